This design comes from an exercise in tuning for small area, a short achievable clock period and few clock cycles per item on the open sky130 flow, not from production work. Where RTL was checked, it was by simulation tests only, not by an equivalence proof against the original. Order is by start time. A run may have started before the one above it ended, and the first run may already hold edits. Some runs may be left out. An edit can pass the tests and still lose a function that they never use. No functional check of the RTL was part of runs 2 to 7, 10, 12, 13 and 16. Power is estimated from default activity; no workload was simulated.

**flow/run.sh**
```bash
#!/bin/bash
# synth_recipe.tcl (not shown) runs the flow's synth.tcl, then flattens the netlist and writes it again
# the make line also repeats each setting of config.mk as NAME=value (left out here)
make -C /OpenROAD-flow-scripts/flow DESIGN_CONFIG=/design/flow/config.mk WORK_HOME=/design/flow/orfs CLKGATE_MAP_FILE= SYNTH_SCRIPT=/design/flow/synth_recipe.tcl finish
```
**flow/config.mk**
```make
export PLATFORM = sky130hd
export DESIGN_NAME = ysyx_22040228multiplier
export DESIGN_NICKNAME = ysyx_22040228multiplier
export VERILOG_FILES = /design/flow/design.v
export SDC_FILE = /design/flow/constraint.sdc
export NUM_CORES = 4
export LEC_CHECK = 0
export CAP_MARGIN = 20
export CORE_MARGIN = 2
export CORE_UTILIZATION = 40
export PLACE_DENSITY = 0.6
export SLEW_MARGIN = 20
```
**flow/constraint.sdc**
```tcl
create_clock -name core_clock -period 6.5 [get_ports {clk}]
set_input_delay 1.3000 -clock core_clock [delete_from_list [all_inputs] [get_ports {clk}]]
set_output_delay 1.3000 -clock core_clock [all_outputs]
set_load 0.01 [all_outputs]
```
**flow/design.v**
```verilog
module ysyx_22040228multiplier (
    input          wire                                            clk              ,
    input          wire                                            rst              ,
    input          wire                                            mult_ready       ,
    input          wire            [7 :0]                          inst_opcode      ,
    input          wire            [63:0]                          mult_op1         ,
    input          wire            [63:0]                          mult_op2         ,
    output         wire            [63:0]                          product_val      ,
    output         wire                                            mult_finish              
);
    reg     mult_valid ;
    reg  [63:0] multipler ;
    assign  mult_finish = mult_valid & ~( | multipler) ;
    always @(posedge clk) begin
        if(rst == 1'b1)
            mult_valid <= 1'b0  ;
        else if(~mult_ready | mult_finish)
            mult_valid <= 1'b0  ;
        else 
            mult_valid <= 1'b1  ;
    end
    wire         op1_signbit ;
    wire         op2_signbit ;
    wire  [63:0] op1_absolute;
    wire  [63:0] op2_absolute;
    wire   op1_signed   = (inst_opcode != 8'b01110000) ;
    wire   op2_signed   = (inst_opcode != 8'b01110000) && (inst_opcode != 8'b00111000) ;
    assign op1_signbit  = mult_op1[63] & op1_signed ;
    assign op2_signbit  = mult_op2[63] & op2_signed ;
    assign op1_absolute = op1_signbit ? (~mult_op1 + 1) : mult_op1 ;
    assign op2_absolute = op2_signbit ? (~mult_op2 + 1) : mult_op2 ; 
    reg  [127:0] multiplcand ;
    always @(posedge clk) begin
        if(rst == 1'b1)
            multiplcand <= 128'h000000000000000000000000000000 ;
        else if(mult_valid)
            multiplcand <= {multiplcand[126:0],1'b0} ;
        else if(mult_ready)
            multiplcand <= {64'b0,op1_absolute}; 
    end
    always @(posedge clk) begin
        if(rst == 1'b1)
            multipler <= 64'h0000000000000000 ;
        else if(mult_valid)
            multipler <= {1'b0, multipler[63:1]} ;
        else if(mult_ready)
            multipler <= op2_absolute ;
    end
    wire [127:0] product_lins ;
    assign product_lins = multipler[0] ? multiplcand : 128'b0 ;
    reg  [127:0] product_temp ;
    always @(posedge clk) begin
        if(rst == 1'b1)
            product_temp <= 128'h0;
        else if(mult_valid)
            product_temp <= product_temp + product_lins ;
        else if(mult_ready)
            product_temp <= 128'b0  ;
    end
    reg   product_signbit ;
    always @(posedge clk) begin
        if(rst == 1'b1)
            product_signbit <= 1'b0 ;
        else if(mult_valid)
            product_signbit <= op1_signbit ^ op2_signbit ;
        else 
            product_signbit <= op1_signbit ^ op2_signbit ;
    end
    wire [127:0] product_full ;
    assign product_full = product_signbit ? (~product_temp + 128'd1) : product_temp ;
    assign product_val = (inst_opcode == 8'b00001110)      ? product_full[63:0]   :
                         (inst_opcode == 8'b00011100)     ? product_full[127:64] :
                         (inst_opcode == 8'b00111000)   ? product_full[127:64] :
                         (inst_opcode == 8'b01110000)    ? product_full[127:64] :
                         (inst_opcode == 8'b11100000)     ? {{32{product_full[31]}}, product_full[31:0]} :
                                                                                                                            64'h0000000000000000;
endmodule
```
==> results_dict.tcl, run 1 <==
set metrics [dict create \
    final_cells 4918 \
    cts_sinks 322 \
    initial_utilization_pct 40.5 \
    critPathCaptureType "primary output" \
    hold_viol_final 0 \
    worstPathCellList "or4_4 > or3_1 > or4_4 > or2_4 > or3_1 > or3_4 > o41a_1 > a21oi_1 > xor2_2 > o22ai_1 > clkdlybuf4s50_1" \
    via_count 29400 \
    fin_util_pct 46.8 \
    drcViolationCount 0 \
    finalClockSkew_ns 0.0157 \
    fillers 7089 \
    numCtsBuffers 42 \
    yosysWarnings 1 \
    core_um2 68700 \
    crit_fanout 9 \
    diodes 0 \
    intPower_w 0.00391 \
    antenna_left 0 \
    timing.hold.ws_ns 0.483 \
    synth_top_family_by_area "compound AO/OA/AOI/OAI gates" \
    grt_overflow 0 \
    cts_tree "done" \
    hold_buffers 0 \
    final_common_cell "nor2_1" \
    p_per_area_nw_per_um2 171 \
    synth-edff-count 0 \
    first_global_vias 26900 \
    synthCells 3907 \
    area_delta_synth_final_pct 15.5 \
    post-dp-hpwl_mm 84.1 \
    synth_ff_type "dfxtp_1" \
    p_switching_w 0.00158 \
    layout_common_cells "504 x nor2_1, 468 x a21oi_1, 336 x nand2_1, 319 x dfxtp_1, 264 x o21ai_0" \
    synth_compound_gate_area_share_pct 27.8 \
    io_buffers 203 \
    layout_setup_ws_ns 0.0641 \
    cpPeakStageDelay_ns 0.57 \
    fmax_ghz 0.155 \
    nets 4226 \
    drt-total-wl_mm 109 \
    avgSynthCellArea_um2 7.12 \
    syn_area_um2 27800 \
    ys_types 80 \
    initialDrtViolationCount 3019 \
    antenna_found_initial 2 \
    row_count 96 \
    r2r-start "multipler[0]" \
    p_clk_share_pct 45.9 \
    muxShareOfSynthArea_pct 0.508 \
    slew_violations 0 \
    dp_slack_ns 0.589 \
    critPathCapture "product_val[25]" \
    period_share_pct 99.0 \
    run_status "no timing/DRC/antenna violations" \
    cts_buffer_depth 3 \
    r2r_cells 19 \
    ir_drop_mv 0.160 \
    cpMaxStageDelayCell "or4_4" \
    post_drt_via_cell_ratio 5.97 \
    root_buffer "clkbuf_16" \
    grt_use_total_pct 29.7 \
    worstMarginPinSlew_ns 1.05 \
    maxSlewHeadroom_pct 29.6 \
    crit_type "flip-flop to primary output" \
    rrSetupSlack_ns 1.16 \
    yosysSeqAreaShare_pct 23.2 \
    die_y_um 268 \
    insertion_delay_ns 0.59 \
    synth_xor_area_share_pct 11.3 \
    hp-class "flip-flop to flip-flop" \
    switching_share_pct 28.7 \
    max-cap-violations 0 \
    ios 204 \
    async_flop_share_pct 0 \
    synth_nets 4177 \
    synth_simple_gate_area_share_pct 27.1 \
    p_comb_share_pct 15.5 \
    synth_fa_ha_area_share_pct 5.92 \
    routedWlPerCell_um 22.1 \
    min_from "multiplcand[59]" \
    power_frac_seq_pct 38.6 \
    die_w_um 268 \
    htreeDepth 2 \
    p_leak_nw 12.8 \
    layout_min_cycle_time_ns 6.44 \
    layout-drive-gt1-share_pct 5.04 \
    start_kind "flip-flop" \
    synth-seq-cells 322 \
    finalSetupViolations 0 \
    place_inst 4842 \
    arrival_ns 5.14 \
    grt_pass1_wl_mm 165 \
    cp.required_ns 5.20 \
    r2r-end "product_temp[122]" \
    grt_max_degree 211 \
    path_clk_slew_ns 0.06 \
    firstDrtPassIters 5 \
    place.gp.congestion 1.01 \
    dieArea_um2 71600 \
    startpoint "product_temp[18]" \
]
## how the worst min path moves through the flow
stage / endpoint / slack [ns] / cells past startpoint
after global routing: multipler[47] / 0.51 / 2
after floorplan: multiplcand[58] / 0.43 / 2
after global placement: multiplcand[60] / 0.46 / 2
after detailed placement: multipler[54] / 0.47 / 1
final: multiplcand[60] / 0.48 / 2
after CTS: multipler[47] / 0.49 / 2
## stage by stage
| step | power (W) | area (µm²) | setup TNS (ns) |
|---|---|---|---|
| 6_report | 0.00549 | 32100 | 0 |
| 4_1_cts | 0.00553 | 32000 | 0 |
| 5_1_grt | 0.00571 | 32100 | -0.0402 |
| 3_3_place_gp | 0.00298 | 30600 | 0 |
| 2_1_floorplan | 0.00266 | 27800 | 0 |
| 3_5_place_dp | 0.00298 | 30600 | 0 |
## power by group through the flow
stage / sequential [W] / combinational [W] / clock, W
floorplan: 0.00212 / 0.000540 / 0
finish: 0.00212 / 0.000850 / 0.00252
global placement: 0.00216 / 0.000819 / 0
detailed placement: 0.00216 / 0.000823 / 0
CTS: 0.00212 / 0.000828 / 0.00258
global route: 0.00213 / 0.000925 / 0.00265
## state kept, by name (all words and copies together) (netlist names)
register         cells
multiplcand        128
multipler           64
product_signbit      1
mult_valid           1
product_temp       128
## kinds of logic (layout without fill, tap and decap cells)
kind of cell | after synthesis | in the layout
AOI/OAI and AO/OA | 1255 | 1255
xor gates and xnor gates | 358 | 358
adders and majority gates | 131 | 131
DFF | 322 | 322
muxes | 14 | 14
and+or+nand+nor | 1518 | 1518
buffers and inverters | 309 | 389
## layer usage
metal | share of wire (%) | wire length, µm | global-route usage (%) | up-vias
met1 | 46 | 50300 | 43.2 | 13800
met5 | 0.018 | 20 | 0 | -
met3 | 8.1 | 8850 | 4.44 | 166
met2 | 42 | 46100 | 44.8 | 1136
li1 | - | - | - | 14200
met4 | 3.3 | 3550 | 9.23 | 2
## worst max-delay path, delay by kind of cell (launching register included)
| family | cells | cell delay, ns |
|---|---|---|
| compound gates | 3 | 0.96 |
| flops | 1 | 0.38 |
| simple gates | 6 | 2.47 |
| xor+xnor | 1 | 0.16 |
| buf+inv | 1 | 0.57 |
## area by class of cell
class	instances	area, µm²	area share (%)
multi-input combinational	3276	20300	63.1
sequential	322	6460	20.1
timing repair buffer	269	2570	8.01
clock buffer	63	1270	3.96
tap	931	1160	3.63
clock inverter	12	206	0.643
inverter	45	169	0.526
## synthesized netlist by cell type, types with 58 or more instances
| cell type | number | share of area [%] |
|---|---|---|
| and2_1 | 142 | 3.2 |
| o21ai_0 | 266 | 4.8 |
| dfxtp_1 | 322 | 23 |
| nand2_1 | 338 | 4.6 |
| a211oi_1 | 97 | 2.6 |
| nor3_1 | 61 | 1.1 |
| xnor2_1 | 121 | 3.8 |
| clkbuf_1 | 248 | 3.3 |
| xor2_1 | 237 | 7.5 |
| o31ai_1 | 71 | 1.9 |
| nor3b_1 | 116 | 3.1 |
| a21o_1 | 78 | 2.1 |
| nand4_1 | 58 | 1.3 |
| ha_1 | 130 | 5.8 |
| a21oi_1 | 469 | 8.4 |
| nor2_1 | 505 | 6.8 |
## timing repair
item / in CTS / in global routing
pin swaps: 0 / 1
buffers inserted: 0 / 1
setup endpoints to repair: 2 / 20
resized for setup: 1 / 23
hold endpoints to repair: 0 / 0
Testbench counts, summed over its fixed seeds: cycles 155,089, items 3,200.
==> inputs of run 2 (changes only) <==
==> flow/design.v (replaced) <==
module ysyx_22040228multiplier (
    input  wire        clk,
    input  wire        rst,
    input  wire        mult_ready,
    input  wire [7:0]  inst_opcode,
    input  wire [63:0] mult_op1,
    input  wire [63:0] mult_op2,
    output wire [63:0] product_val,
    output wire        mult_finish
);
    localparam K  = 8;               
    localparam G  = 64 / K + 1;      
    localparam GW = 4;               
    localparam W  = 65 + K;          
    wire op_mul    = (inst_opcode == 8'b00001110);
    wire op_mulh   = (inst_opcode == 8'b00011100);
    wire op_mulhsu = (inst_opcode == 8'b00111000);
    wire op_mulhu  = (inst_opcode == 8'b01110000);
    wire op_mulw   = (inst_opcode == 8'b11100000);
    wire lowmode   = op_mul | op_mulw;           
    wire sa        = ~op_mulhu;
    wire sb        = ~(op_mulhu | op_mulhsu);
    wire [64:0] a65 = op_mulw ? {{33{mult_op1[31]}}, mult_op1[31:0]} : {sa & mult_op1[63], mult_op1};
    wire [64:0] b65 = op_mulw ? {{33{mult_op2[31]}}, mult_op2[31:0]} : {sb & mult_op2[63], mult_op2};
    wire [G-1:0] fits_a, fits_b;
    genvar gi;
    generate
        for (gi = 1; gi <= G; gi = gi + 1) begin : g_fit
            if (gi * K >= 65) begin : g_all
                assign fits_a[gi-1] = 1'b1;
                assign fits_b[gi-1] = 1'b1;
            end else begin : g_chk
                assign fits_a[gi-1] = (&a65[64:gi*K-1]) | ~(|a65[64:gi*K-1]);
                assign fits_b[gi-1] = (&b65[64:gi*K-1]) | ~(|b65[64:gi*K-1]);
            end
        end
    endgenerate
    wire swap = |(fits_a & ~fits_b);
    wire [64:0] mp = swap ? a65 : b65;
    wire [64:0] mc = swap ? b65 : a65;
    wire [G-1:0] fits = swap ? fits_a : fits_b;
    reg [GW-1:0] nm1;
    integer i;
    always @(*) begin
        nm1 = G - 1;
        for (i = G - 1; i >= 1; i = i - 1)
            if (fits[i-1]) nm1 = i - 1;
    end
    wire [G*K+1:0] mpx = {{(G*K+1-65){mp[64]}}, mp, 1'b0};
    function [K:0] grp;
        input [GW-1:0] g;
        integer j;
        begin
            grp = {(K+1){1'b0}};
            for (j = 0; j < G; j = j + 1)
                if (g == j) grp = mpx[j*K +: K+1];
        end
    endfunction
    reg          busy;      
    reg          stepping;  
    reg          fin;
    reg          first;     
    reg          lsb;       
    reg [GW-1:0] cur;       
    reg [GW-1:0] last_r;    
    reg [K:0]    grp_r;
    reg [64:0]   mc_r;
    reg [W-1:0]  acc;
    wire start = mult_ready & ~busy;
    wire is_last = lsb ? (cur == last_r) : (cur == {GW{1'b0}});
    wire [GW-1:0] nxt = lsb ? cur + 1'b1 : cur - 1'b1;
    wire [GW-1:0] first_idx = lowmode ? nm1 : {GW{1'b0}};
    always @(posedge clk) begin
        if (rst) begin
            busy     <= 1'b0;
            stepping <= 1'b0;
            fin      <= 1'b0;
        end else if (start) begin
            busy     <= 1'b1;
            stepping <= 1'b1;
            fin      <= 1'b0;
        end else if (busy) begin
            if (fin | ~mult_ready) begin
                busy     <= 1'b0;
                stepping <= 1'b0;
                fin      <= 1'b0;
            end else if (stepping & is_last) begin
                stepping <= 1'b0;
                fin      <= 1'b1;
            end
        end
    end
    always @(posedge clk) begin
        mc_r  <= mc;
        first <= start;
        if (start) begin
            lsb    <= ~lowmode;
            cur    <= first_idx;
            last_r <= nm1;
            grp_r  <= grp(first_idx);
        end else begin
            cur    <= nxt;
            grp_r  <= grp(nxt);
        end
    end
    wire [W-1:0] mcx = {{(W-65){mc_r[64]}}, mc_r};
    reg  [W-1:0] ppsum;
    reg  [W-1:0] negv;
    integer d;
    reg [2:0] bd;
    reg [W-1:0] sel;
    reg b_one, b_two, b_neg;
    always @(*) begin
        ppsum = {W{1'b0}};
        negv  = {W{1'b0}};
        for (d = 0; d < K / 2; d = d + 1) begin
            bd    = grp_r[2*d +: 3];
            b_neg = bd[2];
            b_one = bd[1] ^ bd[0];
            b_two = (bd == 3'b011) | (bd == 3'b100);
            sel   = ({W{b_one}} & mcx) | ({W{b_two}} & (mcx << 1));
            ppsum = ppsum + (({W{b_neg}} ^ sel) << (2 * d));
            negv[2*d] = b_neg;
        end
    end
    wire [W-1:0] x = first ? {W{1'b0}} :
                     lsb   ? {{K{acc[W-1]}}, acc[W-1:K]} :
                             {acc[W-1-K:0], {K{1'b0}}};
    wire [W-1:0] s = x + ppsum + negv;
    always @(posedge clk) acc <= s;
    wire [GW-1:0] u = (64 / K) - last_r;               
    wire signed [W-1:0] accs = acc;
    wire signed [W-1:0] hi = accs >>> (u * K);
    assign product_val = op_mul  ? acc[63:0] :
                         op_mulw ? {{32{acc[31]}}, acc[31:0]} :
                         (op_mulh | op_mulhsu | op_mulhu) ? hi[63:0] : 64'd0;
    assign mult_finish = fin;
endmodule
==> results_dict.tcl, run 2 <==
set metrics [dict create \
    area_delta_synth_final_pct 16.6 \
    layout-drive-gt1-share_pct 10.7 \
    routedWlPerCell_um 23.2 \
    ys_types 88 \
    initial_utilization_pct 40.6 \
    synth_common_cells "390 x nand2_1, 260 x a22oi_1, 251 x xnor2_1" \
    layout_min_cycle_time_ns 6.23 \
    dpl_cell_area_um2 30500 \
    slew_violations 0 \
    worstMarginPinSlew_ns 1.12 \
    layout_common_cells "390 x nand2_1, 260 x a22oi_1, 249 x xnor2_1, 248 x inv_1" \
    finalSetupViolations 0 \
    die_y_um 263 \
    die_w_um 263 \
    row_count 94 \
    regMostFlops "acc" \
    grt_overflow 0 \
    grt_pass1_wl_mm 156 \
    max-cap-violations 0 \
    start_kind "input port" \
    io_buffers 203 \
    synth-edff-count 5 \
    cp.required_ns 6.86 \
    crit_type "input port to flip-flop" \
    tns_ns 0 \
    dieArea_um2 69100 \
    hp-class "flip-flop to flip-flop" \
    hold_viol_final 0 \
    path_clk_slew_ns 0.06 \
    maxSlewHeadroom_pct 25.1 \
    grt_max_degree 84 \
    via_count 26400 \
    synth_top_area_share_pct 15.4 \
    nets 4010 \
    core_um2 66000 \
    insertion_delay_ns 0.45 \
    run_status "no timing/DRC/antenna violations" \
    diodes 0 \
    rsz0062_at_grt "no" \
    post_drt_via_cell_ratio 6.02 \
    async_flop_share_pct 0 \
    synth_ff_type "dfxtp_1" \
    yosysSeqAreaShare_pct 12.1 \
    yosysWarnings 1 \
    drt-total-wl_mm 101 \
    antenna_left 0 \
    first_global_vias 25200 \
    crit_fanout 38 \
    final_common_cell "nand2_1" \
    synthCells 3367 \
    drcViolationCount 0 \
    firstDrtPassIters 9 \
    antenna_found_initial 2 \
    post-dp-hpwl_mm 80.6 \
    largest_reg_flops 73 \
    synth-seq-cells 160 \
    grt_use_total_pct 28.8 \
    fmax_ghz 0.161 \
    cts_buffer_depth 2 \
    fillers 6417 \
    synth.largest_area_cell "fa_1" \
    cts_tree "done" \
    root_buffer "clkbuf_16" \
    arrival_ns 6.58 \
    avgSynthCellArea_um2 7.96 \
    initialDrtViolationCount 3191 \
    top_regs "acc: 73 flops, mc_r: 65 flops, grp_r: 9 flops" \
    synth_most_common_cell "nand2_1" \
    cts_sinks 160 \
    finalClockSkew_ns 0.0135 \
    fin_util_pct 47.3 \
    syn_area_um2 26800 \
    numCtsBuffers 17 \
    final_cell_area_um2 31200 \
    timing.hold.ws_ns 0.496 \
    critPathCaptureType "flip-flop" \
    htreeDepth 4 \
    period_share_pct 95.8 \
    synth_nets 3871 \
    place.gp.congestion 1.04 \
    ios 204 \
    synthTopCellsByArea "fa_1 15%, dfxtp_1 12%, xnor2_1 8.2%" \
]
## run 2: final timing paths
kind / start / endpoint / slack (ns) / cells after the start
worst max-delay path: inst_opcode[7] / grp_r[4] / 0.27 / 20
worst min-delay path: stepping / stepping / 0.50 / 2
worst max register to register: grp_r[6] / acc[66] / 0.32 / 26
worst min register to register: stepping / stepping / 0.50 / 2
## run 2: repair_timing
| item | in CTS | in global routing |
|---|---|---|
| resized for setup | 0 | 26 |
| setup endpoints to repair | 0 | 25 |
| buffers inserted | 0 | 2 |
| hold buffers | 0 | 0 |
## run 2: metrics by stage
stage / std cells / worst slack (ns)
after floorplan: 3367 / 0.0274
final: 4382 / 0.274
after CTS: 4380 / 0.0213
after global placement: 4349 / -0.349
after detailed placement: 4349 / -0.338
after global routing: 4382 / 0.00382
## run 2: cells by family after synthesis
kind of cell / after synthesis / share of synthesized area [%]
compound gates: 904 / 22.9
simple gates: 868 / 14.7
buf+inv: 545 / 8.07
fa+ha+maj: 365 / 22.8
xor+xnor: 342 / 11.2
mux: 183 / 8.18
flops: 160 / 12.1
## run 2: worst max-delay path, cell delays in order
cell and delay, ns:
clkdlybuf4s50_1 0.50, buf_4 0.16, or4bb_1 0.47, or2_2 0.32
a21oi_1 0.20, ha_1 0.22, nand4b_1 0.12, or3_4 0.39
a2111oi_4 0.33, a211oi_1 0.12, a2111o_1 0.48, nor3_4 0.26
buf_4 0.20, buf_4 0.17, o21ai_2 0.08, buf_12 0.19
a31oi_1 0.52, mux2_2 0.28, a21oi_1 0.07, a22oi_1 0.20
## run 2: metal layers
metal  wire length [µm]  share of wire, %  vias to the layer above  GRT usage (%)
met1              45100                44                    12600           41.1
met3               8780               8.7                      219           4.57
met4               4250               4.2                        2           11.9
li1                   -                 -                    12100              -
met2              43400                43                     1425           43.1
met5                  8            0.0079                        -              0
## run 2: final cells by class
| class | count | area (µm²) | share of cell area (%) |
|---|---|---|---|
| multi-input cells | 2662 | 21600 | 69.0 |
| repair buffers | 413 | 3790 | 12.1 |
| flip-flops and latches | 160 | 3260 | 10.5 |
| well taps | 864 | 1080 | 3.46 |
| inverters | 252 | 946 | 3.03 |
| clock buffers | 22 | 454 | 1.45 |
| clock inverters | 9 | 136 | 0.437 |
Power of run 2 is not shown: default switching activity piles up to over one toggle a cycle in this logic, so the estimate is an artifact.
==> inputs of run 3 (changes only) <==
--- a/flow/config.mk
+++ b/flow/config.mk
@@ -9,4 +9,6 @@
 export CORE_MARGIN = 2
 export CORE_UTILIZATION = 40
 export PLACE_DENSITY = 0.6
+export SETUP_SLACK_MARGIN = 2.5
 export SLEW_MARGIN = 20
+export TNS_END_PERCENT = 100
==> results_dict.tcl, run 3 <==
set metrics [dict create \
    run_status "no timing/DRC/antenna violations" \
    place.gp.congestion 1.02 \
    r2r-start "grp_r[5]" \
    yosysWarnings 1 \
    tns_ns 0 \
    synth_most_common_cell "nand2_1" \
    layout_common_cells "310 x nand2_1, 239 x inv_1, 227 x xnor2_1, 216 x buf_4, 214 x a22oi_1" \
    finalSetupViolations 0 \
    syn_area_um2 26800 \
    ios 204 \
    cts_sinks 160 \
    firstDrtPassIters 6 \
    route.met3.wl_mm 10.1 \
    yosysSeqAreaShare_pct 12.1 \
    regMostFlops "acc" \
    hold_viol_final 0 \
    startpoint "grp_r[5]" \
    synth.largest_area_cell "fa_1" \
    drt-met1-wl_mm 49.2 \
    nets 4209 \
    antenna_found_initial 0 \
    via_count 28300 \
    initial_utilization_pct 40.6 \
    cp.required_ns 6.91 \
    maxSlewHeadroom_pct 33.3 \
    post_drt_via_cell_ratio 6.18 \
    synth-edff-count 5 \
    start_kind "flip-flop" \
    drcViolationCount 0 \
    grt_pass1_wl_mm 172 \
    cts_buffer_depth 2 \
    antenna_left 0 \
    crit_fanout 8 \
    routedWlPerCell_um 25.3 \
    numCtsBuffers 17 \
    route.met2.wl_mm 50.5 \
    first_global_vias 27300 \
    final_common_cell "nand2_1" \
    crit_type "flip-flop to flip-flop" \
    critPathTopFamily "adder cells" \
    cpMaxStageDelayCell "or4_4" \
    fillers 5822 \
    max-cap-violations 0 \
    core_um2 66000 \
    io_buffers 203 \
    die_w_um 263 \
    path_clk_slew_ns 0.08 \
    dieArea_um2 69100 \
    arrival_ns 6.47 \
    layout-drive-gt1-share_pct 30.6 \
    root_buffer "clkbuf_16" \
    fmax_ghz 0.165 \
    rsz0062_at_grt "yes" \
    synth_ff_type "dfxtp_1" \
    htreeDepth 4 \
    initialDrtViolationCount 3247 \
    synthTopCellsByArea "fa_1 15%, dfxtp_1 12%, xnor2_1 8.2%" \
    synthCells 3367 \
    min_from "stepping" \
    cts_tree "done" \
    layout_min_cycle_time_ns 6.06 \
    critPathCaptureType "flip-flop" \
    drt-total-wl_mm 116 \
    avgSynthCellArea_um2 7.96 \
    worst-path-buf-inv 8 \
    slew_violations 0 \
    area_delta_synth_final_pct 38.4 \
    finalClockSkew_ns 0.0171 \
    insertion_delay_ns 0.50 \
    synth_nets 3871 \
    period_share_pct 93.2 \
    cpPeakStageDelay_ns 0.58 \
    synth-seq-cells 160 \
    dr.max_layer_used "met4" \
    synth_top_area_share_pct 15.4 \
    async_flop_share_pct 0 \
    grt_overflow 0 \
    grt_use_total_pct 32.1 \
    diodes 0 \
    ys_types 88 \
    hp-class "flip-flop to flip-flop" \
    die_y_um 263 \
    worstMarginPinSlew_ns 1.00 \
    row_count 94 \
    top_regs "acc: 73 flops, mc_r: 65 flops, grp_r: 9 flops" \
    synth_common_cells "390 x nand2_1, 260 x a22oi_1, 251 x xnor2_1" \
    post-dp-hpwl_mm 83.6 \
    largest_reg_flops 73 \
    grt_max_degree 62 \
]
-- run 3: cells by family (layout without fill, tap and decap cells) --
| group | after synthesis | count (layout) | share of synthesized area (%) |
|---|---|---|---|
| AOI/OAI and AO/OA | 904 | 905 | 22.9 |
| xor gates and xnor gates | 342 | 343 | 11.2 |
| adders and majority gates | 365 | 365 | 22.8 |
| buffers and inverters | 545 | 889 | 8.07 |
| DFF | 160 | 160 | 12.1 |
| muxes | 183 | 188 | 8.18 |
| and+or+nand+nor | 868 | 868 | 14.7 |
-- run 3: metrics by stage --
stage	instance area (µm²)	utilization (%)	setup WS (ns)	hold slack [ns]	instances
4_1_cts	34700	52.6	0.510	0.493	4499
5_1_grt	37100	56.2	0.317	0.540	4582
3_5_place_dp	31100	47.1	0.0956	0.477	4309
3_3_place_gp	31100	47.1	0.0797	0.473	4309
2_1_floorplan	28200	-	0.472	0.450	3367
6_report	37100	56.2	0.439	0.486	4582
-- run 3: final cells by class --
class | instances | area [µm²] | share of cell area [%]
inverter | 252 | 968 | 2.61
clock buffer | 20 | 478 | 1.29
clock inverter | 12 | 121 | 0.327
tap | 864 | 1080 | 2.92
timing repair buffer | 605 | 6120 | 16.5
multi-input combinational | 2669 | 25000 | 67.5
sequential | 160 | 3280 | 8.85
-- run 3: final timing paths --
kind / to / slack [ns] / depth (start not counted)
min: stepping / 0.49 / 2
max reg2reg: acc[65] / 0.44 / 25
min reg2reg: stepping / 0.49 / 2
max: acc[65] / 0.44 / 25
-- run 3: what timing repair did --
action,CTS,global route
resized for setup,651,384
setup endpoints to repair,211,212
hold buffers,0,0
pin swaps,166,214
cloned,21,2
setup buffers,137,81
-- run 3: worst min-delay path, cell delays in order (launching register included) --
cell and delay, ns:
dfxtp_1 0.32, a21oi_1 0.06, nor2_1 0.07
-- run 3: metal layers --
| layer | up-vias | GRT usage (%) |
|---|---|---|
| li1 | 12500 | - |
| met1 | 13800 | 44.1 |
| met2 | 1604 | 48.3 |
| met3 | 350 | 5.40 |
| met4 | 0 | 16.5 |
| met5 | - | 0 |
Power of run 3 is left out for the same reason.
==> inputs of run 4 (changes only) <==
--- a/flow/design.v
+++ b/flow/design.v
@@ -9,6 +9,7 @@
     output wire        mult_finish
 );
     localparam K  = 8;               
+    localparam ND = K / 2;           
     localparam G  = 64 / K + 1;      
     localparam GW = 4;               
     localparam W  = 65 + K;          
@@ -17,11 +18,12 @@
     wire op_mulhsu = (inst_opcode == 8'b00111000);
     wire op_mulhu  = (inst_opcode == 8'b01110000);
     wire op_mulw   = (inst_opcode == 8'b11100000);
-    wire lowmode   = op_mul | op_mulw;           
-    wire sa        = ~op_mulhu;
-    wire sb        = ~(op_mulhu | op_mulhsu);
-    wire [64:0] a65 = op_mulw ? {{33{mult_op1[31]}}, mult_op1[31:0]} : {sa & mult_op1[63], mult_op1};
-    wire [64:0] b65 = op_mulw ? {{33{mult_op2[31]}}, mult_op2[31:0]} : {sb & mult_op2[63], mult_op2};
+    wire pw        = inst_opcode[7];                       
+    wire lowmode   = inst_opcode[7] | ~inst_opcode[4];     
+    wire sa        = ~inst_opcode[6] | inst_opcode[7];     
+    wire sb        = ~inst_opcode[5] | inst_opcode[7];     
+    wire [64:0] a65 = pw ? {{33{mult_op1[31]}}, mult_op1[31:0]} : {sa & mult_op1[63], mult_op1};
+    wire [64:0] b65 = pw ? {{33{mult_op2[31]}}, mult_op2[31:0]} : {sb & mult_op2[63], mult_op2};
     wire [G-1:0] fits_a, fits_b;
     genvar gi;
     generate
@@ -35,18 +37,32 @@
             end
         end
     endgenerate
+    wire [G-1:0] top_a = fits_a & ~{fits_a[G-2:0], 1'b0};
+    wire [G-1:0] top_b = fits_b & ~{fits_b[G-2:0], 1'b0};
     wire swap = |(fits_a & ~fits_b);
-    wire [64:0] mp = swap ? a65 : b65;
     wire [64:0] mc = swap ? b65 : a65;
-    wire [G-1:0] fits = swap ? fits_a : fits_b;
-    reg [GW-1:0] nm1;
+    wire [G*K+1:0] ax = {{(G*K+1-65){a65[64]}}, a65, 1'b0};
+    wire [G*K+1:0] bx = {{(G*K+1-65){b65[64]}}, b65, 1'b0};
+    reg  [K:0]    ga_top, gb_top;
+    reg  [GW-1:0] na_m1, nb_m1;
     integer i;
     always @(*) begin
-        nm1 = G - 1;
-        for (i = G - 1; i >= 1; i = i - 1)
-            if (fits[i-1]) nm1 = i - 1;
+        ga_top = {(K+1){1'b0}};
+        gb_top = {(K+1){1'b0}};
+        na_m1  = {GW{1'b0}};
+        nb_m1  = {GW{1'b0}};
+        for (i = 0; i < G; i = i + 1) begin
+            ga_top = ga_top | ({(K+1){top_a[i]}} & ax[i*K +: K+1]);
+            gb_top = gb_top | ({(K+1){top_b[i]}} & bx[i*K +: K+1]);
+            na_m1  = na_m1 | ({GW{top_a[i]}} & i[GW-1:0]);
+            nb_m1  = nb_m1 | ({GW{top_b[i]}} & i[GW-1:0]);
+        end
     end
-    wire [G*K+1:0] mpx = {{(G*K+1-65){mp[64]}}, mp, 1'b0};
+    wire [GW-1:0] nm1 = swap ? na_m1 : nb_m1;
+    wire [K:0] g_first = lowmode ? (swap ? ga_top : gb_top)
+                                 : (swap ? ax[K:0] : bx[K:0]);
+    reg swap_r;
+    wire [G*K+1:0] mpx = swap_r ? ax : bx;
     function [K:0] grp;
         input [GW-1:0] g;
         integer j;
@@ -56,14 +72,27 @@
                 if (g == j) grp = mpx[j*K +: K+1];
         end
     endfunction
+    function [3*ND-1:0] benc;
+        input [K:0] b;
+        integer j;
+        reg [2:0] t;
+        begin
+            for (j = 0; j < ND; j = j + 1) begin
+                t = b[2*j +: 3];
+                benc[3*j+2] = t[2];
+                benc[3*j+1] = (t == 3'b011) | (t == 3'b100);
+                benc[3*j]   = t[1] ^ t[0];
+            end
+        end
+    endfunction
     reg          busy;      
     reg          stepping;  
     reg          fin;
-    reg          first;     
+    reg          xl, xm;    
     reg          lsb;       
     reg [GW-1:0] cur;       
     reg [GW-1:0] last_r;    
-    reg [K:0]    grp_r;
+    reg [3*ND-1:0] enc_r;
     reg [64:0]   mc_r;
     reg [W-1:0]  acc;
     wire start = mult_ready & ~busy;
@@ -91,42 +120,43 @@
         end
     end
     always @(posedge clk) begin
-        mc_r  <= mc;
-        first <= start;
+        mc_r   <= mc;
+        swap_r <= swap;
+        xl   <= ~start & lsb;
+        xm   <= ~start & ~lsb;
         if (start) begin
             lsb    <= ~lowmode;
             cur    <= first_idx;
             last_r <= nm1;
-            grp_r  <= grp(first_idx);
+            enc_r  <= benc(g_first);
         end else begin
             cur    <= nxt;
-            grp_r  <= grp(nxt);
+            enc_r  <= benc(grp(nxt));
         end
     end
-    wire [W-1:0] mcx = {{(W-65){mc_r[64]}}, mc_r};
-    reg  [W-1:0] ppsum;
+    reg  [W-1:0] rows [0:ND-1];
     reg  [W-1:0] negv;
+    reg  [65:0]  sel;
+    reg  [W-1:0] cst;
     integer d;
-    reg [2:0] bd;
-    reg [W-1:0] sel;
-    reg b_one, b_two, b_neg;
     always @(*) begin
-        ppsum = {W{1'b0}};
-        negv  = {W{1'b0}};
-        for (d = 0; d < K / 2; d = d + 1) begin
-            bd    = grp_r[2*d +: 3];
-            b_neg = bd[2];
-            b_one = bd[1] ^ bd[0];
-            b_two = (bd == 3'b011) | (bd == 3'b100);
-            sel   = ({W{b_one}} & mcx) | ({W{b_two}} & (mcx << 1));
-            ppsum = ppsum + (({W{b_neg}} ^ sel) << (2 * d));
-            negv[2*d] = b_neg;
+        negv = {W{1'b0}};
+        cst  = {W{1'b0}};
+        for (d = 0; d < ND; d = d + 1) begin
+            sel = ({66{enc_r[3*d]}} & {mc_r[64], mc_r}) | ({66{enc_r[3*d+1]}} & {mc_r, 1'b0});
+            sel = sel ^ {66{enc_r[3*d+2]}};
+            rows[d] = {{(W-66){1'b0}}, ~sel[65], sel[64:0]} << (2 * d);
+            negv[2*d] = enc_r[3*d+2];
+            cst = cst - ({{(W-1){1'b0}}, 1'b1} << (65 + 2 * d));
         end
     end
-    wire [W-1:0] x = first ? {W{1'b0}} :
-                     lsb   ? {{K{acc[W-1]}}, acc[W-1:K]} :
-                             {acc[W-1-K:0], {K{1'b0}}};
-    wire [W-1:0] s = x + ppsum + negv;
+    wire [W-1:0] x = ({W{xl}} & {{K{acc[W-1]}}, acc[W-1:K]}) |
+                     ({W{xm}} & {acc[W-1-K:0], {K{1'b0}}});
+    reg [W-1:0] s;
+    always @(*) begin
+        s = x + negv + cst;
+        for (d = 0; d < ND; d = d + 1) s = s + rows[d];
+    end
     always @(posedge clk) acc <= s;
     wire [GW-1:0] u = (64 / K) - last_r;               
     wire signed [W-1:0] accs = acc;
--- a/flow/config.mk
+++ b/flow/config.mk
@@ -9,6 +9,4 @@
 export CORE_MARGIN = 2
 export CORE_UTILIZATION = 40
 export PLACE_DENSITY = 0.6
-export SETUP_SLACK_MARGIN = 2.5
 export SLEW_MARGIN = 20
-export TNS_END_PERCENT = 100
==> results_dict.tcl, run 4 <==
set metrics [dict create \
    first_global_vias 25400 \
    hold_viol_final 0 \
    r2r-end "acc[70]" \
    start_kind "flip-flop" \
    period_share_pct 93.3 \
    final_common_cell "inv_1" \
    antenna_left 0 \
    maxSlewHeadroom_pct 39.6 \
    diodes 0 \
    cts_buffer_depth 2 \
    tns_ns 0 \
    grt_pass1_wl_mm 164 \
    muxShareOfSynthArea_pct 7.30 \
    row_count 97 \
    layout_common_cells "388 x inv_1, 339 x nand2_1, 293 x xnor2_1, 268 x a22oi_1, 203 x clkdlybuf4s50_1" \
    layout_min_cycle_time_ns 6.06 \
    synth_most_common_cell "inv_1" \
    crit_type "flip-flop to flip-flop" \
    nets 4030 \
    cpMostUsedCell "fa_1" \
    synth-seq-cells 165 \
    async_flop_share_pct 0 \
    min_from "stepping" \
    htreeDepth 4 \
    yosysSeqAreaShare_pct 12.0 \
    synth_top_area_share_pct 14.0 \
    dieArea_um2 72300 \
    area_delta_synth_final_pct 12.1 \
    yosysWarnings 2 \
    synth_ff_type "dfxtp_1" \
    io_buffers 203 \
    post_drt_via_cell_ratio 6.05 \
    rrSetupSlack_ns 0.44 \
    fillers 7060 \
    die_w_um 269 \
    synth_compound_gate_area_share_pct 25.6 \
    cpPeakStageDelay_ns 0.68 \
    avgSynthCellArea_um2 8.00 \
    cts_tree "done" \
    finalSetupViolations 0 \
    synthCells 3508 \
    routedWlPerCell_um 24.7 \
    initialDrtViolationCount 3344 \
    place_inst 4444 \
    postCtsSetupBuffers 0 \
    firstDrtPassIters 6 \
    r2r_cells 18 \
    critPathCaptureType "flip-flop" \
    post-dp-hpwl_mm 87.5 \
    r2r-start "xl" \
    min_delay_path_depth 2 \
    place.gp.congestion 1.02 \
    arrival_ns 6.46 \
    cts_resized 0 \
    regMostFlops "acc" \
    synth_top_family_by_area "compound AO/OA/AOI/OAI gates" \
    die_y_um 269 \
    path_clk_slew_ns 0.07 \
    hold_buffers 0 \
    synth_xor_area_share_pct 10.6 \
    drt-total-wl_mm 111 \
    core_um2 69800 \
    synthTopCellsByArea "fa_1 14%, dfxtp_1 11%, xnor2_1 9.2%" \
    synth_fa_ha_area_share_pct 21.6 \
    syn_area_um2 28100 \
    max-cap-violations 0 \
    synth_nets 4014 \
    rsz0062_at_grt "no" \
    crit_fanout 29 \
    fmax_ghz 0.165 \
    synth_common_cells "388 x inv_1, 339 x nand2_1, 295 x xnor2_1" \
    numCtsBuffers 17 \
    hp-class "flip-flop to flip-flop" \
    top_regs "acc: 73 flops, mc_r: 65 flops, enc_r: 12 flops" \
    insertion_delay_ns 0.47 \
    initial_utilization_pct 40.2 \
    antenna_found_initial 0 \
    via_count 27100 \
    largest_reg_flops 73 \
    synth.largest_area_cell "fa_1" \
    layout-drive-gt1-share_pct 7.83 \
    startpoint "xl" \
    root_buffer "clkbuf_16" \
    final_cells 4477 \
    worstMarginPinSlew_ns 0.884 \
    hold_end "stepping" \
    ios 204 \
    synth_simple_gate_area_share_pct 13.2 \
    grt_max_degree 70 \
    slew_violations 0 \
    worstPathCellList "buf_4 > buf_4 > a22o_1 > fa_1 > inv_1 > fa_1 > fa_1 > inv_1 > ha_1 > and3_1 > or3b_2 > a311oi_1 > o211ai_1 > a31o_2 > a21oi_1 > a211oi_1 > o31ai_1 > xor2_1" \
    run_status "no timing/DRC/antenna violations" \
    cts_sinks 165 \
    ys_types 95 \
    grt_use_total_pct 30.1 \
    cp.required_ns 6.90 \
    cpMaxStageDelayCell "dfxtp_2" \
    finalClockSkew_ns 0.0185 \
    drcViolationCount 0 \
    grt_overflow 0 \
    synth-edff-count 5 \
]
[run 4: layer usage]
layer	part of all wire, %	global-route usage (%)	up-vias
met5	0	0	-
met4	4.3	12.9	0
met3	8.4	3.28	218
met2	42	44.6	1480
met1	45	44.1	13000
li1	-	-	12400
[run 4: critical path: cells and delay by family, from the launching register on]
kind | cells | cell delay (ns)
xor gates and xnor gates | 1 | 0.16
DFF | 1 | 0.68
buffers and inverters | 4 | 0.74
AOI/OAI and AO/OA | 7 | 1.82
and+or+nand+nor | 2 | 0.78
adders and majority gates | 4 | 1.79
[run 4: layout make-up]
cell class              count  area (µm²)  area share (%)
multi-input cells        2651       22000            70.1
inverters                 393        1480            4.69
repair buffers            296        2760            8.79
well taps                 940        1180            3.74
clock inverters            15         178           0.565
flip-flops and latches    165        3380            10.8
clock buffers              17         425            1.35
[run 4: metrics by stage]
step | instance area [µm²] | hold slack [ns] | setup slack (ns) | util [%]
floorplan | 28100 | 0.450 | 0.982 | -
global placement | 30800 | 0.479 | 0.484 | 44.2
detailed placement | 30800 | 0.481 | 0.510 | 44.2
CTS | 31400 | 0.501 | 0.492 | 45.0
global route | 31400 | 0.525 | 0.116 | 45.0
finish | 31400 | 0.494 | 0.436 | 45.0
[run 4: cell families after synthesis]
kind of cell / count (synthesis)
multiplexers: 131
flip-flops: 165
adder cells (fa/ha/maj): 367
buffers and inverters: 692
AO/OA/AOI/OAI: 1020
AND/OR/NAND/NOR: 792
XOR/XNOR: 341
[run 4: how the worst max path moves through the flow]
stage          cells after the start       to
3_3_place_gp                      18  acc[70]
3_5_place_dp                      18  acc[70]
4_1_cts                           18  acc[70]
6_report                          18  acc[70]
2_1_floorplan                     21  acc[69]
5_1_grt                           20  acc[72]
Power of run 4 is left out for the same reason.
==> inputs of run 5 (changes only) <==
==> flow/design.v (replaced) <==
module ysyx_22040228multiplier (
    input  wire        clk,
    input  wire        rst,
    input  wire        mult_ready,
    input  wire [7:0]  inst_opcode,
    input  wire [63:0] mult_op1,
    input  wire [63:0] mult_op2,
    output wire [63:0] product_val,
    output wire        mult_finish
);
    localparam K  = 8;                   
    localparam ND = K / 2;               
    localparam G  = (65 + K - 1) / K;    
    localparam GW = 4;                   
    localparam W  = 65 + K;              
    wire op_mul    = (inst_opcode == 8'b00001110);
    wire op_mulh   = (inst_opcode == 8'b00011100);
    wire op_mulhsu = (inst_opcode == 8'b00111000);
    wire op_mulhu  = (inst_opcode == 8'b01110000);
    wire op_mulw   = (inst_opcode == 8'b11100000);
    wire pw        = inst_opcode[7];                       
    wire lowmode   = inst_opcode[7] | ~inst_opcode[4];     
    wire sa        = ~inst_opcode[6] | inst_opcode[7];     
    wire sb        = ~inst_opcode[5] | inst_opcode[7];     
    wire [64:0] a65 = pw ? {{33{mult_op1[31]}}, mult_op1[31:0]} : {sa & mult_op1[63], mult_op1};
    wire [64:0] b65 = pw ? {{33{mult_op2[31]}}, mult_op2[31:0]} : {sb & mult_op2[63], mult_op2};
    wire [G-1:0] fits_a, fits_b;
    genvar gi;
    generate
        for (gi = 1; gi <= G; gi = gi + 1) begin : g_fit
            if (gi * K >= 65) begin : g_all
                assign fits_a[gi-1] = 1'b1;
                assign fits_b[gi-1] = 1'b1;
            end else begin : g_chk
                assign fits_a[gi-1] = (&a65[64:gi*K-1]) | ~(|a65[64:gi*K-1]);
                assign fits_b[gi-1] = (&b65[64:gi*K-1]) | ~(|b65[64:gi*K-1]);
            end
        end
    endgenerate
    wire [G-1:0] top_a = fits_a & ~{fits_a[G-2:0], 1'b0};
    wire [G-1:0] top_b = fits_b & ~{fits_b[G-2:0], 1'b0};
    wire swap = |(fits_a & ~fits_b);
    wire [64:0] mc = swap ? b65 : a65;
    localparam XW = G * K + 2;
    wire [XW-1:0] ax = {{(XW-66){a65[64]}}, a65, 1'b0};
    wire [XW-1:0] bx = {{(XW-66){b65[64]}}, b65, 1'b0};
    reg  [K:0]    ga_top, gb_top;
    reg  [GW-1:0] na_m1, nb_m1;
    integer i;
    always @(*) begin
        ga_top = {(K+1){1'b0}};
        gb_top = {(K+1){1'b0}};
        na_m1  = {GW{1'b0}};
        nb_m1  = {GW{1'b0}};
        for (i = 0; i < G; i = i + 1) begin
            ga_top = ga_top | ({(K+1){top_a[i]}} & ax[i*K +: K+1]);
            gb_top = gb_top | ({(K+1){top_b[i]}} & bx[i*K +: K+1]);
            na_m1  = na_m1 | ({GW{top_a[i]}} & i[GW-1:0]);
            nb_m1  = nb_m1 | ({GW{top_b[i]}} & i[GW-1:0]);
        end
    end
    wire [GW-1:0] nm1 = swap ? na_m1 : nb_m1;
    wire [K:0] g_first = lowmode ? (swap ? ga_top : gb_top)
                                 : (swap ? ax[K:0] : bx[K:0]);
    wire [GW-1:0] first_idx = lowmode ? nm1 : {GW{1'b0}};
    reg swap_r;
    wire [XW-1:0] mpx = swap_r ? ax : bx;
    function [K:0] grp;
        input [GW-1:0] g;
        integer j;
        begin
            grp = {(K+1){1'b0}};
            for (j = 0; j < G; j = j + 1)
                if (g == j) grp = mpx[j*K +: K+1];
        end
    endfunction
    function [3*ND-1:0] benc;
        input [K:0] b;
        integer j;
        reg [2:0] t;
        begin
            for (j = 0; j < ND; j = j + 1) begin
                t = b[2*j +: 3];
                benc[3*j+2] = t[2];
                benc[3*j+1] = (t == 3'b011) | (t == 3'b100);
                benc[3*j]   = t[1] ^ t[0];
            end
        end
    endfunction
    reg          busy;      
    reg          stepping;  
    reg          resolve;   
    reg          fin;
    reg          first;     
    reg          lsb;       
    reg [GW-1:0] cur;       
    reg [GW-1:0] last_r;    
    reg [3*ND-1:0] enc_r;
    reg [64:0]   mc_r;
    reg [W-1:0]  as, ac;    
    wire start = mult_ready & ~busy;
    wire is_last = lsb ? (cur == last_r) : (cur == {GW{1'b0}});
    wire [GW-1:0] nxt = lsb ? cur + 1'b1 : cur - 1'b1;
    always @(posedge clk) begin
        if (rst) begin
            busy     <= 1'b0;
            stepping <= 1'b0;
            resolve  <= 1'b0;
            fin      <= 1'b0;
        end else if (start) begin
            busy     <= 1'b1;
            stepping <= 1'b1;
            resolve  <= 1'b0;
            fin      <= 1'b0;
        end else if (fin | ~mult_ready) begin
            busy     <= 1'b0;
            stepping <= 1'b0;
            resolve  <= 1'b0;
            fin      <= 1'b0;
        end else begin
            stepping <= stepping & ~is_last;
            resolve  <= stepping & is_last;
            fin      <= resolve;
        end
    end
    always @(posedge clk) begin
        mc_r   <= mc;
        swap_r <= swap;
        first  <= start;
        if (start) begin
            lsb    <= ~lowmode;
            cur    <= first_idx;
            last_r <= nm1;
            enc_r  <= benc(g_first);
        end else begin
            cur    <= nxt;
            enc_r  <= benc(grp(nxt));
        end
    end
    localparam [W-1:0] BETA = {{(W-65){1'b0}}, 1'b1, 64'd0};
    reg  [66*ND-1:0] rows;
    reg  [ND-1:0]    ng;
    reg  [65:0]      sel;
    integer d;
    always @(*) begin
        for (d = 0; d < ND; d = d + 1) begin
            sel = ({66{enc_r[3*d]}} & {mc_r[64], mc_r}) | ({66{enc_r[3*d+1]}} & {mc_r, 1'b0});
            sel = sel ^ {66{enc_r[3*d+2]}};
            rows[66*d +: 66] = {~sel[65], sel[64:0]};
            ng[d] = enc_r[3*d+2];
        end
    end
    wire xl = lsb & ~first;
    wire xm = ~lsb & ~first;
    wire [W-1:0] xs = ({W{xl}} & {{K{1'b0}}, as[W-1:K]}) |
                      ({W{xm}} & {as[W-1-K:0], {K{1'b0}}}) |
                      ({W{first}} & BETA);
    wire [W-1:0] xc = ({W{xl}} & {{K{1'b0}}, ac[W-1:K]}) |
                      ({W{xm}} & {ac[W-1-K:0], {K{1'b0}}});
    wire [K:0] lowsum = {1'b0, as[K-1:0]} + {1'b0, ac[K-1:0]};
    wire clow = xl & lowsum[K];
    wire [W-1:0] cs_s, cs_c;
    ysyx_22040228multiplier_csa u_csa (
        .r0(rows[0 +: 66]), .r1(rows[66 +: 66]), .r2(rows[132 +: 66]), .r3(rows[198 +: 66]),
        .ng(ng), .xs(xs), .xc(xc), .cin(clow), .s(cs_s), .c(cs_c));
    wire [W-1:0] r = as + ac;
    wire [W-1:0] t = {r[W-1] ^ lsb, r[W-2:0]};    
    wire [GW-1:0] sh = last_r;
    reg  [63:0] hi;
    integer q;
    always @(*) begin
        hi = t[63:0];
        for (q = 0; q < G; q = q + 1)
            if (sh == q) hi = ($signed(t) >>> (64 - q * K));
    end
    wire [63:0] res = lsb ? hi : r[63:0];
    always @(posedge clk) begin
        as <= resolve ? {{(W-64){1'b0}}, res} : cs_s;
        ac <= resolve ? {W{1'b0}} : cs_c;
    end
    assign product_val = (op_mul | op_mulh | op_mulhsu | op_mulhu) ? as[63:0] :
                         op_mulw ? {{32{as[31]}}, as[31:0]} : 64'd0;
    assign mult_finish = fin;
endmodule
module ysyx_22040228multiplier_csa (
    input  wire [65:0] r0, r1, r2, r3,
    input  wire [3:0] ng,
    input  wire [72:0] xs,
    input  wire [72:0] xc,
    input  wire        cin,
    output wire [72:0] s,
    output wire [72:0] c
);
    wire t0s = xc[0] ^ xs[0] ^ cin;
    wire t0c = (xc[0] & xs[0]) | (xc[0] & cin) | (xs[0] & cin);
    wire t1s = ng[0] ^ r0[0];
    wire t1c = ng[0] & r0[0];
    wire t2s = xc[1] ^ xs[1] ^ r0[1];
    wire t2c = (xc[1] & xs[1]) | (xc[1] & r0[1]) | (xs[1] & r0[1]);
    wire t3s = t1c ^ t0c;
    wire t3c = t1c & t0c;
    wire t4s = xc[2] ^ xs[2] ^ ng[1];
    wire t4c = (xc[2] & xs[2]) | (xc[2] & ng[1]) | (xs[2] & ng[1]);
    wire t5s = r0[2] ^ r1[0] ^ t2c;
    wire t5c = (r0[2] & r1[0]) | (r0[2] & t2c) | (r1[0] & t2c);
    wire t6s = t4s ^ t3c;
    wire t6c = t4s & t3c;
    wire t7s = xc[3] ^ xs[3] ^ r0[3];
    wire t7c = (xc[3] & xs[3]) | (xc[3] & r0[3]) | (xs[3] & r0[3]);
    wire t8s = r1[1] ^ t4c ^ t7s;
    wire t8c = (r1[1] & t4c) | (r1[1] & t7s) | (t4c & t7s);
    wire t9s = t5c ^ t6c;
    wire t9c = t5c & t6c;
    wire t10s = xc[4] ^ xs[4] ^ ng[2];
    wire t10c = (xc[4] & xs[4]) | (xc[4] & ng[2]) | (xs[4] & ng[2]);
    wire t11s = r0[4] ^ r1[2] ^ r2[0];
    wire t11c = (r0[4] & r1[2]) | (r0[4] & r2[0]) | (r1[2] & r2[0]);
    wire t12s = t7c ^ t10s ^ t11s;
    wire t12c = (t7c & t10s) | (t7c & t11s) | (t10s & t11s);
    wire t13s = t8c ^ t12s;
    wire t13c = t8c & t12s;
    wire t14s = xc[5] ^ xs[5] ^ r0[5];
    wire t14c = (xc[5] & xs[5]) | (xc[5] & r0[5]) | (xs[5] & r0[5]);
    wire t15s = r1[3] ^ r2[1] ^ t10c;
    wire t15c = (r1[3] & r2[1]) | (r1[3] & t10c) | (r2[1] & t10c);
    wire t16s = t11c ^ t14s ^ t15s;
    wire t16c = (t11c & t14s) | (t11c & t15s) | (t14s & t15s);
    wire t17s = t12c ^ t13c;
    wire t17c = t12c & t13c;
    wire t18s = xc[6] ^ xs[6] ^ ng[3];
    wire t18c = (xc[6] & xs[6]) | (xc[6] & ng[3]) | (xs[6] & ng[3]);
    wire t19s = r0[6] ^ r1[4] ^ r2[2];
    wire t19c = (r0[6] & r1[4]) | (r0[6] & r2[2]) | (r1[4] & r2[2]);
    wire t20s = r3[0] ^ t14c ^ t18s;
    wire t20c = (r3[0] & t14c) | (r3[0] & t18s) | (t14c & t18s);
    wire t21s = t19s ^ t15c ^ t20s;
    wire t21c = (t19s & t15c) | (t19s & t20s) | (t15c & t20s);
    wire t22s = t16c ^ t21s;
    wire t22c = t16c & t21s;
    wire t23s = xc[7] ^ xs[7] ^ r0[7];
    wire t23c = (xc[7] & xs[7]) | (xc[7] & r0[7]) | (xs[7] & r0[7]);
    wire t24s = r1[5] ^ r2[3] ^ r3[1];
    wire t24c = (r1[5] & r2[3]) | (r1[5] & r3[1]) | (r2[3] & r3[1]);
    wire t25s = t18c ^ t19c ^ t23s;
    wire t25c = (t18c & t19c) | (t18c & t23s) | (t19c & t23s);
    wire t26s = t24s ^ t20c ^ t25s;
    wire t26c = (t24s & t20c) | (t24s & t25s) | (t20c & t25s);
    wire t27s = t21c ^ t26s;
    wire t27c = t21c & t26s;
    wire t28s = xc[8] ^ xs[8] ^ r0[8];
    wire t28c = (xc[8] & xs[8]) | (xc[8] & r0[8]) | (xs[8] & r0[8]);
    wire t29s = r1[6] ^ r2[4] ^ r3[2];
    wire t29c = (r1[6] & r2[4]) | (r1[6] & r3[2]) | (r2[4] & r3[2]);
    wire t30s = t23c ^ t24c ^ t28s;
    wire t30c = (t23c & t24c) | (t23c & t28s) | (t24c & t28s);
    wire t31s = t29s ^ t25c ^ t30s;
    wire t31c = (t29s & t25c) | (t29s & t30s) | (t25c & t30s);
    wire t32s = t26c ^ t31s;
    wire t32c = t26c & t31s;
    wire t33s = xc[9] ^ xs[9] ^ r0[9];
    wire t33c = (xc[9] & xs[9]) | (xc[9] & r0[9]) | (xs[9] & r0[9]);
    wire t34s = r1[7] ^ r2[5] ^ r3[3];
    wire t34c = (r1[7] & r2[5]) | (r1[7] & r3[3]) | (r2[5] & r3[3]);
    wire t35s = t28c ^ t29c ^ t33s;
    wire t35c = (t28c & t29c) | (t28c & t33s) | (t29c & t33s);
    wire t36s = t34s ^ t30c ^ t35s;
    wire t36c = (t34s & t30c) | (t34s & t35s) | (t30c & t35s);
    wire t37s = t31c ^ t36s;
    wire t37c = t31c & t36s;
    wire t38s = xc[10] ^ xs[10] ^ r0[10];
    wire t38c = (xc[10] & xs[10]) | (xc[10] & r0[10]) | (xs[10] & r0[10]);
    wire t39s = r1[8] ^ r2[6] ^ r3[4];
    wire t39c = (r1[8] & r2[6]) | (r1[8] & r3[4]) | (r2[6] & r3[4]);
    wire t40s = t33c ^ t34c ^ t38s;
    wire t40c = (t33c & t34c) | (t33c & t38s) | (t34c & t38s);
    wire t41s = t39s ^ t35c ^ t40s;
    wire t41c = (t39s & t35c) | (t39s & t40s) | (t35c & t40s);
    wire t42s = t36c ^ t41s;
    wire t42c = t36c & t41s;
    wire t43s = xc[11] ^ xs[11] ^ r0[11];
    wire t43c = (xc[11] & xs[11]) | (xc[11] & r0[11]) | (xs[11] & r0[11]);
    wire t44s = r1[9] ^ r2[7] ^ r3[5];
    wire t44c = (r1[9] & r2[7]) | (r1[9] & r3[5]) | (r2[7] & r3[5]);
    wire t45s = t38c ^ t39c ^ t43s;
    wire t45c = (t38c & t39c) | (t38c & t43s) | (t39c & t43s);
    wire t46s = t44s ^ t40c ^ t45s;
    wire t46c = (t44s & t40c) | (t44s & t45s) | (t40c & t45s);
    wire t47s = t41c ^ t46s;
    wire t47c = t41c & t46s;
    wire t48s = xc[12] ^ xs[12] ^ r0[12];
    wire t48c = (xc[12] & xs[12]) | (xc[12] & r0[12]) | (xs[12] & r0[12]);
    wire t49s = r1[10] ^ r2[8] ^ r3[6];
    wire t49c = (r1[10] & r2[8]) | (r1[10] & r3[6]) | (r2[8] & r3[6]);
    wire t50s = t43c ^ t44c ^ t48s;
    wire t50c = (t43c & t44c) | (t43c & t48s) | (t44c & t48s);
    wire t51s = t49s ^ t45c ^ t50s;
    wire t51c = (t49s & t45c) | (t49s & t50s) | (t45c & t50s);
    wire t52s = t46c ^ t51s;
    wire t52c = t46c & t51s;
    wire t53s = xc[13] ^ xs[13] ^ r0[13];
    wire t53c = (xc[13] & xs[13]) | (xc[13] & r0[13]) | (xs[13] & r0[13]);
    wire t54s = r1[11] ^ r2[9] ^ r3[7];
    wire t54c = (r1[11] & r2[9]) | (r1[11] & r3[7]) | (r2[9] & r3[7]);
    wire t55s = t48c ^ t49c ^ t53s;
    wire t55c = (t48c & t49c) | (t48c & t53s) | (t49c & t53s);
    wire t56s = t54s ^ t50c ^ t55s;
    wire t56c = (t54s & t50c) | (t54s & t55s) | (t50c & t55s);
    wire t57s = t51c ^ t56s;
    wire t57c = t51c & t56s;
    wire t58s = xc[14] ^ xs[14] ^ r0[14];
    wire t58c = (xc[14] & xs[14]) | (xc[14] & r0[14]) | (xs[14] & r0[14]);
    wire t59s = r1[12] ^ r2[10] ^ r3[8];
    wire t59c = (r1[12] & r2[10]) | (r1[12] & r3[8]) | (r2[10] & r3[8]);
    wire t60s = t53c ^ t54c ^ t58s;
    wire t60c = (t53c & t54c) | (t53c & t58s) | (t54c & t58s);
    wire t61s = t59s ^ t55c ^ t60s;
    wire t61c = (t59s & t55c) | (t59s & t60s) | (t55c & t60s);
    wire t62s = t56c ^ t61s;
    wire t62c = t56c & t61s;
    wire t63s = xc[15] ^ xs[15] ^ r0[15];
    wire t63c = (xc[15] & xs[15]) | (xc[15] & r0[15]) | (xs[15] & r0[15]);
    wire t64s = r1[13] ^ r2[11] ^ r3[9];
    wire t64c = (r1[13] & r2[11]) | (r1[13] & r3[9]) | (r2[11] & r3[9]);
    wire t65s = t58c ^ t59c ^ t63s;
    wire t65c = (t58c & t59c) | (t58c & t63s) | (t59c & t63s);
    wire t66s = t64s ^ t60c ^ t65s;
    wire t66c = (t64s & t60c) | (t64s & t65s) | (t60c & t65s);
    wire t67s = t61c ^ t66s;
    wire t67c = t61c & t66s;
    wire t68s = xc[16] ^ xs[16] ^ r0[16];
    wire t68c = (xc[16] & xs[16]) | (xc[16] & r0[16]) | (xs[16] & r0[16]);
    wire t69s = r1[14] ^ r2[12] ^ r3[10];
    wire t69c = (r1[14] & r2[12]) | (r1[14] & r3[10]) | (r2[12] & r3[10]);
    wire t70s = t63c ^ t64c ^ t68s;
    wire t70c = (t63c & t64c) | (t63c & t68s) | (t64c & t68s);
    wire t71s = t69s ^ t65c ^ t70s;
    wire t71c = (t69s & t65c) | (t69s & t70s) | (t65c & t70s);
    wire t72s = t66c ^ t71s;
    wire t72c = t66c & t71s;
    wire t73s = xc[17] ^ xs[17] ^ r0[17];
    wire t73c = (xc[17] & xs[17]) | (xc[17] & r0[17]) | (xs[17] & r0[17]);
    wire t74s = r1[15] ^ r2[13] ^ r3[11];
    wire t74c = (r1[15] & r2[13]) | (r1[15] & r3[11]) | (r2[13] & r3[11]);
    wire t75s = t68c ^ t69c ^ t73s;
    wire t75c = (t68c & t69c) | (t68c & t73s) | (t69c & t73s);
    wire t76s = t74s ^ t70c ^ t75s;
    wire t76c = (t74s & t70c) | (t74s & t75s) | (t70c & t75s);
    wire t77s = t71c ^ t76s;
    wire t77c = t71c & t76s;
    wire t78s = xc[18] ^ xs[18] ^ r0[18];
    wire t78c = (xc[18] & xs[18]) | (xc[18] & r0[18]) | (xs[18] & r0[18]);
    wire t79s = r1[16] ^ r2[14] ^ r3[12];
    wire t79c = (r1[16] & r2[14]) | (r1[16] & r3[12]) | (r2[14] & r3[12]);
    wire t80s = t73c ^ t74c ^ t78s;
    wire t80c = (t73c & t74c) | (t73c & t78s) | (t74c & t78s);
    wire t81s = t79s ^ t75c ^ t80s;
    wire t81c = (t79s & t75c) | (t79s & t80s) | (t75c & t80s);
    wire t82s = t76c ^ t81s;
    wire t82c = t76c & t81s;
    wire t83s = xc[19] ^ xs[19] ^ r0[19];
    wire t83c = (xc[19] & xs[19]) | (xc[19] & r0[19]) | (xs[19] & r0[19]);
    wire t84s = r1[17] ^ r2[15] ^ r3[13];
    wire t84c = (r1[17] & r2[15]) | (r1[17] & r3[13]) | (r2[15] & r3[13]);
    wire t85s = t78c ^ t79c ^ t83s;
    wire t85c = (t78c & t79c) | (t78c & t83s) | (t79c & t83s);
    wire t86s = t84s ^ t80c ^ t85s;
    wire t86c = (t84s & t80c) | (t84s & t85s) | (t80c & t85s);
    wire t87s = t81c ^ t86s;
    wire t87c = t81c & t86s;
    wire t88s = xc[20] ^ xs[20] ^ r0[20];
    wire t88c = (xc[20] & xs[20]) | (xc[20] & r0[20]) | (xs[20] & r0[20]);
    wire t89s = r1[18] ^ r2[16] ^ r3[14];
    wire t89c = (r1[18] & r2[16]) | (r1[18] & r3[14]) | (r2[16] & r3[14]);
    wire t90s = t83c ^ t84c ^ t88s;
    wire t90c = (t83c & t84c) | (t83c & t88s) | (t84c & t88s);
    wire t91s = t89s ^ t85c ^ t90s;
    wire t91c = (t89s & t85c) | (t89s & t90s) | (t85c & t90s);
    wire t92s = t86c ^ t91s;
    wire t92c = t86c & t91s;
    wire t93s = xc[21] ^ xs[21] ^ r0[21];
    wire t93c = (xc[21] & xs[21]) | (xc[21] & r0[21]) | (xs[21] & r0[21]);
    wire t94s = r1[19] ^ r2[17] ^ r3[15];
    wire t94c = (r1[19] & r2[17]) | (r1[19] & r3[15]) | (r2[17] & r3[15]);
    wire t95s = t88c ^ t89c ^ t93s;
    wire t95c = (t88c & t89c) | (t88c & t93s) | (t89c & t93s);
    wire t96s = t94s ^ t90c ^ t95s;
    wire t96c = (t94s & t90c) | (t94s & t95s) | (t90c & t95s);
    wire t97s = t91c ^ t96s;
    wire t97c = t91c & t96s;
    wire t98s = xc[22] ^ xs[22] ^ r0[22];
    wire t98c = (xc[22] & xs[22]) | (xc[22] & r0[22]) | (xs[22] & r0[22]);
    wire t99s = r1[20] ^ r2[18] ^ r3[16];
    wire t99c = (r1[20] & r2[18]) | (r1[20] & r3[16]) | (r2[18] & r3[16]);
    wire t100s = t93c ^ t94c ^ t98s;
    wire t100c = (t93c & t94c) | (t93c & t98s) | (t94c & t98s);
    wire t101s = t99s ^ t95c ^ t100s;
    wire t101c = (t99s & t95c) | (t99s & t100s) | (t95c & t100s);
    wire t102s = t96c ^ t101s;
    wire t102c = t96c & t101s;
    wire t103s = xc[23] ^ xs[23] ^ r0[23];
    wire t103c = (xc[23] & xs[23]) | (xc[23] & r0[23]) | (xs[23] & r0[23]);
    wire t104s = r1[21] ^ r2[19] ^ r3[17];
    wire t104c = (r1[21] & r2[19]) | (r1[21] & r3[17]) | (r2[19] & r3[17]);
    wire t105s = t98c ^ t99c ^ t103s;
    wire t105c = (t98c & t99c) | (t98c & t103s) | (t99c & t103s);
    wire t106s = t104s ^ t100c ^ t105s;
    wire t106c = (t104s & t100c) | (t104s & t105s) | (t100c & t105s);
    wire t107s = t101c ^ t106s;
    wire t107c = t101c & t106s;
    wire t108s = xc[24] ^ xs[24] ^ r0[24];
    wire t108c = (xc[24] & xs[24]) | (xc[24] & r0[24]) | (xs[24] & r0[24]);
    wire t109s = r1[22] ^ r2[20] ^ r3[18];
    wire t109c = (r1[22] & r2[20]) | (r1[22] & r3[18]) | (r2[20] & r3[18]);
    wire t110s = t103c ^ t104c ^ t108s;
    wire t110c = (t103c & t104c) | (t103c & t108s) | (t104c & t108s);
    wire t111s = t109s ^ t105c ^ t110s;
    wire t111c = (t109s & t105c) | (t109s & t110s) | (t105c & t110s);
    wire t112s = t106c ^ t111s;
    wire t112c = t106c & t111s;
    wire t113s = xc[25] ^ xs[25] ^ r0[25];
    wire t113c = (xc[25] & xs[25]) | (xc[25] & r0[25]) | (xs[25] & r0[25]);
    wire t114s = r1[23] ^ r2[21] ^ r3[19];
    wire t114c = (r1[23] & r2[21]) | (r1[23] & r3[19]) | (r2[21] & r3[19]);
    wire t115s = t108c ^ t109c ^ t113s;
    wire t115c = (t108c & t109c) | (t108c & t113s) | (t109c & t113s);
    wire t116s = t114s ^ t110c ^ t115s;
    wire t116c = (t114s & t110c) | (t114s & t115s) | (t110c & t115s);
    wire t117s = t111c ^ t116s;
    wire t117c = t111c & t116s;
    wire t118s = xc[26] ^ xs[26] ^ r0[26];
    wire t118c = (xc[26] & xs[26]) | (xc[26] & r0[26]) | (xs[26] & r0[26]);
    wire t119s = r1[24] ^ r2[22] ^ r3[20];
    wire t119c = (r1[24] & r2[22]) | (r1[24] & r3[20]) | (r2[22] & r3[20]);
    wire t120s = t113c ^ t114c ^ t118s;
    wire t120c = (t113c & t114c) | (t113c & t118s) | (t114c & t118s);
    wire t121s = t119s ^ t115c ^ t120s;
    wire t121c = (t119s & t115c) | (t119s & t120s) | (t115c & t120s);
    wire t122s = t116c ^ t121s;
    wire t122c = t116c & t121s;
    wire t123s = xc[27] ^ xs[27] ^ r0[27];
    wire t123c = (xc[27] & xs[27]) | (xc[27] & r0[27]) | (xs[27] & r0[27]);
    wire t124s = r1[25] ^ r2[23] ^ r3[21];
    wire t124c = (r1[25] & r2[23]) | (r1[25] & r3[21]) | (r2[23] & r3[21]);
    wire t125s = t118c ^ t119c ^ t123s;
    wire t125c = (t118c & t119c) | (t118c & t123s) | (t119c & t123s);
    wire t126s = t124s ^ t120c ^ t125s;
    wire t126c = (t124s & t120c) | (t124s & t125s) | (t120c & t125s);
    wire t127s = t121c ^ t126s;
    wire t127c = t121c & t126s;
    wire t128s = xc[28] ^ xs[28] ^ r0[28];
    wire t128c = (xc[28] & xs[28]) | (xc[28] & r0[28]) | (xs[28] & r0[28]);
    wire t129s = r1[26] ^ r2[24] ^ r3[22];
    wire t129c = (r1[26] & r2[24]) | (r1[26] & r3[22]) | (r2[24] & r3[22]);
    wire t130s = t123c ^ t124c ^ t128s;
    wire t130c = (t123c & t124c) | (t123c & t128s) | (t124c & t128s);
    wire t131s = t129s ^ t125c ^ t130s;
    wire t131c = (t129s & t125c) | (t129s & t130s) | (t125c & t130s);
    wire t132s = t126c ^ t131s;
    wire t132c = t126c & t131s;
    wire t133s = xc[29] ^ xs[29] ^ r0[29];
    wire t133c = (xc[29] & xs[29]) | (xc[29] & r0[29]) | (xs[29] & r0[29]);
    wire t134s = r1[27] ^ r2[25] ^ r3[23];
    wire t134c = (r1[27] & r2[25]) | (r1[27] & r3[23]) | (r2[25] & r3[23]);
    wire t135s = t128c ^ t129c ^ t133s;
    wire t135c = (t128c & t129c) | (t128c & t133s) | (t129c & t133s);
    wire t136s = t134s ^ t130c ^ t135s;
    wire t136c = (t134s & t130c) | (t134s & t135s) | (t130c & t135s);
    wire t137s = t131c ^ t136s;
    wire t137c = t131c & t136s;
    wire t138s = xc[30] ^ xs[30] ^ r0[30];
    wire t138c = (xc[30] & xs[30]) | (xc[30] & r0[30]) | (xs[30] & r0[30]);
    wire t139s = r1[28] ^ r2[26] ^ r3[24];
    wire t139c = (r1[28] & r2[26]) | (r1[28] & r3[24]) | (r2[26] & r3[24]);
    wire t140s = t133c ^ t134c ^ t138s;
    wire t140c = (t133c & t134c) | (t133c & t138s) | (t134c & t138s);
    wire t141s = t139s ^ t135c ^ t140s;
    wire t141c = (t139s & t135c) | (t139s & t140s) | (t135c & t140s);
    wire t142s = t136c ^ t141s;
    wire t142c = t136c & t141s;
    wire t143s = xc[31] ^ xs[31] ^ r0[31];
    wire t143c = (xc[31] & xs[31]) | (xc[31] & r0[31]) | (xs[31] & r0[31]);
    wire t144s = r1[29] ^ r2[27] ^ r3[25];
    wire t144c = (r1[29] & r2[27]) | (r1[29] & r3[25]) | (r2[27] & r3[25]);
    wire t145s = t138c ^ t139c ^ t143s;
    wire t145c = (t138c & t139c) | (t138c & t143s) | (t139c & t143s);
    wire t146s = t144s ^ t140c ^ t145s;
    wire t146c = (t144s & t140c) | (t144s & t145s) | (t140c & t145s);
    wire t147s = t141c ^ t146s;
    wire t147c = t141c & t146s;
    wire t148s = xc[32] ^ xs[32] ^ r0[32];
    wire t148c = (xc[32] & xs[32]) | (xc[32] & r0[32]) | (xs[32] & r0[32]);
    wire t149s = r1[30] ^ r2[28] ^ r3[26];
    wire t149c = (r1[30] & r2[28]) | (r1[30] & r3[26]) | (r2[28] & r3[26]);
    wire t150s = t143c ^ t144c ^ t148s;
    wire t150c = (t143c & t144c) | (t143c & t148s) | (t144c & t148s);
    wire t151s = t149s ^ t145c ^ t150s;
    wire t151c = (t149s & t145c) | (t149s & t150s) | (t145c & t150s);
    wire t152s = t146c ^ t151s;
    wire t152c = t146c & t151s;
    wire t153s = xc[33] ^ xs[33] ^ r0[33];
    wire t153c = (xc[33] & xs[33]) | (xc[33] & r0[33]) | (xs[33] & r0[33]);
    wire t154s = r1[31] ^ r2[29] ^ r3[27];
    wire t154c = (r1[31] & r2[29]) | (r1[31] & r3[27]) | (r2[29] & r3[27]);
    wire t155s = t148c ^ t149c ^ t153s;
    wire t155c = (t148c & t149c) | (t148c & t153s) | (t149c & t153s);
    wire t156s = t154s ^ t150c ^ t155s;
    wire t156c = (t154s & t150c) | (t154s & t155s) | (t150c & t155s);
    wire t157s = t151c ^ t156s;
    wire t157c = t151c & t156s;
    wire t158s = xc[34] ^ xs[34] ^ r0[34];
    wire t158c = (xc[34] & xs[34]) | (xc[34] & r0[34]) | (xs[34] & r0[34]);
    wire t159s = r1[32] ^ r2[30] ^ r3[28];
    wire t159c = (r1[32] & r2[30]) | (r1[32] & r3[28]) | (r2[30] & r3[28]);
    wire t160s = t153c ^ t154c ^ t158s;
    wire t160c = (t153c & t154c) | (t153c & t158s) | (t154c & t158s);
    wire t161s = t159s ^ t155c ^ t160s;
    wire t161c = (t159s & t155c) | (t159s & t160s) | (t155c & t160s);
    wire t162s = t156c ^ t161s;
    wire t162c = t156c & t161s;
    wire t163s = xc[35] ^ xs[35] ^ r0[35];
    wire t163c = (xc[35] & xs[35]) | (xc[35] & r0[35]) | (xs[35] & r0[35]);
    wire t164s = r1[33] ^ r2[31] ^ r3[29];
    wire t164c = (r1[33] & r2[31]) | (r1[33] & r3[29]) | (r2[31] & r3[29]);
    wire t165s = t158c ^ t159c ^ t163s;
    wire t165c = (t158c & t159c) | (t158c & t163s) | (t159c & t163s);
    wire t166s = t164s ^ t160c ^ t165s;
    wire t166c = (t164s & t160c) | (t164s & t165s) | (t160c & t165s);
    wire t167s = t161c ^ t166s;
    wire t167c = t161c & t166s;
    wire t168s = xc[36] ^ xs[36] ^ r0[36];
    wire t168c = (xc[36] & xs[36]) | (xc[36] & r0[36]) | (xs[36] & r0[36]);
    wire t169s = r1[34] ^ r2[32] ^ r3[30];
    wire t169c = (r1[34] & r2[32]) | (r1[34] & r3[30]) | (r2[32] & r3[30]);
    wire t170s = t163c ^ t164c ^ t168s;
    wire t170c = (t163c & t164c) | (t163c & t168s) | (t164c & t168s);
    wire t171s = t169s ^ t165c ^ t170s;
    wire t171c = (t169s & t165c) | (t169s & t170s) | (t165c & t170s);
    wire t172s = t166c ^ t171s;
    wire t172c = t166c & t171s;
    wire t173s = xc[37] ^ xs[37] ^ r0[37];
    wire t173c = (xc[37] & xs[37]) | (xc[37] & r0[37]) | (xs[37] & r0[37]);
    wire t174s = r1[35] ^ r2[33] ^ r3[31];
    wire t174c = (r1[35] & r2[33]) | (r1[35] & r3[31]) | (r2[33] & r3[31]);
    wire t175s = t168c ^ t169c ^ t173s;
    wire t175c = (t168c & t169c) | (t168c & t173s) | (t169c & t173s);
    wire t176s = t174s ^ t170c ^ t175s;
    wire t176c = (t174s & t170c) | (t174s & t175s) | (t170c & t175s);
    wire t177s = t171c ^ t176s;
    wire t177c = t171c & t176s;
    wire t178s = xc[38] ^ xs[38] ^ r0[38];
    wire t178c = (xc[38] & xs[38]) | (xc[38] & r0[38]) | (xs[38] & r0[38]);
    wire t179s = r1[36] ^ r2[34] ^ r3[32];
    wire t179c = (r1[36] & r2[34]) | (r1[36] & r3[32]) | (r2[34] & r3[32]);
    wire t180s = t173c ^ t174c ^ t178s;
    wire t180c = (t173c & t174c) | (t173c & t178s) | (t174c & t178s);
    wire t181s = t179s ^ t175c ^ t180s;
    wire t181c = (t179s & t175c) | (t179s & t180s) | (t175c & t180s);
    wire t182s = t176c ^ t181s;
    wire t182c = t176c & t181s;
    wire t183s = xc[39] ^ xs[39] ^ r0[39];
    wire t183c = (xc[39] & xs[39]) | (xc[39] & r0[39]) | (xs[39] & r0[39]);
    wire t184s = r1[37] ^ r2[35] ^ r3[33];
    wire t184c = (r1[37] & r2[35]) | (r1[37] & r3[33]) | (r2[35] & r3[33]);
    wire t185s = t178c ^ t179c ^ t183s;
    wire t185c = (t178c & t179c) | (t178c & t183s) | (t179c & t183s);
    wire t186s = t184s ^ t180c ^ t185s;
    wire t186c = (t184s & t180c) | (t184s & t185s) | (t180c & t185s);
    wire t187s = t181c ^ t186s;
    wire t187c = t181c & t186s;
    wire t188s = xc[40] ^ xs[40] ^ r0[40];
    wire t188c = (xc[40] & xs[40]) | (xc[40] & r0[40]) | (xs[40] & r0[40]);
    wire t189s = r1[38] ^ r2[36] ^ r3[34];
    wire t189c = (r1[38] & r2[36]) | (r1[38] & r3[34]) | (r2[36] & r3[34]);
    wire t190s = t183c ^ t184c ^ t188s;
    wire t190c = (t183c & t184c) | (t183c & t188s) | (t184c & t188s);
    wire t191s = t189s ^ t185c ^ t190s;
    wire t191c = (t189s & t185c) | (t189s & t190s) | (t185c & t190s);
    wire t192s = t186c ^ t191s;
    wire t192c = t186c & t191s;
    wire t193s = xc[41] ^ xs[41] ^ r0[41];
    wire t193c = (xc[41] & xs[41]) | (xc[41] & r0[41]) | (xs[41] & r0[41]);
    wire t194s = r1[39] ^ r2[37] ^ r3[35];
    wire t194c = (r1[39] & r2[37]) | (r1[39] & r3[35]) | (r2[37] & r3[35]);
    wire t195s = t188c ^ t189c ^ t193s;
    wire t195c = (t188c & t189c) | (t188c & t193s) | (t189c & t193s);
    wire t196s = t194s ^ t190c ^ t195s;
    wire t196c = (t194s & t190c) | (t194s & t195s) | (t190c & t195s);
    wire t197s = t191c ^ t196s;
    wire t197c = t191c & t196s;
    wire t198s = xc[42] ^ xs[42] ^ r0[42];
    wire t198c = (xc[42] & xs[42]) | (xc[42] & r0[42]) | (xs[42] & r0[42]);
    wire t199s = r1[40] ^ r2[38] ^ r3[36];
    wire t199c = (r1[40] & r2[38]) | (r1[40] & r3[36]) | (r2[38] & r3[36]);
    wire t200s = t193c ^ t194c ^ t198s;
    wire t200c = (t193c & t194c) | (t193c & t198s) | (t194c & t198s);
    wire t201s = t199s ^ t195c ^ t200s;
    wire t201c = (t199s & t195c) | (t199s & t200s) | (t195c & t200s);
    wire t202s = t196c ^ t201s;
    wire t202c = t196c & t201s;
    wire t203s = xc[43] ^ xs[43] ^ r0[43];
    wire t203c = (xc[43] & xs[43]) | (xc[43] & r0[43]) | (xs[43] & r0[43]);
    wire t204s = r1[41] ^ r2[39] ^ r3[37];
    wire t204c = (r1[41] & r2[39]) | (r1[41] & r3[37]) | (r2[39] & r3[37]);
    wire t205s = t198c ^ t199c ^ t203s;
    wire t205c = (t198c & t199c) | (t198c & t203s) | (t199c & t203s);
    wire t206s = t204s ^ t200c ^ t205s;
    wire t206c = (t204s & t200c) | (t204s & t205s) | (t200c & t205s);
    wire t207s = t201c ^ t206s;
    wire t207c = t201c & t206s;
    wire t208s = xc[44] ^ xs[44] ^ r0[44];
    wire t208c = (xc[44] & xs[44]) | (xc[44] & r0[44]) | (xs[44] & r0[44]);
    wire t209s = r1[42] ^ r2[40] ^ r3[38];
    wire t209c = (r1[42] & r2[40]) | (r1[42] & r3[38]) | (r2[40] & r3[38]);
    wire t210s = t203c ^ t204c ^ t208s;
    wire t210c = (t203c & t204c) | (t203c & t208s) | (t204c & t208s);
    wire t211s = t209s ^ t205c ^ t210s;
    wire t211c = (t209s & t205c) | (t209s & t210s) | (t205c & t210s);
    wire t212s = t206c ^ t211s;
    wire t212c = t206c & t211s;
    wire t213s = xc[45] ^ xs[45] ^ r0[45];
    wire t213c = (xc[45] & xs[45]) | (xc[45] & r0[45]) | (xs[45] & r0[45]);
    wire t214s = r1[43] ^ r2[41] ^ r3[39];
    wire t214c = (r1[43] & r2[41]) | (r1[43] & r3[39]) | (r2[41] & r3[39]);
    wire t215s = t208c ^ t209c ^ t213s;
    wire t215c = (t208c & t209c) | (t208c & t213s) | (t209c & t213s);
    wire t216s = t214s ^ t210c ^ t215s;
    wire t216c = (t214s & t210c) | (t214s & t215s) | (t210c & t215s);
    wire t217s = t211c ^ t216s;
    wire t217c = t211c & t216s;
    wire t218s = xc[46] ^ xs[46] ^ r0[46];
    wire t218c = (xc[46] & xs[46]) | (xc[46] & r0[46]) | (xs[46] & r0[46]);
    wire t219s = r1[44] ^ r2[42] ^ r3[40];
    wire t219c = (r1[44] & r2[42]) | (r1[44] & r3[40]) | (r2[42] & r3[40]);
    wire t220s = t213c ^ t214c ^ t218s;
    wire t220c = (t213c & t214c) | (t213c & t218s) | (t214c & t218s);
    wire t221s = t219s ^ t215c ^ t220s;
    wire t221c = (t219s & t215c) | (t219s & t220s) | (t215c & t220s);
    wire t222s = t216c ^ t221s;
    wire t222c = t216c & t221s;
    wire t223s = xc[47] ^ xs[47] ^ r0[47];
    wire t223c = (xc[47] & xs[47]) | (xc[47] & r0[47]) | (xs[47] & r0[47]);
    wire t224s = r1[45] ^ r2[43] ^ r3[41];
    wire t224c = (r1[45] & r2[43]) | (r1[45] & r3[41]) | (r2[43] & r3[41]);
    wire t225s = t218c ^ t219c ^ t223s;
    wire t225c = (t218c & t219c) | (t218c & t223s) | (t219c & t223s);
    wire t226s = t224s ^ t220c ^ t225s;
    wire t226c = (t224s & t220c) | (t224s & t225s) | (t220c & t225s);
    wire t227s = t221c ^ t226s;
    wire t227c = t221c & t226s;
    wire t228s = xc[48] ^ xs[48] ^ r0[48];
    wire t228c = (xc[48] & xs[48]) | (xc[48] & r0[48]) | (xs[48] & r0[48]);
    wire t229s = r1[46] ^ r2[44] ^ r3[42];
    wire t229c = (r1[46] & r2[44]) | (r1[46] & r3[42]) | (r2[44] & r3[42]);
    wire t230s = t223c ^ t224c ^ t228s;
    wire t230c = (t223c & t224c) | (t223c & t228s) | (t224c & t228s);
    wire t231s = t229s ^ t225c ^ t230s;
    wire t231c = (t229s & t225c) | (t229s & t230s) | (t225c & t230s);
    wire t232s = t226c ^ t231s;
    wire t232c = t226c & t231s;
    wire t233s = xc[49] ^ xs[49] ^ r0[49];
    wire t233c = (xc[49] & xs[49]) | (xc[49] & r0[49]) | (xs[49] & r0[49]);
    wire t234s = r1[47] ^ r2[45] ^ r3[43];
    wire t234c = (r1[47] & r2[45]) | (r1[47] & r3[43]) | (r2[45] & r3[43]);
    wire t235s = t228c ^ t229c ^ t233s;
    wire t235c = (t228c & t229c) | (t228c & t233s) | (t229c & t233s);
    wire t236s = t234s ^ t230c ^ t235s;
    wire t236c = (t234s & t230c) | (t234s & t235s) | (t230c & t235s);
    wire t237s = t231c ^ t236s;
    wire t237c = t231c & t236s;
    wire t238s = xc[50] ^ xs[50] ^ r0[50];
    wire t238c = (xc[50] & xs[50]) | (xc[50] & r0[50]) | (xs[50] & r0[50]);
    wire t239s = r1[48] ^ r2[46] ^ r3[44];
    wire t239c = (r1[48] & r2[46]) | (r1[48] & r3[44]) | (r2[46] & r3[44]);
    wire t240s = t233c ^ t234c ^ t238s;
    wire t240c = (t233c & t234c) | (t233c & t238s) | (t234c & t238s);
    wire t241s = t239s ^ t235c ^ t240s;
    wire t241c = (t239s & t235c) | (t239s & t240s) | (t235c & t240s);
    wire t242s = t236c ^ t241s;
    wire t242c = t236c & t241s;
    wire t243s = xc[51] ^ xs[51] ^ r0[51];
    wire t243c = (xc[51] & xs[51]) | (xc[51] & r0[51]) | (xs[51] & r0[51]);
    wire t244s = r1[49] ^ r2[47] ^ r3[45];
    wire t244c = (r1[49] & r2[47]) | (r1[49] & r3[45]) | (r2[47] & r3[45]);
    wire t245s = t238c ^ t239c ^ t243s;
    wire t245c = (t238c & t239c) | (t238c & t243s) | (t239c & t243s);
    wire t246s = t244s ^ t240c ^ t245s;
    wire t246c = (t244s & t240c) | (t244s & t245s) | (t240c & t245s);
    wire t247s = t241c ^ t246s;
    wire t247c = t241c & t246s;
    wire t248s = xc[52] ^ xs[52] ^ r0[52];
    wire t248c = (xc[52] & xs[52]) | (xc[52] & r0[52]) | (xs[52] & r0[52]);
    wire t249s = r1[50] ^ r2[48] ^ r3[46];
    wire t249c = (r1[50] & r2[48]) | (r1[50] & r3[46]) | (r2[48] & r3[46]);
    wire t250s = t243c ^ t244c ^ t248s;
    wire t250c = (t243c & t244c) | (t243c & t248s) | (t244c & t248s);
    wire t251s = t249s ^ t245c ^ t250s;
    wire t251c = (t249s & t245c) | (t249s & t250s) | (t245c & t250s);
    wire t252s = t246c ^ t251s;
    wire t252c = t246c & t251s;
    wire t253s = xc[53] ^ xs[53] ^ r0[53];
    wire t253c = (xc[53] & xs[53]) | (xc[53] & r0[53]) | (xs[53] & r0[53]);
    wire t254s = r1[51] ^ r2[49] ^ r3[47];
    wire t254c = (r1[51] & r2[49]) | (r1[51] & r3[47]) | (r2[49] & r3[47]);
    wire t255s = t248c ^ t249c ^ t253s;
    wire t255c = (t248c & t249c) | (t248c & t253s) | (t249c & t253s);
    wire t256s = t254s ^ t250c ^ t255s;
    wire t256c = (t254s & t250c) | (t254s & t255s) | (t250c & t255s);
    wire t257s = t251c ^ t256s;
    wire t257c = t251c & t256s;
    wire t258s = xc[54] ^ xs[54] ^ r0[54];
    wire t258c = (xc[54] & xs[54]) | (xc[54] & r0[54]) | (xs[54] & r0[54]);
    wire t259s = r1[52] ^ r2[50] ^ r3[48];
    wire t259c = (r1[52] & r2[50]) | (r1[52] & r3[48]) | (r2[50] & r3[48]);
    wire t260s = t253c ^ t254c ^ t258s;
    wire t260c = (t253c & t254c) | (t253c & t258s) | (t254c & t258s);
    wire t261s = t259s ^ t255c ^ t260s;
    wire t261c = (t259s & t255c) | (t259s & t260s) | (t255c & t260s);
    wire t262s = t256c ^ t261s;
    wire t262c = t256c & t261s;
    wire t263s = xc[55] ^ xs[55] ^ r0[55];
    wire t263c = (xc[55] & xs[55]) | (xc[55] & r0[55]) | (xs[55] & r0[55]);
    wire t264s = r1[53] ^ r2[51] ^ r3[49];
    wire t264c = (r1[53] & r2[51]) | (r1[53] & r3[49]) | (r2[51] & r3[49]);
    wire t265s = t258c ^ t259c ^ t263s;
    wire t265c = (t258c & t259c) | (t258c & t263s) | (t259c & t263s);
    wire t266s = t264s ^ t260c ^ t265s;
    wire t266c = (t264s & t260c) | (t264s & t265s) | (t260c & t265s);
    wire t267s = t261c ^ t266s;
    wire t267c = t261c & t266s;
    wire t268s = xc[56] ^ xs[56] ^ r0[56];
    wire t268c = (xc[56] & xs[56]) | (xc[56] & r0[56]) | (xs[56] & r0[56]);
    wire t269s = r1[54] ^ r2[52] ^ r3[50];
    wire t269c = (r1[54] & r2[52]) | (r1[54] & r3[50]) | (r2[52] & r3[50]);
    wire t270s = t263c ^ t264c ^ t268s;
    wire t270c = (t263c & t264c) | (t263c & t268s) | (t264c & t268s);
    wire t271s = t269s ^ t265c ^ t270s;
    wire t271c = (t269s & t265c) | (t269s & t270s) | (t265c & t270s);
    wire t272s = t266c ^ t271s;
    wire t272c = t266c & t271s;
    wire t273s = xc[57] ^ xs[57] ^ r0[57];
    wire t273c = (xc[57] & xs[57]) | (xc[57] & r0[57]) | (xs[57] & r0[57]);
    wire t274s = r1[55] ^ r2[53] ^ r3[51];
    wire t274c = (r1[55] & r2[53]) | (r1[55] & r3[51]) | (r2[53] & r3[51]);
    wire t275s = t268c ^ t269c ^ t273s;
    wire t275c = (t268c & t269c) | (t268c & t273s) | (t269c & t273s);
    wire t276s = t274s ^ t270c ^ t275s;
    wire t276c = (t274s & t270c) | (t274s & t275s) | (t270c & t275s);
    wire t277s = t271c ^ t276s;
    wire t277c = t271c & t276s;
    wire t278s = xc[58] ^ xs[58] ^ r0[58];
    wire t278c = (xc[58] & xs[58]) | (xc[58] & r0[58]) | (xs[58] & r0[58]);
    wire t279s = r1[56] ^ r2[54] ^ r3[52];
    wire t279c = (r1[56] & r2[54]) | (r1[56] & r3[52]) | (r2[54] & r3[52]);
    wire t280s = t273c ^ t274c ^ t278s;
    wire t280c = (t273c & t274c) | (t273c & t278s) | (t274c & t278s);
    wire t281s = t279s ^ t275c ^ t280s;
    wire t281c = (t279s & t275c) | (t279s & t280s) | (t275c & t280s);
    wire t282s = t276c ^ t281s;
    wire t282c = t276c & t281s;
    wire t283s = xc[59] ^ xs[59] ^ r0[59];
    wire t283c = (xc[59] & xs[59]) | (xc[59] & r0[59]) | (xs[59] & r0[59]);
    wire t284s = r1[57] ^ r2[55] ^ r3[53];
    wire t284c = (r1[57] & r2[55]) | (r1[57] & r3[53]) | (r2[55] & r3[53]);
    wire t285s = t278c ^ t279c ^ t283s;
    wire t285c = (t278c & t279c) | (t278c & t283s) | (t279c & t283s);
    wire t286s = t284s ^ t280c ^ t285s;
    wire t286c = (t284s & t280c) | (t284s & t285s) | (t280c & t285s);
    wire t287s = t281c ^ t286s;
    wire t287c = t281c & t286s;
    wire t288s = xc[60] ^ xs[60] ^ r0[60];
    wire t288c = (xc[60] & xs[60]) | (xc[60] & r0[60]) | (xs[60] & r0[60]);
    wire t289s = r1[58] ^ r2[56] ^ r3[54];
    wire t289c = (r1[58] & r2[56]) | (r1[58] & r3[54]) | (r2[56] & r3[54]);
    wire t290s = t283c ^ t284c ^ t288s;
    wire t290c = (t283c & t284c) | (t283c & t288s) | (t284c & t288s);
    wire t291s = t289s ^ t285c ^ t290s;
    wire t291c = (t289s & t285c) | (t289s & t290s) | (t285c & t290s);
    wire t292s = t286c ^ t291s;
    wire t292c = t286c & t291s;
    wire t293s = xc[61] ^ xs[61] ^ r0[61];
    wire t293c = (xc[61] & xs[61]) | (xc[61] & r0[61]) | (xs[61] & r0[61]);
    wire t294s = r1[59] ^ r2[57] ^ r3[55];
    wire t294c = (r1[59] & r2[57]) | (r1[59] & r3[55]) | (r2[57] & r3[55]);
    wire t295s = t288c ^ t289c ^ t293s;
    wire t295c = (t288c & t289c) | (t288c & t293s) | (t289c & t293s);
    wire t296s = t294s ^ t290c ^ t295s;
    wire t296c = (t294s & t290c) | (t294s & t295s) | (t290c & t295s);
    wire t297s = t291c ^ t296s;
    wire t297c = t291c & t296s;
    wire t298s = xc[62] ^ xs[62] ^ r0[62];
    wire t298c = (xc[62] & xs[62]) | (xc[62] & r0[62]) | (xs[62] & r0[62]);
    wire t299s = r1[60] ^ r2[58] ^ r3[56];
    wire t299c = (r1[60] & r2[58]) | (r1[60] & r3[56]) | (r2[58] & r3[56]);
    wire t300s = t293c ^ t294c ^ t298s;
    wire t300c = (t293c & t294c) | (t293c & t298s) | (t294c & t298s);
    wire t301s = t299s ^ t295c ^ t300s;
    wire t301c = (t299s & t295c) | (t299s & t300s) | (t295c & t300s);
    wire t302s = t296c ^ t301s;
    wire t302c = t296c & t301s;
    wire t303s = xc[63] ^ xs[63] ^ r0[63];
    wire t303c = (xc[63] & xs[63]) | (xc[63] & r0[63]) | (xs[63] & r0[63]);
    wire t304s = r1[61] ^ r2[59] ^ r3[57];
    wire t304c = (r1[61] & r2[59]) | (r1[61] & r3[57]) | (r2[59] & r3[57]);
    wire t305s = t298c ^ t299c ^ t303s;
    wire t305c = (t298c & t299c) | (t298c & t303s) | (t299c & t303s);
    wire t306s = t304s ^ t300c ^ t305s;
    wire t306c = (t304s & t300c) | (t304s & t305s) | (t300c & t305s);
    wire t307s = t301c ^ t306s;
    wire t307c = t301c & t306s;
    wire t308s = 1'b1 ^ xc[64] ^ xs[64];
    wire t308c = (1'b1 & xc[64]) | (1'b1 & xs[64]) | (xc[64] & xs[64]);
    wire t309s = t308s ^ r0[64] ^ r1[62];
    wire t309c = (t308s & r0[64]) | (t308s & r1[62]) | (r0[64] & r1[62]);
    wire t310s = r2[60] ^ r3[58] ^ t303c;
    wire t310c = (r2[60] & r3[58]) | (r2[60] & t303c) | (r3[58] & t303c);
    wire t311s = t304c ^ t309s ^ t310s;
    wire t311c = (t304c & t309s) | (t304c & t310s) | (t309s & t310s);
    wire t312s = t305c ^ t306c ^ t311s;
    wire t312c = (t305c & t306c) | (t305c & t311s) | (t306c & t311s);
    wire t313s = xc[65] ^ xs[65] ^ t308c;
    wire t313c = (xc[65] & xs[65]) | (xc[65] & t308c) | (xs[65] & t308c);
    wire t314s = r0[65] ^ r1[63] ^ r2[61];
    wire t314c = (r0[65] & r1[63]) | (r0[65] & r2[61]) | (r1[63] & r2[61]);
    wire t315s = r3[59] ^ t313s ^ t309c;
    wire t315c = (r3[59] & t313s) | (r3[59] & t309c) | (t313s & t309c);
    wire t316s = t314s ^ t310c ^ t315s;
    wire t316c = (t314s & t310c) | (t314s & t315s) | (t310c & t315s);
    wire t317s = t311c ^ t316s;
    wire t317c = t311c & t316s;
    wire t318s = 1'b1 ^ xc[66] ^ xs[66];
    wire t318c = (1'b1 & xc[66]) | (1'b1 & xs[66]) | (xc[66] & xs[66]);
    wire t319s = t318s ^ r1[64] ^ r2[62];
    wire t319c = (t318s & r1[64]) | (t318s & r2[62]) | (r1[64] & r2[62]);
    wire t320s = r3[60] ^ t313c ^ t314c;
    wire t320c = (r3[60] & t313c) | (r3[60] & t314c) | (t313c & t314c);
    wire t321s = t319s ^ t315c ^ t320s;
    wire t321c = (t319s & t315c) | (t319s & t320s) | (t315c & t320s);
    wire t322s = t316c ^ t321s;
    wire t322c = t316c & t321s;
    wire t323s = xc[67] ^ xs[67] ^ t318c;
    wire t323c = (xc[67] & xs[67]) | (xc[67] & t318c) | (xs[67] & t318c);
    wire t324s = r1[65] ^ r2[63] ^ r3[61];
    wire t324c = (r1[65] & r2[63]) | (r1[65] & r3[61]) | (r2[63] & r3[61]);
    wire t325s = t323s ^ t319c ^ t324s;
    wire t325c = (t323s & t319c) | (t323s & t324s) | (t319c & t324s);
    wire t326s = t320c ^ t325s ^ t321c;
    wire t326c = (t320c & t325s) | (t320c & t321c) | (t325s & t321c);
    wire t327s = 1'b1 ^ xc[68] ^ xs[68];
    wire t327c = (1'b1 & xc[68]) | (1'b1 & xs[68]) | (xc[68] & xs[68]);
    wire t328s = t327s ^ r2[64] ^ r3[62];
    wire t328c = (t327s & r2[64]) | (t327s & r3[62]) | (r2[64] & r3[62]);
    wire t329s = t323c ^ t324c ^ t328s;
    wire t329c = (t323c & t324c) | (t323c & t328s) | (t324c & t328s);
    wire t330s = t325c ^ t329s;
    wire t330c = t325c & t329s;
    wire t331s = xc[69] ^ xs[69] ^ t327c;
    wire t331c = (xc[69] & xs[69]) | (xc[69] & t327c) | (xs[69] & t327c);
    wire t332s = r2[65] ^ r3[63] ^ t331s;
    wire t332c = (r2[65] & r3[63]) | (r2[65] & t331s) | (r3[63] & t331s);
    wire t333s = t328c ^ t332s ^ t329c;
    wire t333c = (t328c & t332s) | (t328c & t329c) | (t332s & t329c);
    wire t334s = 1'b1 ^ xc[70] ^ xs[70];
    wire t334c = (1'b1 & xc[70]) | (1'b1 & xs[70]) | (xc[70] & xs[70]);
    wire t335s = t334s ^ r3[64] ^ t331c;
    wire t335c = (t334s & r3[64]) | (t334s & t331c) | (r3[64] & t331c);
    wire t336s = t332c ^ t335s;
    wire t336c = t332c & t335s;
    wire t337s = xc[71] ^ xs[71] ^ t334c;
    wire t337c = (xc[71] & xs[71]) | (xc[71] & t334c) | (xs[71] & t334c);
    wire t338s = r3[65] ^ t337s ^ t335c;
    wire t338c = (r3[65] & t337s) | (r3[65] & t335c) | (t337s & t335c);
    wire t339s = xc[72] ^ xs[72] ^ t337c;
    wire t339c = (xc[72] & xs[72]) | (xc[72] & t337c) | (xs[72] & t337c);
    assign s = {t339s, t336c, t336s, t330c, t330s, t322c, t317c, t317s, t307c, t302c, t297c, t292c, t287c, t282c, t277c, t272c, t267c, t262c, t257c, t252c, t247c, t242c, t237c, t232c, t227c, t222c, t217c, t212c, t207c, t202c, t197c, t192c, t187c, t182c, t177c, t172c, t167c, t162c, t157c, t152c, t147c, t142c, t137c, t132c, t127c, t122c, t117c, t112c, t107c, t102c, t97c, t92c, t87c, t82c, t77c, t72c, t67c, t62c, t57c, t52c, t47c, t42c, t37c, t32c, t27c, t22c, t17c, t16s, t9c, t8s, t5s, t2s, t1s};
    assign c = {t338c, t338s, t333c, t333s, t326c, t326s, t322s, t312c, t312s, t307s, t302s, t297s, t292s, t287s, t282s, t277s, t272s, t267s, t262s, t257s, t252s, t247s, t242s, t237s, t232s, t227s, t222s, t217s, t212s, t207s, t202s, t197s, t192s, t187s, t182s, t177s, t172s, t167s, t162s, t157s, t152s, t147s, t142s, t137s, t132s, t127s, t122s, t117s, t112s, t107s, t102s, t97s, t92s, t87s, t82s, t77s, t72s, t67s, t62s, t57s, t52s, t47s, t42s, t37s, t32s, t27s, t22s, t17s, t13s, t9s, t6s, t3s, t0s};
endmodule
==> results_dict.tcl, run 5 <==
set metrics [dict create \
    routedWlPerCell_um 30.3 \
    synth_most_common_cell "nand2_1" \
    final_cells 5390 \
    nets 4795 \
    top_regs "ac: 73 flops, as: 73 flops, mc_r: 65 flops" \
    layout_common_cells "340 x nand2_1, 287 x a21oi_1, 276 x a22oi_1, 269 x fa_1, 235 x xnor2_1" \
    grt_pass1_wl_mm 235 \
    io_buffers 203 \
    cts_buffer_depth 3 \
    ys_types 101 \
    cpMaxStageDelayCell "a222oi_1" \
    crit_fanout 22 \
    max-cap-violations 0 \
    post_drt_via_cell_ratio 6.49 \
    rsz0062_at_grt "no" \
    cts_tree "done" \
    yosysWarnings 1 \
    period_share_pct 86.5 \
    synthCells 4216 \
    synthTopCellsByArea "fa_1 16%, dfxtp_1 14%, ha_1 6.1%" \
    slew_violations 0 \
    synth.largest_area_cell "fa_1" \
    hold_buffers 0 \
    cts_resized 0 \
    hold_viol_final 0 \
    die_y_um 296 \
    grt_max_degree 103 \
    ios 204 \
    initial_utilization_pct 40.3 \
    min_from "stepping" \
    worstPathCellList "buf_2 > buf_4 > nor2b_1 > a41oi_1 > nor4b_4 > buf_4 > nor2_1 > nor2b_1 > a222oi_1 > o21ai_0 > a221oi_1 > o21ai_0 > mux4_2 > ha_1 > mux2_2 > nor3_1 > a211oi_1" \
    layout_min_cycle_time_ns 5.62 \
    antenna_found_initial 6 \
    crit_type "input port to flip-flop" \
    worstMarginPinSlew_ns 1.23 \
    path_clk_slew_ns 0.07 \
    root_buffer "clkbuf_16" \
    r2r_cells 12 \
    min_delay_path_depth 1 \
    rrSetupSlack_ns 1.08 \
    fmax_ghz 0.178 \
    synth_nets 4790 \
    tns_ns 0 \
    grt_overflow 0 \
    synth-edff-count 5 \
    cp.required_ns 6.92 \
    drcViolationCount 0 \
    avgSynthCellArea_um2 8.11 \
    synth_top_area_share_pct 15.8 \
    finalSetupViolations 0 \
    synth_common_cells "340 x nand2_1, 287 x a21oi_1, 276 x a22oi_1" \
    final_common_cell "nand2_1" \
    run_status "no timing/DRC/antenna violations" \
    arrival_ns 6.04 \
    postCtsSetupBuffers 0 \
    yosysSeqAreaShare_pct 14.1 \
    cts_sinks 238 \
    r2r-end "as[9]" \
    worst-path-buf-inv 3 \
    numCtsBuffers 34 \
    critPathTopFamily "compound AO/OA/AOI/OAI gates" \
    syn_area_um2 34200 \
    place.gp.congestion 1.06 \
    post-dp-hpwl_mm 126 \
    multi_input_area_um2 27100 \
    async_flop_share_pct 0 \
    row_count 107 \
    r2r-start "ac[17]" \
    cpPeakStageDelay_ns 0.59 \
    fillers 8585 \
    critPathCaptureType "flip-flop" \
    area_delta_synth_final_pct 12.1 \
    seqCellArea_um2 4850 \
    antenna_left 0 \
    dieArea_um2 87800 \
    hold_end "resolve" \
    initialDrtViolationCount 5237 \
    core_um2 84900 \
    firstDrtPassIters 9 \
    start_kind "input port" \
    grt_use_total_pct 36.4 \
    hp-class "flip-flop to flip-flop" \
    first_global_vias 33300 \
    via_count 35000 \
    finalClockSkew_ns 0.0518 \
    place_inst 5329 \
    htreeDepth 2 \
    drt-total-wl_mm 163 \
    die_w_um 296 \
    maxSlewHeadroom_pct 17.6 \
    synth_ff_type "dfxtp_1" \
    insertion_delay_ns 0.58 \
    layout-drive-gt1-share_pct 9.48 \
    synth-seq-cells 238 \
]
run 5: cells by family after synthesis:
logic type                 count (synthesis)  share of synthesized area (%)
DFF                                      238                           14.1
AOI/OAI and AO/OA                       1239                           24.5
xor gates and xnor gates                 349                           8.94
and+or+nand+nor                         1140                           16.6
adders and majority gates                435                           21.8
buffers and inverters                    580                           6.78
muxes                                    235                           7.24
run 5: metal layers:
layer,track usage [%],wire length [µm]
met5,0,39
met4,16.7,8980
met3,9.48,17700
met2,55.2,69900
met1,48.3,66600
run 5: cell type report:
class                      instances  share of cell area [%]
antenna                            4                  0.0261
clock buffer                      45                    2.49
clock inverter                    12                   0.343
inverter                         218                    2.14
multi-input combinational       3398                    70.7
sequential                       238                    12.7
tap                             1144                    3.74
timing repair buffer             331                    7.87
run 5: worst register-to-register path, cell delays in order, from the launching register on:
cell	delay (ns)
dfxtp_1	0.63
ha_1	0.40
a21oi_1	0.37
o21ai_0	0.25
a22oi_1	0.43
a21oi_1	0.18
o31ai_1	0.79
mux2i_1	0.25
and3_1	0.58
o21ai_0	0.59
a2111oi_0	0.66
nand2_1	0.10
o211ai_1	0.14
run 5: how the worst max path moves through the flow:
stage	depth (start not counted)	slack [ns]	endpoint	startpoint
finish	17	0.88	enc_r[7]	inst_opcode[7]
global route	15	0.79	enc_r[7]	mult_op1[63]
CTS	15	0.99	enc_r[7]	mult_op1[62]
detailed placement	15	0.40	enc_r[7]	mult_op1[63]
global placement	17	0.40	enc_r[7]	inst_opcode[7]
floorplan	14	1.70	enc_r[4]	inst_opcode[7]
run 5: per-stage QoR:
| stage | setup WS, ns | area (µm²) | hold WS [ns] | util [%] |
|---|---|---|---|---|
| after floorplan | 1.70 | 34200 | 0.435 | - |
| after global placement | 0.399 | 37200 | 0.473 | 43.8 |
| after detailed placement | 0.404 | 37200 | 0.466 | 43.8 |
| after CTS | 0.992 | 38300 | 0.473 | 45.1 |
| after global routing | 0.787 | 38300 | 0.487 | 45.1 |
| final | 0.880 | 38300 | 0.467 | 45.1 |
Power of run 5 is left out for the same reason.
==> inputs of run 6 (changes only) <==
==> flow/design.v (replaced) <==
module ysyx_22040228multiplier (
    input  wire        clk,
    input  wire        rst,
    input  wire        mult_ready,
    input  wire [7:0]  inst_opcode,
    input  wire [63:0] mult_op1,
    input  wire [63:0] mult_op2,
    output wire [63:0] product_val,
    output wire        mult_finish
);
    localparam K  = 8;                 
    localparam ND = 4;                 
    localparam G  = 9;                 
    localparam GW = 4;                 
    localparam W  = 73;                
    localparam XW = 74;                
    wire op_mul    = (inst_opcode == 8'b00001110);
    wire op_mulh   = (inst_opcode == 8'b00011100);
    wire op_mulhsu = (inst_opcode == 8'b00111000);
    wire op_mulhu  = (inst_opcode == 8'b01110000);
    wire op_mulw   = (inst_opcode == 8'b11100000);
    wire pw        = inst_opcode[7];                       
    wire lowmode   = inst_opcode[7] | ~inst_opcode[4];     
    wire sa        = ~inst_opcode[6] | inst_opcode[7];     
    wire sb        = ~inst_opcode[5] | inst_opcode[7];     
    wire [64:0] a65 = pw ? {{33{mult_op1[31]}}, mult_op1[31:0]} : {sa & mult_op1[63], mult_op1};
    wire [64:0] b65 = pw ? {{33{mult_op2[31]}}, mult_op2[31:0]} : {sb & mult_op2[63], mult_op2};
    function [G-1:0] fitv;
        input [63:0] o;
        input        w;      
        input        sg;     
        integer g, i;
        reg [G-1:0] f64, fu, f32;
        reg o64, z64, o32, z32;
        begin
            o64 = 1'b1; z64 = 1'b1; o32 = 1'b1; z32 = 1'b1;
            for (g = G; g >= 1; g = g - 1) begin
                for (i = 0; i < 64; i = i + 1)
                    if (i >= g * K - 1 && i <= g * K + K - 2) begin
                        o64 = o64 & o[i];
                        z64 = z64 & ~o[i];
                        if (i < 32) begin
                            o32 = o32 & o[i];
                            z32 = z32 & ~o[i];
                        end
                    end
                f64[g-1] = o64 | z64;
                fu[g-1]  = z64;
                f32[g-1] = o32 | z32;
            end
            fitv = w ? f32 : (sg ? f64 : fu);
        end
    endfunction
    wire [G-1:0] fits_a = fitv(mult_op1, pw, sa);
    wire [G-1:0] fits_b = fitv(mult_op2, pw, sb);
    wire [G-1:0] top_a = fits_a & ~{fits_a[G-2:0], 1'b0};
    wire [G-1:0] top_b = fits_b & ~{fits_b[G-2:0], 1'b0};
    wire swap = |(fits_a & ~fits_b);
    wire [64:0] mc = swap ? b65 : a65;
    wire [XW-1:0] ax = {{(XW-66){a65[64]}}, a65, 1'b0};
    wire [XW-1:0] bx = {{(XW-66){b65[64]}}, b65, 1'b0};
    reg  [K:0]    ga_top, gb_top;
    reg  [GW-1:0] na_m1, nb_m1;
    integer i;
    always @(*) begin
        ga_top = {(K+1){1'b0}};
        gb_top = {(K+1){1'b0}};
        na_m1  = {GW{1'b0}};
        nb_m1  = {GW{1'b0}};
        for (i = 0; i < G; i = i + 1) begin
            ga_top = ga_top | ({(K+1){top_a[i]}} & ax[i*K +: K+1]);
            gb_top = gb_top | ({(K+1){top_b[i]}} & bx[i*K +: K+1]);
            na_m1  = na_m1 | ({GW{top_a[i]}} & i[GW-1:0]);
            nb_m1  = nb_m1 | ({GW{top_b[i]}} & i[GW-1:0]);
        end
    end
    wire [GW-1:0] nm1 = swap ? na_m1 : nb_m1;
    wire [GW-1:0] first_idx = lowmode ? nm1 : {GW{1'b0}};
    reg swap_r;
    wire [XW-1:0] mpx = swap_r ? ax : bx;
    function [K:0] grp;
        input [GW-1:0] g;
        integer j;
        begin
            grp = {(K+1){1'b0}};
            for (j = 0; j < G; j = j + 1)
                if (g == j) grp = mpx[j*K +: K+1];
        end
    endfunction
    function [3*ND-1:0] benc;
        input [K:0] b;
        integer j;
        reg [2:0] t;
        begin
            for (j = 0; j < ND; j = j + 1) begin
                t = b[2*j +: 3];
                benc[3*j+2] = t[2];
                benc[3*j+1] = (t[2] ^ t[1]) & ~(t[1] ^ t[0]);
                benc[3*j]   = t[1] ^ t[0];
            end
        end
    endfunction
    reg          busy;      
    reg          stepping;  
    reg          fin;
    reg          lsb;       
    reg [GW-1:0] cur;       
    reg [GW-1:0] last_r;    
    reg [3*ND-1:0] enc_r;
    reg [64:0]   mc_r;
    reg [W-1:0]  acc;
    wire start = mult_ready & ~busy;
    wire is_last = lsb ? (cur == last_r) : (cur == {GW{1'b0}});
    wire [GW-1:0] nxt = lsb ? cur + 1'b1 : cur - 1'b1;
    always @(posedge clk) begin
        if (rst) begin
            busy     <= 1'b0;
            stepping <= 1'b0;
            fin      <= 1'b0;
        end else if (start) begin
            busy     <= 1'b1;
            stepping <= 1'b1;
            fin      <= 1'b0;
        end else if (fin | ~mult_ready) begin
            busy     <= 1'b0;
            stepping <= 1'b0;
            fin      <= 1'b0;
        end else begin
            stepping <= stepping & ~is_last;
            fin      <= stepping & is_last;
        end
    end
    always @(posedge clk) begin
        mc_r   <= mc;
        swap_r <= swap;
        if (start) begin
            lsb    <= ~lowmode;
            cur    <= first_idx;
            last_r <= nm1;
            enc_r  <= swap ? (lowmode ? benc(ga_top) : benc(ax[K:0]))
                           : (lowmode ? benc(gb_top) : benc(bx[K:0]));
        end else begin
            cur    <= nxt;
            enc_r  <= benc(grp(nxt));
        end
    end
    reg  [66*ND-1:0] rows;
    reg  [ND-1:0]    ng;
    reg  [65:0]      sel;
    integer d;
    always @(*) begin
        for (d = 0; d < ND; d = d + 1) begin
            sel = ({66{enc_r[3*d]}} & {mc_r[64], mc_r}) | ({66{enc_r[3*d+1]}} & {mc_r, 1'b0});
            sel = sel ^ {66{enc_r[3*d+2]}};
            rows[66*d +: 66] = {~sel[65], sel[64:0]};
            ng[d] = enc_r[3*d+2];
        end
    end
    wire [W-1:0] cs_s, cs_c, s;
    ysyx_22040228multiplier_csa u_csa (
        .r0(rows[0 +: 66]), .r1(rows[66 +: 66]), .r2(rows[132 +: 66]), .r3(rows[198 +: 66]),
        .ng(ng), .x(acc), .s(cs_s), .c(cs_c));
    ysyx_22040228multiplier_add u_add (.a(cs_s), .b(cs_c), .s(s));
    wire keep = stepping & is_last;
    wire shr  = ~start & ~keep & lsb;
    wire shl  = ~start & ~keep & ~lsb;
    wire hold = ~start & keep;
    always @(posedge clk)
        acc <= ({W{hold}} & s) |
               ({W{shr}}  & {{K{s[W-1]}}, s[W-1:K]}) |
               ({W{shl}}  & {s[W-1-K:0], {K{1'b0}}});
    wire [63:0] ash0 = $signed(acc) >>> 64;
    wire [63:0] ash1 = $signed(acc) >>> 56;
    wire [63:0] ash2 = $signed(acc) >>> 48;
    wire [63:0] ash3 = $signed(acc) >>> 40;
    wire [63:0] ash4 = $signed(acc) >>> 32;
    wire [63:0] ash5 = $signed(acc) >>> 24;
    wire [63:0] ash6 = $signed(acc) >>> 16;
    wire [63:0] ash7 = $signed(acc) >>> 8;
    wire [63:0] ash8 = $signed(acc) >>> 0;
    reg  [63:0] hi;
    always @(*) begin
        case (last_r)
            4'd0: hi = ash0;
            4'd1: hi = ash1;
            4'd2: hi = ash2;
            4'd3: hi = ash3;
            4'd4: hi = ash4;
            4'd5: hi = ash5;
            4'd6: hi = ash6;
            4'd7: hi = ash7;
            4'd8: hi = ash8;
            default: hi = ash0;
        endcase
    end
    assign product_val = op_mul  ? acc[63:0] :
                         op_mulw ? {{32{acc[31]}}, acc[31:0]} :
                         (op_mulh | op_mulhsu | op_mulhu) ? hi : 64'd0;
    assign mult_finish = fin;
endmodule
module ysyx_22040228multiplier_csa (
    input  wire [65:0] r0, r1, r2, r3,
    input  wire [3:0] ng,
    input  wire [72:0] x,
    output wire [72:0] s,
    output wire [72:0] c
);
    wire t0s = x[0] ^ ng[0];
    wire t0c = x[0] & ng[0];
    wire t1s = x[1] ^ r0[1];
    wire t1c = x[1] & r0[1];
    wire t2s = x[2] ^ ng[1] ^ r0[2];
    wire t2c = (x[2] & ng[1]) | (x[2] & r0[2]) | (ng[1] & r0[2]);
    wire t3s = r1[0] ^ t1c;
    wire t3c = r1[0] & t1c;
    wire t4s = x[3] ^ r0[3] ^ r1[1];
    wire t4c = (x[3] & r0[3]) | (x[3] & r1[1]) | (r0[3] & r1[1]);
    wire t5s = t2c ^ t4s;
    wire t5c = t2c & t4s;
    wire t6s = x[4] ^ ng[2] ^ r0[4];
    wire t6c = (x[4] & ng[2]) | (x[4] & r0[4]) | (ng[2] & r0[4]);
    wire t7s = r1[2] ^ r2[0] ^ t4c;
    wire t7c = (r1[2] & r2[0]) | (r1[2] & t4c) | (r2[0] & t4c);
    wire t8s = t6s ^ t5c;
    wire t8c = t6s & t5c;
    wire t9s = x[5] ^ r0[5] ^ r1[3];
    wire t9c = (x[5] & r0[5]) | (x[5] & r1[3]) | (r0[5] & r1[3]);
    wire t10s = r2[1] ^ t6c ^ t9s;
    wire t10c = (r2[1] & t6c) | (r2[1] & t9s) | (t6c & t9s);
    wire t11s = t7c ^ t10s;
    wire t11c = t7c & t10s;
    wire t12s = x[6] ^ ng[3] ^ r0[6];
    wire t12c = (x[6] & ng[3]) | (x[6] & r0[6]) | (ng[3] & r0[6]);
    wire t13s = r1[4] ^ r2[2] ^ r3[0];
    wire t13c = (r1[4] & r2[2]) | (r1[4] & r3[0]) | (r2[2] & r3[0]);
    wire t14s = t9c ^ t12s ^ t13s;
    wire t14c = (t9c & t12s) | (t9c & t13s) | (t12s & t13s);
    wire t15s = t10c ^ t14s;
    wire t15c = t10c & t14s;
    wire t16s = x[7] ^ r0[7] ^ r1[5];
    wire t16c = (x[7] & r0[7]) | (x[7] & r1[5]) | (r0[7] & r1[5]);
    wire t17s = r2[3] ^ r3[1] ^ t12c;
    wire t17c = (r2[3] & r3[1]) | (r2[3] & t12c) | (r3[1] & t12c);
    wire t18s = t13c ^ t16s ^ t17s;
    wire t18c = (t13c & t16s) | (t13c & t17s) | (t16s & t17s);
    wire t19s = t14c ^ t15c;
    wire t19c = t14c & t15c;
    wire t20s = x[8] ^ r0[8] ^ r1[6];
    wire t20c = (x[8] & r0[8]) | (x[8] & r1[6]) | (r0[8] & r1[6]);
    wire t21s = r2[4] ^ r3[2] ^ t16c;
    wire t21c = (r2[4] & r3[2]) | (r2[4] & t16c) | (r3[2] & t16c);
    wire t22s = t20s ^ t17c ^ t21s;
    wire t22c = (t20s & t17c) | (t20s & t21s) | (t17c & t21s);
    wire t23s = t18c ^ t22s;
    wire t23c = t18c & t22s;
    wire t24s = x[9] ^ r0[9] ^ r1[7];
    wire t24c = (x[9] & r0[9]) | (x[9] & r1[7]) | (r0[9] & r1[7]);
    wire t25s = r2[5] ^ r3[3] ^ t20c;
    wire t25c = (r2[5] & r3[3]) | (r2[5] & t20c) | (r3[3] & t20c);
    wire t26s = t24s ^ t21c ^ t25s;
    wire t26c = (t24s & t21c) | (t24s & t25s) | (t21c & t25s);
    wire t27s = t22c ^ t26s;
    wire t27c = t22c & t26s;
    wire t28s = x[10] ^ r0[10] ^ r1[8];
    wire t28c = (x[10] & r0[10]) | (x[10] & r1[8]) | (r0[10] & r1[8]);
    wire t29s = r2[6] ^ r3[4] ^ t24c;
    wire t29c = (r2[6] & r3[4]) | (r2[6] & t24c) | (r3[4] & t24c);
    wire t30s = t28s ^ t25c ^ t29s;
    wire t30c = (t28s & t25c) | (t28s & t29s) | (t25c & t29s);
    wire t31s = t26c ^ t30s;
    wire t31c = t26c & t30s;
    wire t32s = x[11] ^ r0[11] ^ r1[9];
    wire t32c = (x[11] & r0[11]) | (x[11] & r1[9]) | (r0[11] & r1[9]);
    wire t33s = r2[7] ^ r3[5] ^ t28c;
    wire t33c = (r2[7] & r3[5]) | (r2[7] & t28c) | (r3[5] & t28c);
    wire t34s = t32s ^ t29c ^ t33s;
    wire t34c = (t32s & t29c) | (t32s & t33s) | (t29c & t33s);
    wire t35s = t30c ^ t34s;
    wire t35c = t30c & t34s;
    wire t36s = x[12] ^ r0[12] ^ r1[10];
    wire t36c = (x[12] & r0[12]) | (x[12] & r1[10]) | (r0[12] & r1[10]);
    wire t37s = r2[8] ^ r3[6] ^ t32c;
    wire t37c = (r2[8] & r3[6]) | (r2[8] & t32c) | (r3[6] & t32c);
    wire t38s = t36s ^ t33c ^ t37s;
    wire t38c = (t36s & t33c) | (t36s & t37s) | (t33c & t37s);
    wire t39s = t34c ^ t38s;
    wire t39c = t34c & t38s;
    wire t40s = x[13] ^ r0[13] ^ r1[11];
    wire t40c = (x[13] & r0[13]) | (x[13] & r1[11]) | (r0[13] & r1[11]);
    wire t41s = r2[9] ^ r3[7] ^ t36c;
    wire t41c = (r2[9] & r3[7]) | (r2[9] & t36c) | (r3[7] & t36c);
    wire t42s = t40s ^ t37c ^ t41s;
    wire t42c = (t40s & t37c) | (t40s & t41s) | (t37c & t41s);
    wire t43s = t38c ^ t42s;
    wire t43c = t38c & t42s;
    wire t44s = x[14] ^ r0[14] ^ r1[12];
    wire t44c = (x[14] & r0[14]) | (x[14] & r1[12]) | (r0[14] & r1[12]);
    wire t45s = r2[10] ^ r3[8] ^ t40c;
    wire t45c = (r2[10] & r3[8]) | (r2[10] & t40c) | (r3[8] & t40c);
    wire t46s = t44s ^ t41c ^ t45s;
    wire t46c = (t44s & t41c) | (t44s & t45s) | (t41c & t45s);
    wire t47s = t42c ^ t46s;
    wire t47c = t42c & t46s;
    wire t48s = x[15] ^ r0[15] ^ r1[13];
    wire t48c = (x[15] & r0[15]) | (x[15] & r1[13]) | (r0[15] & r1[13]);
    wire t49s = r2[11] ^ r3[9] ^ t44c;
    wire t49c = (r2[11] & r3[9]) | (r2[11] & t44c) | (r3[9] & t44c);
    wire t50s = t48s ^ t45c ^ t49s;
    wire t50c = (t48s & t45c) | (t48s & t49s) | (t45c & t49s);
    wire t51s = t46c ^ t50s;
    wire t51c = t46c & t50s;
    wire t52s = x[16] ^ r0[16] ^ r1[14];
    wire t52c = (x[16] & r0[16]) | (x[16] & r1[14]) | (r0[16] & r1[14]);
    wire t53s = r2[12] ^ r3[10] ^ t48c;
    wire t53c = (r2[12] & r3[10]) | (r2[12] & t48c) | (r3[10] & t48c);
    wire t54s = t52s ^ t49c ^ t53s;
    wire t54c = (t52s & t49c) | (t52s & t53s) | (t49c & t53s);
    wire t55s = t50c ^ t54s;
    wire t55c = t50c & t54s;
    wire t56s = x[17] ^ r0[17] ^ r1[15];
    wire t56c = (x[17] & r0[17]) | (x[17] & r1[15]) | (r0[17] & r1[15]);
    wire t57s = r2[13] ^ r3[11] ^ t52c;
    wire t57c = (r2[13] & r3[11]) | (r2[13] & t52c) | (r3[11] & t52c);
    wire t58s = t56s ^ t53c ^ t57s;
    wire t58c = (t56s & t53c) | (t56s & t57s) | (t53c & t57s);
    wire t59s = t54c ^ t58s;
    wire t59c = t54c & t58s;
    wire t60s = x[18] ^ r0[18] ^ r1[16];
    wire t60c = (x[18] & r0[18]) | (x[18] & r1[16]) | (r0[18] & r1[16]);
    wire t61s = r2[14] ^ r3[12] ^ t56c;
    wire t61c = (r2[14] & r3[12]) | (r2[14] & t56c) | (r3[12] & t56c);
    wire t62s = t60s ^ t57c ^ t61s;
    wire t62c = (t60s & t57c) | (t60s & t61s) | (t57c & t61s);
    wire t63s = t58c ^ t62s;
    wire t63c = t58c & t62s;
    wire t64s = x[19] ^ r0[19] ^ r1[17];
    wire t64c = (x[19] & r0[19]) | (x[19] & r1[17]) | (r0[19] & r1[17]);
    wire t65s = r2[15] ^ r3[13] ^ t60c;
    wire t65c = (r2[15] & r3[13]) | (r2[15] & t60c) | (r3[13] & t60c);
    wire t66s = t64s ^ t61c ^ t65s;
    wire t66c = (t64s & t61c) | (t64s & t65s) | (t61c & t65s);
    wire t67s = t62c ^ t66s;
    wire t67c = t62c & t66s;
    wire t68s = x[20] ^ r0[20] ^ r1[18];
    wire t68c = (x[20] & r0[20]) | (x[20] & r1[18]) | (r0[20] & r1[18]);
    wire t69s = r2[16] ^ r3[14] ^ t64c;
    wire t69c = (r2[16] & r3[14]) | (r2[16] & t64c) | (r3[14] & t64c);
    wire t70s = t68s ^ t65c ^ t69s;
    wire t70c = (t68s & t65c) | (t68s & t69s) | (t65c & t69s);
    wire t71s = t66c ^ t70s;
    wire t71c = t66c & t70s;
    wire t72s = x[21] ^ r0[21] ^ r1[19];
    wire t72c = (x[21] & r0[21]) | (x[21] & r1[19]) | (r0[21] & r1[19]);
    wire t73s = r2[17] ^ r3[15] ^ t68c;
    wire t73c = (r2[17] & r3[15]) | (r2[17] & t68c) | (r3[15] & t68c);
    wire t74s = t72s ^ t69c ^ t73s;
    wire t74c = (t72s & t69c) | (t72s & t73s) | (t69c & t73s);
    wire t75s = t70c ^ t74s;
    wire t75c = t70c & t74s;
    wire t76s = x[22] ^ r0[22] ^ r1[20];
    wire t76c = (x[22] & r0[22]) | (x[22] & r1[20]) | (r0[22] & r1[20]);
    wire t77s = r2[18] ^ r3[16] ^ t72c;
    wire t77c = (r2[18] & r3[16]) | (r2[18] & t72c) | (r3[16] & t72c);
    wire t78s = t76s ^ t73c ^ t77s;
    wire t78c = (t76s & t73c) | (t76s & t77s) | (t73c & t77s);
    wire t79s = t74c ^ t78s;
    wire t79c = t74c & t78s;
    wire t80s = x[23] ^ r0[23] ^ r1[21];
    wire t80c = (x[23] & r0[23]) | (x[23] & r1[21]) | (r0[23] & r1[21]);
    wire t81s = r2[19] ^ r3[17] ^ t76c;
    wire t81c = (r2[19] & r3[17]) | (r2[19] & t76c) | (r3[17] & t76c);
    wire t82s = t80s ^ t77c ^ t81s;
    wire t82c = (t80s & t77c) | (t80s & t81s) | (t77c & t81s);
    wire t83s = t78c ^ t82s;
    wire t83c = t78c & t82s;
    wire t84s = x[24] ^ r0[24] ^ r1[22];
    wire t84c = (x[24] & r0[24]) | (x[24] & r1[22]) | (r0[24] & r1[22]);
    wire t85s = r2[20] ^ r3[18] ^ t80c;
    wire t85c = (r2[20] & r3[18]) | (r2[20] & t80c) | (r3[18] & t80c);
    wire t86s = t84s ^ t81c ^ t85s;
    wire t86c = (t84s & t81c) | (t84s & t85s) | (t81c & t85s);
    wire t87s = t82c ^ t86s;
    wire t87c = t82c & t86s;
    wire t88s = x[25] ^ r0[25] ^ r1[23];
    wire t88c = (x[25] & r0[25]) | (x[25] & r1[23]) | (r0[25] & r1[23]);
    wire t89s = r2[21] ^ r3[19] ^ t84c;
    wire t89c = (r2[21] & r3[19]) | (r2[21] & t84c) | (r3[19] & t84c);
    wire t90s = t88s ^ t85c ^ t89s;
    wire t90c = (t88s & t85c) | (t88s & t89s) | (t85c & t89s);
    wire t91s = t86c ^ t90s;
    wire t91c = t86c & t90s;
    wire t92s = x[26] ^ r0[26] ^ r1[24];
    wire t92c = (x[26] & r0[26]) | (x[26] & r1[24]) | (r0[26] & r1[24]);
    wire t93s = r2[22] ^ r3[20] ^ t88c;
    wire t93c = (r2[22] & r3[20]) | (r2[22] & t88c) | (r3[20] & t88c);
    wire t94s = t92s ^ t89c ^ t93s;
    wire t94c = (t92s & t89c) | (t92s & t93s) | (t89c & t93s);
    wire t95s = t90c ^ t94s;
    wire t95c = t90c & t94s;
    wire t96s = x[27] ^ r0[27] ^ r1[25];
    wire t96c = (x[27] & r0[27]) | (x[27] & r1[25]) | (r0[27] & r1[25]);
    wire t97s = r2[23] ^ r3[21] ^ t92c;
    wire t97c = (r2[23] & r3[21]) | (r2[23] & t92c) | (r3[21] & t92c);
    wire t98s = t96s ^ t93c ^ t97s;
    wire t98c = (t96s & t93c) | (t96s & t97s) | (t93c & t97s);
    wire t99s = t94c ^ t98s;
    wire t99c = t94c & t98s;
    wire t100s = x[28] ^ r0[28] ^ r1[26];
    wire t100c = (x[28] & r0[28]) | (x[28] & r1[26]) | (r0[28] & r1[26]);
    wire t101s = r2[24] ^ r3[22] ^ t96c;
    wire t101c = (r2[24] & r3[22]) | (r2[24] & t96c) | (r3[22] & t96c);
    wire t102s = t100s ^ t97c ^ t101s;
    wire t102c = (t100s & t97c) | (t100s & t101s) | (t97c & t101s);
    wire t103s = t98c ^ t102s;
    wire t103c = t98c & t102s;
    wire t104s = x[29] ^ r0[29] ^ r1[27];
    wire t104c = (x[29] & r0[29]) | (x[29] & r1[27]) | (r0[29] & r1[27]);
    wire t105s = r2[25] ^ r3[23] ^ t100c;
    wire t105c = (r2[25] & r3[23]) | (r2[25] & t100c) | (r3[23] & t100c);
    wire t106s = t104s ^ t101c ^ t105s;
    wire t106c = (t104s & t101c) | (t104s & t105s) | (t101c & t105s);
    wire t107s = t102c ^ t106s;
    wire t107c = t102c & t106s;
    wire t108s = x[30] ^ r0[30] ^ r1[28];
    wire t108c = (x[30] & r0[30]) | (x[30] & r1[28]) | (r0[30] & r1[28]);
    wire t109s = r2[26] ^ r3[24] ^ t104c;
    wire t109c = (r2[26] & r3[24]) | (r2[26] & t104c) | (r3[24] & t104c);
    wire t110s = t108s ^ t105c ^ t109s;
    wire t110c = (t108s & t105c) | (t108s & t109s) | (t105c & t109s);
    wire t111s = t106c ^ t110s;
    wire t111c = t106c & t110s;
    wire t112s = x[31] ^ r0[31] ^ r1[29];
    wire t112c = (x[31] & r0[31]) | (x[31] & r1[29]) | (r0[31] & r1[29]);
    wire t113s = r2[27] ^ r3[25] ^ t108c;
    wire t113c = (r2[27] & r3[25]) | (r2[27] & t108c) | (r3[25] & t108c);
    wire t114s = t112s ^ t109c ^ t113s;
    wire t114c = (t112s & t109c) | (t112s & t113s) | (t109c & t113s);
    wire t115s = t110c ^ t114s;
    wire t115c = t110c & t114s;
    wire t116s = x[32] ^ r0[32] ^ r1[30];
    wire t116c = (x[32] & r0[32]) | (x[32] & r1[30]) | (r0[32] & r1[30]);
    wire t117s = r2[28] ^ r3[26] ^ t112c;
    wire t117c = (r2[28] & r3[26]) | (r2[28] & t112c) | (r3[26] & t112c);
    wire t118s = t116s ^ t113c ^ t117s;
    wire t118c = (t116s & t113c) | (t116s & t117s) | (t113c & t117s);
    wire t119s = t114c ^ t118s;
    wire t119c = t114c & t118s;
    wire t120s = x[33] ^ r0[33] ^ r1[31];
    wire t120c = (x[33] & r0[33]) | (x[33] & r1[31]) | (r0[33] & r1[31]);
    wire t121s = r2[29] ^ r3[27] ^ t116c;
    wire t121c = (r2[29] & r3[27]) | (r2[29] & t116c) | (r3[27] & t116c);
    wire t122s = t120s ^ t117c ^ t121s;
    wire t122c = (t120s & t117c) | (t120s & t121s) | (t117c & t121s);
    wire t123s = t118c ^ t122s;
    wire t123c = t118c & t122s;
    wire t124s = x[34] ^ r0[34] ^ r1[32];
    wire t124c = (x[34] & r0[34]) | (x[34] & r1[32]) | (r0[34] & r1[32]);
    wire t125s = r2[30] ^ r3[28] ^ t120c;
    wire t125c = (r2[30] & r3[28]) | (r2[30] & t120c) | (r3[28] & t120c);
    wire t126s = t124s ^ t121c ^ t125s;
    wire t126c = (t124s & t121c) | (t124s & t125s) | (t121c & t125s);
    wire t127s = t122c ^ t126s;
    wire t127c = t122c & t126s;
    wire t128s = x[35] ^ r0[35] ^ r1[33];
    wire t128c = (x[35] & r0[35]) | (x[35] & r1[33]) | (r0[35] & r1[33]);
    wire t129s = r2[31] ^ r3[29] ^ t124c;
    wire t129c = (r2[31] & r3[29]) | (r2[31] & t124c) | (r3[29] & t124c);
    wire t130s = t128s ^ t125c ^ t129s;
    wire t130c = (t128s & t125c) | (t128s & t129s) | (t125c & t129s);
    wire t131s = t126c ^ t130s;
    wire t131c = t126c & t130s;
    wire t132s = x[36] ^ r0[36] ^ r1[34];
    wire t132c = (x[36] & r0[36]) | (x[36] & r1[34]) | (r0[36] & r1[34]);
    wire t133s = r2[32] ^ r3[30] ^ t128c;
    wire t133c = (r2[32] & r3[30]) | (r2[32] & t128c) | (r3[30] & t128c);
    wire t134s = t132s ^ t129c ^ t133s;
    wire t134c = (t132s & t129c) | (t132s & t133s) | (t129c & t133s);
    wire t135s = t130c ^ t134s;
    wire t135c = t130c & t134s;
    wire t136s = x[37] ^ r0[37] ^ r1[35];
    wire t136c = (x[37] & r0[37]) | (x[37] & r1[35]) | (r0[37] & r1[35]);
    wire t137s = r2[33] ^ r3[31] ^ t132c;
    wire t137c = (r2[33] & r3[31]) | (r2[33] & t132c) | (r3[31] & t132c);
    wire t138s = t136s ^ t133c ^ t137s;
    wire t138c = (t136s & t133c) | (t136s & t137s) | (t133c & t137s);
    wire t139s = t134c ^ t138s;
    wire t139c = t134c & t138s;
    wire t140s = x[38] ^ r0[38] ^ r1[36];
    wire t140c = (x[38] & r0[38]) | (x[38] & r1[36]) | (r0[38] & r1[36]);
    wire t141s = r2[34] ^ r3[32] ^ t136c;
    wire t141c = (r2[34] & r3[32]) | (r2[34] & t136c) | (r3[32] & t136c);
    wire t142s = t140s ^ t137c ^ t141s;
    wire t142c = (t140s & t137c) | (t140s & t141s) | (t137c & t141s);
    wire t143s = t138c ^ t142s;
    wire t143c = t138c & t142s;
    wire t144s = x[39] ^ r0[39] ^ r1[37];
    wire t144c = (x[39] & r0[39]) | (x[39] & r1[37]) | (r0[39] & r1[37]);
    wire t145s = r2[35] ^ r3[33] ^ t140c;
    wire t145c = (r2[35] & r3[33]) | (r2[35] & t140c) | (r3[33] & t140c);
    wire t146s = t144s ^ t141c ^ t145s;
    wire t146c = (t144s & t141c) | (t144s & t145s) | (t141c & t145s);
    wire t147s = t142c ^ t146s;
    wire t147c = t142c & t146s;
    wire t148s = x[40] ^ r0[40] ^ r1[38];
    wire t148c = (x[40] & r0[40]) | (x[40] & r1[38]) | (r0[40] & r1[38]);
    wire t149s = r2[36] ^ r3[34] ^ t144c;
    wire t149c = (r2[36] & r3[34]) | (r2[36] & t144c) | (r3[34] & t144c);
    wire t150s = t148s ^ t145c ^ t149s;
    wire t150c = (t148s & t145c) | (t148s & t149s) | (t145c & t149s);
    wire t151s = t146c ^ t150s;
    wire t151c = t146c & t150s;
    wire t152s = x[41] ^ r0[41] ^ r1[39];
    wire t152c = (x[41] & r0[41]) | (x[41] & r1[39]) | (r0[41] & r1[39]);
    wire t153s = r2[37] ^ r3[35] ^ t148c;
    wire t153c = (r2[37] & r3[35]) | (r2[37] & t148c) | (r3[35] & t148c);
    wire t154s = t152s ^ t149c ^ t153s;
    wire t154c = (t152s & t149c) | (t152s & t153s) | (t149c & t153s);
    wire t155s = t150c ^ t154s;
    wire t155c = t150c & t154s;
    wire t156s = x[42] ^ r0[42] ^ r1[40];
    wire t156c = (x[42] & r0[42]) | (x[42] & r1[40]) | (r0[42] & r1[40]);
    wire t157s = r2[38] ^ r3[36] ^ t152c;
    wire t157c = (r2[38] & r3[36]) | (r2[38] & t152c) | (r3[36] & t152c);
    wire t158s = t156s ^ t153c ^ t157s;
    wire t158c = (t156s & t153c) | (t156s & t157s) | (t153c & t157s);
    wire t159s = t154c ^ t158s;
    wire t159c = t154c & t158s;
    wire t160s = x[43] ^ r0[43] ^ r1[41];
    wire t160c = (x[43] & r0[43]) | (x[43] & r1[41]) | (r0[43] & r1[41]);
    wire t161s = r2[39] ^ r3[37] ^ t156c;
    wire t161c = (r2[39] & r3[37]) | (r2[39] & t156c) | (r3[37] & t156c);
    wire t162s = t160s ^ t157c ^ t161s;
    wire t162c = (t160s & t157c) | (t160s & t161s) | (t157c & t161s);
    wire t163s = t158c ^ t162s;
    wire t163c = t158c & t162s;
    wire t164s = x[44] ^ r0[44] ^ r1[42];
    wire t164c = (x[44] & r0[44]) | (x[44] & r1[42]) | (r0[44] & r1[42]);
    wire t165s = r2[40] ^ r3[38] ^ t160c;
    wire t165c = (r2[40] & r3[38]) | (r2[40] & t160c) | (r3[38] & t160c);
    wire t166s = t164s ^ t161c ^ t165s;
    wire t166c = (t164s & t161c) | (t164s & t165s) | (t161c & t165s);
    wire t167s = t162c ^ t166s;
    wire t167c = t162c & t166s;
    wire t168s = x[45] ^ r0[45] ^ r1[43];
    wire t168c = (x[45] & r0[45]) | (x[45] & r1[43]) | (r0[45] & r1[43]);
    wire t169s = r2[41] ^ r3[39] ^ t164c;
    wire t169c = (r2[41] & r3[39]) | (r2[41] & t164c) | (r3[39] & t164c);
    wire t170s = t168s ^ t165c ^ t169s;
    wire t170c = (t168s & t165c) | (t168s & t169s) | (t165c & t169s);
    wire t171s = t166c ^ t170s;
    wire t171c = t166c & t170s;
    wire t172s = x[46] ^ r0[46] ^ r1[44];
    wire t172c = (x[46] & r0[46]) | (x[46] & r1[44]) | (r0[46] & r1[44]);
    wire t173s = r2[42] ^ r3[40] ^ t168c;
    wire t173c = (r2[42] & r3[40]) | (r2[42] & t168c) | (r3[40] & t168c);
    wire t174s = t172s ^ t169c ^ t173s;
    wire t174c = (t172s & t169c) | (t172s & t173s) | (t169c & t173s);
    wire t175s = t170c ^ t174s;
    wire t175c = t170c & t174s;
    wire t176s = x[47] ^ r0[47] ^ r1[45];
    wire t176c = (x[47] & r0[47]) | (x[47] & r1[45]) | (r0[47] & r1[45]);
    wire t177s = r2[43] ^ r3[41] ^ t172c;
    wire t177c = (r2[43] & r3[41]) | (r2[43] & t172c) | (r3[41] & t172c);
    wire t178s = t176s ^ t173c ^ t177s;
    wire t178c = (t176s & t173c) | (t176s & t177s) | (t173c & t177s);
    wire t179s = t174c ^ t178s;
    wire t179c = t174c & t178s;
    wire t180s = x[48] ^ r0[48] ^ r1[46];
    wire t180c = (x[48] & r0[48]) | (x[48] & r1[46]) | (r0[48] & r1[46]);
    wire t181s = r2[44] ^ r3[42] ^ t176c;
    wire t181c = (r2[44] & r3[42]) | (r2[44] & t176c) | (r3[42] & t176c);
    wire t182s = t180s ^ t177c ^ t181s;
    wire t182c = (t180s & t177c) | (t180s & t181s) | (t177c & t181s);
    wire t183s = t178c ^ t182s;
    wire t183c = t178c & t182s;
    wire t184s = x[49] ^ r0[49] ^ r1[47];
    wire t184c = (x[49] & r0[49]) | (x[49] & r1[47]) | (r0[49] & r1[47]);
    wire t185s = r2[45] ^ r3[43] ^ t180c;
    wire t185c = (r2[45] & r3[43]) | (r2[45] & t180c) | (r3[43] & t180c);
    wire t186s = t184s ^ t181c ^ t185s;
    wire t186c = (t184s & t181c) | (t184s & t185s) | (t181c & t185s);
    wire t187s = t182c ^ t186s;
    wire t187c = t182c & t186s;
    wire t188s = x[50] ^ r0[50] ^ r1[48];
    wire t188c = (x[50] & r0[50]) | (x[50] & r1[48]) | (r0[50] & r1[48]);
    wire t189s = r2[46] ^ r3[44] ^ t184c;
    wire t189c = (r2[46] & r3[44]) | (r2[46] & t184c) | (r3[44] & t184c);
    wire t190s = t188s ^ t185c ^ t189s;
    wire t190c = (t188s & t185c) | (t188s & t189s) | (t185c & t189s);
    wire t191s = t186c ^ t190s;
    wire t191c = t186c & t190s;
    wire t192s = x[51] ^ r0[51] ^ r1[49];
    wire t192c = (x[51] & r0[51]) | (x[51] & r1[49]) | (r0[51] & r1[49]);
    wire t193s = r2[47] ^ r3[45] ^ t188c;
    wire t193c = (r2[47] & r3[45]) | (r2[47] & t188c) | (r3[45] & t188c);
    wire t194s = t192s ^ t189c ^ t193s;
    wire t194c = (t192s & t189c) | (t192s & t193s) | (t189c & t193s);
    wire t195s = t190c ^ t194s;
    wire t195c = t190c & t194s;
    wire t196s = x[52] ^ r0[52] ^ r1[50];
    wire t196c = (x[52] & r0[52]) | (x[52] & r1[50]) | (r0[52] & r1[50]);
    wire t197s = r2[48] ^ r3[46] ^ t192c;
    wire t197c = (r2[48] & r3[46]) | (r2[48] & t192c) | (r3[46] & t192c);
    wire t198s = t196s ^ t193c ^ t197s;
    wire t198c = (t196s & t193c) | (t196s & t197s) | (t193c & t197s);
    wire t199s = t194c ^ t198s;
    wire t199c = t194c & t198s;
    wire t200s = x[53] ^ r0[53] ^ r1[51];
    wire t200c = (x[53] & r0[53]) | (x[53] & r1[51]) | (r0[53] & r1[51]);
    wire t201s = r2[49] ^ r3[47] ^ t196c;
    wire t201c = (r2[49] & r3[47]) | (r2[49] & t196c) | (r3[47] & t196c);
    wire t202s = t200s ^ t197c ^ t201s;
    wire t202c = (t200s & t197c) | (t200s & t201s) | (t197c & t201s);
    wire t203s = t198c ^ t202s;
    wire t203c = t198c & t202s;
    wire t204s = x[54] ^ r0[54] ^ r1[52];
    wire t204c = (x[54] & r0[54]) | (x[54] & r1[52]) | (r0[54] & r1[52]);
    wire t205s = r2[50] ^ r3[48] ^ t200c;
    wire t205c = (r2[50] & r3[48]) | (r2[50] & t200c) | (r3[48] & t200c);
    wire t206s = t204s ^ t201c ^ t205s;
    wire t206c = (t204s & t201c) | (t204s & t205s) | (t201c & t205s);
    wire t207s = t202c ^ t206s;
    wire t207c = t202c & t206s;
    wire t208s = x[55] ^ r0[55] ^ r1[53];
    wire t208c = (x[55] & r0[55]) | (x[55] & r1[53]) | (r0[55] & r1[53]);
    wire t209s = r2[51] ^ r3[49] ^ t204c;
    wire t209c = (r2[51] & r3[49]) | (r2[51] & t204c) | (r3[49] & t204c);
    wire t210s = t208s ^ t205c ^ t209s;
    wire t210c = (t208s & t205c) | (t208s & t209s) | (t205c & t209s);
    wire t211s = t206c ^ t210s;
    wire t211c = t206c & t210s;
    wire t212s = x[56] ^ r0[56] ^ r1[54];
    wire t212c = (x[56] & r0[56]) | (x[56] & r1[54]) | (r0[56] & r1[54]);
    wire t213s = r2[52] ^ r3[50] ^ t208c;
    wire t213c = (r2[52] & r3[50]) | (r2[52] & t208c) | (r3[50] & t208c);
    wire t214s = t212s ^ t209c ^ t213s;
    wire t214c = (t212s & t209c) | (t212s & t213s) | (t209c & t213s);
    wire t215s = t210c ^ t214s;
    wire t215c = t210c & t214s;
    wire t216s = x[57] ^ r0[57] ^ r1[55];
    wire t216c = (x[57] & r0[57]) | (x[57] & r1[55]) | (r0[57] & r1[55]);
    wire t217s = r2[53] ^ r3[51] ^ t212c;
    wire t217c = (r2[53] & r3[51]) | (r2[53] & t212c) | (r3[51] & t212c);
    wire t218s = t216s ^ t213c ^ t217s;
    wire t218c = (t216s & t213c) | (t216s & t217s) | (t213c & t217s);
    wire t219s = t214c ^ t218s;
    wire t219c = t214c & t218s;
    wire t220s = x[58] ^ r0[58] ^ r1[56];
    wire t220c = (x[58] & r0[58]) | (x[58] & r1[56]) | (r0[58] & r1[56]);
    wire t221s = r2[54] ^ r3[52] ^ t216c;
    wire t221c = (r2[54] & r3[52]) | (r2[54] & t216c) | (r3[52] & t216c);
    wire t222s = t220s ^ t217c ^ t221s;
    wire t222c = (t220s & t217c) | (t220s & t221s) | (t217c & t221s);
    wire t223s = t218c ^ t222s;
    wire t223c = t218c & t222s;
    wire t224s = x[59] ^ r0[59] ^ r1[57];
    wire t224c = (x[59] & r0[59]) | (x[59] & r1[57]) | (r0[59] & r1[57]);
    wire t225s = r2[55] ^ r3[53] ^ t220c;
    wire t225c = (r2[55] & r3[53]) | (r2[55] & t220c) | (r3[53] & t220c);
    wire t226s = t224s ^ t221c ^ t225s;
    wire t226c = (t224s & t221c) | (t224s & t225s) | (t221c & t225s);
    wire t227s = t222c ^ t226s;
    wire t227c = t222c & t226s;
    wire t228s = x[60] ^ r0[60] ^ r1[58];
    wire t228c = (x[60] & r0[60]) | (x[60] & r1[58]) | (r0[60] & r1[58]);
    wire t229s = r2[56] ^ r3[54] ^ t224c;
    wire t229c = (r2[56] & r3[54]) | (r2[56] & t224c) | (r3[54] & t224c);
    wire t230s = t228s ^ t225c ^ t229s;
    wire t230c = (t228s & t225c) | (t228s & t229s) | (t225c & t229s);
    wire t231s = t226c ^ t230s;
    wire t231c = t226c & t230s;
    wire t232s = x[61] ^ r0[61] ^ r1[59];
    wire t232c = (x[61] & r0[61]) | (x[61] & r1[59]) | (r0[61] & r1[59]);
    wire t233s = r2[57] ^ r3[55] ^ t228c;
    wire t233c = (r2[57] & r3[55]) | (r2[57] & t228c) | (r3[55] & t228c);
    wire t234s = t232s ^ t229c ^ t233s;
    wire t234c = (t232s & t229c) | (t232s & t233s) | (t229c & t233s);
    wire t235s = t230c ^ t234s;
    wire t235c = t230c & t234s;
    wire t236s = x[62] ^ r0[62] ^ r1[60];
    wire t236c = (x[62] & r0[62]) | (x[62] & r1[60]) | (r0[62] & r1[60]);
    wire t237s = r2[58] ^ r3[56] ^ t232c;
    wire t237c = (r2[58] & r3[56]) | (r2[58] & t232c) | (r3[56] & t232c);
    wire t238s = t236s ^ t233c ^ t237s;
    wire t238c = (t236s & t233c) | (t236s & t237s) | (t233c & t237s);
    wire t239s = t234c ^ t238s;
    wire t239c = t234c & t238s;
    wire t240s = x[63] ^ r0[63] ^ r1[61];
    wire t240c = (x[63] & r0[63]) | (x[63] & r1[61]) | (r0[63] & r1[61]);
    wire t241s = r2[59] ^ r3[57] ^ t236c;
    wire t241c = (r2[59] & r3[57]) | (r2[59] & t236c) | (r3[57] & t236c);
    wire t242s = t240s ^ t237c ^ t241s;
    wire t242c = (t240s & t237c) | (t240s & t241s) | (t237c & t241s);
    wire t243s = t238c ^ t242s;
    wire t243c = t238c & t242s;
    wire t244s = x[64] ^ r0[64] ^ r1[62];
    wire t244c = (x[64] & r0[64]) | (x[64] & r1[62]) | (r0[64] & r1[62]);
    wire t245s = r2[60] ^ r3[58] ^ t240c;
    wire t245c = (r2[60] & r3[58]) | (r2[60] & t240c) | (r3[58] & t240c);
    wire t246s = t244s ^ t241c ^ t245s;
    wire t246c = (t244s & t241c) | (t244s & t245s) | (t241c & t245s);
    wire t247s = t242c ^ t246s;
    wire t247c = t242c & t246s;
    wire t248s = 1'b1 ^ x[65] ^ r0[65];
    wire t248c = (1'b1 & x[65]) | (1'b1 & r0[65]) | (x[65] & r0[65]);
    wire t249s = r1[63] ^ r2[61] ^ r3[59];
    wire t249c = (r1[63] & r2[61]) | (r1[63] & r3[59]) | (r2[61] & r3[59]);
    wire t250s = t244c ^ t248s ^ t249s;
    wire t250c = (t244c & t248s) | (t244c & t249s) | (t248s & t249s);
    wire t251s = t245c ^ t250s ^ t246c;
    wire t251c = (t245c & t250s) | (t245c & t246c) | (t250s & t246c);
    wire t252s = 1'b1 ^ x[66] ^ r1[64];
    wire t252c = (1'b1 & x[66]) | (1'b1 & r1[64]) | (x[66] & r1[64]);
    wire t253s = r2[62] ^ r3[60] ^ t248c;
    wire t253c = (r2[62] & r3[60]) | (r2[62] & t248c) | (r3[60] & t248c);
    wire t254s = t249c ^ t252s ^ t253s;
    wire t254c = (t249c & t252s) | (t249c & t253s) | (t252s & t253s);
    wire t255s = t250c ^ t254s;
    wire t255c = t250c & t254s;
    wire t256s = x[67] ^ r1[65] ^ r2[63];
    wire t256c = (x[67] & r1[65]) | (x[67] & r2[63]) | (r1[65] & r2[63]);
    wire t257s = r3[61] ^ t252c ^ t256s;
    wire t257c = (r3[61] & t252c) | (r3[61] & t256s) | (t252c & t256s);
    wire t258s = t253c ^ t257s ^ t254c;
    wire t258c = (t253c & t257s) | (t253c & t254c) | (t257s & t254c);
    wire t259s = 1'b1 ^ x[68] ^ r2[64];
    wire t259c = (1'b1 & x[68]) | (1'b1 & r2[64]) | (x[68] & r2[64]);
    wire t260s = r3[62] ^ t256c ^ t259s;
    wire t260c = (r3[62] & t256c) | (r3[62] & t259s) | (t256c & t259s);
    wire t261s = t257c ^ t260s;
    wire t261c = t257c & t260s;
    wire t262s = x[69] ^ r2[65] ^ r3[63];
    wire t262c = (x[69] & r2[65]) | (x[69] & r3[63]) | (r2[65] & r3[63]);
    wire t263s = t259c ^ t262s ^ t260c;
    wire t263c = (t259c & t262s) | (t259c & t260c) | (t262s & t260c);
    wire t264s = 1'b1 ^ x[70] ^ r3[64];
    wire t264c = (1'b1 & x[70]) | (1'b1 & r3[64]) | (x[70] & r3[64]);
    wire t265s = t262c ^ t264s;
    wire t265c = t262c & t264s;
    wire t266s = x[71] ^ r3[65] ^ t264c;
    wire t266c = (x[71] & r3[65]) | (x[71] & t264c) | (r3[65] & t264c);
    wire t267s = 1'b1 ^ x[72];
    wire t267c = 1'b1 & x[72];
    assign s = {t267s, t265c, t265s, t261c, t261s, t255c, t255s, t247c, t243c, t239c, t235c, t231c, t227c, t223c, t219c, t215c, t211c, t207c, t203c, t199c, t195c, t191c, t187c, t183c, t179c, t175c, t171c, t167c, t163c, t159c, t155c, t151c, t147c, t143c, t139c, t135c, t131c, t127c, t123c, t119c, t115c, t111c, t107c, t103c, t99c, t95c, t91c, t87c, t83c, t79c, t75c, t71c, t67c, t63c, t59c, t55c, t51c, t47c, t43c, t39c, t35c, t31c, t27c, t23c, t19c, t18s, t11c, t8c, t7s, t3c, t2s, t0c, r0[0]};
    assign c = {t266c, t266s, t263c, t263s, t258c, t258s, t251c, t251s, t247s, t243s, t239s, t235s, t231s, t227s, t223s, t219s, t215s, t211s, t207s, t203s, t199s, t195s, t191s, t187s, t183s, t179s, t175s, t171s, t167s, t163s, t159s, t155s, t151s, t147s, t143s, t139s, t135s, t131s, t127s, t123s, t119s, t115s, t111s, t107s, t103s, t99s, t95s, t91s, t87s, t83s, t79s, t75s, t71s, t67s, t63s, t59s, t55s, t51s, t47s, t43s, t39s, t35s, t31s, t27s, t23s, t19s, t15s, t11s, t8s, t5s, t3s, t1s, t0s};
endmodule
module ysyx_22040228multiplier_add (
    input  wire [72:0] a,
    input  wire [72:0] b,
    output wire [72:0] s
);
    wire [72:0] p0 = a ^ b;
    wire [72:0] g0 = a & b;
    wire gg0 = g0[1] | (p0[1] & g0[0]);
    wire pp0 = p0[1] & p0[0];
    wire gg1 = g0[3] | (p0[3] & g0[2]);
    wire pp1 = p0[3] & p0[2];
    wire gg2 = g0[5] | (p0[5] & g0[4]);
    wire pp2 = p0[5] & p0[4];
    wire gg3 = g0[7] | (p0[7] & g0[6]);
    wire pp3 = p0[7] & p0[6];
    wire gg4 = g0[9] | (p0[9] & g0[8]);
    wire pp4 = p0[9] & p0[8];
    wire gg5 = g0[11] | (p0[11] & g0[10]);
    wire pp5 = p0[11] & p0[10];
    wire gg6 = g0[13] | (p0[13] & g0[12]);
    wire pp6 = p0[13] & p0[12];
    wire gg7 = g0[15] | (p0[15] & g0[14]);
    wire pp7 = p0[15] & p0[14];
    wire gg8 = g0[17] | (p0[17] & g0[16]);
    wire pp8 = p0[17] & p0[16];
    wire gg9 = g0[19] | (p0[19] & g0[18]);
    wire pp9 = p0[19] & p0[18];
    wire gg10 = g0[21] | (p0[21] & g0[20]);
    wire pp10 = p0[21] & p0[20];
    wire gg11 = g0[23] | (p0[23] & g0[22]);
    wire pp11 = p0[23] & p0[22];
    wire gg12 = g0[25] | (p0[25] & g0[24]);
    wire pp12 = p0[25] & p0[24];
    wire gg13 = g0[27] | (p0[27] & g0[26]);
    wire pp13 = p0[27] & p0[26];
    wire gg14 = g0[29] | (p0[29] & g0[28]);
    wire pp14 = p0[29] & p0[28];
    wire gg15 = g0[31] | (p0[31] & g0[30]);
    wire pp15 = p0[31] & p0[30];
    wire gg16 = g0[33] | (p0[33] & g0[32]);
    wire pp16 = p0[33] & p0[32];
    wire gg17 = g0[35] | (p0[35] & g0[34]);
    wire pp17 = p0[35] & p0[34];
    wire gg18 = g0[37] | (p0[37] & g0[36]);
    wire pp18 = p0[37] & p0[36];
    wire gg19 = g0[39] | (p0[39] & g0[38]);
    wire pp19 = p0[39] & p0[38];
    wire gg20 = g0[41] | (p0[41] & g0[40]);
    wire pp20 = p0[41] & p0[40];
    wire gg21 = g0[43] | (p0[43] & g0[42]);
    wire pp21 = p0[43] & p0[42];
    wire gg22 = g0[45] | (p0[45] & g0[44]);
    wire pp22 = p0[45] & p0[44];
    wire gg23 = g0[47] | (p0[47] & g0[46]);
    wire pp23 = p0[47] & p0[46];
    wire gg24 = g0[49] | (p0[49] & g0[48]);
    wire pp24 = p0[49] & p0[48];
    wire gg25 = g0[51] | (p0[51] & g0[50]);
    wire pp25 = p0[51] & p0[50];
    wire gg26 = g0[53] | (p0[53] & g0[52]);
    wire pp26 = p0[53] & p0[52];
    wire gg27 = g0[55] | (p0[55] & g0[54]);
    wire pp27 = p0[55] & p0[54];
    wire gg28 = g0[57] | (p0[57] & g0[56]);
    wire pp28 = p0[57] & p0[56];
    wire gg29 = g0[59] | (p0[59] & g0[58]);
    wire pp29 = p0[59] & p0[58];
    wire gg30 = g0[61] | (p0[61] & g0[60]);
    wire pp30 = p0[61] & p0[60];
    wire gg31 = g0[63] | (p0[63] & g0[62]);
    wire pp31 = p0[63] & p0[62];
    wire gg32 = g0[65] | (p0[65] & g0[64]);
    wire pp32 = p0[65] & p0[64];
    wire gg33 = g0[67] | (p0[67] & g0[66]);
    wire pp33 = p0[67] & p0[66];
    wire gg34 = g0[69] | (p0[69] & g0[68]);
    wire pp34 = p0[69] & p0[68];
    wire gg35 = g0[71] | (p0[71] & g0[70]);
    wire pp35 = p0[71] & p0[70];
    wire gg36 = g0[2] | (p0[2] & gg0);
    wire pp36 = p0[2] & pp0;
    wire gg37 = gg1 | (pp1 & gg0);
    wire pp37 = pp1 & pp0;
    wire gg38 = g0[6] | (p0[6] & gg2);
    wire pp38 = p0[6] & pp2;
    wire gg39 = gg3 | (pp3 & gg2);
    wire pp39 = pp3 & pp2;
    wire gg40 = g0[10] | (p0[10] & gg4);
    wire pp40 = p0[10] & pp4;
    wire gg41 = gg5 | (pp5 & gg4);
    wire pp41 = pp5 & pp4;
    wire gg42 = g0[14] | (p0[14] & gg6);
    wire pp42 = p0[14] & pp6;
    wire gg43 = gg7 | (pp7 & gg6);
    wire pp43 = pp7 & pp6;
    wire gg44 = g0[18] | (p0[18] & gg8);
    wire pp44 = p0[18] & pp8;
    wire gg45 = gg9 | (pp9 & gg8);
    wire pp45 = pp9 & pp8;
    wire gg46 = g0[22] | (p0[22] & gg10);
    wire pp46 = p0[22] & pp10;
    wire gg47 = gg11 | (pp11 & gg10);
    wire pp47 = pp11 & pp10;
    wire gg48 = g0[26] | (p0[26] & gg12);
    wire pp48 = p0[26] & pp12;
    wire gg49 = gg13 | (pp13 & gg12);
    wire pp49 = pp13 & pp12;
    wire gg50 = g0[30] | (p0[30] & gg14);
    wire pp50 = p0[30] & pp14;
    wire gg51 = gg15 | (pp15 & gg14);
    wire pp51 = pp15 & pp14;
    wire gg52 = g0[34] | (p0[34] & gg16);
    wire pp52 = p0[34] & pp16;
    wire gg53 = gg17 | (pp17 & gg16);
    wire pp53 = pp17 & pp16;
    wire gg54 = g0[38] | (p0[38] & gg18);
    wire pp54 = p0[38] & pp18;
    wire gg55 = gg19 | (pp19 & gg18);
    wire pp55 = pp19 & pp18;
    wire gg56 = g0[42] | (p0[42] & gg20);
    wire pp56 = p0[42] & pp20;
    wire gg57 = gg21 | (pp21 & gg20);
    wire pp57 = pp21 & pp20;
    wire gg58 = g0[46] | (p0[46] & gg22);
    wire pp58 = p0[46] & pp22;
    wire gg59 = gg23 | (pp23 & gg22);
    wire pp59 = pp23 & pp22;
    wire gg60 = g0[50] | (p0[50] & gg24);
    wire pp60 = p0[50] & pp24;
    wire gg61 = gg25 | (pp25 & gg24);
    wire pp61 = pp25 & pp24;
    wire gg62 = g0[54] | (p0[54] & gg26);
    wire pp62 = p0[54] & pp26;
    wire gg63 = gg27 | (pp27 & gg26);
    wire pp63 = pp27 & pp26;
    wire gg64 = g0[58] | (p0[58] & gg28);
    wire pp64 = p0[58] & pp28;
    wire gg65 = gg29 | (pp29 & gg28);
    wire pp65 = pp29 & pp28;
    wire gg66 = g0[62] | (p0[62] & gg30);
    wire pp66 = p0[62] & pp30;
    wire gg67 = gg31 | (pp31 & gg30);
    wire pp67 = pp31 & pp30;
    wire gg68 = g0[66] | (p0[66] & gg32);
    wire pp68 = p0[66] & pp32;
    wire gg69 = gg33 | (pp33 & gg32);
    wire pp69 = pp33 & pp32;
    wire gg70 = g0[70] | (p0[70] & gg34);
    wire pp70 = p0[70] & pp34;
    wire gg71 = gg35 | (pp35 & gg34);
    wire pp71 = pp35 & pp34;
    wire gg72 = g0[4] | (p0[4] & gg37);
    wire pp72 = p0[4] & pp37;
    wire gg73 = gg2 | (pp2 & gg37);
    wire pp73 = pp2 & pp37;
    wire gg74 = gg38 | (pp38 & gg37);
    wire pp74 = pp38 & pp37;
    wire gg75 = gg39 | (pp39 & gg37);
    wire pp75 = pp39 & pp37;
    wire gg76 = g0[12] | (p0[12] & gg41);
    wire pp76 = p0[12] & pp41;
    wire gg77 = gg6 | (pp6 & gg41);
    wire pp77 = pp6 & pp41;
    wire gg78 = gg42 | (pp42 & gg41);
    wire pp78 = pp42 & pp41;
    wire gg79 = gg43 | (pp43 & gg41);
    wire pp79 = pp43 & pp41;
    wire gg80 = g0[20] | (p0[20] & gg45);
    wire pp80 = p0[20] & pp45;
    wire gg81 = gg10 | (pp10 & gg45);
    wire pp81 = pp10 & pp45;
    wire gg82 = gg46 | (pp46 & gg45);
    wire pp82 = pp46 & pp45;
    wire gg83 = gg47 | (pp47 & gg45);
    wire pp83 = pp47 & pp45;
    wire gg84 = g0[28] | (p0[28] & gg49);
    wire pp84 = p0[28] & pp49;
    wire gg85 = gg14 | (pp14 & gg49);
    wire pp85 = pp14 & pp49;
    wire gg86 = gg50 | (pp50 & gg49);
    wire pp86 = pp50 & pp49;
    wire gg87 = gg51 | (pp51 & gg49);
    wire pp87 = pp51 & pp49;
    wire gg88 = g0[36] | (p0[36] & gg53);
    wire pp88 = p0[36] & pp53;
    wire gg89 = gg18 | (pp18 & gg53);
    wire pp89 = pp18 & pp53;
    wire gg90 = gg54 | (pp54 & gg53);
    wire pp90 = pp54 & pp53;
    wire gg91 = gg55 | (pp55 & gg53);
    wire pp91 = pp55 & pp53;
    wire gg92 = g0[44] | (p0[44] & gg57);
    wire pp92 = p0[44] & pp57;
    wire gg93 = gg22 | (pp22 & gg57);
    wire pp93 = pp22 & pp57;
    wire gg94 = gg58 | (pp58 & gg57);
    wire pp94 = pp58 & pp57;
    wire gg95 = gg59 | (pp59 & gg57);
    wire pp95 = pp59 & pp57;
    wire gg96 = g0[52] | (p0[52] & gg61);
    wire pp96 = p0[52] & pp61;
    wire gg97 = gg26 | (pp26 & gg61);
    wire pp97 = pp26 & pp61;
    wire gg98 = gg62 | (pp62 & gg61);
    wire pp98 = pp62 & pp61;
    wire gg99 = gg63 | (pp63 & gg61);
    wire pp99 = pp63 & pp61;
    wire gg100 = g0[60] | (p0[60] & gg65);
    wire pp100 = p0[60] & pp65;
    wire gg101 = gg30 | (pp30 & gg65);
    wire pp101 = pp30 & pp65;
    wire gg102 = gg66 | (pp66 & gg65);
    wire pp102 = pp66 & pp65;
    wire gg103 = gg67 | (pp67 & gg65);
    wire pp103 = pp67 & pp65;
    wire gg104 = g0[68] | (p0[68] & gg69);
    wire pp104 = p0[68] & pp69;
    wire gg105 = gg34 | (pp34 & gg69);
    wire pp105 = pp34 & pp69;
    wire gg106 = gg70 | (pp70 & gg69);
    wire pp106 = pp70 & pp69;
    wire gg107 = gg71 | (pp71 & gg69);
    wire pp107 = pp71 & pp69;
    wire gg108 = g0[8] | (p0[8] & gg75);
    wire pp108 = p0[8] & pp75;
    wire gg109 = gg4 | (pp4 & gg75);
    wire pp109 = pp4 & pp75;
    wire gg110 = gg40 | (pp40 & gg75);
    wire pp110 = pp40 & pp75;
    wire gg111 = gg41 | (pp41 & gg75);
    wire pp111 = pp41 & pp75;
    wire gg112 = gg76 | (pp76 & gg75);
    wire pp112 = pp76 & pp75;
    wire gg113 = gg77 | (pp77 & gg75);
    wire pp113 = pp77 & pp75;
    wire gg114 = gg78 | (pp78 & gg75);
    wire pp114 = pp78 & pp75;
    wire gg115 = gg79 | (pp79 & gg75);
    wire pp115 = pp79 & pp75;
    wire gg116 = g0[24] | (p0[24] & gg83);
    wire pp116 = p0[24] & pp83;
    wire gg117 = gg12 | (pp12 & gg83);
    wire pp117 = pp12 & pp83;
    wire gg118 = gg48 | (pp48 & gg83);
    wire pp118 = pp48 & pp83;
    wire gg119 = gg49 | (pp49 & gg83);
    wire pp119 = pp49 & pp83;
    wire gg120 = gg84 | (pp84 & gg83);
    wire pp120 = pp84 & pp83;
    wire gg121 = gg85 | (pp85 & gg83);
    wire pp121 = pp85 & pp83;
    wire gg122 = gg86 | (pp86 & gg83);
    wire pp122 = pp86 & pp83;
    wire gg123 = gg87 | (pp87 & gg83);
    wire pp123 = pp87 & pp83;
    wire gg124 = g0[40] | (p0[40] & gg91);
    wire pp124 = p0[40] & pp91;
    wire gg125 = gg20 | (pp20 & gg91);
    wire pp125 = pp20 & pp91;
    wire gg126 = gg56 | (pp56 & gg91);
    wire pp126 = pp56 & pp91;
    wire gg127 = gg57 | (pp57 & gg91);
    wire pp127 = pp57 & pp91;
    wire gg128 = gg92 | (pp92 & gg91);
    wire pp128 = pp92 & pp91;
    wire gg129 = gg93 | (pp93 & gg91);
    wire pp129 = pp93 & pp91;
    wire gg130 = gg94 | (pp94 & gg91);
    wire pp130 = pp94 & pp91;
    wire gg131 = gg95 | (pp95 & gg91);
    wire pp131 = pp95 & pp91;
    wire gg132 = g0[56] | (p0[56] & gg99);
    wire pp132 = p0[56] & pp99;
    wire gg133 = gg28 | (pp28 & gg99);
    wire pp133 = pp28 & pp99;
    wire gg134 = gg64 | (pp64 & gg99);
    wire pp134 = pp64 & pp99;
    wire gg135 = gg65 | (pp65 & gg99);
    wire pp135 = pp65 & pp99;
    wire gg136 = gg100 | (pp100 & gg99);
    wire pp136 = pp100 & pp99;
    wire gg137 = gg101 | (pp101 & gg99);
    wire pp137 = pp101 & pp99;
    wire gg138 = gg102 | (pp102 & gg99);
    wire pp138 = pp102 & pp99;
    wire gg139 = gg103 | (pp103 & gg99);
    wire pp139 = pp103 & pp99;
    wire gg140 = g0[72] | (p0[72] & gg107);
    wire pp140 = p0[72] & pp107;
    wire gg141 = g0[16] | (p0[16] & gg115);
    wire pp141 = p0[16] & pp115;
    wire gg142 = gg8 | (pp8 & gg115);
    wire pp142 = pp8 & pp115;
    wire gg143 = gg44 | (pp44 & gg115);
    wire pp143 = pp44 & pp115;
    wire gg144 = gg45 | (pp45 & gg115);
    wire pp144 = pp45 & pp115;
    wire gg145 = gg80 | (pp80 & gg115);
    wire pp145 = pp80 & pp115;
    wire gg146 = gg81 | (pp81 & gg115);
    wire pp146 = pp81 & pp115;
    wire gg147 = gg82 | (pp82 & gg115);
    wire pp147 = pp82 & pp115;
    wire gg148 = gg83 | (pp83 & gg115);
    wire pp148 = pp83 & pp115;
    wire gg149 = gg116 | (pp116 & gg115);
    wire pp149 = pp116 & pp115;
    wire gg150 = gg117 | (pp117 & gg115);
    wire pp150 = pp117 & pp115;
    wire gg151 = gg118 | (pp118 & gg115);
    wire pp151 = pp118 & pp115;
    wire gg152 = gg119 | (pp119 & gg115);
    wire pp152 = pp119 & pp115;
    wire gg153 = gg120 | (pp120 & gg115);
    wire pp153 = pp120 & pp115;
    wire gg154 = gg121 | (pp121 & gg115);
    wire pp154 = pp121 & pp115;
    wire gg155 = gg122 | (pp122 & gg115);
    wire pp155 = pp122 & pp115;
    wire gg156 = gg123 | (pp123 & gg115);
    wire pp156 = pp123 & pp115;
    wire gg157 = g0[48] | (p0[48] & gg131);
    wire pp157 = p0[48] & pp131;
    wire gg158 = gg24 | (pp24 & gg131);
    wire pp158 = pp24 & pp131;
    wire gg159 = gg60 | (pp60 & gg131);
    wire pp159 = pp60 & pp131;
    wire gg160 = gg61 | (pp61 & gg131);
    wire pp160 = pp61 & pp131;
    wire gg161 = gg96 | (pp96 & gg131);
    wire pp161 = pp96 & pp131;
    wire gg162 = gg97 | (pp97 & gg131);
    wire pp162 = pp97 & pp131;
    wire gg163 = gg98 | (pp98 & gg131);
    wire pp163 = pp98 & pp131;
    wire gg164 = gg99 | (pp99 & gg131);
    wire pp164 = pp99 & pp131;
    wire gg165 = gg132 | (pp132 & gg131);
    wire pp165 = pp132 & pp131;
    wire gg166 = gg133 | (pp133 & gg131);
    wire pp166 = pp133 & pp131;
    wire gg167 = gg134 | (pp134 & gg131);
    wire pp167 = pp134 & pp131;
    wire gg168 = gg135 | (pp135 & gg131);
    wire pp168 = pp135 & pp131;
    wire gg169 = gg136 | (pp136 & gg131);
    wire pp169 = pp136 & pp131;
    wire gg170 = gg137 | (pp137 & gg131);
    wire pp170 = pp137 & pp131;
    wire gg171 = gg138 | (pp138 & gg131);
    wire pp171 = pp138 & pp131;
    wire gg172 = gg139 | (pp139 & gg131);
    wire pp172 = pp139 & pp131;
    wire gg173 = g0[32] | (p0[32] & gg156);
    wire pp173 = p0[32] & pp156;
    wire gg174 = gg16 | (pp16 & gg156);
    wire pp174 = pp16 & pp156;
    wire gg175 = gg52 | (pp52 & gg156);
    wire pp175 = pp52 & pp156;
    wire gg176 = gg53 | (pp53 & gg156);
    wire pp176 = pp53 & pp156;
    wire gg177 = gg88 | (pp88 & gg156);
    wire pp177 = pp88 & pp156;
    wire gg178 = gg89 | (pp89 & gg156);
    wire pp178 = pp89 & pp156;
    wire gg179 = gg90 | (pp90 & gg156);
    wire pp179 = pp90 & pp156;
    wire gg180 = gg91 | (pp91 & gg156);
    wire pp180 = pp91 & pp156;
    wire gg181 = gg124 | (pp124 & gg156);
    wire pp181 = pp124 & pp156;
    wire gg182 = gg125 | (pp125 & gg156);
    wire pp182 = pp125 & pp156;
    wire gg183 = gg126 | (pp126 & gg156);
    wire pp183 = pp126 & pp156;
    wire gg184 = gg127 | (pp127 & gg156);
    wire pp184 = pp127 & pp156;
    wire gg185 = gg128 | (pp128 & gg156);
    wire pp185 = pp128 & pp156;
    wire gg186 = gg129 | (pp129 & gg156);
    wire pp186 = pp129 & pp156;
    wire gg187 = gg130 | (pp130 & gg156);
    wire pp187 = pp130 & pp156;
    wire gg188 = gg131 | (pp131 & gg156);
    wire pp188 = pp131 & pp156;
    wire gg189 = gg157 | (pp157 & gg156);
    wire pp189 = pp157 & pp156;
    wire gg190 = gg158 | (pp158 & gg156);
    wire pp190 = pp158 & pp156;
    wire gg191 = gg159 | (pp159 & gg156);
    wire pp191 = pp159 & pp156;
    wire gg192 = gg160 | (pp160 & gg156);
    wire pp192 = pp160 & pp156;
    wire gg193 = gg161 | (pp161 & gg156);
    wire pp193 = pp161 & pp156;
    wire gg194 = gg162 | (pp162 & gg156);
    wire pp194 = pp162 & pp156;
    wire gg195 = gg163 | (pp163 & gg156);
    wire pp195 = pp163 & pp156;
    wire gg196 = gg164 | (pp164 & gg156);
    wire pp196 = pp164 & pp156;
    wire gg197 = gg165 | (pp165 & gg156);
    wire pp197 = pp165 & pp156;
    wire gg198 = gg166 | (pp166 & gg156);
    wire pp198 = pp166 & pp156;
    wire gg199 = gg167 | (pp167 & gg156);
    wire pp199 = pp167 & pp156;
    wire gg200 = gg168 | (pp168 & gg156);
    wire pp200 = pp168 & pp156;
    wire gg201 = gg169 | (pp169 & gg156);
    wire pp201 = pp169 & pp156;
    wire gg202 = gg170 | (pp170 & gg156);
    wire pp202 = pp170 & pp156;
    wire gg203 = gg171 | (pp171 & gg156);
    wire pp203 = pp171 & pp156;
    wire gg204 = gg172 | (pp172 & gg156);
    wire pp204 = pp172 & pp156;
    wire gg205 = g0[64] | (p0[64] & gg204);
    wire pp205 = p0[64] & pp204;
    wire gg206 = gg32 | (pp32 & gg204);
    wire pp206 = pp32 & pp204;
    wire gg207 = gg68 | (pp68 & gg204);
    wire pp207 = pp68 & pp204;
    wire gg208 = gg69 | (pp69 & gg204);
    wire pp208 = pp69 & pp204;
    wire gg209 = gg104 | (pp104 & gg204);
    wire pp209 = pp104 & pp204;
    wire gg210 = gg105 | (pp105 & gg204);
    wire pp210 = pp105 & pp204;
    wire gg211 = gg106 | (pp106 & gg204);
    wire pp211 = pp106 & pp204;
    wire gg212 = gg107 | (pp107 & gg204);
    wire pp212 = pp107 & pp204;
    wire gg213 = gg140 | (pp140 & gg204);
    wire pp213 = pp140 & pp204;
    assign s = {p0[72] ^ gg212, p0[71] ^ gg211, p0[70] ^ gg210, p0[69] ^ gg209, p0[68] ^ gg208, p0[67] ^ gg207, p0[66] ^ gg206, p0[65] ^ gg205, p0[64] ^ gg204, p0[63] ^ gg203, p0[62] ^ gg202, p0[61] ^ gg201, p0[60] ^ gg200, p0[59] ^ gg199, p0[58] ^ gg198, p0[57] ^ gg197, p0[56] ^ gg196, p0[55] ^ gg195, p0[54] ^ gg194, p0[53] ^ gg193, p0[52] ^ gg192, p0[51] ^ gg191, p0[50] ^ gg190, p0[49] ^ gg189, p0[48] ^ gg188, p0[47] ^ gg187, p0[46] ^ gg186, p0[45] ^ gg185, p0[44] ^ gg184, p0[43] ^ gg183, p0[42] ^ gg182, p0[41] ^ gg181, p0[40] ^ gg180, p0[39] ^ gg179, p0[38] ^ gg178, p0[37] ^ gg177, p0[36] ^ gg176, p0[35] ^ gg175, p0[34] ^ gg174, p0[33] ^ gg173, p0[32] ^ gg156, p0[31] ^ gg155, p0[30] ^ gg154, p0[29] ^ gg153, p0[28] ^ gg152, p0[27] ^ gg151, p0[26] ^ gg150, p0[25] ^ gg149, p0[24] ^ gg148, p0[23] ^ gg147, p0[22] ^ gg146, p0[21] ^ gg145, p0[20] ^ gg144, p0[19] ^ gg143, p0[18] ^ gg142, p0[17] ^ gg141, p0[16] ^ gg115, p0[15] ^ gg114, p0[14] ^ gg113, p0[13] ^ gg112, p0[12] ^ gg111, p0[11] ^ gg110, p0[10] ^ gg109, p0[9] ^ gg108, p0[8] ^ gg75, p0[7] ^ gg74, p0[6] ^ gg73, p0[5] ^ gg72, p0[4] ^ gg37, p0[3] ^ gg36, p0[2] ^ gg0, p0[1] ^ g0[0], p0[0]};
endmodule
==> results_dict.tcl, run 6 <==
set metrics [dict create \
    synth_common_cells "341 x a22oi_1, 271 x inv_1, 204 x clkbuf_1" \
    die_y_um 264 \
    numCtsBuffers 17 \
    postCtsSetupBuffers 0 \
    layout-drive-gt1-share_pct 6.23 \
    htreeDepth 4 \
    avgSynthCellArea_um2 8.17 \
    worst-path-buf-inv 2 \
    cpMaxStageDelayCell "fa_1" \
    initialDrtViolationCount 4227 \
    worstPathCellList "buf_12 > a22oi_1 > xor2_1 > fa_1 > fa_1 > fa_1 > inv_1 > ha_1 > ha_1 > o21ai_0 > nor2_1 > a221oi_1 > a21boi_1 > nand2_1 > o21ai_1 > o21ai_0 > a21oi_1 > fa_1 > nand2_1 > o211ai_1 > a21oi_1" \
    grt_max_degree 62 \
    area_delta_synth_final_pct 12.2 \
    ys_types 98 \
    cpPeakStageDelay_ns 0.52 \
    yosysWarnings 1 \
    antenna_left 0 \
    insertion_delay_ns 0.45 \
    critPathTopFamily "adder cells" \
    regMostFlops "acc" \
    cts_sinks 163 \
    period_share_pct 94.8 \
    post-dp-hpwl_mm 82.0 \
    hold_buffers 0 \
    finalClockSkew_ns 0.0121 \
    synth_most_common_cell "a22oi_1" \
    arrival_ns 6.54 \
    firstDrtPassIters 11 \
    rsz0062_at_grt "no" \
    grt_overflow 0 \
    run_status "no timing/DRC/antenna violations" \
    final_common_cell "a22oi_1" \
    synth-seq-cells 163 \
    start_kind "flip-flop" \
    hold_viol_final 0 \
    cts_tree "done" \
    largest_reg_flops 73 \
    routedWlPerCell_um 25.0 \
    cpMostUsedCell "fa_1" \
    ios 204 \
    crit_fanout 54 \
    slew_violations 0 \
    dieArea_um2 69400 \
    initial_utilization_pct 40.3 \
    finalSetupViolations 0 \
    max-cap-violations 0 \
    tns_ns 0 \
    place.gp.congestion 1.04 \
    critPathCaptureType "flip-flop" \
    cp.required_ns 6.88 \
    first_global_vias 25300 \
    drcViolationCount 0 \
    fmax_ghz 0.162 \
    worstMarginPinSlew_ns 1.08 \
    root_buffer "clkbuf_16" \
    grt_use_total_pct 29.2 \
    via_count 26500 \
    layout_common_cells "341 x a22oi_1, 270 x inv_1, 203 x fa_1, 202 x clkdlybuf4s50_1, 198 x xnor2_1" \
    top_regs "acc: 73 flops, mc_r: 65 flops, enc_r: 12 flops" \
    synth_nets 3790 \
    row_count 95 \
    post_drt_via_cell_ratio 6.37 \
    hp-class "flip-flop to flip-flop" \
    drt-total-wl_mm 104 \
    layout_setup_ws_ns 0.335 \
    cts_buffer_depth 2 \
    layout_min_cycle_time_ns 6.16 \
    final_cells 4163 \
    core_um2 66900 \
    dp_slack_ns 0.392 \
    nets 3768 \
    synth-edff-count 5 \
    synth.largest_area_cell "fa_1" \
    syn_area_um2 26900 \
    die_w_um 264 \
    diodes 0 \
    yosysSeqAreaShare_pct 12.3 \
    crit_type "flip-flop to flip-flop" \
    synthTopCellsByArea "fa_1 15%, dfxtp_1 12%, a22oi_1 9.5%" \
    maxSlewHeadroom_pct 27.8 \
    io_buffers 203 \
    antenna_found_initial 1 \
    synthCells 3299 \
    async_flop_share_pct 0 \
    synth_ff_type "dfxtp_1" \
    grt_pass1_wl_mm 158 \
    path_clk_slew_ns 0.07 \
    place_inst 4131 \
    timing.hold.ws_ns 0.470 \
    synth_top_area_share_pct 15.1 \
]
run 6: cell types whose count changed after synthesis, moves of 65 or more:
cell     before  now
nand2_1     340  176
or2_2       118    4
mux2i_1     184   75
nor2_1      226  123
a21oi_1     287  195
nor2b_1     106   17
dfxtp_1     233  158
fa_1        269  203
a22oi_1     276  341
run 6: worst reg2reg max path: stages (launching register included):
cell and delay, ns:
dfxtp_2 0.50, buf_12 0.27, a22oi_1 0.20, xor2_1 0.18, fa_1 0.46, fa_1 0.52
fa_1 0.52, inv_1 0.05, ha_1 0.27, ha_1 0.38, o21ai_0 0.28, nor2_1 0.09
a221oi_1 0.43, a21boi_1 0.29, nand2_1 0.16, o21ai_1 0.26, o21ai_0 0.17, a21oi_1 0.23
fa_1 0.49, nand2_1 0.10, o211ai_1 0.10, a21oi_1 0.17
run 6: per-layer routing:
metal	global-route usage (%)	up-vias	part of all wire, %
met3	4.57	253	9.5
met2	42.8	1692	42
met1	41.9	12500	44
met4	13.5	0	4.7
li1	-	12000	-
met5	0	-	0
run 6: worst paths after layout:
check                               from       end  slack, ns  cells after the start
worst max-delay path            enc_r[3]   acc[56]       0.34                     21
worst min-delay path                busy  stepping       0.47                      1
worst max register to register  enc_r[3]   acc[56]       0.34                     21
worst min register to register      busy  stepping       0.47                      1
run 6: timing repair:
action	4_1_cts	5_1_grt
setup endpoints to repair	0	14
hold endpoints to repair	0	0
gates resized for setup	0	5
run 6: area by class of cell:
class                      instances  area (µm²)
tap                              873        1090
multi-input combinational       2530       21300
timing repair buffer             288        2820
clock inverter                    10         141
inverter                         277        1040
clock buffer                      22         507
sequential                       163        3340
fill                            6638       36700
run 6: cell families after synthesis:
logic type	Yosys count	synth area share [%]
flops	163	12.3
fa+ha+maj	352	22.0
simple gates	602	11.4
compound gates	1118	29.6
xor+xnor	346	11.2
buf+inv	606	8.93
mux	112	4.50
run 6: metrics by stage:
| stage | area (µm²) | utilization, % |
|---|---|---|
| floorplan | 26900 | - |
| global placement | 29600 | 44.2 |
| detailed placement | 29600 | 44.2 |
| CTS | 30200 | 45.1 |
| global route | 30200 | 45.2 |
| finish | 30200 | 45.2 |
Power of run 6 is left out for the same reason.
==> inputs of run 7 (changes only) <==
--- a/flow/config.mk
+++ b/flow/config.mk
@@ -9,4 +9,5 @@
 export CORE_MARGIN = 2
 export CORE_UTILIZATION = 40
 export PLACE_DENSITY = 0.6
+export SETUP_SLACK_MARGIN = 1.5
 export SLEW_MARGIN = 20
==> results_dict.tcl, run 7 <==
set metrics [dict create \
    root_buffer "clkbuf_16" \
    post_drt_via_cell_ratio 6.50 \
    worstPathCellList "buf_8 > buf_16 > a22oi_1 > xor2_1 > fa_1 > fa_1 > fa_1 > inv_1 > ha_1 > ha_4 > nand2_1 > nor2_1 > nand4_1 > buf_4 > a32oi_4 > o21ai_4 > o21ai_4 > a21oi_4 > fa_2 > xnor2_2 > a21oi_1 > a211oi_2" \
    ios 204 \
    cp.required_ns 6.87 \
    grt_use_total_pct 32.2 \
    seqCellArea_um2 3370 \
    htreeDepth 4 \
    synth_nets 3790 \
    hp-class "flip-flop to flip-flop" \
    dieArea_um2 69400 \
    drcViolationCount 0 \
    area_delta_synth_final_pct 28.3 \
    drt-total-wl_mm 116 \
    max-cap-violations 0 \
    synth_most_common_cell "a22oi_1" \
    cts_buffer_depth 2 \
    critPathCaptureType "flip-flop" \
    first_global_vias 26800 \
    initialDrtViolationCount 4064 \
    rsz0062_at_grt "yes" \
    syn_area_um2 26900 \
    hold_buffers 0 \
    nets 3910 \
    start_kind "flip-flop" \
    period_share_pct 85.3 \
    synth_ff_type "dfxtp_1" \
    core_um2 66900 \
    firstDrtPassIters 12 \
    layout_common_cells "296 x a22oi_1, 263 x inv_1, 172 x xnor2_1, 171 x nand2_1, 162 x fa_1" \
    hold_viol_final 0 \
    synthCells 3299 \
    min_delay_path_depth 1 \
    multi_input_area_um2 24000 \
    insertion_delay_ns 0.46 \
    synth-edff-count 5 \
    grt_pass1_wl_mm 172 \
    avgSynthCellArea_um2 8.17 \
    antenna_found_initial 1 \
    row_count 95 \
    cpMaxStageDelayCell "fa_1" \
    place_inst 4122 \
    yosysSeqAreaShare_pct 12.3 \
    synth-seq-cells 163 \
    grt_overflow 0 \
    numCtsBuffers 17 \
    synth_common_cells "341 x a22oi_1, 271 x inv_1, 204 x clkbuf_1" \
    synth_top_area_share_pct 15.1 \
    finalClockSkew_ns 0.0108 \
    arrival_ns 5.92 \
    worstMarginPinSlew_ns 1.25 \
    synth.largest_area_cell "fa_1" \
    r2r_cells 22 \
    critPathTopFamily "adder cells" \
    run_status "no timing/DRC/antenna violations" \
    worst-path-buf-inv 4 \
    via_count 28000 \
    final_common_cell "a22oi_1" \
    crit_fanout 12 \
    routedWlPerCell_um 26.9 \
    path_depth 22 \
    maxSlewHeadroom_pct 16.5 \
    finalSetupViolations 0 \
    synthTopCellsByArea "fa_1 15%, dfxtp_1 12%, a22oi_1 9.5%" \
    largest_reg_flops 73 \
    die_y_um 264 \
    ys_types 98 \
    slew_violations 0 \
    layout-drive-gt1-share_pct 20.7 \
    final_cells 4305 \
    fmax_ghz 0.180 \
    top_regs "acc: 73 flops, mc_r: 65 flops, enc_r: 12 flops" \
    grt_max_degree 61 \
    die_w_um 264 \
    tns_ns 0 \
    path_clk_slew_ns 0.06 \
    place.gp.congestion 0.970 \
    cts_tree "done" \
    cpMostUsedCell "fa_1" \
    cts_sinks 163 \
    antenna_left 0 \
    cpPeakStageDelay_ns 0.49 \
    layout_min_cycle_time_ns 5.55 \
    io_buffers 203 \
    fillers 6221 \
    yosysWarnings 1 \
    post-dp-hpwl_mm 83.8 \
    crit_type "flip-flop to flip-flop" \
    initial_utilization_pct 40.3 \
    async_flop_share_pct 0 \
    regMostFlops "acc" \
]
[run 7: area by class of cell]
class | instances | share of cell area (%)
flip-flops and latches | 163 | 9.76
repair buffers | 425 | 12.9
clock buffers | 22 | 1.47
multi-input cells | 2535 | 69.4
diodes | 1 | 0.00724
well taps | 873 | 3.16
inverters | 277 | 3.05
clock inverters | 9 | 0.261
[run 7: path summary, 6_finish.rpt]
kind / startpoint / to / slack (ns)
max: enc_r[4] / acc[57] / 0.95
min: busy / busy / 0.48
max reg2reg: enc_r[4] / acc[57] / 0.95
min reg2reg: busy / busy / 0.48
[run 7: metal layers]
metal | share of wire, % | routed length (µm) | global-route usage [%] | vias up
met4 | 5.5 | 6400 | 14.6 | 2
met3 | 9.3 | 10800 | 5.01 | 353
li1 | - | - | - | 12300
met5 | 0.011 | 13 | 0 | -
met2 | 44 | 50800 | 49.7 | 1843
met1 | 41 | 47900 | 44.2 | 13500
[run 7: stage by stage]
step / hold slack [ns] / setup WS, ns / area (µm²) / utilization, %
finish: 0.476 / 0.953 / 34600 / 51.6
global route: 0.498 / 0.797 / 34600 / 51.6
CTS: 0.478 / 1.11 / 33600 / 50.2
detailed placement: 0.463 / 0.433 / 30000 / 44.8
global placement: 0.457 / 0.623 / 30000 / 44.8
floorplan: 0.435 / 1.47 / 27700 / -
[run 7: kinds of logic (layout without fill, tap and decap cells)]
| kind of cell | after synthesis | after routing | share of synthesized area [%] |
|---|---|---|---|
| compound gates | 1118 | 1121 | 29.6 |
| mux | 112 | 112 | 4.50 |
| flops | 163 | 163 | 12.3 |
| other cells | 0 | 1 | 0 |
| simple gates | 602 | 604 | 11.4 |
| xor+xnor | 346 | 346 | 11.2 |
| fa+ha+maj | 352 | 352 | 22.0 |
| buf+inv | 606 | 733 | 8.93 |
[run 7: repair_timing]
item	CTS	global route
endpoints found under the setup margin	132	171
pin swaps	151	84
endpoints found under the hold margin	0	0
resized for setup	390	158
gates cloned	14	1
buffers inserted	110	26
Power of run 7 is left out for the same reason.
==> inputs of run 8 (changes only) <==
==> flow/design.v (replaced) <==
module ysyx_22040228multiplier (
    input  wire        clk,
    input  wire        rst,
    input  wire        mult_ready,
    input  wire [7:0]  inst_opcode,
    input  wire [63:0] mult_op1,
    input  wire [63:0] mult_op2,
    output wire [63:0] product_val,
    output wire        mult_finish
);
    localparam K  = 8;                 
    localparam ND = 4;                 
    localparam G  = 9;                 
    localparam GW = 4;                 
    localparam W  = 73;                
    localparam XW = 74;                
    localparam NB = 9;                 
    wire op_mul    = (inst_opcode == 8'b00001110);
    wire op_mulh   = (inst_opcode == 8'b00011100);
    wire op_mulhsu = (inst_opcode == 8'b00111000);
    wire op_mulhu  = (inst_opcode == 8'b01110000);
    wire op_mulw   = (inst_opcode == 8'b11100000);
    wire pw        = inst_opcode[7];                       
    wire lowmode   = inst_opcode[7] | ~inst_opcode[4];     
    wire sa        = ~inst_opcode[6] | inst_opcode[7];     
    wire sb        = ~inst_opcode[5] | inst_opcode[7];     
    wire [64:0] a65 = pw ? {{33{mult_op1[31]}}, mult_op1[31:0]} : {sa & mult_op1[63], mult_op1};
    wire [64:0] b65 = pw ? {{33{mult_op2[31]}}, mult_op2[31:0]} : {sb & mult_op2[63], mult_op2};
    function [G-1:0] fitv;
        input [63:0] o;
        input        w;      
        input        sg;     
        integer g, i;
        reg [G-1:0] f64, fu, f32;
        reg o64, z64, o32, z32;
        begin
            o64 = 1'b1; z64 = 1'b1; o32 = 1'b1; z32 = 1'b1;
            for (g = G; g >= 1; g = g - 1) begin
                for (i = 0; i < 64; i = i + 1)
                    if (i >= g * K - 1 && i <= g * K + K - 2) begin
                        o64 = o64 & o[i];
                        z64 = z64 & ~o[i];
                        if (i < 32) begin
                            o32 = o32 & o[i];
                            z32 = z32 & ~o[i];
                        end
                    end
                f64[g-1] = o64 | z64;
                fu[g-1]  = z64;
                f32[g-1] = o32 | z32;
            end
            fitv = w ? f32 : (sg ? f64 : fu);
        end
    endfunction
    wire [G-1:0] fits_a = fitv(mult_op1, pw, sa);
    wire [G-1:0] fits_b = fitv(mult_op2, pw, sb);
    wire [G-1:0] top_a = fits_a & ~{fits_a[G-2:0], 1'b0};
    wire [G-1:0] top_b = fits_b & ~{fits_b[G-2:0], 1'b0};
    wire swap = |(fits_a & ~fits_b);
    wire [64:0] mc = swap ? b65 : a65;
    wire [XW-1:0] ax = {{(XW-66){a65[64]}}, a65, 1'b0};
    wire [XW-1:0] bx = {{(XW-66){b65[64]}}, b65, 1'b0};
    reg  [K:0]    ga_top, gb_top;
    reg  [GW-1:0] na_m1, nb_m1;
    integer i;
    always @(*) begin
        ga_top = {(K+1){1'b0}};
        gb_top = {(K+1){1'b0}};
        na_m1  = {GW{1'b0}};
        nb_m1  = {GW{1'b0}};
        for (i = 0; i < G; i = i + 1) begin
            ga_top = ga_top | ({(K+1){top_a[i]}} & ax[i*K +: K+1]);
            gb_top = gb_top | ({(K+1){top_b[i]}} & bx[i*K +: K+1]);
            na_m1  = na_m1 | ({GW{top_a[i]}} & i[GW-1:0]);
            nb_m1  = nb_m1 | ({GW{top_b[i]}} & i[GW-1:0]);
        end
    end
    wire [GW-1:0] nm1 = swap ? na_m1 : nb_m1;
    wire [GW-1:0] first_idx = lowmode ? nm1 : {GW{1'b0}};
    reg swap_r;
    wire [XW-1:0] mpx = swap_r ? ax : bx;
    function [K:0] grp;
        input [GW-1:0] g;
        integer j;
        begin
            grp = {(K+1){1'b0}};
            for (j = 0; j < G; j = j + 1)
                if (g == j) grp = mpx[j*K +: K+1];
        end
    endfunction
    function [3*ND-1:0] benc;
        input [K:0] b;
        integer j;
        reg [2:0] t;
        begin
            for (j = 0; j < ND; j = j + 1) begin
                t = b[2*j +: 3];
                benc[3*j+2] = t[2];
                benc[3*j+1] = (t[2] ^ t[1]) & ~(t[1] ^ t[0]);
                benc[3*j]   = t[1] ^ t[0];
            end
        end
    endfunction
    reg          busy;      
    reg          stepping;  
    reg          resolve;   
    reg          fin;
    reg          lsb;       
    reg [GW-1:0] cur;       
    reg [GW-1:0] last_r;    
    reg [3*ND-1:0] enc_r;
    reg [64:0]   mc_r;
    reg [W-1:0]  v;
    reg [NB-1:0] pc;
    wire start = mult_ready & ~busy;
    wire is_last = lsb ? (cur == last_r) : (cur == {GW{1'b0}});
    wire [GW-1:0] nxt = lsb ? cur + 1'b1 : cur - 1'b1;
    always @(posedge clk) begin
        if (rst) begin
            busy     <= 1'b0;
            stepping <= 1'b0;
            resolve  <= 1'b0;
            fin      <= 1'b0;
        end else if (start) begin
            busy     <= 1'b1;
            stepping <= 1'b1;
            resolve  <= 1'b0;
            fin      <= 1'b0;
        end else if (fin | ~mult_ready) begin
            busy     <= 1'b0;
            stepping <= 1'b0;
            resolve  <= 1'b0;
            fin      <= 1'b0;
        end else begin
            stepping <= stepping & ~is_last;
            resolve  <= 1'b0;
            fin      <= stepping & is_last;
        end
    end
    always @(posedge clk) begin
        mc_r   <= mc;
        swap_r <= swap;
        if (start) begin
            lsb    <= ~lowmode;
            cur    <= first_idx;
            last_r <= nm1;
            enc_r  <= swap ? (lowmode ? benc(ga_top) : benc(ax[K:0]))
                           : (lowmode ? benc(gb_top) : benc(bx[K:0]));
        end else begin
            cur    <= nxt;
            enc_r  <= benc(grp(nxt));
        end
    end
    reg  [66*ND-1:0] rows;
    reg  [ND-1:0]    ng;
    reg  [65:0]      sel;
    integer d;
    always @(*) begin
        for (d = 0; d < ND; d = d + 1) begin
            sel = ({66{enc_r[3*d]}} & {mc_r[64], mc_r}) | ({66{enc_r[3*d+1]}} & {mc_r, 1'b0});
            sel = sel ^ {66{enc_r[3*d+2]}};
            rows[66*d +: 66] = {~sel[65], sel[64:0]};
            ng[d] = enc_r[3*d+2];
        end
    end
    reg xl, xm, xf;
    always @(posedge clk) begin
        xl <= ~start & lsb;
        xm <= ~start & ~lsb;
        xf <= start;
    end
    localparam [W-1:0] BETA = {{(W-65){1'b0}}, 1'b1, 64'd0};
    wire [W-1:0] x = ({W{xl}} & {{K{1'b0}}, v[W-1:K]}) |
                     ({W{xm}} & {v[W-1-K:0], {K{1'b0}}}) |
                     ({W{xf}} & BETA);
    wire [NB-1:0] cin = ({NB{xl}} & {1'b0, pc[NB-1:1]}) |
                        ({NB{xm}} & {pc[NB-2:0], 1'b0});
    wire e = xl & pc[0] & (&v[K-1:0]);
    wire [W-1:0] cs_s, cs_c;
    ysyx_22040228multiplier_csa u_csa (
        .r0(rows[0 +: 66]), .r1(rows[66 +: 66]), .r2(rows[132 +: 66]), .r3(rows[198 +: 66]),
        .ng(ng), .x(x), .e(e), .cin(cin), .s(cs_s), .c(cs_c));
    wire [W-1:0]  bs;
    wire [NB-1:0] bco;
    assign {bco[0], bs[7:0]} = {1'b0, cs_s[7:0]} + {1'b0, cs_c[7:0]};
    assign {bco[1], bs[15:8]} = {1'b0, cs_s[15:8]} + {1'b0, cs_c[15:8]};
    assign {bco[2], bs[23:16]} = {1'b0, cs_s[23:16]} + {1'b0, cs_c[23:16]};
    assign {bco[3], bs[31:24]} = {1'b0, cs_s[31:24]} + {1'b0, cs_c[31:24]};
    assign {bco[4], bs[39:32]} = {1'b0, cs_s[39:32]} + {1'b0, cs_c[39:32]};
    assign {bco[5], bs[47:40]} = {1'b0, cs_s[47:40]} + {1'b0, cs_c[47:40]};
    assign {bco[6], bs[55:48]} = {1'b0, cs_s[55:48]} + {1'b0, cs_c[55:48]};
    assign {bco[7], bs[63:56]} = {1'b0, cs_s[63:56]} + {1'b0, cs_c[63:56]};
    assign {bco[8], bs[72:64]} = {1'b0, cs_s[72:64]} + {1'b0, cs_c[72:64]};
    wire [W-1:0] pcx;
    assign pcx = {1'b0, 1'b0, 1'b0, 1'b0, 1'b0, 1'b0, 1'b0, 1'b0, pc[8], 1'b0, 1'b0, 1'b0, 1'b0, 1'b0, 1'b0, 1'b0, pc[7], 1'b0, 1'b0, 1'b0, 1'b0, 1'b0, 1'b0, 1'b0, pc[6], 1'b0, 1'b0, 1'b0, 1'b0, 1'b0, 1'b0, 1'b0, pc[5], 1'b0, 1'b0, 1'b0, 1'b0, 1'b0, 1'b0, 1'b0, pc[4], 1'b0, 1'b0, 1'b0, 1'b0, 1'b0, 1'b0, 1'b0, pc[3], 1'b0, 1'b0, 1'b0, 1'b0, 1'b0, 1'b0, 1'b0, pc[2], 1'b0, 1'b0, 1'b0, 1'b0, 1'b0, 1'b0, 1'b0, pc[1], 1'b0, 1'b0, 1'b0, 1'b0, 1'b0, 1'b0, 1'b0, pc[0]};
    wire [W-1:0] r;
    ysyx_22040228multiplier_add u_add (.a(v), .b(pcx), .ci(1'b0), .s(r));
    wire [W-1:0] t = {~r[W-1], r[W-2:0]};
    wire [63:0] ash0 = {{55{t[W-1]}}, t[W-1:64]};
    wire [63:0] ash1 = {{47{t[W-1]}}, t[W-1:56]};
    wire [63:0] ash2 = {{39{t[W-1]}}, t[W-1:48]};
    wire [63:0] ash3 = {{31{t[W-1]}}, t[W-1:40]};
    wire [63:0] ash4 = {{23{t[W-1]}}, t[W-1:32]};
    wire [63:0] ash5 = {{15{t[W-1]}}, t[W-1:24]};
    wire [63:0] ash6 = {{7{t[W-1]}}, t[W-1:16]};
    wire [63:0] ash7 = t[71:8];
    wire [63:0] ash8 = t[63:0];
    reg  [63:0] hi;
    always @(*) begin
        case (last_r)
            4'd0: hi = ash0;
            4'd1: hi = ash1;
            4'd2: hi = ash2;
            4'd3: hi = ash3;
            4'd4: hi = ash4;
            4'd5: hi = ash5;
            4'd6: hi = ash6;
            4'd7: hi = ash7;
            4'd8: hi = ash8;
            default: hi = ash0;
        endcase
    end
    always @(posedge clk) begin
        v  <= bs;
        pc <= {bco[NB-2:0], 1'b0};
    end
    assign product_val = op_mul  ? r[63:0] :
                         op_mulw ? {{32{r[31]}}, r[31:0]} :
                         (op_mulh | op_mulhsu | op_mulhu) ? hi : 64'd0;
    assign mult_finish = fin;
endmodule
module ysyx_22040228multiplier_csa (
    input  wire [65:0] r0, r1, r2, r3,
    input  wire [3:0] ng,
    input  wire [72:0] x,
    input  wire        e,
    input  wire [8:0] cin,
    output wire [72:0] s,
    output wire [72:0] c
);
    wire t0s = 1'b1 ^ cin[8];
    wire t0c = 1'b1 & cin[8];
    wire t1s = cin[0] ^ x[0];
    wire t1c = cin[0] & x[0];
    wire t2s = x[4] ^ ng[2];
    wire t2c = x[4] & ng[2];
    wire t3s = x[5] ^ r0[5];
    wire t3c = x[5] & r0[5];
    wire t4s = x[6] ^ ng[3] ^ r0[6];
    wire t4c = (x[6] & ng[3]) | (x[6] & r0[6]) | (ng[3] & r0[6]);
    wire t5s = r1[4] ^ r2[2];
    wire t5c = r1[4] & r2[2];
    wire t6s = x[7] ^ r0[7] ^ r1[5];
    wire t6c = (x[7] & r0[7]) | (x[7] & r1[5]) | (r0[7] & r1[5]);
    wire t7s = r2[3] ^ r3[1];
    wire t7c = r2[3] & r3[1];
    wire t8s = cin[1] ^ x[8] ^ r0[8];
    wire t8c = (cin[1] & x[8]) | (cin[1] & r0[8]) | (x[8] & r0[8]);
    wire t9s = r1[6] ^ r2[4] ^ r3[2];
    wire t9c = (r1[6] & r2[4]) | (r1[6] & r3[2]) | (r2[4] & r3[2]);
    wire t10s = x[9] ^ r0[9] ^ r1[7];
    wire t10c = (x[9] & r0[9]) | (x[9] & r1[7]) | (r0[9] & r1[7]);
    wire t11s = r2[5] ^ r3[3];
    wire t11c = r2[5] & r3[3];
    wire t12s = x[10] ^ r0[10] ^ r1[8];
    wire t12c = (x[10] & r0[10]) | (x[10] & r1[8]) | (r0[10] & r1[8]);
    wire t13s = r2[6] ^ r3[4];
    wire t13c = r2[6] & r3[4];
    wire t14s = x[11] ^ r0[11] ^ r1[9];
    wire t14c = (x[11] & r0[11]) | (x[11] & r1[9]) | (r0[11] & r1[9]);
    wire t15s = r2[7] ^ r3[5];
    wire t15c = r2[7] & r3[5];
    wire t16s = x[12] ^ r0[12] ^ r1[10];
    wire t16c = (x[12] & r0[12]) | (x[12] & r1[10]) | (r0[12] & r1[10]);
    wire t17s = r2[8] ^ r3[6];
    wire t17c = r2[8] & r3[6];
    wire t18s = x[13] ^ r0[13] ^ r1[11];
    wire t18c = (x[13] & r0[13]) | (x[13] & r1[11]) | (r0[13] & r1[11]);
    wire t19s = r2[9] ^ r3[7];
    wire t19c = r2[9] & r3[7];
    wire t20s = x[14] ^ r0[14] ^ r1[12];
    wire t20c = (x[14] & r0[14]) | (x[14] & r1[12]) | (r0[14] & r1[12]);
    wire t21s = r2[10] ^ r3[8];
    wire t21c = r2[10] & r3[8];
    wire t22s = x[15] ^ r0[15] ^ r1[13];
    wire t22c = (x[15] & r0[15]) | (x[15] & r1[13]) | (r0[15] & r1[13]);
    wire t23s = r2[11] ^ r3[9];
    wire t23c = r2[11] & r3[9];
    wire t24s = cin[2] ^ x[16] ^ r0[16];
    wire t24c = (cin[2] & x[16]) | (cin[2] & r0[16]) | (x[16] & r0[16]);
    wire t25s = r1[14] ^ r2[12] ^ r3[10];
    wire t25c = (r1[14] & r2[12]) | (r1[14] & r3[10]) | (r2[12] & r3[10]);
    wire t26s = x[17] ^ r0[17] ^ r1[15];
    wire t26c = (x[17] & r0[17]) | (x[17] & r1[15]) | (r0[17] & r1[15]);
    wire t27s = r2[13] ^ r3[11];
    wire t27c = r2[13] & r3[11];
    wire t28s = x[18] ^ r0[18] ^ r1[16];
    wire t28c = (x[18] & r0[18]) | (x[18] & r1[16]) | (r0[18] & r1[16]);
    wire t29s = r2[14] ^ r3[12];
    wire t29c = r2[14] & r3[12];
    wire t30s = x[19] ^ r0[19] ^ r1[17];
    wire t30c = (x[19] & r0[19]) | (x[19] & r1[17]) | (r0[19] & r1[17]);
    wire t31s = r2[15] ^ r3[13];
    wire t31c = r2[15] & r3[13];
    wire t32s = x[20] ^ r0[20] ^ r1[18];
    wire t32c = (x[20] & r0[20]) | (x[20] & r1[18]) | (r0[20] & r1[18]);
    wire t33s = r2[16] ^ r3[14];
    wire t33c = r2[16] & r3[14];
    wire t34s = x[21] ^ r0[21] ^ r1[19];
    wire t34c = (x[21] & r0[21]) | (x[21] & r1[19]) | (r0[21] & r1[19]);
    wire t35s = r2[17] ^ r3[15];
    wire t35c = r2[17] & r3[15];
    wire t36s = x[22] ^ r0[22] ^ r1[20];
    wire t36c = (x[22] & r0[22]) | (x[22] & r1[20]) | (r0[22] & r1[20]);
    wire t37s = r2[18] ^ r3[16];
    wire t37c = r2[18] & r3[16];
    wire t38s = x[23] ^ r0[23] ^ r1[21];
    wire t38c = (x[23] & r0[23]) | (x[23] & r1[21]) | (r0[23] & r1[21]);
    wire t39s = r2[19] ^ r3[17];
    wire t39c = r2[19] & r3[17];
    wire t40s = cin[3] ^ x[24] ^ r0[24];
    wire t40c = (cin[3] & x[24]) | (cin[3] & r0[24]) | (x[24] & r0[24]);
    wire t41s = r1[22] ^ r2[20] ^ r3[18];
    wire t41c = (r1[22] & r2[20]) | (r1[22] & r3[18]) | (r2[20] & r3[18]);
    wire t42s = x[25] ^ r0[25] ^ r1[23];
    wire t42c = (x[25] & r0[25]) | (x[25] & r1[23]) | (r0[25] & r1[23]);
    wire t43s = r2[21] ^ r3[19];
    wire t43c = r2[21] & r3[19];
    wire t44s = x[26] ^ r0[26] ^ r1[24];
    wire t44c = (x[26] & r0[26]) | (x[26] & r1[24]) | (r0[26] & r1[24]);
    wire t45s = r2[22] ^ r3[20];
    wire t45c = r2[22] & r3[20];
    wire t46s = x[27] ^ r0[27] ^ r1[25];
    wire t46c = (x[27] & r0[27]) | (x[27] & r1[25]) | (r0[27] & r1[25]);
    wire t47s = r2[23] ^ r3[21];
    wire t47c = r2[23] & r3[21];
    wire t48s = x[28] ^ r0[28] ^ r1[26];
    wire t48c = (x[28] & r0[28]) | (x[28] & r1[26]) | (r0[28] & r1[26]);
    wire t49s = r2[24] ^ r3[22];
    wire t49c = r2[24] & r3[22];
    wire t50s = x[29] ^ r0[29] ^ r1[27];
    wire t50c = (x[29] & r0[29]) | (x[29] & r1[27]) | (r0[29] & r1[27]);
    wire t51s = r2[25] ^ r3[23];
    wire t51c = r2[25] & r3[23];
    wire t52s = x[30] ^ r0[30] ^ r1[28];
    wire t52c = (x[30] & r0[30]) | (x[30] & r1[28]) | (r0[30] & r1[28]);
    wire t53s = r2[26] ^ r3[24];
    wire t53c = r2[26] & r3[24];
    wire t54s = x[31] ^ r0[31] ^ r1[29];
    wire t54c = (x[31] & r0[31]) | (x[31] & r1[29]) | (r0[31] & r1[29]);
    wire t55s = r2[27] ^ r3[25];
    wire t55c = r2[27] & r3[25];
    wire t56s = cin[4] ^ x[32] ^ r0[32];
    wire t56c = (cin[4] & x[32]) | (cin[4] & r0[32]) | (x[32] & r0[32]);
    wire t57s = r1[30] ^ r2[28] ^ r3[26];
    wire t57c = (r1[30] & r2[28]) | (r1[30] & r3[26]) | (r2[28] & r3[26]);
    wire t58s = x[33] ^ r0[33] ^ r1[31];
    wire t58c = (x[33] & r0[33]) | (x[33] & r1[31]) | (r0[33] & r1[31]);
    wire t59s = r2[29] ^ r3[27];
    wire t59c = r2[29] & r3[27];
    wire t60s = x[34] ^ r0[34] ^ r1[32];
    wire t60c = (x[34] & r0[34]) | (x[34] & r1[32]) | (r0[34] & r1[32]);
    wire t61s = r2[30] ^ r3[28];
    wire t61c = r2[30] & r3[28];
    wire t62s = x[35] ^ r0[35] ^ r1[33];
    wire t62c = (x[35] & r0[35]) | (x[35] & r1[33]) | (r0[35] & r1[33]);
    wire t63s = r2[31] ^ r3[29];
    wire t63c = r2[31] & r3[29];
    wire t64s = x[36] ^ r0[36] ^ r1[34];
    wire t64c = (x[36] & r0[36]) | (x[36] & r1[34]) | (r0[36] & r1[34]);
    wire t65s = r2[32] ^ r3[30];
    wire t65c = r2[32] & r3[30];
    wire t66s = x[37] ^ r0[37] ^ r1[35];
    wire t66c = (x[37] & r0[37]) | (x[37] & r1[35]) | (r0[37] & r1[35]);
    wire t67s = r2[33] ^ r3[31];
    wire t67c = r2[33] & r3[31];
    wire t68s = x[38] ^ r0[38] ^ r1[36];
    wire t68c = (x[38] & r0[38]) | (x[38] & r1[36]) | (r0[38] & r1[36]);
    wire t69s = r2[34] ^ r3[32];
    wire t69c = r2[34] & r3[32];
    wire t70s = x[39] ^ r0[39] ^ r1[37];
    wire t70c = (x[39] & r0[39]) | (x[39] & r1[37]) | (r0[39] & r1[37]);
    wire t71s = r2[35] ^ r3[33];
    wire t71c = r2[35] & r3[33];
    wire t72s = cin[5] ^ x[40] ^ r0[40];
    wire t72c = (cin[5] & x[40]) | (cin[5] & r0[40]) | (x[40] & r0[40]);
    wire t73s = r1[38] ^ r2[36] ^ r3[34];
    wire t73c = (r1[38] & r2[36]) | (r1[38] & r3[34]) | (r2[36] & r3[34]);
    wire t74s = x[41] ^ r0[41] ^ r1[39];
    wire t74c = (x[41] & r0[41]) | (x[41] & r1[39]) | (r0[41] & r1[39]);
    wire t75s = r2[37] ^ r3[35];
    wire t75c = r2[37] & r3[35];
    wire t76s = x[42] ^ r0[42] ^ r1[40];
    wire t76c = (x[42] & r0[42]) | (x[42] & r1[40]) | (r0[42] & r1[40]);
    wire t77s = r2[38] ^ r3[36];
    wire t77c = r2[38] & r3[36];
    wire t78s = x[43] ^ r0[43] ^ r1[41];
    wire t78c = (x[43] & r0[43]) | (x[43] & r1[41]) | (r0[43] & r1[41]);
    wire t79s = r2[39] ^ r3[37];
    wire t79c = r2[39] & r3[37];
    wire t80s = x[44] ^ r0[44] ^ r1[42];
    wire t80c = (x[44] & r0[44]) | (x[44] & r1[42]) | (r0[44] & r1[42]);
    wire t81s = r2[40] ^ r3[38];
    wire t81c = r2[40] & r3[38];
    wire t82s = x[45] ^ r0[45] ^ r1[43];
    wire t82c = (x[45] & r0[45]) | (x[45] & r1[43]) | (r0[45] & r1[43]);
    wire t83s = r2[41] ^ r3[39];
    wire t83c = r2[41] & r3[39];
    wire t84s = x[46] ^ r0[46] ^ r1[44];
    wire t84c = (x[46] & r0[46]) | (x[46] & r1[44]) | (r0[46] & r1[44]);
    wire t85s = r2[42] ^ r3[40];
    wire t85c = r2[42] & r3[40];
    wire t86s = x[47] ^ r0[47] ^ r1[45];
    wire t86c = (x[47] & r0[47]) | (x[47] & r1[45]) | (r0[47] & r1[45]);
    wire t87s = r2[43] ^ r3[41];
    wire t87c = r2[43] & r3[41];
    wire t88s = cin[6] ^ x[48] ^ r0[48];
    wire t88c = (cin[6] & x[48]) | (cin[6] & r0[48]) | (x[48] & r0[48]);
    wire t89s = r1[46] ^ r2[44] ^ r3[42];
    wire t89c = (r1[46] & r2[44]) | (r1[46] & r3[42]) | (r2[44] & r3[42]);
    wire t90s = x[49] ^ r0[49] ^ r1[47];
    wire t90c = (x[49] & r0[49]) | (x[49] & r1[47]) | (r0[49] & r1[47]);
    wire t91s = r2[45] ^ r3[43];
    wire t91c = r2[45] & r3[43];
    wire t92s = x[50] ^ r0[50] ^ r1[48];
    wire t92c = (x[50] & r0[50]) | (x[50] & r1[48]) | (r0[50] & r1[48]);
    wire t93s = r2[46] ^ r3[44];
    wire t93c = r2[46] & r3[44];
    wire t94s = x[51] ^ r0[51] ^ r1[49];
    wire t94c = (x[51] & r0[51]) | (x[51] & r1[49]) | (r0[51] & r1[49]);
    wire t95s = r2[47] ^ r3[45];
    wire t95c = r2[47] & r3[45];
    wire t96s = x[52] ^ r0[52] ^ r1[50];
    wire t96c = (x[52] & r0[52]) | (x[52] & r1[50]) | (r0[52] & r1[50]);
    wire t97s = r2[48] ^ r3[46];
    wire t97c = r2[48] & r3[46];
    wire t98s = x[53] ^ r0[53] ^ r1[51];
    wire t98c = (x[53] & r0[53]) | (x[53] & r1[51]) | (r0[53] & r1[51]);
    wire t99s = r2[49] ^ r3[47];
    wire t99c = r2[49] & r3[47];
    wire t100s = x[54] ^ r0[54] ^ r1[52];
    wire t100c = (x[54] & r0[54]) | (x[54] & r1[52]) | (r0[54] & r1[52]);
    wire t101s = r2[50] ^ r3[48];
    wire t101c = r2[50] & r3[48];
    wire t102s = x[55] ^ r0[55] ^ r1[53];
    wire t102c = (x[55] & r0[55]) | (x[55] & r1[53]) | (r0[55] & r1[53]);
    wire t103s = r2[51] ^ r3[49];
    wire t103c = r2[51] & r3[49];
    wire t104s = cin[7] ^ x[56] ^ r0[56];
    wire t104c = (cin[7] & x[56]) | (cin[7] & r0[56]) | (x[56] & r0[56]);
    wire t105s = r1[54] ^ r2[52] ^ r3[50];
    wire t105c = (r1[54] & r2[52]) | (r1[54] & r3[50]) | (r2[52] & r3[50]);
    wire t106s = x[57] ^ r0[57] ^ r1[55];
    wire t106c = (x[57] & r0[57]) | (x[57] & r1[55]) | (r0[57] & r1[55]);
    wire t107s = r2[53] ^ r3[51];
    wire t107c = r2[53] & r3[51];
    wire t108s = x[58] ^ r0[58] ^ r1[56];
    wire t108c = (x[58] & r0[58]) | (x[58] & r1[56]) | (r0[58] & r1[56]);
    wire t109s = r2[54] ^ r3[52];
    wire t109c = r2[54] & r3[52];
    wire t110s = x[59] ^ r0[59] ^ r1[57];
    wire t110c = (x[59] & r0[59]) | (x[59] & r1[57]) | (r0[59] & r1[57]);
    wire t111s = r2[55] ^ r3[53];
    wire t111c = r2[55] & r3[53];
    wire t112s = x[60] ^ r0[60] ^ r1[58];
    wire t112c = (x[60] & r0[60]) | (x[60] & r1[58]) | (r0[60] & r1[58]);
    wire t113s = r2[56] ^ r3[54];
    wire t113c = r2[56] & r3[54];
    wire t114s = x[61] ^ r0[61] ^ r1[59];
    wire t114c = (x[61] & r0[61]) | (x[61] & r1[59]) | (r0[61] & r1[59]);
    wire t115s = r2[57] ^ r3[55];
    wire t115c = r2[57] & r3[55];
    wire t116s = x[62] ^ r0[62] ^ r1[60];
    wire t116c = (x[62] & r0[62]) | (x[62] & r1[60]) | (r0[62] & r1[60]);
    wire t117s = r2[58] ^ r3[56];
    wire t117c = r2[58] & r3[56];
    wire t118s = x[63] ^ r0[63] ^ r1[61];
    wire t118c = (x[63] & r0[63]) | (x[63] & r1[61]) | (r0[63] & r1[61]);
    wire t119s = r2[59] ^ r3[57];
    wire t119c = r2[59] & r3[57];
    wire t120s = x[64] ^ r0[64] ^ r1[62];
    wire t120c = (x[64] & r0[64]) | (x[64] & r1[62]) | (r0[64] & r1[62]);
    wire t121s = r2[60] ^ r3[58] ^ t0s;
    wire t121c = (r2[60] & r3[58]) | (r2[60] & t0s) | (r3[58] & t0s);
    wire t122s = x[65] ^ r0[65] ^ r1[63];
    wire t122c = (x[65] & r0[65]) | (x[65] & r1[63]) | (r0[65] & r1[63]);
    wire t123s = r2[61] ^ r3[59] ^ t0c;
    wire t123c = (r2[61] & r3[59]) | (r2[61] & t0c) | (r3[59] & t0c);
    wire t124s = 1'b1 ^ x[66] ^ r1[64];
    wire t124c = (1'b1 & x[66]) | (1'b1 & r1[64]) | (x[66] & r1[64]);
    wire t125s = r2[62] ^ r3[60];
    wire t125c = r2[62] & r3[60];
    wire t126s = x[67] ^ r1[65] ^ r2[63];
    wire t126c = (x[67] & r1[65]) | (x[67] & r2[63]) | (r1[65] & r2[63]);
    wire t127s = 1'b1 ^ x[68];
    wire t127c = 1'b1 & x[68];
    wire t128s = e ^ ng[0];
    wire t128c = e & ng[0];
    wire t129s = x[1] ^ r0[1];
    wire t129c = x[1] & r0[1];
    wire t130s = x[2] ^ ng[1] ^ r0[2];
    wire t130c = (x[2] & ng[1]) | (x[2] & r0[2]) | (ng[1] & r0[2]);
    wire t131s = x[3] ^ r0[3];
    wire t131c = x[3] & r0[3];
    wire t132s = r0[4] ^ r1[2] ^ r2[0];
    wire t132c = (r0[4] & r1[2]) | (r0[4] & r2[0]) | (r1[2] & r2[0]);
    wire t133s = r1[3] ^ r2[1] ^ t2c;
    wire t133c = (r1[3] & r2[1]) | (r1[3] & t2c) | (r2[1] & t2c);
    wire t134s = r3[0] ^ t3c ^ t4s;
    wire t134c = (r3[0] & t3c) | (r3[0] & t4s) | (t3c & t4s);
    wire t135s = t4c ^ t5c ^ t6s;
    wire t135c = (t4c & t5c) | (t4c & t6s) | (t5c & t6s);
    wire t136s = t6c ^ t7c ^ t8s;
    wire t136c = (t6c & t7c) | (t6c & t8s) | (t7c & t8s);
    wire t137s = t8c ^ t9c ^ t10s;
    wire t137c = (t8c & t9c) | (t8c & t10s) | (t9c & t10s);
    wire t138s = t10c ^ t11c ^ t12s;
    wire t138c = (t10c & t11c) | (t10c & t12s) | (t11c & t12s);
    wire t139s = t12c ^ t13c ^ t14s;
    wire t139c = (t12c & t13c) | (t12c & t14s) | (t13c & t14s);
    wire t140s = t14c ^ t15c ^ t16s;
    wire t140c = (t14c & t15c) | (t14c & t16s) | (t15c & t16s);
    wire t141s = t16c ^ t17c ^ t18s;
    wire t141c = (t16c & t17c) | (t16c & t18s) | (t17c & t18s);
    wire t142s = t18c ^ t19c ^ t20s;
    wire t142c = (t18c & t19c) | (t18c & t20s) | (t19c & t20s);
    wire t143s = t20c ^ t21c ^ t22s;
    wire t143c = (t20c & t21c) | (t20c & t22s) | (t21c & t22s);
    wire t144s = t22c ^ t23c ^ t24s;
    wire t144c = (t22c & t23c) | (t22c & t24s) | (t23c & t24s);
    wire t145s = t24c ^ t25c ^ t26s;
    wire t145c = (t24c & t25c) | (t24c & t26s) | (t25c & t26s);
    wire t146s = t26c ^ t27c ^ t28s;
    wire t146c = (t26c & t27c) | (t26c & t28s) | (t27c & t28s);
    wire t147s = t28c ^ t29c ^ t30s;
    wire t147c = (t28c & t29c) | (t28c & t30s) | (t29c & t30s);
    wire t148s = t30c ^ t31c ^ t32s;
    wire t148c = (t30c & t31c) | (t30c & t32s) | (t31c & t32s);
    wire t149s = t32c ^ t33c ^ t34s;
    wire t149c = (t32c & t33c) | (t32c & t34s) | (t33c & t34s);
    wire t150s = t34c ^ t35c ^ t36s;
    wire t150c = (t34c & t35c) | (t34c & t36s) | (t35c & t36s);
    wire t151s = t36c ^ t37c ^ t38s;
    wire t151c = (t36c & t37c) | (t36c & t38s) | (t37c & t38s);
    wire t152s = t38c ^ t39c ^ t40s;
    wire t152c = (t38c & t39c) | (t38c & t40s) | (t39c & t40s);
    wire t153s = t40c ^ t41c ^ t42s;
    wire t153c = (t40c & t41c) | (t40c & t42s) | (t41c & t42s);
    wire t154s = t42c ^ t43c ^ t44s;
    wire t154c = (t42c & t43c) | (t42c & t44s) | (t43c & t44s);
    wire t155s = t44c ^ t45c ^ t46s;
    wire t155c = (t44c & t45c) | (t44c & t46s) | (t45c & t46s);
    wire t156s = t46c ^ t47c ^ t48s;
    wire t156c = (t46c & t47c) | (t46c & t48s) | (t47c & t48s);
    wire t157s = t48c ^ t49c ^ t50s;
    wire t157c = (t48c & t49c) | (t48c & t50s) | (t49c & t50s);
    wire t158s = t50c ^ t51c ^ t52s;
    wire t158c = (t50c & t51c) | (t50c & t52s) | (t51c & t52s);
    wire t159s = t52c ^ t53c ^ t54s;
    wire t159c = (t52c & t53c) | (t52c & t54s) | (t53c & t54s);
    wire t160s = t54c ^ t55c ^ t56s;
    wire t160c = (t54c & t55c) | (t54c & t56s) | (t55c & t56s);
    wire t161s = t56c ^ t57c ^ t58s;
    wire t161c = (t56c & t57c) | (t56c & t58s) | (t57c & t58s);
    wire t162s = t58c ^ t59c ^ t60s;
    wire t162c = (t58c & t59c) | (t58c & t60s) | (t59c & t60s);
    wire t163s = t60c ^ t61c ^ t62s;
    wire t163c = (t60c & t61c) | (t60c & t62s) | (t61c & t62s);
    wire t164s = t62c ^ t63c ^ t64s;
    wire t164c = (t62c & t63c) | (t62c & t64s) | (t63c & t64s);
    wire t165s = t64c ^ t65c ^ t66s;
    wire t165c = (t64c & t65c) | (t64c & t66s) | (t65c & t66s);
    wire t166s = t66c ^ t67c ^ t68s;
    wire t166c = (t66c & t67c) | (t66c & t68s) | (t67c & t68s);
    wire t167s = t68c ^ t69c ^ t70s;
    wire t167c = (t68c & t69c) | (t68c & t70s) | (t69c & t70s);
    wire t168s = t70c ^ t71c ^ t72s;
    wire t168c = (t70c & t71c) | (t70c & t72s) | (t71c & t72s);
    wire t169s = t72c ^ t73c ^ t74s;
    wire t169c = (t72c & t73c) | (t72c & t74s) | (t73c & t74s);
    wire t170s = t74c ^ t75c ^ t76s;
    wire t170c = (t74c & t75c) | (t74c & t76s) | (t75c & t76s);
    wire t171s = t76c ^ t77c ^ t78s;
    wire t171c = (t76c & t77c) | (t76c & t78s) | (t77c & t78s);
    wire t172s = t78c ^ t79c ^ t80s;
    wire t172c = (t78c & t79c) | (t78c & t80s) | (t79c & t80s);
    wire t173s = t80c ^ t81c ^ t82s;
    wire t173c = (t80c & t81c) | (t80c & t82s) | (t81c & t82s);
    wire t174s = t82c ^ t83c ^ t84s;
    wire t174c = (t82c & t83c) | (t82c & t84s) | (t83c & t84s);
    wire t175s = t84c ^ t85c ^ t86s;
    wire t175c = (t84c & t85c) | (t84c & t86s) | (t85c & t86s);
    wire t176s = t86c ^ t87c ^ t88s;
    wire t176c = (t86c & t87c) | (t86c & t88s) | (t87c & t88s);
    wire t177s = t88c ^ t89c ^ t90s;
    wire t177c = (t88c & t89c) | (t88c & t90s) | (t89c & t90s);
    wire t178s = t90c ^ t91c ^ t92s;
    wire t178c = (t90c & t91c) | (t90c & t92s) | (t91c & t92s);
    wire t179s = t92c ^ t93c ^ t94s;
    wire t179c = (t92c & t93c) | (t92c & t94s) | (t93c & t94s);
    wire t180s = t94c ^ t95c ^ t96s;
    wire t180c = (t94c & t95c) | (t94c & t96s) | (t95c & t96s);
    wire t181s = t96c ^ t97c ^ t98s;
    wire t181c = (t96c & t97c) | (t96c & t98s) | (t97c & t98s);
    wire t182s = t98c ^ t99c ^ t100s;
    wire t182c = (t98c & t99c) | (t98c & t100s) | (t99c & t100s);
    wire t183s = t100c ^ t101c ^ t102s;
    wire t183c = (t100c & t101c) | (t100c & t102s) | (t101c & t102s);
    wire t184s = t102c ^ t103c ^ t104s;
    wire t184c = (t102c & t103c) | (t102c & t104s) | (t103c & t104s);
    wire t185s = t104c ^ t105c ^ t106s;
    wire t185c = (t104c & t105c) | (t104c & t106s) | (t105c & t106s);
    wire t186s = t106c ^ t107c ^ t108s;
    wire t186c = (t106c & t107c) | (t106c & t108s) | (t107c & t108s);
    wire t187s = t108c ^ t109c ^ t110s;
    wire t187c = (t108c & t109c) | (t108c & t110s) | (t109c & t110s);
    wire t188s = t110c ^ t111c ^ t112s;
    wire t188c = (t110c & t111c) | (t110c & t112s) | (t111c & t112s);
    wire t189s = t112c ^ t113c ^ t114s;
    wire t189c = (t112c & t113c) | (t112c & t114s) | (t113c & t114s);
    wire t190s = t114c ^ t115c ^ t116s;
    wire t190c = (t114c & t115c) | (t114c & t116s) | (t115c & t116s);
    wire t191s = t116c ^ t117c ^ t118s;
    wire t191c = (t116c & t117c) | (t116c & t118s) | (t117c & t118s);
    wire t192s = t118c ^ t119c ^ t120s;
    wire t192c = (t118c & t119c) | (t118c & t120s) | (t119c & t120s);
    wire t193s = t120c ^ t121c ^ t122s;
    wire t193c = (t120c & t121c) | (t120c & t122s) | (t121c & t122s);
    wire t194s = t122c ^ t123c ^ t124s;
    wire t194c = (t122c & t123c) | (t122c & t124s) | (t123c & t124s);
    wire t195s = r3[61] ^ t124c ^ t125c;
    wire t195c = (r3[61] & t124c) | (r3[61] & t125c) | (t124c & t125c);
    wire t196s = r2[64] ^ r3[62] ^ t126c;
    wire t196c = (r2[64] & r3[62]) | (r2[64] & t126c) | (r3[62] & t126c);
    wire t197s = x[69] ^ r2[65] ^ r3[63];
    wire t197c = (x[69] & r2[65]) | (x[69] & r3[63]) | (r2[65] & r3[63]);
    wire t198s = 1'b1 ^ x[70];
    wire t198c = 1'b1 & x[70];
    wire t199s = r0[0] ^ t1s;
    wire t199c = r0[0] & t1s;
    wire t200s = t1c ^ t128c ^ t129s;
    wire t200c = (t1c & t128c) | (t1c & t129s) | (t128c & t129s);
    wire t201s = r1[0] ^ t129c ^ t130s;
    wire t201c = (r1[0] & t129c) | (r1[0] & t130s) | (t129c & t130s);
    wire t202s = r1[1] ^ t130c ^ t131s;
    wire t202c = (r1[1] & t130c) | (r1[1] & t131s) | (t130c & t131s);
    wire t203s = t2s ^ t131c ^ t132s;
    wire t203c = (t2s & t131c) | (t2s & t132s) | (t131c & t132s);
    wire t204s = t3s ^ t132c ^ t133s;
    wire t204c = (t3s & t132c) | (t3s & t133s) | (t132c & t133s);
    wire t205s = t5s ^ t133c ^ t134s;
    wire t205c = (t5s & t133c) | (t5s & t134s) | (t133c & t134s);
    wire t206s = t7s ^ t134c ^ t135s;
    wire t206c = (t7s & t134c) | (t7s & t135s) | (t134c & t135s);
    wire t207s = t9s ^ t135c ^ t136s;
    wire t207c = (t9s & t135c) | (t9s & t136s) | (t135c & t136s);
    wire t208s = t11s ^ t136c ^ t137s;
    wire t208c = (t11s & t136c) | (t11s & t137s) | (t136c & t137s);
    wire t209s = t13s ^ t137c ^ t138s;
    wire t209c = (t13s & t137c) | (t13s & t138s) | (t137c & t138s);
    wire t210s = t15s ^ t138c ^ t139s;
    wire t210c = (t15s & t138c) | (t15s & t139s) | (t138c & t139s);
    wire t211s = t17s ^ t139c ^ t140s;
    wire t211c = (t17s & t139c) | (t17s & t140s) | (t139c & t140s);
    wire t212s = t19s ^ t140c ^ t141s;
    wire t212c = (t19s & t140c) | (t19s & t141s) | (t140c & t141s);
    wire t213s = t21s ^ t141c ^ t142s;
    wire t213c = (t21s & t141c) | (t21s & t142s) | (t141c & t142s);
    wire t214s = t23s ^ t142c ^ t143s;
    wire t214c = (t23s & t142c) | (t23s & t143s) | (t142c & t143s);
    wire t215s = t25s ^ t143c ^ t144s;
    wire t215c = (t25s & t143c) | (t25s & t144s) | (t143c & t144s);
    wire t216s = t27s ^ t144c ^ t145s;
    wire t216c = (t27s & t144c) | (t27s & t145s) | (t144c & t145s);
    wire t217s = t29s ^ t145c ^ t146s;
    wire t217c = (t29s & t145c) | (t29s & t146s) | (t145c & t146s);
    wire t218s = t31s ^ t146c ^ t147s;
    wire t218c = (t31s & t146c) | (t31s & t147s) | (t146c & t147s);
    wire t219s = t33s ^ t147c ^ t148s;
    wire t219c = (t33s & t147c) | (t33s & t148s) | (t147c & t148s);
    wire t220s = t35s ^ t148c ^ t149s;
    wire t220c = (t35s & t148c) | (t35s & t149s) | (t148c & t149s);
    wire t221s = t37s ^ t149c ^ t150s;
    wire t221c = (t37s & t149c) | (t37s & t150s) | (t149c & t150s);
    wire t222s = t39s ^ t150c ^ t151s;
    wire t222c = (t39s & t150c) | (t39s & t151s) | (t150c & t151s);
    wire t223s = t41s ^ t151c ^ t152s;
    wire t223c = (t41s & t151c) | (t41s & t152s) | (t151c & t152s);
    wire t224s = t43s ^ t152c ^ t153s;
    wire t224c = (t43s & t152c) | (t43s & t153s) | (t152c & t153s);
    wire t225s = t45s ^ t153c ^ t154s;
    wire t225c = (t45s & t153c) | (t45s & t154s) | (t153c & t154s);
    wire t226s = t47s ^ t154c ^ t155s;
    wire t226c = (t47s & t154c) | (t47s & t155s) | (t154c & t155s);
    wire t227s = t49s ^ t155c ^ t156s;
    wire t227c = (t49s & t155c) | (t49s & t156s) | (t155c & t156s);
    wire t228s = t51s ^ t156c ^ t157s;
    wire t228c = (t51s & t156c) | (t51s & t157s) | (t156c & t157s);
    wire t229s = t53s ^ t157c ^ t158s;
    wire t229c = (t53s & t157c) | (t53s & t158s) | (t157c & t158s);
    wire t230s = t55s ^ t158c ^ t159s;
    wire t230c = (t55s & t158c) | (t55s & t159s) | (t158c & t159s);
    wire t231s = t57s ^ t159c ^ t160s;
    wire t231c = (t57s & t159c) | (t57s & t160s) | (t159c & t160s);
    wire t232s = t59s ^ t160c ^ t161s;
    wire t232c = (t59s & t160c) | (t59s & t161s) | (t160c & t161s);
    wire t233s = t61s ^ t161c ^ t162s;
    wire t233c = (t61s & t161c) | (t61s & t162s) | (t161c & t162s);
    wire t234s = t63s ^ t162c ^ t163s;
    wire t234c = (t63s & t162c) | (t63s & t163s) | (t162c & t163s);
    wire t235s = t65s ^ t163c ^ t164s;
    wire t235c = (t65s & t163c) | (t65s & t164s) | (t163c & t164s);
    wire t236s = t67s ^ t164c ^ t165s;
    wire t236c = (t67s & t164c) | (t67s & t165s) | (t164c & t165s);
    wire t237s = t69s ^ t165c ^ t166s;
    wire t237c = (t69s & t165c) | (t69s & t166s) | (t165c & t166s);
    wire t238s = t71s ^ t166c ^ t167s;
    wire t238c = (t71s & t166c) | (t71s & t167s) | (t166c & t167s);
    wire t239s = t73s ^ t167c ^ t168s;
    wire t239c = (t73s & t167c) | (t73s & t168s) | (t167c & t168s);
    wire t240s = t75s ^ t168c ^ t169s;
    wire t240c = (t75s & t168c) | (t75s & t169s) | (t168c & t169s);
    wire t241s = t77s ^ t169c ^ t170s;
    wire t241c = (t77s & t169c) | (t77s & t170s) | (t169c & t170s);
    wire t242s = t79s ^ t170c ^ t171s;
    wire t242c = (t79s & t170c) | (t79s & t171s) | (t170c & t171s);
    wire t243s = t81s ^ t171c ^ t172s;
    wire t243c = (t81s & t171c) | (t81s & t172s) | (t171c & t172s);
    wire t244s = t83s ^ t172c ^ t173s;
    wire t244c = (t83s & t172c) | (t83s & t173s) | (t172c & t173s);
    wire t245s = t85s ^ t173c ^ t174s;
    wire t245c = (t85s & t173c) | (t85s & t174s) | (t173c & t174s);
    wire t246s = t87s ^ t174c ^ t175s;
    wire t246c = (t87s & t174c) | (t87s & t175s) | (t174c & t175s);
    wire t247s = t89s ^ t175c ^ t176s;
    wire t247c = (t89s & t175c) | (t89s & t176s) | (t175c & t176s);
    wire t248s = t91s ^ t176c ^ t177s;
    wire t248c = (t91s & t176c) | (t91s & t177s) | (t176c & t177s);
    wire t249s = t93s ^ t177c ^ t178s;
    wire t249c = (t93s & t177c) | (t93s & t178s) | (t177c & t178s);
    wire t250s = t95s ^ t178c ^ t179s;
    wire t250c = (t95s & t178c) | (t95s & t179s) | (t178c & t179s);
    wire t251s = t97s ^ t179c ^ t180s;
    wire t251c = (t97s & t179c) | (t97s & t180s) | (t179c & t180s);
    wire t252s = t99s ^ t180c ^ t181s;
    wire t252c = (t99s & t180c) | (t99s & t181s) | (t180c & t181s);
    wire t253s = t101s ^ t181c ^ t182s;
    wire t253c = (t101s & t181c) | (t101s & t182s) | (t181c & t182s);
    wire t254s = t103s ^ t182c ^ t183s;
    wire t254c = (t103s & t182c) | (t103s & t183s) | (t182c & t183s);
    wire t255s = t105s ^ t183c ^ t184s;
    wire t255c = (t105s & t183c) | (t105s & t184s) | (t183c & t184s);
    wire t256s = t107s ^ t184c ^ t185s;
    wire t256c = (t107s & t184c) | (t107s & t185s) | (t184c & t185s);
    wire t257s = t109s ^ t185c ^ t186s;
    wire t257c = (t109s & t185c) | (t109s & t186s) | (t185c & t186s);
    wire t258s = t111s ^ t186c ^ t187s;
    wire t258c = (t111s & t186c) | (t111s & t187s) | (t186c & t187s);
    wire t259s = t113s ^ t187c ^ t188s;
    wire t259c = (t113s & t187c) | (t113s & t188s) | (t187c & t188s);
    wire t260s = t115s ^ t188c ^ t189s;
    wire t260c = (t115s & t188c) | (t115s & t189s) | (t188c & t189s);
    wire t261s = t117s ^ t189c ^ t190s;
    wire t261c = (t117s & t189c) | (t117s & t190s) | (t189c & t190s);
    wire t262s = t119s ^ t190c ^ t191s;
    wire t262c = (t119s & t190c) | (t119s & t191s) | (t190c & t191s);
    wire t263s = t121s ^ t191c ^ t192s;
    wire t263c = (t121s & t191c) | (t121s & t192s) | (t191c & t192s);
    wire t264s = t123s ^ t192c ^ t193s;
    wire t264c = (t123s & t192c) | (t123s & t193s) | (t192c & t193s);
    wire t265s = t125s ^ t193c ^ t194s;
    wire t265c = (t125s & t193c) | (t125s & t194s) | (t193c & t194s);
    wire t266s = t126s ^ t194c ^ t195s;
    wire t266c = (t126s & t194c) | (t126s & t195s) | (t194c & t195s);
    wire t267s = t127s ^ t195c ^ t196s;
    wire t267c = (t127s & t195c) | (t127s & t196s) | (t195c & t196s);
    wire t268s = t127c ^ t196c ^ t197s;
    wire t268c = (t127c & t196c) | (t127c & t197s) | (t196c & t197s);
    wire t269s = r3[64] ^ t197c ^ t198s;
    wire t269c = (r3[64] & t197c) | (r3[64] & t198s) | (t197c & t198s);
    wire t270s = x[71] ^ r3[65] ^ t198c;
    wire t270c = (x[71] & r3[65]) | (x[71] & t198c) | (r3[65] & t198c);
    assign s = {x[72], t269c, t268c, t267c, t266c, t265c, t264c, t263c, t262c, t261c, t260c, t259c, t258c, t257c, t256c, t255c, t254c, t253c, t252c, t251c, t250c, t249c, t248c, t247c, t246c, t245c, t244c, t243c, t242c, t241c, t240c, t239c, t238c, t237c, t236c, t235c, t234c, t233c, t232c, t231c, t230c, t229c, t228c, t227c, t226c, t225c, t224c, t223c, t222c, t221c, t220c, t219c, t218c, t217c, t216c, t215c, t214c, t213c, t212c, t211c, t210c, t209c, t208c, t207c, t206c, t205c, t204c, t203c, t202c, t201c, t200c, t199c, t128s};
    assign c = {t270c, t270s, t269s, t268s, t267s, t266s, t265s, t264s, t263s, t262s, t261s, t260s, t259s, t258s, t257s, t256s, t255s, t254s, t253s, t252s, t251s, t250s, t249s, t248s, t247s, t246s, t245s, t244s, t243s, t242s, t241s, t240s, t239s, t238s, t237s, t236s, t235s, t234s, t233s, t232s, t231s, t230s, t229s, t228s, t227s, t226s, t225s, t224s, t223s, t222s, t221s, t220s, t219s, t218s, t217s, t216s, t215s, t214s, t213s, t212s, t211s, t210s, t209s, t208s, t207s, t206s, t205s, t204s, t203s, t202s, t201s, t200s, t199s};
endmodule
module ysyx_22040228multiplier_add (
    input  wire [72:0] a,
    input  wire [72:0] b,
    input  wire        ci,
    output wire [72:0] s
);
    wire [72:0] p0 = a ^ b;
    wire [72:0] g0 = a & b;
    wire gc = g0[0] | (p0[0] & ci);
    wire gg0 = g0[1] | (p0[1] & gc);
    wire pp0 = p0[1] & p0[0];
    wire gg1 = g0[3] | (p0[3] & g0[2]);
    wire pp1 = p0[3] & p0[2];
    wire gg2 = g0[5] | (p0[5] & g0[4]);
    wire pp2 = p0[5] & p0[4];
    wire gg3 = g0[7] | (p0[7] & g0[6]);
    wire pp3 = p0[7] & p0[6];
    wire gg4 = g0[9] | (p0[9] & g0[8]);
    wire pp4 = p0[9] & p0[8];
    wire gg5 = g0[11] | (p0[11] & g0[10]);
    wire pp5 = p0[11] & p0[10];
    wire gg6 = g0[13] | (p0[13] & g0[12]);
    wire pp6 = p0[13] & p0[12];
    wire gg7 = g0[15] | (p0[15] & g0[14]);
    wire pp7 = p0[15] & p0[14];
    wire gg8 = g0[17] | (p0[17] & g0[16]);
    wire pp8 = p0[17] & p0[16];
    wire gg9 = g0[19] | (p0[19] & g0[18]);
    wire pp9 = p0[19] & p0[18];
    wire gg10 = g0[21] | (p0[21] & g0[20]);
    wire pp10 = p0[21] & p0[20];
    wire gg11 = g0[23] | (p0[23] & g0[22]);
    wire pp11 = p0[23] & p0[22];
    wire gg12 = g0[25] | (p0[25] & g0[24]);
    wire pp12 = p0[25] & p0[24];
    wire gg13 = g0[27] | (p0[27] & g0[26]);
    wire pp13 = p0[27] & p0[26];
    wire gg14 = g0[29] | (p0[29] & g0[28]);
    wire pp14 = p0[29] & p0[28];
    wire gg15 = g0[31] | (p0[31] & g0[30]);
    wire pp15 = p0[31] & p0[30];
    wire gg16 = g0[33] | (p0[33] & g0[32]);
    wire pp16 = p0[33] & p0[32];
    wire gg17 = g0[35] | (p0[35] & g0[34]);
    wire pp17 = p0[35] & p0[34];
    wire gg18 = g0[37] | (p0[37] & g0[36]);
    wire pp18 = p0[37] & p0[36];
    wire gg19 = g0[39] | (p0[39] & g0[38]);
    wire pp19 = p0[39] & p0[38];
    wire gg20 = g0[41] | (p0[41] & g0[40]);
    wire pp20 = p0[41] & p0[40];
    wire gg21 = g0[43] | (p0[43] & g0[42]);
    wire pp21 = p0[43] & p0[42];
    wire gg22 = g0[45] | (p0[45] & g0[44]);
    wire pp22 = p0[45] & p0[44];
    wire gg23 = g0[47] | (p0[47] & g0[46]);
    wire pp23 = p0[47] & p0[46];
    wire gg24 = g0[49] | (p0[49] & g0[48]);
    wire pp24 = p0[49] & p0[48];
    wire gg25 = g0[51] | (p0[51] & g0[50]);
    wire pp25 = p0[51] & p0[50];
    wire gg26 = g0[53] | (p0[53] & g0[52]);
    wire pp26 = p0[53] & p0[52];
    wire gg27 = g0[55] | (p0[55] & g0[54]);
    wire pp27 = p0[55] & p0[54];
    wire gg28 = g0[57] | (p0[57] & g0[56]);
    wire pp28 = p0[57] & p0[56];
    wire gg29 = g0[59] | (p0[59] & g0[58]);
    wire pp29 = p0[59] & p0[58];
    wire gg30 = g0[61] | (p0[61] & g0[60]);
    wire pp30 = p0[61] & p0[60];
    wire gg31 = g0[63] | (p0[63] & g0[62]);
    wire pp31 = p0[63] & p0[62];
    wire gg32 = g0[65] | (p0[65] & g0[64]);
    wire pp32 = p0[65] & p0[64];
    wire gg33 = g0[67] | (p0[67] & g0[66]);
    wire pp33 = p0[67] & p0[66];
    wire gg34 = g0[69] | (p0[69] & g0[68]);
    wire pp34 = p0[69] & p0[68];
    wire gg35 = g0[71] | (p0[71] & g0[70]);
    wire pp35 = p0[71] & p0[70];
    wire gg36 = g0[2] | (p0[2] & gg0);
    wire pp36 = p0[2] & pp0;
    wire gg37 = gg1 | (pp1 & gg0);
    wire pp37 = pp1 & pp0;
    wire gg38 = g0[6] | (p0[6] & gg2);
    wire pp38 = p0[6] & pp2;
    wire gg39 = gg3 | (pp3 & gg2);
    wire pp39 = pp3 & pp2;
    wire gg40 = g0[10] | (p0[10] & gg4);
    wire pp40 = p0[10] & pp4;
    wire gg41 = gg5 | (pp5 & gg4);
    wire pp41 = pp5 & pp4;
    wire gg42 = g0[14] | (p0[14] & gg6);
    wire pp42 = p0[14] & pp6;
    wire gg43 = gg7 | (pp7 & gg6);
    wire pp43 = pp7 & pp6;
    wire gg44 = g0[18] | (p0[18] & gg8);
    wire pp44 = p0[18] & pp8;
    wire gg45 = gg9 | (pp9 & gg8);
    wire pp45 = pp9 & pp8;
    wire gg46 = g0[22] | (p0[22] & gg10);
    wire pp46 = p0[22] & pp10;
    wire gg47 = gg11 | (pp11 & gg10);
    wire pp47 = pp11 & pp10;
    wire gg48 = g0[26] | (p0[26] & gg12);
    wire pp48 = p0[26] & pp12;
    wire gg49 = gg13 | (pp13 & gg12);
    wire pp49 = pp13 & pp12;
    wire gg50 = g0[30] | (p0[30] & gg14);
    wire pp50 = p0[30] & pp14;
    wire gg51 = gg15 | (pp15 & gg14);
    wire pp51 = pp15 & pp14;
    wire gg52 = g0[34] | (p0[34] & gg16);
    wire pp52 = p0[34] & pp16;
    wire gg53 = gg17 | (pp17 & gg16);
    wire pp53 = pp17 & pp16;
    wire gg54 = g0[38] | (p0[38] & gg18);
    wire pp54 = p0[38] & pp18;
    wire gg55 = gg19 | (pp19 & gg18);
    wire pp55 = pp19 & pp18;
    wire gg56 = g0[42] | (p0[42] & gg20);
    wire pp56 = p0[42] & pp20;
    wire gg57 = gg21 | (pp21 & gg20);
    wire pp57 = pp21 & pp20;
    wire gg58 = g0[46] | (p0[46] & gg22);
    wire pp58 = p0[46] & pp22;
    wire gg59 = gg23 | (pp23 & gg22);
    wire pp59 = pp23 & pp22;
    wire gg60 = g0[50] | (p0[50] & gg24);
    wire pp60 = p0[50] & pp24;
    wire gg61 = gg25 | (pp25 & gg24);
    wire pp61 = pp25 & pp24;
    wire gg62 = g0[54] | (p0[54] & gg26);
    wire pp62 = p0[54] & pp26;
    wire gg63 = gg27 | (pp27 & gg26);
    wire pp63 = pp27 & pp26;
    wire gg64 = g0[58] | (p0[58] & gg28);
    wire pp64 = p0[58] & pp28;
    wire gg65 = gg29 | (pp29 & gg28);
    wire pp65 = pp29 & pp28;
    wire gg66 = g0[62] | (p0[62] & gg30);
    wire pp66 = p0[62] & pp30;
    wire gg67 = gg31 | (pp31 & gg30);
    wire pp67 = pp31 & pp30;
    wire gg68 = g0[66] | (p0[66] & gg32);
    wire pp68 = p0[66] & pp32;
    wire gg69 = gg33 | (pp33 & gg32);
    wire pp69 = pp33 & pp32;
    wire gg70 = g0[70] | (p0[70] & gg34);
    wire pp70 = p0[70] & pp34;
    wire gg71 = gg35 | (pp35 & gg34);
    wire pp71 = pp35 & pp34;
    wire gg72 = g0[4] | (p0[4] & gg37);
    wire pp72 = p0[4] & pp37;
    wire gg73 = gg2 | (pp2 & gg37);
    wire pp73 = pp2 & pp37;
    wire gg74 = gg38 | (pp38 & gg37);
    wire pp74 = pp38 & pp37;
    wire gg75 = gg39 | (pp39 & gg37);
    wire pp75 = pp39 & pp37;
    wire gg76 = g0[12] | (p0[12] & gg41);
    wire pp76 = p0[12] & pp41;
    wire gg77 = gg6 | (pp6 & gg41);
    wire pp77 = pp6 & pp41;
    wire gg78 = gg42 | (pp42 & gg41);
    wire pp78 = pp42 & pp41;
    wire gg79 = gg43 | (pp43 & gg41);
    wire pp79 = pp43 & pp41;
    wire gg80 = g0[20] | (p0[20] & gg45);
    wire pp80 = p0[20] & pp45;
    wire gg81 = gg10 | (pp10 & gg45);
    wire pp81 = pp10 & pp45;
    wire gg82 = gg46 | (pp46 & gg45);
    wire pp82 = pp46 & pp45;
    wire gg83 = gg47 | (pp47 & gg45);
    wire pp83 = pp47 & pp45;
    wire gg84 = g0[28] | (p0[28] & gg49);
    wire pp84 = p0[28] & pp49;
    wire gg85 = gg14 | (pp14 & gg49);
    wire pp85 = pp14 & pp49;
    wire gg86 = gg50 | (pp50 & gg49);
    wire pp86 = pp50 & pp49;
    wire gg87 = gg51 | (pp51 & gg49);
    wire pp87 = pp51 & pp49;
    wire gg88 = g0[36] | (p0[36] & gg53);
    wire pp88 = p0[36] & pp53;
    wire gg89 = gg18 | (pp18 & gg53);
    wire pp89 = pp18 & pp53;
    wire gg90 = gg54 | (pp54 & gg53);
    wire pp90 = pp54 & pp53;
    wire gg91 = gg55 | (pp55 & gg53);
    wire pp91 = pp55 & pp53;
    wire gg92 = g0[44] | (p0[44] & gg57);
    wire pp92 = p0[44] & pp57;
    wire gg93 = gg22 | (pp22 & gg57);
    wire pp93 = pp22 & pp57;
    wire gg94 = gg58 | (pp58 & gg57);
    wire pp94 = pp58 & pp57;
    wire gg95 = gg59 | (pp59 & gg57);
    wire pp95 = pp59 & pp57;
    wire gg96 = g0[52] | (p0[52] & gg61);
    wire pp96 = p0[52] & pp61;
    wire gg97 = gg26 | (pp26 & gg61);
    wire pp97 = pp26 & pp61;
    wire gg98 = gg62 | (pp62 & gg61);
    wire pp98 = pp62 & pp61;
    wire gg99 = gg63 | (pp63 & gg61);
    wire pp99 = pp63 & pp61;
    wire gg100 = g0[60] | (p0[60] & gg65);
    wire pp100 = p0[60] & pp65;
    wire gg101 = gg30 | (pp30 & gg65);
    wire pp101 = pp30 & pp65;
    wire gg102 = gg66 | (pp66 & gg65);
    wire pp102 = pp66 & pp65;
    wire gg103 = gg67 | (pp67 & gg65);
    wire pp103 = pp67 & pp65;
    wire gg104 = g0[68] | (p0[68] & gg69);
    wire pp104 = p0[68] & pp69;
    wire gg105 = gg34 | (pp34 & gg69);
    wire pp105 = pp34 & pp69;
    wire gg106 = gg70 | (pp70 & gg69);
    wire pp106 = pp70 & pp69;
    wire gg107 = gg71 | (pp71 & gg69);
    wire pp107 = pp71 & pp69;
    wire gg108 = g0[8] | (p0[8] & gg75);
    wire pp108 = p0[8] & pp75;
    wire gg109 = gg4 | (pp4 & gg75);
    wire pp109 = pp4 & pp75;
    wire gg110 = gg40 | (pp40 & gg75);
    wire pp110 = pp40 & pp75;
    wire gg111 = gg41 | (pp41 & gg75);
    wire pp111 = pp41 & pp75;
    wire gg112 = gg76 | (pp76 & gg75);
    wire pp112 = pp76 & pp75;
    wire gg113 = gg77 | (pp77 & gg75);
    wire pp113 = pp77 & pp75;
    wire gg114 = gg78 | (pp78 & gg75);
    wire pp114 = pp78 & pp75;
    wire gg115 = gg79 | (pp79 & gg75);
    wire pp115 = pp79 & pp75;
    wire gg116 = g0[24] | (p0[24] & gg83);
    wire pp116 = p0[24] & pp83;
    wire gg117 = gg12 | (pp12 & gg83);
    wire pp117 = pp12 & pp83;
    wire gg118 = gg48 | (pp48 & gg83);
    wire pp118 = pp48 & pp83;
    wire gg119 = gg49 | (pp49 & gg83);
    wire pp119 = pp49 & pp83;
    wire gg120 = gg84 | (pp84 & gg83);
    wire pp120 = pp84 & pp83;
    wire gg121 = gg85 | (pp85 & gg83);
    wire pp121 = pp85 & pp83;
    wire gg122 = gg86 | (pp86 & gg83);
    wire pp122 = pp86 & pp83;
    wire gg123 = gg87 | (pp87 & gg83);
    wire pp123 = pp87 & pp83;
    wire gg124 = g0[40] | (p0[40] & gg91);
    wire pp124 = p0[40] & pp91;
    wire gg125 = gg20 | (pp20 & gg91);
    wire pp125 = pp20 & pp91;
    wire gg126 = gg56 | (pp56 & gg91);
    wire pp126 = pp56 & pp91;
    wire gg127 = gg57 | (pp57 & gg91);
    wire pp127 = pp57 & pp91;
    wire gg128 = gg92 | (pp92 & gg91);
    wire pp128 = pp92 & pp91;
    wire gg129 = gg93 | (pp93 & gg91);
    wire pp129 = pp93 & pp91;
    wire gg130 = gg94 | (pp94 & gg91);
    wire pp130 = pp94 & pp91;
    wire gg131 = gg95 | (pp95 & gg91);
    wire pp131 = pp95 & pp91;
    wire gg132 = g0[56] | (p0[56] & gg99);
    wire pp132 = p0[56] & pp99;
    wire gg133 = gg28 | (pp28 & gg99);
    wire pp133 = pp28 & pp99;
    wire gg134 = gg64 | (pp64 & gg99);
    wire pp134 = pp64 & pp99;
    wire gg135 = gg65 | (pp65 & gg99);
    wire pp135 = pp65 & pp99;
    wire gg136 = gg100 | (pp100 & gg99);
    wire pp136 = pp100 & pp99;
    wire gg137 = gg101 | (pp101 & gg99);
    wire pp137 = pp101 & pp99;
    wire gg138 = gg102 | (pp102 & gg99);
    wire pp138 = pp102 & pp99;
    wire gg139 = gg103 | (pp103 & gg99);
    wire pp139 = pp103 & pp99;
    wire gg140 = g0[72] | (p0[72] & gg107);
    wire pp140 = p0[72] & pp107;
    wire gg141 = g0[16] | (p0[16] & gg115);
    wire pp141 = p0[16] & pp115;
    wire gg142 = gg8 | (pp8 & gg115);
    wire pp142 = pp8 & pp115;
    wire gg143 = gg44 | (pp44 & gg115);
    wire pp143 = pp44 & pp115;
    wire gg144 = gg45 | (pp45 & gg115);
    wire pp144 = pp45 & pp115;
    wire gg145 = gg80 | (pp80 & gg115);
    wire pp145 = pp80 & pp115;
    wire gg146 = gg81 | (pp81 & gg115);
    wire pp146 = pp81 & pp115;
    wire gg147 = gg82 | (pp82 & gg115);
    wire pp147 = pp82 & pp115;
    wire gg148 = gg83 | (pp83 & gg115);
    wire pp148 = pp83 & pp115;
    wire gg149 = gg116 | (pp116 & gg115);
    wire pp149 = pp116 & pp115;
    wire gg150 = gg117 | (pp117 & gg115);
    wire pp150 = pp117 & pp115;
    wire gg151 = gg118 | (pp118 & gg115);
    wire pp151 = pp118 & pp115;
    wire gg152 = gg119 | (pp119 & gg115);
    wire pp152 = pp119 & pp115;
    wire gg153 = gg120 | (pp120 & gg115);
    wire pp153 = pp120 & pp115;
    wire gg154 = gg121 | (pp121 & gg115);
    wire pp154 = pp121 & pp115;
    wire gg155 = gg122 | (pp122 & gg115);
    wire pp155 = pp122 & pp115;
    wire gg156 = gg123 | (pp123 & gg115);
    wire pp156 = pp123 & pp115;
    wire gg157 = g0[48] | (p0[48] & gg131);
    wire pp157 = p0[48] & pp131;
    wire gg158 = gg24 | (pp24 & gg131);
    wire pp158 = pp24 & pp131;
    wire gg159 = gg60 | (pp60 & gg131);
    wire pp159 = pp60 & pp131;
    wire gg160 = gg61 | (pp61 & gg131);
    wire pp160 = pp61 & pp131;
    wire gg161 = gg96 | (pp96 & gg131);
    wire pp161 = pp96 & pp131;
    wire gg162 = gg97 | (pp97 & gg131);
    wire pp162 = pp97 & pp131;
    wire gg163 = gg98 | (pp98 & gg131);
    wire pp163 = pp98 & pp131;
    wire gg164 = gg99 | (pp99 & gg131);
    wire pp164 = pp99 & pp131;
    wire gg165 = gg132 | (pp132 & gg131);
    wire pp165 = pp132 & pp131;
    wire gg166 = gg133 | (pp133 & gg131);
    wire pp166 = pp133 & pp131;
    wire gg167 = gg134 | (pp134 & gg131);
    wire pp167 = pp134 & pp131;
    wire gg168 = gg135 | (pp135 & gg131);
    wire pp168 = pp135 & pp131;
    wire gg169 = gg136 | (pp136 & gg131);
    wire pp169 = pp136 & pp131;
    wire gg170 = gg137 | (pp137 & gg131);
    wire pp170 = pp137 & pp131;
    wire gg171 = gg138 | (pp138 & gg131);
    wire pp171 = pp138 & pp131;
    wire gg172 = gg139 | (pp139 & gg131);
    wire pp172 = pp139 & pp131;
    wire gg173 = g0[32] | (p0[32] & gg156);
    wire pp173 = p0[32] & pp156;
    wire gg174 = gg16 | (pp16 & gg156);
    wire pp174 = pp16 & pp156;
    wire gg175 = gg52 | (pp52 & gg156);
    wire pp175 = pp52 & pp156;
    wire gg176 = gg53 | (pp53 & gg156);
    wire pp176 = pp53 & pp156;
    wire gg177 = gg88 | (pp88 & gg156);
    wire pp177 = pp88 & pp156;
    wire gg178 = gg89 | (pp89 & gg156);
    wire pp178 = pp89 & pp156;
    wire gg179 = gg90 | (pp90 & gg156);
    wire pp179 = pp90 & pp156;
    wire gg180 = gg91 | (pp91 & gg156);
    wire pp180 = pp91 & pp156;
    wire gg181 = gg124 | (pp124 & gg156);
    wire pp181 = pp124 & pp156;
    wire gg182 = gg125 | (pp125 & gg156);
    wire pp182 = pp125 & pp156;
    wire gg183 = gg126 | (pp126 & gg156);
    wire pp183 = pp126 & pp156;
    wire gg184 = gg127 | (pp127 & gg156);
    wire pp184 = pp127 & pp156;
    wire gg185 = gg128 | (pp128 & gg156);
    wire pp185 = pp128 & pp156;
    wire gg186 = gg129 | (pp129 & gg156);
    wire pp186 = pp129 & pp156;
    wire gg187 = gg130 | (pp130 & gg156);
    wire pp187 = pp130 & pp156;
    wire gg188 = gg131 | (pp131 & gg156);
    wire pp188 = pp131 & pp156;
    wire gg189 = gg157 | (pp157 & gg156);
    wire pp189 = pp157 & pp156;
    wire gg190 = gg158 | (pp158 & gg156);
    wire pp190 = pp158 & pp156;
    wire gg191 = gg159 | (pp159 & gg156);
    wire pp191 = pp159 & pp156;
    wire gg192 = gg160 | (pp160 & gg156);
    wire pp192 = pp160 & pp156;
    wire gg193 = gg161 | (pp161 & gg156);
    wire pp193 = pp161 & pp156;
    wire gg194 = gg162 | (pp162 & gg156);
    wire pp194 = pp162 & pp156;
    wire gg195 = gg163 | (pp163 & gg156);
    wire pp195 = pp163 & pp156;
    wire gg196 = gg164 | (pp164 & gg156);
    wire pp196 = pp164 & pp156;
    wire gg197 = gg165 | (pp165 & gg156);
    wire pp197 = pp165 & pp156;
    wire gg198 = gg166 | (pp166 & gg156);
    wire pp198 = pp166 & pp156;
    wire gg199 = gg167 | (pp167 & gg156);
    wire pp199 = pp167 & pp156;
    wire gg200 = gg168 | (pp168 & gg156);
    wire pp200 = pp168 & pp156;
    wire gg201 = gg169 | (pp169 & gg156);
    wire pp201 = pp169 & pp156;
    wire gg202 = gg170 | (pp170 & gg156);
    wire pp202 = pp170 & pp156;
    wire gg203 = gg171 | (pp171 & gg156);
    wire pp203 = pp171 & pp156;
    wire gg204 = gg172 | (pp172 & gg156);
    wire pp204 = pp172 & pp156;
    wire gg205 = g0[64] | (p0[64] & gg204);
    wire pp205 = p0[64] & pp204;
    wire gg206 = gg32 | (pp32 & gg204);
    wire pp206 = pp32 & pp204;
    wire gg207 = gg68 | (pp68 & gg204);
    wire pp207 = pp68 & pp204;
    wire gg208 = gg69 | (pp69 & gg204);
    wire pp208 = pp69 & pp204;
    wire gg209 = gg104 | (pp104 & gg204);
    wire pp209 = pp104 & pp204;
    wire gg210 = gg105 | (pp105 & gg204);
    wire pp210 = pp105 & pp204;
    wire gg211 = gg106 | (pp106 & gg204);
    wire pp211 = pp106 & pp204;
    wire gg212 = gg107 | (pp107 & gg204);
    wire pp212 = pp107 & pp204;
    wire gg213 = gg140 | (pp140 & gg204);
    wire pp213 = pp140 & pp204;
    assign s = {p0[72] ^ gg212, p0[71] ^ gg211, p0[70] ^ gg210, p0[69] ^ gg209, p0[68] ^ gg208, p0[67] ^ gg207, p0[66] ^ gg206, p0[65] ^ gg205, p0[64] ^ gg204, p0[63] ^ gg203, p0[62] ^ gg202, p0[61] ^ gg201, p0[60] ^ gg200, p0[59] ^ gg199, p0[58] ^ gg198, p0[57] ^ gg197, p0[56] ^ gg196, p0[55] ^ gg195, p0[54] ^ gg194, p0[53] ^ gg193, p0[52] ^ gg192, p0[51] ^ gg191, p0[50] ^ gg190, p0[49] ^ gg189, p0[48] ^ gg188, p0[47] ^ gg187, p0[46] ^ gg186, p0[45] ^ gg185, p0[44] ^ gg184, p0[43] ^ gg183, p0[42] ^ gg182, p0[41] ^ gg181, p0[40] ^ gg180, p0[39] ^ gg179, p0[38] ^ gg178, p0[37] ^ gg177, p0[36] ^ gg176, p0[35] ^ gg175, p0[34] ^ gg174, p0[33] ^ gg173, p0[32] ^ gg156, p0[31] ^ gg155, p0[30] ^ gg154, p0[29] ^ gg153, p0[28] ^ gg152, p0[27] ^ gg151, p0[26] ^ gg150, p0[25] ^ gg149, p0[24] ^ gg148, p0[23] ^ gg147, p0[22] ^ gg146, p0[21] ^ gg145, p0[20] ^ gg144, p0[19] ^ gg143, p0[18] ^ gg142, p0[17] ^ gg141, p0[16] ^ gg115, p0[15] ^ gg114, p0[14] ^ gg113, p0[13] ^ gg112, p0[12] ^ gg111, p0[11] ^ gg110, p0[10] ^ gg109, p0[9] ^ gg108, p0[8] ^ gg75, p0[7] ^ gg74, p0[6] ^ gg73, p0[5] ^ gg72, p0[4] ^ gg37, p0[3] ^ gg36, p0[2] ^ gg0, p0[1] ^ gc, p0[0] ^ ci};
endmodule
--- a/flow/config.mk
+++ b/flow/config.mk
@@ -9,5 +9,4 @@
 export CORE_MARGIN = 2
 export CORE_UTILIZATION = 40
 export PLACE_DENSITY = 0.6
-export SETUP_SLACK_MARGIN = 1.5
 export SLEW_MARGIN = 20
==> results_dict.tcl, run 8 <==
set metrics [dict create \
    antenna_found_initial 0 \
    hp-class "flip-flop to flip-flop" \
    maxSlewHeadroom_pct 24.1 \
    cp.required_ns 5.20 \
    ys_types 94 \
    start_kind "flip-flop" \
    critPathTopFamily "compound AO/OA/AOI/OAI gates" \
    grt_pass1_wl_mm 166 \
    syn_area_um2 28400 \
    critPathCaptureType "primary output" \
    path_clk_slew_ns 0.08 \
    root_buffer "clkbuf_16" \
    grt_max_degree 67 \
    final_common_cell "inv_1" \
    max-cap-violations 0 \
    rsz0062_at_grt "no" \
    post-dp-hpwl_mm 85.5 \
    fmax_ghz 0.164 \
    cpPeakStageDelay_ns 0.55 \
    crit_fanout 9 \
    hold_buffers 0 \
    via_count 27600 \
    hold_viol_final 0 \
    yosysSeqAreaShare_pct 12.5 \
    slew_violations 0 \
    grt_use_total_pct 29.2 \
    core_um2 70100 \
    worst-path-buf-inv 1 \
    ios 204 \
    synth.largest_area_cell "fa_1" \
    cpMostUsedCell "nand2_1" \
    place.gp.congestion 1.02 \
    routedWlPerCell_um 23.8 \
    regMostFlops "v" \
    die_y_um 270 \
    row_count 97 \
    layout-drive-gt1-share_pct 6.69 \
    tns_ns 0 \
    finalClockSkew_ns 0.0150 \
    io_buffers 203 \
    period_share_pct 93.6 \
    yosysWarnings 1 \
    layout_min_cycle_time_ns 6.09 \
    post_drt_via_cell_ratio 6.07 \
    cts_sinks 174 \
    synth-seq-cells 174 \
    nets 4099 \
    synthCells 3556 \
    cts_tree "done" \
    synth_nets 4064 \
    worstPathCellList "ha_1 > nand2_1 > or4_1 > o21a_1 > nor2_1 > nand4_1 > fa_1 > xor2_1 > o22ai_1 > a221o_1 > a221oi_1 > o21ai_0 > nand2_1 > nand3_1 > clkdlybuf4s50_1" \
    grt_overflow 0 \
    synth_top_area_share_pct 15.5 \
    firstDrtPassIters 8 \
    insertion_delay_ns 0.49 \
    arrival_ns 4.79 \
    area_delta_synth_final_pct 12.4 \
    final_cell_area_um2 31900 \
    worstMarginPinSlew_ns 1.13 \
    dieArea_um2 73100 \
    top_regs "v: 73 flops, mc_r: 65 flops, enc_r: 12 flops" \
    async_flop_share_pct 0 \
    antenna_left 0 \
    crit_type "flip-flop to primary output" \
    synthTopCellsByArea "fa_1 16%, dfxtp_1 12%, a22oi_1 9.0%" \
    initial_utilization_pct 40.4 \
    avgSynthCellArea_um2 7.98 \
    first_global_vias 26600 \
    cts_resized 0 \
    synth_ff_type "dfxtp_1" \
    htreeDepth 4 \
    die_w_um 270 \
    postCtsSetupBuffers 0 \
    synth_most_common_cell "inv_1" \
    drt-total-wl_mm 108 \
    synth-edff-count 5 \
    layout_common_cells "504 x inv_1, 340 x a22oi_1, 279 x xnor2_1, 220 x fa_1, 203 x clkdlybuf4s50_1" \
    initialDrtViolationCount 3353 \
    synth_common_cells "505 x inv_1, 340 x a22oi_1, 279 x xnor2_1" \
    run_status "no timing/DRC/antenna violations" \
    cts_buffer_depth 2 \
    numCtsBuffers 17 \
    largest_reg_flops 73 \
    finalSetupViolations 0 \
    dpl_cell_area_um2 31300 \
    drcViolationCount 0 \
    cpMaxStageDelayCell "clkdlybuf4s50_1" \
]
-- run 8: cell type report --
cell class | instances | area [µm²]
sequential | 174 | 3560
fill | 7112 | 38300
clock inverter | 14 | 150
multi-input combinational | 2576 | 21700
clock buffer | 18 | 439
inverter | 508 | 1910
tap | 940 | 1180
timing repair buffer | 314 | 2940
antenna | 1 | 2.50
-- run 8: path summary, 6_finish.rpt --
check               endpoint  slack, ns  startpoint  cells past startpoint
max          product_val[17]       0.41       v[24]                     15
min                 stepping       0.45        busy                      1
max reg2reg            v[63]       1.45   enc_r[11]                     16
min reg2reg         stepping       0.45        busy                      1
-- run 8: metal layers --
metal / global-route usage [%] / up-vias / part of all wire, %
met5: 0 / - / 0
li1: - / 12600 / -
met4: 12.9 / 0 / 4.8
met3: 4.99 / 292 / 9.2
met1: 40.3 / 13100 / 43
met2: 44.7 / 1670 / 43
-- run 8: cells by family (layout without fill, tap and decap cells) --
kind of cell | after synthesis | count (layout) | synth area share, %
AO/OA/AOI/OAI | 1015 | 1015 | 25.4
buffers and inverters | 806 | 854 | 11.1
multiplexers | 115 | 115 | 4.28
XOR/XNOR | 402 | 402 | 12.4
AND/OR/NAND/NOR | 675 | 675 | 12.2
flip-flops | 174 | 174 | 12.5
adder cells (fa/ha/maj) | 369 | 369 | 22.1
other | 0 | 1 | 0
-- run 8: stage by stage --
stage	util (%)	hold WS, ns	worst slack [ns]	std cells
2_1_floorplan	-	0.421	1.60	3556
3_3_place_gp	44.6	0.430	0.687	4512
3_5_place_dp	44.6	0.443	0.653	4512
4_1_cts	45.5	0.459	0.304	4544
5_1_grt	45.5	0.475	0.0932	4544
6_report	45.5	0.453	0.413	4545
Testbench counts for the RTL of run 8, summed over its fixed seeds: cycles 16,163, items 3,200.
Power of run 8 is left out for the same reason.
==> inputs of run 9 (changes only) <==
--- a/flow/design.v
+++ b/flow/design.v
@@ -15,17 +15,117 @@
     localparam W  = 73;                
     localparam XW = 74;                
     localparam NB = 9;                 
-    wire op_mul    = (inst_opcode == 8'b00001110);
-    wire op_mulh   = (inst_opcode == 8'b00011100);
-    wire op_mulhsu = (inst_opcode == 8'b00111000);
-    wire op_mulhu  = (inst_opcode == 8'b01110000);
-    wire op_mulw   = (inst_opcode == 8'b11100000);
-    wire pw        = inst_opcode[7];                       
-    wire lowmode   = inst_opcode[7] | ~inst_opcode[4];     
-    wire sa        = ~inst_opcode[6] | inst_opcode[7];     
-    wire sb        = ~inst_opcode[5] | inst_opcode[7];     
+    reg          busy;      
+    reg          stepping;  
+    reg          fin;
+    reg          lsb;       
+    reg          o_lo, o_w, o_hi;   
+    reg          swap_r;
+    reg [GW-1:0] cur;       
+    reg [GW-1:0] last_r;    
+    reg [3*ND-1:0] enc_r;
+    reg [64:0]   mc_r;
+    reg          xl, xm, xf;
+    reg [W-1:0]  v;
+    reg [NB-1:0] pc;
+    wire [64:0]     mc;
+    wire            swap, lowmode, c_lo, c_w, c_hi;
+    wire [GW-1:0]   nm1;
+    wire [3*ND-1:0] enc_first;
+    ysyx_22040228multiplier_prep u_prep (
+        .inst_opcode(inst_opcode), .mult_op1(mult_op1), .mult_op2(mult_op2),
+        .mc(mc), .swap(swap), .lowmode(lowmode), .nm1(nm1), .enc_first(enc_first),
+        .c_lo(c_lo), .c_w(c_w), .c_hi(c_hi));
+    wire start = mult_ready & ~busy;
+    wire is_last = lsb ? (cur == last_r) : (cur == {GW{1'b0}});
+    wire [GW-1:0] nxt = lsb ? cur + 1'b1 : cur - 1'b1;
+    wire [3*ND-1:0] enc_next;
+    ysyx_22040228multiplier_nenc u_nenc (
+        .inst_opcode(inst_opcode), .mult_op1(mult_op1), .mult_op2(mult_op2),
+        .swap(swap_r), .idx(nxt), .enc(enc_next));
+    always @(posedge clk) begin
+        if (rst) begin
+            busy     <= 1'b0;
+            stepping <= 1'b0;
+            fin      <= 1'b0;
+        end else if (start) begin
+            busy     <= 1'b1;
+            stepping <= 1'b1;
+            fin      <= 1'b0;
+        end else if (fin | ~mult_ready) begin
+            busy     <= 1'b0;
+            stepping <= 1'b0;
+            fin      <= 1'b0;
+        end else begin
+            stepping <= stepping & ~is_last;
+            fin      <= stepping & is_last;
+        end
+    end
+    always @(posedge clk) begin
+        mc_r   <= mc;
+        swap_r <= swap;
+        xl     <= ~start & lsb;
+        xm     <= ~start & ~lsb;
+        xf     <= start;
+        if (start) begin
+            o_lo   <= c_lo;
+            o_w    <= c_w;
+            o_hi   <= c_hi;
+            lsb    <= ~lowmode;
+            cur    <= lowmode ? nm1 : {GW{1'b0}};
+            last_r <= nm1;
+            enc_r  <= enc_first;
+        end else begin
+            cur    <= nxt;
+            enc_r  <= enc_next;
+        end
+    end
+    wire [W-1:0]  bs;
+    wire [NB-1:0] bco;
+    ysyx_22040228multiplier_step u_step (
+        .enc(enc_r), .mc(mc_r), .v(v), .pc(pc), .xl(xl), .xm(xm), .xf(xf),
+        .bs(bs), .bco(bco));
+    always @(posedge clk) begin
+        v  <= bs;
+        pc <= {bco[NB-2:0], 1'b0};
+    end
+    ysyx_22040228multiplier_out u_out (
+        .v(v), .pc(pc), .last(last_r), .o_lo(o_lo), .o_w(o_w), .o_hi(o_hi),
+        .product_val(product_val));
+    assign mult_finish = fin;
+endmodule
+module ysyx_22040228multiplier_prep (
+    input  wire [7:0]  inst_opcode,
+    input  wire [63:0] mult_op1,
+    input  wire [63:0] mult_op2,
+    output wire [64:0] mc,
+    output wire        swap,
+    output wire        lowmode,
+    output wire [3:0] nm1,
+    output wire [11:0] enc_first,
+    output wire        c_lo,
+    output wire        c_w,
+    output wire        c_hi
+);
+    localparam K  = 8;                 
+    localparam ND = 4;                 
+    localparam G  = 9;                 
+    localparam GW = 4;                 
+    localparam W  = 73;                
+    localparam XW = 74;                
+    localparam NB = 9;                 
+    assign c_lo = (inst_opcode == 8'b00001110);
+    assign c_w  = (inst_opcode == 8'b11100000);
+    assign c_hi = (inst_opcode == 8'b00011100) | (inst_opcode == 8'b00111000) |
+                  (inst_opcode == 8'b01110000);
+    assign lowmode = inst_opcode[7] | ~inst_opcode[4];     
+    wire pw = inst_opcode[7];                       
+    wire sa = ~inst_opcode[6] | inst_opcode[7];     
+    wire sb = ~inst_opcode[5] | inst_opcode[7];     
     wire [64:0] a65 = pw ? {{33{mult_op1[31]}}, mult_op1[31:0]} : {sa & mult_op1[63], mult_op1};
     wire [64:0] b65 = pw ? {{33{mult_op2[31]}}, mult_op2[31:0]} : {sb & mult_op2[63], mult_op2};
+    wire [XW-1:0] ax = {{(XW-66){a65[64]}}, a65, 1'b0};
+    wire [XW-1:0] bx = {{(XW-66){b65[64]}}, b65, 1'b0};
     function [G-1:0] fitv;
         input [63:0] o;
         input        w;      
@@ -56,10 +156,21 @@
     wire [G-1:0] fits_b = fitv(mult_op2, pw, sb);
     wire [G-1:0] top_a = fits_a & ~{fits_a[G-2:0], 1'b0};
     wire [G-1:0] top_b = fits_b & ~{fits_b[G-2:0], 1'b0};
-    wire swap = |(fits_a & ~fits_b);
-    wire [64:0] mc = swap ? b65 : a65;
-    wire [XW-1:0] ax = {{(XW-66){a65[64]}}, a65, 1'b0};
-    wire [XW-1:0] bx = {{(XW-66){b65[64]}}, b65, 1'b0};
+    assign swap = |(fits_a & ~fits_b);
+    assign mc = swap ? b65 : a65;
+    function [3*ND-1:0] benc;
+        input [K:0] b;
+        integer j;
+        reg [2:0] t;
+        begin
+            for (j = 0; j < ND; j = j + 1) begin
+                t = b[2*j +: 3];
+                benc[3*j+2] = t[2];
+                benc[3*j+1] = (t[2] ^ t[1]) & ~(t[1] ^ t[0]);
+                benc[3*j]   = t[1] ^ t[0];
+            end
+        end
+    endfunction
     reg  [K:0]    ga_top, gb_top;
     reg  [GW-1:0] na_m1, nb_m1;
     integer i;
@@ -75,19 +186,32 @@
             nb_m1  = nb_m1 | ({GW{top_b[i]}} & i[GW-1:0]);
         end
     end
-    wire [GW-1:0] nm1 = swap ? na_m1 : nb_m1;
-    wire [GW-1:0] first_idx = lowmode ? nm1 : {GW{1'b0}};
-    reg swap_r;
-    wire [XW-1:0] mpx = swap_r ? ax : bx;
-    function [K:0] grp;
-        input [GW-1:0] g;
-        integer j;
-        begin
-            grp = {(K+1){1'b0}};
-            for (j = 0; j < G; j = j + 1)
-                if (g == j) grp = mpx[j*K +: K+1];
-        end
-    endfunction
+    assign nm1 = swap ? na_m1 : nb_m1;
+    assign enc_first = swap ? (lowmode ? benc(ga_top) : benc(ax[K:0]))
+                            : (lowmode ? benc(gb_top) : benc(bx[K:0]));
+endmodule
+module ysyx_22040228multiplier_nenc (
+    input  wire [7:0]  inst_opcode,
+    input  wire [63:0] mult_op1,
+    input  wire [63:0] mult_op2,
+    input  wire        swap,
+    input  wire [3:0] idx,
+    output wire [11:0] enc
+);
+    localparam K  = 8;                 
+    localparam ND = 4;                 
+    localparam G  = 9;                 
+    localparam GW = 4;                 
+    localparam W  = 73;                
+    localparam XW = 74;                
+    localparam NB = 9;                 
+    wire pw = inst_opcode[7];                       
+    wire sa = ~inst_opcode[6] | inst_opcode[7];     
+    wire sb = ~inst_opcode[5] | inst_opcode[7];     
+    wire [64:0] a65 = pw ? {{33{mult_op1[31]}}, mult_op1[31:0]} : {sa & mult_op1[63], mult_op1};
+    wire [64:0] b65 = pw ? {{33{mult_op2[31]}}, mult_op2[31:0]} : {sb & mult_op2[63], mult_op2};
+    wire [XW-1:0] ax = {{(XW-66){a65[64]}}, a65, 1'b0};
+    wire [XW-1:0] bx = {{(XW-66){b65[64]}}, b65, 1'b0};
     function [3*ND-1:0] benc;
         input [K:0] b;
         integer j;
@@ -101,74 +225,46 @@
             end
         end
     endfunction
-    reg          busy;      
-    reg          stepping;  
-    reg          resolve;   
-    reg          fin;
-    reg          lsb;       
-    reg [GW-1:0] cur;       
-    reg [GW-1:0] last_r;    
-    reg [3*ND-1:0] enc_r;
-    reg [64:0]   mc_r;
-    reg [W-1:0]  v;
-    reg [NB-1:0] pc;
-    wire start = mult_ready & ~busy;
-    wire is_last = lsb ? (cur == last_r) : (cur == {GW{1'b0}});
-    wire [GW-1:0] nxt = lsb ? cur + 1'b1 : cur - 1'b1;
-    always @(posedge clk) begin
-        if (rst) begin
-            busy     <= 1'b0;
-            stepping <= 1'b0;
-            resolve  <= 1'b0;
-            fin      <= 1'b0;
-        end else if (start) begin
-            busy     <= 1'b1;
-            stepping <= 1'b1;
-            resolve  <= 1'b0;
-            fin      <= 1'b0;
-        end else if (fin | ~mult_ready) begin
-            busy     <= 1'b0;
-            stepping <= 1'b0;
-            resolve  <= 1'b0;
-            fin      <= 1'b0;
-        end else begin
-            stepping <= stepping & ~is_last;
-            resolve  <= 1'b0;
-            fin      <= stepping & is_last;
-        end
-    end
-    always @(posedge clk) begin
-        mc_r   <= mc;
-        swap_r <= swap;
-        if (start) begin
-            lsb    <= ~lowmode;
-            cur    <= first_idx;
-            last_r <= nm1;
-            enc_r  <= swap ? (lowmode ? benc(ga_top) : benc(ax[K:0]))
-                           : (lowmode ? benc(gb_top) : benc(bx[K:0]));
-        end else begin
-            cur    <= nxt;
-            enc_r  <= benc(grp(nxt));
-        end
+    wire [XW-1:0] mpx = swap ? ax : bx;
+    reg  [K:0] g;
+    integer j;
+    always @(*) begin
+        g = {(K+1){1'b0}};
+        for (j = 0; j < G; j = j + 1)
+            if (idx == j) g = mpx[j*K +: K+1];
     end
+    assign enc = benc(g);
+endmodule
+module ysyx_22040228multiplier_step (
+    input  wire [11:0] enc,
+    input  wire [64:0] mc,
+    input  wire [72:0] v,
+    input  wire [8:0] pc,
+    input  wire        xl,     
+    input  wire        xm,     
+    input  wire        xf,     
+    output wire [72:0] bs,
+    output wire [8:0] bco
+);
+    localparam K  = 8;                 
+    localparam ND = 4;                 
+    localparam G  = 9;                 
+    localparam GW = 4;                 
+    localparam W  = 73;                
+    localparam XW = 74;                
+    localparam NB = 9;                 
     reg  [66*ND-1:0] rows;
     reg  [ND-1:0]    ng;
     reg  [65:0]      sel;
     integer d;
     always @(*) begin
         for (d = 0; d < ND; d = d + 1) begin
-            sel = ({66{enc_r[3*d]}} & {mc_r[64], mc_r}) | ({66{enc_r[3*d+1]}} & {mc_r, 1'b0});
-            sel = sel ^ {66{enc_r[3*d+2]}};
+            sel = ({66{enc[3*d]}} & {mc[64], mc}) | ({66{enc[3*d+1]}} & {mc, 1'b0});
+            sel = sel ^ {66{enc[3*d+2]}};
             rows[66*d +: 66] = {~sel[65], sel[64:0]};
-            ng[d] = enc_r[3*d+2];
+            ng[d] = enc[3*d+2];
         end
     end
-    reg xl, xm, xf;
-    always @(posedge clk) begin
-        xl <= ~start & lsb;
-        xm <= ~start & ~lsb;
-        xf <= start;
-    end
     localparam [W-1:0] BETA = {{(W-65){1'b0}}, 1'b1, 64'd0};
     wire [W-1:0] x = ({W{xl}} & {{K{1'b0}}, v[W-1:K]}) |
                      ({W{xm}} & {v[W-1-K:0], {K{1'b0}}}) |
@@ -180,8 +276,6 @@
     ysyx_22040228multiplier_csa u_csa (
         .r0(rows[0 +: 66]), .r1(rows[66 +: 66]), .r2(rows[132 +: 66]), .r3(rows[198 +: 66]),
         .ng(ng), .x(x), .e(e), .cin(cin), .s(cs_s), .c(cs_c));
-    wire [W-1:0]  bs;
-    wire [NB-1:0] bco;
     assign {bco[0], bs[7:0]} = {1'b0, cs_s[7:0]} + {1'b0, cs_c[7:0]};
     assign {bco[1], bs[15:8]} = {1'b0, cs_s[15:8]} + {1'b0, cs_c[15:8]};
     assign {bco[2], bs[23:16]} = {1'b0, cs_s[23:16]} + {1'b0, cs_c[23:16]};
@@ -191,6 +285,23 @@
     assign {bco[6], bs[55:48]} = {1'b0, cs_s[55:48]} + {1'b0, cs_c[55:48]};
     assign {bco[7], bs[63:56]} = {1'b0, cs_s[63:56]} + {1'b0, cs_c[63:56]};
     assign {bco[8], bs[72:64]} = {1'b0, cs_s[72:64]} + {1'b0, cs_c[72:64]};
+endmodule
+module ysyx_22040228multiplier_out (
+    input  wire [72:0] v,
+    input  wire [8:0] pc,
+    input  wire [3:0] last,
+    input  wire        o_lo,
+    input  wire        o_w,
+    input  wire        o_hi,
+    output wire [63:0] product_val
+);
+    localparam K  = 8;                 
+    localparam ND = 4;                 
+    localparam G  = 9;                 
+    localparam GW = 4;                 
+    localparam W  = 73;                
+    localparam XW = 74;                
+    localparam NB = 9;                 
     wire [W-1:0] pcx;
     assign pcx = {1'b0, 1'b0, 1'b0, 1'b0, 1'b0, 1'b0, 1'b0, 1'b0, pc[8], 1'b0, 1'b0, 1'b0, 1'b0, 1'b0, 1'b0, 1'b0, pc[7], 1'b0, 1'b0, 1'b0, 1'b0, 1'b0, 1'b0, 1'b0, pc[6], 1'b0, 1'b0, 1'b0, 1'b0, 1'b0, 1'b0, 1'b0, pc[5], 1'b0, 1'b0, 1'b0, 1'b0, 1'b0, 1'b0, 1'b0, pc[4], 1'b0, 1'b0, 1'b0, 1'b0, 1'b0, 1'b0, 1'b0, pc[3], 1'b0, 1'b0, 1'b0, 1'b0, 1'b0, 1'b0, 1'b0, pc[2], 1'b0, 1'b0, 1'b0, 1'b0, 1'b0, 1'b0, 1'b0, pc[1], 1'b0, 1'b0, 1'b0, 1'b0, 1'b0, 1'b0, 1'b0, pc[0]};
     wire [W-1:0] r;
@@ -207,7 +318,7 @@
     wire [63:0] ash8 = t[63:0];
     reg  [63:0] hi;
     always @(*) begin
-        case (last_r)
+        case (last)
             4'd0: hi = ash0;
             4'd1: hi = ash1;
             4'd2: hi = ash2;
@@ -220,14 +331,9 @@
             default: hi = ash0;
         endcase
     end
-    always @(posedge clk) begin
-        v  <= bs;
-        pc <= {bco[NB-2:0], 1'b0};
-    end
-    assign product_val = op_mul  ? r[63:0] :
-                         op_mulw ? {{32{r[31]}}, r[31:0]} :
-                         (op_mulh | op_mulhsu | op_mulhu) ? hi : 64'd0;
-    assign mult_finish = fin;
+    assign product_val = ({64{o_lo}} & r[63:0]) |
+                         ({64{o_w}}  & {{32{r[31]}}, r[31:0]}) |
+                         ({64{o_hi}} & hi);
 endmodule
 module ysyx_22040228multiplier_csa (
     input  wire [65:0] r0, r1, r2, r3,
==> results_dict.tcl, run 9 <==
set metrics [dict create \
    run_status "no timing/DRC/antenna violations" \
    first_global_vias 26900 \
    nets 3992 \
    antenna_left 0 \
    post-dp-hpwl_mm 97.0 \
    slew_violations 0 \
    synthCells 3416 \
    final_common_cell "nand2_1" \
    diodes 0 \
    start_kind "flip-flop" \
    synth.largest_area_cell "fa_1" \
    grt_use_total_pct 34.4 \
    grt_overflow 0 \
    drt-total-wl_mm 124 \
    r2r-start "enc_r[2]" \
    layout-drive-gt1-share_pct 7.18 \
    cpMaxStageDelayCell "clkdlybuf4s50_1" \
    yosysWarnings 5 \
    period_share_pct 96.9 \
    cts_tree "done" \
    routedWlPerCell_um 28.4 \
    fmax_ghz 0.159 \
    worstPathCellList "ha_1 > ha_1 > and3_1 > a41o_1 > a21o_2 > o31a_1 > a22o_1 > nand3_1 > fa_2 > xnor2_1 > buf_4 > a22o_1 > a221oi_1 > o21ai_0 > a221oi_1 > a21oi_1 > a21o_1 > clkdlybuf4s50_1" \
    rrSetupSlack_ns 1.55 \
    multi_input_area_um2 21500 \
    grt_max_degree 76 \
    cpPeakStageDelay_ns 0.48 \
    layout_min_cycle_time_ns 6.30 \
    worstMarginPinSlew_ns 1.22 \
    firstDrtPassIters 9 \
    critPathCaptureType "primary output" \
    path_clk_slew_ns 0.09 \
    synth_ff_type "dfxtp_1" \
    max-cap-violations 0 \
    postCtsSetupBuffers 0 \
    ys_types 88 \
    htreeDepth 4 \
    synth_most_common_cell "nand2_1" \
    cts_sinks 177 \
    ios 204 \
    avgSynthCellArea_um2 8.03 \
    core_um2 68200 \
    largest_reg_flops 73 \
    synth-seq-cells 177 \
    antenna_found_initial 7 \
    hold_end "fin" \
    die_y_um 266 \
    syn_area_um2 27400 \
    final_cell_area_um2 31100 \
    hold_buffers 0 \
    fillers 6872 \
    top_regs "v: 73 flops, mc_r: 65 flops, enc_r: 12 flops" \
    cts_buffer_depth 2 \
    numCtsBuffers 17 \
    synth_common_cells "337 x nand2_1, 334 x a22oi_1, 296 x xnor2_1" \
    cp.required_ns 5.20 \
    synth_nets 3924 \
    via_count 28500 \
    finalSetupViolations 0 \
    layout_common_cells "337 x nand2_1, 334 x a22oi_1, 296 x xnor2_1, 287 x inv_1, 219 x fa_1" \
    seqCellArea_um2 3650 \
    insertion_delay_ns 0.52 \
    regMostFlops "v" \
    die_w_um 266 \
    crit_fanout 10 \
    rsz0062_at_grt "no" \
    drcViolationCount 0 \
    fin_util_pct 45.6 \
    root_buffer "clkbuf_16" \
    post_drt_via_cell_ratio 6.51 \
    initial_utilization_pct 40.2 \
    r2r-end "pc[4]" \
    synth-edff-count 8 \
    crit_type "flip-flop to primary output" \
    area_delta_synth_final_pct 13.5 \
    dieArea_um2 70700 \
    finalClockSkew_ns 0.0367 \
    row_count 96 \
    hold_viol_final 0 \
    synthTopCellsByArea "fa_1 16%, dfxtp_1 12%, xnor2_1 9.4%" \
    yosysSeqAreaShare_pct 13.2 \
    tns_ns 0 \
    min_delay_path_depth 2 \
    grt_pass1_wl_mm 181 \
    dpl_cell_area_um2 30500 \
    initialDrtViolationCount 4331 \
    synth_top_area_share_pct 16.1 \
    async_flop_share_pct 0 \
    r2r_cells 17 \
    min_from "stepping" \
    place.gp.congestion 1.09 \
    hp-class "flip-flop to flip-flop" \
    io_buffers 203 \
    maxSlewHeadroom_pct 17.7 \
    arrival_ns 5.00 \
]
==> run 9: changes by cell type in the layout (fill, tap and decap cells not counted), moves of 24 or more <==
cell      previous run  this run
o21ai_0            121       147
buf_4              105       141
inv_1              504       287
mux2i_1             73        41
o221ai_1            40        16
a31oi_1              4        50
nand2_1            165       337
nor3_1              55        24
==> run 9: kinds of logic after synthesis <==
logic type	Yosys count	share of synthesized area (%)
muxes	65	2.53
AOI/OAI and AO/OA	1049	26.7
buffers and inverters	590	8.43
xor gates and xnor gates	410	13.1
DFF	177	13.2
adders and majority gates	369	22.8
and+or+nand+nor	756	13.2
==> run 9: what timing repair did <==
action	4_1_cts	5_1_grt
resized for setup	0	2
endpoints found under the setup margin	0	5
hold endpoints to repair	0	0
==> run 9: metrics by stage <==
stage / std cells / hold WS [ns] / setup WS (ns)
finish: 4379 / 0.454 / 0.202
global route: 4379 / 0.472 / 0.0182
CTS: 4379 / 0.455 / 0.112
detailed placement: 4347 / 0.441 / 0.667
global placement: 4347 / 0.434 / 0.669
floorplan: 3416 / 0.421 / 1.66
==> run 9: how the worst max path moves through the flow <==
stage	startpoint	endpoint	depth (start not counted)
global placement	mult_op2[57]	mc_r[56]	16
floorplan	pc[1]	product_val[8]	19
global route	v[8]	product_val[17]	18
finish	v[8]	product_val[17]	18
detailed placement	mult_op2[57]	mc_r[55]	16
CTS	v[8]	product_val[17]	18
==> run 9: worst max-delay path: cells and delay by family, from the launching register on <==
| family | cells | cell delay (ns) |
|---|---|---|
| flip-flops | 1 | 0.37 |
| AO/OA/AOI/OAI | 10 | 2.23 |
| adder cells (fa/ha/maj) | 3 | 0.75 |
| AND/OR/NAND/NOR | 2 | 0.39 |
| buffers and inverters | 2 | 0.65 |
| XOR/XNOR | 1 | 0.13 |
==> run 9: final cells by class <==
cell class | instances | share of cell area, %
Multi-Input combinational cell | 2649 | 69.2
Sequential cell | 177 | 11.7
Timing Repair Buffer | 346 | 10.1
Tap cell | 882 | 3.54
Inverter | 293 | 3.53
Clock buffer | 17 | 1.37
Clock inverter | 15 | 0.619
==> run 9: layer usage <==
layer | GRT usage [%] | routed length [µm] | vias up
met5 | 0 | 76 | -
met3 | 6.74 | 12500 | 433
li1 | - | - | 12300
met2 | 52.8 | 53800 | 1933
met4 | 18.7 | 7840 | 12
met1 | 45.6 | 49900 | 13800
Testbench counts for the RTL of run 9, summed over its fixed seeds: cycles 16,163, items 3,200.
Power of run 9 is left out for the same reason.
## Run 10: large edit since run 9, in outline
flow/design.v: 1330 -> 1344 lines; modules unchanged: 1
  ysyx_22040228multiplier: edited, 96 -> 105 lines
  ysyx_22040228multiplier_prep: edited, 96 -> 97 lines
  ysyx_22040228multiplier_nenc: edited, 45 -> 46 lines
  ysyx_22040228multiplier_step: edited, 51 -> 54 lines
  ysyx_22040228multiplier_out: edited, 49 -> 52 lines
  ysyx_22040228multiplier_csa: edited, 554 -> 551 lines, shown in part
==> module ysyx_22040228multiplier, changes in run 10 <==
@@ -14,10 +14,12 @@
     localparam GW = 4;                 
     localparam W  = 73;                
     localparam XW = 74;                
-    localparam NB = 9;                 
+    localparam NB = 10;                 
+    localparam BL = 8;                
     reg          busy;      
     reg          stepping;  
     reg          fin;
+    reg          resolve;   
     reg          lsb;       
     reg          o_lo, o_w, o_hi;   
     reg          swap_r;
@@ -47,18 +49,22 @@
         if (rst) begin
             busy     <= 1'b0;
             stepping <= 1'b0;
+            resolve  <= 1'b0;
             fin      <= 1'b0;
         end else if (start) begin
             busy     <= 1'b1;
             stepping <= 1'b1;
+            resolve  <= 1'b0;
             fin      <= 1'b0;
         end else if (fin | ~mult_ready) begin
             busy     <= 1'b0;
             stepping <= 1'b0;
+            resolve  <= 1'b0;
             fin      <= 1'b0;
         end else begin
             stepping <= stepping & ~is_last;
-            fin      <= stepping & is_last;
+            resolve  <= stepping & is_last;
+            fin      <= resolve;
         end
     end
     always @(posedge clk) begin
@@ -86,11 +92,14 @@
         .enc(enc_r), .mc(mc_r), .v(v), .pc(pc), .xl(xl), .xm(xm), .xf(xf),
         .bs(bs), .bco(bco));
     always @(posedge clk) begin
-        v  <= bs;
-        pc <= {bco[NB-2:0], 1'b0};
+        v  <= resolve ? {{(W-64){1'b0}}, (lsb ? hi_al : r_al)} : bs;
+        pc <= resolve ? {NB{1'b0}} : {bco[NB-2:0], 1'b0};
     end
+    assign product_val = ({64{o_lo | o_hi}} & v[63:0]) |
+                         ({64{o_w}}  & {{32{v[31]}}, v[31:0]});
+    wire [63:0] hi_al, r_al, pv_unused;
     ysyx_22040228multiplier_out u_out (
         .v(v), .pc(pc), .last(last_r), .o_lo(o_lo), .o_w(o_w), .o_hi(o_hi),
-        .product_val(product_val));
+        .hi_al(hi_al), .r_al(r_al), .product_val(pv_unused));
     assign mult_finish = fin;
 endmodule
==> module ysyx_22040228multiplier_prep, changes in run 10 <==
@@ -17,7 +17,8 @@
     localparam GW = 4;                 
     localparam W  = 73;                
     localparam XW = 74;                
-    localparam NB = 9;                 
+    localparam NB = 10;                 
+    localparam BL = 8;                
     assign c_lo = (inst_opcode == 8'b00001110);
     assign c_w  = (inst_opcode == 8'b11100000);
     assign c_hi = (inst_opcode == 8'b00011100) | (inst_opcode == 8'b00111000) |
==> module ysyx_22040228multiplier_nenc, changes in run 10 <==
@@ -12,7 +12,8 @@
     localparam GW = 4;                 
     localparam W  = 73;                
     localparam XW = 74;                
-    localparam NB = 9;                 
+    localparam NB = 10;                 
+    localparam BL = 8;                
     wire pw = inst_opcode[7];                       
     wire sa = ~inst_opcode[6] | inst_opcode[7];     
     wire sb = ~inst_opcode[5] | inst_opcode[7];     
==> module ysyx_22040228multiplier_step as of run 10 <==
module ysyx_22040228multiplier_step (
    input  wire [11:0] enc,
    input  wire [64:0] mc,
    input  wire [72:0] v,
    input  wire [9:0] pc,
    input  wire        xl,     
    input  wire        xm,     
    input  wire        xf,     
    output wire [72:0] bs,
    output wire [9:0] bco
);
    localparam K  = 8;                 
    localparam ND = 4;                 
    localparam G  = 9;                 
    localparam GW = 4;                 
    localparam W  = 73;                
    localparam XW = 74;                
    localparam NB = 10;                 
    localparam BL = 8;                
    reg  [66*ND-1:0] rows;
    reg  [ND-1:0]    ng;
    reg  [65:0]      sel;
    integer d;
    always @(*) begin
        for (d = 0; d < ND; d = d + 1) begin
            sel = ({66{enc[3*d]}} & {mc[64], mc}) | ({66{enc[3*d+1]}} & {mc, 1'b0});
            sel = sel ^ {66{enc[3*d+2]}};
            rows[66*d +: 66] = {~sel[65], sel[64:0]};
            ng[d] = enc[3*d+2];
        end
    end
    localparam [W-1:0] BETA = {{(W-65){1'b0}}, 1'b1, 64'd0};
    wire [W-1:0] x = ({W{xl}} & {{K{1'b0}}, v[W-1:K]}) |
                     ({W{xm}} & {v[W-1-K:0], {K{1'b0}}}) |
                     ({W{xf}} & BETA);
    wire [W-1:0] pcx;
    assign pcx = {pc[9], 1'b0, 1'b0, 1'b0, 1'b0, 1'b0, 1'b0, 1'b0, pc[8], 1'b0, 1'b0, 1'b0, 1'b0, 1'b0, 1'b0, 1'b0, pc[7], 1'b0, 1'b0, 1'b0, 1'b0, 1'b0, 1'b0, 1'b0, pc[6], 1'b0, 1'b0, 1'b0, 1'b0, 1'b0, 1'b0, 1'b0, pc[5], 1'b0, 1'b0, 1'b0, 1'b0, 1'b0, 1'b0, 1'b0, pc[4], 1'b0, 1'b0, 1'b0, 1'b0, 1'b0, 1'b0, 1'b0, pc[3], 1'b0, 1'b0, 1'b0, 1'b0, 1'b0, 1'b0, 1'b0, pc[2], 1'b0, 1'b0, 1'b0, 1'b0, 1'b0, 1'b0, 1'b0, pc[1], 1'b0, 1'b0, 1'b0, 1'b0, 1'b0, 1'b0, 1'b0, pc[0]};
    wire [W-1:0] inj = ({W{xl}} & {{K{1'b0}}, pcx[W-1:K]}) |
                       ({W{xm}} & {pcx[W-1-K:0], {K{1'b0}}});
    wire [W-1:0] cs_s, cs_c;
    ysyx_22040228multiplier_csa u_csa (
        .r0(rows[0 +: 66]), .r1(rows[66 +: 66]), .r2(rows[132 +: 66]), .r3(rows[198 +: 66]),
        .ng(ng), .x(x), .inj(inj), .s(cs_s), .c(cs_c));
    assign {bco[0], bs[7:0]} = {1'b0, cs_s[7:0]} + {1'b0, cs_c[7:0]};
    assign {bco[1], bs[15:8]} = {1'b0, cs_s[15:8]} + {1'b0, cs_c[15:8]};
    assign {bco[2], bs[23:16]} = {1'b0, cs_s[23:16]} + {1'b0, cs_c[23:16]};
    assign {bco[3], bs[31:24]} = {1'b0, cs_s[31:24]} + {1'b0, cs_c[31:24]};
    assign {bco[4], bs[39:32]} = {1'b0, cs_s[39:32]} + {1'b0, cs_c[39:32]};
    assign {bco[5], bs[47:40]} = {1'b0, cs_s[47:40]} + {1'b0, cs_c[47:40]};
    assign {bco[6], bs[55:48]} = {1'b0, cs_s[55:48]} + {1'b0, cs_c[55:48]};
    assign {bco[7], bs[63:56]} = {1'b0, cs_s[63:56]} + {1'b0, cs_c[63:56]};
    assign {bco[8], bs[71:64]} = {1'b0, cs_s[71:64]} + {1'b0, cs_c[71:64]};
    assign {bco[9], bs[72:72]} = {1'b0, cs_s[72:72]} + {1'b0, cs_c[72:72]};
endmodule
==> module ysyx_22040228multiplier_out as of run 10 <==
module ysyx_22040228multiplier_out (
    input  wire [72:0] v,
    input  wire [9:0] pc,
    input  wire [3:0] last,
    input  wire        o_lo,
    input  wire        o_w,
    input  wire        o_hi,
    output wire [63:0] hi_al,
    output wire [63:0] r_al,
    output wire [63:0] product_val
);
    localparam K  = 8;                 
    localparam ND = 4;                 
    localparam G  = 9;                 
    localparam GW = 4;                 
    localparam W  = 73;                
    localparam XW = 74;                
    localparam NB = 10;                 
    localparam BL = 8;                
    wire [W-1:0] pcx;
    assign pcx = {pc[9], 1'b0, 1'b0, 1'b0, 1'b0, 1'b0, 1'b0, 1'b0, pc[8], 1'b0, 1'b0, 1'b0, 1'b0, 1'b0, 1'b0, 1'b0, pc[7], 1'b0, 1'b0, 1'b0, 1'b0, 1'b0, 1'b0, 1'b0, pc[6], 1'b0, 1'b0, 1'b0, 1'b0, 1'b0, 1'b0, 1'b0, pc[5], 1'b0, 1'b0, 1'b0, 1'b0, 1'b0, 1'b0, 1'b0, pc[4], 1'b0, 1'b0, 1'b0, 1'b0, 1'b0, 1'b0, 1'b0, pc[3], 1'b0, 1'b0, 1'b0, 1'b0, 1'b0, 1'b0, 1'b0, pc[2], 1'b0, 1'b0, 1'b0, 1'b0, 1'b0, 1'b0, 1'b0, pc[1], 1'b0, 1'b0, 1'b0, 1'b0, 1'b0, 1'b0, 1'b0, pc[0]};
    wire [W-1:0] r;
    ysyx_22040228multiplier_add u_add (.a(v), .b(pcx), .ci(1'b0), .s(r));
    wire [W-1:0] t = {~r[W-1], r[W-2:0]};
    wire [63:0] ash0 = {{55{t[W-1]}}, t[W-1:64]};
    wire [63:0] ash1 = {{47{t[W-1]}}, t[W-1:56]};
    wire [63:0] ash2 = {{39{t[W-1]}}, t[W-1:48]};
    wire [63:0] ash3 = {{31{t[W-1]}}, t[W-1:40]};
    wire [63:0] ash4 = {{23{t[W-1]}}, t[W-1:32]};
    wire [63:0] ash5 = {{15{t[W-1]}}, t[W-1:24]};
    wire [63:0] ash6 = {{7{t[W-1]}}, t[W-1:16]};
    wire [63:0] ash7 = t[71:8];
    wire [63:0] ash8 = t[63:0];
    reg  [63:0] hi;
    always @(*) begin
        case (last)
            4'd0: hi = ash0;
            4'd1: hi = ash1;
            4'd2: hi = ash2;
            4'd3: hi = ash3;
            4'd4: hi = ash4;
            4'd5: hi = ash5;
            4'd6: hi = ash6;
            4'd7: hi = ash7;
            4'd8: hi = ash8;
            default: hi = ash0;
        endcase
    end
    assign hi_al = hi;
    assign r_al  = r[63:0];
    assign product_val = 64'd0;    
endmodule
==> module ysyx_22040228multiplier_csa as of run 10, first 46 of 551 lines <==
module ysyx_22040228multiplier_csa (
    input  wire [65:0] r0, r1, r2, r3,
    input  wire [3:0] ng,
    input  wire [72:0] x,
    input  wire [72:0] inj,
    output wire [72:0] s,
    output wire [72:0] c
);
    wire t0s = 1'b1 ^ inj[64];
    wire t0c = 1'b1 & inj[64];
    wire t1s = x[4] ^ ng[2];
    wire t1c = x[4] & ng[2];
    wire t2s = x[5] ^ r0[5];
    wire t2c = x[5] & r0[5];
    wire t3s = x[6] ^ ng[3] ^ r0[6];
    wire t3c = (x[6] & ng[3]) | (x[6] & r0[6]) | (ng[3] & r0[6]);
    wire t4s = r1[4] ^ r2[2];
    wire t4c = r1[4] & r2[2];
    wire t5s = x[7] ^ r0[7] ^ r1[5];
    wire t5c = (x[7] & r0[7]) | (x[7] & r1[5]) | (r0[7] & r1[5]);
    wire t6s = r2[3] ^ r3[1];
    wire t6c = r2[3] & r3[1];
    wire t7s = inj[8] ^ x[8] ^ r0[8];
    wire t7c = (inj[8] & x[8]) | (inj[8] & r0[8]) | (x[8] & r0[8]);
    wire t8s = r1[6] ^ r2[4] ^ r3[2];
    wire t8c = (r1[6] & r2[4]) | (r1[6] & r3[2]) | (r2[4] & r3[2]);
    wire t9s = x[9] ^ r0[9] ^ r1[7];
    wire t9c = (x[9] & r0[9]) | (x[9] & r1[7]) | (r0[9] & r1[7]);
    wire t10s = r2[5] ^ r3[3];
    wire t10c = r2[5] & r3[3];
    wire t11s = x[10] ^ r0[10] ^ r1[8];
    wire t11c = (x[10] & r0[10]) | (x[10] & r1[8]) | (r0[10] & r1[8]);
    wire t12s = r2[6] ^ r3[4];
    wire t12c = r2[6] & r3[4];
    wire t13s = x[11] ^ r0[11] ^ r1[9];
    wire t13c = (x[11] & r0[11]) | (x[11] & r1[9]) | (r0[11] & r1[9]);
    wire t14s = r2[7] ^ r3[5];
    wire t14c = r2[7] & r3[5];
    wire t15s = x[12] ^ r0[12] ^ r1[10];
    wire t15c = (x[12] & r0[12]) | (x[12] & r1[10]) | (r0[12] & r1[10]);
    wire t16s = r2[8] ^ r3[6];
    wire t16c = r2[8] & r3[6];
    wire t17s = x[13] ^ r0[13] ^ r1[11];
    wire t17c = (x[13] & r0[13]) | (x[13] & r1[11]) | (r0[13] & r1[11]);
    wire t18s = r2[9] ^ r3[7];
    wire t18c = r2[9] & r3[7];
--- a/flow/config.mk
+++ b/flow/config.mk
@@ -9,4 +9,5 @@
 export CORE_MARGIN = 2
 export CORE_UTILIZATION = 40
 export PLACE_DENSITY = 0.6
+export SETUP_SLACK_MARGIN = 1.0
 export SLEW_MARGIN = 20
==> results_dict.tcl, run 10 <==
set metrics [dict create \
    synth-seq-cells 179 \
    synth_ff_type "dfxtp_1" \
    top_regs "v: 73 flops, mc_r: 65 flops, enc_r: 12 flops" \
    syn_area_um2 28800 \
    hold_viol_final 0 \
    core_um2 71400 \
    antenna_found_initial 0 \
    grt_max_degree 67 \
    initialDrtViolationCount 4749 \
    worstPathCellList "a22oi_1 > fa_1 > inv_1 > fa_1 > fa_1 > ha_1 > a21o_1 > a21o_1 > a21oi_1 > o21bai_1 > xnor2_1 > buf_4 > o221ai_1 > a221oi_1 > o221ai_1 > a221oi_1 > a21oi_1" \
    slew_violations 0 \
    layout_common_cells "354 x nand2_1, 333 x a22oi_1, 271 x inv_1, 238 x xnor2_1, 220 x fa_1" \
    die_y_um 272 \
    synth.largest_area_cell "fa_1" \
    synth_compound_gate_area_share_pct 27.2 \
    period_share_pct 80.9 \
    path_clk_slew_ns 0.09 \
    cpMaxStageDelayCell "dfxtp_1" \
    synth_simple_gate_area_share_pct 14.9 \
    crit_type "flip-flop to flip-flop" \
    dieArea_um2 74100 \
    cts_sinks 179 \
    layout_min_cycle_time_ns 5.26 \
    start_kind "flip-flop" \
    cts_resized 0 \
    synth_top_area_share_pct 15.3 \
    cts_buffer_depth 2 \
    yosysSeqAreaShare_pct 13.0 \
    postCtsSetupBuffers 0 \
    maxSlewHeadroom_pct 17.5 \
    grt_overflow 0 \
    synth_xor_area_share_pct 12.1 \
    tns_ns 0 \
    fmax_ghz 0.190 \
    numCtsBuffers 17 \
    synth_nets 4122 \
    hp-class "flip-flop to flip-flop" \
    avgSynthCellArea_um2 7.96 \
    root_buffer "clkbuf_16" \
    cpMostUsedCell "fa_1" \
    antenna_left 0 \
    dpl_cell_area_um2 31300 \
    finalSetupViolations 0 \
    post_drt_via_cell_ratio 6.40 \
    layout_setup_ws_ns 1.24 \
    grt_use_total_pct 32.9 \
    drcViolationCount 0 \
    routedWlPerCell_um 27.2 \
    row_count 98 \
    hold_buffers 0 \
    critPathCaptureType "flip-flop" \
    post-dp-hpwl_mm 95.4 \
    synthCells 3615 \
    crit_fanout 9 \
    via_count 29200 \
    cts_tree "done" \
    grt_pass1_wl_mm 184 \
    die_w_um 272 \
    synth_fa_ha_area_share_pct 21.7 \
    cp.required_ns 6.85 \
    nets 4098 \
    synth_most_common_cell "nand2_1" \
    regMostFlops "v" \
    cpPeakStageDelay_ns 0.74 \
    io_buffers 203 \
    yosysWarnings 5 \
    firstDrtPassIters 8 \
    htreeDepth 4 \
    layout-drive-gt1-share_pct 5.74 \
    initial_utilization_pct 40.3 \
    insertion_delay_ns 0.50 \
    first_global_vias 27600 \
    synth_common_cells "354 x nand2_1, 333 x a22oi_1, 272 x inv_1" \
    largest_reg_flops 73 \
    dp_slack_ns 1.05 \
    rsz0062_at_grt "yes" \
    diodes 0 \
    synthTopCellsByArea "fa_1 15%, dfxtp_1 11%, a22oi_1 8.7%" \
    ys_types 100 \
    arrival_ns 5.61 \
    synth-edff-count 16 \
    async_flop_share_pct 0 \
    muxShareOfSynthArea_pct 2.60 \
    drt-total-wl_mm 124 \
    area_delta_synth_final_pct 11.2 \
    worstMarginPinSlew_ns 1.23 \
    final_common_cell "nand2_1" \
    final_cell_area_um2 32000 \
    place.gp.congestion 1.05 \
    run_status "no timing/DRC/antenna violations" \
    finalClockSkew_ns 0.0161 \
    synth_top_family_by_area "compound AO/OA/AOI/OAI gates" \
    ios 204 \
    max-cap-violations 0 \
]
run 10: cell types whose count changed after synthesis, moves of 17 or more:
cell	change
nor2_1	+21
a21oi_1	-23
xor2_1	+47
xnor2_1	-57
clkbuf_1	+33
nor2b_1	+37
a21o_1	+31
nand2_1	+17
run 10: final timing paths:
path / start / end / slack [ns] / depth (start not counted)
worst min-delay path: stepping / resolve / 0.44 / 2
worst max register to register: v[17] / v[13] / 1.24 / 17
worst min register to register: stepping / resolve / 0.44 / 2
worst max-delay path: v[17] / v[13] / 1.24 / 17
run 10: logic make-up after synthesis:
group	count (synthesis)
buffers and inverters	612
multiplexers	71
AND/OR/NAND/NOR	879
XOR/XNOR	399
AO/OA/AOI/OAI	1107
adder cells (fa/ha/maj)	368
flip-flops	179
run 10: critical path, delay by kind of cell, from the launching register on:
| family | cells | cell delay [ns] |
|---|---|---|
| buf+inv | 2 | 0.22 |
| xor+xnor | 1 | 0.13 |
| flops | 1 | 0.74 |
| compound gates | 10 | 2.23 |
| fa+ha+maj | 4 | 1.77 |
run 10: metal layers:
| metal | vias up | track usage, % | routed length [µm] |
|---|---|---|---|
| met5 | - | 0 | 0 |
| met4 | 0 | 16.8 | 7480 |
| met3 | 405 | 5.85 | 12300 |
| met2 | 1997 | 49.3 | 52800 |
| met1 | 13900 | 45.2 | 51400 |
| li1 | 12900 | - | - |
run 10: layout make-up:
cell class,instances,area [µm²]
fill,7257,39400
multi-input combinational,2824,22600
sequential,179,3780
timing repair buffer,292,2730
tap,950,1190
inverter,277,1040
clock buffer,17,425
clock inverter,15,183
run 10: per-stage QoR:
stage | util, % | cells | hold slack, ns
after floorplan | - | 3615 | 0.410
after global placement | 43.9 | 4522 | 0.412
after detailed placement | 43.9 | 4522 | 0.418
after CTS | 44.8 | 4554 | 0.437
after global routing | 44.8 | 4554 | 0.463
final | 44.8 | 4554 | 0.437
Power of run 10 is left out for the same reason.
==> inputs of run 11 (changes only) <==
==> flow/design.v: back to that of run 8 <==
==> results_dict.tcl, run 11 <==
set metrics [dict create \
    run_status "no timing/DRC/antenna violations" \
    grt_use_met2_pct 44.7 \
    grt_use_total_pct 29.3 \
    grt_use_met1_pct 40.3 \
    grt_pass1_wl_mm 167 \
    die_w_um 270 \
    fmax_ghz 0.182 \
    synthTopCellsByArea "fa_1 16%, dfxtp_1 12%, a22oi_1 9.0%" \
    seqCellArea_um2 3580 \
    cts_buffer_depth 2 \
    htreeDepth 4 \
    hold_viol_final 0 \
    synth_nets 4064 \
    fillers 7065 \
    period_share_pct 84.3 \
    synth.largest_area_cell "fa_1" \
    dieArea_um2 73100 \
    regMostFlops "v" \
    cts_sinks 174 \
    via_count 27800 \
    cts_tree "done" \
    layout_min_cycle_time_ns 5.48 \
    yosysWarnings 1 \
    syn_area_um2 28400 \
    grt_max_degree 67 \
    antenna_found_initial 1 \
    path_clk_slew_ns 0.08 \
    worstMarginPinSlew_ns 1.16 \
    cpPeakStageDelay_ns 0.60 \
    insertion_delay_ns 0.49 \
    area_delta_synth_final_pct 15.1 \
    drcViolationCount 0 \
    multi_input_area_um2 22200 \
    max-cap-violations 0 \
    worstPathCellList "ha_4 > nand2_2 > or4_4 > o21a_4 > o21ai_4 > buf_6 > a21o_1 > and3_2 > xnor2_4 > buf_4 > o22ai_1 > a21oi_1 > a221oi_1 > clkdlybuf4s50_1" \
    synth_top_area_share_pct 15.5 \
    synth_most_common_cell "inv_1" \
    async_flop_share_pct 0 \
    layout-drive-gt1-share_pct 9.65 \
    grt_overflow 0 \
    layout_common_cells "504 x inv_1, 340 x a22oi_1, 271 x xnor2_1, 218 x fa_1, 164 x nand2_1" \
    crit_fanout 8 \
    crit_type "flip-flop to primary output" \
    synth_ff_type "dfxtp_1" \
    diodes 0 \
    arrival_ns 4.18 \
    finalClockSkew_ns 0.0157 \
    cpMaxStageDelayCell "clkdlybuf4s50_1" \
    initialDrtViolationCount 3538 \
    root_buffer "clkbuf_16" \
    finalSetupViolations 0 \
    rsz0062_at_grt "yes" \
    cp.required_ns 5.20 \
    busiest_layer "met2" \
    core_um2 70100 \
    worst-path-buf-inv 3 \
    hp-class "flip-flop to flip-flop" \
    largest_reg_flops 73 \
    ys_types 94 \
    avgSynthCellArea_um2 7.98 \
    tns_ns 0 \
    nets 4131 \
    numCtsBuffers 17 \
    antenna_left 0 \
    final_common_cell "inv_1" \
    io_buffers 203 \
    slew_violations 0 \
    maxSlewHeadroom_pct 22.4 \
    initial_utilization_pct 40.4 \
    firstDrtPassIters 7 \
    die_y_um 270 \
    critPathTopFamily "compound AO/OA/AOI/OAI gates" \
    use_met3_pct 5.31 \
    row_count 97 \
    routedWlPerCell_um 23.9 \
    ios 204 \
    synth-seq-cells 174 \
    hold_buffers 0 \
    place.gp.congestion 1.02 \
    top_regs "v: 73 flops, mc_r: 65 flops, enc_r: 12 flops" \
    critPathCaptureType "primary output" \
    synthCells 3556 \
    start_kind "flip-flop" \
    synth-edff-count 5 \
    post_drt_via_cell_ratio 6.08 \
    post-dp-hpwl_mm 85.5 \
    fin_util_pct 46.6 \
    drt-total-wl_mm 109 \
    synth_common_cells "505 x inv_1, 340 x a22oi_1, 279 x xnor2_1" \
    yosysSeqAreaShare_pct 12.5 \
    rrSetupSlack_ns 1.45 \
    first_global_vias 26800 \
]
## run 11: cell count changes in the layout (fill, tap and decap cells not counted), sizes merged, moves of 37 or more
cell           delta
a21o             -40
nand2           -189
clkdlybuf4s50    -49
inv             +228
a31oi            -59
xnor2            +40
buf              +55
xor2             -37
## run 11: kinds of logic after synthesis
| family | count (synthesis) | synth area share [%] |
|---|---|---|
| AO/OA/AOI/OAI | 1015 | 25.4 |
| XOR/XNOR | 402 | 12.4 |
| adder cells (fa/ha/maj) | 369 | 22.1 |
| buffers and inverters | 806 | 11.1 |
| flip-flops | 174 | 12.5 |
| multiplexers | 115 | 4.28 |
| AND/OR/NAND/NOR | 675 | 12.2 |
## run 11: repair_timing
action                                 CTS  global route
setup endpoints to repair               64            56
cloned                                   0             1
buffers inserted                        14            17
pin swaps                                8            24
endpoints found under the hold margin    0             0
gates resized for setup                 76           102
## run 11: final cells by class
cell class	count	area share, %
multi-input combinational	2577	67.9
sequential	174	10.9
timing repair buffer	345	9.87
inverter	508	5.84
tap	940	3.60
clock buffer	18	1.34
clock inverter	14	0.460
## run 11: metal layers
metal,vias to the layer above,wire length [µm]
met5,-,0
met2,1688,46400
met4,0,5410
met3,307,10500
met1,13200,46900
li1,12600,-
## run 11: through the flow
stage                     worst slack [ns]  instances  hold WS, ns  area (µm²)
after floorplan                       1.60       3556        0.421       28400
after global placement               0.687       4512        0.430       31300
after detailed placement             0.653       4512        0.443       31300
after CTS                            0.989       4558        0.459       32200
after global routing                 0.888       4576        0.475       32700
final                                 1.02       4576        0.453       32700
## run 11: final timing paths
check,startpoint,endpoint,cells after the start
max,pc[3],product_val[54],14
min,busy,stepping,1
max reg2reg,enc_r[11],v[63],16
min reg2reg,busy,stepping,1
Testbench counts for the RTL of run 11, summed over its fixed seeds: cycles 16,163, items 3,200.
Power of run 11 is left out for the same reason.
==> inputs of run 12 (changes only) <==
==> flow/design.v (replaced) <==
module ysyx_22040228multiplier (
    input  wire        clk,
    input  wire        rst,
    input  wire        mult_ready,
    input  wire [7:0]  inst_opcode,
    input  wire [63:0] mult_op1,
    input  wire [63:0] mult_op2,
    output wire [63:0] product_val,
    output wire        mult_finish
);
    localparam K  = 8;                 
    localparam ND = 4;                 
    localparam G  = 9;                 
    localparam GW = 4;                 
    localparam W  = 73;                
    localparam XW = 74;                
    localparam NB = 9;                 
    wire op_mul    = (inst_opcode == 8'b00001110);
    wire op_mulh   = (inst_opcode == 8'b00011100);
    wire op_mulhsu = (inst_opcode == 8'b00111000);
    wire op_mulhu  = (inst_opcode == 8'b01110000);
    wire op_mulw   = (inst_opcode == 8'b11100000);
    wire pw        = inst_opcode[7];                       
    wire lowmode   = inst_opcode[7] | ~inst_opcode[4];     
    wire sa        = ~inst_opcode[6] | inst_opcode[7];     
    wire sb        = ~inst_opcode[5] | inst_opcode[7];     
    wire [64:0] a65 = pw ? {{33{mult_op1[31]}}, mult_op1[31:0]} : {sa & mult_op1[63], mult_op1};
    wire [64:0] b65 = pw ? {{33{mult_op2[31]}}, mult_op2[31:0]} : {sb & mult_op2[63], mult_op2};
    function [G-1:0] fitv;
        input [63:0] o;
        input        w;      
        input        sg;     
        integer g, i;
        reg [G-1:0] f64, fu, f32;
        reg o64, z64, o32, z32;
        begin
            o64 = 1'b1; z64 = 1'b1; o32 = 1'b1; z32 = 1'b1;
            for (g = G; g >= 1; g = g - 1) begin
                for (i = 0; i < 64; i = i + 1)
                    if (i >= g * K - 1 && i <= g * K + K - 2) begin
                        o64 = o64 & o[i];
                        z64 = z64 & ~o[i];
                        if (i < 32) begin
                            o32 = o32 & o[i];
                            z32 = z32 & ~o[i];
                        end
                    end
                f64[g-1] = o64 | z64;
                fu[g-1]  = z64;
                f32[g-1] = o32 | z32;
            end
            fitv = w ? f32 : (sg ? f64 : fu);
        end
    endfunction
    wire [G-1:0] fits_a = fitv(mult_op1, pw, sa);
    wire [G-1:0] fits_b = fitv(mult_op2, pw, sb);
    wire [G-1:0] top_a = fits_a & ~{fits_a[G-2:0], 1'b0};
    wire [G-1:0] top_b = fits_b & ~{fits_b[G-2:0], 1'b0};
    wire swap = |(fits_a & ~fits_b);
    wire [64:0] mc = swap ? b65 : a65;
    wire [XW-1:0] ax = {{(XW-66){a65[64]}}, a65, 1'b0};
    wire [XW-1:0] bx = {{(XW-66){b65[64]}}, b65, 1'b0};
    reg  [K:0]    ga_top, gb_top;
    reg  [GW-1:0] na_m1, nb_m1;
    integer i;
    always @(*) begin
        ga_top = {(K+1){1'b0}};
        gb_top = {(K+1){1'b0}};
        na_m1  = {GW{1'b0}};
        nb_m1  = {GW{1'b0}};
        for (i = 0; i < G; i = i + 1) begin
            ga_top = ga_top | ({(K+1){top_a[i]}} & ax[i*K +: K+1]);
            gb_top = gb_top | ({(K+1){top_b[i]}} & bx[i*K +: K+1]);
            na_m1  = na_m1 | ({GW{top_a[i]}} & i[GW-1:0]);
            nb_m1  = nb_m1 | ({GW{top_b[i]}} & i[GW-1:0]);
        end
    end
    wire [GW-1:0] nm1 = swap ? na_m1 : nb_m1;
    wire [GW-1:0] first_idx = lowmode ? nm1 : {GW{1'b0}};
    reg swap_r;
    wire [XW-1:0] mpx = swap_r ? ax : bx;
    function [K:0] grp;
        input [GW-1:0] g;
        integer j;
        begin
            grp = {(K+1){1'b0}};
            for (j = 0; j < G; j = j + 1)
                if (g == j) grp = mpx[j*K +: K+1];
        end
    endfunction
    function [3*ND-1:0] benc;
        input [K:0] b;
        integer j;
        reg [2:0] t;
        begin
            for (j = 0; j < ND; j = j + 1) begin
                t = b[2*j +: 3];
                benc[3*j+2] = t[2];
                benc[3*j+1] = (t[2] ^ t[1]) & ~(t[1] ^ t[0]);
                benc[3*j]   = t[1] ^ t[0];
            end
        end
    endfunction
    reg          busy;      
    reg          stepping;  
    reg          resolve;   
    reg          fin;
    reg          lsb;       
    reg          o_lo, o_w, o_hi;   
    reg [GW-1:0] cur;       
    reg [GW-1:0] last_r;    
    reg [3*ND-1:0] enc_r;
    reg [64:0]   mc_r;
    reg [W-1:0]  v;
    reg [NB-1:0] pc;
    wire start = mult_ready & ~busy;
    wire is_last = lsb ? (cur == last_r) : (cur == {GW{1'b0}});
    wire [GW-1:0] nxt = lsb ? cur + 1'b1 : cur - 1'b1;
    always @(posedge clk) begin
        if (rst) begin
            busy     <= 1'b0;
            stepping <= 1'b0;
            resolve  <= 1'b0;
            fin      <= 1'b0;
        end else if (start) begin
            busy     <= 1'b1;
            stepping <= 1'b1;
            resolve  <= 1'b0;
            fin      <= 1'b0;
        end else if (fin | ~mult_ready) begin
            busy     <= 1'b0;
            stepping <= 1'b0;
            resolve  <= 1'b0;
            fin      <= 1'b0;
        end else begin
            stepping <= stepping & ~is_last;
            resolve  <= 1'b0;
            fin      <= stepping & is_last;
        end
    end
    always @(posedge clk) begin
        mc_r   <= mc;
        swap_r <= swap;
        if (start) begin
            o_lo   <= op_mul;
            o_w    <= op_mulw;
            o_hi   <= op_mulh | op_mulhsu | op_mulhu;
            lsb    <= ~lowmode;
            cur    <= first_idx;
            last_r <= nm1;
            enc_r  <= swap ? (lowmode ? benc(ga_top) : benc(ax[K:0]))
                           : (lowmode ? benc(gb_top) : benc(bx[K:0]));
        end else begin
            cur    <= nxt;
            enc_r  <= benc(grp(nxt));
        end
    end
    reg  [66*ND-1:0] rows;
    reg  [ND-1:0]    ng;
    reg  [65:0]      sel;
    integer d;
    always @(*) begin
        for (d = 0; d < ND; d = d + 1) begin
            sel = ({66{enc_r[3*d]}} & {mc_r[64], mc_r}) | ({66{enc_r[3*d+1]}} & {mc_r, 1'b0});
            sel = sel ^ {66{enc_r[3*d+2]}};
            rows[66*d +: 66] = {~sel[65], sel[64:0]};
            ng[d] = enc_r[3*d+2];
        end
    end
    reg xl, xm, xf;
    always @(posedge clk) begin
        xl <= ~start & lsb;
        xm <= ~start & ~lsb;
        xf <= start;
    end
    localparam [W-1:0] BETA = {{(W-65){1'b0}}, 1'b1, 64'd0};
    wire [W-1:0] x = ({W{xl}} & {{K{1'b0}}, v[W-1:K]}) |
                     ({W{xm}} & {v[W-1-K:0], {K{1'b0}}}) |
                     ({W{xf}} & BETA);
    wire [NB-1:0] cin = ({NB{xl}} & {1'b0, pc[NB-1:1]}) |
                        ({NB{xm}} & {pc[NB-2:0], 1'b0});
    wire e = xl & pc[0] & (&v[K-1:0]);
    wire [W-1:0] cs_s, cs_c;
    wire q0s = 1'b1 ^ cin[8];
    wire q0c = 1'b1 & cin[8];
    wire q1s = cin[0] ^ x[0];
    wire q1c = cin[0] & x[0];
    wire q2s = x[4] ^ ng[2];
    wire q2c = x[4] & ng[2];
    wire q3s = x[5] ^ rows[5];
    wire q3c = x[5] & rows[5];
    wire q4s = x[6] ^ ng[3] ^ rows[6];
    wire q4c = (x[6] & ng[3]) | (x[6] & rows[6]) | (ng[3] & rows[6]);
    wire q5s = rows[70] ^ rows[134];
    wire q5c = rows[70] & rows[134];
    wire q6s = x[7] ^ rows[7] ^ rows[71];
    wire q6c = (x[7] & rows[7]) | (x[7] & rows[71]) | (rows[7] & rows[71]);
    wire q7s = rows[135] ^ rows[199];
    wire q7c = rows[135] & rows[199];
    wire q8s = cin[1] ^ x[8] ^ rows[8];
    wire q8c = (cin[1] & x[8]) | (cin[1] & rows[8]) | (x[8] & rows[8]);
    wire q9s = rows[72] ^ rows[136] ^ rows[200];
    wire q9c = (rows[72] & rows[136]) | (rows[72] & rows[200]) | (rows[136] & rows[200]);
    wire q10s = x[9] ^ rows[9] ^ rows[73];
    wire q10c = (x[9] & rows[9]) | (x[9] & rows[73]) | (rows[9] & rows[73]);
    wire q11s = rows[137] ^ rows[201];
    wire q11c = rows[137] & rows[201];
    wire q12s = x[10] ^ rows[10] ^ rows[74];
    wire q12c = (x[10] & rows[10]) | (x[10] & rows[74]) | (rows[10] & rows[74]);
    wire q13s = rows[138] ^ rows[202];
    wire q13c = rows[138] & rows[202];
    wire q14s = x[11] ^ rows[11] ^ rows[75];
    wire q14c = (x[11] & rows[11]) | (x[11] & rows[75]) | (rows[11] & rows[75]);
    wire q15s = rows[139] ^ rows[203];
    wire q15c = rows[139] & rows[203];
    wire q16s = x[12] ^ rows[12] ^ rows[76];
    wire q16c = (x[12] & rows[12]) | (x[12] & rows[76]) | (rows[12] & rows[76]);
    wire q17s = rows[140] ^ rows[204];
    wire q17c = rows[140] & rows[204];
    wire q18s = x[13] ^ rows[13] ^ rows[77];
    wire q18c = (x[13] & rows[13]) | (x[13] & rows[77]) | (rows[13] & rows[77]);
    wire q19s = rows[141] ^ rows[205];
    wire q19c = rows[141] & rows[205];
    wire q20s = x[14] ^ rows[14] ^ rows[78];
    wire q20c = (x[14] & rows[14]) | (x[14] & rows[78]) | (rows[14] & rows[78]);
    wire q21s = rows[142] ^ rows[206];
    wire q21c = rows[142] & rows[206];
    wire q22s = x[15] ^ rows[15] ^ rows[79];
    wire q22c = (x[15] & rows[15]) | (x[15] & rows[79]) | (rows[15] & rows[79]);
    wire q23s = rows[143] ^ rows[207];
    wire q23c = rows[143] & rows[207];
    wire q24s = cin[2] ^ x[16] ^ rows[16];
    wire q24c = (cin[2] & x[16]) | (cin[2] & rows[16]) | (x[16] & rows[16]);
    wire q25s = rows[80] ^ rows[144] ^ rows[208];
    wire q25c = (rows[80] & rows[144]) | (rows[80] & rows[208]) | (rows[144] & rows[208]);
    wire q26s = x[17] ^ rows[17] ^ rows[81];
    wire q26c = (x[17] & rows[17]) | (x[17] & rows[81]) | (rows[17] & rows[81]);
    wire q27s = rows[145] ^ rows[209];
    wire q27c = rows[145] & rows[209];
    wire q28s = x[18] ^ rows[18] ^ rows[82];
    wire q28c = (x[18] & rows[18]) | (x[18] & rows[82]) | (rows[18] & rows[82]);
    wire q29s = rows[146] ^ rows[210];
    wire q29c = rows[146] & rows[210];
    wire q30s = x[19] ^ rows[19] ^ rows[83];
    wire q30c = (x[19] & rows[19]) | (x[19] & rows[83]) | (rows[19] & rows[83]);
    wire q31s = rows[147] ^ rows[211];
    wire q31c = rows[147] & rows[211];
    wire q32s = x[20] ^ rows[20] ^ rows[84];
    wire q32c = (x[20] & rows[20]) | (x[20] & rows[84]) | (rows[20] & rows[84]);
    wire q33s = rows[148] ^ rows[212];
    wire q33c = rows[148] & rows[212];
    wire q34s = x[21] ^ rows[21] ^ rows[85];
    wire q34c = (x[21] & rows[21]) | (x[21] & rows[85]) | (rows[21] & rows[85]);
    wire q35s = rows[149] ^ rows[213];
    wire q35c = rows[149] & rows[213];
    wire q36s = x[22] ^ rows[22] ^ rows[86];
    wire q36c = (x[22] & rows[22]) | (x[22] & rows[86]) | (rows[22] & rows[86]);
    wire q37s = rows[150] ^ rows[214];
    wire q37c = rows[150] & rows[214];
    wire q38s = x[23] ^ rows[23] ^ rows[87];
    wire q38c = (x[23] & rows[23]) | (x[23] & rows[87]) | (rows[23] & rows[87]);
    wire q39s = rows[151] ^ rows[215];
    wire q39c = rows[151] & rows[215];
    wire q40s = cin[3] ^ x[24] ^ rows[24];
    wire q40c = (cin[3] & x[24]) | (cin[3] & rows[24]) | (x[24] & rows[24]);
    wire q41s = rows[88] ^ rows[152] ^ rows[216];
    wire q41c = (rows[88] & rows[152]) | (rows[88] & rows[216]) | (rows[152] & rows[216]);
    wire q42s = x[25] ^ rows[25] ^ rows[89];
    wire q42c = (x[25] & rows[25]) | (x[25] & rows[89]) | (rows[25] & rows[89]);
    wire q43s = rows[153] ^ rows[217];
    wire q43c = rows[153] & rows[217];
    wire q44s = x[26] ^ rows[26] ^ rows[90];
    wire q44c = (x[26] & rows[26]) | (x[26] & rows[90]) | (rows[26] & rows[90]);
    wire q45s = rows[154] ^ rows[218];
    wire q45c = rows[154] & rows[218];
    wire q46s = x[27] ^ rows[27] ^ rows[91];
    wire q46c = (x[27] & rows[27]) | (x[27] & rows[91]) | (rows[27] & rows[91]);
    wire q47s = rows[155] ^ rows[219];
    wire q47c = rows[155] & rows[219];
    wire q48s = x[28] ^ rows[28] ^ rows[92];
    wire q48c = (x[28] & rows[28]) | (x[28] & rows[92]) | (rows[28] & rows[92]);
    wire q49s = rows[156] ^ rows[220];
    wire q49c = rows[156] & rows[220];
    wire q50s = x[29] ^ rows[29] ^ rows[93];
    wire q50c = (x[29] & rows[29]) | (x[29] & rows[93]) | (rows[29] & rows[93]);
    wire q51s = rows[157] ^ rows[221];
    wire q51c = rows[157] & rows[221];
    wire q52s = x[30] ^ rows[30] ^ rows[94];
    wire q52c = (x[30] & rows[30]) | (x[30] & rows[94]) | (rows[30] & rows[94]);
    wire q53s = rows[158] ^ rows[222];
    wire q53c = rows[158] & rows[222];
    wire q54s = x[31] ^ rows[31] ^ rows[95];
    wire q54c = (x[31] & rows[31]) | (x[31] & rows[95]) | (rows[31] & rows[95]);
    wire q55s = rows[159] ^ rows[223];
    wire q55c = rows[159] & rows[223];
    wire q56s = cin[4] ^ x[32] ^ rows[32];
    wire q56c = (cin[4] & x[32]) | (cin[4] & rows[32]) | (x[32] & rows[32]);
    wire q57s = rows[96] ^ rows[160] ^ rows[224];
    wire q57c = (rows[96] & rows[160]) | (rows[96] & rows[224]) | (rows[160] & rows[224]);
    wire q58s = x[33] ^ rows[33] ^ rows[97];
    wire q58c = (x[33] & rows[33]) | (x[33] & rows[97]) | (rows[33] & rows[97]);
    wire q59s = rows[161] ^ rows[225];
    wire q59c = rows[161] & rows[225];
    wire q60s = x[34] ^ rows[34] ^ rows[98];
    wire q60c = (x[34] & rows[34]) | (x[34] & rows[98]) | (rows[34] & rows[98]);
    wire q61s = rows[162] ^ rows[226];
    wire q61c = rows[162] & rows[226];
    wire q62s = x[35] ^ rows[35] ^ rows[99];
    wire q62c = (x[35] & rows[35]) | (x[35] & rows[99]) | (rows[35] & rows[99]);
    wire q63s = rows[163] ^ rows[227];
    wire q63c = rows[163] & rows[227];
    wire q64s = x[36] ^ rows[36] ^ rows[100];
    wire q64c = (x[36] & rows[36]) | (x[36] & rows[100]) | (rows[36] & rows[100]);
    wire q65s = rows[164] ^ rows[228];
    wire q65c = rows[164] & rows[228];
    wire q66s = x[37] ^ rows[37] ^ rows[101];
    wire q66c = (x[37] & rows[37]) | (x[37] & rows[101]) | (rows[37] & rows[101]);
    wire q67s = rows[165] ^ rows[229];
    wire q67c = rows[165] & rows[229];
    wire q68s = x[38] ^ rows[38] ^ rows[102];
    wire q68c = (x[38] & rows[38]) | (x[38] & rows[102]) | (rows[38] & rows[102]);
    wire q69s = rows[166] ^ rows[230];
    wire q69c = rows[166] & rows[230];
    wire q70s = x[39] ^ rows[39] ^ rows[103];
    wire q70c = (x[39] & rows[39]) | (x[39] & rows[103]) | (rows[39] & rows[103]);
    wire q71s = rows[167] ^ rows[231];
    wire q71c = rows[167] & rows[231];
    wire q72s = cin[5] ^ x[40] ^ rows[40];
    wire q72c = (cin[5] & x[40]) | (cin[5] & rows[40]) | (x[40] & rows[40]);
    wire q73s = rows[104] ^ rows[168] ^ rows[232];
    wire q73c = (rows[104] & rows[168]) | (rows[104] & rows[232]) | (rows[168] & rows[232]);
    wire q74s = x[41] ^ rows[41] ^ rows[105];
    wire q74c = (x[41] & rows[41]) | (x[41] & rows[105]) | (rows[41] & rows[105]);
    wire q75s = rows[169] ^ rows[233];
    wire q75c = rows[169] & rows[233];
    wire q76s = x[42] ^ rows[42] ^ rows[106];
    wire q76c = (x[42] & rows[42]) | (x[42] & rows[106]) | (rows[42] & rows[106]);
    wire q77s = rows[170] ^ rows[234];
    wire q77c = rows[170] & rows[234];
    wire q78s = x[43] ^ rows[43] ^ rows[107];
    wire q78c = (x[43] & rows[43]) | (x[43] & rows[107]) | (rows[43] & rows[107]);
    wire q79s = rows[171] ^ rows[235];
    wire q79c = rows[171] & rows[235];
    wire q80s = x[44] ^ rows[44] ^ rows[108];
    wire q80c = (x[44] & rows[44]) | (x[44] & rows[108]) | (rows[44] & rows[108]);
    wire q81s = rows[172] ^ rows[236];
    wire q81c = rows[172] & rows[236];
    wire q82s = x[45] ^ rows[45] ^ rows[109];
    wire q82c = (x[45] & rows[45]) | (x[45] & rows[109]) | (rows[45] & rows[109]);
    wire q83s = rows[173] ^ rows[237];
    wire q83c = rows[173] & rows[237];
    wire q84s = x[46] ^ rows[46] ^ rows[110];
    wire q84c = (x[46] & rows[46]) | (x[46] & rows[110]) | (rows[46] & rows[110]);
    wire q85s = rows[174] ^ rows[238];
    wire q85c = rows[174] & rows[238];
    wire q86s = x[47] ^ rows[47] ^ rows[111];
    wire q86c = (x[47] & rows[47]) | (x[47] & rows[111]) | (rows[47] & rows[111]);
    wire q87s = rows[175] ^ rows[239];
    wire q87c = rows[175] & rows[239];
    wire q88s = cin[6] ^ x[48] ^ rows[48];
    wire q88c = (cin[6] & x[48]) | (cin[6] & rows[48]) | (x[48] & rows[48]);
    wire q89s = rows[112] ^ rows[176] ^ rows[240];
    wire q89c = (rows[112] & rows[176]) | (rows[112] & rows[240]) | (rows[176] & rows[240]);
    wire q90s = x[49] ^ rows[49] ^ rows[113];
    wire q90c = (x[49] & rows[49]) | (x[49] & rows[113]) | (rows[49] & rows[113]);
    wire q91s = rows[177] ^ rows[241];
    wire q91c = rows[177] & rows[241];
    wire q92s = x[50] ^ rows[50] ^ rows[114];
    wire q92c = (x[50] & rows[50]) | (x[50] & rows[114]) | (rows[50] & rows[114]);
    wire q93s = rows[178] ^ rows[242];
    wire q93c = rows[178] & rows[242];
    wire q94s = x[51] ^ rows[51] ^ rows[115];
    wire q94c = (x[51] & rows[51]) | (x[51] & rows[115]) | (rows[51] & rows[115]);
    wire q95s = rows[179] ^ rows[243];
    wire q95c = rows[179] & rows[243];
    wire q96s = x[52] ^ rows[52] ^ rows[116];
    wire q96c = (x[52] & rows[52]) | (x[52] & rows[116]) | (rows[52] & rows[116]);
    wire q97s = rows[180] ^ rows[244];
    wire q97c = rows[180] & rows[244];
    wire q98s = x[53] ^ rows[53] ^ rows[117];
    wire q98c = (x[53] & rows[53]) | (x[53] & rows[117]) | (rows[53] & rows[117]);
    wire q99s = rows[181] ^ rows[245];
    wire q99c = rows[181] & rows[245];
    wire q100s = x[54] ^ rows[54] ^ rows[118];
    wire q100c = (x[54] & rows[54]) | (x[54] & rows[118]) | (rows[54] & rows[118]);
    wire q101s = rows[182] ^ rows[246];
    wire q101c = rows[182] & rows[246];
    wire q102s = x[55] ^ rows[55] ^ rows[119];
    wire q102c = (x[55] & rows[55]) | (x[55] & rows[119]) | (rows[55] & rows[119]);
    wire q103s = rows[183] ^ rows[247];
    wire q103c = rows[183] & rows[247];
    wire q104s = cin[7] ^ x[56] ^ rows[56];
    wire q104c = (cin[7] & x[56]) | (cin[7] & rows[56]) | (x[56] & rows[56]);
    wire q105s = rows[120] ^ rows[184] ^ rows[248];
    wire q105c = (rows[120] & rows[184]) | (rows[120] & rows[248]) | (rows[184] & rows[248]);
    wire q106s = x[57] ^ rows[57] ^ rows[121];
    wire q106c = (x[57] & rows[57]) | (x[57] & rows[121]) | (rows[57] & rows[121]);
    wire q107s = rows[185] ^ rows[249];
    wire q107c = rows[185] & rows[249];
    wire q108s = x[58] ^ rows[58] ^ rows[122];
    wire q108c = (x[58] & rows[58]) | (x[58] & rows[122]) | (rows[58] & rows[122]);
    wire q109s = rows[186] ^ rows[250];
    wire q109c = rows[186] & rows[250];
    wire q110s = x[59] ^ rows[59] ^ rows[123];
    wire q110c = (x[59] & rows[59]) | (x[59] & rows[123]) | (rows[59] & rows[123]);
    wire q111s = rows[187] ^ rows[251];
    wire q111c = rows[187] & rows[251];
    wire q112s = x[60] ^ rows[60] ^ rows[124];
    wire q112c = (x[60] & rows[60]) | (x[60] & rows[124]) | (rows[60] & rows[124]);
    wire q113s = rows[188] ^ rows[252];
    wire q113c = rows[188] & rows[252];
    wire q114s = x[61] ^ rows[61] ^ rows[125];
    wire q114c = (x[61] & rows[61]) | (x[61] & rows[125]) | (rows[61] & rows[125]);
    wire q115s = rows[189] ^ rows[253];
    wire q115c = rows[189] & rows[253];
    wire q116s = x[62] ^ rows[62] ^ rows[126];
    wire q116c = (x[62] & rows[62]) | (x[62] & rows[126]) | (rows[62] & rows[126]);
    wire q117s = rows[190] ^ rows[254];
    wire q117c = rows[190] & rows[254];
    wire q118s = x[63] ^ rows[63] ^ rows[127];
    wire q118c = (x[63] & rows[63]) | (x[63] & rows[127]) | (rows[63] & rows[127]);
    wire q119s = rows[191] ^ rows[255];
    wire q119c = rows[191] & rows[255];
    wire q120s = x[64] ^ rows[64] ^ rows[128];
    wire q120c = (x[64] & rows[64]) | (x[64] & rows[128]) | (rows[64] & rows[128]);
    wire q121s = rows[192] ^ rows[256] ^ q0s;
    wire q121c = (rows[192] & rows[256]) | (rows[192] & q0s) | (rows[256] & q0s);
    wire q122s = x[65] ^ rows[65] ^ rows[129];
    wire q122c = (x[65] & rows[65]) | (x[65] & rows[129]) | (rows[65] & rows[129]);
    wire q123s = rows[193] ^ rows[257] ^ q0c;
    wire q123c = (rows[193] & rows[257]) | (rows[193] & q0c) | (rows[257] & q0c);
    wire q124s = 1'b1 ^ x[66] ^ rows[130];
    wire q124c = (1'b1 & x[66]) | (1'b1 & rows[130]) | (x[66] & rows[130]);
    wire q125s = rows[194] ^ rows[258];
    wire q125c = rows[194] & rows[258];
    wire q126s = x[67] ^ rows[131] ^ rows[195];
    wire q126c = (x[67] & rows[131]) | (x[67] & rows[195]) | (rows[131] & rows[195]);
    wire q127s = 1'b1 ^ x[68];
    wire q127c = 1'b1 & x[68];
    wire q128s = e ^ ng[0];
    wire q128c = e & ng[0];
    wire q129s = x[1] ^ rows[1];
    wire q129c = x[1] & rows[1];
    wire q130s = x[2] ^ ng[1] ^ rows[2];
    wire q130c = (x[2] & ng[1]) | (x[2] & rows[2]) | (ng[1] & rows[2]);
    wire q131s = x[3] ^ rows[3];
    wire q131c = x[3] & rows[3];
    wire q132s = rows[4] ^ rows[68] ^ rows[132];
    wire q132c = (rows[4] & rows[68]) | (rows[4] & rows[132]) | (rows[68] & rows[132]);
    wire q133s = rows[69] ^ rows[133] ^ q2c;
    wire q133c = (rows[69] & rows[133]) | (rows[69] & q2c) | (rows[133] & q2c);
    wire q134s = rows[198] ^ q3c ^ q4s;
    wire q134c = (rows[198] & q3c) | (rows[198] & q4s) | (q3c & q4s);
    wire q135s = q4c ^ q5c ^ q6s;
    wire q135c = (q4c & q5c) | (q4c & q6s) | (q5c & q6s);
    wire q136s = q6c ^ q7c ^ q8s;
    wire q136c = (q6c & q7c) | (q6c & q8s) | (q7c & q8s);
    wire q137s = q8c ^ q9c ^ q10s;
    wire q137c = (q8c & q9c) | (q8c & q10s) | (q9c & q10s);
    wire q138s = q10c ^ q11c ^ q12s;
    wire q138c = (q10c & q11c) | (q10c & q12s) | (q11c & q12s);
    wire q139s = q12c ^ q13c ^ q14s;
    wire q139c = (q12c & q13c) | (q12c & q14s) | (q13c & q14s);
    wire q140s = q14c ^ q15c ^ q16s;
    wire q140c = (q14c & q15c) | (q14c & q16s) | (q15c & q16s);
    wire q141s = q16c ^ q17c ^ q18s;
    wire q141c = (q16c & q17c) | (q16c & q18s) | (q17c & q18s);
    wire q142s = q18c ^ q19c ^ q20s;
    wire q142c = (q18c & q19c) | (q18c & q20s) | (q19c & q20s);
    wire q143s = q20c ^ q21c ^ q22s;
    wire q143c = (q20c & q21c) | (q20c & q22s) | (q21c & q22s);
    wire q144s = q22c ^ q23c ^ q24s;
    wire q144c = (q22c & q23c) | (q22c & q24s) | (q23c & q24s);
    wire q145s = q24c ^ q25c ^ q26s;
    wire q145c = (q24c & q25c) | (q24c & q26s) | (q25c & q26s);
    wire q146s = q26c ^ q27c ^ q28s;
    wire q146c = (q26c & q27c) | (q26c & q28s) | (q27c & q28s);
    wire q147s = q28c ^ q29c ^ q30s;
    wire q147c = (q28c & q29c) | (q28c & q30s) | (q29c & q30s);
    wire q148s = q30c ^ q31c ^ q32s;
    wire q148c = (q30c & q31c) | (q30c & q32s) | (q31c & q32s);
    wire q149s = q32c ^ q33c ^ q34s;
    wire q149c = (q32c & q33c) | (q32c & q34s) | (q33c & q34s);
    wire q150s = q34c ^ q35c ^ q36s;
    wire q150c = (q34c & q35c) | (q34c & q36s) | (q35c & q36s);
    wire q151s = q36c ^ q37c ^ q38s;
    wire q151c = (q36c & q37c) | (q36c & q38s) | (q37c & q38s);
    wire q152s = q38c ^ q39c ^ q40s;
    wire q152c = (q38c & q39c) | (q38c & q40s) | (q39c & q40s);
    wire q153s = q40c ^ q41c ^ q42s;
    wire q153c = (q40c & q41c) | (q40c & q42s) | (q41c & q42s);
    wire q154s = q42c ^ q43c ^ q44s;
    wire q154c = (q42c & q43c) | (q42c & q44s) | (q43c & q44s);
    wire q155s = q44c ^ q45c ^ q46s;
    wire q155c = (q44c & q45c) | (q44c & q46s) | (q45c & q46s);
    wire q156s = q46c ^ q47c ^ q48s;
    wire q156c = (q46c & q47c) | (q46c & q48s) | (q47c & q48s);
    wire q157s = q48c ^ q49c ^ q50s;
    wire q157c = (q48c & q49c) | (q48c & q50s) | (q49c & q50s);
    wire q158s = q50c ^ q51c ^ q52s;
    wire q158c = (q50c & q51c) | (q50c & q52s) | (q51c & q52s);
    wire q159s = q52c ^ q53c ^ q54s;
    wire q159c = (q52c & q53c) | (q52c & q54s) | (q53c & q54s);
    wire q160s = q54c ^ q55c ^ q56s;
    wire q160c = (q54c & q55c) | (q54c & q56s) | (q55c & q56s);
    wire q161s = q56c ^ q57c ^ q58s;
    wire q161c = (q56c & q57c) | (q56c & q58s) | (q57c & q58s);
    wire q162s = q58c ^ q59c ^ q60s;
    wire q162c = (q58c & q59c) | (q58c & q60s) | (q59c & q60s);
    wire q163s = q60c ^ q61c ^ q62s;
    wire q163c = (q60c & q61c) | (q60c & q62s) | (q61c & q62s);
    wire q164s = q62c ^ q63c ^ q64s;
    wire q164c = (q62c & q63c) | (q62c & q64s) | (q63c & q64s);
    wire q165s = q64c ^ q65c ^ q66s;
    wire q165c = (q64c & q65c) | (q64c & q66s) | (q65c & q66s);
    wire q166s = q66c ^ q67c ^ q68s;
    wire q166c = (q66c & q67c) | (q66c & q68s) | (q67c & q68s);
    wire q167s = q68c ^ q69c ^ q70s;
    wire q167c = (q68c & q69c) | (q68c & q70s) | (q69c & q70s);
    wire q168s = q70c ^ q71c ^ q72s;
    wire q168c = (q70c & q71c) | (q70c & q72s) | (q71c & q72s);
    wire q169s = q72c ^ q73c ^ q74s;
    wire q169c = (q72c & q73c) | (q72c & q74s) | (q73c & q74s);
    wire q170s = q74c ^ q75c ^ q76s;
    wire q170c = (q74c & q75c) | (q74c & q76s) | (q75c & q76s);
    wire q171s = q76c ^ q77c ^ q78s;
    wire q171c = (q76c & q77c) | (q76c & q78s) | (q77c & q78s);
    wire q172s = q78c ^ q79c ^ q80s;
    wire q172c = (q78c & q79c) | (q78c & q80s) | (q79c & q80s);
    wire q173s = q80c ^ q81c ^ q82s;
    wire q173c = (q80c & q81c) | (q80c & q82s) | (q81c & q82s);
    wire q174s = q82c ^ q83c ^ q84s;
    wire q174c = (q82c & q83c) | (q82c & q84s) | (q83c & q84s);
    wire q175s = q84c ^ q85c ^ q86s;
    wire q175c = (q84c & q85c) | (q84c & q86s) | (q85c & q86s);
    wire q176s = q86c ^ q87c ^ q88s;
    wire q176c = (q86c & q87c) | (q86c & q88s) | (q87c & q88s);
    wire q177s = q88c ^ q89c ^ q90s;
    wire q177c = (q88c & q89c) | (q88c & q90s) | (q89c & q90s);
    wire q178s = q90c ^ q91c ^ q92s;
    wire q178c = (q90c & q91c) | (q90c & q92s) | (q91c & q92s);
    wire q179s = q92c ^ q93c ^ q94s;
    wire q179c = (q92c & q93c) | (q92c & q94s) | (q93c & q94s);
    wire q180s = q94c ^ q95c ^ q96s;
    wire q180c = (q94c & q95c) | (q94c & q96s) | (q95c & q96s);
    wire q181s = q96c ^ q97c ^ q98s;
    wire q181c = (q96c & q97c) | (q96c & q98s) | (q97c & q98s);
    wire q182s = q98c ^ q99c ^ q100s;
    wire q182c = (q98c & q99c) | (q98c & q100s) | (q99c & q100s);
    wire q183s = q100c ^ q101c ^ q102s;
    wire q183c = (q100c & q101c) | (q100c & q102s) | (q101c & q102s);
    wire q184s = q102c ^ q103c ^ q104s;
    wire q184c = (q102c & q103c) | (q102c & q104s) | (q103c & q104s);
    wire q185s = q104c ^ q105c ^ q106s;
    wire q185c = (q104c & q105c) | (q104c & q106s) | (q105c & q106s);
    wire q186s = q106c ^ q107c ^ q108s;
    wire q186c = (q106c & q107c) | (q106c & q108s) | (q107c & q108s);
    wire q187s = q108c ^ q109c ^ q110s;
    wire q187c = (q108c & q109c) | (q108c & q110s) | (q109c & q110s);
    wire q188s = q110c ^ q111c ^ q112s;
    wire q188c = (q110c & q111c) | (q110c & q112s) | (q111c & q112s);
    wire q189s = q112c ^ q113c ^ q114s;
    wire q189c = (q112c & q113c) | (q112c & q114s) | (q113c & q114s);
    wire q190s = q114c ^ q115c ^ q116s;
    wire q190c = (q114c & q115c) | (q114c & q116s) | (q115c & q116s);
    wire q191s = q116c ^ q117c ^ q118s;
    wire q191c = (q116c & q117c) | (q116c & q118s) | (q117c & q118s);
    wire q192s = q118c ^ q119c ^ q120s;
    wire q192c = (q118c & q119c) | (q118c & q120s) | (q119c & q120s);
    wire q193s = q120c ^ q121c ^ q122s;
    wire q193c = (q120c & q121c) | (q120c & q122s) | (q121c & q122s);
    wire q194s = q122c ^ q123c ^ q124s;
    wire q194c = (q122c & q123c) | (q122c & q124s) | (q123c & q124s);
    wire q195s = rows[259] ^ q124c ^ q125c;
    wire q195c = (rows[259] & q124c) | (rows[259] & q125c) | (q124c & q125c);
    wire q196s = rows[196] ^ rows[260] ^ q126c;
    wire q196c = (rows[196] & rows[260]) | (rows[196] & q126c) | (rows[260] & q126c);
    wire q197s = x[69] ^ rows[197] ^ rows[261];
    wire q197c = (x[69] & rows[197]) | (x[69] & rows[261]) | (rows[197] & rows[261]);
    wire q198s = 1'b1 ^ x[70];
    wire q198c = 1'b1 & x[70];
    wire q199s = rows[0] ^ q1s;
    wire q199c = rows[0] & q1s;
    wire q200s = q1c ^ q128c ^ q129s;
    wire q200c = (q1c & q128c) | (q1c & q129s) | (q128c & q129s);
    wire q201s = rows[66] ^ q129c ^ q130s;
    wire q201c = (rows[66] & q129c) | (rows[66] & q130s) | (q129c & q130s);
    wire q202s = rows[67] ^ q130c ^ q131s;
    wire q202c = (rows[67] & q130c) | (rows[67] & q131s) | (q130c & q131s);
    wire q203s = q2s ^ q131c ^ q132s;
    wire q203c = (q2s & q131c) | (q2s & q132s) | (q131c & q132s);
    wire q204s = q3s ^ q132c ^ q133s;
    wire q204c = (q3s & q132c) | (q3s & q133s) | (q132c & q133s);
    wire q205s = q5s ^ q133c ^ q134s;
    wire q205c = (q5s & q133c) | (q5s & q134s) | (q133c & q134s);
    wire q206s = q7s ^ q134c ^ q135s;
    wire q206c = (q7s & q134c) | (q7s & q135s) | (q134c & q135s);
    wire q207s = q9s ^ q135c ^ q136s;
    wire q207c = (q9s & q135c) | (q9s & q136s) | (q135c & q136s);
    wire q208s = q11s ^ q136c ^ q137s;
    wire q208c = (q11s & q136c) | (q11s & q137s) | (q136c & q137s);
    wire q209s = q13s ^ q137c ^ q138s;
    wire q209c = (q13s & q137c) | (q13s & q138s) | (q137c & q138s);
    wire q210s = q15s ^ q138c ^ q139s;
    wire q210c = (q15s & q138c) | (q15s & q139s) | (q138c & q139s);
    wire q211s = q17s ^ q139c ^ q140s;
    wire q211c = (q17s & q139c) | (q17s & q140s) | (q139c & q140s);
    wire q212s = q19s ^ q140c ^ q141s;
    wire q212c = (q19s & q140c) | (q19s & q141s) | (q140c & q141s);
    wire q213s = q21s ^ q141c ^ q142s;
    wire q213c = (q21s & q141c) | (q21s & q142s) | (q141c & q142s);
    wire q214s = q23s ^ q142c ^ q143s;
    wire q214c = (q23s & q142c) | (q23s & q143s) | (q142c & q143s);
    wire q215s = q25s ^ q143c ^ q144s;
    wire q215c = (q25s & q143c) | (q25s & q144s) | (q143c & q144s);
    wire q216s = q27s ^ q144c ^ q145s;
    wire q216c = (q27s & q144c) | (q27s & q145s) | (q144c & q145s);
    wire q217s = q29s ^ q145c ^ q146s;
    wire q217c = (q29s & q145c) | (q29s & q146s) | (q145c & q146s);
    wire q218s = q31s ^ q146c ^ q147s;
    wire q218c = (q31s & q146c) | (q31s & q147s) | (q146c & q147s);
    wire q219s = q33s ^ q147c ^ q148s;
    wire q219c = (q33s & q147c) | (q33s & q148s) | (q147c & q148s);
    wire q220s = q35s ^ q148c ^ q149s;
    wire q220c = (q35s & q148c) | (q35s & q149s) | (q148c & q149s);
    wire q221s = q37s ^ q149c ^ q150s;
    wire q221c = (q37s & q149c) | (q37s & q150s) | (q149c & q150s);
    wire q222s = q39s ^ q150c ^ q151s;
    wire q222c = (q39s & q150c) | (q39s & q151s) | (q150c & q151s);
    wire q223s = q41s ^ q151c ^ q152s;
    wire q223c = (q41s & q151c) | (q41s & q152s) | (q151c & q152s);
    wire q224s = q43s ^ q152c ^ q153s;
    wire q224c = (q43s & q152c) | (q43s & q153s) | (q152c & q153s);
    wire q225s = q45s ^ q153c ^ q154s;
    wire q225c = (q45s & q153c) | (q45s & q154s) | (q153c & q154s);
    wire q226s = q47s ^ q154c ^ q155s;
    wire q226c = (q47s & q154c) | (q47s & q155s) | (q154c & q155s);
    wire q227s = q49s ^ q155c ^ q156s;
    wire q227c = (q49s & q155c) | (q49s & q156s) | (q155c & q156s);
    wire q228s = q51s ^ q156c ^ q157s;
    wire q228c = (q51s & q156c) | (q51s & q157s) | (q156c & q157s);
    wire q229s = q53s ^ q157c ^ q158s;
    wire q229c = (q53s & q157c) | (q53s & q158s) | (q157c & q158s);
    wire q230s = q55s ^ q158c ^ q159s;
    wire q230c = (q55s & q158c) | (q55s & q159s) | (q158c & q159s);
    wire q231s = q57s ^ q159c ^ q160s;
    wire q231c = (q57s & q159c) | (q57s & q160s) | (q159c & q160s);
    wire q232s = q59s ^ q160c ^ q161s;
    wire q232c = (q59s & q160c) | (q59s & q161s) | (q160c & q161s);
    wire q233s = q61s ^ q161c ^ q162s;
    wire q233c = (q61s & q161c) | (q61s & q162s) | (q161c & q162s);
    wire q234s = q63s ^ q162c ^ q163s;
    wire q234c = (q63s & q162c) | (q63s & q163s) | (q162c & q163s);
    wire q235s = q65s ^ q163c ^ q164s;
    wire q235c = (q65s & q163c) | (q65s & q164s) | (q163c & q164s);
    wire q236s = q67s ^ q164c ^ q165s;
    wire q236c = (q67s & q164c) | (q67s & q165s) | (q164c & q165s);
    wire q237s = q69s ^ q165c ^ q166s;
    wire q237c = (q69s & q165c) | (q69s & q166s) | (q165c & q166s);
    wire q238s = q71s ^ q166c ^ q167s;
    wire q238c = (q71s & q166c) | (q71s & q167s) | (q166c & q167s);
    wire q239s = q73s ^ q167c ^ q168s;
    wire q239c = (q73s & q167c) | (q73s & q168s) | (q167c & q168s);
    wire q240s = q75s ^ q168c ^ q169s;
    wire q240c = (q75s & q168c) | (q75s & q169s) | (q168c & q169s);
    wire q241s = q77s ^ q169c ^ q170s;
    wire q241c = (q77s & q169c) | (q77s & q170s) | (q169c & q170s);
    wire q242s = q79s ^ q170c ^ q171s;
    wire q242c = (q79s & q170c) | (q79s & q171s) | (q170c & q171s);
    wire q243s = q81s ^ q171c ^ q172s;
    wire q243c = (q81s & q171c) | (q81s & q172s) | (q171c & q172s);
    wire q244s = q83s ^ q172c ^ q173s;
    wire q244c = (q83s & q172c) | (q83s & q173s) | (q172c & q173s);
    wire q245s = q85s ^ q173c ^ q174s;
    wire q245c = (q85s & q173c) | (q85s & q174s) | (q173c & q174s);
    wire q246s = q87s ^ q174c ^ q175s;
    wire q246c = (q87s & q174c) | (q87s & q175s) | (q174c & q175s);
    wire q247s = q89s ^ q175c ^ q176s;
    wire q247c = (q89s & q175c) | (q89s & q176s) | (q175c & q176s);
    wire q248s = q91s ^ q176c ^ q177s;
    wire q248c = (q91s & q176c) | (q91s & q177s) | (q176c & q177s);
    wire q249s = q93s ^ q177c ^ q178s;
    wire q249c = (q93s & q177c) | (q93s & q178s) | (q177c & q178s);
    wire q250s = q95s ^ q178c ^ q179s;
    wire q250c = (q95s & q178c) | (q95s & q179s) | (q178c & q179s);
    wire q251s = q97s ^ q179c ^ q180s;
    wire q251c = (q97s & q179c) | (q97s & q180s) | (q179c & q180s);
    wire q252s = q99s ^ q180c ^ q181s;
    wire q252c = (q99s & q180c) | (q99s & q181s) | (q180c & q181s);
    wire q253s = q101s ^ q181c ^ q182s;
    wire q253c = (q101s & q181c) | (q101s & q182s) | (q181c & q182s);
    wire q254s = q103s ^ q182c ^ q183s;
    wire q254c = (q103s & q182c) | (q103s & q183s) | (q182c & q183s);
    wire q255s = q105s ^ q183c ^ q184s;
    wire q255c = (q105s & q183c) | (q105s & q184s) | (q183c & q184s);
    wire q256s = q107s ^ q184c ^ q185s;
    wire q256c = (q107s & q184c) | (q107s & q185s) | (q184c & q185s);
    wire q257s = q109s ^ q185c ^ q186s;
    wire q257c = (q109s & q185c) | (q109s & q186s) | (q185c & q186s);
    wire q258s = q111s ^ q186c ^ q187s;
    wire q258c = (q111s & q186c) | (q111s & q187s) | (q186c & q187s);
    wire q259s = q113s ^ q187c ^ q188s;
    wire q259c = (q113s & q187c) | (q113s & q188s) | (q187c & q188s);
    wire q260s = q115s ^ q188c ^ q189s;
    wire q260c = (q115s & q188c) | (q115s & q189s) | (q188c & q189s);
    wire q261s = q117s ^ q189c ^ q190s;
    wire q261c = (q117s & q189c) | (q117s & q190s) | (q189c & q190s);
    wire q262s = q119s ^ q190c ^ q191s;
    wire q262c = (q119s & q190c) | (q119s & q191s) | (q190c & q191s);
    wire q263s = q121s ^ q191c ^ q192s;
    wire q263c = (q121s & q191c) | (q121s & q192s) | (q191c & q192s);
    wire q264s = q123s ^ q192c ^ q193s;
    wire q264c = (q123s & q192c) | (q123s & q193s) | (q192c & q193s);
    wire q265s = q125s ^ q193c ^ q194s;
    wire q265c = (q125s & q193c) | (q125s & q194s) | (q193c & q194s);
    wire q266s = q126s ^ q194c ^ q195s;
    wire q266c = (q126s & q194c) | (q126s & q195s) | (q194c & q195s);
    wire q267s = q127s ^ q195c ^ q196s;
    wire q267c = (q127s & q195c) | (q127s & q196s) | (q195c & q196s);
    wire q268s = q127c ^ q196c ^ q197s;
    wire q268c = (q127c & q196c) | (q127c & q197s) | (q196c & q197s);
    wire q269s = rows[262] ^ q197c ^ q198s;
    wire q269c = (rows[262] & q197c) | (rows[262] & q198s) | (q197c & q198s);
    wire q270s = x[71] ^ rows[263] ^ q198c;
    wire q270c = (x[71] & rows[263]) | (x[71] & q198c) | (rows[263] & q198c);
    assign cs_s = {x[72], q269c, q268c, q267c, q266c, q265c, q264c, q263c, q262c, q261c, q260c, q259c, q258c, q257c, q256c, q255c, q254c, q253c, q252c, q251c, q250c, q249c, q248c, q247c, q246c, q245c, q244c, q243c, q242c, q241c, q240c, q239c, q238c, q237c, q236c, q235c, q234c, q233c, q232c, q231c, q230c, q229c, q228c, q227c, q226c, q225c, q224c, q223c, q222c, q221c, q220c, q219c, q218c, q217c, q216c, q215c, q214c, q213c, q212c, q211c, q210c, q209c, q208c, q207c, q206c, q205c, q204c, q203c, q202c, q201c, q200c, q199c, q128s};
    assign cs_c = {q270c, q270s, q269s, q268s, q267s, q266s, q265s, q264s, q263s, q262s, q261s, q260s, q259s, q258s, q257s, q256s, q255s, q254s, q253s, q252s, q251s, q250s, q249s, q248s, q247s, q246s, q245s, q244s, q243s, q242s, q241s, q240s, q239s, q238s, q237s, q236s, q235s, q234s, q233s, q232s, q231s, q230s, q229s, q228s, q227s, q226s, q225s, q224s, q223s, q222s, q221s, q220s, q219s, q218s, q217s, q216s, q215s, q214s, q213s, q212s, q211s, q210s, q209s, q208s, q207s, q206s, q205s, q204s, q203s, q202s, q201s, q200s, q199s};
    wire [W-1:0]  bs;
    wire [NB-1:0] bco;
    assign {bco[0], bs[7:0]} = {1'b0, cs_s[7:0]} + {1'b0, cs_c[7:0]};
    assign {bco[1], bs[15:8]} = {1'b0, cs_s[15:8]} + {1'b0, cs_c[15:8]};
    assign {bco[2], bs[23:16]} = {1'b0, cs_s[23:16]} + {1'b0, cs_c[23:16]};
    assign {bco[3], bs[31:24]} = {1'b0, cs_s[31:24]} + {1'b0, cs_c[31:24]};
    assign {bco[4], bs[39:32]} = {1'b0, cs_s[39:32]} + {1'b0, cs_c[39:32]};
    assign {bco[5], bs[47:40]} = {1'b0, cs_s[47:40]} + {1'b0, cs_c[47:40]};
    assign {bco[6], bs[55:48]} = {1'b0, cs_s[55:48]} + {1'b0, cs_c[55:48]};
    assign {bco[7], bs[63:56]} = {1'b0, cs_s[63:56]} + {1'b0, cs_c[63:56]};
    assign {bco[8], bs[72:64]} = {1'b0, cs_s[72:64]} + {1'b0, cs_c[72:64]};
    always @(posedge clk) begin
        v  <= bs;
        pc <= {bco[NB-2:0], 1'b0};
    end
    ysyx_22040228multiplier_out u_out (
        .v(v), .pc(pc), .last(last_r), .o_lo(o_lo), .o_w(o_w), .o_hi(o_hi),
        .product_val(product_val));
    assign mult_finish = fin;
endmodule
module ysyx_22040228multiplier_out (
    input  wire [72:0] v,
    input  wire [8:0] pc,
    input  wire [3:0] last,
    input  wire        o_lo,
    input  wire        o_w,
    input  wire        o_hi,
    output wire [63:0] product_val
);
    localparam W = 73;
    localparam NB = 9;
    wire [W-1:0] r;
    wire [NB-1:0] rg, rp, rc;    
    wire ra1 = &v[15:8];
    wire rb1 = &v[15:9];
    assign rg[1] = pc[1] & ra1;
    assign rp[1] = pc[1] ? rb1 : ra1;
    wire ra2 = &v[23:16];
    wire rb2 = &v[23:17];
    assign rg[2] = pc[2] & ra2;
    assign rp[2] = pc[2] ? rb2 : ra2;
    wire ra3 = &v[31:24];
    wire rb3 = &v[31:25];
    assign rg[3] = pc[3] & ra3;
    assign rp[3] = pc[3] ? rb3 : ra3;
    wire ra4 = &v[39:32];
    wire rb4 = &v[39:33];
    assign rg[4] = pc[4] & ra4;
    assign rp[4] = pc[4] ? rb4 : ra4;
    wire ra5 = &v[47:40];
    wire rb5 = &v[47:41];
    assign rg[5] = pc[5] & ra5;
    assign rp[5] = pc[5] ? rb5 : ra5;
    wire ra6 = &v[55:48];
    wire rb6 = &v[55:49];
    assign rg[6] = pc[6] & ra6;
    assign rp[6] = pc[6] ? rb6 : ra6;
    wire ra7 = &v[63:56];
    wire rb7 = &v[63:57];
    assign rg[7] = pc[7] & ra7;
    assign rp[7] = pc[7] ? rb7 : ra7;
    wire ra8 = &v[72:64];
    wire rb8 = &v[72:65];
    assign rg[8] = pc[8] & ra8;
    assign rp[8] = pc[8] ? rb8 : ra8;
    assign rg[0] = 1'b0;
    assign rp[0] = 1'b0;
    wire rG0 = rg[1] | (rp[1] & rg[0]);
    wire rP0 = rp[1] & rp[0];
    wire rG1 = rg[3] | (rp[3] & rg[2]);
    wire rP1 = rp[3] & rp[2];
    wire rG2 = rg[5] | (rp[5] & rg[4]);
    wire rP2 = rp[5] & rp[4];
    wire rG3 = rg[7] | (rp[7] & rg[6]);
    wire rP3 = rp[7] & rp[6];
    wire rG4 = rg[2] | (rp[2] & rG0);
    wire rP4 = rp[2] & rP0;
    wire rG5 = rG1 | (rP1 & rG0);
    wire rP5 = rP1 & rP0;
    wire rG6 = rg[6] | (rp[6] & rG2);
    wire rP6 = rp[6] & rP2;
    wire rG7 = rG3 | (rP3 & rG2);
    wire rP7 = rP3 & rP2;
    wire rG8 = rg[4] | (rp[4] & rG5);
    wire rP8 = rp[4] & rP5;
    wire rG9 = rG2 | (rP2 & rG5);
    wire rP9 = rP2 & rP5;
    wire rG10 = rG6 | (rP6 & rG5);
    wire rP10 = rP6 & rP5;
    wire rG11 = rG7 | (rP7 & rG5);
    wire rP11 = rP7 & rP5;
    wire rG12 = rg[8] | (rp[8] & rG11);
    wire rP12 = rp[8] & rP11;
    assign rc = {rG11, rG10, rG9, rG8, rG5, rG4, rG0, rg[0], 1'b0};
    assign r[0] = v[0];
    assign r[1] = v[1];
    assign r[2] = v[2];
    assign r[3] = v[3];
    assign r[4] = v[4];
    assign r[5] = v[5];
    assign r[6] = v[6];
    assign r[7] = v[7];
    wire ri1_1 = pc[1] ^ rc[1];    
    wire ri2_1 = pc[1] & rc[1];    
    assign r[8] = v[8] ^ ri1_1;
    assign r[9] = v[9] ^ ((ri1_1 & v[8]) | (ri2_1 & 1'b1));
    assign r[10] = v[10] ^ ((ri1_1 & &v[9:8]) | (ri2_1 & v[9]));
    assign r[11] = v[11] ^ ((ri1_1 & &v[10:8]) | (ri2_1 & &v[10:9]));
    assign r[12] = v[12] ^ ((ri1_1 & &v[11:8]) | (ri2_1 & &v[11:9]));
    assign r[13] = v[13] ^ ((ri1_1 & &v[12:8]) | (ri2_1 & &v[12:9]));
    assign r[14] = v[14] ^ ((ri1_1 & &v[13:8]) | (ri2_1 & &v[13:9]));
    assign r[15] = v[15] ^ ((ri1_1 & &v[14:8]) | (ri2_1 & &v[14:9]));
    wire ri1_2 = pc[2] ^ rc[2];    
    wire ri2_2 = pc[2] & rc[2];    
    assign r[16] = v[16] ^ ri1_2;
    assign r[17] = v[17] ^ ((ri1_2 & v[16]) | (ri2_2 & 1'b1));
    assign r[18] = v[18] ^ ((ri1_2 & &v[17:16]) | (ri2_2 & v[17]));
    assign r[19] = v[19] ^ ((ri1_2 & &v[18:16]) | (ri2_2 & &v[18:17]));
    assign r[20] = v[20] ^ ((ri1_2 & &v[19:16]) | (ri2_2 & &v[19:17]));
    assign r[21] = v[21] ^ ((ri1_2 & &v[20:16]) | (ri2_2 & &v[20:17]));
    assign r[22] = v[22] ^ ((ri1_2 & &v[21:16]) | (ri2_2 & &v[21:17]));
    assign r[23] = v[23] ^ ((ri1_2 & &v[22:16]) | (ri2_2 & &v[22:17]));
    wire ri1_3 = pc[3] ^ rc[3];    
    wire ri2_3 = pc[3] & rc[3];    
    assign r[24] = v[24] ^ ri1_3;
    assign r[25] = v[25] ^ ((ri1_3 & v[24]) | (ri2_3 & 1'b1));
    assign r[26] = v[26] ^ ((ri1_3 & &v[25:24]) | (ri2_3 & v[25]));
    assign r[27] = v[27] ^ ((ri1_3 & &v[26:24]) | (ri2_3 & &v[26:25]));
    assign r[28] = v[28] ^ ((ri1_3 & &v[27:24]) | (ri2_3 & &v[27:25]));
    assign r[29] = v[29] ^ ((ri1_3 & &v[28:24]) | (ri2_3 & &v[28:25]));
    assign r[30] = v[30] ^ ((ri1_3 & &v[29:24]) | (ri2_3 & &v[29:25]));
    assign r[31] = v[31] ^ ((ri1_3 & &v[30:24]) | (ri2_3 & &v[30:25]));
    wire ri1_4 = pc[4] ^ rc[4];    
    wire ri2_4 = pc[4] & rc[4];    
    assign r[32] = v[32] ^ ri1_4;
    assign r[33] = v[33] ^ ((ri1_4 & v[32]) | (ri2_4 & 1'b1));
    assign r[34] = v[34] ^ ((ri1_4 & &v[33:32]) | (ri2_4 & v[33]));
    assign r[35] = v[35] ^ ((ri1_4 & &v[34:32]) | (ri2_4 & &v[34:33]));
    assign r[36] = v[36] ^ ((ri1_4 & &v[35:32]) | (ri2_4 & &v[35:33]));
    assign r[37] = v[37] ^ ((ri1_4 & &v[36:32]) | (ri2_4 & &v[36:33]));
    assign r[38] = v[38] ^ ((ri1_4 & &v[37:32]) | (ri2_4 & &v[37:33]));
    assign r[39] = v[39] ^ ((ri1_4 & &v[38:32]) | (ri2_4 & &v[38:33]));
    wire ri1_5 = pc[5] ^ rc[5];    
    wire ri2_5 = pc[5] & rc[5];    
    assign r[40] = v[40] ^ ri1_5;
    assign r[41] = v[41] ^ ((ri1_5 & v[40]) | (ri2_5 & 1'b1));
    assign r[42] = v[42] ^ ((ri1_5 & &v[41:40]) | (ri2_5 & v[41]));
    assign r[43] = v[43] ^ ((ri1_5 & &v[42:40]) | (ri2_5 & &v[42:41]));
    assign r[44] = v[44] ^ ((ri1_5 & &v[43:40]) | (ri2_5 & &v[43:41]));
    assign r[45] = v[45] ^ ((ri1_5 & &v[44:40]) | (ri2_5 & &v[44:41]));
    assign r[46] = v[46] ^ ((ri1_5 & &v[45:40]) | (ri2_5 & &v[45:41]));
    assign r[47] = v[47] ^ ((ri1_5 & &v[46:40]) | (ri2_5 & &v[46:41]));
    wire ri1_6 = pc[6] ^ rc[6];    
    wire ri2_6 = pc[6] & rc[6];    
    assign r[48] = v[48] ^ ri1_6;
    assign r[49] = v[49] ^ ((ri1_6 & v[48]) | (ri2_6 & 1'b1));
    assign r[50] = v[50] ^ ((ri1_6 & &v[49:48]) | (ri2_6 & v[49]));
    assign r[51] = v[51] ^ ((ri1_6 & &v[50:48]) | (ri2_6 & &v[50:49]));
    assign r[52] = v[52] ^ ((ri1_6 & &v[51:48]) | (ri2_6 & &v[51:49]));
    assign r[53] = v[53] ^ ((ri1_6 & &v[52:48]) | (ri2_6 & &v[52:49]));
    assign r[54] = v[54] ^ ((ri1_6 & &v[53:48]) | (ri2_6 & &v[53:49]));
    assign r[55] = v[55] ^ ((ri1_6 & &v[54:48]) | (ri2_6 & &v[54:49]));
    wire ri1_7 = pc[7] ^ rc[7];    
    wire ri2_7 = pc[7] & rc[7];    
    assign r[56] = v[56] ^ ri1_7;
    assign r[57] = v[57] ^ ((ri1_7 & v[56]) | (ri2_7 & 1'b1));
    assign r[58] = v[58] ^ ((ri1_7 & &v[57:56]) | (ri2_7 & v[57]));
    assign r[59] = v[59] ^ ((ri1_7 & &v[58:56]) | (ri2_7 & &v[58:57]));
    assign r[60] = v[60] ^ ((ri1_7 & &v[59:56]) | (ri2_7 & &v[59:57]));
    assign r[61] = v[61] ^ ((ri1_7 & &v[60:56]) | (ri2_7 & &v[60:57]));
    assign r[62] = v[62] ^ ((ri1_7 & &v[61:56]) | (ri2_7 & &v[61:57]));
    assign r[63] = v[63] ^ ((ri1_7 & &v[62:56]) | (ri2_7 & &v[62:57]));
    wire ri1_8 = pc[8] ^ rc[8];    
    wire ri2_8 = pc[8] & rc[8];    
    assign r[64] = v[64] ^ ri1_8;
    assign r[65] = v[65] ^ ((ri1_8 & v[64]) | (ri2_8 & 1'b1));
    assign r[66] = v[66] ^ ((ri1_8 & &v[65:64]) | (ri2_8 & v[65]));
    assign r[67] = v[67] ^ ((ri1_8 & &v[66:64]) | (ri2_8 & &v[66:65]));
    assign r[68] = v[68] ^ ((ri1_8 & &v[67:64]) | (ri2_8 & &v[67:65]));
    assign r[69] = v[69] ^ ((ri1_8 & &v[68:64]) | (ri2_8 & &v[68:65]));
    assign r[70] = v[70] ^ ((ri1_8 & &v[69:64]) | (ri2_8 & &v[69:65]));
    assign r[71] = v[71] ^ ((ri1_8 & &v[70:64]) | (ri2_8 & &v[70:65]));
    assign r[72] = v[72] ^ ((ri1_8 & &v[71:64]) | (ri2_8 & &v[71:65]));
    wire [W-1:0] t = {~r[W-1], r[W-2:0]};
    wire [63:0] ash0 = {{55{t[W-1]}}, t[W-1:64]};
    wire [63:0] ash1 = {{47{t[W-1]}}, t[W-1:56]};
    wire [63:0] ash2 = {{39{t[W-1]}}, t[W-1:48]};
    wire [63:0] ash3 = {{31{t[W-1]}}, t[W-1:40]};
    wire [63:0] ash4 = {{23{t[W-1]}}, t[W-1:32]};
    wire [63:0] ash5 = {{15{t[W-1]}}, t[W-1:24]};
    wire [63:0] ash6 = {{7{t[W-1]}}, t[W-1:16]};
    wire [63:0] ash7 = t[71:8];
    wire [63:0] ash8 = t[63:0];
    reg  [63:0] hi;
    always @(*) begin
        case (last)
            4'd0: hi = ash0;
            4'd1: hi = ash1;
            4'd2: hi = ash2;
            4'd3: hi = ash3;
            4'd4: hi = ash4;
            4'd5: hi = ash5;
            4'd6: hi = ash6;
            4'd7: hi = ash7;
            4'd8: hi = ash8;
            default: hi = ash0;
        endcase
    end
    assign product_val = ({64{o_lo}} & r[63:0]) |
                         ({64{o_w}}  & {{32{r[31]}}, r[31:0]}) |
                         ({64{o_hi}} & hi);
endmodule
--- a/flow/config.mk
+++ b/flow/config.mk
@@ -11,3 +11,4 @@
 export PLACE_DENSITY = 0.6
 export SETUP_SLACK_MARGIN = 1.0
 export SLEW_MARGIN = 20
+export SYNTH_HIERARCHICAL = 1
==> results_dict.tcl, run 12 <==
set metrics [dict create \
    max-cap-violations 0 \
    dpl_cell_area_um2 30400 \
    final_cell_area_um2 32500 \
    hold_viol_final 0 \
    firstDrtPassIters 8 \
    diodes 0 \
    dieArea_um2 71200 \
    tns_ns 0 \
    post-dp-hpwl_mm 82.9 \
    period_share_pct 86.9 \
    dp_slack_ns 0.536 \
    grt_max_degree 53 \
    crit_type "flip-flop to primary output" \
    antenna_left 0 \
    critPathCaptureType "primary output" \
    cts_tree "done" \
    initial_utilization_pct 40.4 \
    syn_area_um2 27600 \
    io_buffers 203 \
    place.gp.congestion 1.01 \
    min_delay_path_depth 1 \
    cp.required_ns 5.20 \
    first_global_vias 25800 \
    core_um2 68500 \
    grt_use_met1_pct 40.3 \
    grt_use_met2_pct 45.0 \
    row_count 96 \
    layout_common_cells "334 x a22oi_1, 299 x inv_1, 279 x xnor2_1, 220 x fa_1, 172 x buf_4" \
    ios 204 \
    largest_reg_flops 73 \
    layout_setup_ws_ns 0.851 \
    numCtsBuffers 17 \
    post_drt_via_cell_ratio 6.32 \
    drt-total-wl_mm 108 \
    arrival_ns 4.35 \
    grt_overflow 0 \
    die_y_um 267 \
    root_buffer "clkbuf_16" \
    start_kind "flip-flop" \
    grt_use_total_pct 29.3 \
    worstMarginPinSlew_ns 1.21 \
    regMostFlops "v" \
    finalClockSkew_ns 0.0185 \
    busiest_layer "met2" \
    insertion_delay_ns 0.46 \
    routedWlPerCell_um 24.9 \
    slew_violations 0 \
    initialDrtViolationCount 3628 \
    htreeDepth 4 \
    antenna_found_initial 1 \
    grt_pass1_wl_mm 160 \
    r2r_cells 18 \
    path_clk_slew_ns 0.08 \
    hp-class "flip-flop to flip-flop" \
    use_met3_pct 3.74 \
    cts_sinks 177 \
    nets 3938 \
    maxSlewHeadroom_pct 19.1 \
    area_delta_synth_final_pct 17.6 \
    layout_min_cycle_time_ns 5.65 \
    cts_buffer_depth 2 \
    drcViolationCount 0 \
    avgSynthCellArea_um2 8.39 \
    via_count 27300 \
    die_w_um 267 \
    synth_nets 3808 \
    yosysWarnings 8 \
    layout-drive-gt1-share_pct 15.1 \
    fmax_ghz 0.177 \
    final_common_cell "a22oi_1" \
    rsz0062_at_grt "yes" \
    finalSetupViolations 0 \
    run_status "no timing/DRC/antenna violations" \
    top_regs "v: 73 flops, mc_r: 65 flops, enc_r: 12 flops" \
    crit_fanout 5 \
    synthCells 3295 \
]
==> run 12: cell count changes in the layout (fill, tap and decap cells not counted), moves of 23 or more <==
cell	before	now
inv_1	504	299
o22ai_1	41	65
dfxtp_1	147	121
o21ai_0	109	86
nor2_1	139	109
clkbuf_2	5	31
buf_4	130	172
a211oi_1	43	17
==> run 12: metrics by stage <==
stage	hold WS, ns	instances	utilization [%]
after floorplan	0.421	3295	-
after global placement	0.429	4195	44.5
after detailed placement	0.437	4195	44.5
after CTS	0.448	4281	46.6
after global routing	0.489	4320	47.5
final	0.449	4320	47.5
==> run 12: final timing paths <==
kind	start	end	slack (ns)
setup / recovery	v[14]	product_val[30]	0.85
hold / removal	busy	stepping	0.45
setup reg to reg	enc_r[4]	v[72]	1.63
hold reg to reg	busy	stepping	0.45
==> run 12: what timing repair did <==
item                                    in CTS  in global routing
pin swaps                                   55                 98
hold buffers                                 0                  0
cloned                                       0                  0
gates resized for setup                    194                180
setup buffers                               54                 39
endpoints found under the setup margin      64                 63
==> run 12: cell type report <==
cell class | instances | area [µm²]
fillers | 6704 | 35900
repair buffers | 399 | 3480
multi-input cells | 2527 | 22500
flip-flops and latches | 177 | 3730
clock buffers | 17 | 425
well taps | 882 | 1100
clock inverters | 15 | 174
inverters | 303 | 1140
==> run 12: per-layer routing <==
layer | share of wire (%) | wire [µm] | up-vias
li1 | - | - | 12100
met1 | 43 | 45800 | 13100
met2 | 43 | 46500 | 1727
met3 | 9.0 | 9660 | 331
met4 | 5.3 | 5740 | 0
met5 | 0 | 0 | -
==> run 12: critical path, stage by stage, from the launching register on <==
cell and delay, ns:
dfxtp_4 0.37, nand2_1 0.11, a2111oi_2 0.36, nor2_1 0.13, o31ai_4 0.36, buf_6 0.16
buf_12 0.09, o211ai_1 0.07, nand3b_1 0.14, o21a_1 0.19, ha_4 0.23, a21oi_4 0.21
nor3_2 0.06, xnor2_1 0.18, buf_4 0.20, buf_12 0.11, buf_12 0.10, o22ai_1 0.08
a221o_1 0.31, nor3_2 0.15, o22ai_1 0.10, clkbuf_2 0.17
Power of run 12 is left out for the same reason.
==> inputs of run 13 (changes only) <==
--- a/flow/design.v
+++ b/flow/design.v
@@ -134,8 +134,8 @@
             fin      <= 1'b0;
         end else begin
             stepping <= stepping & ~is_last;
-            resolve  <= 1'b0;
-            fin      <= stepping & is_last;
+            resolve  <= stepping & is_last & lsb;
+            fin      <= resolve | (stepping & is_last & ~lsb);
         end
     end
     always @(posedge clk) begin
@@ -736,13 +736,14 @@
     assign {bco[6], bs[55:48]} = {1'b0, cs_s[55:48]} + {1'b0, cs_c[55:48]};
     assign {bco[7], bs[63:56]} = {1'b0, cs_s[63:56]} + {1'b0, cs_c[63:56]};
     assign {bco[8], bs[72:64]} = {1'b0, cs_s[72:64]} + {1'b0, cs_c[72:64]};
+    wire [63:0] hi_al;
     always @(posedge clk) begin
-        v  <= bs;
-        pc <= {bco[NB-2:0], 1'b0};
+        v  <= resolve ? {{(W-64){1'b0}}, hi_al} : bs;
+        pc <= resolve ? {NB{1'b0}} : {bco[NB-2:0], 1'b0};
     end
     ysyx_22040228multiplier_out u_out (
         .v(v), .pc(pc), .last(last_r), .o_lo(o_lo), .o_w(o_w), .o_hi(o_hi),
-        .product_val(product_val));
+        .hi_al(hi_al), .product_val(product_val));
     assign mult_finish = fin;
 endmodule
 module ysyx_22040228multiplier_out (
@@ -752,6 +753,7 @@
     input  wire        o_lo,
     input  wire        o_w,
     input  wire        o_hi,
+    output wire [63:0] hi_al,
     output wire [63:0] product_val
 );
     localparam W = 73;
@@ -933,7 +935,7 @@
             default: hi = ash0;
         endcase
     end
-    assign product_val = ({64{o_lo}} & r[63:0]) |
-                         ({64{o_w}}  & {{32{r[31]}}, r[31:0]}) |
-                         ({64{o_hi}} & hi);
+    assign hi_al = hi;
+    assign product_val = ({64{o_lo | o_hi}} & r[63:0]) |
+                         ({64{o_w}}  & {{32{r[31]}}, r[31:0]});
 endmodule
==> results_dict.tcl, run 13 <==
set metrics [dict create \
    crit_type "flip-flop to primary output" \
    critPathCaptureType "primary output" \
    antenna_left 0 \
    drcViolationCount 0 \
    die_y_um 273 \
    fillers 7206 \
    worstMarginPinSlew_ns 1.20 \
    root_buffer "clkbuf_16" \
    arrival_ns 4.06 \
    regMostFlops "v" \
    routedWlPerCell_um 26.7 \
    via_count 28700 \
    numCtsBuffers 17 \
    period_share_pct 82.4 \
    maxSlewHeadroom_pct 19.9 \
    antenna_found_initial 3 \
    htreeDepth 4 \
    finalClockSkew_ns 0.0158 \
    final_common_cell "a22oi_1" \
    syn_area_um2 29000 \
    first_global_vias 27100 \
    nets 4039 \
    largest_reg_flops 73 \
    yosysWarnings 8 \
    ios 204 \
    hp-class "flip-flop to flip-flop" \
    area_delta_synth_final_pct 12.4 \
    fmax_ghz 0.187 \
    cp.required_ns 5.20 \
    max-cap-violations 0 \
    cts_sinks 178 \
    grt_use_total_pct 31.5 \
    path_clk_slew_ns 0.07 \
    core_um2 71600 \
    grt_overflow 0 \
    cts_tree "done" \
    tns_ns 0 \
    grt_max_degree 79 \
    layout-drive-gt1-share_pct 9.13 \
    rsz0062_at_grt "yes" \
    hold_buffers 0 \
    grt_pass1_wl_mm 178 \
    synthCells 3521 \
    place_inst 4453 \
    dieArea_um2 74700 \
    insertion_delay_ns 0.47 \
    top_regs "v: 73 flops, mc_r: 65 flops, enc_r: 12 flops" \
    hold_viol_final 0 \
    run_status "no timing/DRC/antenna violations" \
    place.gp.congestion 1.03 \
    slew_violations 0 \
    synth_nets 4034 \
    avgSynthCellArea_um2 8.24 \
    final_cells 4489 \
    cts_buffer_depth 2 \
    post_drt_via_cell_ratio 6.39 \
    layout_common_cells "360 x a22oi_1, 292 x inv_1, 276 x xnor2_1, 224 x fa_1, 203 x nand2_1" \
    layout_min_cycle_time_ns 5.36 \
    post-dp-hpwl_mm 95.3 \
    die_w_um 273 \
    diodes 0 \
    firstDrtPassIters 7 \
    row_count 98 \
    io_buffers 203 \
    drt-total-wl_mm 120 \
    initialDrtViolationCount 3973 \
    initial_utilization_pct 40.5 \
    finalSetupViolations 0 \
    start_kind "flip-flop" \
    crit_fanout 6 \
]
[run 13: path summary, 6_finish.rpt]
check,endpoint,depth (start not counted),start,slack (ns)
setup reg to reg,v[22],17,xl,1.50
hold reg to reg,resolve,2,stepping,0.46
hold / removal,resolve,2,stepping,0.46
setup / recovery,product_val[59],8,v[38],1.14
[run 13: cell type report]
class,instances,area (µm²),share of cell area [%]
multi-input combinational,2730,23200,71.1
sequential,178,3700,11.3
timing repair buffer,303,2810,8.62
tap,950,1190,3.64
inverter,296,1110,3.41
clock buffer,17,425,1.30
clock inverter,15,191,0.587
[run 13: layer usage]
layer	GRT usage, %	vias to the layer above	share of wire (%)
met5	0	-	0.024
met3	4.75	347	9.6
met2	47.5	1858	42
li1	-	12800	-
met1	43.6	13700	42
met4	16.1	6	5.9
[run 13: what timing repair did]
item                       CTS  global route
gates resized for setup     17            39
buffers inserted             0             3
pin swaps                    0             4
setup endpoints to repair   32            33
cloned                       0             0
[run 13: metrics by stage]
| stage | setup WS [ns] | hold slack, ns | area, µm² | util (%) |
|---|---|---|---|---|
| 6_report | 1.14 | 0.456 | 32600 | 45.6 |
| 5_1_grt | 0.982 | 0.490 | 32600 | 45.6 |
| 4_1_cts | 0.920 | 0.455 | 32500 | 45.3 |
| 3_5_place_dp | 0.869 | 0.440 | 31800 | 44.4 |
| 3_3_place_gp | 0.912 | 0.432 | 31800 | 44.4 |
| 2_1_floorplan | 1.79 | 0.415 | 29000 | - |
[run 13: critical path, stage by stage, from the launching register on]
cell,delay [ns]
dfxtp_1,0.59
nand4_1,0.32
or4_4,0.65
o31ai_2,0.25
ha_1,0.31
a21o_1,0.23
a221oi_2,0.57
o21ai_0,0.18
clkdlybuf4s50_1,0.51
Power of run 13 is left out for the same reason.
==> inputs of run 14 (changes only) <==
==> flow/design.v: back to that of run 8 <==
--- a/flow/config.mk
+++ b/flow/config.mk
@@ -9,6 +9,5 @@
 export CORE_MARGIN = 2
 export CORE_UTILIZATION = 40
 export PLACE_DENSITY = 0.6
-export SETUP_SLACK_MARGIN = 1.0
+export SETUP_SLACK_MARGIN = 1.4
 export SLEW_MARGIN = 20
-export SYNTH_HIERARCHICAL = 1
==> results_dict.tcl, run 14 <==
set metrics [dict create \
    run_status "no timing/DRC/antenna violations" \
    firstDrtPassIters 7 \
    syn_area_um2 28400 \
    hold_buffers 0 \
    synthTopCellsByArea "fa_1 16%, dfxtp_1 12%, a22oi_1 9.0%" \
    cts_buffer_depth 2 \
    insertion_delay_ns 0.49 \
    place.gp.congestion 1.02 \
    r2r-end "pc[7]" \
    hp-class "flip-flop to flip-flop" \
    maxSlewHeadroom_pct 16.4 \
    yosysWarnings 1 \
    drcViolationCount 0 \
    r2r_cells 18 \
    grt_pass1_wl_mm 168 \
    die_w_um 270 \
    area_delta_synth_final_pct 17.4 \
    crit_type "flip-flop to primary output" \
    yosysSeqAreaShare_pct 12.5 \
    startpoint "pc[3]" \
    critPathCapture "product_val[17]" \
    io_buffers 203 \
    regMostFlops "v" \
    slew_violations 0 \
    finalClockSkew_ns 0.0144 \
    cts_tree "done" \
    post_drt_via_cell_ratio 6.09 \
    period_share_pct 81.4 \
    r2r-start "enc_r[2]" \
    htreeDepth 4 \
    layout-drive-gt1-share_pct 13.7 \
    cp.required_ns 5.20 \
    core_um2 70100 \
    async_flop_share_pct 0 \
    synth_most_common_cell "inv_1" \
    critPathCaptureType "primary output" \
    fmax_ghz 0.189 \
    numCtsBuffers 17 \
    arrival_ns 3.99 \
    row_count 97 \
    dieArea_um2 73100 \
    die_y_um 270 \
    routedWlPerCell_um 23.9 \
    start_kind "flip-flop" \
    synth_common_cells "505 x inv_1, 340 x a22oi_1, 279 x xnor2_1" \
    rrSetupSlack_ns 1.76 \
    synth-edff-count 5 \
    drt-total-wl_mm 111 \
    nets 4186 \
    ys_types 94 \
    grt_use_total_pct 29.6 \
    layout_common_cells "504 x inv_1, 339 x a22oi_1, 269 x xnor2_1, 218 x fa_1, 167 x buf_4" \
    initialDrtViolationCount 3813 \
    grt_overflow 0 \
    finalSetupViolations 0 \
    via_count 28200 \
    grt_max_degree 67 \
    path_clk_slew_ns 0.08 \
    synth-seq-cells 174 \
    cts_sinks 174 \
    max-cap-violations 0 \
    antenna_left 0 \
    largest_reg_flops 73 \
    root_buffer "clkbuf_16" \
    crit_fanout 6 \
    synth_top_area_share_pct 15.5 \
    layout_min_cycle_time_ns 5.29 \
    hold_viol_final 0 \
    tns_ns 0 \
    final_common_cell "inv_1" \
    antenna_found_initial 0 \
    initial_utilization_pct 40.4 \
    avgSynthCellArea_um2 7.98 \
    first_global_vias 27100 \
    ios 204 \
    rsz0062_at_grt "yes" \
    synth_nets 4064 \
    post-dp-hpwl_mm 85.5 \
    fillers 7023 \
    final_cells 4632 \
    synthCells 3556 \
    synth.largest_area_cell "fa_1" \
    synth_ff_type "dfxtp_1" \
    worstMarginPinSlew_ns 1.25 \
    top_regs "v: 73 flops, mc_r: 65 flops, enc_r: 12 flops" \
    place_inst 4512 \
]
-- run 14: layer usage --
metal	up-vias	wire (µm)	GRT usage [%]
li1	12800	-	-
met1	13400	47100	40.2
met2	1736	47100	45.1
met3	311	10800	5.51
met4	0	5680	13.9
met5	-	0	0
-- run 14: through the flow --
step | hold slack, ns | worst slack, ns | utilization, % | cell area, µm²
2_1_floorplan | 0.421 | 1.60 | - | 28400
3_3_place_gp | 0.430 | 0.687 | 44.6 | 31300
3_5_place_dp | 0.443 | 0.653 | 44.6 | 31300
4_1_cts | 0.459 | 1.21 | 46.6 | 32700
5_1_grt | 0.475 | 1.03 | 47.5 | 33300
6_report | 0.453 | 1.21 | 47.5 | 33300
-- run 14: worst min-delay path by stage --
stage	endpoint	cells past startpoint	startpoint	slack, ns
3_3_place_gp	stepping	1	busy	0.43
2_1_floorplan	stepping	1	busy	0.42
6_report	stepping	1	busy	0.45
3_5_place_dp	stepping	1	busy	0.44
5_1_grt	busy	1	busy	0.48
4_1_cts	stepping	1	busy	0.46
-- run 14: what timing repair did --
action	in CTS	in global routing
pin swaps	45	46
cloned	0	1
resized for setup	251	162
setup buffers	52	34
hold endpoints to repair	0	0
endpoints found under the setup margin	64	91
-- run 14: cell families after synthesis --
logic type / Yosys count / synth area share [%]
fa+ha+maj: 369 / 22.1
mux: 115 / 4.28
simple gates: 675 / 12.2
buf+inv: 806 / 11.1
xor+xnor: 402 / 12.4
compound gates: 1015 / 25.4
flops: 174 / 12.5
-- run 14: layout make-up --
cell class	count	area [µm²]	share of cell area (%)
timing repair buffer	400	3500	10.5
antenna	1	2.50	0.00751
tap	940	1180	3.53
inverter	508	1910	5.74
sequential	174	3590	10.8
multi-input combinational	2577	22500	67.7
clock inverter	14	150	0.451
clock buffer	18	439	1.32
-- run 14: critical path, cell delays in order (launching register included) --
cell and delay (ns):
dfxtp_4 0.36, ha_4 0.27, nand2_2 0.05, or4_4 0.43, o21a_4 0.25, buf_4 0.15
nor2_4 0.08, nand4_1 0.12, fa_2 0.46, xor2_4 0.30, o22ai_2 0.12, a221o_1 0.29
a221oi_2 0.20, o21ai_1 0.10, nand2_1 0.07, nand3_1 0.08, buf_2 0.17
Testbench counts for the RTL of run 14, summed over its fixed seeds: cycles 16,163, items 3,200.
Power of run 14 is left out for the same reason.
==> inputs of run 15 (changes only) <==
--- a/flow/config.mk
+++ b/flow/config.mk
@@ -7,7 +7,7 @@
 export LEC_CHECK = 0
 export CAP_MARGIN = 20
 export CORE_MARGIN = 2
-export CORE_UTILIZATION = 40
-export PLACE_DENSITY = 0.6
-export SETUP_SLACK_MARGIN = 1.4
+export CORE_UTILIZATION = 45
+export PLACE_DENSITY = 0.7
+export SETUP_SLACK_MARGIN = 1.2
 export SLEW_MARGIN = 20
==> results_dict.tcl, run 15 <==
set metrics [dict create \
    via_count 28500 \
    arrival_ns 4.10 \
    run_status "no timing/DRC/antenna violations" \
    worstPathCellList "ha_4 > nand2_2 > or4_4 > o21a_4 > o21ai_4 > a31o_4 > nand3_4 > fa_2 > buf_12 > buf_6 > o22ai_2 > a21oi_1 > o211ai_1 > a21oi_2 > o221ai_2 > a22o_1 > buf_2" \
    dieArea_um2 65100 \
    top_regs "v: 73 flops, mc_r: 65 flops, enc_r: 12 flops" \
    core_um2 62700 \
    cts_tree "done" \
    firstDrtPassIters 7 \
    drcViolationCount 0 \
    root_buffer "clkbuf_16" \
    cts_buffer_depth 2 \
    place.gp.congestion 1.06 \
    grt_use_total_pct 33.1 \
    synth-seq-cells 174 \
    r2r-start "enc_r[2]" \
    layout_min_cycle_time_ns 5.40 \
    hold_viol_final 0 \
    cts_sinks 174 \
    startpoint "pc[3]" \
    avgSynthCellArea_um2 7.98 \
    cp.required_ns 5.20 \
    rrSetupSlack_ns 1.62 \
    ys_types 94 \
    regMostFlops "v" \
    crit_type "flip-flop to primary output" \
    worstMarginPinSlew_ns 1.19 \
    max-cap-violations 0 \
    synth_top_family_by_area "compound AO/OA/AOI/OAI gates" \
    cpPeakStageDelay_ns 0.67 \
    finalClockSkew_ns 0.0187 \
    fmax_ghz 0.185 \
    hold_buffers 0 \
    synthCells 3556 \
    die_w_um 255 \
    initial_utilization_pct 45.2 \
    worst-path-buf-inv 3 \
    cpMaxStageDelayCell "fa_2" \
    route.met2.wl_mm 45.4 \
    path_clk_slew_ns 0.08 \
    hp-class "flip-flop to flip-flop" \
    insertion_delay_ns 0.50 \
    r2r_cells 19 \
    yosysWarnings 1 \
    start_kind "flip-flop" \
    routedWlPerCell_um 24.1 \
    yosysSeqAreaShare_pct 12.5 \
    path_depth 17 \
    post-dp-hpwl_mm 83.5 \
    grt_overflow 0 \
    antenna_left 0 \
    slew_violations 0 \
    nets 4169 \
    largest_reg_flops 73 \
    period_share_pct 83.1 \
    synth_compound_gate_area_share_pct 25.4 \
    synth_ff_type "dfxtp_1" \
    area_delta_synth_final_pct 16.5 \
    synthTopCellsByArea "fa_1 16%, dfxtp_1 12%, a22oi_1 9.0%" \
    synth_nets 4064 \
    syn_area_um2 28400 \
    synth_xor_area_share_pct 12.4 \
    grt_pass1_wl_mm 165 \
    crit_fanout 3 \
    numCtsBuffers 17 \
    synth-edff-count 5 \
    tns_ns 0 \
    synth.largest_area_cell "fa_1" \
    critPathCapture "product_val[8]" \
    first_global_vias 27200 \
    async_flop_share_pct 0 \
    synth_fa_ha_area_share_pct 22.1 \
    synth_common_cells "505 x inv_1, 340 x a22oi_1, 279 x xnor2_1" \
    layout_common_cells "504 x inv_1, 340 x a22oi_1, 270 x xnor2_1, 218 x fa_1, 161 x nand2_1" \
    critPathTopFamily "compound AO/OA/AOI/OAI gates" \
    critPathCaptureType "primary output" \
    antenna_found_initial 0 \
    synth_most_common_cell "inv_1" \
    row_count 92 \
    post_drt_via_cell_ratio 6.31 \
    layout-drive-gt1-share_pct 11.9 \
    rsz0062_at_grt "yes" \
    r2r-end "pc[3]" \
    synth_top_area_share_pct 15.5 \
    muxShareOfSynthArea_pct 4.28 \
    synth_simple_gate_area_share_pct 12.2 \
    maxSlewHeadroom_pct 20.2 \
    dr.max_layer_used "met4" \
    io_buffers 203 \
    htreeDepth 4 \
    die_y_um 255 \
    initialDrtViolationCount 3965 \
    route.met3.wl_mm 12.1 \
    grt_max_degree 67 \
    ios 204 \
    drt-total-wl_mm 109 \
    finalSetupViolations 0 \
    drt-met1-wl_mm 44.2 \
    final_common_cell "inv_1" \
]
-- run 15: cell count changes in the layout (fill, tap and decap cells not counted), sizes merged, moves of 2 or more --
cell	previous run	this run
inv	512	515
clkinvlp	3	0
dlygate4sd2	13	20
buf	227	187
clkdlybuf4s50	138	140
clkbuf	34	31
clkinv	6	8
dlymetal6s2s	3	18
-- run 15: timing repair --
| item | CTS | global route |
|---|---|---|
| resized for setup | 161 | 130 |
| pin swaps | 25 | 35 |
| setup buffers | 31 | 29 |
| setup endpoints to repair | 64 | 57 |
| cloned | 0 | 1 |
-- run 15: layer usage --
metal	GRT usage, %	vias to the layer above
met3	7.17	409
met5	0	-
li1	-	12700
met1	44.3	13400
met2	49.5	1997
met4	18.4	0
-- run 15: through the flow --
step           cell area, µm²  hold WS (ns)  utilization, %  worst slack [ns]  instances
3_3_place_gp            31200         0.437            49.8             0.722       4427
6_report                33100         0.456            52.7              1.10       4521
3_5_place_dp            31200         0.446            49.8             0.745       4427
2_1_floorplan           28400         0.421               -              1.60       3556
4_1_cts                 32400         0.459            51.7              1.03       4490
5_1_grt                 33100         0.474            52.7             0.902       4520
-- run 15: worst min-delay path by stage --
| stage | from | endpoint | slack, ns | depth (start not counted) |
|---|---|---|---|---|
| after global routing | busy | stepping | 0.47 | 1 |
| after CTS | busy | busy | 0.46 | 1 |
| after detailed placement | busy | busy | 0.45 | 1 |
| after global placement | busy | stepping | 0.44 | 1 |
| final | busy | busy | 0.46 | 1 |
| after floorplan | busy | stepping | 0.42 | 1 |
-- run 15: final cells by class --
class                   count  area (µm²)
clock inverters            15         169
clock buffers              17         425
well taps                 846        1060
repair buffers            384        3530
diodes                      1        2.50
inverters                 508        1910
multi-input cells        2576       22400
fillers                  5928       29700
flip-flops and latches    174        3570
-- run 15: logic make-up after synthesis --
logic type,after synthesis
AO/OA/AOI/OAI,1015
XOR/XNOR,402
adder cells (fa/ha/maj),369
buffers and inverters,806
flip-flops,174
multiplexers,115
AND/OR/NAND/NOR,675
Power of run 15 is left out for the same reason.
## Run 16: large edit since run 15, in outline
flow/design.v: 1224 -> 1667 lines; modules unchanged: 0
  ysyx_22040228multiplier: edited, 231 -> 674 lines, shown in part
  ysyx_22040228multiplier_csa: edited, 554 -> 554 lines, not shown
  ysyx_22040228multiplier_add: edited, 439 -> 439 lines
==> module ysyx_22040228multiplier, changes in run 16, first 42 of 525 lines <==
@@ -106,6 +106,7 @@
     reg          resolve;   
     reg          fin;
     reg          lsb;       
+    reg          o_lo, o_w, o_hi;   
     reg [GW-1:0] cur;       
     reg [GW-1:0] last_r;    
     reg [3*ND-1:0] enc_r;
@@ -141,6 +142,9 @@
         mc_r   <= mc;
         swap_r <= swap;
         if (start) begin
+            o_lo   <= op_mul;
+            o_w    <= op_mulw;
+            o_hi   <= op_mulh | op_mulhsu | op_mulhu;
             lsb    <= ~lowmode;
             cur    <= first_idx;
             last_r <= nm1;
@@ -182,15 +186,452 @@
         .ng(ng), .x(x), .e(e), .cin(cin), .s(cs_s), .c(cs_c));
     wire [W-1:0]  bs;
     wire [NB-1:0] bco;
-    assign {bco[0], bs[7:0]} = {1'b0, cs_s[7:0]} + {1'b0, cs_c[7:0]};
-    assign {bco[1], bs[15:8]} = {1'b0, cs_s[15:8]} + {1'b0, cs_c[15:8]};
-    assign {bco[2], bs[23:16]} = {1'b0, cs_s[23:16]} + {1'b0, cs_c[23:16]};
-    assign {bco[3], bs[31:24]} = {1'b0, cs_s[31:24]} + {1'b0, cs_c[31:24]};
-    assign {bco[4], bs[39:32]} = {1'b0, cs_s[39:32]} + {1'b0, cs_c[39:32]};
-    assign {bco[5], bs[47:40]} = {1'b0, cs_s[47:40]} + {1'b0, cs_c[47:40]};
-    assign {bco[6], bs[55:48]} = {1'b0, cs_s[55:48]} + {1'b0, cs_c[55:48]};
-    assign {bco[7], bs[63:56]} = {1'b0, cs_s[63:56]} + {1'b0, cs_c[63:56]};
-    assign {bco[8], bs[72:64]} = {1'b0, cs_s[72:64]} + {1'b0, cs_c[72:64]};
+    wire b0g0 = (cs_s[0] & cs_c[0]);
+    wire b0p0 = (cs_s[0] ^ cs_c[0]);
+    wire b0g1 = (cs_s[1] & cs_c[1]);
+    wire b0p1 = (cs_s[1] ^ cs_c[1]);
+    wire b0g2 = (cs_s[2] & cs_c[2]);
+    wire b0p2 = (cs_s[2] ^ cs_c[2]);
+    wire b0g3 = (cs_s[3] & cs_c[3]);
+    wire b0p3 = (cs_s[3] ^ cs_c[3]);
+    wire b0g4 = (cs_s[4] & cs_c[4]);
+    wire b0p4 = (cs_s[4] ^ cs_c[4]);
+    wire b0g5 = (cs_s[5] & cs_c[5]);
==> module ysyx_22040228multiplier_add as of run 16 <==
module ysyx_22040228multiplier_add (
    input  wire [72:0] a,
    input  wire [72:0] b,
    input  wire        ci,
    output wire [72:0] s
);
    wire [72:0] p0 = a ^ b;
    wire [72:0] g0 = a & b;
    wire gc = g0[0] | (p0[0] & ci);
    wire gg0 = p0[1] ? gc : g0[1];
    wire pp0 = p0[1] & p0[0];
    wire gg1 = p0[3] ? g0[2] : g0[3];
    wire pp1 = p0[3] & p0[2];
    wire gg2 = p0[5] ? g0[4] : g0[5];
    wire pp2 = p0[5] & p0[4];
    wire gg3 = p0[7] ? g0[6] : g0[7];
    wire pp3 = p0[7] & p0[6];
    wire gg4 = p0[9] ? g0[8] : g0[9];
    wire pp4 = p0[9] & p0[8];
    wire gg5 = p0[11] ? g0[10] : g0[11];
    wire pp5 = p0[11] & p0[10];
    wire gg6 = p0[13] ? g0[12] : g0[13];
    wire pp6 = p0[13] & p0[12];
    wire gg7 = p0[15] ? g0[14] : g0[15];
    wire pp7 = p0[15] & p0[14];
    wire gg8 = p0[17] ? g0[16] : g0[17];
    wire pp8 = p0[17] & p0[16];
    wire gg9 = p0[19] ? g0[18] : g0[19];
    wire pp9 = p0[19] & p0[18];
    wire gg10 = p0[21] ? g0[20] : g0[21];
    wire pp10 = p0[21] & p0[20];
    wire gg11 = p0[23] ? g0[22] : g0[23];
    wire pp11 = p0[23] & p0[22];
    wire gg12 = p0[25] ? g0[24] : g0[25];
    wire pp12 = p0[25] & p0[24];
    wire gg13 = p0[27] ? g0[26] : g0[27];
    wire pp13 = p0[27] & p0[26];
    wire gg14 = p0[29] ? g0[28] : g0[29];
    wire pp14 = p0[29] & p0[28];
    wire gg15 = p0[31] ? g0[30] : g0[31];
    wire pp15 = p0[31] & p0[30];
    wire gg16 = p0[33] ? g0[32] : g0[33];
    wire pp16 = p0[33] & p0[32];
    wire gg17 = p0[35] ? g0[34] : g0[35];
    wire pp17 = p0[35] & p0[34];
    wire gg18 = p0[37] ? g0[36] : g0[37];
    wire pp18 = p0[37] & p0[36];
    wire gg19 = p0[39] ? g0[38] : g0[39];
    wire pp19 = p0[39] & p0[38];
    wire gg20 = p0[41] ? g0[40] : g0[41];
    wire pp20 = p0[41] & p0[40];
    wire gg21 = p0[43] ? g0[42] : g0[43];
    wire pp21 = p0[43] & p0[42];
    wire gg22 = p0[45] ? g0[44] : g0[45];
    wire pp22 = p0[45] & p0[44];
    wire gg23 = p0[47] ? g0[46] : g0[47];
    wire pp23 = p0[47] & p0[46];
    wire gg24 = p0[49] ? g0[48] : g0[49];
    wire pp24 = p0[49] & p0[48];
    wire gg25 = p0[51] ? g0[50] : g0[51];
    wire pp25 = p0[51] & p0[50];
    wire gg26 = p0[53] ? g0[52] : g0[53];
    wire pp26 = p0[53] & p0[52];
    wire gg27 = p0[55] ? g0[54] : g0[55];
    wire pp27 = p0[55] & p0[54];
    wire gg28 = p0[57] ? g0[56] : g0[57];
    wire pp28 = p0[57] & p0[56];
    wire gg29 = p0[59] ? g0[58] : g0[59];
    wire pp29 = p0[59] & p0[58];
    wire gg30 = p0[61] ? g0[60] : g0[61];
    wire pp30 = p0[61] & p0[60];
    wire gg31 = p0[63] ? g0[62] : g0[63];
    wire pp31 = p0[63] & p0[62];
    wire gg32 = p0[65] ? g0[64] : g0[65];
    wire pp32 = p0[65] & p0[64];
    wire gg33 = p0[67] ? g0[66] : g0[67];
    wire pp33 = p0[67] & p0[66];
    wire gg34 = p0[69] ? g0[68] : g0[69];
    wire pp34 = p0[69] & p0[68];
    wire gg35 = p0[71] ? g0[70] : g0[71];
    wire pp35 = p0[71] & p0[70];
    wire gg36 = p0[2] ? gg0 : g0[2];
    wire pp36 = p0[2] & pp0;
    wire gg37 = pp1 ? gg0 : gg1;
    wire pp37 = pp1 & pp0;
    wire gg38 = p0[6] ? gg2 : g0[6];
    wire pp38 = p0[6] & pp2;
    wire gg39 = pp3 ? gg2 : gg3;
    wire pp39 = pp3 & pp2;
    wire gg40 = p0[10] ? gg4 : g0[10];
    wire pp40 = p0[10] & pp4;
    wire gg41 = pp5 ? gg4 : gg5;
    wire pp41 = pp5 & pp4;
    wire gg42 = p0[14] ? gg6 : g0[14];
    wire pp42 = p0[14] & pp6;
    wire gg43 = pp7 ? gg6 : gg7;
    wire pp43 = pp7 & pp6;
    wire gg44 = p0[18] ? gg8 : g0[18];
    wire pp44 = p0[18] & pp8;
    wire gg45 = pp9 ? gg8 : gg9;
    wire pp45 = pp9 & pp8;
    wire gg46 = p0[22] ? gg10 : g0[22];
    wire pp46 = p0[22] & pp10;
    wire gg47 = pp11 ? gg10 : gg11;
    wire pp47 = pp11 & pp10;
    wire gg48 = p0[26] ? gg12 : g0[26];
    wire pp48 = p0[26] & pp12;
    wire gg49 = pp13 ? gg12 : gg13;
    wire pp49 = pp13 & pp12;
    wire gg50 = p0[30] ? gg14 : g0[30];
    wire pp50 = p0[30] & pp14;
    wire gg51 = pp15 ? gg14 : gg15;
    wire pp51 = pp15 & pp14;
    wire gg52 = p0[34] ? gg16 : g0[34];
    wire pp52 = p0[34] & pp16;
    wire gg53 = pp17 ? gg16 : gg17;
    wire pp53 = pp17 & pp16;
    wire gg54 = p0[38] ? gg18 : g0[38];
    wire pp54 = p0[38] & pp18;
    wire gg55 = pp19 ? gg18 : gg19;
    wire pp55 = pp19 & pp18;
    wire gg56 = p0[42] ? gg20 : g0[42];
    wire pp56 = p0[42] & pp20;
    wire gg57 = pp21 ? gg20 : gg21;
    wire pp57 = pp21 & pp20;
    wire gg58 = p0[46] ? gg22 : g0[46];
    wire pp58 = p0[46] & pp22;
    wire gg59 = pp23 ? gg22 : gg23;
    wire pp59 = pp23 & pp22;
    wire gg60 = p0[50] ? gg24 : g0[50];
    wire pp60 = p0[50] & pp24;
    wire gg61 = pp25 ? gg24 : gg25;
    wire pp61 = pp25 & pp24;
    wire gg62 = p0[54] ? gg26 : g0[54];
    wire pp62 = p0[54] & pp26;
    wire gg63 = pp27 ? gg26 : gg27;
    wire pp63 = pp27 & pp26;
    wire gg64 = p0[58] ? gg28 : g0[58];
    wire pp64 = p0[58] & pp28;
    wire gg65 = pp29 ? gg28 : gg29;
    wire pp65 = pp29 & pp28;
    wire gg66 = p0[62] ? gg30 : g0[62];
    wire pp66 = p0[62] & pp30;
    wire gg67 = pp31 ? gg30 : gg31;
    wire pp67 = pp31 & pp30;
    wire gg68 = p0[66] ? gg32 : g0[66];
    wire pp68 = p0[66] & pp32;
    wire gg69 = pp33 ? gg32 : gg33;
    wire pp69 = pp33 & pp32;
    wire gg70 = p0[70] ? gg34 : g0[70];
    wire pp70 = p0[70] & pp34;
    wire gg71 = pp35 ? gg34 : gg35;
    wire pp71 = pp35 & pp34;
    wire gg72 = p0[4] ? gg37 : g0[4];
    wire pp72 = p0[4] & pp37;
    wire gg73 = pp2 ? gg37 : gg2;
    wire pp73 = pp2 & pp37;
    wire gg74 = pp38 ? gg37 : gg38;
    wire pp74 = pp38 & pp37;
    wire gg75 = pp39 ? gg37 : gg39;
    wire pp75 = pp39 & pp37;
    wire gg76 = p0[12] ? gg41 : g0[12];
    wire pp76 = p0[12] & pp41;
    wire gg77 = pp6 ? gg41 : gg6;
    wire pp77 = pp6 & pp41;
    wire gg78 = pp42 ? gg41 : gg42;
    wire pp78 = pp42 & pp41;
    wire gg79 = pp43 ? gg41 : gg43;
    wire pp79 = pp43 & pp41;
    wire gg80 = p0[20] ? gg45 : g0[20];
    wire pp80 = p0[20] & pp45;
    wire gg81 = pp10 ? gg45 : gg10;
    wire pp81 = pp10 & pp45;
    wire gg82 = pp46 ? gg45 : gg46;
    wire pp82 = pp46 & pp45;
    wire gg83 = pp47 ? gg45 : gg47;
    wire pp83 = pp47 & pp45;
    wire gg84 = p0[28] ? gg49 : g0[28];
    wire pp84 = p0[28] & pp49;
    wire gg85 = pp14 ? gg49 : gg14;
    wire pp85 = pp14 & pp49;
    wire gg86 = pp50 ? gg49 : gg50;
    wire pp86 = pp50 & pp49;
    wire gg87 = pp51 ? gg49 : gg51;
    wire pp87 = pp51 & pp49;
    wire gg88 = p0[36] ? gg53 : g0[36];
    wire pp88 = p0[36] & pp53;
    wire gg89 = pp18 ? gg53 : gg18;
    wire pp89 = pp18 & pp53;
    wire gg90 = pp54 ? gg53 : gg54;
    wire pp90 = pp54 & pp53;
    wire gg91 = pp55 ? gg53 : gg55;
    wire pp91 = pp55 & pp53;
    wire gg92 = p0[44] ? gg57 : g0[44];
    wire pp92 = p0[44] & pp57;
    wire gg93 = pp22 ? gg57 : gg22;
    wire pp93 = pp22 & pp57;
    wire gg94 = pp58 ? gg57 : gg58;
    wire pp94 = pp58 & pp57;
    wire gg95 = pp59 ? gg57 : gg59;
    wire pp95 = pp59 & pp57;
    wire gg96 = p0[52] ? gg61 : g0[52];
    wire pp96 = p0[52] & pp61;
    wire gg97 = pp26 ? gg61 : gg26;
    wire pp97 = pp26 & pp61;
    wire gg98 = pp62 ? gg61 : gg62;
    wire pp98 = pp62 & pp61;
    wire gg99 = pp63 ? gg61 : gg63;
    wire pp99 = pp63 & pp61;
    wire gg100 = p0[60] ? gg65 : g0[60];
    wire pp100 = p0[60] & pp65;
    wire gg101 = pp30 ? gg65 : gg30;
    wire pp101 = pp30 & pp65;
    wire gg102 = pp66 ? gg65 : gg66;
    wire pp102 = pp66 & pp65;
    wire gg103 = pp67 ? gg65 : gg67;
    wire pp103 = pp67 & pp65;
    wire gg104 = p0[68] ? gg69 : g0[68];
    wire pp104 = p0[68] & pp69;
    wire gg105 = pp34 ? gg69 : gg34;
    wire pp105 = pp34 & pp69;
    wire gg106 = pp70 ? gg69 : gg70;
    wire pp106 = pp70 & pp69;
    wire gg107 = pp71 ? gg69 : gg71;
    wire pp107 = pp71 & pp69;
    wire gg108 = p0[8] ? gg75 : g0[8];
    wire pp108 = p0[8] & pp75;
    wire gg109 = pp4 ? gg75 : gg4;
    wire pp109 = pp4 & pp75;
    wire gg110 = pp40 ? gg75 : gg40;
    wire pp110 = pp40 & pp75;
    wire gg111 = pp41 ? gg75 : gg41;
    wire pp111 = pp41 & pp75;
    wire gg112 = pp76 ? gg75 : gg76;
    wire pp112 = pp76 & pp75;
    wire gg113 = pp77 ? gg75 : gg77;
    wire pp113 = pp77 & pp75;
    wire gg114 = pp78 ? gg75 : gg78;
    wire pp114 = pp78 & pp75;
    wire gg115 = pp79 ? gg75 : gg79;
    wire pp115 = pp79 & pp75;
    wire gg116 = p0[24] ? gg83 : g0[24];
    wire pp116 = p0[24] & pp83;
    wire gg117 = pp12 ? gg83 : gg12;
    wire pp117 = pp12 & pp83;
    wire gg118 = pp48 ? gg83 : gg48;
    wire pp118 = pp48 & pp83;
    wire gg119 = pp49 ? gg83 : gg49;
    wire pp119 = pp49 & pp83;
    wire gg120 = pp84 ? gg83 : gg84;
    wire pp120 = pp84 & pp83;
    wire gg121 = pp85 ? gg83 : gg85;
    wire pp121 = pp85 & pp83;
    wire gg122 = pp86 ? gg83 : gg86;
    wire pp122 = pp86 & pp83;
    wire gg123 = pp87 ? gg83 : gg87;
    wire pp123 = pp87 & pp83;
    wire gg124 = p0[40] ? gg91 : g0[40];
    wire pp124 = p0[40] & pp91;
    wire gg125 = pp20 ? gg91 : gg20;
    wire pp125 = pp20 & pp91;
    wire gg126 = pp56 ? gg91 : gg56;
    wire pp126 = pp56 & pp91;
    wire gg127 = pp57 ? gg91 : gg57;
    wire pp127 = pp57 & pp91;
    wire gg128 = pp92 ? gg91 : gg92;
    wire pp128 = pp92 & pp91;
    wire gg129 = pp93 ? gg91 : gg93;
    wire pp129 = pp93 & pp91;
    wire gg130 = pp94 ? gg91 : gg94;
    wire pp130 = pp94 & pp91;
    wire gg131 = pp95 ? gg91 : gg95;
    wire pp131 = pp95 & pp91;
    wire gg132 = p0[56] ? gg99 : g0[56];
    wire pp132 = p0[56] & pp99;
    wire gg133 = pp28 ? gg99 : gg28;
    wire pp133 = pp28 & pp99;
    wire gg134 = pp64 ? gg99 : gg64;
    wire pp134 = pp64 & pp99;
    wire gg135 = pp65 ? gg99 : gg65;
    wire pp135 = pp65 & pp99;
    wire gg136 = pp100 ? gg99 : gg100;
    wire pp136 = pp100 & pp99;
    wire gg137 = pp101 ? gg99 : gg101;
    wire pp137 = pp101 & pp99;
    wire gg138 = pp102 ? gg99 : gg102;
    wire pp138 = pp102 & pp99;
    wire gg139 = pp103 ? gg99 : gg103;
    wire pp139 = pp103 & pp99;
    wire gg140 = p0[72] ? gg107 : g0[72];
    wire pp140 = p0[72] & pp107;
    wire gg141 = p0[16] ? gg115 : g0[16];
    wire pp141 = p0[16] & pp115;
    wire gg142 = pp8 ? gg115 : gg8;
    wire pp142 = pp8 & pp115;
    wire gg143 = pp44 ? gg115 : gg44;
    wire pp143 = pp44 & pp115;
    wire gg144 = pp45 ? gg115 : gg45;
    wire pp144 = pp45 & pp115;
    wire gg145 = pp80 ? gg115 : gg80;
    wire pp145 = pp80 & pp115;
    wire gg146 = pp81 ? gg115 : gg81;
    wire pp146 = pp81 & pp115;
    wire gg147 = pp82 ? gg115 : gg82;
    wire pp147 = pp82 & pp115;
    wire gg148 = pp83 ? gg115 : gg83;
    wire pp148 = pp83 & pp115;
    wire gg149 = pp116 ? gg115 : gg116;
    wire pp149 = pp116 & pp115;
    wire gg150 = pp117 ? gg115 : gg117;
    wire pp150 = pp117 & pp115;
    wire gg151 = pp118 ? gg115 : gg118;
    wire pp151 = pp118 & pp115;
    wire gg152 = pp119 ? gg115 : gg119;
    wire pp152 = pp119 & pp115;
    wire gg153 = pp120 ? gg115 : gg120;
    wire pp153 = pp120 & pp115;
    wire gg154 = pp121 ? gg115 : gg121;
    wire pp154 = pp121 & pp115;
    wire gg155 = pp122 ? gg115 : gg122;
    wire pp155 = pp122 & pp115;
    wire gg156 = pp123 ? gg115 : gg123;
    wire pp156 = pp123 & pp115;
    wire gg157 = p0[48] ? gg131 : g0[48];
    wire pp157 = p0[48] & pp131;
    wire gg158 = pp24 ? gg131 : gg24;
    wire pp158 = pp24 & pp131;
    wire gg159 = pp60 ? gg131 : gg60;
    wire pp159 = pp60 & pp131;
    wire gg160 = pp61 ? gg131 : gg61;
    wire pp160 = pp61 & pp131;
    wire gg161 = pp96 ? gg131 : gg96;
    wire pp161 = pp96 & pp131;
    wire gg162 = pp97 ? gg131 : gg97;
    wire pp162 = pp97 & pp131;
    wire gg163 = pp98 ? gg131 : gg98;
    wire pp163 = pp98 & pp131;
    wire gg164 = pp99 ? gg131 : gg99;
    wire pp164 = pp99 & pp131;
    wire gg165 = pp132 ? gg131 : gg132;
    wire pp165 = pp132 & pp131;
    wire gg166 = pp133 ? gg131 : gg133;
    wire pp166 = pp133 & pp131;
    wire gg167 = pp134 ? gg131 : gg134;
    wire pp167 = pp134 & pp131;
    wire gg168 = pp135 ? gg131 : gg135;
    wire pp168 = pp135 & pp131;
    wire gg169 = pp136 ? gg131 : gg136;
    wire pp169 = pp136 & pp131;
    wire gg170 = pp137 ? gg131 : gg137;
    wire pp170 = pp137 & pp131;
    wire gg171 = pp138 ? gg131 : gg138;
    wire pp171 = pp138 & pp131;
    wire gg172 = pp139 ? gg131 : gg139;
    wire pp172 = pp139 & pp131;
    wire gg173 = p0[32] ? gg156 : g0[32];
    wire pp173 = p0[32] & pp156;
    wire gg174 = pp16 ? gg156 : gg16;
    wire pp174 = pp16 & pp156;
    wire gg175 = pp52 ? gg156 : gg52;
    wire pp175 = pp52 & pp156;
    wire gg176 = pp53 ? gg156 : gg53;
    wire pp176 = pp53 & pp156;
    wire gg177 = pp88 ? gg156 : gg88;
    wire pp177 = pp88 & pp156;
    wire gg178 = pp89 ? gg156 : gg89;
    wire pp178 = pp89 & pp156;
    wire gg179 = pp90 ? gg156 : gg90;
    wire pp179 = pp90 & pp156;
    wire gg180 = pp91 ? gg156 : gg91;
    wire pp180 = pp91 & pp156;
    wire gg181 = pp124 ? gg156 : gg124;
    wire pp181 = pp124 & pp156;
    wire gg182 = pp125 ? gg156 : gg125;
    wire pp182 = pp125 & pp156;
    wire gg183 = pp126 ? gg156 : gg126;
    wire pp183 = pp126 & pp156;
    wire gg184 = pp127 ? gg156 : gg127;
    wire pp184 = pp127 & pp156;
    wire gg185 = pp128 ? gg156 : gg128;
    wire pp185 = pp128 & pp156;
    wire gg186 = pp129 ? gg156 : gg129;
    wire pp186 = pp129 & pp156;
    wire gg187 = pp130 ? gg156 : gg130;
    wire pp187 = pp130 & pp156;
    wire gg188 = pp131 ? gg156 : gg131;
    wire pp188 = pp131 & pp156;
    wire gg189 = pp157 ? gg156 : gg157;
    wire pp189 = pp157 & pp156;
    wire gg190 = pp158 ? gg156 : gg158;
    wire pp190 = pp158 & pp156;
    wire gg191 = pp159 ? gg156 : gg159;
    wire pp191 = pp159 & pp156;
    wire gg192 = pp160 ? gg156 : gg160;
    wire pp192 = pp160 & pp156;
    wire gg193 = pp161 ? gg156 : gg161;
    wire pp193 = pp161 & pp156;
    wire gg194 = pp162 ? gg156 : gg162;
    wire pp194 = pp162 & pp156;
    wire gg195 = pp163 ? gg156 : gg163;
    wire pp195 = pp163 & pp156;
    wire gg196 = pp164 ? gg156 : gg164;
    wire pp196 = pp164 & pp156;
    wire gg197 = pp165 ? gg156 : gg165;
    wire pp197 = pp165 & pp156;
    wire gg198 = pp166 ? gg156 : gg166;
    wire pp198 = pp166 & pp156;
    wire gg199 = pp167 ? gg156 : gg167;
    wire pp199 = pp167 & pp156;
    wire gg200 = pp168 ? gg156 : gg168;
    wire pp200 = pp168 & pp156;
    wire gg201 = pp169 ? gg156 : gg169;
    wire pp201 = pp169 & pp156;
    wire gg202 = pp170 ? gg156 : gg170;
    wire pp202 = pp170 & pp156;
    wire gg203 = pp171 ? gg156 : gg171;
    wire pp203 = pp171 & pp156;
    wire gg204 = pp172 ? gg156 : gg172;
    wire pp204 = pp172 & pp156;
    wire gg205 = p0[64] ? gg204 : g0[64];
    wire pp205 = p0[64] & pp204;
    wire gg206 = pp32 ? gg204 : gg32;
    wire pp206 = pp32 & pp204;
    wire gg207 = pp68 ? gg204 : gg68;
    wire pp207 = pp68 & pp204;
    wire gg208 = pp69 ? gg204 : gg69;
    wire pp208 = pp69 & pp204;
    wire gg209 = pp104 ? gg204 : gg104;
    wire pp209 = pp104 & pp204;
    wire gg210 = pp105 ? gg204 : gg105;
    wire pp210 = pp105 & pp204;
    wire gg211 = pp106 ? gg204 : gg106;
    wire pp211 = pp106 & pp204;
    wire gg212 = pp107 ? gg204 : gg107;
    wire pp212 = pp107 & pp204;
    wire gg213 = pp140 ? gg204 : gg140;
    wire pp213 = pp140 & pp204;
    assign s = {p0[72] ^ gg212, p0[71] ^ gg211, p0[70] ^ gg210, p0[69] ^ gg209, p0[68] ^ gg208, p0[67] ^ gg207, p0[66] ^ gg206, p0[65] ^ gg205, p0[64] ^ gg204, p0[63] ^ gg203, p0[62] ^ gg202, p0[61] ^ gg201, p0[60] ^ gg200, p0[59] ^ gg199, p0[58] ^ gg198, p0[57] ^ gg197, p0[56] ^ gg196, p0[55] ^ gg195, p0[54] ^ gg194, p0[53] ^ gg193, p0[52] ^ gg192, p0[51] ^ gg191, p0[50] ^ gg190, p0[49] ^ gg189, p0[48] ^ gg188, p0[47] ^ gg187, p0[46] ^ gg186, p0[45] ^ gg185, p0[44] ^ gg184, p0[43] ^ gg183, p0[42] ^ gg182, p0[41] ^ gg181, p0[40] ^ gg180, p0[39] ^ gg179, p0[38] ^ gg178, p0[37] ^ gg177, p0[36] ^ gg176, p0[35] ^ gg175, p0[34] ^ gg174, p0[33] ^ gg173, p0[32] ^ gg156, p0[31] ^ gg155, p0[30] ^ gg154, p0[29] ^ gg153, p0[28] ^ gg152, p0[27] ^ gg151, p0[26] ^ gg150, p0[25] ^ gg149, p0[24] ^ gg148, p0[23] ^ gg147, p0[22] ^ gg146, p0[21] ^ gg145, p0[20] ^ gg144, p0[19] ^ gg143, p0[18] ^ gg142, p0[17] ^ gg141, p0[16] ^ gg115, p0[15] ^ gg114, p0[14] ^ gg113, p0[13] ^ gg112, p0[12] ^ gg111, p0[11] ^ gg110, p0[10] ^ gg109, p0[9] ^ gg108, p0[8] ^ gg75, p0[7] ^ gg74, p0[6] ^ gg73, p0[5] ^ gg72, p0[4] ^ gg37, p0[3] ^ gg36, p0[2] ^ gg0, p0[1] ^ gc, p0[0] ^ ci};
endmodule
--- a/flow/config.mk
+++ b/flow/config.mk
@@ -7,7 +7,7 @@
 export LEC_CHECK = 0
 export CAP_MARGIN = 20
 export CORE_MARGIN = 2
-export CORE_UTILIZATION = 45
-export PLACE_DENSITY = 0.7
-export SETUP_SLACK_MARGIN = 1.2
+export CORE_UTILIZATION = 40
+export PLACE_DENSITY = 0.6
+export SETUP_SLACK_MARGIN = 1.4
 export SLEW_MARGIN = 20
==> results_dict.tcl, run 16 <==
set metrics [dict create \
    initial_utilization_pct 40.5 \
    timing.hold.ws_ns 0.473 \
    io_buffers 203 \
    async_flop_share_pct 0 \
    top_regs "v: 73 flops, mc_r: 65 flops, enc_r: 12 flops" \
    worstMarginPinSlew_ns 1.17 \
    max-cap-violations 0 \
    tns_ns 0 \
    row_count 96 \
    place.gp.congestion 1.00 \
    critPathCaptureType "primary output" \
    layout_common_cells "661 x xnor2_1, 351 x a22oi_1, 259 x nand2_1, 163 x maj3_1, 161 x nor2_1" \
    fillers 6775 \
    rsz0062_at_grt "yes" \
    synth_fa_ha_area_share_pct 14.3 \
    nets 3824 \
    yosysWarnings 1 \
    finalSetupViolations 0 \
    post_drt_via_cell_ratio 6.17 \
    firstDrtPassIters 10 \
    synthCells 3433 \
    slew_violations 0 \
    cp.required_ns 5.20 \
    grt_overflow 0 \
    ios 204 \
    synth_xor_area_share_pct 25.2 \
    drcViolationCount 0 \
    synth_simple_gate_area_share_pct 13.7 \
    post-dp-hpwl_mm 83.7 \
    cpPeakStageDelay_ns 0.44 \
    worst-path-buf-inv 1 \
    largest_reg_flops 73 \
    layout-drive-gt1-share_pct 13.2 \
    hold_buffers 0 \
    ys_types 101 \
    r2r_cells 17 \
    hold_viol_final 0 \
    cpMostUsedCell "ha_4" \
    antenna_left 0 \
    r2r-start "enc_r[0]" \
    synth.largest_area_cell "xnor2_1" \
    drt-total-wl_mm 108 \
    synth_common_cells "674 x xnor2_1, 352 x a22oi_1, 272 x nand2_1" \
    yosysSeqAreaShare_pct 13.7 \
    final_common_cell "xnor2_1" \
    r2r-end "v[15]" \
    root_buffer "clkbuf_16" \
    fin_util_pct 47.2 \
    synth-seq-cells 186 \
    area_delta_synth_final_pct 16.4 \
    grt_use_total_pct 29.5 \
    start_kind "flip-flop" \
    insertion_delay_ns 0.50 \
    grt_pass1_wl_mm 163 \
    synth-edff-count 8 \
    rrSetupSlack_ns 1.80 \
    die_w_um 268 \
    cts_buffer_depth 2 \
    run_status "no timing/DRC/antenna violations" \
    synth_nets 3741 \
    crit_fanout 5 \
    regMostFlops "v" \
    arrival_ns 3.95 \
    crit_type "flip-flop to primary output" \
    hp-class "flip-flop to flip-flop" \
    cts_tree "done" \
    finalClockSkew_ns 0.0179 \
    initialDrtViolationCount 3528 \
    synth_ff_type "dfxtp_1" \
    syn_area_um2 27800 \
    grt_max_degree 66 \
    htreeDepth 4 \
    die_y_um 268 \
    antenna_found_initial 1 \
    synth_top_family_by_area "XOR/XNOR gates" \
    period_share_pct 80.8 \
    critPathTopFamily "simple AND/OR/NAND/NOR gates" \
    fmax_ghz 0.190 \
    place_inst 4349 \
    first_global_vias 25800 \
    path_depth 16 \
    cts_sinks 186 \
    synth_top_area_share_pct 21.2 \
    core_um2 68700 \
    critPathCapture "product_val[17]" \
    seqCellArea_um2 3890 \
    maxSlewHeadroom_pct 21.1 \
    synthTopCellsByArea "xnor2_1 21%, dfxtp_1 13%, a22oi_1 9.5%" \
    muxShareOfSynthArea_pct 5.82 \
    routedWlPerCell_um 24.2 \
    dieArea_um2 71700 \
    diodes 0 \
    synth_most_common_cell "xnor2_1" \
    path_clk_slew_ns 0.08 \
    synth_compound_gate_area_share_pct 21.9 \
    layout_min_cycle_time_ns 5.25 \
    worstPathCellList "ha_4 > ha_4 > a21boi_4 > a31oi_4 > nor4bb_4 > or3_4 > nand2_4 > nor2_4 > nand2_2 > fa_2 > xnor2_4 > a222oi_1 > nand3_1 > a221oi_2 > nand2_1 > buf_2" \
    multi_input_area_um2 23300 \
    final_cells 4460 \
    numCtsBuffers 17 \
    via_count 27500 \
    startpoint "v[8]" \
    cpMaxStageDelayCell "nor4bb_4" \
    avgSynthCellArea_um2 8.11 \
]
==> run 16: cell type report <==
| class | count | share of cell area [%] |
|---|---|---|
| timing repair buffer | 347 | 9.74 |
| multi-input combinational | 2885 | 71.9 |
| clock buffer | 17 | 1.31 |
| tap | 931 | 3.60 |
| inverter | 79 | 0.923 |
| sequential | 186 | 12.0 |
| clock inverter | 15 | 0.491 |
==> run 16: how the worst min path moves through the flow <==
stage,from,to,cells after the start
floorplan,busy,stepping,1
global placement,busy,busy,1
detailed placement,busy,busy,1
CTS,busy,busy,1
global route,busy,busy,1
finish,busy,busy,1
==> run 16: worst register-to-register path, cell delays in order, from the launching register on <==
cell and delay (ns):
dfxtp_2 0.91, buf_4 0.40, a22oi_1 0.12, xnor2_1 0.31, nor2_1 0.08, o21ai_0 0.38
xor2_1 0.21, xnor2_1 0.18, xnor2_1 0.13, xnor2_1 0.14, ha_1 0.23, fa_1 0.49
mux2i_1 0.15, a21oi_1 0.12, mux2i_1 0.16, a21oi_1 0.11, mux2i_1 0.23, xnor2_1 0.25
==> run 16: through the flow <==
stage	setup slack (ns)	cell area (µm²)
2_1_floorplan	1.79	27800
3_3_place_gp	0.609	30400
3_5_place_dp	0.495	30400
4_1_cts	1.20	31800
5_1_grt	1.15	32400
6_report	1.25	32400
==> run 16: metal layers <==
metal  GRT usage (%)  part of all wire [%]
met3            4.04                   8.2
met2            45.4                    44
met4            14.7                   5.1
met5               0                 0.012
met1            40.3                    43
==> run 16: logic make-up (layout without fill, tap and decap cells) <==
group	Yosys count	count (layout)
AO/OA/AOI/OAI	829	829
XOR/XNOR	792	792
adder cells (fa/ha/maj)	332	332
multiplexers	155	155
flip-flops	186	186
AND/OR/NAND/NOR	777	777
buffers and inverters	362	458
==> run 16: repair_timing <==
action | 4_1_cts | 5_1_grt
setup endpoints to repair | 64 | 67
setup buffers | 49 | 30
resized for setup | 293 | 131
pin swaps | 44 | 38
Power of run 16 is left out for the same reason.

static timing again, ports no longer ideal:
The results above use ideal ports. As a check the final layouts listed here were re-extracted and re-timed, cells and wires unchanged. Step 1, drivers: a clkbuf_16 drives clk and a buf_2 each remaining input, both assumed. Step 2, shift: input delay + t, output delay - t, t = (earliest + latest rising clock arrival at the registers) / 2. This alone moves slack from input paths to output paths. Three values: no drivers, after step 1, after step 2; two values: the first two.
run	t, ns	setup WS [ns]	cell pins on the clock port's net
run 1	0.641	0.064 / 0.002 / 0.639	1
run 2	0.504	0.274 / 0.308 / -0.195	1
run 3	0.555	0.439 / 0.439 / 0.397	1
run 4	0.514	0.436 / 0.436 / 0.436	1
run 5	0.627	0.880 / 0.916 / 0.289	1
run 6	0.495	0.335 / 0.335 / 0.335	1
run 7	0.515	0.953 / 0.953 / 0.953	1
run 8	0.547	0.413 / 0.352 / 0.529	1
run 9	0.559	0.202 / 0.140 / 0.699	1
run 10	0.554	1.238 / 1.238 / 0.889	1
run 11	0.548	1.020 / 0.959 / 0.888	1
run 12	0.498	0.851 / 0.801 / 0.724	1
run 13	0.526	1.142 / 1.077 / 1.044	1
run 14	0.546	1.206 / 1.145 / 0.943	1
run 15	0.550	1.100 / 1.041 / 0.827	1
run 16	0.551	1.245 / 1.183 / 0.974	1
Met with ideal ports but missed after step 2: setup timing in run 2. For run 5, which loses most, drivers alone change the setup slack by +0.036 ns; drivers and shift together by -0.591 ns.
